Context: an optimization exercise on an open-source flow, tuned for small area and a short achievable clock period. The choices shown serve that exercise and are no tape-out recipe.
At most, simulation tests tie the RTL to the original design; equivalence was not proved.
Runs are listed by start time; runs that overlapped did not see each other's results, and the first one shown may already differ from the original design.
Some runs may be left out. An edit can pass the tests and still lose a function that they never use.
For runs 3 to 6, 14 to 16, 18, 22 to 26 and 34, only the layout was checked, not whether the RTL still works.

File: flow/constraint.sdc
create_clock -name core_clock -period 9.5 [get_ports {clk}]
set_input_delay 1.9000 -clock core_clock [delete_from_list [all_inputs] [get_ports {clk}]]
set_output_delay 1.9000 -clock core_clock [all_outputs]
set_load 0.01 [all_outputs]
File: flow/design.v
module cmplxmul #(
 parameter DBW = 3
) (
 input  [2*DBW-1:0] op1,
 input  [2*DBW-1:0] op2,
 output [4*DBW-1:0] prod
);
wire signed [  DBW-1:0] op1_re, op1_im, op2_re, op2_im;
wire signed [2*DBW-1:0] prod_re, prod_im;
assign {op1_im, op1_re} = op1;
assign {op2_im, op2_re} = op2;
assign prod_re = op1_re * op2_re - op1_im * op2_im;
assign prod_im = op1_re * op2_im + op1_im * op2_re;
assign prod = {prod_im, prod_re};
endmodule
module halfrate #(
 parameter DBW = 3,
 parameter CBW = 3 ) (
 input            clk,
 input  [CBW-1:0] cnt,
 input  [DBW-1:0] din,
 output [DBW-1:0] dout );
reg  [DBW-1:0] mem [(1<<(CBW-1))- 2:0];
reg  [DBW-1:0] mem_rd;
wire [CBW-1:0] cnt_half = {~cnt[CBW-1], cnt[CBW-2:0]};
wire mem_wren = cnt[CBW-1] && |cnt[CBW-2:1];
wire [CBW-2:0] mem_waddr = cnt[CBW-2:0] - 2;
always @(posedge clk)
  if (mem_wren)
    mem[mem_waddr] <= din;
wire mem_rden = cnt[0] && 3 <= cnt_half && !(&cnt_half);
wire [CBW-2:0] mem_raddr = cnt_half[CBW-1:1] - {{(CBW-1){1'b0}}, 1'b1};
always @(posedge clk)
  if (mem_rden)
    mem_rd <= mem[mem_raddr];
reg [DBW-1:0] din_d1;
always @(posedge clk)
  if (cnt[CBW-1] && cnt[CBW-2:1] == 0) din_d1 <= din;
assign dout
 = !cnt[CBW-1]                              ? mem_rd
 : (cnt[CBW-2:0] == 0)                      ? din
 : (1 <= cnt[CBW-2:0] && cnt[CBW-2:0] <= 3) ? din_d1
 :                                            mem_rd;
endmodule
module stage1 #(
 parameter DBW = 4,
 parameter CBW = 3,
 parameter FBW = 2 ) (
 input                           clk,
 input  [               CBW-1:0] cnt,
 input  [2*DBW*(1<<(CBW-1))-1:0] trigon,
 input  [             2*DBW-1:0] din,     
 output [             2*DBW-1:0] dout );  
function [DBW*2:0] addsub(
 input [  DBW-1:0] din1,
 input [DBW*2-1:0] din2,
 input             sub);
  addsub
   = {{(DBW-FBW+1){din1[DBW-1]}}, din1, {(FBW){1'b0}}}
   + ({(2*DBW+1){sub}} ^ {din2[2*DBW-1], din2})
   + {{(2*DBW){1'b0}}, sub};
endfunction
function [DBW+2:0] round(input [DBW*2:0] din);
  round = {din[2*DBW], din[2*DBW:DBW-1]} + {{(DBW+2){1'b0}}, din[DBW-2]};
endfunction
function [DBW-1:0] clip(input [DBW+2:0] din);
  if      (!din[DBW+2] && din[DBW+1:DBW-1] != 3'b000)
    clip = {1'b0, {(DBW-1){1'b1}}};
  else if ( din[DBW+2] && din[DBW+1:DBW-1] != 3'b111)
    clip = {1'b1, {(DBW-1){1'b0}}};
  else
    clip = din[DBW-1:0];
endfunction
reg [2*DBW-1:0] mem [(1<<(CBW-1))-1:0];
reg [2*DBW-1:0] mem_rd;
wire [CBW-2:0] mem_raddr
 = {~cnt[CBW-1], cnt[CBW-2:1]} + {{(CBW-2){1'b0}}, 1'b1};
always @(posedge clk)
  if (!cnt[CBW-1]) mem[cnt[CBW-2:0]] <= din;
always @(posedge clk)
  if (cnt[0])
    mem_rd <= mem[mem_raddr];
wire [2*DBW-1:0] dout_half;
halfrate #( .DBW(2*DBW), .CBW(CBW) ) halfrate_i (
 .clk  (clk),
 .cnt  (cnt),
 .din  (din),
 .dout (dout_half) );
wire [4*DBW-1:0] prod;  
wire [2*DBW-1:0] trigon1 = trigon >> ({~cnt[CBW-1], cnt[CBW-2:1]}*2*DBW);
cmplxmul #( .DBW(DBW) ) cmplxmul_i (
 .op1  (trigon1),
 .op2  (dout_half),
 .prod (prod) );
wire [2*DBW:0] sum_im
 = addsub(mem_rd[2*DBW-1:DBW], prod[4*DBW-1:2*DBW], cnt[0]);  
wire [DBW+2:0] sum_im_round = round(sum_im);  
assign dout[2*DBW-1:DBW] = clip(sum_im_round);  
wire [2*DBW:0] sum_re
 = addsub(mem_rd[DBW-1:0], prod[2*DBW-1:0], cnt[0]);
wire [DBW+2:0] sum_re_round = round(sum_re);
assign dout[DBW-1:0] = clip(sum_re_round);
endmodule
module fft_3_8 #(
 parameter DBW = 8,
 parameter CBW = 3) (
 input                  clk,
 input                  rstx,
 input                  clear,
 input      [  DBW-1:0] din,
 output reg [2*DBW-1:0] dout );
reg [CBW-1:0] cnt;
always @(posedge clk or negedge rstx)
  if (!rstx)      cnt <= {CBW{1'b0}};
  else if (clear) cnt <= {CBW{1'b0}};
  else            cnt <= cnt + {{(CBW-1){1'b0}}, 1'b1};
wire [2*DBW-1:0] dout_1, dout_2, dout_pre;
reg  [2*DBW-1:0] dout_1_d, dout_2_d;
stage1 #(.DBW(DBW), .CBW(CBW), .FBW(6)) stage1_1 (
 .clk    (clk),
 .cnt    (cnt),
 .trigon ({ 8'h00, 8'h40
          , 8'h00, 8'h40
          , 8'h00, 8'h40
          , 8'h00, 8'h40 }),
 .din    ({{DBW{1'b0}}, din}),
 .dout   (dout_1) );
always @(posedge clk) dout_1_d <= dout_1;
stage1 #(.DBW(DBW), .CBW(CBW), .FBW(6)) stage1_2 (
 .clk    (clk),
 .cnt    (cnt + 3'd3),
 .trigon ({ 8'hC0, 8'h00
          , 8'h00, 8'h40
          , 8'hC0, 8'h00
          , 8'h00, 8'h40 }),
 .din    (dout_1_d),
 .dout   (dout_2) );
always @(posedge clk) dout_2_d <= dout_2;
stage1 #(.DBW(DBW), .CBW(CBW), .FBW(6)) stage1_3 (
 .clk    (clk),
 .cnt    (cnt + 3'd6),
 .trigon ({ 8'hD3, 8'hD3
          , 8'hD3, 8'h2D
          , 8'hC0, 8'h00
          , 8'h00, 8'h40 }),
 .din    (dout_2_d),
 .dout   (dout_pre) );
always @(posedge clk) dout <= dout_pre;
endmodule
File: flow/config.mk
export PLATFORM = sky130hd
export DESIGN_NAME = fft_3_8
export DESIGN_NICKNAME = fft_3_8
export VERILOG_FILES = /design/flow/design.v
export SDC_FILE = /design/flow/constraint.sdc
export NUM_CORES = 4
export LEC_CHECK = 0
export CAP_MARGIN = 20
export CORE_MARGIN = 2
export CORE_UTILIZATION = 40
export SLEW_MARGIN = 20
File: flow/run.sh
#!/bin/bash
# synth_recipe.tcl (not shown) runs the flow's synth.tcl, then flattens the netlist and writes it again
# the make line also repeats each setting of config.mk as NAME=value (left out here)
make -C /OpenROAD-flow-scripts/flow DESIGN_CONFIG=/design/flow/config.mk WORK_HOME=/design/flow/orfs CLKGATE_MAP_FILE= SYNTH_SCRIPT=/design/flow/synth_recipe.tcl finish
==> flow_summary.ini, run 1 <==
[clocking]
cts_tree = done
clk_latency_ns = 0.57
cts_root_buffer = clkbuf_16
cts.sinks = 363
cts.hold.buffers_added = 0
cts_max_level = 2
numCtsBuffers = 39
clk_pin_slew_worst_paths_ns = 0.07
cts.path.max_buffers = 3

[floorplan]
initial_core_util_pct = 40.4
rows = 97
core_area_sq_mm = 0.0700
boundaryPins = 27
die_area_sq_mm = 0.0729
dieHeight_um = 270
die_w_um = 270

[logic_synthesis]
synth_compound_area_share_pct = 8.29
synth_top_family_by_area = adder cells
yosysWarningCount = 3
yosys.area_share.simple_pct = 7.22
syn_nets = 2992
syn_inst = 2458
synth_area_sq_mm = 0.0283
async_flop_share_pct = 0.826
synthAdderAreaFrac_pct = 29.1
synth_flop_cell = edfxtp_1
yosysUniqueCellTypes = 96
synth_xor_area_share_pct = 6.49
ys_ff_latch = 363
synth_area_per_cell_sq_um = 11.5
yosysSeqAreaShare_pct = 37.1
synth-edff-count = 320
yosys-mux-area-fraction_pct = 4.96

[drt]
ant_nets = 0
dr.first_iter.drc_count = 883
avgViaCountPerCell = 4.95
drc_errors = 0
totalWireLength_um = 57500
first_pass_iters = 5
routedWlPerCell_um = 16.6
via_count = 17167

[timing]
slew_viol_final = 0
finalCriticalPeriod_ns = 8.90
period_share_pct = 93.7
worstMarginPinSlew_ns = 1.06
holdWs_ns = 0.514
setup_viol = 0
fin_ws_ns = 0.596
rsz0062_at_grt = false
fin_skew_ns = 0.0339
setup_tns_ns = 0
relSlewSlack_pct = 29.1
final-hold-violation-count = 0
fmax_mhz = 112

[grt]
grt_max_degree = 55
use_met2_pct = 28.0
grt_first_pass_wirelength_um = 94800
grt-busiest-layer = met2
track_usage_pct = 16.1
grt_pass1_vias = 17993
use_met3_pct = 1.90
grt_use_met1_pct = 21.5
grt_overflow_total = 0
antenna_found_initial = 2

[critical_path]
critical_path.startpoint = cnt[1]
path_common_cell = inv_1
crit_path_end_kind = register
r2r_end = dout[2]
reg2regPathDepth = 36
critPathMaxStageDelay_ns = 0.55
worstPathRequired_ns = 9.92
r2r-start = cnt[1]
arrival_ns = 9.33
crit_path_max_fanout = 23
slowest_stage = fa_1
worstSetupPathType = reg2reg
r2r_slack_ns = 0.60
start_kind = register

[placed_design]
gp_congestion = 0.888
dp.cells = 3395
place.port_buffers = 26
pre_cts_ws_ns = 0.452
dp_hpwl_um = 45200

[final_layout]
antennaDiodeCount = 0
final_common_cell = inv_1
final_cell_mix = inv_1 (449), edfxtp_1 (320), ha_1 (299), fa_1 (222), xnor2_1 (153)
nFillCells = 6462
area_delta_synth_final_pct = 9.84
num-nets-final = 3030
instances_no_fill = 3467
drive_gt1_share_pct = 7.44

[outcome]
status = timing/DRC/antenna clean

[hold_path]
holdPathEnd = stage1_1.halfrate_i.mem_rd[4]
hold_start = stage1_1.halfrate_i.mem[2][4]
whs_path_depth = 2
worstHoldPathType = reg2reg

[job]
cap_violations = 0
-- stage by stage --
stage	cell area, sq um	util [%]
global route	31100	44.4
floorplan	28300	-
detailed placement	29700	42.4
finish	31100	44.4
CTS	31000	44.3
global placement	29700	42.4
-- final cells by class --
| class | count | area [sq um] | area share [%] |
|---|---|---|---|
| multi-input combinational | 1586 | 15900 | 51.2 |
| sequential | 363 | 10500 | 33.8 |
| inverter | 451 | 1690 | 5.45 |
| tap | 940 | 1180 | 3.78 |
| clock buffer | 44 | 995 | 3.20 |
| timing repair buffer | 55 | 478 | 1.54 |
| clock inverter | 28 | 327 | 1.05 |
-- cell usage after synthesis (4+ instances only) --
master / n / area [sq um]
o21bai_1: 10 / 75.1
or3_1: 9 / 56.3
o21ai_0: 86 / 430
clkbuf_1: 41 / 154
nor2b_1: 27 / 169
nand3_1: 17 / 85.1
nand2b_1: 16 / 100
buf_1: 8 / 30.0
nand2_1: 101 / 379
edfxtp_1: 320 / 9610
fa_1: 222 / 4440
nor3b_1: 5 / 37.5
xor2_1: 55 / 482
dfxtp_1: 40 / 801
inv_1: 449 / 1690
a211o_1: 4 / 35.0
nor2_1: 108 / 405
o21a_1: 17 / 128
o211ai_2: 4 / 50.1
or2_2: 13 / 81.3
ha_1: 301 / 3770
xnor2_1: 153 / 1340
a21boi_0: 9 / 67.6
nor4_1: 5 / 31.3
a31oi_1: 12 / 75.1
buf_2: 5 / 25.0
mux4_2: 32 / 721
and3_1: 10 / 62.6
a21o_1: 41 / 308
a211oi_1: 9 / 67.6
a21oi_1: 74 / 370
mux2i_1: 66 / 661
o211ai_1: 6 / 45.0
nand4_1: 8 / 50.1
nor3_1: 20 / 100
and2_1: 38 / 238
o21ai_1: 23 / 115
-- cells by family after synthesis --
kind of cell,after synthesis
fa+ha+maj,526
buf+inv,509
simple gates,403
flops,363
compound gates,348
xor+xnor,209
mux,100
-- worst max-delay path by stage --
stage,to,slack (ns)
2_1_floorplan,dout[2],0.05
3_3_place_gp,dout[8],0.68
3_5_place_dp,dout[6],0.45
4_1_cts,dout[6],0.38
5_1_grt,dout[2],0.008
6_report,dout[2],0.60
-- critical path: cells and delay by family, from the launching register on --
family	cells	cell delay, ns
AOI/OAI and AO/OA	11	2.34
xor gates and xnor gates	2	0.29
adders and majority gates	9	4.05
buffers and inverters	9	0.93
DFF	1	0.45
and+or+nand+nor	5	0.68
-- routing by layer --
metal  up-vias  share of wire, %
met5         -             0.047
met4         4               1.8
met3        70               3.2
met2       241                50
met1      8476                45
li1       8376                 -
-- flip-flops by register name (all words and copies together) (netlist names), 16 cells and up --
name                        cells
stage1_1.halfrate_i.mem        24
stage1_1.mem                   32
stage1_3.halfrate_i.din_d1     16
dout_2_d                       16
stage1_2.mem                   32
stage1_2.halfrate_i.mem        24
stage1_3.halfrate_i.mem        48
dout                           16
stage1_3.halfrate_i.mem_rd     16
stage1_3.mem_rd                16
stage1_3.mem                   64
-- timing repair --
item                                   CTS  global route
setup endpoints to repair                0            13
resized for setup                        0            11
buffers inserted                         0             0
endpoints found under the hold margin    0             0
Power of run 1 is not shown: default switching activity piles up to over one toggle a cycle in this logic, so the estimate is an artifact.
==> inputs of run 2 (changes only) <==
==> flow/design.v (replaced) <==
module fft_3_8 #(
 parameter DBW = 8,
 parameter CBW = 3) (
 input                  clk,
 input                  rstx,
 input                  clear,
 input      [  DBW-1:0] din,
 output reg [2*DBW-1:0] dout );
reg [2:0] cnt;
always @(posedge clk or negedge rstx)
  if (!rstx)      cnt <= 3'd0;
  else if (clear) cnt <= 3'd0;
  else            cnt <= cnt + 3'd1;
wire ph0 = cnt == 3'd0;
wire ph1 = cnt == 3'd1;
wire ph2 = cnt == 3'd2;
wire ph3 = cnt == 3'd3;
wire ph4 = cnt == 3'd4;
wire ph5 = cnt == 3'd5;
wire ph6 = cnt == 3'd6;
wire ph7 = cnt == 3'd7;
reg [7:0] din_r, sr1, sr2, sr3, sr4;
wire st1 = ph5 | ph6 | ph7 | ph0;
wire [7:0] opb = (ph1 | ph2) ? sr2 : din_r;
wire [9:0] sum  = {{2{sr4[7]}}, sr4} + {{2{opb[7]}}, opb} + 10'd1;
wire [9:0] diff = {{2{sr4[7]}}, sr4} - {{2{opb[7]}}, opb} + 10'd1;
wire [7:0] s = sum[8:1];
wire [7:0] d = (!diff[9] && diff[8]) ? 8'h7f : diff[8:1];
always @(posedge clk) begin
  din_r <= din;
  sr1   <= st1 ? s : din_r;
  sr2   <= sr1;
  sr3   <= sr2;
  sr4   <= sr3;
end
reg [7:0] d0, d1, d2, d3;       
reg [7:0] c0, c1, c4, c5;
always @(posedge clk) begin
  if (ph5) d0 <= d;
  if (ph6) d1 <= d;
  if (ph7) d2 <= d;
  if (ph0) d3 <= d;
  if (ph1) begin c0 <= s; c1 <= d; end
  if (ph2) begin c4 <= s; c5 <= d; end
end
wire [9:0] w2 = {{2{d1[7]}}, d1} + {9'd0, d1[0]};        
wire [8:0] w  = w2[9:1];
wire [8:0] m7 = -{{2{d3[7]}}, d3[7:1]};
wire [8:0] tsum = (cnt[0] ? -w : w) + m7;    
reg  [8:0] t;
always @(posedge clk) t <= tsum;
wire [13:0] tx = {{5{t[8]}}, t};
wire [13:0] p45 = (tx << 5) + (tx << 3) + (tx << 2) + tx;
reg [13:0] wp1, wp2;
reg [7:0] wa1, wa5;
reg       we;
always @(posedge clk) begin
  if (ph5) begin wp1 <= p45; wa1 <= d0; wa5 <= d2; we <= d3[0]; end
  if (ph6) wp2 <= p45;
end
wire real_a  = ph6 | ph7;           
wire real_b  = ph0 | ph1;           
wire cplx    = ph2 | ph3 | ph4 | ph5;
wire [15:0] are = real_a ? {{2{c0[7]}}, c0, 6'd0}
                       : real_b ? {{2{c1[7]}}, c1, 6'd0}
                       :          {{3{wa1[7]}}, wa1, 5'd0};
wire [15:0] pre = real_a ? {{2{c4[7]}}, c4, 6'd0}
                       : cplx   ? {{2{wp1[13]}}, wp1}
                       :          16'd0;
wire neg_re = ph7 | ph3 | ph4;
wire [15:0] kre = 16'd64 + (cplx ? {10'd0, wa1[0], 5'd0} : 16'd0)
                       + (ph4 & we ? 16'd45 : 16'd0)
                       - (ph5 & we ? 16'd45 : 16'd0);
wire [15:0] vre = are + (neg_re ? -pre : pre) + kre;
wire [7:0] xre = (!vre[15] && vre[14]) ? 8'h7f : vre[14:7];
wire neg_a5 = ph2 | ph3;
wire [15:0] aim = cplx ? {{3{wa5[7]}}, wa5, 5'd0} : 16'd0;
wire [15:0] pim = real_b ? {{2{c5[7]}}, c5, 6'd0}
                       : cplx   ? {{2{wp2[13]}}, wp2}
                       :          16'd0;
wire neg_im = ph0 | ph3 | ph5;
wire [15:0] kim = 16'd64 + (cplx ? {10'd0, wa5[0], 5'd0} : 16'd0)
                       - (ph4 & we ? 16'd45 : 16'd0)
                       + (ph5 & we ? 16'd45 : 16'd0);
wire [15:0] vim = (neg_a5 ? -aim : aim) + (neg_im ? -pim : pim) + kim;
wire [7:0] xim = vim[14:7];
always @(posedge clk) dout <= {xim, xre};
endmodule
==> run 2 against run 1 <==
  * Clock skew down 0.016 ns
  * Utilization increased by 1.6 points
  * Count of clock-buffer cells in the layout fell by 26
  * Routed wire length is 63% lower
  * Via count down 61%
  * Synthesized cell count fell by 62%
  * Critical path depth down 13
  * Register-to-register slack improved by 2.5 ns
  * Flip-flop and latch count shrank 186
  * Die area is 63% lower
  * Global-route usage grew 0.78 points
  * Area after synthesis down 63%
  * Critical path type unchanged
==> flow_summary.ini, run 2 <==
[floorplan]
core_area_sq_mm = 0.0253
rows = 58
die_w_um = 165
boundaryPins = 27
die_area_sq_mm = 0.0272
dieHeight_um = 165
initial_core_util_pct = 40.9

[critical_path]
crit_path_max_fanout = 24
crit_path_end_kind = register
arrival_ns = 6.81
worstPathRequired_ns = 9.87
start_kind = register
worstSetupPathType = reg2reg

[drt]
drc_errors = 0
totalWireLength_um = 21300
avgViaCountPerCell = 5.13
ant_nets = 0
dr.first_iter.drc_count = 487
via_count = 6766
first_pass_iters = 5
routedWlPerCell_um = 16.2

[logic_synthesis]
syn_inst = 942
yosysWarningCount = 1
synth_area_sq_mm = 0.0104
synth-edff-count = 109
ys_ff_latch = 177
yosys.area.top_type = edfxtp_1
synth.area.top_cells = edfxtp_1 (32%), ha_1 (16%), dfxtp_1 (13%)
synth_area_per_cell_sq_um = 11.0
synth.most_common_cell = ha_1
ys_top_cells_by_count = ha_1 (129), edfxtp_1 (109), nand2_1 (86)
yosysUniqueCellTypes = 78
yosysSeqAreaShare_pct = 44.9
async_flop_share_pct = 1.69
syn_nets = 1107
synth_top_area_share_pct = 31.6
synth_flop_cell = edfxtp_1

[clocking]
ctsResizeCount = 0
clk_pin_slew_worst_paths_ns = 0.07
cts.path.max_buffers = 2
cts_setup_buffers = 0
numCtsBuffers = 17
cts_tree = done
cts_root_buffer = clkbuf_16
cts.hold.buffers_added = 0
cts.sinks = 177
clk_latency_ns = 0.44
cts_max_level = 4

[timing]
rsz0062_at_grt = false
fin_ws_ns = 3.05
final-hold-violation-count = 0
worstMarginPinSlew_ns = 1.02
finalCriticalPeriod_ns = 6.45
period_share_pct = 67.9
slew_viol_final = 0
setup_viol = 0
relSlewSlack_pct = 32.1
setup_tns_ns = 0
fmax_mhz = 155
fin_skew_ns = 0.0178

[final_layout]
final_common_cell = ha_1
largest-register = dout
antennaDiodeCount = 0
drive_gt1_share_pct = 6.58
area_delta_synth_final_pct = 12.3
top_regs = dout (16), wp1 (14), wp2 (14)
largest_register_ffs = 16
final_cell_mix = ha_1 (129), edfxtp_1 (109), nand2_1 (86), inv_1 (70), dfxtp_1 (65)
instances_no_fill = 1318
num-nets-final = 1140

[grt]
grt_max_degree = 43
grt_first_pass_wirelength_um = 34700
grt_overflow_total = 0
antenna_found_initial = 0
track_usage_pct = 16.9
grt_pass1_vias = 6458

[placed_design]
pre_cts_ws_ns = 3.11
dp_hpwl_um = 16500
gp_congestion = 0.880
dp.cells = 1285
place.port_buffers = 26

[outcome]
status = timing/DRC/antenna clean

[hold_path]
worstHoldPathType = reg2reg

[job]
cap_violations = 0
-- run 2: cell types whose count changed in the layout (fill, tap and decap cells not counted), moves of 27 or more --
cell	delta
a21o_1	-27
o21ai_0	-48
xor2_1	-31
inv_1	-379
and2_1	-31
mux2i_1	-61
mux4_2	-32
xnor2_1	-98
nor2_1	-53
fa_1	-197
ha_1	-170
edfxtp_1	-211
-- run 2: routing by layer --
layer	up-vias	part of all wire [%]	track usage, %
met4	0	2.8	6.80
met1	3163	49	23.8
li1	3429	-	-
met5	-	0	0
met3	28	3.8	2.41
met2	146	44	26.1
-- run 2: final cells by class --
| type | instances | area, sq um |
|---|---|---|
| Fill cell | 2345 | 13700 |
| Sequential cell | 177 | 4650 |
| Multi-Input combinational cell | 675 | 5370 |
| Timing Repair Buffer | 33 | 310 |
| Clock inverter | 14 | 183 |
| Inverter | 71 | 267 |
| Clock buffer | 18 | 450 |
| Tap cell | 330 | 413 |
-- run 2: path summary, 6_finish.rpt --
kind	start	to	depth (start not counted)	slack, ns
max	cnt[0]	dout[2]	23	3.05
min	sr3[7]	sr4[7]	0	0.33
max reg2reg	cnt[0]	dout[2]	23	3.05
min reg2reg	sr3[7]	sr4[7]	0	0.33
max in group asynchronous	rstx	cnt[2]	1	7.64
min in group asynchronous	rstx	cnt[0]	1	1.68
-- run 2: through the flow --
step	hold WS (ns)	utilization, %	instance area [sq um]
floorplan	0.310	-	10400
global placement	0.310	43.4	11000
detailed placement	0.312	43.4	11000
CTS	0.331	45.9	11600
global route	0.334	46.0	11600
finish	0.330	46.0	11600
-- run 2: cells by family after synthesis --
group | Yosys count | share of synthesized area (%)
flops | 177 | 44.9
compound gates | 197 | 12.2
buf+inv | 90 | 3.37
xor+xnor | 80 | 7.01
fa+ha+maj | 154 | 20.4
simple gates | 227 | 10.3
mux | 17 | 1.79
-- run 2: critical path, cell delays in order (launching register included) --
cell and delay [ns]:
dfrtp_1 0.52, ha_1 0.29, ha_1 0.35, a21o_1 0.49
a21oi_2 0.65, nand2_1 0.16, ha_1 0.27, o21ai_0 0.20
o21ai_0 0.17, o31ai_1 0.22, o21a_1 0.15, a21oi_1 0.04
ha_1 0.28, inv_1 0.04, ha_1 0.28, ha_1 0.30
ha_1 0.36, a21o_1 0.21, a2111oi_0 0.38, o21a_1 0.20
nor2_1 0.07, o311a_1 0.34, or2_1 0.30, o21ai_1 0.10
Power of run 2 is not shown: the default activity estimate is doubtful for this run.
==> inputs of run 3 (changes only) <==
==> flow/design.v (replaced) <==
module fft_3_8 #(
 parameter DBW = 8,
 parameter CBW = 3) (
 input                  clk,
 input                  rstx,
 input                  clear,
 input      [  DBW-1:0] din,
 output reg [2*DBW-1:0] dout );
reg [7:0] ph;
always @(posedge clk or negedge rstx)
  if (!rstx)      ph <= 8'd1;
  else if (clear) ph <= 8'd1;
  else            ph <= {ph[6:0], ph[7]};
reg [7:0] din_r, sr1, sr2, sr3, sr4;
wire st1 = ph[5] | ph[6] | ph[7] | ph[0];
wire [7:0] opb = (ph[1] | ph[2]) ? sr2 : din_r;
wire [9:0] sum  = {{2{sr4[7]}}, sr4} + {{2{opb[7]}}, opb} + 10'd1;
wire [9:0] diff = {{2{sr4[7]}}, sr4} - {{2{opb[7]}}, opb} + 10'd1;
wire [7:0] s = sum[8:1];
wire [7:0] d = (!diff[9] && diff[8]) ? 8'h7f : diff[8:1];
always @(posedge clk) begin
  din_r <= din;
  sr1   <= st1 ? s : din_r;
  sr2   <= sr1;
  sr3   <= sr2;
  sr4   <= sr3;
end
reg [7:0] d0, d1, d2, d3;       
reg [7:0] c0, c1, c4, c5;
always @(posedge clk) begin
  if (ph[5]) d0 <= d;
  if (ph[6]) d1 <= d;
  if (ph[7]) d2 <= d;
  if (ph[0]) d3 <= d;
  if (ph[1]) begin c0 <= s; c1 <= d; end
  if (ph[2]) begin c4 <= s; c5 <= d; end
end
wire       tneg = ph[5];
wire [9:0] ta3  = {{2{d1[7]}}, d1} ^ {10{tneg}};
wire [9:0] ta7  = ~{{2{d3[7]}}, d3};
wire [1:0] tk   = tneg ? (2'd2 - d1[0] + d3[0]) : (2'd1 + d1[0] + d3[0]);
wire [9:0] t2   = ta3 + ta7 + {8'd0, tk};
reg  [8:0] t;
always @(posedge clk) t <= t2[9:1];
wire [13:0] tx  = {{5{t[8]}}, t};
wire [13:0] p45 = (tx << 5) + (tx << 3) + (tx << 2) + tx;
reg [13:0] wp1, wp2;
reg [7:0]  wa1, wa5;
reg        we;
always @(posedge clk) begin
  if (ph[5]) begin wp1 <= p45; wa1 <= d0; wa5 <= d2; we <= d3[0]; end
  if (ph[6]) wp2 <= p45;
end
wire rA = ph[6] | ph[7];                
wire rB = ph[0] | ph[1];                
wire cx = ph[2] | ph[3] | ph[4] | ph[5];
wire [15:0] are = ({16{rA}} & {{2{c0[7]}}, c0, 6'd0})
                | ({16{rB}} & {{2{c1[7]}}, c1, 6'd0})
                | ({16{cx}} & {{3{wa1[7]}}, wa1, 5'd0});
wire [15:0] pre = ({16{rA}} & {{2{c4[7]}}, c4, 6'd0})
                | ({16{cx}} & {{2{wp1[13]}}, wp1});
wire nre = ph[7] | ph[3] | ph[4];
wire [7:0] kre = (ph[2] | ph[6] | rB) ? 8'd64
               : ph[5] ? (we ? 8'd19 : 8'd64)
               : ph[4] ? (we ? 8'd110 : 8'd65)
               :         8'd65;
wire [7:0] kre2 = kre + {2'd0, cx & wa1[0], 5'd0};
wire [15:0] vre = are + (pre ^ {16{nre}}) + {8'd0, kre2};
wire [7:0] xre = (!vre[15] && vre[14]) ? 8'h7f : vre[14:7];
wire nai = ph[2] | ph[3];
wire [15:0] aim = {16{cx}} & ({{3{wa5[7]}}, wa5, 5'd0} ^ {16{nai}});
wire [15:0] pim = ({16{rB}} & {{2{c5[7]}}, c5, 6'd0})
                | ({16{cx}} & {{2{wp2[13]}}, wp2});
wire nim = ph[0] | ph[3] | ph[5];
wire [7:0] kim = (ph[6] | ph[7]) ? 8'd0
               : ph[0] ? 8'd65
               : ph[1] ? 8'd64
               : ph[2] ? 8'd65
               : ph[3] ? 8'd66
               : ph[4] ? (we ? 8'd19 : 8'd64)
               :         (we ? 8'd110 : 8'd65);
wire [7:0] kim2 = kim + {2'd0, cx & wa5[0], 5'd0};
wire [15:0] vim = aim + (pim ^ {16{nim}}) + {8'd0, kim2};
wire [7:0] xim = vim[14:7];
always @(posedge clk) dout <= {xim, xre};
endmodule
==> run 3 against run 2 <==
  * Still clean on timing, DRC and antenna
  * Clock skew fell by 0.00079 ns
  * Flip-flop and latch count rose by 5
  * Design area down 8.0%
  * Synthesized cell count decreased by 18%
  * Via count is 17% lower
  * Routed wire length down 16%
  * Cell count shrank 14%
  * Critical path depth is 4 lower
  * Die area shrank 8.2%
  * Non-clock buffer count decreased by 1
  * Register-to-register slack better by 1.5 ns
  * Utilization decreased by 0.18 points
  * Largest cell class is now sequential cells
==> flow_summary.ini, run 3 <==
[outcome]
status = timing/DRC/antenna clean

[logic_synthesis]
synth_area_sq_mm = 0.00949
synth-edff-count = 109
synth_area_per_cell_sq_um = 12.3
syn_nets = 921
syn_inst = 773
synth_flop_cell = edfxtp_1
async_flop_share_pct = 4.40
yosysUniqueCellTypes = 61
synth.area.top_cells = edfxtp_1 (34%), ha_1 (15%), dfxtp_1 (14%)
synth_top_area_share_pct = 34.5
yosysSeqAreaShare_pct = 50.3
synth.most_common_cell = ha_1
yosys.area.top_type = edfxtp_1
yosysWarningCount = 1
ys_ff_latch = 182
ys_top_cells_by_count = ha_1 (110), edfxtp_1 (109), inv_1 (73)

[placed_design]
pre_cts_ws_ns = 4.46
place.port_buffers = 26
dp.cells = 1107
dp_hpwl_um = 13300
gp_congestion = 0.772

[critical_path]
start_kind = register
critical_path.startpoint = ph[2]
arrival_ns = 5.29
crit_path_end_kind = register
worstPathRequired_ns = 9.81
r2r_slack_ns = 4.52
r2r-start = ph[2]
crit_path_max_fanout = 37
worstSetupPathType = reg2reg

[floorplan]
die_area_sq_mm = 0.0250
die_w_um = 158
initial_core_util_pct = 40.5
dieHeight_um = 158
core_area_sq_mm = 0.0234
rows = 56
boundaryPins = 27

[timing]
period_share_pct = 52.4
finalCriticalPeriod_ns = 4.98
worstMarginPinSlew_ns = 0.883
slew_viol_final = 0
final-hold-violation-count = 0
setup_tns_ns = 0
fmax_mhz = 201
relSlewSlack_pct = 41.1
fin_ws_ns = 4.52
rsz0062_at_grt = false
setup_viol = 0
fin_skew_ns = 0.0170

[drt]
drc_errors = 0
avgViaCountPerCell = 4.94
ant_nets = 0
dr.first_iter.drc_count = 361
via_count = 5628
wl_met2_um = 8190
top_layer_used = met4
wl_met1_um = 8830
wl_met3_um = 531
first_pass_iters = 7
routedWlPerCell_um = 15.6
totalWireLength_um = 17800

[clocking]
ctsResizeCount = 0
cts_setup_buffers = 0
numCtsBuffers = 17
cts.path.max_buffers = 2
cts.hold.buffers_added = 0
cts_tree = done
cts.sinks = 182
clk_latency_ns = 0.45
cts_root_buffer = clkbuf_16
clk_pin_slew_worst_paths_ns = 0.07
cts_max_level = 4

[grt]
grt_pass1_vias = 5464
grt_first_pass_wirelength_um = 28700
grt_overflow_total = 0
track_usage_pct = 15.4
grt_max_degree = 61
antenna_found_initial = 0

[final_layout]
top_regs = dout (16), wp1 (14), wp2 (14)
largest_register_ffs = 16
drive_gt1_share_pct = 8.05
instances_no_fill = 1139
num-nets-final = 955
final_common_cell = ha_1
largest-register = dout
final_cell_mix = ha_1 (110), edfxtp_1 (109), inv_1 (73), dfxtp_1 (65)
antennaDiodeCount = 0
area_delta_synth_final_pct = 12.9

[job]
cap_violations = 0

[hold_path]
hold_start = sr3[1]
worstHoldPathType = reg2reg
run 3: changes by cell type in the layout (fill, tap and decap cells not counted), moves of 6 or more:
| cell | change |
|---|---|
| xnor2_1 | -22 |
| nand3_1 | +9 |
| nand2_1 | -50 |
| ha_1 | -19 |
| a21o_1 | -6 |
| o21ai_0 | -19 |
| a222oi_1 | +6 |
| o21ai_1 | -11 |
| xor2_1 | +16 |
| or3_1 | -7 |
| a21oi_1 | -18 |
| nor2_1 | -20 |
| a22oi_1 | +11 |
run 3: path summary, 6_finish.rpt:
kind	endpoint	cells after the start
setup reg to reg	dout[6]	19
min in group asynchronous	ph[4]	1
hold / removal	sr4[1]	0
max in group asynchronous	ph[0]	1
setup / recovery	dout[6]	19
hold reg to reg	sr4[1]	0
run 3: cells by family (layout without fill, tap and decap cells):
| family | count (synthesis) | after routing | share of synthesized area (%) |
|---|---|---|---|
| xor+xnor | 72 | 72 | 6.65 |
| simple gates | 144 | 144 | 7.85 |
| mux | 16 | 16 | 1.89 |
| compound gates | 132 | 132 | 9.41 |
| fa+ha+maj | 137 | 137 | 20.2 |
| buf+inv | 90 | 137 | 3.68 |
| flops | 182 | 182 | 50.3 |
run 3: final cells by class:
type	instances	area, sq um
repair buffers	32	305
clock inverters	14	158
clock buffers	18	429
inverters	73	274
fillers	2132	12700
multi-input cells	501	4370
well taps	319	399
flip-flops and latches	182	4780
run 3: routing by layer:
| metal | vias to the layer above | track usage (%) |
|---|---|---|
| li1 | 2826 | - |
| met1 | 2686 | 21.2 |
| met2 | 98 | 24.6 |
| met3 | 18 | 2.55 |
| met4 | 0 | 5.45 |
| met5 | - | 0 |
run 3: stage by stage:
step | area (sq um) | utilization, % | hold WS, ns
2_1_floorplan | 9490 | - | 0.310
3_3_place_gp | 10100 | 43.3 | 0.310
3_5_place_dp | 10100 | 43.3 | 0.313
4_1_cts | 10700 | 45.8 | 0.326
5_1_grt | 10700 | 45.8 | 0.332
6_report | 10700 | 45.8 | 0.324
run 3: critical path, cell delays in order, from the launching register on:
cell and delay, ns:
dfrtp_1 0.42, buf_4 0.24, nor2_1 0.35, inv_1 0.30, or3_1 0.37, buf_4 0.25
and2_1 0.22, ha_1 0.20, ha_1 0.27, inv_1 0.05, fa_1 0.47, inv_1 0.04
ha_1 0.19, a211oi_1 0.28, nand2_1 0.15, a31oi_4 0.27, nor3_4 0.09, o211ai_2 0.23
a221o_1 0.32, o211ai_1 0.12
Power of run 3 is not shown: the default activity estimate is doubtful for this run.
==> inputs of run 4 (changes only) <==
--- a/flow/config.mk
+++ b/flow/config.mk
@@ -5,7 +5,9 @@
 export SDC_FILE = /design/flow/constraint.sdc
 export NUM_CORES = 4
 export LEC_CHECK = 0
+export ABC_CLOCK_PERIOD_IN_PS = 3500
 export CAP_MARGIN = 20
 export CORE_MARGIN = 2
 export CORE_UTILIZATION = 40
+export SETUP_SLACK_MARGIN = 5
 export SLEW_MARGIN = 20
==> run 4 against run 3 <==
  * Global-route usage is essentially flat
  * Area after synthesis is the same
  * Register-to-register slack gained 0.75 ns
  * Worst setup slack gained 0.75 ns
  * Hold slack gained 0.0044 ns
  * Cell count grew 0.26%
  * Flip-flop and latch count is the same
  * Fmax grew 18%
  * Utilization grew 0.40 points
  * Highest routed layer unchanged
==> flow_summary.ini, run 4 <==
[final_layout]
largest-register = dout
num-nets-final = 958
final_common_cell = ha_1
area_delta_synth_final_pct = 13.9
instances_no_fill = 1142
drive_gt1_share_pct = 9.84
largest_register_ffs = 16
final_cell_mix = ha_1 (110), edfxtp_1 (109), inv_1 (72), dfxtp_1 (65)
top_regs = dout (16), wp1 (14), wp2 (14)
antennaDiodeCount = 0

[critical_path]
crit_chain = nor2_4 > clkinvlp_4 > or3_4 > buf_6 > and2_1 > ha_1 > ha_1 > inv_1 > fa_1 > inv_1 > ha_1 > a211oi_2 > nand2_1 > a31oi_4 > nor3_4 > o211ai_2 > a221o_2 > o211ai_1
crit_path_end_kind = register
crit_buf_inv = 4
path_common_cell = ha_1
r2r-start = ph[3]
worstSetupPathType = reg2reg
arrival_ns = 4.55
reg2regPathDepth = 18
slowest_stage = dfrtp_1
cp_top_family = adder cells
crit_path_max_fanout = 29
start_kind = register
critPathMaxStageDelay_ns = 0.53
r2r_end = dout[6]
r2r_slack_ns = 5.27
worstPathRequired_ns = 9.82

[drt]
via_count = 5643
avgViaCountPerCell = 4.94
ant_nets = 0
first_pass_iters = 6
totalWireLength_um = 18000
drc_errors = 0
dr.first_iter.drc_count = 333
routedWlPerCell_um = 15.7

[logic_synthesis]
ys_top_cells_by_count = ha_1 (110), edfxtp_1 (109), inv_1 (73)
async_flop_share_pct = 4.40
synth_area_per_cell_sq_um = 12.3
ys_ff_latch = 182
yosys.area_share.simple_pct = 7.85
synth_flop_cell = edfxtp_1
synth.most_common_cell = ha_1
yosysSeqAreaShare_pct = 50.3
yosysUniqueCellTypes = 61
syn_nets = 921
yosys.area.top_type = edfxtp_1
synthAdderAreaFrac_pct = 20.2
synth_top_area_share_pct = 34.5
syn_inst = 773
synth-edff-count = 109
synth.area.top_cells = edfxtp_1 (34%), ha_1 (15%), dfxtp_1 (14%)
synth_xor_area_share_pct = 6.65
synth_compound_area_share_pct = 9.41
synth_area_sq_mm = 0.00949
synth_top_family_by_area = adder cells
yosysWarningCount = 1
yosys-mux-area-fraction_pct = 1.89

[clocking]
cts_tree = done
clk_pin_slew_worst_paths_ns = 0.07
cts.path.max_buffers = 2
cts_root_buffer = clkbuf_16
cts.hold.buffers_added = 0
clk_latency_ns = 0.44
cts.sinks = 182
cts_max_level = 4
numCtsBuffers = 17

[timing]
rsz0062_at_grt = true
final-hold-violation-count = 0
worstMarginPinSlew_ns = 0.908
relSlewSlack_pct = 39.5
fin_ws_ns = 5.27
setup_viol = 0
holdWs_ns = 0.329
setup_tns_ns = 0
slew_viol_final = 0
fin_skew_ns = 0.0114
period_share_pct = 44.6
fmax_mhz = 236
finalCriticalPeriod_ns = 4.23

[hold_path]
whs_path_depth = 0
holdPathEnd = sr2[5]
worstHoldPathType = reg2reg
hold_start = sr1[5]

[placed_design]
dp.cells = 1106
place.port_buffers = 26
dp_hpwl_um = 13200
gp_congestion = 0.772
pre_cts_ws_ns = 4.59

[floorplan]
die_area_sq_mm = 0.0250
boundaryPins = 27
rows = 56
core_area_sq_mm = 0.0234
initial_core_util_pct = 40.5
dieHeight_um = 158
die_w_um = 158

[grt]
grt_first_pass_wirelength_um = 28900
antenna_found_initial = 0
grt_overflow_total = 0
grt_max_degree = 33
grt_pass1_vias = 5531
track_usage_pct = 15.4

[outcome]
status = timing/DRC/antenna clean

[job]
cap_violations = 0
run 4: what timing repair did:
item / CTS / global route
setup buffers: 2 / 2
pin swaps: 1 / 3
gates cloned: 0 / 0
setup endpoints to repair: 54 / 61
resized for setup: 5 / 11
hold endpoints to repair: 0 / 0
run 4: worst register-to-register path, cell delays in order (launching register included):
cell	delay, ns
dfrtp_1	0.53
nor2_4	0.22
clkinvlp_4	0.11
or3_4	0.39
buf_6	0.21
and2_1	0.19
ha_1	0.19
ha_1	0.27
inv_1	0.05
fa_1	0.47
inv_1	0.04
ha_1	0.22
a211oi_2	0.19
nand2_1	0.13
a31oi_4	0.25
nor3_4	0.08
o211ai_2	0.22
a221o_2	0.26
o211ai_1	0.10
run 4: worst max path at each step:
stage / from / end / depth (start not counted)
final: ph[3] / dout[6] / 18
after floorplan: ph[5] / dout[14] / 16
after detailed placement: ph[2] / dout[6] / 19
after global placement: ph[2] / dout[6] / 17
after CTS: ph[2] / dout[6] / 19
after global routing: ph[3] / dout[6] / 18
run 4: per-layer routing:
metal  track usage (%)  part of all wire, %  up-vias
met4              5.23                  1.5        0
li1                  -                    -     2831
met5                 0                    0        -
met2              25.1                   47       86
met1              20.4                   48     2707
met3              3.31                  3.5       19
run 4: cell families after synthesis:
family / count (synthesis)
flops: 182
xor+xnor: 72
mux: 16
simple gates: 144
fa+ha+maj: 137
compound gates: 132
buf+inv: 90
run 4: layout make-up:
type,instances,area (sq um)
Tap cell,319,399
Inverter,73,278
Multi-Input combinational cell,501,4420
Timing Repair Buffer,35,348
Sequential cell,182,4780
Clock inverter,15,156
Fill cell,2152,12600
Clock buffer,17,425
run 4: metrics by stage:
| stage | util, % | cell area (sq um) |
|---|---|---|
| floorplan | - | 9500 |
| global route | 46.2 | 10800 |
| global placement | 43.3 | 10100 |
| finish | 46.2 | 10800 |
| CTS | 45.9 | 10800 |
| detailed placement | 43.3 | 10100 |
Power of run 4 is not shown: the default activity estimate is doubtful for this run.
==> inputs of run 5 (changes only) <==
--- a/flow/design.v
+++ b/flow/design.v
@@ -17,7 +17,8 @@
 wire [9:0] sum  = {{2{sr4[7]}}, sr4} + {{2{opb[7]}}, opb} + 10'd1;
 wire [9:0] diff = {{2{sr4[7]}}, sr4} - {{2{opb[7]}}, opb} + 10'd1;
 wire [7:0] s = sum[8:1];
-wire [7:0] d = (!diff[9] && diff[8]) ? 8'h7f : diff[8:1];
+wire       dsat = (sr4 == 8'h7f) && (opb == 8'h80);
+wire [7:0] d = dsat ? 8'h7f : diff[8:1];
 always @(posedge clk) begin
   din_r <= din;
   sr1   <= st1 ? s : din_r;
@@ -51,35 +52,41 @@
   if (ph[5]) begin wp1 <= p45; wa1 <= d0; wa5 <= d2; we <= d3[0]; end
   if (ph[6]) wp2 <= p45;
 end
-wire rA = ph[6] | ph[7];                
-wire rB = ph[0] | ph[1];                
-wire cx = ph[2] | ph[3] | ph[4] | ph[5];
+wire [7:0] phn = clear ? 8'd1 : {ph[6:0], ph[7]};
+reg rA, rB, cx, nre, nim, nai, k4, k5, sat4;
+always @(posedge clk or negedge rstx)
+  if (!rstx) begin
+    rA <= 1'b0; rB <= 1'b1; cx <= 1'b0; nre <= 1'b0; nim <= 1'b1; nai <= 1'b0;
+    k4 <= 1'b0; k5 <= 1'b0;
+  end else begin
+    rA  <= phn[6] | phn[7];                       
+    rB  <= phn[0] | phn[1];                       
+    cx  <= phn[2] | phn[3] | phn[4] | phn[5];     
+    nre <= phn[7] | phn[3] | phn[4];
+    nim <= phn[0] | phn[3] | phn[5];
+    nai <= phn[2] | phn[3];
+    k4  <= phn[4];
+    k5  <= phn[5];
+  end
+reg x4s;
+always @(posedge clk) if (ph[3]) x4s <= (c0 == 8'h7f) && (c4 == 8'h80);
+always @(posedge clk) sat4 <= x4s & phn[7];
 wire [15:0] are = ({16{rA}} & {{2{c0[7]}}, c0, 6'd0})
                 | ({16{rB}} & {{2{c1[7]}}, c1, 6'd0})
                 | ({16{cx}} & {{3{wa1[7]}}, wa1, 5'd0});
 wire [15:0] pre = ({16{rA}} & {{2{c4[7]}}, c4, 6'd0})
                 | ({16{cx}} & {{2{wp1[13]}}, wp1});
-wire nre = ph[7] | ph[3] | ph[4];
-wire [7:0] kre = (ph[2] | ph[6] | rB) ? 8'd64
-               : ph[5] ? (we ? 8'd19 : 8'd64)
-               : ph[4] ? (we ? 8'd110 : 8'd65)
-               :         8'd65;
-wire [7:0] kre2 = kre + {2'd0, cx & wa1[0], 5'd0};
+wire       ken = k4 & we, kep = k5 & we;
+wire [7:0] kre2 = (ken ? 8'd110 : kep ? 8'd19 : {7'd32, nre})
+                + {2'd0, cx & wa1[0], 5'd0};
 wire [15:0] vre = are + (pre ^ {16{nre}}) + {8'd0, kre2};
-wire [7:0] xre = (!vre[15] && vre[14]) ? 8'h7f : vre[14:7];
-wire nai = ph[2] | ph[3];
+wire [7:0] xre = sat4 ? 8'h7f : vre[14:7];
 wire [15:0] aim = {16{cx}} & ({{3{wa5[7]}}, wa5, 5'd0} ^ {16{nai}});
 wire [15:0] pim = ({16{rB}} & {{2{c5[7]}}, c5, 6'd0})
                 | ({16{cx}} & {{2{wp2[13]}}, wp2});
-wire nim = ph[0] | ph[3] | ph[5];
-wire [7:0] kim = (ph[6] | ph[7]) ? 8'd0
-               : ph[0] ? 8'd65
-               : ph[1] ? 8'd64
-               : ph[2] ? 8'd65
-               : ph[3] ? 8'd66
-               : ph[4] ? (we ? 8'd19 : 8'd64)
-               :         (we ? 8'd110 : 8'd65);
-wire [7:0] kim2 = kim + {2'd0, cx & wa5[0], 5'd0};
+wire [7:0] kim2 = (rA ? 8'd0 : ken ? 8'd19 : kep ? 8'd110
+                 : 8'd64 + {6'd0, nai & nim, nai ^ nim})
+                + {2'd0, cx & wa5[0], 5'd0};
 wire [15:0] vim = aim + (pim ^ {16{nim}}) + {8'd0, kim2};
 wire [7:0] xim = vim[14:7];
 always @(posedge clk) dout <= {xim, xre};
==> run 5 against run 4 <==
  * Still clean on timing, DRC and antenna
  * Register-to-register slack gained 0.38 ns
  * Synthesized cell count shrank 0.91%
  * Critical path depth fell by 4
==> flow_summary.ini, run 5 <==
[drt]
wl_met3_um = 522
routedWlPerCell_um = 16.3
drc_errors = 0
via_count = 5578
ant_nets = 0
first_pass_iters = 7
top_layer_used = met4
avgViaCountPerCell = 4.95
dr.first_iter.drc_count = 401
wl_met1_um = 8680
wl_met2_um = 8950
totalWireLength_um = 18300

[timing]
worstMarginPinSlew_ns = 0.833
relSlewSlack_pct = 44.5
rsz0062_at_grt = false
final-hold-violation-count = 0
fin_skew_ns = 0.0182
period_share_pct = 40.5
slew_viol_final = 0
fmax_mhz = 260
finalCriticalPeriod_ns = 3.85
setup_tns_ns = 0
setup_viol = 0

[critical_path]
critPathMaxStageDelay_ns = 0.70
worstPathRequired_ns = 9.63
worstSetupPathType = reg2reg
arrival_ns = 3.98
crit_buf_inv = 2
start_kind = register
crit_chain = nor2_2 > mux2_2 > ha_1 > inv_1 > ha_1 > inv_1 > fa_1 > nor2b_1 > o21a_1 > o21ai_0 > nand2b_1 > a21oi_1 > xor2_1 > nand2_1
cp_top_family = simple AND/OR/NAND/NOR gates
crit_path_max_fanout = 20
crit_path_end_kind = register
slowest_stage = dfrtp_1

[grt]
antenna_found_initial = 0
grt_first_pass_wirelength_um = 29400
track_usage_pct = 14.9
grt_max_degree = 49
grt_overflow_total = 0
grt_pass1_vias = 5517

[floorplan]
die_area_sq_mm = 0.0254
die_w_um = 159
initial_core_util_pct = 40.9
boundaryPins = 27
core_area_sq_mm = 0.0236
rows = 56
dieHeight_um = 159

[clocking]
cts_tree = done
cts_max_level = 4
numCtsBuffers = 17
cts.path.max_buffers = 2
clk_latency_ns = 0.43
cts_root_buffer = clkbuf_16
cts.sinks = 190
clk_pin_slew_worst_paths_ns = 0.08

[logic_synthesis]
async_flop_share_pct = 7.37
yosysWarningCount = 1
synth.area.top_cells = edfxtp_1 (34%), ha_1 (14%), dfxtp_1 (14%)
syn_inst = 766
yosysUniqueCellTypes = 62
yosys.area.top_type = edfxtp_1
synth_area_per_cell_sq_um = 12.6
yosysSeqAreaShare_pct = 51.5
ys_ff_latch = 190
synth.most_common_cell = edfxtp_1
synth_top_area_share_pct = 34.2
syn_nets = 910
synth_area_sq_mm = 0.00966
ys_top_cells_by_count = edfxtp_1 (110), ha_1 (109), inv_1 (67)
synth-edff-count = 110
synth_flop_cell = edfxtp_1

[final_layout]
top_regs = dout (16), wp1 (14), wp2 (14)
multi_input_area_sq_mm = 0.00435
final_common_cell = edfxtp_1
ff_latch_area_sq_mm = 0.00498
final_cell_mix = edfxtp_1 (110), ha_1 (109), inv_1 (67), dfxtp_1 (66), xnor2_1 (49)
num-nets-final = 940
antennaDiodeCount = 0
area_delta_synth_final_pct = 12.6
largest_register_ffs = 16
nFillCells = 2186
drive_gt1_share_pct = 7.42
largest-register = dout

[hold_path]
worstHoldPathType = reg2reg

[job]
cap_violations = 0

[placed_design]
gp_congestion = 0.807
dp_hpwl_um = 13800
place.port_buffers = 26

[outcome]
status = timing/DRC/antenna clean
## run 5: cell count changes after synthesis, moves of 5 or more
cell / change
o21ai_0: -11
nor2b_1: +5
inv_1: -6
nand3_1: -22
nand2b_1: +8
or2_2: -5
xnor2_1: +16
a21oi_1: -15
nand4_1: +7
## run 5: metal layers
layer / up-vias / global-route usage [%]
met5: - / 0
met4: 0 / 3.97
met3: 12 / 2.76
met2: 98 / 25.1
met1: 2704 / 19.7
li1: 2764 / -
## run 5: per-stage QoR
stage / instance area (sq um) / instances / utilization [%] / hold slack, ns / worst slack [ns]
after floorplan: 9660 / 766 / - / 0.310 / 5.39
after global placement: 10300 / 1096 / 43.5 / 0.310 / 5.46
after detailed placement: 10300 / 1096 / 43.5 / 0.312 / 5.34
after CTS: 10900 / 1128 / 46.1 / 0.328 / 5.32
after global routing: 10900 / 1128 / 46.1 / 0.332 / 5.24
final: 10900 / 1128 / 46.1 / 0.328 / 5.65
## run 5: cell families after synthesis
logic type,count (synthesis),synth area share (%)
mux,15,1.67
flops,190,51.5
fa+ha+maj,133,19.1
simple gates,134,7.03
compound gates,117,8.94
xor+xnor,91,8.25
buf+inv,86,3.47
## run 5: worst reg2reg max path, stage by stage, from the launching register on
cell and delay, ns:
dfrtp_1 0.70, nor2_2 0.64, mux2_2 0.46, ha_1 0.30
inv_1 0.09, ha_1 0.17, inv_1 0.05, fa_1 0.37
nor2b_1 0.15, o21a_1 0.14, o21ai_0 0.08, nand2b_1 0.08
a21oi_1 0.07, xor2_1 0.13, nand2_1 0.14
## run 5: worst paths after layout
| path | depth (start not counted) | from | slack (ns) | endpoint |
|---|---|---|---|---|
| max | 14 | ph[2] | 5.65 | d3[6] |
| min reg2reg | 0 | sr3[7] | 0.33 | sr4[7] |
| min | 0 | sr3[7] | 0.33 | sr4[7] |
| max in group asynchronous | 1 | rstx | 7.01 | ph[5] |
| max reg2reg | 14 | ph[2] | 5.65 | d3[6] |
| min in group asynchronous | 1 | rstx | 1.93 | ph[2] |
## run 5: layout make-up
class	instances	share of cell area (%)
clock buffers	18	4.14
clock inverters	14	1.50
inverters	68	2.35
multi-input cells	490	40.0
flip-flops and latches	190	45.8
well taps	319	3.67
repair buffers	29	2.60
## run 5: what timing repair did
| action | 4_1_cts | 5_1_grt |
|---|---|---|
| setup endpoints to repair | 0 | 6 |
| hold buffers | 0 | 0 |
| setup buffers | 0 | 0 |
| gates resized for setup | 0 | 1 |
Power of run 5 is not shown: the default activity estimate is doubtful for this run.
==> inputs of run 6 (changes only) <==
--- a/flow/design.v
+++ b/flow/design.v
@@ -13,7 +13,8 @@
   else            ph <= {ph[6:0], ph[7]};
 reg [7:0] din_r, sr1, sr2, sr3, sr4;
 wire st1 = ph[5] | ph[6] | ph[7] | ph[0];
-wire [7:0] opb = (ph[1] | ph[2]) ? sr2 : din_r;
+reg [7:0] opb;
+always @(posedge clk) opb <= (ph[0] | ph[1]) ? sr1 : din;
 wire [9:0] sum  = {{2{sr4[7]}}, sr4} + {{2{opb[7]}}, opb} + 10'd1;
 wire [9:0] diff = {{2{sr4[7]}}, sr4} - {{2{opb[7]}}, opb} + 10'd1;
 wire [7:0] s = sum[8:1];
@@ -44,7 +45,12 @@
 reg  [8:0] t;
 always @(posedge clk) t <= t2[9:1];
 wire [13:0] tx  = {{5{t[8]}}, t};
-wire [13:0] p45 = (tx << 5) + (tx << 3) + (tx << 2) + tx;
+wire [13:0] q1 = tx << 5, q2 = tx << 3, q3 = tx << 2;
+wire [13:0] ps1 = q1 ^ q2 ^ q3;
+wire [13:0] pc1 = {(q1[12:0] & q2[12:0]) | (q1[12:0] & q3[12:0]) | (q2[12:0] & q3[12:0]), 1'b0};
+wire [13:0] ps2 = ps1 ^ pc1 ^ tx;
+wire [13:0] pc2 = {(ps1[12:0] & pc1[12:0]) | (ps1[12:0] & tx[12:0]) | (pc1[12:0] & tx[12:0]), 1'b0};
+wire [13:0] p45 = ps2 + pc2;
 reg [13:0] wp1, wp2;
 reg [7:0]  wa1, wa5;
 reg        we;
==> run 6 against run 5 <==
  * Still clean on timing, DRC and antenna
  * Register-to-register slack lost 0.08 ns
  * Sequential share of layout area grew 0.70 points
  * Critical endpoint is now dout[7]
  * Die area grew 1.7%
  * Synthesized cell count grew 3.1%
  * Critical path depth shrank 2
  * Via count grew 3.1%
  * Area after synthesis grew 1.8%
  * Utilization shrank 0.46 points
  * Hold slack gained 0.0027 ns
  * Critical path type unchanged
  * First-iteration DRC count shrank 15%
  * Worst setup slack lost 0.078 ns
  * Fmax shrank 2.0%
==> flow_summary.ini, run 6 <==
[outcome]
status = timing/DRC/antenna clean

[logic_synthesis]
synth-edff-count = 110
ys_top_cells_by_count = edfxtp_1 (110), ha_1 (110), dfxtp_1 (74)
synth.area.top_cells = edfxtp_1 (34%), dfxtp_1 (15%), ha_1 (14%)
yosysUniqueCellTypes = 65
ys_ff_latch = 198
yosysSeqAreaShare_pct = 52.3
async_flop_share_pct = 7.07
syn_nets = 935
yosysWarningCount = 1
yosys.area.top_type = edfxtp_1
synth_area_sq_mm = 0.00983
synth_area_per_cell_sq_um = 12.4
synth_top_area_share_pct = 33.6
synth_flop_cell = edfxtp_1
syn_inst = 790

[clocking]
cts.hold.buffers_added = 0
ctsResizeCount = 0
numCtsBuffers = 17
cts_setup_buffers = 0
cts.path.max_buffers = 2
cts_tree = done
clk_pin_slew_worst_paths_ns = 0.08
clk_latency_ns = 0.44
cts_root_buffer = clkbuf_16
cts.sinks = 198
cts_max_level = 4

[placed_design]
place.port_buffers = 26
dp_hpwl_um = 14000
dp.cells = 1128
placed_area_sq_mm = 0.0105
gp_congestion = 0.807

[timing]
fmax_mhz = 255
finalCriticalPeriod_ns = 3.93
final-hold-violation-count = 0
period_share_pct = 41.3
setup_viol = 0
rsz0062_at_grt = false
slew_viol_final = 0
worstMarginPinSlew_ns = 0.812
relSlewSlack_pct = 45.7
fin_skew_ns = 0.0179
setup_tns_ns = 0

[critical_path]
path_common_cell = ha_1
crit_buf_inv = 0
slowest_stage = dfrtp_1
reg2regPathDepth = 12
r2r_slack_ns = 5.57
r2r_end = dout[7]
arrival_ns = 4.29
worstPathRequired_ns = 9.86
start_kind = register
crit_path_max_fanout = 22
crit_chain = a22oi_1 > xnor2_1 > fa_1 > ha_1 > ha_1 > nand2_1 > o21ai_0 > a31o_2 > a221o_1 > o31a_1 > or3_1 > a21oi_1
crit_path_end_kind = register
worstSetupPathType = reg2reg
critPathMaxStageDelay_ns = 0.82
cp_top_family = compound AO/OA/AOI/OAI gates
cp.depth = 12
r2r-start = rA

[grt]
antenna_found_initial = 0
grt_max_degree = 56
grt_first_pass_wirelength_um = 30000
track_usage_pct = 15.1
grt_pass1_vias = 5726
grt_overflow_total = 0

[final_layout]
antennaDiodeCount = 0
drive_gt1_share_pct = 6.46
instances_no_fill = 1160
area_delta_synth_final_pct = 12.5
final_cell_mix = ha_1 (110), edfxtp_1 (110), dfxtp_1 (74), inv_1 (61), nand2_1 (52)
largest_register_ffs = 16
num-nets-final = 968
largest-register = dout
stdcell_area_sq_mm = 0.0111
top_regs = dout (16), wp1 (14), wp2 (14)
nFillCells = 2246

[drt]
first_pass_iters = 7
drc_errors = 0
avgViaCountPerCell = 4.96
via_count = 5752
ant_nets = 0
routedWlPerCell_um = 16.1
dr.first_iter.drc_count = 340
totalWireLength_um = 18700

[hold_path]
whs_path_depth = 0
hold_start = sr3[3]
holdPathEnd = sr4[3]
worstHoldPathType = reg2reg

[floorplan]
boundaryPins = 27
dieHeight_um = 161
core_area_sq_mm = 0.0242
die_area_sq_mm = 0.0258
rows = 57
die_w_um = 161
initial_core_util_pct = 40.5

[job]
cap_violations = 0
==> run 6: worst max path at each step <==
| stage | from | to | slack [ns] |
|---|---|---|---|
| 6_report | rA | dout[7] | 5.57 |
| 3_3_place_gp | rA | dout[7] | 5.71 |
| 4_1_cts | rA | dout[7] | 5.59 |
| 5_1_grt | cx | dout[7] | 5.36 |
| 3_5_place_dp | rA | dout[7] | 5.62 |
| 2_1_floorplan | ph[5] | dout[7] | 5.31 |
==> run 6: cells by family after synthesis <==
| logic type | Yosys count | synth area share, % |
|---|---|---|
| multiplexers | 14 | 1.59 |
| buffers and inverters | 80 | 3.11 |
| XOR/XNOR | 86 | 7.66 |
| AND/OR/NAND/NOR | 151 | 7.59 |
| AO/OA/AOI/OAI | 127 | 8.90 |
| flip-flops | 198 | 52.3 |
| adder cells (fa/ha/maj) | 134 | 18.9 |
==> run 6: layout make-up <==
type,count,area (sq um),share of cell area (%)
repair buffers,30,290,2.63
inverters,64,240,2.17
flip-flops and latches,198,5140,46.5
multi-input cells,512,4390,39.7
clock inverters,15,170,1.54
well taps,324,405,3.67
clock buffers,17,425,3.85
==> run 6: per-stage QoR <==
step | setup slack, ns | utilization, % | hold slack (ns)
after global routing | 5.36 | 45.6 | 0.341
after global placement | 5.71 | 43.1 | 0.310
after detailed placement | 5.62 | 43.1 | 0.312
final | 5.57 | 45.6 | 0.331
after floorplan | 5.31 | - | 0.310
after CTS | 5.59 | 45.6 | 0.331
==> run 6: layer usage <==
metal / GRT usage, % / up-vias / part of all wire [%]
met4: 4.10 / 0 / 1.7
met3: 3.18 / 17 / 3.1
met2: 26.1 / 86 / 49
met1: 19.4 / 2774 / 46
li1: - / 2875 / -
met5: 0 / - / 0
Power of run 6 is not shown: the default activity estimate is doubtful for this run.
==> inputs of run 7 (changes only) <==
--- a/flow/design.v
+++ b/flow/design.v
@@ -11,6 +11,7 @@
   if (!rstx)      ph <= 8'd1;
   else if (clear) ph <= 8'd1;
   else            ph <= {ph[6:0], ph[7]};
+wire [7:0] phn = clear ? 8'd1 : {ph[6:0], ph[7]};    
 reg [7:0] din_r, sr1, sr2, sr3, sr4;
 wire st1 = ph[5] | ph[6] | ph[7] | ph[0];
 reg [7:0] opb;
@@ -37,7 +38,8 @@
   if (ph[1]) begin c0 <= s; c1 <= d; end
   if (ph[2]) begin c4 <= s; c5 <= d; end
 end
-wire       tneg = ph[5];
+reg        tneg;                   
+always @(posedge clk) tneg <= phn[5] | phn[6];
 wire [9:0] ta3  = {{2{d1[7]}}, d1} ^ {10{tneg}};
 wire [9:0] ta7  = ~{{2{d3[7]}}, d3};
 wire [1:0] tk   = tneg ? (2'd2 - d1[0] + d3[0]) : (2'd1 + d1[0] + d3[0]);
@@ -58,21 +60,20 @@
   if (ph[5]) begin wp1 <= p45; wa1 <= d0; wa5 <= d2; we <= d3[0]; end
   if (ph[6]) wp2 <= p45;
 end
-wire [7:0] phn = clear ? 8'd1 : {ph[6:0], ph[7]};
-reg rA, rB, cx, nre, nim, nai, k4, k5, sat4;
+reg rA, rB, cx, nre, nim, nai, ken, kep, sat4;
 always @(posedge clk or negedge rstx)
   if (!rstx) begin
-    rA <= 1'b0; rB <= 1'b1; cx <= 1'b0; nre <= 1'b0; nim <= 1'b1; nai <= 1'b0;
-    k4 <= 1'b0; k5 <= 1'b0;
+    rA <= 1'b0; rB <= 1'b1; cx <= 1'b0; nre <= 1'b0; nim <= 1'b0; nai <= 1'b0;
+    ken <= 1'b0; kep <= 1'b0;
   end else begin
-    rA  <= phn[6] | phn[7];                       
-    rB  <= phn[0] | phn[1];                       
-    cx  <= phn[2] | phn[3] | phn[4] | phn[5];     
-    nre <= phn[7] | phn[3] | phn[4];
-    nim <= phn[0] | phn[3] | phn[5];
-    nai <= phn[2] | phn[3];
-    k4  <= phn[4];
-    k5  <= phn[5];
+    rA  <= phn[5] | phn[6];                       
+    rB  <= phn[7] | phn[0];                       
+    cx  <= phn[1] | phn[2] | phn[3] | phn[4];     
+    nre <= phn[6] | phn[2] | phn[3];
+    nim <= phn[7] | phn[2] | phn[4];
+    nai <= phn[1] | phn[2];
+    ken <= phn[3] & we;
+    kep <= phn[4] & we;
   end
 reg x4s;
 always @(posedge clk) if (ph[3]) x4s <= (c0 == 8'h7f) && (c4 == 8'h80);
@@ -80,20 +81,29 @@
 wire [15:0] are = ({16{rA}} & {{2{c0[7]}}, c0, 6'd0})
                 | ({16{rB}} & {{2{c1[7]}}, c1, 6'd0})
                 | ({16{cx}} & {{3{wa1[7]}}, wa1, 5'd0});
-wire [15:0] pre = ({16{rA}} & {{2{c4[7]}}, c4, 6'd0})
-                | ({16{cx}} & {{2{wp1[13]}}, wp1});
-wire       ken = k4 & we, kep = k5 & we;
-wire [7:0] kre2 = (ken ? 8'd110 : kep ? 8'd19 : {7'd32, nre})
-                + {2'd0, cx & wa1[0], 5'd0};
-wire [15:0] vre = are + (pre ^ {16{nre}}) + {8'd0, kre2};
-wire [7:0] xre = sat4 ? 8'h7f : vre[14:7];
+wire [15:0] pre = (({16{rA}} & {{2{c4[7]}}, c4, 6'd0})
+                |  ({16{cx}} & {{2{wp1[13]}}, wp1})) ^ {16{nre}};
+wire [7:0] kre = (ken ? 8'd110 : kep ? 8'd19 : {7'd32, nre})
+               + {2'd0, cx & wa1[0], 5'd0};
 wire [15:0] aim = {16{cx}} & ({{3{wa5[7]}}, wa5, 5'd0} ^ {16{nai}});
-wire [15:0] pim = ({16{rB}} & {{2{c5[7]}}, c5, 6'd0})
-                | ({16{cx}} & {{2{wp2[13]}}, wp2});
-wire [7:0] kim2 = (rA ? 8'd0 : ken ? 8'd19 : kep ? 8'd110
+wire [15:0] pim = (({16{rB}} & {{2{c5[7]}}, c5, 6'd0})
+                |  ({16{cx}} & {{2{wp2[13]}}, wp2})) ^ {16{nim}};
+wire [7:0] kim = (rA ? 8'd0 : ken ? 8'd19 : kep ? 8'd110
                  : 8'd64 + {6'd0, nai & nim, nai ^ nim})
-                + {2'd0, cx & wa5[0], 5'd0};
-wire [15:0] vim = aim + (pim ^ {16{nim}}) + {8'd0, kim2};
-wire [7:0] xim = vim[14:7];
+               + {2'd0, cx & wa5[0], 5'd0};
+wire [14:0] sre = are[14:0] ^ pre[14:0] ^ {7'd0, kre};
+wire [14:0] cre = {(are[13:0] & pre[13:0]) | ((are[13:0] | pre[13:0]) & {6'd0, kre}), 1'b0};
+wire [14:0] sim = aim[14:0] ^ pim[14:0] ^ {7'd0, kim};
+wire [14:0] cim = {(aim[13:0] & pim[13:0]) | ((aim[13:0] | pim[13:0]) & {6'd0, kim}), 1'b0};
+wire [7:0] lre = {1'b0, sre[6:0]} + {1'b0, cre[6:0]};
+wire [7:0] lim = {1'b0, sim[6:0]} + {1'b0, cim[6:0]};
+reg [7:0] hre_s, hre_c, him_s, him_c;
+reg       hre_k, him_k;
+always @(posedge clk) begin
+  hre_s <= sre[14:7]; hre_c <= cre[14:7]; hre_k <= lre[7];
+  him_s <= sim[14:7]; him_c <= cim[14:7]; him_k <= lim[7];
+end
+wire [7:0] xre = sat4 ? 8'h7f : hre_s + hre_c + {7'd0, hre_k};
+wire [7:0] xim = him_s + him_c + {7'd0, him_k};
 always @(posedge clk) dout <= {xim, xre};
 endmodule
--- a/flow/config.mk
+++ b/flow/config.mk
@@ -5,7 +5,6 @@
 export SDC_FILE = /design/flow/constraint.sdc
 export NUM_CORES = 4
 export LEC_CHECK = 0
-export ABC_CLOCK_PERIOD_IN_PS = 3500
 export CAP_MARGIN = 20
 export CORE_MARGIN = 2
 export CORE_UTILIZATION = 40
==> run 7 against run 6 <==
  * Die area rose by 7.9%
  * Via count is 5.6% higher
  * Sequential share of layout area grew 2.0 points
  * Non-clock buffer count is 3 higher
  * Cell count increased by 6.6%
  * Critical endpoint is now wp2[12]
==> flow_summary.ini, run 7 <==
[outcome]
status = timing/DRC/antenna clean

[critical_path]
start_kind = register
worstSetupPathType = reg2reg
arrival_ns = 3.50
crit_path_max_fanout = 5
crit_path_end_kind = register
worstPathRequired_ns = 9.76

[logic_synthesis]
synth.area.top_cells = edfxtp_1 (31%), dfxtp_1 (20%), ha_1 (11%)
yosys.area.top_type = edfxtp_1
ys_top_cells_by_count = edfxtp_1 (110), dfxtp_1 (107), ha_1 (97)
synth_area_per_cell_sq_um = 12.7
async_flop_share_pct = 6.87
synth.most_common_cell = edfxtp_1
yosysSeqAreaShare_pct = 55.0
synth-edff-count = 110
syn_nets = 977
yosysWarningCount = 1
synth_top_area_share_pct = 31.1
syn_inst = 839
synth_area_sq_mm = 0.0106
yosysUniqueCellTypes = 59
ys_ff_latch = 233
synth_flop_cell = edfxtp_1

[timing]
finalCriticalPeriod_ns = 3.24
final-hold-violation-count = 0
period_share_pct = 34.1
worstMarginPinSlew_ns = 1.03
relSlewSlack_pct = 30.8
fin_skew_ns = 0.0101
fmax_mhz = 308
setup_viol = 0
setup_tns_ns = 0
rsz0062_at_grt = false
slew_viol_final = 0

[grt]
grt_overflow_total = 0
grt_first_pass_wirelength_um = 32200
track_usage_pct = 14.4
grt_pass1_vias = 6131
antenna_found_initial = 0
grt_max_degree = 51

[floorplan]
dieHeight_um = 167
die_w_um = 167
rows = 59
boundaryPins = 27
initial_core_util_pct = 40.8
die_area_sq_mm = 0.0279
core_area_sq_mm = 0.0261

[drt]
first_pass_iters = 4
wl_met3_um = 717
routedWlPerCell_um = 15.8
via_count = 6074
avgViaCountPerCell = 4.91
wl_met2_um = 8990
ant_nets = 0
wl_met1_um = 9220
drc_errors = 0
dr.first_iter.drc_count = 413
totalWireLength_um = 19500
top_layer_used = met4

[clocking]
cts.path.max_buffers = 3
clk_latency_ns = 0.51
ctsResizeCount = 0
cts_root_buffer = clkbuf_16
cts_max_level = 1
cts_tree = done
cts.hold.buffers_added = 0
clk_pin_slew_worst_paths_ns = 0.06
numCtsBuffers = 25
cts_setup_buffers = 0
cts.sinks = 233

[final_layout]
ff_latch_area_sq_mm = 0.00585
area_delta_synth_final_pct = 13.4
final_common_cell = edfxtp_1
top_regs = dout (16), wp1 (14), wp2 (14)
nFillCells = 2338
drive_gt1_share_pct = 7.33
final_cell_mix = edfxtp_1 (110), dfxtp_1 (107), ha_1 (97), inv_1 (84), nand2_1 (49)
antennaDiodeCount = 0
multi_input_area_sq_mm = 0.00441
largest-register = dout
largest_register_ffs = 16
num-nets-final = 1021

[placed_design]
gp_congestion = 0.787
place.port_buffers = 26
dp_hpwl_um = 14200

[hold_path]
worstHoldPathType = reg2reg

[job]
cap_violations = 0
-- run 7: worst paths after layout --
check | to | startpoint | slack, ns | cells after the start
worst min register to register | sr3[3] | sr2[3] | 0.32 | 0
max in group asynchronous | ken | rstx | 7.22 | 1
min in group asynchronous | nai | rstx | 1.82 | 1
worst max register to register | wp2[12] | t[3] | 6.26 | 10
worst min-delay path | sr3[3] | sr2[3] | 0.32 | 0
worst max-delay path | wp2[12] | t[3] | 6.26 | 10
-- run 7: per-stage QoR --
stage	hold WS (ns)	utilization, %	setup WS (ns)	cells	instance area (sq um)
final	0.325	46.3	6.26	1236	12100
after global routing	0.330	46.3	6.02	1236	12100
after CTS	0.326	46.3	6.22	1236	12100
after detailed placement	0.313	43.4	6.15	1191	11300
after global placement	0.310	43.4	6.15	1191	11300
after floorplan	0.310	-	6.44	839	10600
-- run 7: layout make-up --
type / count / area share (%)
clock inverter: 10 / 0.405
inverter: 84 / 2.62
timing repair buffer: 33 / 2.59
tap: 335 / 3.48
multi-input combinational: 506 / 36.6
sequential: 233 / 48.5
clock buffer: 35 / 5.84
-- run 7: cells by family after synthesis --
kind of cell,synth area share [%]
fa+ha+maj,17.1
simple gates,7.85
flops,55.0
xor+xnor,7.09
compound gates,8.15
buf+inv,3.58
mux,1.26
-- run 7: metal layers --
metal / track usage [%] / vias up
li1: - / 3037
met5: 0 / -
met1: 19.8 / 2899
met3: 2.19 / 33
met4: 4.39 / 0
met2: 23.5 / 105
-- run 7: critical path, stage by stage (launching register included) --
cell and delay [ns]:
dfxtp_1 0.43, inv_1 0.10, fa_1 0.52, fa_1 0.51, inv_1 0.04, ha_1 0.33
and3_1 0.24, a2111oi_4 0.42, o21ai_0 0.13, a21oi_1 0.18, xnor2_1 0.09
Power of run 7 is not shown: the default activity estimate is doubtful for this run.
==> inputs of run 8 (changes only) <==
--- a/flow/config.mk
+++ b/flow/config.mk
@@ -7,6 +7,7 @@
 export LEC_CHECK = 0
 export CAP_MARGIN = 20
 export CORE_MARGIN = 2
-export CORE_UTILIZATION = 40
+export CORE_UTILIZATION = 60
+export CTS_BUF_LIST = sky130_fd_sc_hd__clkbuf_4 sky130_fd_sc_hd__clkbuf_8
 export SETUP_SLACK_MARGIN = 5
 export SLEW_MARGIN = 20
==> run 8 against run 7 <==
  * Worst setup slack got worse by 0.032 ns
  * Design area did not move
  * Die area fell by 33%
  * Sequential share of layout area barely moved
  * Critical endpoint is now wp1[12]
  * Hold slack barely moved
  * Cell count fell by 7.0%
  * Largest cell class unchanged
  * Utilization rose by 23 points
  * Register-to-register slack got worse by 0.03 ns
==> flow_summary.ini, run 8 <==
[logic_synthesis]
synth.area.top_cells = edfxtp_1 (31%), dfxtp_1 (20%), ha_1 (11%)
synth_xor_area_share_pct = 7.09
synth_compound_area_share_pct = 8.15
synth_area_per_cell_sq_um = 12.7
synth-edff-count = 110
yosys.area_share.simple_pct = 7.85
syn_nets = 977
ys_ff_latch = 233
ys_top_cells_by_count = edfxtp_1 (110), dfxtp_1 (107), ha_1 (97)
yosysWarningCount = 1
synth_area_sq_mm = 0.0106
yosys-mux-area-fraction_pct = 1.26
yosysUniqueCellTypes = 59
synth_top_family_by_area = adder cells
async_flop_share_pct = 6.87
synthAdderAreaFrac_pct = 17.1
synth_flop_cell = edfxtp_1
yosysSeqAreaShare_pct = 55.0
yosys.area.top_type = edfxtp_1
synth_top_area_share_pct = 31.1
syn_inst = 839
synth.most_common_cell = edfxtp_1

[critical_path]
arrival_ns = 3.55
worstSetupPathType = reg2reg
crit_path_end_kind = register
worstPathRequired_ns = 9.77
start_kind = register
crit_chain = inv_1 > fa_1 > fa_1 > inv_1 > ha_1 > and3_1 > a2111oi_4 > o21ai_0 > a21oi_1 > xnor2_1
crit_path_max_fanout = 5
crit_buf_inv = 2
critPathMaxStageDelay_ns = 0.53
cp_top_family = adder cells
reg2regPathDepth = 10
slowest_stage = fa_1
cp.depth = 10

[drt]
via_count = 6284
ant_nets = 0
drc_errors = 0
totalWireLength_um = 20200
routedWlPerCell_um = 17.6
avgViaCountPerCell = 5.47
first_pass_iters = 6
dr.first_iter.drc_count = 352

[placed_design]
gp_congestion = 0.851
place.port_buffers = 26
dp_hpwl_um = 14800

[final_layout]
drive_gt1_share_pct = 10.7
nFillCells = 1269
antennaDiodeCount = 0
largest-register = dout
top_regs = dout (16), wp1 (14), wp2 (14)
area_delta_synth_final_pct = 13.4
final_common_cell = edfxtp_1
final_cell_mix = edfxtp_1 (110), dfxtp_1 (107), ha_1 (97), inv_1 (84), nand2_1 (49)
num-nets-final = 1031
largest_register_ffs = 16

[grt]
use_met3_pct = 4.59
grt-busiest-layer = met2
grt_use_met1_pct = 29.7
grt_max_degree = 51
antenna_found_initial = 0
track_usage_pct = 22.9
grt_first_pass_wirelength_um = 32600
grt_overflow_total = 0
use_met2_pct = 37.3
grt_pass1_vias = 6453

[timing]
setup_tns_ns = 0
rsz0062_at_grt = false
holdWs_ns = 0.325
slew_viol_final = 0
setup_viol = 0
fmax_mhz = 305
finalCriticalPeriod_ns = 3.28
relSlewSlack_pct = 36.8
period_share_pct = 34.5
worstMarginPinSlew_ns = 0.945
final-hold-violation-count = 0
fin_skew_ns = 0.0159

[floorplan]
boundaryPins = 27
rows = 48
core_area_sq_mm = 0.0173
die_area_sq_mm = 0.0188
initial_core_util_pct = 61.5
dieHeight_um = 137
die_w_um = 137

[job]
cap_violations = 0

[hold_path]
whs_path_depth = 0
worstHoldPathType = reg2reg

[clocking]
cts.path.max_buffers = 3
cts_root_buffer = clkbuf_8
cts.sinks = 233
numCtsBuffers = 39
clk_pin_slew_worst_paths_ns = 0.06
cts_setup_buffers = 0
cts_tree = done
clk_latency_ns = 0.52
ctsResizeCount = 0
cts.hold.buffers_added = 0
cts_max_level = 2

[outcome]
status = timing/DRC/antenna clean
==> run 8: layout make-up <==
| class | instances | area (sq um) | share of cell area [%] |
|---|---|---|---|
| Clock inverter | 17 | 244 | 2.02 |
| Inverter | 84 | 315 | 2.62 |
| Clock buffer | 55 | 676 | 5.60 |
| Timing Repair Buffer | 29 | 283 | 2.35 |
| Sequential cell | 233 | 5850 | 48.5 |
| Tap cell | 225 | 282 | 2.33 |
| Multi-Input combinational cell | 506 | 4410 | 36.6 |
==> run 8: final timing paths <==
check,start,end,slack (ns)
min in group asynchronous,rstx,ph[5],1.81
min reg2reg,sr3[0],sr4[0],0.32
min,sr3[0],sr4[0],0.32
max,t[3],wp1[12],6.22
max reg2reg,t[3],wp1[12],6.22
max in group asynchronous,rstx,ph[6],7.20
==> run 8: through the flow <==
step | setup slack, ns | std cells | cell area, sq um | utilization [%]
after floorplan | 6.44 | 839 | 10600 | -
after global placement | 6.19 | 1077 | 11100 | 64.3
after detailed placement | 6.15 | 1077 | 11100 | 64.4
after CTS | 6.22 | 1149 | 12100 | 69.7
after global routing | 5.99 | 1149 | 12100 | 69.7
final | 6.22 | 1149 | 12100 | 69.7
==> run 8: routing by layer <==
metal | vias up | share of wire (%)
met5 | - | 0
li1 | 3057 | -
met3 | 43 | 4.4
met4 | 0 | 3.4
met2 | 131 | 48
met1 | 3053 | 44
==> run 8: cell families (layout without fill, tap and decap cells) <==
| kind of cell | Yosys count | in the layout |
|---|---|---|
| and+or+nand+nor | 160 | 160 |
| AOI/OAI and AO/OA | 121 | 121 |
| muxes | 12 | 12 |
| DFF | 233 | 233 |
| adders and majority gates | 127 | 127 |
| buffers and inverters | 100 | 185 |
| xor gates and xnor gates | 86 | 86 |
Power of run 8 is left out: the tool's default activity adds up to more than one toggle a clock period on the data nets, which glitch-free logic cannot reach.
==> inputs of run 9 (changes only) <==
==> flow/flow/run.sh (new file) <==
#!/bin/bash
set -euo pipefail
MARGIN=${MARGIN:-7}
sed "s/SETUP_SLACK_MARGIN=[0-9.]*/SETUP_SLACK_MARGIN=$MARGIN/" standard.sh > margin_flow.sh
bash margin_flow.sh > margin_flow.log 2>&1
==> flow/standard.sh (new file) <==
#!/bin/bash
# synth_recipe.tcl (not shown) runs the flow's synth.tcl, then flattens the netlist and writes it again
# the make line also repeats each setting of config.mk as NAME=value (left out here)
make -C /OpenROAD-flow-scripts/flow DESIGN_CONFIG=/design/flow/config.mk WORK_HOME=/design/flow/orfs CLKGATE_MAP_FILE= SYNTH_SCRIPT=/design/flow/synth_recipe.tcl "${@:-finish}"
--- a/flow/config.mk
+++ b/flow/config.mk
@@ -7,7 +7,6 @@
 export LEC_CHECK = 0
 export CAP_MARGIN = 20
 export CORE_MARGIN = 2
-export CORE_UTILIZATION = 60
-export CTS_BUF_LIST = sky130_fd_sc_hd__clkbuf_4 sky130_fd_sc_hd__clkbuf_8
+export CORE_UTILIZATION = 40
 export SETUP_SLACK_MARGIN = 5
 export SLEW_MARGIN = 20
removed: flow/run.sh
==> run 9 against run 8 <==
  * Highest routed layer unchanged
  * Hold slack about the same
  * Critical path depth stayed put
  * Fmax increased by 13%
  * Still clean on timing, DRC and antenna
  * Flip-flop and latch count did not move
  * Routed wire length is 1.5% higher
  * Register-to-register slack gained 0.37 ns
  * Clock skew grew 0.00094 ns
  * Utilization decreased by 21 points
  * Area after synthesis unchanged
  * Sequential share of layout area decreased by 1.9 points
==> flow_summary.ini, run 9 <==
[placed_design]
dp_hpwl_um = 14100
placed_area_sq_mm = 0.0114
gp_congestion = 0.786
pre_cts_ws_ns = 6.07
place.port_buffers = 26
dp.cells = 1189

[drt]
wl_met1_um = 9260
wl_met2_um = 9750
wl_met3_um = 941
routedWlPerCell_um = 16.3
ant_nets = 0
first_pass_iters = 5
totalWireLength_um = 20500
dr.first_iter.drc_count = 434
drc_errors = 0
avgViaCountPerCell = 4.91
via_count = 6181
top_layer_used = met4

[final_layout]
instances_no_fill = 1260
largest_register_ffs = 16
stdcell_area_sq_mm = 0.0127
multi_input_area_sq_mm = 0.00476
area_delta_synth_final_pct = 19.0
drive_gt1_share_pct = 21.4
num-nets-final = 1044
final_common_cell = edfxtp_1
ff_latch_area_sq_mm = 0.00590
largest-register = dout
nFillCells = 2273
top_regs = dout (16), wp1 (14), wp2 (14)
final_cell_mix = edfxtp_1 (110), dfxtp_1 (92), ha_1 (82), inv_1 (74), nand2_1 (48)

[clocking]
cts.sinks = 233
cts_root_buffer = clkbuf_16
numCtsBuffers = 25
cts.path.max_buffers = 3
cts_max_level = 1
clk_latency_ns = 0.52
clk_pin_slew_worst_paths_ns = 0.06
cts_tree = done
cts.hold.buffers_added = 0

[timing]
rsz0062_at_grt = true
fmax_mhz = 344
period_share_pct = 30.6
slew_viol_final = 0
setup_viol = 0
relSlewSlack_pct = 35.2
worstMarginPinSlew_ns = 0.968
fin_ws_ns = 6.60
final-hold-violation-count = 0
fin_skew_ns = 0.0169
setup_tns_ns = 0
finalCriticalPeriod_ns = 2.90

[critical_path]
crit_path_max_fanout = 5
slowest_stage = fa_1
critPathMaxStageDelay_ns = 0.51
arrival_ns = 3.15
worstSetupPathType = reg2reg
cp_top_family = adder cells
worstPathRequired_ns = 9.74
crit_chain = inv_2 > fa_1 > fa_1 > inv_2 > ha_4 > and3_4 > a2111oi_4 > o21bai_1 > a21oi_1 > xnor2_1
crit_buf_inv = 2
crit_path_end_kind = register
start_kind = register

[grt]
grt_max_degree = 42
grt_overflow_total = 0
track_usage_pct = 14.9
grt_pass1_vias = 6263
antenna_found_initial = 1
grt_first_pass_wirelength_um = 32900

[hold_path]
worstHoldPathType = reg2reg

[logic_synthesis]
async_flop_share_pct = 6.87
yosysUniqueCellTypes = 59
synth_top_area_share_pct = 31.1
synth_area_per_cell_sq_um = 12.7
synth_flop_cell = edfxtp_1
yosysSeqAreaShare_pct = 55.0
ys_top_cells_by_count = edfxtp_1 (110), dfxtp_1 (107), ha_1 (97)
synth-edff-count = 110
yosysWarningCount = 1
synth_area_sq_mm = 0.0106
synth.area.top_cells = edfxtp_1 (31%), dfxtp_1 (20%), ha_1 (11%)
syn_inst = 839
yosys.area.top_type = edfxtp_1
syn_nets = 977
ys_ff_latch = 233
synth.most_common_cell = edfxtp_1

[floorplan]
boundaryPins = 27
die_w_um = 167
rows = 59
die_area_sq_mm = 0.0279
dieHeight_um = 167
initial_core_util_pct = 40.8
core_area_sq_mm = 0.0261

[outcome]
status = timing/DRC/antenna clean

[job]
cap_violations = 0
[run 9: kinds of logic after synthesis]
| logic type | after synthesis | share of synthesized area [%] |
|---|---|---|
| flops | 233 | 55.0 |
| simple gates | 160 | 7.85 |
| fa+ha+maj | 127 | 17.1 |
| compound gates | 121 | 8.15 |
| buf+inv | 100 | 3.58 |
| xor+xnor | 86 | 7.09 |
| mux | 12 | 1.26 |
[run 9: repair_timing]
action	4_1_cts	5_1_grt
pin swaps	26	25
endpoints found under the setup margin	73	59
resized for setup	131	41
setup buffers	20	4
gates cloned	1	0
[run 9: final cells by class]
cell class                      instances  area share [%]
Clock inverter                         17            1.14
Inverter                               84            2.55
Sequential cell                       233            46.6
Tap cell                              335            3.31
Clock buffer                           28            5.03
Timing Repair Buffer                   56            3.71
Antenna cell                            1          0.0198
Multi-Input combinational cell        506            37.6
[run 9: final timing paths]
check | cells past startpoint | startpoint | slack (ns) | endpoint
worst max register to register | 10 | t[1] | 6.60 | wp1[10]
worst min register to register | 0 | sr2[7] | 0.32 | sr3[7]
worst max-delay path | 10 | t[1] | 6.60 | wp1[10]
worst min-delay path | 0 | sr2[7] | 0.32 | sr3[7]
max in group asynchronous | 1 | rstx | 7.54 | rA
min in group asynchronous | 1 | rstx | 1.43 | nim
[run 9: per-stage QoR]
stage	utilization [%]	hold WS, ns
final	48.6	0.325
after global routing	48.5	0.327
after CTS	47.8	0.326
after detailed placement	43.7	0.312
after global placement	43.7	0.310
after floorplan	-	0.310
[run 9: per-layer routing]
| metal | track usage [%] | vias to the layer above |
|---|---|---|
| met1 | 19.6 | 2947 |
| met2 | 25.3 | 124 |
| met4 | 4.12 | 0 |
| li1 | - | 3076 |
| met3 | 2.73 | 34 |
| met5 | 0 | - |
Power of run 9 is left out for the same reason.
==> inputs of run 10 (changes only) <==
==> flow/run.sh (new file) <==
#!/bin/bash
# synth_recipe.tcl (not shown) runs the flow's synth.tcl, then flattens the netlist and writes it again
# the make line also repeats each setting of config.mk as NAME=value (left out here)
make -C /OpenROAD-flow-scripts/flow DESIGN_CONFIG=/design/flow/config.mk WORK_HOME=/design/flow/orfs CLKGATE_MAP_FILE= SYNTH_SCRIPT=/design/flow/synth_recipe.tcl finish
--- a/flow/config.mk
+++ b/flow/config.mk
@@ -8,5 +8,7 @@
 export CAP_MARGIN = 20
 export CORE_MARGIN = 2
 export CORE_UTILIZATION = 40
+export CTS_CLUSTER_DIAMETER = 100
+export CTS_CLUSTER_SIZE = 30
 export SETUP_SLACK_MARGIN = 5
 export SLEW_MARGIN = 20
removed: flow/flow/run.sh
removed: flow/standard.sh
==> run 10 against run 9 <==
  * Fmax is 11% lower
  * Sequential share of layout area is 3.7 points higher
  * Routed wire length is 6.4% lower
  * Largest cell class unchanged
==> flow_summary.ini, run 10 <==
[logic_synthesis]
synth_flop_cell = edfxtp_1
yosys.area_share.simple_pct = 7.85
synthAdderAreaFrac_pct = 17.1
async_flop_share_pct = 6.87
synth-edff-count = 110
syn_inst = 839
yosysUniqueCellTypes = 59
ys_top_cells_by_count = edfxtp_1 (110), dfxtp_1 (107), ha_1 (97)
synth.most_common_cell = edfxtp_1
syn_nets = 977
yosysWarningCount = 1
synth_top_area_share_pct = 31.1
synth_top_family_by_area = adder cells
synth_xor_area_share_pct = 7.09
yosys-mux-area-fraction_pct = 1.26
ys_ff_latch = 233
yosys.area.top_type = edfxtp_1
synth_area_per_cell_sq_um = 12.7
synth_area_sq_mm = 0.0106
synth_compound_area_share_pct = 8.15
yosysSeqAreaShare_pct = 55.0
synth.area.top_cells = edfxtp_1 (31%), dfxtp_1 (20%), ha_1 (11%)

[clocking]
ctsResizeCount = 0
cts_tree = done
cts.path.max_buffers = 3
cts_setup_buffers = 0
cts.sinks = 233
clk_latency_ns = 0.47
cts_max_level = 1
cts.hold.buffers_added = 0
numCtsBuffers = 11
cts_root_buffer = clkbuf_16
clk_pin_slew_worst_paths_ns = 0.11

[final_layout]
antennaDiodeCount = 0
area_delta_synth_final_pct = 9.43
drive_gt1_share_pct = 5.04
top_regs = dout (16), wp1 (14), wp2 (14)
nFillCells = 2370
final_cell_mix = edfxtp_1 (110), dfxtp_1 (107), ha_1 (97), inv_1 (84), nand2_1 (49)
largest_register_ffs = 16
largest-register = dout
num-nets-final = 1007
final_common_cell = edfxtp_1

[placed_design]
dp_hpwl_um = 14200
gp_congestion = 0.787
place.port_buffers = 26

[timing]
relSlewSlack_pct = 31.5
rsz0062_at_grt = false
finalCriticalPeriod_ns = 3.26
period_share_pct = 34.3
final-hold-violation-count = 0
setup_viol = 0
fmax_mhz = 307
fin_skew_ns = 0.0113
worstMarginPinSlew_ns = 1.02
setup_tns_ns = 0
slew_viol_final = 0

[critical_path]
r2r_slack_ns = 6.24
r2r_end = wp1[12]
worstPathRequired_ns = 9.73
r2r-start = t[3]
reg2regPathDepth = 10
crit_path_max_fanout = 5
crit_path_end_kind = register
arrival_ns = 3.49
worstSetupPathType = reg2reg
start_kind = register

[drt]
via_count = 5926
ant_nets = 0
drc_errors = 0
dr.first_iter.drc_count = 439
totalWireLength_um = 19200
first_pass_iters = 5
avgViaCountPerCell = 4.91
routedWlPerCell_um = 15.9

[floorplan]
core_area_sq_mm = 0.0261
boundaryPins = 27
die_area_sq_mm = 0.0279
rows = 59
dieHeight_um = 167
initial_core_util_pct = 40.8
die_w_um = 167

[grt]
antenna_found_initial = 0
grt_max_degree = 51
grt_first_pass_wirelength_um = 31600
grt_pass1_vias = 6030
grt_overflow_total = 0
track_usage_pct = 14.1

[hold_path]
whs_path_depth = 0
holdPathEnd = sr3[3]
worstHoldPathType = reg2reg
hold_start = sr2[3]

[job]
cap_violations = 0

[outcome]
status = timing/DRC/antenna clean
[run 10: cell counts after synthesis]
No cell type changed its count.
[run 10: cell families (layout without fill, tap and decap cells)]
family,after synthesis,in the layout
adder cells (fa/ha/maj),127,127
flip-flops,233,233
multiplexers,12,12
AO/OA/AOI/OAI,121,121
buffers and inverters,100,134
AND/OR/NAND/NOR,160,160
XOR/XNOR,86,86
[run 10: area by class of cell]
cell class | instances | area (sq um) | area share (%)
sequential | 233 | 5850 | 50.3
multi-input combinational | 506 | 4410 | 37.9
tap | 335 | 419 | 3.60
clock buffer | 17 | 329 | 2.83
inverter | 84 | 315 | 2.71
timing repair buffer | 33 | 313 | 2.69
[run 10: per-stage QoR]
stage                     cells  hold slack (ns)  utilization, %  worst slack [ns]  area [sq um]
final                      1208            0.331            44.6              6.24         11600
after global routing       1208            0.344            44.6              6.00         11600
after CTS                  1208            0.336            44.6              6.22         11600
after detailed placement   1191            0.313            43.4              6.15         11300
after global placement     1191            0.310            43.4              6.15         11300
after floorplan             839            0.310               -              6.44         10600
[run 10: worst max path at each step]
stage	startpoint	to	cells past startpoint
6_report	t[3]	wp1[12]	10
5_1_grt	t[3]	wp2[10]	10
4_1_cts	t[3]	wp1[12]	10
3_5_place_dp	clear	cx	3
3_3_place_gp	clear	cx	3
2_1_floorplan	t[3]	wp1[12]	10
[run 10: critical path, cell delays in order, from the launching register on]
cell and delay, ns:
dfxtp_1 0.45, inv_1 0.10, fa_1 0.52, fa_1 0.51, inv_1 0.04, ha_1 0.33, and3_1 0.24, a2111oi_4 0.41
o21ai_0 0.13, a21oi_1 0.18, xnor2_1 0.09
[run 10: metal layers]
layer / share of wire [%] / track usage [%] / vias up
li1: - / - / 2982
met1: 48 / 19.9 / 2841
met2: 46 / 23.6 / 85
met3: 3.5 / 1.69 / 18
met4: 1.7 / 2.89 / 0
met5: 0 / 0 / -
Power of run 10 is not shown: the default activity estimate is doubtful for this run.
==> inputs of run 11 (changes only) <==
==> flow/flow/run.sh (new file) <==
#!/bin/bash
set -euo pipefail
MARGIN=${MARGIN:-8}
sed "s/SETUP_SLACK_MARGIN=[0-9.]*/SETUP_SLACK_MARGIN=$MARGIN/" standard.sh > margin_flow.sh
bash margin_flow.sh > margin_flow.log 2>&1
==> flow/standard.sh (new file) <==
#!/bin/bash
# synth_recipe.tcl (not shown) runs the flow's synth.tcl, then flattens the netlist and writes it again
# the make line also repeats each setting of config.mk as NAME=value (left out here)
make -C /OpenROAD-flow-scripts/flow DESIGN_CONFIG=/design/flow/config.mk WORK_HOME=/design/flow/orfs CLKGATE_MAP_FILE= SYNTH_SCRIPT=/design/flow/synth_recipe.tcl "${@:-finish}"
removed: flow/run.sh
==> run 11 against run 10 <==
  * Synthesized cell count did not move
  * Worst setup slack improved by 0.31 ns
  * Count of clock-buffer cells in the layout fell by 1
  * First-iteration DRC count fell by 25%
  * Highest routed layer unchanged
  * Register-to-register slack improved by 0.31 ns
  * Design area rose by 19%
==> flow_summary.ini, run 11 <==
[outcome]
status = timing/DRC/antenna clean

[clocking]
cts_max_level = 1
cts.sinks = 233
numCtsBuffers = 12
cts.path.max_buffers = 3
cts.hold.buffers_added = 0
cts_root_buffer = clkbuf_16
clk_latency_ns = 0.48
clk_pin_slew_worst_paths_ns = 0.11
cts_tree = done

[final_layout]
num-nets-final = 1089
antennaDiodeCount = 0
largest_register_ffs = 16
top_regs = dout (16), wp1 (14), wp2 (14)
area_delta_synth_final_pct = 29.9
drive_gt1_share_pct = 38.9
nFillCells = 2200
largest-register = dout
final_cell_mix = edfxtp_1 (110), dfxtp_1 (72), ha_1 (65), inv_1 (59), buf_6 (56)
final_common_cell = edfxtp_1

[timing]
relSlewSlack_pct = 45.9
worstMarginPinSlew_ns = 0.811
holdWs_ns = 0.333
slew_viol_final = 0
setup_viol = 0
fin_skew_ns = 0.0183
period_share_pct = 31.0
final-hold-violation-count = 0
setup_tns_ns = 0
rsz0062_at_grt = true
fmax_mhz = 340
finalCriticalPeriod_ns = 2.94

[critical_path]
start_kind = register
crit_path_end_kind = register
slowest_stage = fa_1
worstSetupPathType = reg2reg
arrival_ns = 3.18
crit_chain = inv_2 > fa_1 > fa_1 > inv_2 > ha_4 > and3_4 > a2111oi_4 > o21bai_1 > a21oi_2 > xnor2_1
crit_path_max_fanout = 6
worstPathRequired_ns = 9.74
critPathMaxStageDelay_ns = 0.51

[logic_synthesis]
synth.area.top_cells = edfxtp_1 (31%), dfxtp_1 (20%), ha_1 (11%)
synth_top_area_share_pct = 31.1
synth-edff-count = 110
syn_nets = 977
async_flop_share_pct = 6.87
yosys.area.top_type = edfxtp_1
ys_top_cells_by_count = edfxtp_1 (110), dfxtp_1 (107), ha_1 (97)
synth_flop_cell = edfxtp_1
synth.most_common_cell = edfxtp_1
synth_area_per_cell_sq_um = 12.7
ys_ff_latch = 233
syn_inst = 839
yosysUniqueCellTypes = 59
yosysWarningCount = 1
yosysSeqAreaShare_pct = 55.0
synth_area_sq_mm = 0.0106

[grt]
track_usage_pct = 15.0
grt_first_pass_wirelength_um = 33500
grt_pass1_vias = 6291
grt_overflow_total = 0
grt_max_degree = 51
antenna_found_initial = 0

[drt]
via_count = 6420
first_pass_iters = 5
routedWlPerCell_um = 16.7
drc_errors = 0
avgViaCountPerCell = 4.97
totalWireLength_um = 21500
dr.first_iter.drc_count = 331
ant_nets = 0

[floorplan]
core_area_sq_mm = 0.0261
dieHeight_um = 167
die_w_um = 167
die_area_sq_mm = 0.0279
boundaryPins = 27
initial_core_util_pct = 40.8
rows = 59

[job]
cap_violations = 0

[placed_design]
gp_congestion = 0.815
place.port_buffers = 26
dp_hpwl_um = 14100

[hold_path]
worstHoldPathType = reg2reg
==> run 11: cell count changes in the layout (fill, tap and decap cells not counted), moves of 14 or more <==
cell	change
buf_6	+56
buf_4	+38
dfxtp_1	-35
ha_1	-32
clkdlybuf4s50_1	-26
dfxtp_2	+26
inv_1	-25
ha_4	+24
inv_2	+22
o21ai_0	-16
a21oi_1	-14
==> run 11: cells by family (layout without fill, tap and decap cells) <==
logic type	count (synthesis)	after routing	synth area share [%]
AND/OR/NAND/NOR	160	160	7.85
buffers and inverters	100	218	3.58
XOR/XNOR	86	86	7.09
multiplexers	12	12	1.26
adder cells (fa/ha/maj)	127	127	17.1
AO/OA/AOI/OAI	121	121	8.15
flip-flops	233	233	55.0
==> run 11: per-layer routing <==
| layer | GRT usage, % | vias up | routed length, um |
|---|---|---|---|
| met5 | 0 | - | 0 |
| met4 | 4.16 | 0 | 461 |
| met3 | 1.76 | 25 | 725 |
| met2 | 24.3 | 94 | 10300 |
| met1 | 21.4 | 3151 | 10100 |
| li1 | - | 3150 | - |
==> run 11: metrics by stage <==
| stage | utilization, % | cells | instance area (sq um) | setup WS, ns |
|---|---|---|---|---|
| 2_1_floorplan | - | 839 | 11200 | 6.71 |
| 3_3_place_gp | 45.1 | 1188 | 11800 | 5.83 |
| 3_5_place_dp | 45.1 | 1188 | 11800 | 5.82 |
| 4_1_cts | 50.1 | 1255 | 13100 | 6.57 |
| 5_1_grt | 53.0 | 1292 | 13800 | 6.46 |
| 6_report | 53.0 | 1292 | 13800 | 6.56 |
==> run 11: worst paths after layout <==
check,from,end,slack [ns],cells past startpoint
worst max-delay path,t[2],wp2[10],6.56,10
worst min register to register,sr3[1],sr4[1],0.33,0
worst max register to register,t[2],wp2[10],6.56,10
worst min-delay path,sr3[1],sr4[1],0.33,0
max in group asynchronous,rstx,rB,8.05,1
min in group asynchronous,rstx,ph[2],1.21,1
==> run 11: final cells by class <==
| cell class | instances | area, sq um | area share, % |
|---|---|---|---|
| clock buffers | 16 | 337 | 2.44 |
| clock inverters | 4 | 52.6 | 0.380 |
| inverters | 84 | 323 | 2.34 |
| multi-input cells | 506 | 5510 | 39.9 |
| flip-flops and latches | 233 | 5930 | 43.0 |
| well taps | 335 | 419 | 3.03 |
| repair buffers | 114 | 1240 | 8.97 |
==> run 11: critical path: cells and delay by family, from the launching register on <==
kind,cells,cell delay (ns)
xor+xnor,1,0.10
simple gates,1,0.16
flops,1,0.40
compound gates,3,0.72
buf+inv,2,0.09
fa+ha+maj,3,1.22
==> run 11: what timing repair did <==
item                                    in CTS  in global routing
cloned                                       0                  2
endpoints found under the setup margin     204                186
buffers inserted                            47                 35
hold endpoints to repair                     0                  0
resized for setup                          244                100
pin swaps                                   42                 63
Power of run 11 is not shown: default switching activity piles up to over one toggle a cycle in this logic, so the estimate is an artifact.
==> inputs of run 12 (changes only) <==
==> flow/flow/run.sh (replaced) <==
#!/bin/bash
set -euo pipefail
MARGIN=${MARGIN:-7}
sed "s/SETUP_SLACK_MARGIN=[0-9.]*/SETUP_SLACK_MARGIN=$MARGIN/" standard.sh > margin_flow.sh
bash margin_flow.sh > margin_flow.log 2>&1
==> run 12 against run 11 <==
  * Count of clock-buffer cells in the layout unchanged
  * Synthesized cell count unchanged
  * Area after synthesis unchanged
  * Die area unchanged
  * Sequential share of layout area increased by 4.8 points
  * First-iteration DRC count increased by 11%
  * Non-clock buffer count decreased by 51
  * Fmax increased by 1.1%
  * Flip-flop and latch count unchanged
==> flow_summary.ini, run 12 <==
[logic_synthesis]
yosys.area.top_type = edfxtp_1
ys_ff_latch = 233
syn_nets = 977
synth.most_common_cell = edfxtp_1
yosysWarningCount = 1
synth_area_per_cell_sq_um = 12.7
yosysUniqueCellTypes = 59
synth_flop_cell = edfxtp_1
yosysSeqAreaShare_pct = 55.0
synth_top_area_share_pct = 31.1
ys_top_cells_by_count = edfxtp_1 (110), dfxtp_1 (107), ha_1 (97)
synth-edff-count = 110
synth.area.top_cells = edfxtp_1 (31%), dfxtp_1 (20%), ha_1 (11%)
synth_area_sq_mm = 0.0106
async_flop_share_pct = 6.87
syn_inst = 839

[critical_path]
arrival_ns = 3.13
worstSetupPathType = reg2reg
worstPathRequired_ns = 9.72
crit_buf_inv = 2
r2r_slack_ns = 6.59
start_kind = register
critical_path.startpoint = t[1]
crit_path_max_fanout = 5
r2r-start = t[1]
crit_chain = inv_2 > fa_1 > fa_1 > inv_2 > ha_4 > and3_4 > a2111oi_4 > o21bai_1 > a21oi_1 > xnor2_1
reg2regPathDepth = 10
critPathMaxStageDelay_ns = 0.51
crit_path_end_kind = register
slowest_stage = fa_1
cp_top_family = adder cells
cp.depth = 10
r2r_end = wp1[10]
cp-endpoint = wp1[10]

[clocking]
cts.path.max_buffers = 3
cts_tree = done
clk_latency_ns = 0.48
cts.sinks = 233
cts_root_buffer = clkbuf_16
numCtsBuffers = 12
clk_pin_slew_worst_paths_ns = 0.11
cts_max_level = 1

[floorplan]
dieHeight_um = 167
rows = 59
die_area_sq_mm = 0.0279
die_w_um = 167
core_area_sq_mm = 0.0261
initial_core_util_pct = 40.8
boundaryPins = 27

[timing]
setup_tns_ns = 0
period_share_pct = 30.7
rsz0062_at_grt = true
relSlewSlack_pct = 35.2
worstMarginPinSlew_ns = 0.969
setup_viol = 0
finalCriticalPeriod_ns = 2.91
final-hold-violation-count = 0
slew_viol_final = 0
fin_skew_ns = 0.0125
fmax_mhz = 343

[drt]
ant_nets = 0
via_count = 6176
drc_errors = 0
routedWlPerCell_um = 16.6
avgViaCountPerCell = 4.97
totalWireLength_um = 20600
first_pass_iters = 7
dr.first_iter.drc_count = 369

[final_layout]
area_delta_synth_final_pct = 16.2
largest-register = dout
drive_gt1_share_pct = 20.4
final_common_cell = edfxtp_1
largest_register_ffs = 16
top_regs = dout (16), wp1 (14), wp2 (14)
num-nets-final = 1038
final_cell_mix = edfxtp_1 (110), dfxtp_1 (92), ha_1 (83), inv_1 (74), nand2_1 (48)

[grt]
grt_first_pass_wirelength_um = 32500
grt_max_degree = 51
grt_overflow_total = 0
antenna_found_initial = 1
track_usage_pct = 14.7
grt_pass1_vias = 6142

[job]
cap_violations = 0

[placed_design]
gp_congestion = 0.786
dp_hpwl_um = 14100
place.port_buffers = 26

[hold_path]
worstHoldPathType = reg2reg

[outcome]
status = timing/DRC/antenna clean
[run 12: cell counts after synthesis]
Identical to the previous run, type by type.
[run 12: area by class of cell]
type                       count  area (sq um)
timing repair buffer          63           526
fill                        2304         13700
multi-input combinational    506          4800
sequential                   233          5900
antenna                        1          2.50
clock inverter                 4          45.0
inverter                      84           323
tap                          335           419
clock buffer                  16           337
[run 12: how the worst min path moves through the flow]
stage	startpoint	endpoint	slack, ns	depth (start not counted)
2_1_floorplan	sr2[0]	sr3[0]	0.31	0
4_1_cts	sr2[1]	sr3[1]	0.33	0
3_3_place_gp	sr2[6]	sr3[6]	0.31	0
5_1_grt	sr2[1]	sr3[1]	0.33	0
6_report	sr2[1]	sr3[1]	0.33	0
3_5_place_dp	sr2[4]	sr3[4]	0.31	0
[run 12: logic make-up after synthesis]
family                   share of synthesized area [%]
AO/OA/AOI/OAI                                     8.15
XOR/XNOR                                          7.09
adder cells (fa/ha/maj)                           17.1
buffers and inverters                             3.58
flip-flops                                        55.0
multiplexers                                      1.26
AND/OR/NAND/NOR                                   7.85
[run 12: what timing repair did]
| action | CTS | global route |
|---|---|---|
| resized for setup | 133 | 45 |
| setup buffers | 20 | 11 |
| endpoints found under the hold margin | 0 | 0 |
| endpoints found under the setup margin | 74 | 64 |
| gates cloned | 0 | 1 |
| hold buffers | 0 | 0 |
| pin swaps | 28 | 23 |
[run 12: through the flow]
step / hold slack [ns] / util (%) / instances / setup WS [ns] / area [sq um]
floorplan: 0.310 / - / 839 / 6.71 / 10700
global placement: 0.310 / 43.7 / 1189 / 6.12 / 11400
detailed placement: 0.312 / 43.7 / 1189 / 6.07 / 11400
CTS: 0.330 / 46.3 / 1229 / 6.55 / 12100
global route: 0.331 / 47.4 / 1241 / 6.47 / 12300
finish: 0.328 / 47.4 / 1242 / 6.59 / 12400
[run 12: layer usage]
layer	vias up	GRT usage [%]	part of all wire [%]
li1	3042	-	-
met1	3012	19.6	46
met2	94	24.9	48
met3	28	2.04	3.4
met4	0	4.39	2.7
met5	-	0	0
[run 12: worst register-to-register path: stages, from the launching register on]
cell,delay [ns]
dfxtp_4,0.37
inv_2,0.04
fa_1,0.48
fa_1,0.51
inv_2,0.05
ha_4,0.23
and3_4,0.19
a2111oi_4,0.40
o21bai_1,0.10
a21oi_1,0.16
xnor2_1,0.13
Power of run 12 is left out for the same reason.
==> inputs of run 13 (changes only) <==
==> flow/flow/run.sh (replaced) <==
#!/bin/bash
set -euo pipefail
MARGIN=${MARGIN:-6.5}
sed "s/SETUP_SLACK_MARGIN=[0-9.]*/SETUP_SLACK_MARGIN=$MARGIN/" standard.sh > margin_flow.sh
bash margin_flow.sh > margin_flow.log 2>&1
==> run 13 against run 12 <==
  * Fmax fell by 1.6%
  * Via count fell by 1.9%
  * Clock skew rose by 0.021 ns
  * Flip-flop and latch count did not move
  * Count of clock-buffer cells in the layout rose by 2
  * Hold slack got worse by 0.0027 ns
  * Critical path depth fell by 9
  * Design area fell by 4.2%
  * Cell count fell by 1.7%
  * Global-route usage fell by 0.23 points
  * Still clean
  * Largest cell class unchanged
  * First-iteration DRC count rose by 15%
  * Synthesized cell count did not move
==> flow_summary.ini, run 13 <==
[outcome]
status = timing/DRC/antenna clean

[floorplan]
die_w_um = 167
initial_core_util_pct = 40.8
dieHeight_um = 167
die_area_sq_mm = 0.0279
boundaryPins = 27
core_area_sq_mm = 0.0261
rows = 59

[timing]
rsz0062_at_grt = true
period_share_pct = 31.1
relSlewSlack_pct = 28.5
finalCriticalPeriod_ns = 2.96
setup_viol = 0
worstMarginPinSlew_ns = 1.06
setup_tns_ns = 0
fin_ws_ns = 6.54
fin_skew_ns = 0.0331
fmax_mhz = 338
final-hold-violation-count = 0
holdWs_ns = 0.325
slew_viol_final = 0

[clocking]
cts.path.max_buffers = 3
cts_max_level = 1
cts.hold.buffers_added = 0
cts_root_buffer = clkbuf_16
cts.sinks = 233
clk_pin_slew_worst_paths_ns = 0.11
numCtsBuffers = 12
clk_latency_ns = 0.49
cts_tree = done

[grt]
use_met2_pct = 23.9
use_met3_pct = 2.16
grt_use_met1_pct = 20.0
grt-busiest-layer = met2
track_usage_pct = 14.5
grt_pass1_vias = 5905
grt_overflow_total = 0
grt_first_pass_wirelength_um = 32100
antenna_found_initial = 0
grt_max_degree = 51

[logic_synthesis]
synth_flop_cell = edfxtp_1
async_flop_share_pct = 6.87
yosysUniqueCellTypes = 59
ys_top_cells_by_count = edfxtp_1 (110), dfxtp_1 (107), ha_1 (97)
synth-edff-count = 110
synth.most_common_cell = edfxtp_1
yosys.area.top_type = edfxtp_1
synth_area_per_cell_sq_um = 12.7
syn_inst = 839
synth_area_sq_mm = 0.0106
synth.area.top_cells = edfxtp_1 (31%), dfxtp_1 (20%), ha_1 (11%)
synth_top_area_share_pct = 31.1
yosysWarningCount = 1
ys_ff_latch = 233
yosysSeqAreaShare_pct = 55.0
syn_nets = 977

[final_layout]
top_regs = dout (16), wp1 (14), wp2 (14)
drive_gt1_share_pct = 9.14
largest_register_ffs = 16
nFillCells = 2391
largest-register = dout
final_cell_mix = edfxtp_1 (110), dfxtp_1 (98), ha_1 (94), inv_1 (78), nand2_1 (49)
final_common_cell = edfxtp_1
antennaDiodeCount = 0
area_delta_synth_final_pct = 11.4
num-nets-final = 1018

[drt]
ant_nets = 0
first_pass_iters = 5
routedWlPerCell_um = 16.2
avgViaCountPerCell = 4.96
via_count = 6060
drc_errors = 0
dr.first_iter.drc_count = 425
totalWireLength_um = 19800

[critical_path]
cp.depth = 1
arrival_ns = 1.06
crit_path_end_kind = output pin
reg2regPathDepth = 10
r2r_end = wp2[12]
critical_path.startpoint = dout[1]
r2r_slack_ns = 6.56
cp_top_family = flip-flops
worstSetupPathType = reg2out
worstPathRequired_ns = 7.60
crit_chain = dlygate4sd2_1
cp-endpoint = dout[1]
r2r-start = t[5]
start_kind = register
critPathMaxStageDelay_ns = 0.31
crit_path_max_fanout = 1
slowest_stage = dfxtp_1
crit_buf_inv = 1

[job]
cap_violations = 0

[placed_design]
dp_hpwl_um = 14300
pre_cts_ws_ns = 6.08
gp_congestion = 0.776
place.port_buffers = 26

[hold_path]
worstHoldPathType = reg2reg
==> run 13: cell types whose count changed in the layout (fill, tap and decap cells not counted), moves of 5 or more <==
| cell | previous run | this run |
|---|---|---|
| a21oi_1 | 17 | 25 |
| a21oi_2 | 6 | 0 |
| buf_2 | 12 | 0 |
| buf_4 | 31 | 16 |
| buf_6 | 7 | 1 |
| clkdlybuf4s15_1 | 0 | 5 |
| dfxtp_1 | 92 | 98 |
| dlygate4sd2_1 | 0 | 9 |
| ha_1 | 83 | 94 |
| ha_4 | 10 | 3 |
| o21ai_0 | 11 | 19 |
| o21ai_2 | 5 | 0 |
==> run 13: per-layer routing <==
| metal | wire length (um) | vias up |
|---|---|---|
| met3 | 760 | 27 |
| met1 | 9340 | 2924 |
| met4 | 448 | 0 |
| met5 | 0 | - |
| li1 | - | 3010 |
| met2 | 9280 | 99 |
==> run 13: how the worst min path moves through the flow <==
stage | startpoint | to | slack, ns | depth (start not counted)
2_1_floorplan | sr2[0] | sr3[0] | 0.31 | 0
3_3_place_gp | sr2[3] | sr3[3] | 0.31 | 0
3_5_place_dp | sr2[4] | sr3[4] | 0.31 | 0
4_1_cts | sr3[1] | sr4[1] | 0.33 | 0
5_1_grt | sr3[1] | sr4[1] | 0.33 | 0
6_report | sr3[1] | sr4[1] | 0.32 | 0
==> run 13: kinds of logic after synthesis <==
kind of cell             share of synthesized area [%]
XOR/XNOR                                          7.09
AO/OA/AOI/OAI                                     8.15
flip-flops                                        55.0
multiplexers                                      1.26
buffers and inverters                             3.58
AND/OR/NAND/NOR                                   7.85
adder cells (fa/ha/maj)                           17.1
==> run 13: through the flow <==
| step | cell area [sq um] | cells | util [%] |
|---|---|---|---|
| 2_1_floorplan | 10600 | 839 | - |
| 3_3_place_gp | 11300 | 1189 | 43.3 |
| 3_5_place_dp | 11300 | 1189 | 43.3 |
| 4_1_cts | 11700 | 1212 | 45.0 |
| 5_1_grt | 11800 | 1221 | 45.4 |
| 6_report | 11800 | 1221 | 45.4 |
==> run 13: repair_timing <==
item                       CTS  global route
gates resized for setup     25            30
setup endpoints to repair   21            26
buffers inserted             3             9
pin swaps                    1            12
==> run 13: area by class of cell <==
class                      count  area, sq um  share of cell area [%]
sequential                   233         5880                    49.6
multi-input combinational    506         4460                    37.7
tap                          335          419                    3.54
timing repair buffer          43          370                    3.13
clock buffer                  18          344                    2.91
inverter                      84          318                    2.68
clock inverter                 2         46.3                   0.391
Power of run 13 is left out for the same reason.
==> inputs of run 14 (changes only) <==
--- a/flow/design.v
+++ b/flow/design.v
@@ -6,12 +6,14 @@
  input                  clear,
  input      [  DBW-1:0] din,
  output reg [2*DBW-1:0] dout );
-reg [7:0] ph;
+reg [2:0] cnt;
 always @(posedge clk or negedge rstx)
-  if (!rstx)      ph <= 8'd1;
-  else if (clear) ph <= 8'd1;
-  else            ph <= {ph[6:0], ph[7]};
-wire [7:0] phn = clear ? 8'd1 : {ph[6:0], ph[7]};    
+  if (!rstx)      cnt <= 3'd0;
+  else if (clear) cnt <= 3'd0;
+  else            cnt <= cnt + 3'd1;
+wire [2:0] cntn = clear ? 3'd0 : cnt + 3'd1;
+wire [7:0] ph  = 8'd1 << cnt;
+wire [7:0] phn = 8'd1 << cntn;                       
 reg [7:0] din_r, sr1, sr2, sr3, sr4;
 wire st1 = ph[5] | ph[6] | ph[7] | ph[0];
 reg [7:0] opb;
@@ -95,15 +97,18 @@
 wire [14:0] cre = {(are[13:0] & pre[13:0]) | ((are[13:0] | pre[13:0]) & {6'd0, kre}), 1'b0};
 wire [14:0] sim = aim[14:0] ^ pim[14:0] ^ {7'd0, kim};
 wire [14:0] cim = {(aim[13:0] & pim[13:0]) | ((aim[13:0] | pim[13:0]) & {6'd0, kim}), 1'b0};
-wire [7:0] lre = {1'b0, sre[6:0]} + {1'b0, cre[6:0]};
-wire [7:0] lim = {1'b0, sim[6:0]} + {1'b0, cim[6:0]};
-reg [7:0] hre_s, hre_c, him_s, him_c;
+wire [13:0] lre = {1'b0, sre[12:0]} + {1'b0, cre[12:0]};
+wire [13:0] lim = {1'b0, sim[12:0]} + {1'b0, cim[12:0]};
+reg [5:0] hre_l, him_l;
+reg [1:0] hre_s, hre_c, him_s, him_c;
 reg       hre_k, him_k;
 always @(posedge clk) begin
-  hre_s <= sre[14:7]; hre_c <= cre[14:7]; hre_k <= lre[7];
-  him_s <= sim[14:7]; him_c <= cim[14:7]; him_k <= lim[7];
+  hre_l <= lre[12:7]; hre_k <= lre[13]; hre_s <= sre[14:13]; hre_c <= cre[14:13];
+  him_l <= lim[12:7]; him_k <= lim[13]; him_s <= sim[14:13]; him_c <= cim[14:13];
 end
-wire [7:0] xre = sat4 ? 8'h7f : hre_s + hre_c + {7'd0, hre_k};
-wire [7:0] xim = him_s + him_c + {7'd0, him_k};
+wire [1:0] tre = hre_s + hre_c + {1'b0, hre_k};
+wire [1:0] tim = him_s + him_c + {1'b0, him_k};
+wire [7:0] xre = sat4 ? 8'h7f : {tre, hre_l};
+wire [7:0] xim = {tim, him_l};
 always @(posedge clk) dout <= {xim, xre};
 endmodule
==> run 14 against run 13 <==
  * Sequential share of layout area shrank 3.6 points
  * Critical path depth increased by 13
  * Count of clock-buffer cells in the layout fell by 3
  * Register-to-register slack is essentially flat
==> flow_summary.ini, run 14 <==
[logic_synthesis]
ys_top_cells_by_count = edfxtp_1 (110), ha_1 (103), dfxtp_1 (95)
synthAdderAreaFrac_pct = 17.8
yosys.area.top_type = edfxtp_1
synth_flop_cell = edfxtp_1
synth.most_common_cell = edfxtp_1
synth-edff-count = 110
synth.area.top_cells = edfxtp_1 (32%), dfxtp_1 (18%), ha_1 (12%)
synth_top_area_share_pct = 31.8
synth_xor_area_share_pct = 7.51
yosysSeqAreaShare_pct = 52.8
syn_inst = 842
synth_top_family_by_area = adder cells
async_flop_share_pct = 5.09
synth_compound_area_share_pct = 7.72
yosysUniqueCellTypes = 57
syn_nets = 984
yosys.area_share.simple_pct = 8.01
yosys-mux-area-fraction_pct = 2.06
ys_ff_latch = 216
synth_area_sq_mm = 0.0104
synth_area_per_cell_sq_um = 12.3
yosysWarningCount = 1

[placed_design]
place.port_buffers = 26
dp.cells = 1182
dp_hpwl_um = 14100
pre_cts_ws_ns = 6.14
gp_congestion = 0.797

[drt]
avgViaCountPerCell = 4.87
routedWlPerCell_um = 16.3
ant_nets = 0
first_pass_iters = 5
via_count = 5981
drc_errors = 0
dr.first_iter.drc_count = 313
totalWireLength_um = 20000

[clocking]
cts.path.max_buffers = 3
numCtsBuffers = 11
cts_max_level = 1
clk_pin_slew_worst_paths_ns = 0.11
cts_tree = done
clk_latency_ns = 0.47
cts.sinks = 216
cts_root_buffer = clkbuf_16

[floorplan]
die_w_um = 165
dieHeight_um = 165
initial_core_util_pct = 41.0
die_area_sq_mm = 0.0272
core_area_sq_mm = 0.0253
rows = 58
boundaryPins = 27

[timing]
relSlewSlack_pct = 28.9
rsz0062_at_grt = true
finalCriticalPeriod_ns = 2.95
setup_viol = 0
worstMarginPinSlew_ns = 1.06
holdWs_ns = 0.324
slew_viol_final = 0
period_share_pct = 31.1
final-hold-violation-count = 0
fin_ws_ns = 6.55
setup_tns_ns = 0
fmax_mhz = 339
fin_skew_ns = 0.0171

[critical_path]
r2r_slack_ns = 6.55
reg2regPathDepth = 14
crit_path_max_fanout = 13
critical_path.startpoint = cx
start_kind = register
arrival_ns = 3.32
worstSetupPathType = reg2reg
r2r_end = him_k
crit_path_end_kind = register
worstPathRequired_ns = 9.87
r2r-start = cx

[grt]
grt_max_degree = 37
antenna_found_initial = 0
grt_overflow_total = 0
grt_first_pass_wirelength_um = 31700
grt_pass1_vias = 5969
track_usage_pct = 15.0

[final_layout]
antennaDiodeCount = 0
top_regs = dout (16), wp1 (14), wp2 (14)
num-nets-final = 1036
final_cell_mix = edfxtp_1 (110), ha_1 (89), dfxtp_1 (87), inv_1 (82), xnor2_1 (49)
largest_register_ffs = 16
ff_latch_area_sq_mm = 0.00552
multi_input_area_sq_mm = 0.00481
area_delta_synth_final_pct = 15.6
instances_no_fill = 1228
final_common_cell = edfxtp_1
largest-register = dout
drive_gt1_share_pct = 16.7
nFillCells = 2238

[job]
cap_violations = 0

[hold_path]
holdPathEnd = sr4[0]
worstHoldPathType = reg2reg
whs_path_depth = 0
hold_start = sr3[0]

[outcome]
status = timing/DRC/antenna clean
==> run 14: cell types whose count changed in the layout (fill, tap and decap cells not counted), moves of 10 or more <==
cell and delta:
nand2_1 -12, nor2_1 +15, dfxtp_1 -11, ha_4 +10, buf_4 +11
==> run 14: repair_timing <==
item / in CTS / in global routing
endpoints found under the hold margin: 0 / 0
setup endpoints to repair: 40 / 34
pin swaps: 10 / 32
cloned: 2 / 0
resized for setup: 48 / 67
setup buffers: 20 / 7
hold buffers: 0 / 0
==> run 14: cell type report <==
class	count	share of cell area, %
clock buffers	15	2.42
clock inverters	2	0.417
inverters	89	2.79
multi-input cells	517	40.1
flip-flops and latches	216	46.0
well taps	330	3.44
repair buffers	59	4.81
==> run 14: metal layers <==
layer / wire [um] / global-route usage (%) / vias to the layer above
li1: - / - / 3008
met1: 9350 / 20.0 / 2843
met2: 9440 / 25.5 / 100
met3: 520 / 1.91 / 30
met4: 661 / 5.02 / 0
met5: 0 / 0 / -
==> run 14: worst max-delay path, cell delays in order (launching register included) <==
cell and delay [ns]:
dfrtp_2 0.44, buf_4 0.17, buf_16 0.15, nand2_1 0.09, xor2_1 0.22, fa_1 0.44
inv_1 0.10, ha_4 0.20, a21o_1 0.18, a21oi_4 0.14, a2bb2oi_2 0.15, nand2b_1 0.09
nor2_2 0.16, o21ai_2 0.09, or2_4 0.23
==> run 14: how the worst max path moves through the flow <==
| stage | to | slack (ns) | depth (start not counted) |
|---|---|---|---|
| 5_1_grt | him_k | 6.34 | 14 |
| 4_1_cts | t[8] | 6.50 | 13 |
| 3_3_place_gp | hre_k | 6.19 | 10 |
| 3_5_place_dp | him_k | 6.14 | 13 |
| 6_report | him_k | 6.55 | 14 |
| 2_1_floorplan | him_k | 6.44 | 13 |
==> run 14: kinds of logic after synthesis <==
| logic type | count (synthesis) |
|---|---|
| flops | 216 |
| simple gates | 166 |
| compound gates | 112 |
| mux | 19 |
| fa+ha+maj | 131 |
| buf+inv | 109 |
| xor+xnor | 89 |
==> run 14: stage by stage <==
| stage | cell area [sq um] | utilization [%] |
|---|---|---|
| 2_1_floorplan | 10400 | - |
| 3_3_place_gp | 11000 | 43.5 |
| 3_5_place_dp | 11000 | 43.5 |
| 4_1_cts | 11700 | 46.0 |
| 5_1_grt | 12000 | 47.4 |
| 6_report | 12000 | 47.4 |
Power of run 14 is left out for the same reason.
==> inputs of run 15 (changes only) <==
==> flow/flow/run.sh (replaced) <==
#!/bin/bash
set -euo pipefail
MARGIN=${MARGIN:-6}
sed "s/SETUP_SLACK_MARGIN=[0-9.]*/SETUP_SLACK_MARGIN=$MARGIN/" standard.sh > margin_flow.sh
bash margin_flow.sh > margin_flow.log 2>&1
==> run 15 against run 14 <==
  * Highest routed layer unchanged
  * First-iteration DRC count increased by 39%
  * Still clean on timing, DRC and antenna
  * Design area decreased by 5.2%
  * Sequential share of layout area increased by 2.3 points
  * Critical path type unchanged
  * Synthesized cell count unchanged
  * Largest cell class unchanged
  * Via count decreased by 1.6%
==> flow_summary.ini, run 15 <==
[final_layout]
area_delta_synth_final_pct = 9.64
drive_gt1_share_pct = 7.57
nFillCells = 2315
antennaDiodeCount = 0
largest-register = dout
num-nets-final = 1010
ff_latch_area_sq_mm = 0.00549
final_common_cell = edfxtp_1
final_cell_mix = edfxtp_1 (110), ha_1 (103), dfxtp_1 (91), inv_1 (89), xnor2_1 (50)
multi_input_area_sq_mm = 0.00448
largest_register_ffs = 16
top_regs = dout (16), wp1 (14), wp2 (14)

[drt]
avgViaCountPerCell = 4.89
first_pass_iters = 6
drc_errors = 0
via_count = 5883
dr.first_iter.drc_count = 436
routedWlPerCell_um = 15.2
ant_nets = 0
totalWireLength_um = 18300

[critical_path]
worstPathRequired_ns = 9.89
worstSetupPathType = reg2reg
start_kind = register
cp-endpoint = t[8]
critical_path.startpoint = tneg
r2r_slack_ns = 6.27
r2r-start = tneg
arrival_ns = 3.63
r2r_end = t[8]
reg2regPathDepth = 12
crit_path_end_kind = register
crit_path_max_fanout = 10

[timing]
worstMarginPinSlew_ns = 0.915
setup_tns_ns = 0
setup_viol = 0
finalCriticalPeriod_ns = 3.23
rsz0062_at_grt = false
slew_viol_final = 0
fin_ws_ns = 6.27
period_share_pct = 34.0
fmax_mhz = 309
holdWs_ns = 0.337
fin_skew_ns = 0.0239
relSlewSlack_pct = 38.7
final-hold-violation-count = 0

[placed_design]
dp_hpwl_um = 13700
gp_congestion = 0.793
place.port_buffers = 26
pre_cts_ws_ns = 6.05

[grt]
grt_max_degree = 52
grt_first_pass_wirelength_um = 29000
track_usage_pct = 13.7
grt_pass1_vias = 5565
grt_overflow_total = 0
antenna_found_initial = 0

[logic_synthesis]
yosysWarningCount = 1
syn_inst = 842
synth_flop_cell = edfxtp_1
synthAdderAreaFrac_pct = 17.8
synth.area.top_cells = edfxtp_1 (32%), dfxtp_1 (18%), ha_1 (12%)
yosysUniqueCellTypes = 57
synth.most_common_cell = edfxtp_1
synth_area_sq_mm = 0.0104
yosysSeqAreaShare_pct = 52.8
synth_top_family_by_area = adder cells
synth_xor_area_share_pct = 7.51
synth_area_per_cell_sq_um = 12.3
ys_top_cells_by_count = edfxtp_1 (110), ha_1 (103), dfxtp_1 (95)
ys_ff_latch = 216
syn_nets = 984
yosys-mux-area-fraction_pct = 2.06
async_flop_share_pct = 5.09
synth-edff-count = 110
yosys.area_share.simple_pct = 8.01
synth_top_area_share_pct = 31.8
yosys.area.top_type = edfxtp_1
synth_compound_area_share_pct = 7.72

[clocking]
clk_latency_ns = 0.47
clk_pin_slew_worst_paths_ns = 0.11
cts_tree = done
cts_root_buffer = clkbuf_16
cts.sinks = 216
numCtsBuffers = 11
cts.path.max_buffers = 3
cts.hold.buffers_added = 0
cts_max_level = 1

[job]
cap_violations = 0

[outcome]
status = timing/DRC/antenna clean

[floorplan]
boundaryPins = 27
core_area_sq_mm = 0.0253
die_area_sq_mm = 0.0272
initial_core_util_pct = 41.0
rows = 58
dieHeight_um = 165
die_w_um = 165

[hold_path]
worstHoldPathType = reg2reg
[run 15: metrics by stage]
step / instances / utilization, % / area [sq um]
global placement: 1181 / 43.4 / 11000
global route: 1202 / 44.9 / 11400
detailed placement: 1181 / 43.4 / 11000
finish: 1202 / 44.9 / 11400
CTS: 1198 / 44.7 / 11300
floorplan: 842 / - / 10400
[run 15: cell type report]
| type | instances | share of cell area (%) |
|---|---|---|
| Clock buffer | 15 | 2.74 |
| Clock inverter | 2 | 0.209 |
| Inverter | 89 | 2.94 |
| Multi-Input combinational cell | 517 | 39.4 |
| Sequential cell | 216 | 48.3 |
| Tap cell | 330 | 3.63 |
| Timing Repair Buffer | 33 | 2.78 |
[run 15: critical path, stage by stage (launching register included)]
cell,delay [ns]
dfxtp_1,0.67
mux2_2,0.40
fa_1,0.49
inv_1,0.05
ha_1,0.22
fa_1,0.41
a21oi_1,0.17
nor2_1,0.05
nor2_1,0.14
nor2b_1,0.07
o21a_1,0.18
o21ai_0,0.17
a32o_1,0.15
[run 15: worst min path at each step]
stage                  start       end  cells past startpoint
floorplan           him_l[2]  dout[10]                      0
global placement      sr3[1]    sr4[1]                      0
detailed placement    sr2[6]    sr3[6]                      0
CTS                   sr2[6]    sr3[6]                      0
global route          sr2[6]    sr3[6]                      0
finish                sr3[4]    sr4[4]                      0
[run 15: what timing repair did]
action                                  4_1_cts  5_1_grt
buffers inserted                              0        4
endpoints found under the setup margin        0       10
resized for setup                             0        9
[run 15: logic make-up after synthesis]
group / after synthesis
DFF: 216
buffers and inverters: 109
adders and majority gates: 131
and+or+nand+nor: 166
muxes: 19
xor gates and xnor gates: 89
AOI/OAI and AO/OA: 112
[run 15: routing by layer]
metal  up-vias  share of wire, %  track usage (%)
met5         -                 0                0
met4         0               2.1             3.12
met3        25               4.1             1.58
met2       106                48             23.6
met1      2801                46             18.6
li1       2951                 -                -
Power of run 15 is left out for the same reason.
==> inputs of run 16 (changes only) <==
--- a/flow/design.v
+++ b/flow/design.v
@@ -19,10 +19,10 @@
 reg [7:0] opb;
 always @(posedge clk) opb <= (ph[0] | ph[1]) ? sr1 : din;
 wire [9:0] sum  = {{2{sr4[7]}}, sr4} + {{2{opb[7]}}, opb} + 10'd1;
-wire [9:0] diff = {{2{sr4[7]}}, sr4} - {{2{opb[7]}}, opb} + 10'd1;
+wire [8:0] nd = {opb[7], opb} - {sr4[7], sr4};
 wire [7:0] s = sum[8:1];
 wire       dsat = (sr4 == 8'h7f) && (opb == 8'h80);
-wire [7:0] d = dsat ? 8'h7f : diff[8:1];
+wire [7:0] d = dsat ? 8'h81 : nd[8:1];
 always @(posedge clk) begin
   din_r <= din;
   sr1   <= st1 ? s : din_r;
@@ -31,7 +31,7 @@
   sr4   <= sr3;
 end
 reg [7:0] d0, d1, d2, d3;       
-reg [7:0] c0, c1, c4, c5;
+reg [7:0] c0, c1, c4, c5;       
 always @(posedge clk) begin
   if (ph[5]) d0 <= d;
   if (ph[6]) d1 <= d;
@@ -42,9 +42,9 @@
 end
 reg        tneg;                   
 always @(posedge clk) tneg <= phn[5] | phn[6];
-wire [9:0] ta3  = {{2{d1[7]}}, d1} ^ {10{tneg}};
-wire [9:0] ta7  = ~{{2{d3[7]}}, d3};
-wire [1:0] tk   = tneg ? (2'd2 - d1[0] + d3[0]) : (2'd1 + d1[0] + d3[0]);
+wire [9:0] ta3  = {{2{d1[7]}}, d1[7:1], 1'b0} ^ {10{~tneg}};
+wire [9:0] ta7  = {{2{d3[7]}}, d3};
+wire [1:0] tk   = tneg ? {1'b0, d3[0]} : {d3[0], ~d3[0]};
 wire [9:0] t2   = ta3 + ta7 + {8'd0, tk};
 reg  [8:0] t;
 always @(posedge clk) t <= t2[9:1];
@@ -62,18 +62,18 @@
   if (ph[5]) begin wp1 <= p45; wa1 <= d0; wa5 <= d2; we <= d3[0]; end
   if (ph[6]) wp2 <= p45;
 end
-reg rA, rB, cx, nre, nim, nai, ken, kep, sat4;
+reg rA, rB, cx, nre, nim, ni, ken, kep, sat4;
 always @(posedge clk or negedge rstx)
   if (!rstx) begin
-    rA <= 1'b0; rB <= 1'b1; cx <= 1'b0; nre <= 1'b0; nim <= 1'b0; nai <= 1'b0;
+    rA <= 1'b0; rB <= 1'b1; cx <= 1'b0; nre <= 1'b0; nim <= 1'b1; ni <= 1'b0;
     ken <= 1'b0; kep <= 1'b0;
   end else begin
     rA  <= phn[5] | phn[6];                       
     rB  <= phn[7] | phn[0];                       
     cx  <= phn[1] | phn[2] | phn[3] | phn[4];     
     nre <= phn[6] | phn[2] | phn[3];
-    nim <= phn[7] | phn[2] | phn[4];
-    nai <= phn[1] | phn[2];
+    nim <= phn[0] | phn[2] | phn[4];
+    ni  <= phn[3] | phn[4];
     ken <= phn[3] & we;
     kep <= phn[4] & we;
   end
@@ -81,18 +81,26 @@
 always @(posedge clk) if (ph[3]) x4s <= (c0 == 8'h7f) && (c4 == 8'h80);
 always @(posedge clk) sat4 <= x4s & phn[7];
 wire [15:0] are = ({16{rA}} & {{2{c0[7]}}, c0, 6'd0})
-                | ({16{rB}} & {{2{c1[7]}}, c1, 6'd0})
-                | ({16{cx}} & {{3{wa1[7]}}, wa1, 5'd0});
+                | ({16{rB}} & {{2{~c1[7]}}, ~c1, 6'd0})
+                | ({16{cx}} & {{3{~wa1[7]}}, ~wa1, 5'd0});
 wire [15:0] pre = (({16{rA}} & {{2{c4[7]}}, c4, 6'd0})
                 |  ({16{cx}} & {{2{wp1[13]}}, wp1})) ^ {16{nre}};
-wire [7:0] kre = (ken ? 8'd110 : kep ? 8'd19 : {7'd32, nre})
-               + {2'd0, cx & wa1[0], 5'd0};
-wire [15:0] aim = {16{cx}} & ({{3{wa5[7]}}, wa5, 5'd0} ^ {16{nai}});
+wire       l1 = wa1[0];
+wire [7:0] kre = rB  ? 8'd128
+               : ken ? (l1 ? 8'd174 : 8'd142)
+               : kep ? (l1 ? 8'd83 : 8'd51)
+               : cx  ? ((l1 ? 8'd128 : 8'd96) | {7'd0, nre})
+               :       {7'd32, nre};
+wire [7:0]  a5x = wa5 ^ {8{ni}};
+wire [15:0] aim = {16{cx}} & {{3{a5x[7]}}, a5x, 5'd0};
 wire [15:0] pim = (({16{rB}} & {{2{c5[7]}}, c5, 6'd0})
                 |  ({16{cx}} & {{2{wp2[13]}}, wp2})) ^ {16{nim}};
-wire [7:0] kim = (rA ? 8'd0 : ken ? 8'd19 : kep ? 8'd110
-                 : 8'd64 + {6'd0, nai & nim, nai ^ nim})
-               + {2'd0, cx & wa5[0], 5'd0};
+wire       q5 = wa5[0];
+wire [7:0] kim = rA  ? 8'd0
+               : ken ? (q5 ? 8'd83 : 8'd51)
+               : kep ? (q5 ? 8'd174 : 8'd142)
+               : cx  ? ((ni ? (q5 ? 8'd128 : 8'd96) : (q5 ? 8'd96 : 8'd64)) | {7'd0, nim})
+               :       {7'd32, nim};
 wire [14:0] sre = are[14:0] ^ pre[14:0] ^ {7'd0, kre};
 wire [14:0] cre = {(are[13:0] & pre[13:0]) | ((are[13:0] | pre[13:0]) & {6'd0, kre}), 1'b0};
 wire [14:0] sim = aim[14:0] ^ pim[14:0] ^ {7'd0, kim};
==> flow/flow/run.sh (replaced) <==
#!/bin/bash
set -euo pipefail
MARGIN=${MARGIN:-6.5}
sed "s/SETUP_SLACK_MARGIN=[0-9.]*/SETUP_SLACK_MARGIN=$MARGIN/" standard.sh > margin_flow.sh
bash margin_flow.sh > margin_flow.log 2>&1
==> run 16 against run 15 <==
  * Still clean on timing, DRC and antenna
  * Via count down 0.51%
  * Critical path depth unchanged
  * Routed wire length up 5.8%
  * Non-clock buffer count up 15
  * Largest cell class unchanged
==> flow_summary.ini, run 16 <==
[critical_path]
worstPathRequired_ns = 9.85
arrival_ns = 3.36
crit_path_end_kind = register
r2r-start = ni
r2r_slack_ns = 6.49
crit_path_max_fanout = 3
r2r_end = him_l[5]
worstSetupPathType = reg2reg
start_kind = register
reg2regPathDepth = 12

[logic_synthesis]
yosys.area_share.simple_pct = 8.85
async_flop_share_pct = 5.12
synth_area_per_cell_sq_um = 12.4
synth_top_family_by_area = adder cells
yosysUniqueCellTypes = 66
yosysSeqAreaShare_pct = 53.9
synth_top_area_share_pct = 32.3
yosys.area.top_type = edfxtp_1
synth-edff-count = 109
syn_inst = 819
synth.most_common_cell = edfxtp_1
synth.area.top_cells = edfxtp_1 (32%), dfxtp_1 (19%), ha_1 (12%)
synth_compound_area_share_pct = 8.67
yosysWarningCount = 1
synth_flop_cell = edfxtp_1
ys_top_cells_by_count = edfxtp_1 (109), dfxtp_1 (95), ha_1 (94)
yosys-mux-area-fraction_pct = 1.85
syn_nets = 949
synth_xor_area_share_pct = 6.84
synthAdderAreaFrac_pct = 16.6
synth_area_sq_mm = 0.0101
ys_ff_latch = 215

[final_layout]
area_delta_synth_final_pct = 14.2
drive_gt1_share_pct = 13.6
largest-register = dout
final_cell_mix = edfxtp_1 (109), dfxtp_1 (87), ha_1 (86), inv_1 (66), xnor2_1 (60)
antennaDiodeCount = 0
stdcell_area_sq_mm = 0.0116
largest_register_ffs = 16
nFillCells = 2275
top_regs = dout (16), wp1 (14), wp2 (14)
num-nets-final = 991
final_common_cell = edfxtp_1

[timing]
final-hold-violation-count = 0
slew_viol_final = 0
finalCriticalPeriod_ns = 3.01
fin_skew_ns = 0.0156
relSlewSlack_pct = 26.2
setup_viol = 0
period_share_pct = 31.7
setup_tns_ns = 0
rsz0062_at_grt = true
worstMarginPinSlew_ns = 1.10
fmax_mhz = 332

[hold_path]
whs_path_depth = 0
worstHoldPathType = reg2reg
hold_start = sr2[3]
holdPathEnd = sr3[3]

[grt]
track_usage_pct = 14.9
grt_first_pass_wirelength_um = 30900
grt_pass1_vias = 5864
antenna_found_initial = 0
grt_use_met1_pct = 19.5
grt-busiest-layer = met2
use_met3_pct = 1.93
grt_max_degree = 40
use_met2_pct = 26.5
grt_overflow_total = 0

[floorplan]
dieHeight_um = 163
initial_core_util_pct = 40.4
die_w_um = 163
core_area_sq_mm = 0.0250
boundaryPins = 27
rows = 58
die_area_sq_mm = 0.0266

[placed_design]
place.port_buffers = 26
placed_area_sq_mm = 0.0108
gp_congestion = 0.839
dp_hpwl_um = 13900

[drt]
first_pass_iters = 5
avgViaCountPerCell = 4.90
dr.first_iter.drc_count = 329
ant_nets = 0
via_count = 5853
totalWireLength_um = 19300
drc_errors = 0
routedWlPerCell_um = 16.2

[clocking]
clk_latency_ns = 0.47
cts_root_buffer = clkbuf_16
cts_tree = done
cts.path.max_buffers = 3
cts_max_level = 1
numCtsBuffers = 11
cts.hold.buffers_added = 0
cts.sinks = 215
clk_pin_slew_worst_paths_ns = 0.11

[job]
cap_violations = 0

[outcome]
status = timing/DRC/antenna clean
-- run 16: metal layers --
layer / part of all wire, % / wire length (um)
met2: 50 / 9600
met5: 0 / 0
met1: 44 / 8560
met4: 1.7 / 334
met3: 4.4 / 850
-- run 16: final cells by class --
type                       count  area (sq um)  share of cell area (%)
clock buffer                  14           308                    2.66
clock inverter                 3          52.6                   0.455
inverter                      69           267                    2.31
multi-input combinational    516          4560                    39.5
sequential                   215          5490                    47.5
tap                          330           413                    3.57
timing repair buffer          48           462                    4.00
-- run 16: per-stage QoR --
step | util (%) | std cells | hold WS (ns) | setup WS (ns)
6_report | 46.1 | 1195 | 0.318 | 6.49
5_1_grt | 46.1 | 1195 | 0.324 | 6.35
4_1_cts | 45.3 | 1189 | 0.323 | 6.45
3_5_place_dp | 43.0 | 1160 | 0.312 | 6.03
3_3_place_gp | 43.0 | 1160 | 0.310 | 6.10
2_1_floorplan | - | 819 | 0.310 | 6.44
-- run 16: critical path, stage by stage (launching register included) --
cell      delay [ns]
dfrtp_2         0.45
ha_4            0.24
and2_4          0.15
mux2i_1         0.19
a21oi_2         0.09
fa_1            0.48
ha_4            0.19
nor2_2          0.11
nand2_1         0.07
o211ai_1        0.27
a21oi_2         0.12
and3b_1         0.17
or3_1           0.36
-- run 16: logic make-up after synthesis --
| group | count (synthesis) |
|---|---|
| and+or+nand+nor | 177 |
| adders and majority gates | 119 |
| DFF | 215 |
| muxes | 17 |
| xor gates and xnor gates | 79 |
| AOI/OAI and AO/OA | 124 |
| buffers and inverters | 88 |
-- run 16: how the worst max path moves through the flow --
stage / startpoint / to / depth (start not counted)
after floorplan: cx / hre_l[4] / 13
after global placement: rB / hre_l[4] / 12
after detailed placement: rB / hre_l[4] / 12
after CTS: rB / hre_l[4] / 12
after global routing: wa5[0] / him_l[5] / 12
final: ni / him_l[5] / 12
-- run 16: timing repair --
action	CTS	global route
resized for setup	48	39
setup buffers	11	6
cloned	1	0
setup endpoints to repair	33	31
pin swaps	5	18
Power of run 16 is left out for the same reason.
==> inputs of run 17 (changes only) <==
==> flow/design.v (replaced) <==
module fft_3_8 #(
 parameter DBW = 8,
 parameter CBW = 3) (
 input                  clk,
 input                  rstx,
 input                  clear,
 input      [  DBW-1:0] din,
 output reg [2*DBW-1:0] dout );
reg [2:0] cnt;
always @(posedge clk or negedge rstx)
  if (!rstx)      cnt <= 3'd0;
  else if (clear) cnt <= 3'd0;
  else            cnt <= cnt + 3'd1;
wire [2:0] cntn = clear ? 3'd0 : cnt + 3'd1;
wire [7:0] ph  = 8'd1 << cnt;
wire [7:0] phn = 8'd1 << cntn;                       
reg [7:0] din_r, sr1, sr2, sr3, sr4, opb;
wire st1 = ph[5] | ph[6] | ph[7] | ph[0];
wire [9:0] sum = {{2{sr4[7]}}, sr4} + {{2{opb[7]}}, opb} + 10'd1;
wire [8:0] nd  = {opb[7], opb} - {sr4[7], sr4};
wire [7:0] s   = sum[8:1];
wire       sat = (sr4 == 8'h7f) && (opb == 8'h80);    
wire [7:0] q   = sat ? 8'h81 : nd[8:1];
always @(posedge clk) begin
  din_r <= din;
  sr1   <= st1 ? s : din_r;
  sr2   <= sr1;
  sr3   <= ph[1] ? s : sr2;              
  sr4   <= sr3;
  opb   <= (ph[0] | ph[1]) ? sr1 : ph[2] ? s : din;
end
reg [7:0] d0, d1, d2, d3;       
reg [7:0] c1, c5, x0, x4;       
always @(posedge clk) begin
  if (ph[5]) d0 <= q;
  if (ph[6]) d1 <= q;
  if (ph[7]) d2 <= q;
  if (ph[0]) d3 <= q;
  if (ph[1]) c1 <= q;
  if (ph[2]) c5 <= q;
  if (ph[3]) begin x0 <= s; x4 <= q; end
end
reg tneg, te;
always @(posedge clk) begin
  tneg <= phn[2] | phn[4];
  te   <= phn[2] | phn[3];
end
wire [8:0] tq3 = {{2{d1[7]}}, d1[7:1]} ^ {9{tneg}};
wire [8:0] tq7 = {{2{d3[7]}}, d3[7:1]};
wire [1:0] tk  = {1'b0, tneg} + {1'b0, te & d3[0]};
wire [8:0] tsum = tq3 + tq7 + {7'd0, tk};
reg  [8:0] t;
always @(posedge clk) t <= tsum;
wire [13:0] tx = {{5{t[8]}}, t};
wire [13:0] q1 = tx << 5, q2 = tx << 3, q3 = tx << 2;
wire [13:0] ps1 = q1 ^ q2 ^ q3;
wire [13:0] pc1 = {(q1[12:0] & q2[12:0]) | (q1[12:0] & q3[12:0]) | (q2[12:0] & q3[12:0]), 1'b0};
wire [13:0] ps2 = ps1 ^ pc1 ^ tx;
wire [13:0] pc2 = {(ps1[12:0] & pc1[12:0]) | (ps1[12:0] & tx[12:0]) | (pc1[12:0] & tx[12:0]), 1'b0};
wire [13:0] p45 = ps2 + pc2;
wire        pz  = t[5:0] == 6'd0;         
wire [7:0] u1 = ~{d0[7], d0[7:1]} + 8'd2;
wire [7:0] mi = ({d2[7], d2} + 9'd3) >> 1;
wire [7:0] ni = ~{d2[7], d2[7:1]} + 8'd2;
reg [7:0] wu, wm, wn, h1, h2, g1, g2;
reg       z1, z2, y1, y2;
always @(posedge clk) begin
  if (ph[3]) begin h1 <= p45[13:6]; z1 <= pz; end         
  if (ph[4]) begin h2 <= p45[13:6]; z2 <= pz; end         
  if (ph[5]) begin g1 <= p45[13:6]; y1 <= pz;             
                   wu <= u1; wm <= mi; wn <= ni; end
  if (ph[6]) begin g2 <= p45[13:6]; y2 <= pz; end         
end
reg rx0, rx4, rc1, rcx, rh, rg, rinv, rci, rzh, rzg;        
reg ic5, ic6, im, in, ih, ig, iinv, ione, izh, izg;         
always @(posedge clk or negedge rstx)
  if (!rstx) begin
    {rx0, rx4, rc1, rcx, rh, rg, rinv, rci, rzh, rzg} <= 10'b0010000100;
    {ic5, ic6, im, in, ih, ig, iinv, ione, izh, izg} <= 10'b1000000000;
  end else begin
    rx0  <= phn[6];                                    
    rx4  <= phn[7];                                    
    rc1  <= phn[0] | phn[1];                           
    rcx  <= phn[2] | phn[3] | phn[4] | phn[5];         
    rh   <= phn[2] | phn[3];
    rg   <= phn[4] | phn[5];
    rinv <= phn[3] | phn[4];
    rci  <= phn[7] | phn[0] | phn[1];
    rzh  <= phn[3];
    rzg  <= phn[4];
    ic5  <= phn[0];                                    
    ic6  <= phn[1];                                    
    im   <= phn[2] | phn[3];
    in   <= phn[4] | phn[5];
    ih   <= phn[2] | phn[3];
    ig   <= phn[4] | phn[5];
    iinv <= phn[3] | phn[5];
    ione <= phn[0] | phn[1];
    izh  <= phn[3];
    izg  <= phn[5];
  end
wire [8:0] are = ({9{rx0}} & {x0, 1'b0})
               | ({9{rx4}} & {~x4, 1'b1})
               | ({9{rc1}} & ~{c1[7], c1})
               | ({9{rcx}} & {wu[7], wu});
wire [7:0] bre = (({8{rh}} & h1) | ({8{rg}} & g1)) ^ {8{rinv}};
wire [8:0] bre9 = {bre[7], bre} | {8'd0, rc1};
wire       cre = rci | (rzh & z1) | (rzg & y1);
wire [8:0] vre = are + bre9 + {8'd0, cre};
wire [8:0] aim = ({9{ic5}} & {c5[7], c5})
               | ({9{ic6}} & ~{c5[7], c5})
               | ({9{im}} & {wm[7], wm})
               | ({9{in}} & {wn[7], wn});
wire [7:0] bim = (({8{ih}} & h2) | ({8{ig}} & g2)) ^ {8{iinv}};
wire [8:0] bim9 = {bim[7], bim} | {8'd0, ic6};
wire       cim = ione | (izh & z2) | (izg & y2);
wire [8:0] vim = aim + bim9 + {8'd0, cim};
always @(posedge clk) dout <= {vim[8:1], vre[8:1]};
endmodule
==> flow/flow/run.sh (replaced) <==
#!/bin/bash
set -euo pipefail
MARGIN=${MARGIN:-7}
sed "s/SETUP_SLACK_MARGIN=[0-9.]*/SETUP_SLACK_MARGIN=$MARGIN/" standard.sh > margin_flow.sh
bash margin_flow.sh > margin_flow.log 2>&1
==> run 17 against run 16 <==
  * Critical path depth shrank 2
  * Utilization grew 1.3 points
  * Fmax increased by 3.2%
  * Die area fell by 2.6%
  * Flip-flop and latch count is the same
  * Routed wire length up 1.1%
  * Hold slack gained 0.0083 ns
  * Critical endpoint is now g2[6]
  * Count of clock-buffer cells in the layout up 1
  * Cell count down 0.50%
  * Area after synthesis shrank 2.7%
  * Still clean
  * Highest routed layer unchanged
  * Sequential share of layout area rose by 1.6 points
==> flow_summary.ini, run 17 <==
[final_layout]
largest_register_ffs = 16
nFillCells = 2187
area_delta_synth_final_pct = 16.8
antennaDiodeCount = 0
num-nets-final = 961
drive_gt1_share_pct = 20.3
final_common_cell = edfxtp_1
final_cell_mix = edfxtp_1 (122), inv_1 (68), ha_1 (63), dfxtp_1 (61), nand2_1 (52)
largest-register = dout
stdcell_area_sq_mm = 0.0115
fin_util_pct = 47.4
top_regs = dout (16), t (9)

[grt]
antenna_found_initial = 0
track_usage_pct = 15.0
grt_max_degree = 42
grt_first_pass_wirelength_um = 30800
grt_overflow_total = 0
grt_pass1_vias = 5825

[timing]
worstMarginPinSlew_ns = 0.855
slew_viol_final = 0
setup_tns_ns = 0
final-hold-violation-count = 0
finalCriticalPeriod_ns = 2.91
rsz0062_at_grt = true
fmax_mhz = 343
relSlewSlack_pct = 42.9
setup_viol = 0
fin_skew_ns = 0.0153
period_share_pct = 30.7

[logic_synthesis]
synth_area_sq_mm = 0.00985
synth_top_area_share_pct = 37.2
synth.most_common_cell = edfxtp_1
yosys.area.top_type = edfxtp_1
ys_ff_latch = 215
syn_inst = 803
syn_nets = 903
yosysWarningCount = 1
synth_flop_cell = edfxtp_1
synth_area_per_cell_sq_um = 12.3
async_flop_share_pct = 8.37
ys_top_cells_by_count = edfxtp_1 (122), dfxtp_1 (75), inv_1 (72)
synth-edff-count = 122
synth.area.top_cells = edfxtp_1 (37%), dfxtp_1 (15%), ha_1 (9.0%)
yosysUniqueCellTypes = 57
yosysSeqAreaShare_pct = 57.0

[floorplan]
die_area_sq_mm = 0.0259
die_w_um = 161
initial_core_util_pct = 40.6
boundaryPins = 27
rows = 57
core_area_sq_mm = 0.0242
dieHeight_um = 161

[drt]
ant_nets = 0
drc_errors = 0
top_layer_used = met4
wl_met2_um = 9510
via_count = 5833
totalWireLength_um = 19600
avgViaCountPerCell = 4.91
wl_met1_um = 9200
dr.first_iter.drc_count = 285
routedWlPerCell_um = 16.5
first_pass_iters = 4
wl_met3_um = 561

[clocking]
cts.sinks = 215
cts_tree = done
clk_pin_slew_worst_paths_ns = 0.11
numCtsBuffers = 11
cts.path.max_buffers = 3
cts_root_buffer = clkbuf_16
cts_max_level = 1
clk_latency_ns = 0.46
cts.hold.buffers_added = 0

[placed_design]
gp_congestion = 0.827
placed_area_sq_mm = 0.0105
place.port_buffers = 26
dp_hpwl_um = 14000

[critical_path]
crit_chain = fa_1 > fa_1 > ha_4 > nand4_1 > a21oi_2 > nor2_2 > o21ai_2 > a21oi_2 > xnor2_1 > buf_4
cp_top_family = adder cells
critPathMaxStageDelay_ns = 0.55
crit_buf_inv = 1
start_kind = register
worstPathRequired_ns = 9.73
worstSetupPathType = reg2reg
slowest_stage = fa_1
arrival_ns = 3.14
crit_path_end_kind = register
crit_path_max_fanout = 5

[hold_path]
worstHoldPathType = reg2reg

[outcome]
status = timing/DRC/antenna clean

[job]
cap_violations = 0
==> run 17: cell types whose count changed after synthesis, moves of 6 or more <==
cell | before | now
dfxtp_1 | 95 | 75
o21ai_0 | 10 | 34
dfrtp_1 | 9 | 15
a22oi_1 | 16 | 25
mux2i_1 | 3 | 12
fa_1 | 25 | 18
a221o_1 | 1 | 10
nand2_1 | 40 | 53
edfxtp_1 | 109 | 122
ha_1 | 94 | 71
xnor2_1 | 60 | 51
or2_2 | 9 | 2
a21o_1 | 15 | 3
==> run 17: layout make-up <==
| type | instances | area [sq um] | area share [%] |
|---|---|---|---|
| multi-input cells | 497 | 4300 | 37.4 |
| flip-flops and latches | 215 | 5650 | 49.2 |
| well taps | 324 | 405 | 3.52 |
| repair buffers | 63 | 533 | 4.63 |
| clock inverters | 2 | 25.0 | 0.218 |
| clock buffers | 15 | 312 | 2.71 |
| inverters | 73 | 277 | 2.40 |
==> run 17: repair_timing <==
action / CTS / global route
gates cloned: 1 / 0
setup endpoints to repair: 104 / 119
buffers inserted: 22 / 11
resized for setup: 129 / 38
pin swaps: 44 / 34
==> run 17: kinds of logic (layout without fill, tap and decap cells) <==
family / after synthesis / in the layout / synth area share, %
adders and majority gates: 89 / 89 / 12.7
buffers and inverters: 91 / 153 / 3.54
AOI/OAI and AO/OA: 139 / 139 / 9.58
and+or+nand+nor: 175 / 175 / 8.42
xor gates and xnor gates: 73 / 73 / 6.49
DFF: 215 / 215 / 57.0
muxes: 21 / 21 / 2.25
==> run 17: path summary, 6_finish.rpt <==
path / start / end / slack [ns] / cells past startpoint
worst max-delay path: t[3] / g2[6] / 6.59 / 10
worst min-delay path: sr3[3] / sr4[3] / 0.33 / 0
worst max register to register: t[3] / g2[6] / 6.59 / 10
worst min register to register: sr3[3] / sr4[3] / 0.33 / 0
max in group asynchronous: rstx / rh / 7.36 / 1
min in group asynchronous: rstx / rh / 1.52 / 1
==> run 17: through the flow <==
step / hold slack (ns) / setup slack (ns) / std cells
2_1_floorplan: 0.310 / 6.86 / 803
3_3_place_gp: 0.310 / 6.25 / 1137
3_5_place_dp: 0.312 / 6.21 / 1138
4_1_cts: 0.333 / 6.58 / 1178
5_1_grt: 0.329 / 6.44 / 1189
6_report: 0.326 / 6.59 / 1189
==> run 17: metal layers <==
layer  vias up  global-route usage [%]
met5         -                       0
met4         0                    2.96
met3        18                    1.70
met2        83                    25.9
met1      2802                    20.6
li1       2930                       -
Power of run 17 is left out for the same reason.
==> inputs of run 18 (changes only) <==
--- a/flow/design.v
+++ b/flow/design.v
@@ -11,9 +11,7 @@
   if (!rstx)      cnt <= 3'd0;
   else if (clear) cnt <= 3'd0;
   else            cnt <= cnt + 3'd1;
-wire [2:0] cntn = clear ? 3'd0 : cnt + 3'd1;
 wire [7:0] ph  = 8'd1 << cnt;
-wire [7:0] phn = 8'd1 << cntn;                       
 reg [7:0] din_r, sr1, sr2, sr3, sr4, opb;
 wire st1 = ph[5] | ph[6] | ph[7] | ph[0];
 wire [9:0] sum = {{2{sr4[7]}}, sr4} + {{2{opb[7]}}, opb} + 10'd1;
@@ -40,11 +38,8 @@
   if (ph[2]) c5 <= q;
   if (ph[3]) begin x0 <= s; x4 <= q; end
 end
-reg tneg, te;
-always @(posedge clk) begin
-  tneg <= phn[2] | phn[4];
-  te   <= phn[2] | phn[3];
-end
+wire tneg = ph[2] | ph[4];
+wire te   = ph[2] | ph[3];
 wire [8:0] tq3 = {{2{d1[7]}}, d1[7:1]} ^ {9{tneg}};
 wire [8:0] tq7 = {{2{d3[7]}}, d3[7:1]};
 wire [1:0] tk  = {1'b0, tneg} + {1'b0, te & d3[0]};
@@ -71,34 +66,26 @@
                    wu <= u1; wm <= mi; wn <= ni; end
   if (ph[6]) begin g2 <= p45[13:6]; y2 <= pz; end         
 end
-reg rx0, rx4, rc1, rcx, rh, rg, rinv, rci, rzh, rzg;        
-reg ic5, ic6, im, in, ih, ig, iinv, ione, izh, izg;         
-always @(posedge clk or negedge rstx)
-  if (!rstx) begin
-    {rx0, rx4, rc1, rcx, rh, rg, rinv, rci, rzh, rzg} <= 10'b0010000100;
-    {ic5, ic6, im, in, ih, ig, iinv, ione, izh, izg} <= 10'b1000000000;
-  end else begin
-    rx0  <= phn[6];                                    
-    rx4  <= phn[7];                                    
-    rc1  <= phn[0] | phn[1];                           
-    rcx  <= phn[2] | phn[3] | phn[4] | phn[5];         
-    rh   <= phn[2] | phn[3];
-    rg   <= phn[4] | phn[5];
-    rinv <= phn[3] | phn[4];
-    rci  <= phn[7] | phn[0] | phn[1];
-    rzh  <= phn[3];
-    rzg  <= phn[4];
-    ic5  <= phn[0];                                    
-    ic6  <= phn[1];                                    
-    im   <= phn[2] | phn[3];
-    in   <= phn[4] | phn[5];
-    ih   <= phn[2] | phn[3];
-    ig   <= phn[4] | phn[5];
-    iinv <= phn[3] | phn[5];
-    ione <= phn[0] | phn[1];
-    izh  <= phn[3];
-    izg  <= phn[5];
-  end
+wire rx0  = ph[6];                                 
+wire rx4  = ph[7];                                 
+wire rc1  = ph[0] | ph[1];                         
+wire rcx  = ph[2] | ph[3] | ph[4] | ph[5];         
+wire rh   = ph[2] | ph[3];
+wire rg   = ph[4] | ph[5];
+wire rinv = ph[3] | ph[4];
+wire rci  = ph[7] | ph[0] | ph[1];
+wire rzh  = ph[3];
+wire rzg  = ph[4];
+wire ic5  = ph[0];                                 
+wire ic6  = ph[1];                                 
+wire im   = rh;
+wire in   = rg;
+wire ih   = rh;
+wire ig   = rg;
+wire iinv = ph[3] | ph[5];
+wire ione = rc1;
+wire izh  = ph[3];
+wire izg  = ph[5];
 wire [8:0] are = ({9{rx0}} & {x0, 1'b0})
                | ({9{rx4}} & {~x4, 1'b1})
                | ({9{rc1}} & ~{c1[7], c1})
==> flow/flow/run.sh (replaced) <==
#!/bin/bash
set -euo pipefail
MARGIN=${MARGIN:-6.5}
sed "s/SETUP_SLACK_MARGIN=[0-9.]*/SETUP_SLACK_MARGIN=$MARGIN/" standard.sh > margin_flow.sh
bash margin_flow.sh > margin_flow.log 2>&1
==> run 18 against run 17 <==
  * Still clean
  * Design area shrank 0.60%
  * Worst setup slack got worse by 0.19 ns
  * Area after synthesis is 4.2% lower
  * Flip-flop and latch count fell by 17
  * Routed wire length increased by 5.4%
  * Die area decreased by 4.1%
  * Cell count down 0.76%
  * Via count is 1.5% higher
  * Clock skew down 0.0081 ns
  * First-iteration DRC count increased by 24%
  * Sequential share of layout area fell by 3.5 points
  * Utilization grew 1.6 points
  * Critical endpoint is now g1[5]
  * Largest cell class unchanged
==> flow_summary.ini, run 18 <==
[critical_path]
worstSetupPathType = reg2reg
worstPathRequired_ns = 9.66
crit_path_max_fanout = 5
r2r_slack_ns = 6.40
arrival_ns = 3.26
start_kind = register
crit_path_end_kind = register

[logic_synthesis]
synth.area.top_cells = edfxtp_1 (39%), dfxtp_1 (15%), ha_1 (9.9%)
syn_nets = 876
synth.most_common_cell = edfxtp_1
yosysWarningCount = 1
synth-edff-count = 122
async_flop_share_pct = 1.52
ys_ff_latch = 198
ys_top_cells_by_count = edfxtp_1 (122), ha_1 (75), dfxtp_1 (73)
yosys.area.top_type = edfxtp_1
synth_area_sq_mm = 0.00943
synth_flop_cell = edfxtp_1
synth_top_area_share_pct = 38.8
synth_area_per_cell_sq_um = 12.2
yosysUniqueCellTypes = 68
yosysSeqAreaShare_pct = 55.1
syn_inst = 772

[timing]
holdWs_ns = 0.328
finalCriticalPeriod_ns = 3.10
fmax_mhz = 322
rsz0062_at_grt = true
fin_skew_ns = 0.00713
setup_tns_ns = 0
period_share_pct = 32.6
worstMarginPinSlew_ns = 1.08
relSlewSlack_pct = 27.6
setup_viol = 0
slew_viol_final = 0
final-hold-violation-count = 0

[final_layout]
antennaDiodeCount = 0
final_cell_mix = edfxtp_1 (122), dfxtp_1 (67), inv_1 (61), ha_1 (59), nand2_1 (47)
largest-register = dout
largest_register_ffs = 16
num-nets-final = 952
drive_gt1_share_pct = 20.1
fin_util_pct = 49.0
top_regs = dout (16), t (9)
final_common_cell = edfxtp_1
area_delta_synth_final_pct = 21.2

[grt]
track_usage_pct = 17.0
grt-busiest-layer = met2
grt_pass1_vias = 5839
use_met3_pct = 3.85
use_met2_pct = 27.6
grt_first_pass_wirelength_um = 31400
grt_overflow_total = 0
antenna_found_initial = 0
grt_max_degree = 25
grt_use_met1_pct = 23.2

[clocking]
clk_pin_slew_worst_paths_ns = 0.07
cts_root_buffer = clkbuf_16
cts_tree = done
cts_max_level = 4
cts.path.max_buffers = 2
clk_latency_ns = 0.43
numCtsBuffers = 17
cts.sinks = 198

[job]
cap_violations = 0

[placed_design]
gp_congestion = 0.814
dp_hpwl_um = 13700
place.port_buffers = 26

[drt]
routedWlPerCell_um = 17.5
dr.first_iter.drc_count = 353
via_count = 5921
first_pass_iters = 4
ant_nets = 0
drc_errors = 0
totalWireLength_um = 20600
avgViaCountPerCell = 5.02

[hold_path]
worstHoldPathType = reg2reg

[floorplan]
rows = 56
die_w_um = 158
core_area_sq_mm = 0.0233
boundaryPins = 27
die_area_sq_mm = 0.0248
initial_core_util_pct = 40.4
dieHeight_um = 158

[outcome]
status = timing/DRC/antenna clean
run 18: cell types whose count changed after synthesis, moves of 5 or more:
cell | before | now
xor2_1 | 22 | 32
a221o_2 | 0 | 5
xnor2_1 | 51 | 40
and2_1 | 8 | 1
dfrtp_1 | 15 | 3
nor2_1 | 50 | 43
mux2_2 | 9 | 1
a22oi_1 | 25 | 16
mux2i_1 | 12 | 2
run 18: path summary, 6_finish.rpt:
path,end,from,depth (start not counted)
setup / recovery,g1[5],t[5],10
hold / removal,sr4[6],sr3[6],0
setup reg to reg,g1[5],t[5],10
hold reg to reg,sr4[6],sr3[6],0
max in group asynchronous,cnt[1],rstx,1
min in group asynchronous,cnt[2],rstx,1
run 18: cell families (layout without fill, tap and decap cells):
group,count (synthesis),count (layout),share of synthesized area [%]
AND/OR/NAND/NOR,162,165,8.69
flip-flops,198,198,55.1
multiplexers,5,5,0.650
XOR/XNOR,72,72,6.69
AO/OA/AOI/OAI,149,149,11.1
adder cells (fa/ha/maj),93,93,13.8
buffers and inverters,93,179,4.01
run 18: routing by layer:
metal / vias to the layer above / wire length, um
met2: 95 / 9940
met3: 16 / 617
li1: 2886 / -
met5: - / 0
met4: 0 / 210
met1: 2924 / 9840
run 18: layout make-up:
class                      instances  area [sq um]
tap                              319           399
inverter                          73           302
clock buffer                      23           500
multi-input combinational        484          4300
sequential                       198          5220
clock inverter                     9          87.6
fill                            2059         11900
timing repair buffer              74           629
run 18: stage by stage:
stage	setup WS [ns]	instances	area, sq um
floorplan	6.48	772	9490
CTS	6.32	1166	11100
detailed placement	5.66	1102	10100
global placement	5.72	1102	10100
finish	6.40	1180	11400
global route	6.28	1180	11400
run 18: repair_timing:
| item | 4_1_cts | 5_1_grt |
|---|---|---|
| buffers inserted | 29 | 14 |
| pin swaps | 19 | 27 |
| cloned | 3 | 0 |
| gates resized for setup | 67 | 45 |
| hold buffers | 0 | 0 |
| setup endpoints to repair | 63 | 30 |
run 18: critical path: stages (launching register included):
cell,delay [ns]
dfxtp_4,0.37
buf_4,0.14
fa_1,0.49
fa_1,0.57
ha_4,0.23
nor2b_2,0.16
a311oi_4,0.32
buf_4,0.19
o21bai_4,0.06
a21oi_2,0.17
xnor2_2,0.13
Power of run 18 is left out for the same reason.
==> inputs of run 19 (changes only) <==
==> flow/design.v: back to that of run 17 <==
==> flow/flow/run.sh (replaced) <==
#!/bin/bash
set -euo pipefail
MARGIN=${MARGIN:-6.25}
sed "s/SETUP_SLACK_MARGIN=[0-9.]*/SETUP_SLACK_MARGIN=$MARGIN/" standard.sh > margin_flow.sh
bash margin_flow.sh > margin_flow.log 2>&1
==> run 19 against run 18 <==
  * Critical path depth is 9 lower
  * Clock skew is 0.013 ns higher
  * Die area is 4.3% higher
  * Via count is 4.7% lower
  * Area after synthesis is 4.4% higher
  * Design area is 5.2% lower
  * Flip-flop and latch count is 17 higher
  * Count of clock-buffer cells in the layout is 9 lower
  * First-iteration DRC count is 14% higher
  * Synthesized cell count is 4.0% higher
  * Sequential share of layout area is 6.3 points higher
  * Non-clock buffer count is 46 lower
==> flow_summary.ini, run 19 <==
[critical_path]
crit_chain = clkdlybuf4s50_1
start_kind = register
critPathMaxStageDelay_ns = 0.52
cp_top_family = buffers and inverters
worstSetupPathType = reg2out
crit_buf_inv = 1
worstPathRequired_ns = 7.60
slowest_stage = clkdlybuf4s50_1
crit_path_max_fanout = 1
crit_path_end_kind = output pin
arrival_ns = 1.29

[timing]
setup_tns_ns = 0
finalCriticalPeriod_ns = 3.19
fmax_mhz = 313
relSlewSlack_pct = 29.6
worstMarginPinSlew_ns = 1.05
slew_viol_final = 0
final-hold-violation-count = 0
fin_skew_ns = 0.0196
setup_viol = 0
period_share_pct = 33.6
rsz0062_at_grt = false

[logic_synthesis]
ys_top_cells_by_count = edfxtp_1 (122), dfxtp_1 (75), inv_1 (72)
yosysSeqAreaShare_pct = 57.0
yosys.area.top_type = edfxtp_1
synth_flop_cell = edfxtp_1
syn_inst = 803
yosysUniqueCellTypes = 57
synth_area_sq_mm = 0.00985
synth.most_common_cell = edfxtp_1
async_flop_share_pct = 8.37
ys_ff_latch = 215
synth.area.top_cells = edfxtp_1 (37%), dfxtp_1 (15%), ha_1 (9.0%)
synth_area_per_cell_sq_um = 12.3
syn_nets = 903
synth-edff-count = 122
synth_top_area_share_pct = 37.2
yosysWarningCount = 1

[clocking]
cts_root_buffer = clkbuf_16
cts_setup_buffers = 0
cts.sinks = 215
clk_pin_slew_worst_paths_ns = 0.10
clk_latency_ns = 0.47
cts.hold.buffers_added = 0
numCtsBuffers = 11
cts_tree = done
cts.path.max_buffers = 3
cts_max_level = 1

[floorplan]
initial_core_util_pct = 40.6
rows = 57
die_area_sq_mm = 0.0259
dieHeight_um = 161
die_w_um = 161
core_area_sq_mm = 0.0242
boundaryPins = 27

[grt]
grt_pass1_vias = 5569
grt_max_degree = 42
grt_overflow_total = 0
use_met2_pct = 24.4
antenna_found_initial = 0
track_usage_pct = 14.8
use_met3_pct = 1.58
grt_use_met1_pct = 21.3
grt_first_pass_wirelength_um = 30200
grt-busiest-layer = met2

[drt]
avgViaCountPerCell = 4.89
first_pass_iters = 4
totalWireLength_um = 19000
routedWlPerCell_um = 16.4
dr.first_iter.drc_count = 404
via_count = 5641
drc_errors = 0
ant_nets = 0

[final_layout]
final_cell_mix = edfxtp_1 (122), inv_1 (72), ha_1 (71), dfxtp_1 (70), nand2_1 (53)
largest-register = dout
num-nets-final = 926
drive_gt1_share_pct = 5.90
area_delta_synth_final_pct = 10.0
nFillCells = 2255
largest_register_ffs = 16
antennaDiodeCount = 0
final_common_cell = edfxtp_1
top_regs = dout (16), t (9)

[placed_design]
dp_hpwl_um = 13700
place.port_buffers = 26
gp_congestion = 0.804

[job]
cap_violations = 0

[hold_path]
worstHoldPathType = reg2reg

[outcome]
status = timing/DRC/antenna clean
run 19: changes by cell type after synthesis, moves of 5 or more:
cell / previous run / this run
a221o_2: 5 / 0
a22oi_1: 16 / 25
and2_1: 1 / 8
dfrtp_1: 3 / 15
mux2_2: 1 / 9
mux2i_1: 2 / 12
nor2_1: 43 / 50
xnor2_1: 40 / 51
xor2_1: 32 / 22
run 19: stage by stage:
stage | area, sq um | setup slack (ns) | cells | hold WS, ns | util [%]
finish | 10800 | 6.31 | 1154 | 0.336 | 44.7
global route | 10800 | 6.26 | 1154 | 0.343 | 44.7
CTS | 10800 | 6.25 | 1154 | 0.337 | 44.5
detailed placement | 10500 | 6.24 | 1137 | 0.312 | 43.1
global placement | 10500 | 6.29 | 1137 | 0.311 | 43.1
floorplan | 9850 | 6.57 | 803 | 0.310 | -
run 19: cells by family after synthesis:
kind of cell    Yosys count  synth area share, %
flops                   215                 57.0
simple gates            175                 8.42
compound gates          139                 9.58
buf+inv                  91                 3.54
fa+ha+maj                89                 12.7
xor+xnor                 73                 6.49
mux                      21                 2.25
run 19: final timing paths:
kind	slack, ns	cells after the start	startpoint	to
hold reg to reg	0.34	0	sr3[6]	sr4[6]
setup reg to reg	6.51	10	t[5]	h1[7]
min in group asynchronous	1.89	1	rstx	izh
hold / removal	0.34	0	sr3[6]	sr4[6]
max in group asynchronous	7.04	1	rstx	rh
setup / recovery	6.31	1	dout[6]	dout[6]
run 19: metal layers:
| metal | vias to the layer above | share of wire, % |
|---|---|---|
| met5 | - | 0 |
| met4 | 0 | 1.6 |
| met3 | 12 | 2.3 |
| met2 | 63 | 47 |
| met1 | 2709 | 49 |
| li1 | 2857 | - |
run 19: layout make-up:
cell class | count | area, sq um | area share (%)
multi-input cells | 497 | 3910 | 36.0
inverters | 73 | 274 | 2.53
clock buffers | 14 | 308 | 2.84
well taps | 324 | 405 | 3.74
clock inverters | 3 | 27.5 | 0.254
flip-flops and latches | 215 | 5630 | 52.0
repair buffers | 28 | 287 | 2.64
run 19: what timing repair did:
action	in CTS	in global routing
pin swaps	0	1
resized for setup	8	20
endpoints found under the setup margin	8	32
Power of run 19 is left out for the same reason.
==> inputs of run 20 (changes only) <==
==> flow/flow/run.sh (replaced) <==
#!/bin/bash
set -euo pipefail
MARGIN=${MARGIN:-6.5}
sed "s/SETUP_SLACK_MARGIN=[0-9.]*/SETUP_SLACK_MARGIN=$MARGIN/" standard.sh > margin_flow.sh
bash margin_flow.sh > margin_flow.log 2>&1
==> run 20 against run 19 <==
  * Design area up 1.3%
  * Area after synthesis did not move
  * Critical path type unchanged
  * Still clean on timing, DRC and antenna
  * Flip-flop and latch count stayed put
  * Critical path depth did not move
  * Fmax grew 8.0%
  * Die area did not move
  * Register-to-register slack better by 0.09 ns
==> flow_summary.ini, run 20 <==
[timing]
period_share_pct = 31.1
fmax_mhz = 338
worstMarginPinSlew_ns = 1.06
relSlewSlack_pct = 29.6
fin_skew_ns = 0.0228
setup_tns_ns = 0
finalCriticalPeriod_ns = 2.95
rsz0062_at_grt = true
slew_viol_final = 0
final-hold-violation-count = 0
setup_viol = 0

[grt]
grt_first_pass_wirelength_um = 30300
grt_pass1_vias = 5576
antenna_found_initial = 0
grt_max_degree = 42
grt_overflow_total = 0
track_usage_pct = 14.8

[drt]
via_count = 5644
drc_errors = 0
routedWlPerCell_um = 16.6
first_pass_iters = 4
dr.first_iter.drc_count = 391
ant_nets = 0
avgViaCountPerCell = 4.87
totalWireLength_um = 19200

[logic_synthesis]
yosysSeqAreaShare_pct = 57.0
synth_area_per_cell_sq_um = 12.3
synth_flop_cell = edfxtp_1
synthAdderAreaFrac_pct = 12.7
synth_top_family_by_area = adder cells
synth_area_sq_mm = 0.00985
yosys.area.top_type = edfxtp_1
synth.most_common_cell = edfxtp_1
yosys.area_share.simple_pct = 8.42
synth-edff-count = 122
ys_top_cells_by_count = edfxtp_1 (122), dfxtp_1 (75), inv_1 (72)
ys_ff_latch = 215
synth_top_area_share_pct = 37.2
async_flop_share_pct = 8.37
yosysUniqueCellTypes = 57
yosys-mux-area-fraction_pct = 2.25
synth.area.top_cells = edfxtp_1 (37%), dfxtp_1 (15%), ha_1 (9.0%)
syn_inst = 803
synth_xor_area_share_pct = 6.49
syn_nets = 903
yosysWarningCount = 1
synth_compound_area_share_pct = 9.58

[clocking]
cts.sinks = 215
numCtsBuffers = 11
cts.path.max_buffers = 3
cts_root_buffer = clkbuf_16
cts_max_level = 1
cts.hold.buffers_added = 0
clk_pin_slew_worst_paths_ns = 0.12
cts_tree = done
clk_latency_ns = 0.48

[job]
cap_violations = 0

[hold_path]
whs_path_depth = 0
holdPathEnd = sr4[6]
worstHoldPathType = reg2reg
hold_start = sr3[6]

[critical_path]
worstSetupPathType = reg2out
crit_buf_inv = 1
r2r_slack_ns = 6.60
cp_top_family = flip-flops
worstPathRequired_ns = 7.60
r2r-start = t[2]
start_kind = register
crit_path_end_kind = output pin
critPathMaxStageDelay_ns = 0.32
reg2regPathDepth = 9
crit_path_max_fanout = 1
crit_chain = dlygate4sd2_1
slowest_stage = dfxtp_1
arrival_ns = 1.05
r2r_end = g2[6]

[placed_design]
gp_congestion = 0.804
place.port_buffers = 26
dp_hpwl_um = 13700

[floorplan]
die_w_um = 161
core_area_sq_mm = 0.0242
die_area_sq_mm = 0.0259
boundaryPins = 27
initial_core_util_pct = 40.6
dieHeight_um = 161
rows = 57

[final_layout]
top_regs = dout (16), t (9)
final_common_cell = edfxtp_1
drive_gt1_share_pct = 8.63
num-nets-final = 930
antennaDiodeCount = 0
largest_register_ffs = 16
final_cell_mix = edfxtp_1 (122), inv_1 (70), ha_1 (68), dfxtp_1 (67), nand2_1 (53)
area_delta_synth_final_pct = 11.4
largest-register = dout

[outcome]
status = timing/DRC/antenna clean
## run 20: changes by cell type in the layout (fill, tap and decap cells not counted), moves of 3 or more
cell	before	now
dlymetal6s2s_1	8	0
ha_1	71	68
dfxtp_4	1	4
dfxtp_1	70	67
ha_4	0	3
clkdlybuf4s15_1	0	7
## run 20: cells by family after synthesis
| logic type | Yosys count |
|---|---|
| buf+inv | 91 |
| simple gates | 175 |
| xor+xnor | 73 |
| mux | 21 |
| compound gates | 139 |
| flops | 215 |
| fa+ha+maj | 89 |
## run 20: worst max path at each step
| stage | slack (ns) | startpoint | cells past startpoint | to |
|---|---|---|---|---|
| finish | 6.55 | dout[8] | 1 | dout[8] |
| global route | 6.44 | t[4] | 11 | g2[6] |
| CTS | 6.46 | dout[7] | 1 | dout[7] |
| detailed placement | 6.24 | rh | 12 | dout[15] |
| global placement | 6.29 | clear | 4 | rinv |
| floorplan | 6.57 | t[5] | 11 | g1[6] |
## run 20: layout make-up
cell class / count / area [sq um]
fillers: 2247 / 13300
clock inverters: 3 / 27.5
well taps: 324 / 405
multi-input cells: 497 / 4010
flip-flops and latches: 215 / 5650
clock buffers: 14 / 308
inverters: 73 / 274
repair buffers: 32 / 300
## run 20: routing by layer
| metal | vias up | part of all wire, % | track usage (%) |
|---|---|---|---|
| met3 | 12 | 2.7 | 1.58 |
| met4 | 0 | 1.5 | 2.92 |
| met2 | 78 | 47 | 24.4 |
| met5 | - | 0 | 0 |
| met1 | 2697 | 49 | 21.3 |
| li1 | 2857 | - | - |
## run 20: through the flow
| stage | hold slack [ns] | util, % | std cells | area [sq um] | setup WS, ns |
|---|---|---|---|---|---|
| detailed placement | 0.312 | 43.1 | 1137 | 10500 | 6.24 |
| floorplan | 0.310 | - | 803 | 9850 | 6.57 |
| finish | 0.336 | 45.3 | 1158 | 11000 | 6.55 |
| global placement | 0.311 | 43.1 | 1137 | 10500 | 6.29 |
| global route | 0.343 | 45.3 | 1158 | 11000 | 6.44 |
| CTS | 0.337 | 44.5 | 1154 | 10800 | 6.46 |
## run 20: what timing repair did
action,in CTS,in global routing
buffers inserted,0,4
resized for setup,28,38
setup endpoints to repair,46,38
pin swaps,4,4
hold endpoints to repair,0,0
Power of run 20 is left out for the same reason.
==> inputs of run 21 (changes only) <==
==> flow/flow/run.sh (replaced) <==
#!/bin/bash
set -euo pipefail
MARGIN=${MARGIN:-6.5}
sed -e "s/SETUP_SLACK_MARGIN=[0-9.]*/SETUP_SLACK_MARGIN=$MARGIN/" \
    -e "s/ SLEW_MARGIN=/ BUFFER_PORTS_ARGS='-buffer_cell sky130_fd_sc_hd__buf_2' SLEW_MARGIN=/" \
    standard.sh > margin_flow.sh
bash margin_flow.sh > margin_flow.log 2>&1
==> run 21 against run 20 <==
  * Still clean
  * First-iteration DRC count fell by 23%
  * Worst setup slack improved by 0.074 ns
  * Synthesized cell count did not move
  * Clock skew rose by 0.0019 ns
  * Register-to-register slack improved by 0.02 ns
  * Die area did not move
  * Utilization fell by 0.49 points
  * Design area fell by 1.1%
  * Non-clock buffer count rose by 9
  * Highest routed layer unchanged
==> flow_summary.ini, run 21 <==
[outcome]
status = timing/DRC/antenna clean

[critical_path]
path_common_cell = fa_1
crit_path_end_kind = register
crit_path_max_fanout = 4
slowest_stage = fa_1
critPathMaxStageDelay_ns = 0.56
worstPathRequired_ns = 9.78
start_kind = register
worstSetupPathType = reg2reg
crit_buf_inv = 0
r2r_slack_ns = 6.62
cp_top_family = adder cells
arrival_ns = 3.16
crit_chain = fa_1 > fa_1 > ha_4 > nand4_1 > a21oi_2 > nor3_2 > o31ai_1 > xor2_1

[logic_synthesis]
yosys.area.top_type = edfxtp_1
yosysSeqAreaShare_pct = 57.0
synth_compound_area_share_pct = 9.58
synth.area.top_cells = edfxtp_1 (37%), dfxtp_1 (15%), ha_1 (9.0%)
syn_inst = 803
yosysWarningCount = 1
yosysUniqueCellTypes = 57
synth_top_area_share_pct = 37.2
synth_flop_cell = edfxtp_1
yosys.area_share.simple_pct = 8.42
synth_top_family_by_area = adder cells
synthAdderAreaFrac_pct = 12.7
async_flop_share_pct = 8.37
synth_area_sq_mm = 0.00985
synth_xor_area_share_pct = 6.49
ys_ff_latch = 215
synth_area_per_cell_sq_um = 12.3
synth.most_common_cell = edfxtp_1
syn_nets = 903
yosys-mux-area-fraction_pct = 2.25
ys_top_cells_by_count = edfxtp_1 (122), dfxtp_1 (75), inv_1 (72)
synth-edff-count = 122

[timing]
worstMarginPinSlew_ns = 0.983
final-hold-violation-count = 0
fmax_mhz = 347
setup_tns_ns = 0
fin_skew_ns = 0.0247
slew_viol_final = 0
relSlewSlack_pct = 34.5
finalCriticalPeriod_ns = 2.88
rsz0062_at_grt = true
period_share_pct = 30.3
setup_viol = 0

[floorplan]
rows = 57
core_area_sq_mm = 0.0242
die_w_um = 161
die_area_sq_mm = 0.0259
dieHeight_um = 161
initial_core_util_pct = 40.6
boundaryPins = 27

[grt]
grt_first_pass_wirelength_um = 30000
track_usage_pct = 14.7
grt_overflow_total = 0
grt_pass1_vias = 5592
grt_max_degree = 42
antenna_found_initial = 0

[clocking]
cts_max_level = 1
cts_root_buffer = clkbuf_16
cts.hold.buffers_added = 0
numCtsBuffers = 11
cts.sinks = 215
clk_pin_slew_worst_paths_ns = 0.12
clk_latency_ns = 0.48
cts_tree = done
cts.path.max_buffers = 3

[job]
cap_violations = 0

[drt]
avgViaCountPerCell = 4.84
top_layer_used = met4
via_count = 5649
totalWireLength_um = 18800
wl_met2_um = 8730
dr.first_iter.drc_count = 303
routedWlPerCell_um = 16.1
wl_met3_um = 631
wl_met1_um = 9130
first_pass_iters = 4
drc_errors = 0
ant_nets = 0

[final_layout]
num-nets-final = 939
largest_register_ffs = 16
drive_gt1_share_pct = 11.6
largest-register = dout
final_common_cell = edfxtp_1
area_delta_synth_final_pct = 10.2
top_regs = dout (16), t (9)
final_cell_mix = edfxtp_1 (122), inv_1 (70), ha_1 (68), dfxtp_1 (68), nand2_1 (53)

[placed_design]
place.port_buffers = 26
dp_hpwl_um = 13800
gp_congestion = 0.808

[hold_path]
worstHoldPathType = reg2reg
## run 21: cell counts after synthesis
Identical to the previous run, type by type.
## run 21: through the flow
stage               setup slack (ns)  util, %  instances  hold slack (ns)  area [sq um]
floorplan                       6.57        -        803            0.310          9850
global placement                6.40     42.6       1138            0.311         10300
detailed placement              6.32     42.6       1138            0.313         10300
CTS                             6.41     44.0       1155            0.339         10700
global route                    6.49     44.8       1167            0.345         10900
finish                          6.62     44.8       1168            0.332         10900
## run 21: path summary, 6_finish.rpt
check | startpoint | end | cells after the start
worst max-delay path | t[2] | g1[7] | 8
worst min-delay path | sr3[0] | sr4[0] | 0
worst max register to register | t[2] | g1[7] | 8
worst min register to register | sr3[0] | sr4[0] | 0
max in group asynchronous | rstx | rg | 1
min in group asynchronous | rstx | cnt[0] | 1
## run 21: worst reg2reg max path, delay by kind of cell (launching register included)
kind | cells | cell delay [ns]
AOI/OAI and AO/OA | 2 | 0.50
xor gates and xnor gates | 1 | 0.27
adders and majority gates | 3 | 1.32
DFF | 1 | 0.38
and+or+nand+nor | 2 | 0.23
## run 21: cell type report
cell class	instances	area (sq um)
Inverter	73	274
Fill cell	2256	13400
Timing Repair Buffer	41	243
Clock inverter	4	35.0
Clock buffer	13	283
Multi-Input combinational cell	497	3970
Tap cell	324	405
Sequential cell	215	5650
Antenna cell	1	2.50
## run 21: what timing repair did
item,in CTS,in global routing
gates resized for setup,7,25
setup endpoints to repair,23,31
gates cloned,0,0
pin swaps,0,12
setup buffers,0,12
## run 21: cells by family after synthesis
logic type / count (synthesis)
flops: 215
mux: 21
buf+inv: 91
fa+ha+maj: 89
simple gates: 175
compound gates: 139
xor+xnor: 73
## run 21: metal layers
metal	global-route usage, %	vias to the layer above
li1	-	2881
met2	23.9	76
met4	3.08	0
met1	21.0	2672
met5	0	-
met3	1.99	20
Power of run 21 is left out for the same reason.
==> inputs of run 22 (changes only) <==
--- a/flow/design.v
+++ b/flow/design.v
@@ -73,11 +73,7 @@
 end
 reg rx0, rx4, rc1, rcx, rh, rg, rinv, rci, rzh, rzg;        
 reg ic5, ic6, im, in, ih, ig, iinv, ione, izh, izg;         
-always @(posedge clk or negedge rstx)
-  if (!rstx) begin
-    {rx0, rx4, rc1, rcx, rh, rg, rinv, rci, rzh, rzg} <= 10'b0010000100;
-    {ic5, ic6, im, in, ih, ig, iinv, ione, izh, izg} <= 10'b1000000000;
-  end else begin
+always @(posedge clk) begin
     rx0  <= phn[6];                                    
     rx4  <= phn[7];                                    
     rc1  <= phn[0] | phn[1];                           
==> run 22 against run 21 <==
  * Sequential share of layout area fell by 0.36 points
  * Fmax shrank 0.73%
  * Non-clock buffer count decreased by 9
  * Area after synthesis shrank 1.2%
  * First-iteration DRC count is 8.3% higher
  * Worst setup slack lost 0.021 ns
  * Design area fell by 1.5%
  * Register-to-register slack worse by 0.02 ns
  * Utilization shrank 0.39 points
==> flow_summary.ini, run 22 <==
[outcome]
status = timing/DRC/antenna clean

[final_layout]
instances_no_fill = 1156
largest_register_ffs = 16
largest-register = dout
num-nets-final = 928
final_common_cell = edfxtp_1
top_regs = dout (16), t (9)
antennaDiodeCount = 0
nFillCells = 2263
ff_latch_area_sq_mm = 0.00553
drive_gt1_share_pct = 10.6
fin_util_pct = 44.4
final_cell_mix = edfxtp_1 (122), dfxtp_1 (80), inv_1 (70), ha_1 (68), nand2_1 (53)
area_delta_synth_final_pct = 9.87
multi_input_area_sq_mm = 0.00399

[floorplan]
core_area_sq_mm = 0.0241
dieHeight_um = 160
die_area_sq_mm = 0.0256
boundaryPins = 27
rows = 57
die_w_um = 160
initial_core_util_pct = 40.4

[critical_path]
crit_path_max_fanout = 4
start_kind = register
crit_path_end_kind = register
worstSetupPathType = reg2reg
arrival_ns = 3.11
worstPathRequired_ns = 9.71

[drt]
wl_met1_um = 8400
drc_errors = 0
avgViaCountPerCell = 4.84
via_count = 5598
top_layer_used = met4
first_pass_iters = 4
dr.first_iter.drc_count = 328
wl_met2_um = 9150
wl_met3_um = 386
totalWireLength_um = 18200
ant_nets = 0
routedWlPerCell_um = 15.8

[logic_synthesis]
yosys.area.top_type = edfxtp_1
synth_area_sq_mm = 0.00974
syn_nets = 902
synth.area.top_cells = edfxtp_1 (38%), dfxtp_1 (18%), ha_1 (9.1%)
synth.most_common_cell = edfxtp_1
yosysUniqueCellTypes = 56
syn_inst = 802
yosysSeqAreaShare_pct = 56.5
synth_top_area_share_pct = 37.6
synth_area_per_cell_sq_um = 12.1
async_flop_share_pct = 1.41
ys_ff_latch = 213
ys_top_cells_by_count = edfxtp_1 (122), dfxtp_1 (88), inv_1 (72)
synth-edff-count = 122
synth_flop_cell = edfxtp_1
yosysWarningCount = 1

[grt]
grt_overflow_total = 0
grt_first_pass_wirelength_um = 28600
grt_max_degree = 42
antenna_found_initial = 0
grt_pass1_vias = 5484
track_usage_pct = 14.0

[timing]
fmax_mhz = 345
rsz0062_at_grt = true
relSlewSlack_pct = 26.9
worstMarginPinSlew_ns = 1.09
period_share_pct = 30.5
fin_skew_ns = 0.00959
setup_viol = 0
setup_tns_ns = 0
finalCriticalPeriod_ns = 2.90
final-hold-violation-count = 0
slew_viol_final = 0

[clocking]
cts.hold.buffers_added = 0
cts_max_level = 1
cts_tree = done
cts.sinks = 213
clk_pin_slew_worst_paths_ns = 0.11
cts.path.max_buffers = 3
cts_root_buffer = clkbuf_16
numCtsBuffers = 11
clk_latency_ns = 0.46

[placed_design]
place.port_buffers = 26
dp_hpwl_um = 13500
dp.cells = 1134
gp_congestion = 0.786

[hold_path]
worstHoldPathType = reg2reg

[job]
cap_violations = 0
## run 22: cell count changes after synthesis, sizes merged
cell | previous run | this run
clkbuf | 15 | 16
dfrtp | 15 | 3
dfxtp | 75 | 88
dfstp | 3 | 0
## run 22: final timing paths
| check | startpoint | endpoint | slack [ns] | depth (start not counted) |
|---|---|---|---|---|
| max reg2reg | t[4] | g1[6] | 6.60 | 9 |
| min in group asynchronous | rstx | cnt[0] | 1.23 | 1 |
| max in group asynchronous | rstx | cnt[1] | 8.15 | 1 |
| max | t[4] | g1[6] | 6.60 | 9 |
| min | sr3[4] | sr4[4] | 0.33 | 0 |
| min reg2reg | sr3[4] | sr4[4] | 0.33 | 0 |
## run 22: kinds of logic after synthesis
logic type	after synthesis	share of synthesized area, %
buffers and inverters	92	3.62
AND/OR/NAND/NOR	175	8.52
XOR/XNOR	73	6.57
AO/OA/AOI/OAI	139	9.69
multiplexers	21	2.27
adder cells (fa/ha/maj)	89	12.8
flip-flops	213	56.5
## run 22: critical path: stages, from the launching register on
cell     delay [ns]
dfxtp_4        0.37
buf_4          0.13
fa_1           0.58
fa_1           0.43
ha_1           0.34
a21o_1         0.19
a21oi_1        0.19
o21ai_2        0.11
a21oi_2        0.18
xnor2_2        0.10
## run 22: per-layer routing
layer	vias to the layer above	global-route usage (%)
met5	-	0
met2	65	25.2
met1	2654	18.4
met4	0	2.54
met3	18	1.84
li1	2861	-
## run 22: stage by stage
step | hold WS (ns) | cell area, sq um | setup WS (ns)
after floorplan | 0.310 | 9740 | 6.57
after global placement | 0.310 | 10200 | 6.29
after detailed placement | 0.312 | 10200 | 6.21
after CTS | 0.338 | 10500 | 6.48
after global routing | 0.343 | 10700 | 6.46
final | 0.334 | 10700 | 6.60
## run 22: area by class of cell
| cell class | count | share of cell area, % |
|---|---|---|
| well taps | 324 | 3.79 |
| multi-input cells | 497 | 37.3 |
| inverters | 73 | 2.56 |
| flip-flops and latches | 213 | 51.7 |
| clock buffers | 14 | 2.77 |
| clock inverters | 3 | 0.328 |
| repair buffers | 32 | 1.64 |
## run 22: timing repair
| item | CTS | global route |
|---|---|---|
| pin swaps | 1 | 5 |
| gates resized for setup | 9 | 24 |
| endpoints found under the setup margin | 29 | 27 |
| buffers inserted | 0 | 5 |
| hold endpoints to repair | 0 | 0 |
Power of run 22 is left out for the same reason.
==> inputs of run 23 (changes only) <==
--- a/flow/config.mk
+++ b/flow/config.mk
@@ -7,7 +7,7 @@
 export LEC_CHECK = 0
 export CAP_MARGIN = 20
 export CORE_MARGIN = 2
-export CORE_UTILIZATION = 40
+export CORE_UTILIZATION = 60
 export CTS_CLUSTER_DIAMETER = 100
 export CTS_CLUSTER_SIZE = 30
 export SETUP_SLACK_MARGIN = 5
==> run 23 against run 22 <==
  * Count of clock-buffer cells in the layout rose by 1
  * Non-clock buffer count shrank 4
  * Die area fell by 33%
  * Critical path depth unchanged
  * Sequential share of layout area increased by 0.75 points
  * Clock skew up 0.015 ns
  * Synthesized cell count unchanged
  * Hold slack gained 0.0022 ns
  * Cell count decreased by 9.7%
==> flow_summary.ini, run 23 <==
[outcome]
status = timing/DRC/antenna clean

[critical_path]
r2r_slack_ns = 6.55
worstSetupPathType = reg2reg
crit_path_max_fanout = 5
r2r_end = h1[6]
r2r-start = t[2]
arrival_ns = 3.16
start_kind = register
reg2regPathDepth = 9
crit_path_end_kind = register
worstPathRequired_ns = 9.72

[logic_synthesis]
synth_area_sq_mm = 0.00974
synth.area.top_cells = edfxtp_1 (38%), dfxtp_1 (18%), ha_1 (9.1%)
yosysWarningCount = 1
async_flop_share_pct = 1.41
yosys.area.top_type = edfxtp_1
syn_inst = 802
yosysSeqAreaShare_pct = 56.5
ys_top_cells_by_count = edfxtp_1 (122), dfxtp_1 (88), inv_1 (72)
ys_ff_latch = 213
synth.most_common_cell = edfxtp_1
yosysUniqueCellTypes = 56
synth_top_area_share_pct = 37.6
synth_area_per_cell_sq_um = 12.1
syn_nets = 902
synth-edff-count = 122
synth_flop_cell = edfxtp_1

[hold_path]
worstHoldPathType = reg2reg
whs_path_depth = 0
holdPathEnd = sr4[1]
hold_start = sr3[1]

[timing]
worstMarginPinSlew_ns = 1.03
relSlewSlack_pct = 31.0
setup_tns_ns = 0
fmax_mhz = 339
slew_viol_final = 0
holdWs_ns = 0.337
final-hold-violation-count = 0
period_share_pct = 31.0
setup_viol = 0
finalCriticalPeriod_ns = 2.95
rsz0062_at_grt = true
fin_skew_ns = 0.0242

[final_layout]
antennaDiodeCount = 0
final_cell_mix = edfxtp_1 (122), dfxtp_1 (80), inv_1 (71), ha_1 (67), nand2_1 (53)
largest-register = dout
nFillCells = 1242
area_delta_synth_final_pct = 8.30
top_regs = dout (16), t (9)
final_common_cell = edfxtp_1
drive_gt1_share_pct = 10.1
num-nets-final = 924
largest_register_ffs = 16

[drt]
dr.first_iter.drc_count = 339
avgViaCountPerCell = 5.56
routedWlPerCell_um = 18.3
first_pass_iters = 7
via_count = 5805
ant_nets = 0
drc_errors = 0
totalWireLength_um = 19100

[clocking]
cts.hold.buffers_added = 0
clk_pin_slew_worst_paths_ns = 0.11
numCtsBuffers = 11
cts.path.max_buffers = 3
cts.sinks = 213
cts_root_buffer = clkbuf_16
clk_latency_ns = 0.47
cts_max_level = 1
cts_tree = done

[grt]
antenna_found_initial = 0
grt_use_met1_pct = 28.5
grt-busiest-layer = met2
use_met2_pct = 40.8
grt_max_degree = 42
grt_first_pass_wirelength_um = 30100
grt_overflow_total = 0
track_usage_pct = 22.1
use_met3_pct = 2.47
grt_pass1_vias = 5841

[job]
cap_violations = 0

[floorplan]
core_area_sq_mm = 0.0159
die_area_sq_mm = 0.0173
dieHeight_um = 131
die_w_um = 131
initial_core_util_pct = 61.3
boundaryPins = 27
rows = 46

[placed_design]
gp_congestion = 0.889
place.port_buffers = 26
dp_hpwl_um = 14100
## run 23: cell type report
type                            count  area, sq um  share of cell area (%)
Sequential cell                   213         5530                    52.4
Multi-Input combinational cell    497         4000                    38.0
Clock buffer                       15          290                    2.75
Inverter                           73          274                    2.60
Tap cell                          216          270                    2.56
Timing Repair Buffer               28          149                    1.41
Clock inverter                      2         31.3                   0.297
## run 23: per-layer routing
layer | vias to the layer above | routed length, um
met1 | 2827 | 8330
li1 | 2845 | -
met4 | 0 | 333
met3 | 25 | 673
met5 | - | 0
met2 | 108 | 9790
## run 23: critical path: stages (launching register included)
cell     delay, ns
dfxtp_4       0.38
fa_1          0.55
fa_1          0.46
ha_4          0.31
nand4_1       0.19
a21oi_4       0.27
nor2_1        0.09
o21ai_2       0.16
a21oi_1       0.12
xnor2_2       0.17
## run 23: kinds of logic (layout without fill, tap and decap cells)
family / after synthesis / after routing / share of synthesized area, %
muxes: 21 / 21 / 2.27
adders and majority gates: 89 / 89 / 12.8
buffers and inverters: 92 / 118 / 3.62
xor gates and xnor gates: 73 / 73 / 6.57
DFF: 213 / 213 / 56.5
and+or+nand+nor: 175 / 175 / 8.52
AOI/OAI and AO/OA: 139 / 139 / 9.69
## run 23: timing repair
item	4_1_cts	5_1_grt
endpoints found under the setup margin	33	26
buffers inserted	0	2
pin swaps	2	10
gates resized for setup	10	25
## run 23: worst max path at each step
stage / start / endpoint / slack (ns) / cells after the start
after floorplan: t[5] / g1[6] / 6.57 / 11
after global placement: te / dout[15] / 6.35 / 12
after detailed placement: te / dout[15] / 6.18 / 12
after CTS: t[0] / g2[2] / 6.50 / 9
after global routing: t[2] / g2[6] / 6.43 / 9
final: t[2] / h1[6] / 6.55 / 9
## run 23: per-stage QoR
stage / std cells / setup slack, ns / area, sq um / util (%)
after floorplan: 802 / 6.57 / 9740 / -
after global placement: 1025 / 6.35 / 10100 / 63.3
after detailed placement: 1025 / 6.18 / 10100 / 63.3
after CTS: 1042 / 6.50 / 10400 / 65.5
after global routing: 1044 / 6.43 / 10500 / 66.4
final: 1044 / 6.55 / 10500 / 66.4
Power of run 23 is left out for the same reason.
==> inputs of run 24 (changes only) <==
==> flow/flow/run.sh (replaced) <==
#!/bin/bash
set -euo pipefail
MARGIN=${MARGIN:-6.75}
sed -e "s/SETUP_SLACK_MARGIN=[0-9.]*/SETUP_SLACK_MARGIN=$MARGIN/" \
    -e "s/ SLEW_MARGIN=/ BUFFER_PORTS_ARGS='-buffer_cell sky130_fd_sc_hd__buf_2' SLEW_MARGIN=/" \
    standard.sh > margin_flow.sh
bash margin_flow.sh > margin_flow.log 2>&1
--- a/flow/config.mk
+++ b/flow/config.mk
@@ -7,7 +7,7 @@
 export LEC_CHECK = 0
 export CAP_MARGIN = 20
 export CORE_MARGIN = 2
-export CORE_UTILIZATION = 60
+export CORE_UTILIZATION = 40
 export CTS_CLUSTER_DIAMETER = 100
 export CTS_CLUSTER_SIZE = 30
 export SETUP_SLACK_MARGIN = 5
==> run 24 against run 23 <==
  * Design area up 4.4%
  * Worst setup slack better by 0.014 ns
  * Area after synthesis is the same
  * Non-clock buffer count is 13 higher
  * Highest routed layer unchanged
  * Hold slack got worse by 0.0041 ns
  * Synthesized cell count stayed put
  * Clock skew decreased by 0.0055 ns
  * Still clean on timing, DRC and antenna
  * First-iteration DRC count is 7.7% higher
  * Routed wire length is 2.0% lower
  * Cell count rose by 12%
  * Count of clock-buffer cells in the layout unchanged
  * Global-route usage down 7.5 points
==> flow_summary.ini, run 24 <==
[outcome]
status = timing/DRC/antenna clean

[final_layout]
final_cell_mix = edfxtp_1 (122), inv_1 (69), dfxtp_1 (66), ha_1 (65), nand2_1 (52)
top_regs = dout (16), t (9)
num-nets-final = 938
stdcell_area_sq_mm = 0.0110
largest-register = dout
antennaDiodeCount = 0
final_common_cell = edfxtp_1
area_delta_synth_final_pct = 13.1
largest_register_ffs = 16
drive_gt1_share_pct = 15.6

[logic_synthesis]
async_flop_share_pct = 1.41
synthAdderAreaFrac_pct = 12.8
syn_inst = 802
yosysWarningCount = 1
yosys-mux-area-fraction_pct = 2.27
synth.most_common_cell = edfxtp_1
synth_xor_area_share_pct = 6.57
synth_area_sq_mm = 0.00974
ys_ff_latch = 213
yosysUniqueCellTypes = 56
synth_compound_area_share_pct = 9.69
synth-edff-count = 122
synth_area_per_cell_sq_um = 12.1
ys_top_cells_by_count = edfxtp_1 (122), dfxtp_1 (88), inv_1 (72)
synth_flop_cell = edfxtp_1
synth_top_area_share_pct = 37.6
yosysSeqAreaShare_pct = 56.5
yosys.area_share.simple_pct = 8.52
synth.area.top_cells = edfxtp_1 (38%), dfxtp_1 (18%), ha_1 (9.1%)
yosys.area.top_type = edfxtp_1
synth_top_family_by_area = adder cells
syn_nets = 902

[clocking]
cts.hold.buffers_added = 0
clk_pin_slew_worst_paths_ns = 0.11
cts.path.max_buffers = 3
numCtsBuffers = 12
cts_root_buffer = clkbuf_16
cts_max_level = 1
clk_latency_ns = 0.48
cts_tree = done
cts.sinks = 213

[grt]
track_usage_pct = 14.6
grt_overflow_total = 0
grt_first_pass_wirelength_um = 30000
grt_max_degree = 42
antenna_found_initial = 0
grt_pass1_vias = 5741

[timing]
fin_skew_ns = 0.0188
finalCriticalPeriod_ns = 2.93
rsz0062_at_grt = true
worstMarginPinSlew_ns = 0.933
setup_tns_ns = 0
relSlewSlack_pct = 37.3
final-hold-violation-count = 0
setup_viol = 0
slew_viol_final = 0
fmax_mhz = 341
period_share_pct = 30.9

[floorplan]
die_w_um = 160
rows = 57
boundaryPins = 27
core_area_sq_mm = 0.0241
dieHeight_um = 160
initial_core_util_pct = 40.4
die_area_sq_mm = 0.0256

[placed_design]
placed_area_sq_mm = 0.0102
place.port_buffers = 26
dp_hpwl_um = 13700
gp_congestion = 0.827

[drt]
routedWlPerCell_um = 16.0
dr.first_iter.drc_count = 365
totalWireLength_um = 18700
first_pass_iters = 4
via_count = 5714
avgViaCountPerCell = 4.89
ant_nets = 0
drc_errors = 0

[critical_path]
start_kind = register
crit_path_end_kind = register
arrival_ns = 3.16
worstPathRequired_ns = 9.72
crit_path_max_fanout = 5
worstSetupPathType = reg2reg

[hold_path]
worstHoldPathType = reg2reg

[job]
cap_violations = 0
==> run 24: cell counts after synthesis <==
Identical to the previous run, type by type.
==> run 24: repair_timing <==
action | 4_1_cts | 5_1_grt
pin swaps | 13 | 6
gates resized for setup | 32 | 41
setup endpoints to repair | 59 | 58
setup buffers | 6 | 7
==> run 24: per-stage QoR <==
| stage | cells | hold slack (ns) | setup WS, ns | util, % |
|---|---|---|---|---|
| floorplan | 802 | 0.310 | 6.75 | - |
| global placement | 1135 | 0.311 | 6.31 | 42.4 |
| detailed placement | 1135 | 0.312 | 6.21 | 42.4 |
| CTS | 1161 | 0.337 | 6.57 | 44.8 |
| global route | 1168 | 0.345 | 6.44 | 45.7 |
| finish | 1168 | 0.333 | 6.57 | 45.7 |
==> run 24: cell type report <==
class                           instances  area, sq um
Clock inverter                          5         66.3
Clock buffer                           15          333
Fill cell                            2255        13100
Multi-Input combinational cell        497         4100
Inverter                               73          274
Timing Repair Buffer                   41          290
Sequential cell                       213         5550
Tap cell                              324          405
==> run 24: final timing paths <==
kind                            cells past startpoint   start  slack [ns]      to
worst max-delay path                                9    t[2]        6.57   h1[7]
worst min-delay path                                0  sr3[0]        0.33  sr4[0]
worst max register to register                      9    t[2]        6.57   h1[7]
worst min register to register                      0  sr3[0]        0.33  sr4[0]
max in group asynchronous                           1    rstx        8.18  cnt[0]
min in group asynchronous                           1    rstx        1.20  cnt[2]
==> run 24: worst max-delay path, stage by stage, from the launching register on <==
cell	delay, ns
dfxtp_4	0.38
fa_1	0.55
fa_1	0.46
ha_4	0.30
nand4_1	0.17
a21oi_4	0.27
nor3_4	0.09
o31ai_2	0.21
xor2_1	0.10
buf_4	0.16
==> run 24: routing by layer <==
metal,GRT usage (%),vias up,routed length [um]
met4,2.70,0,289
li1,-,2881,-
met2,25.4,68,9160
met3,1.82,20,478
met1,20.0,2745,8820
met5,0,-,0
==> run 24: cell families (layout without fill, tap and decap cells) <==
kind of cell,Yosys count,in the layout
multiplexers,21,21
AND/OR/NAND/NOR,175,175
adder cells (fa/ha/maj),89,89
AO/OA/AOI/OAI,139,139
buffers and inverters,92,134
flip-flops,213,213
XOR/XNOR,73,73
Power of run 24 is left out for the same reason.
==> inputs of run 25 (changes only) <==
--- a/flow/design.v
+++ b/flow/design.v
@@ -60,15 +60,14 @@
 wire [13:0] p45 = ps2 + pc2;
 wire        pz  = t[5:0] == 6'd0;         
 wire [7:0] u1 = ~{d0[7], d0[7:1]} + 8'd2;
-wire [7:0] mi = ({d2[7], d2} + 9'd3) >> 1;
-wire [7:0] ni = ~{d2[7], d2[7:1]} + 8'd2;
-reg [7:0] wu, wm, wn, h1, h2, g1, g2;
-reg       z1, z2, y1, y2;
+reg [7:0] wu, h1, h2, g1, g2;
+reg [6:0] wq5;
+reg       wp5, z1, z2, y1, y2;
 always @(posedge clk) begin
   if (ph[3]) begin h1 <= p45[13:6]; z1 <= pz; end         
   if (ph[4]) begin h2 <= p45[13:6]; z2 <= pz; end         
   if (ph[5]) begin g1 <= p45[13:6]; y1 <= pz;             
-                   wu <= u1; wm <= mi; wn <= ni; end
+                   wu <= u1; wq5 <= d2[7:1]; wp5 <= d2[0]; end
   if (ph[6]) begin g2 <= p45[13:6]; y2 <= pz; end         
 end
 reg rx0, rx4, rc1, rcx, rh, rg, rinv, rci, rzh, rzg;        
@@ -105,11 +104,15 @@
 wire [8:0] vre = are + bre9 + {8'd0, cre};
 wire [8:0] aim = ({9{ic5}} & {c5[7], c5})
                | ({9{ic6}} & ~{c5[7], c5})
-               | ({9{im}} & {wm[7], wm})
-               | ({9{in}} & {wn[7], wn});
+               | ({9{im}} & {{2{wq5[6]}}, wq5})
+               | ({9{in}} & ~{{2{wq5[6]}}, wq5});
 wire [7:0] bim = (({8{ih}} & h2) | ({8{ig}} & g2)) ^ {8{iinv}};
-wire [8:0] bim9 = {bim[7], bim} | {8'd0, ic6};
-wire       cim = ione | (izh & z2) | (izg & y2);
-wire [8:0] vim = aim + bim9 + {8'd0, cim};
+wire [8:0] bim9 = {bim[7], bim};
+wire [1:0] kim = ic5 ? 2'd1
+               : ic6 ? 2'd2
+               : im  ? 2'd1 + {1'b0, wp5} + {1'b0, izh & z2}
+               : in  ? {1'b1, izg & y2}
+               :       2'd0;
+wire [8:0] vim = aim + bim9 + {7'd0, kim};
 always @(posedge clk) dout <= {vim[8:1], vre[8:1]};
 endmodule
==> flow/flow/run.sh (replaced) <==
#!/bin/bash
set -euo pipefail
MARGIN=${MARGIN:-6.5}
sed -e "s/SETUP_SLACK_MARGIN=[0-9.]*/SETUP_SLACK_MARGIN=$MARGIN/" \
    -e "s/ SLEW_MARGIN=/ BUFFER_PORTS_ARGS='-buffer_cell sky130_fd_sc_hd__buf_2' SLEW_MARGIN=/" \
    standard.sh > margin_flow.sh
bash margin_flow.sh > margin_flow.log 2>&1
==> run 25 against run 24 <==
  * Global-route usage fell by 0.11 points
  * Worst setup slack improved by 0.052 ns
  * Area after synthesis down 2.6%
  * Via count down 3.8%
  * First-iteration DRC count down 13%
  * Non-clock buffer count decreased by 8
  * Utilization down 1.3 points
  * Hold slack got worse by 0.0031 ns
  * Sequential share of layout area up 0.56 points
  * Cell count down 3.9%
  * Critical path type unchanged
  * Critical endpoint is now g1[7]
==> flow_summary.ini, run 25 <==
[drt]
routedWlPerCell_um = 16.0
ant_nets = 0
drc_errors = 0
via_count = 5497
first_pass_iters = 5
dr.first_iter.drc_count = 318
totalWireLength_um = 17900
avgViaCountPerCell = 4.89

[logic_synthesis]
yosys.area_share.simple_pct = 8.89
synth_top_family_by_area = adder cells
synth_flop_cell = edfxtp_1
syn_nets = 883
synth_top_area_share_pct = 36.1
synth.area.top_cells = edfxtp_1 (36%), dfxtp_1 (19%), ha_1 (9.9%)
ys_top_cells_by_count = edfxtp_1 (114), dfxtp_1 (88), ha_1 (75)
yosys-mux-area-fraction_pct = 2.61
syn_inst = 778
synth_xor_area_share_pct = 5.99
yosysUniqueCellTypes = 58
async_flop_share_pct = 1.46
synth_compound_area_share_pct = 9.60
yosysWarningCount = 1
synth_area_per_cell_sq_um = 12.2
synth.most_common_cell = edfxtp_1
synth-edff-count = 114
synthAdderAreaFrac_pct = 13.9
yosys.area.top_type = edfxtp_1
yosysSeqAreaShare_pct = 55.5
synth_area_sq_mm = 0.00949
ys_ff_latch = 205

[critical_path]
r2r_slack_ns = 6.62
crit_path_max_fanout = 4
arrival_ns = 3.06
start_kind = register
r2r-start = t[4]
reg2regPathDepth = 10
worstSetupPathType = reg2reg
crit_path_end_kind = register
worstPathRequired_ns = 9.68
critical_path.startpoint = t[4]
r2r_end = g1[7]

[final_layout]
fin_util_pct = 44.4
drive_gt1_share_pct = 11.0
num-nets-final = 904
ff_latch_area_sq_mm = 0.00529
multi_input_area_sq_mm = 0.00396
stdcell_area_sq_mm = 0.0104
top_regs = dout (16), t (9)
final_cell_mix = edfxtp_1 (114), dfxtp_1 (78), ha_1 (72), inv_1 (59), nand2_1 (50)
largest_register_ffs = 16
nFillCells = 2184
area_delta_synth_final_pct = 9.47
largest-register = dout
final_common_cell = edfxtp_1

[grt]
antenna_found_initial = 0
grt_first_pass_wirelength_um = 28000
grt_pass1_vias = 5294
grt_max_degree = 33
track_usage_pct = 14.5
grt_overflow_total = 0

[floorplan]
core_area_sq_mm = 0.0234
dieHeight_um = 158
initial_core_util_pct = 40.5
rows = 56
die_w_um = 158
die_area_sq_mm = 0.0250
boundaryPins = 27

[timing]
setup_viol = 0
fmax_mhz = 347
slew_viol_final = 0
relSlewSlack_pct = 32.0
worstMarginPinSlew_ns = 0.991
rsz0062_at_grt = true
setup_tns_ns = 0
fin_skew_ns = 0.0113
period_share_pct = 30.3
finalCriticalPeriod_ns = 2.88
final-hold-violation-count = 0

[clocking]
cts_tree = done
cts.hold.buffers_added = 0
cts_root_buffer = clkbuf_16
cts_max_level = 1
clk_latency_ns = 0.46
cts.path.max_buffers = 3
cts.sinks = 205
numCtsBuffers = 10
clk_pin_slew_worst_paths_ns = 0.11

[outcome]
status = timing/DRC/antenna clean

[hold_path]
hold_start = sr3[2]
worstHoldPathType = reg2reg
whs_path_depth = 0
holdPathEnd = sr4[2]

[job]
cap_violations = 0

[placed_design]
placed_area_sq_mm = 0.00995
dp_hpwl_um = 13000
place.port_buffers = 26
gp_congestion = 0.850
==> run 25: how the worst max path moves through the flow <==
| stage | endpoint | slack [ns] |
|---|---|---|
| floorplan | dout[14] | 6.53 |
| global placement | dout[14] | 6.14 |
| detailed placement | dout[14] | 6.09 |
| CTS | dout[14] | 6.49 |
| global route | g1[7] | 6.44 |
| finish | g1[7] | 6.62 |
==> run 25: per-stage QoR <==
step / hold slack (ns) / setup slack (ns) / cells
6_report: 0.329 / 6.62 / 1123
5_1_grt: 0.344 / 6.44 / 1122
4_1_cts: 0.335 / 6.49 / 1119
3_5_place_dp: 0.313 / 6.09 / 1103
3_3_place_gp: 0.310 / 6.14 / 1103
2_1_floorplan: 0.310 / 6.53 / 778
==> run 25: cells by family (layout without fill, tap and decap cells) <==
logic type | count (synthesis) | count (layout)
AND/OR/NAND/NOR | 175 | 175
multiplexers | 23 | 23
buffers and inverters | 86 | 111
adder cells (fa/ha/maj) | 94 | 94
XOR/XNOR | 64 | 64
other | 0 | 1
flip-flops | 205 | 205
AO/OA/AOI/OAI | 131 | 131
==> run 25: what timing repair did <==
action                                  in CTS  in global routing
gates resized for setup                      9                 18
setup buffers                                0                  3
pin swaps                                    0                  9
endpoints found under the setup margin      23                 23
==> run 25: final cells by class <==
type / count / share of cell area (%)
sequential: 205 / 50.9
multi-input combinational: 487 / 38.1
tap: 319 / 3.84
clock buffer: 15 / 2.90
inverter: 62 / 2.24
timing repair buffer: 33 / 1.80
clock inverter: 1 / 0.169
antenna: 1 / 0.0241
==> run 25: layer usage <==
| layer | routed length, um | GRT usage [%] | vias to the layer above |
|---|---|---|---|
| met5 | 0 | 0 | - |
| met4 | 544 | 5.19 | 0 |
| met3 | 600 | 2.03 | 19 |
| met2 | 8080 | 23.4 | 81 |
| met1 | 8700 | 20.1 | 2612 |
| li1 | - | - | 2785 |
==> run 25: critical path: stages, from the launching register on <==
cell and delay, ns:
dfxtp_4 0.38, inv_2 0.06, fa_1 0.49, fa_1 0.51, inv_1 0.06, ha_4 0.28
nand3_1 0.09, a21oi_2 0.21, o2111ai_2 0.17, mux2i_1 0.17, nand4_1 0.18
Power of run 25 is left out for the same reason.
==> inputs of run 26 (changes only) <==
--- a/flow/design.v
+++ b/flow/design.v
@@ -59,15 +59,14 @@
 wire [13:0] pc2 = {(ps1[12:0] & pc1[12:0]) | (ps1[12:0] & tx[12:0]) | (pc1[12:0] & tx[12:0]), 1'b0};
 wire [13:0] p45 = ps2 + pc2;
 wire        pz  = t[5:0] == 6'd0;         
-wire [7:0] u1 = ~{d0[7], d0[7:1]} + 8'd2;
-reg [7:0] wu, h1, h2, g1, g2;
-reg [6:0] wq5;
+reg [7:0] h1, h2, g1, g2;
+reg [6:0] wq1, wq5;
 reg       wp5, z1, z2, y1, y2;
 always @(posedge clk) begin
   if (ph[3]) begin h1 <= p45[13:6]; z1 <= pz; end         
   if (ph[4]) begin h2 <= p45[13:6]; z2 <= pz; end         
   if (ph[5]) begin g1 <= p45[13:6]; y1 <= pz;             
-                   wu <= u1; wq5 <= d2[7:1]; wp5 <= d2[0]; end
+                   wq1 <= d0[7:1]; wq5 <= d2[7:1]; wp5 <= d2[0]; end
   if (ph[6]) begin g2 <= p45[13:6]; y2 <= pz; end         
 end
 reg rx0, rx4, rc1, rcx, rh, rg, rinv, rci, rzh, rzg;        
@@ -97,11 +96,13 @@
 wire [8:0] are = ({9{rx0}} & {x0, 1'b0})
                | ({9{rx4}} & {~x4, 1'b1})
                | ({9{rc1}} & ~{c1[7], c1})
-               | ({9{rcx}} & {wu[7], wu});
+               | ({9{rcx}} & ~{{2{wq1[6]}}, wq1});
 wire [7:0] bre = (({8{rh}} & h1) | ({8{rg}} & g1)) ^ {8{rinv}};
-wire [8:0] bre9 = {bre[7], bre} | {8'd0, rc1};
-wire       cre = rci | (rzh & z1) | (rzg & y1);
-wire [8:0] vre = are + bre9 + {8'd0, cre};
+wire [8:0] bre9 = {bre[7], bre};
+wire [1:0] kre = rx0 ? 2'd0
+               : rx4 ? 2'd1
+               :       {1'b1, (rzh & z1) | (rzg & y1)};
+wire [8:0] vre = are + bre9 + {7'd0, kre};
 wire [8:0] aim = ({9{ic5}} & {c5[7], c5})
                | ({9{ic6}} & ~{c5[7], c5})
                | ({9{im}} & {{2{wq5[6]}}, wq5})
==> run 26 against run 25 <==
  * Still clean
  * Count of clock-buffer cells in the layout unchanged
  * Global-route usage about the same
  * Hold slack improved by 0.0080 ns
  * Routed wire length decreased by 3.3%
  * Register-to-register slack got worse by 0.03 ns
  * Fmax decreased by 0.89%
  * Critical path depth decreased by 1
  * Die area decreased by 2.2%
==> flow_summary.ini, run 26 <==
[outcome]
status = timing/DRC/antenna clean

[logic_synthesis]
yosys.area.top_type = edfxtp_1
yosysSeqAreaShare_pct = 56.2
synth_top_area_share_pct = 36.6
synthAdderAreaFrac_pct = 15.1
ys_top_cells_by_count = edfxtp_1 (113), dfxtp_1 (87), ha_1 (80)
yosysUniqueCellTypes = 50
synth-edff-count = 113
synth_area_per_cell_sq_um = 12.4
ys_ff_latch = 203
yosys.area_share.simple_pct = 7.91
synth_compound_area_share_pct = 8.77
yosys-mux-area-fraction_pct = 2.74
synth_flop_cell = edfxtp_1
synth_top_family_by_area = adder cells
syn_inst = 745
synth_xor_area_share_pct = 6.05
syn_nets = 856
synth.area.top_cells = edfxtp_1 (37%), dfxtp_1 (19%), ha_1 (11%)
synth_area_sq_mm = 0.00927
async_flop_share_pct = 1.48
synth.most_common_cell = edfxtp_1
yosysWarningCount = 1

[critical_path]
worstSetupPathType = reg2reg
start_kind = register
arrival_ns = 3.12
crit_path_max_fanout = 4
worstPathRequired_ns = 9.71
crit_path_end_kind = register

[floorplan]
dieHeight_um = 156
boundaryPins = 27
core_area_sq_mm = 0.0227
initial_core_util_pct = 40.8
die_area_sq_mm = 0.0244
rows = 55
die_w_um = 156

[hold_path]
worstHoldPathType = reg2reg

[grt]
grt_max_degree = 32
grt_first_pass_wirelength_um = 27600
track_usage_pct = 14.6
grt_pass1_vias = 5030
grt_overflow_total = 0
antenna_found_initial = 1

[timing]
worstMarginPinSlew_ns = 0.995
slew_viol_final = 0
final-hold-violation-count = 0
setup_viol = 0
fin_ws_ns = 6.59
period_share_pct = 30.6
rsz0062_at_grt = false
fmax_mhz = 344
fin_skew_ns = 0.0277
setup_tns_ns = 0
relSlewSlack_pct = 33.7
finalCriticalPeriod_ns = 2.91

[drt]
avgViaCountPerCell = 4.96
dr.first_iter.drc_count = 263
routedWlPerCell_um = 16.4
via_count = 5256
first_pass_iters = 4
ant_nets = 0
totalWireLength_um = 17300
drc_errors = 0

[final_layout]
area_delta_synth_final_pct = 9.65
largest_register_ffs = 16
top_regs = dout (16), t (9)
final_common_cell = edfxtp_1
num-nets-final = 881
largest-register = dout
drive_gt1_share_pct = 10.7
final_cell_mix = edfxtp_1 (113), dfxtp_1 (80), ha_1 (78), inv_1 (56), nor2_1 (51)
nFillCells = 2043
stdcell_area_sq_mm = 0.0102

[clocking]
cts.hold.buffers_added = 0
clk_latency_ns = 0.47
numCtsBuffers = 10
cts.path.max_buffers = 3
clk_pin_slew_worst_paths_ns = 0.11
cts.sinks = 203
cts_max_level = 1
cts_root_buffer = clkbuf_16
cts_tree = done

[placed_design]
dp_hpwl_um = 12400
place.port_buffers = 26
pre_cts_ws_ns = 6.18
placed_area_sq_mm = 0.00971
gp_congestion = 0.826

[job]
cap_violations = 0
[run 26: cell type report]
type | instances | area, sq um | area share, %
antenna | 1 | 2.50 | 0.0246
clock buffer | 15 | 300 | 2.95
clock inverter | 1 | 5.00 | 0.0492
inverter | 60 | 225 | 2.22
multi-input combinational | 463 | 3860 | 38.0
sequential | 203 | 5230 | 51.5
tap | 285 | 357 | 3.51
timing repair buffer | 32 | 175 | 1.72
[run 26: cell families (layout without fill, tap and decap cells)]
group,count (synthesis),after routing
DFF,203,203
and+or+nand+nor,156,156
AOI/OAI and AO/OA,119,119
adders and majority gates,100,100
buffers and inverters,79,108
xor gates and xnor gates,64,64
muxes,24,24
other,0,1
[run 26: worst max-delay path: stages (launching register included)]
cell,delay [ns]
dfxtp_1,0.44
fa_1,0.47
fa_1,0.47
ha_1,0.32
a21oi_2,0.22
nand2_1,0.11
and2_1,0.17
o21a_1,0.19
nor3_1,0.18
nor3_2,0.10
[run 26: per-stage QoR]
stage / hold WS, ns / utilization [%] / cells
final: 0.337 / 44.8 / 1060
after global routing: 0.345 / 44.7 / 1059
after CTS: 0.338 / 44.2 / 1057
after detailed placement: 0.312 / 42.8 / 1041
after global placement: 0.310 / 42.8 / 1041
after floorplan: 0.310 / - / 745
[run 26: timing repair]
| item | in CTS | in global routing |
|---|---|---|
| hold endpoints to repair | 0 | 0 |
| endpoints found under the setup margin | 29 | 30 |
| setup buffers | 0 | 2 |
| pin swaps | 2 | 2 |
| resized for setup | 10 | 21 |
| cloned | 0 | 0 |
[run 26: final timing paths]
| kind | startpoint | slack [ns] | endpoint | cells after the start |
|---|---|---|---|---|
| worst max-delay path | t[0] | 6.59 | g1[2] | 9 |
| worst min-delay path | sr3[6] | 0.34 | sr4[6] | 0 |
| worst max register to register | t[0] | 6.59 | g1[2] | 9 |
| worst min register to register | sr3[6] | 0.34 | sr4[6] | 0 |
| max in group asynchronous | rstx | 8.16 | cnt[0] | 1 |
| min in group asynchronous | rstx | 1.21 | cnt[1] | 1 |
[run 26: per-layer routing]
metal | up-vias | GRT usage, % | wire length [um]
met5 | - | 0 | 0
met4 | 0 | 3.06 | 199
met3 | 11 | 2.30 | 565
met2 | 71 | 23.4 | 7730
met1 | 2506 | 21.0 | 8830
li1 | 2668 | - | -
Power of run 26 is left out for the same reason.
==> inputs of run 27 (changes only) <==
--- a/flow/design.v
+++ b/flow/design.v
@@ -40,14 +40,11 @@
   if (ph[2]) c5 <= q;
   if (ph[3]) begin x0 <= s; x4 <= q; end
 end
-reg tneg, te;
-always @(posedge clk) begin
-  tneg <= phn[2] | phn[4];
-  te   <= phn[2] | phn[3];
-end
+reg tneg;
+always @(posedge clk) tneg <= phn[4];
 wire [8:0] tq3 = {{2{d1[7]}}, d1[7:1]} ^ {9{tneg}};
 wire [8:0] tq7 = {{2{d3[7]}}, d3[7:1]};
-wire [1:0] tk  = {1'b0, tneg} + {1'b0, te & d3[0]};
+wire [1:0] tk  = {1'b0, tneg} + {1'b0, d3[0]};
 wire [8:0] tsum = tq3 + tq7 + {7'd0, tk};
 reg  [8:0] t;
 always @(posedge clk) t <= tsum;
@@ -58,61 +55,57 @@
 wire [13:0] ps2 = ps1 ^ pc1 ^ tx;
 wire [13:0] pc2 = {(ps1[12:0] & pc1[12:0]) | (ps1[12:0] & tx[12:0]) | (pc1[12:0] & tx[12:0]), 1'b0};
 wire [13:0] p45 = ps2 + pc2;
+wire        e   = d3[0];
 wire        pz  = t[5:0] == 6'd0;         
-reg [7:0] h1, h2, g1, g2;
+wire        pc  = e && (p45[5:0] < 6'd45);
+wire        pcy = pc | (e ? (p45[5:0] == 6'd45) : pz);
+reg [7:0] h1, h2;
 reg [6:0] wq1, wq5;
-reg       wp5, z1, z2, y1, y2;
+reg       wp5, z1, z2, c1f, c2f, y1, y2;
 always @(posedge clk) begin
-  if (ph[3]) begin h1 <= p45[13:6]; z1 <= pz; end         
-  if (ph[4]) begin h2 <= p45[13:6]; z2 <= pz; end         
-  if (ph[5]) begin g1 <= p45[13:6]; y1 <= pz;             
+  if (ph[5]) begin h1 <= p45[13:6]; z1 <= pz; c1f <= pc; y1 <= pcy;    
                    wq1 <= d0[7:1]; wq5 <= d2[7:1]; wp5 <= d2[0]; end
-  if (ph[6]) begin g2 <= p45[13:6]; y2 <= pz; end         
+  if (ph[6]) begin h2 <= p45[13:6]; z2 <= pz; c2f <= pc; y2 <= pcy; end  
 end
-reg rx0, rx4, rc1, rcx, rh, rg, rinv, rci, rzh, rzg;        
-reg ic5, ic6, im, in, ih, ig, iinv, ione, izh, izg;         
+reg rx0, rx4, rc1, rcx, rinv, r3, r4, r5;                    
+reg ic5, ic6, im, in, iinv;                                  
 always @(posedge clk) begin
     rx0  <= phn[6];                                    
     rx4  <= phn[7];                                    
     rc1  <= phn[0] | phn[1];                           
     rcx  <= phn[2] | phn[3] | phn[4] | phn[5];         
-    rh   <= phn[2] | phn[3];
-    rg   <= phn[4] | phn[5];
     rinv <= phn[3] | phn[4];
-    rci  <= phn[7] | phn[0] | phn[1];
-    rzh  <= phn[3];
-    rzg  <= phn[4];
+    r3   <= phn[3];
+    r4   <= phn[4];
+    r5   <= phn[5];
     ic5  <= phn[0];                                    
     ic6  <= phn[1];                                    
     im   <= phn[2] | phn[3];
     in   <= phn[4] | phn[5];
-    ih   <= phn[2] | phn[3];
-    ig   <= phn[4] | phn[5];
     iinv <= phn[3] | phn[5];
-    ione <= phn[0] | phn[1];
-    izh  <= phn[3];
-    izg  <= phn[5];
   end
 wire [8:0] are = ({9{rx0}} & {x0, 1'b0})
                | ({9{rx4}} & {~x4, 1'b1})
                | ({9{rc1}} & ~{c1[7], c1})
                | ({9{rcx}} & ~{{2{wq1[6]}}, wq1});
-wire [7:0] bre = (({8{rh}} & h1) | ({8{rg}} & g1)) ^ {8{rinv}};
+wire [7:0] bre = ({8{rcx}} & h1) ^ {8{rinv}};
 wire [8:0] bre9 = {bre[7], bre};
 wire [1:0] kre = rx0 ? 2'd0
                : rx4 ? 2'd1
-               :       {1'b1, (rzh & z1) | (rzg & y1)};
+               : r5  ? {~c1f, c1f}
+               :       {1'b1, (r3 & z1) | (r4 & y1)};
 wire [8:0] vre = are + bre9 + {7'd0, kre};
 wire [8:0] aim = ({9{ic5}} & {c5[7], c5})
                | ({9{ic6}} & ~{c5[7], c5})
                | ({9{im}} & {{2{wq5[6]}}, wq5})
                | ({9{in}} & ~{{2{wq5[6]}}, wq5});
-wire [7:0] bim = (({8{ih}} & h2) | ({8{ig}} & g2)) ^ {8{iinv}};
+wire [7:0] bim = ({8{im | in}} & h2) ^ {8{iinv}};
 wire [8:0] bim9 = {bim[7], bim};
 wire [1:0] kim = ic5 ? 2'd1
                : ic6 ? 2'd2
-               : im  ? 2'd1 + {1'b0, wp5} + {1'b0, izh & z2}
-               : in  ? {1'b1, izg & y2}
+               : im  ? 2'd1 + {1'b0, wp5} + {1'b0, r3 & z2}
+               : r4  ? {~c2f, c2f}
+               : r5  ? {1'b1, y2}
                :       2'd0;
 wire [8:0] vim = aim + bim9 + {7'd0, kim};
 always @(posedge clk) dout <= {vim[8:1], vre[8:1]};
==> run 27 against run 26 <==
  * Still clean on timing, DRC and antenna
  * Via count up 1.1%
  * Synthesized cell count up 1.2%
  * Clock skew down 0.011 ns
  * Count of clock-buffer cells in the layout up 8
  * Fmax down 0.22%
  * Global-route usage up 0.19 points
  * Design area down 0.52%
  * Critical path depth unchanged
  * Critical path type unchanged
==> flow_summary.ini, run 27 <==
[timing]
finalCriticalPeriod_ns = 2.91
setup_viol = 0
slew_viol_final = 0
setup_tns_ns = 0
rsz0062_at_grt = true
final-hold-violation-count = 0
worstMarginPinSlew_ns = 0.924
fmax_mhz = 343
relSlewSlack_pct = 38.4
fin_ws_ns = 6.59
period_share_pct = 30.7
fin_skew_ns = 0.0164
holdWs_ns = 0.330

[logic_synthesis]
yosysSeqAreaShare_pct = 53.2
syn_inst = 754
synth_area_per_cell_sq_um = 11.9
ys_ff_latch = 188
synth.area.top_cells = edfxtp_1 (33%), dfxtp_1 (19%), ha_1 (11%)
synth_top_area_share_pct = 33.1
ys_top_cells_by_count = edfxtp_1 (99), dfxtp_1 (86), ha_1 (82)
async_flop_share_pct = 1.60
synth_area_sq_mm = 0.00897
syn_nets = 868
synth_flop_cell = edfxtp_1
yosys.area.top_type = edfxtp_1
yosysWarningCount = 1
yosysUniqueCellTypes = 60
synth.most_common_cell = edfxtp_1
synth-edff-count = 99

[final_layout]
top_regs = dout (16), t (9)
largest-register = dout
multi_input_area_sq_mm = 0.00393
ff_latch_area_sq_mm = 0.00479
num-nets-final = 906
final_common_cell = edfxtp_1
drive_gt1_share_pct = 12.4
final_cell_mix = edfxtp_1 (99), ha_1 (80), dfxtp_1 (77), inv_1 (64), nor2_1 (55)
largest_register_ffs = 16
instances_no_fill = 1086
nFillCells = 2009
area_delta_synth_final_pct = 12.7

[critical_path]
worstSetupPathType = reg2reg
crit_chain = fa_1 > fa_1 > ha_1 > nor2b_1 > o31a_1 > o21a_1 > nor2_2 > a21oi_1 > xor2_1
worstPathRequired_ns = 9.68
r2r_slack_ns = 6.59
critPathMaxStageDelay_ns = 0.56
slowest_stage = fa_1
start_kind = register
path_common_cell = fa_1
arrival_ns = 3.09
crit_buf_inv = 0
crit_path_end_kind = register
crit_path_max_fanout = 5
cp_top_family = adder cells

[drt]
dr.first_iter.drc_count = 270
totalWireLength_um = 16800
ant_nets = 0
drc_errors = 0
avgViaCountPerCell = 4.89
routedWlPerCell_um = 15.5
first_pass_iters = 5
via_count = 5313

[outcome]
status = timing/DRC/antenna clean

[grt]
antenna_found_initial = 1
track_usage_pct = 14.8
grt_max_degree = 35
grt_overflow_total = 0
grt_first_pass_wirelength_um = 26900
grt_pass1_vias = 5243

[floorplan]
initial_core_util_pct = 41.0
die_area_sq_mm = 0.0236
boundaryPins = 27
rows = 54
die_w_um = 154
core_area_sq_mm = 0.0219
dieHeight_um = 154

[clocking]
cts.path.max_buffers = 2
cts_max_level = 4
cts_tree = done
cts_root_buffer = clkbuf_16
cts.sinks = 188
clk_pin_slew_worst_paths_ns = 0.07
numCtsBuffers = 17
cts.hold.buffers_added = 0
clk_latency_ns = 0.43

[placed_design]
dp_hpwl_um = 12400
dp.cells = 1050
pre_cts_ws_ns = 6.41
gp_congestion = 0.833
place.port_buffers = 26

[hold_path]
worstHoldPathType = reg2reg

[job]
cap_violations = 0
## run 27: changes by cell type after synthesis, sizes merged, moves of 5 or more
cell	change
a21oi	+10
a22oi	-15
buf	+5
clkbuf	-10
edfxtp	-14
inv	+6
nand2	+9
o21ai	+5
## run 27: worst register-to-register path: stages, from the launching register on
cell and delay [ns]:
dfxtp_4 0.36, fa_1 0.56, fa_1 0.43, ha_1 0.34
nor2b_1 0.16, o31a_1 0.28, o21a_1 0.19, nor2_2 0.11
a21oi_1 0.09, xor2_1 0.15
## run 27: cells by family after synthesis
logic type	share of synthesized area, %
flops	53.2
simple gates	9.20
compound gates	9.15
fa+ha+maj	16.1
buf+inv	3.47
xor+xnor	6.15
mux	2.75
## run 27: through the flow
stage               util (%)  area (sq um)
finish                  46.2         10100
global route            46.2         10100
CTS                     45.8         10000
detailed placement      43.0          9420
global placement        43.0          9420
floorplan                  -          8970
## run 27: timing repair
item	in CTS	in global routing
pin swaps	0	2
gates resized for setup	3	21
buffers inserted	0	3
endpoints found under the setup margin	9	22
cloned	0	0
## run 27: area by class of cell
cell class,count,share of cell area [%]
clock buffer,23,4.94
multi-input combinational,485,38.9
inverter,67,2.52
antenna,1,0.0247
timing repair buffer,33,1.81
sequential,188,47.4
clock inverter,9,0.953
tap,280,3.46
## run 27: worst paths after layout
| path | start | endpoint | cells after the start |
|---|---|---|---|
| worst max register to register | t[2] | h1[5] | 9 |
| worst min register to register | sr3[5] | sr4[5] | 0 |
| max in group asynchronous | rstx | cnt[2] | 1 |
| min in group asynchronous | rstx | cnt[1] | 1 |
| worst max-delay path | t[2] | h1[5] | 9 |
| worst min-delay path | sr3[5] | sr4[5] | 0 |
## run 27: per-layer routing
metal  GRT usage [%]  wire length, um
met1            19.6             8120
met2            24.3             8010
met3            3.04              568
met4            4.72              110
met5               0                0
Power of run 27 is left out for the same reason.
==> inputs of run 28 (changes only) <==
--- a/flow/config.mk
+++ b/flow/config.mk
@@ -8,7 +8,7 @@
 export CAP_MARGIN = 20
 export CORE_MARGIN = 2
 export CORE_UTILIZATION = 40
-export CTS_CLUSTER_DIAMETER = 100
-export CTS_CLUSTER_SIZE = 30
+export CTS_CLUSTER_DIAMETER = 120
+export CTS_CLUSTER_SIZE = 26
 export SETUP_SLACK_MARGIN = 5
 export SLEW_MARGIN = 20
==> run 28 against run 27 <==
  * Still clean
  * Die area unchanged
  * Cell count unchanged
  * Flip-flop and latch count unchanged
  * Sequential share of layout area unchanged
  * Routed wire length unchanged
  * Critical path depth unchanged
  * Area after synthesis unchanged
  * Fmax unchanged
  * Clock skew unchanged
  * Design area unchanged
  * Synthesized cell count unchanged
  * Largest cell class unchanged
==> flow_summary.ini, run 28 <==
[clocking]
clk_latency_ns = 0.43
cts.sinks = 188
clk_pin_slew_worst_paths_ns = 0.07
numCtsBuffers = 17
cts.path.max_buffers = 2
cts_root_buffer = clkbuf_16
cts_tree = done
cts_max_level = 4
cts.hold.buffers_added = 0

[placed_design]
dp_hpwl_um = 12400
place.port_buffers = 26
gp_congestion = 0.833

[floorplan]
dieHeight_um = 154
rows = 54
initial_core_util_pct = 41.0
core_area_sq_mm = 0.0219
boundaryPins = 27
die_w_um = 154
die_area_sq_mm = 0.0236

[hold_path]
worstHoldPathType = reg2reg

[drt]
ant_nets = 0
first_pass_iters = 5
drc_errors = 0
dr.first_iter.drc_count = 270
totalWireLength_um = 16800
avgViaCountPerCell = 4.89
via_count = 5313
routedWlPerCell_um = 15.5

[critical_path]
cp_top_family = adder cells
worstPathRequired_ns = 9.68
arrival_ns = 3.09
crit_path_end_kind = register
crit_chain = fa_1 > fa_1 > ha_1 > nor2b_1 > o31a_1 > o21a_1 > nor2_2 > a21oi_1 > xor2_1
critPathMaxStageDelay_ns = 0.56
path_common_cell = fa_1
slowest_stage = fa_1
crit_buf_inv = 0
start_kind = register
crit_path_max_fanout = 5
worstSetupPathType = reg2reg

[timing]
worstMarginPinSlew_ns = 0.924
rsz0062_at_grt = true
fin_skew_ns = 0.0164
slew_viol_final = 0
setup_tns_ns = 0
final-hold-violation-count = 0
fmax_mhz = 343
relSlewSlack_pct = 38.4
finalCriticalPeriod_ns = 2.91
period_share_pct = 30.7
setup_viol = 0

[logic_synthesis]
synth.most_common_cell = edfxtp_1
synth_area_per_cell_sq_um = 11.9
yosysSeqAreaShare_pct = 53.2
syn_nets = 868
synth_area_sq_mm = 0.00897
synth_flop_cell = edfxtp_1
yosysUniqueCellTypes = 60
async_flop_share_pct = 1.60
ys_ff_latch = 188
ys_top_cells_by_count = edfxtp_1 (99), dfxtp_1 (86), ha_1 (82)
syn_inst = 754
yosys.area.top_type = edfxtp_1
yosysWarningCount = 1
synth.area.top_cells = edfxtp_1 (33%), dfxtp_1 (19%), ha_1 (11%)
synth_top_area_share_pct = 33.1
synth-edff-count = 99

[outcome]
status = timing/DRC/antenna clean

[grt]
track_usage_pct = 14.8
grt_pass1_vias = 5243
grt_overflow_total = 0
antenna_found_initial = 1
grt_max_degree = 35
grt_first_pass_wirelength_um = 26900

[final_layout]
final_common_cell = edfxtp_1
drive_gt1_share_pct = 12.4
largest-register = dout
largest_register_ffs = 16
final_cell_mix = edfxtp_1 (99), ha_1 (80), dfxtp_1 (77), inv_1 (64), nor2_1 (55)
area_delta_synth_final_pct = 12.7
top_regs = dout (16), t (9)
num-nets-final = 906

[job]
cap_violations = 0
[run 28: area by class of cell]
cell class                      count  area (sq um)
Clock inverter                      9          96.3
Tap cell                          280           350
Timing Repair Buffer               33           183
Sequential cell                   188          4790
Fill cell                        2009         11800
Inverter                           67           255
Antenna cell                        1          2.50
Multi-Input combinational cell    485          3930
Clock buffer                       23           499
[run 28: through the flow]
| stage | utilization, % | hold slack [ns] | std cells | area, sq um | setup slack [ns] |
|---|---|---|---|---|---|
| final | 46.2 | 0.330 | 1086 | 10100 | 6.59 |
| after global routing | 46.2 | 0.337 | 1085 | 10100 | 6.42 |
| after CTS | 45.8 | 0.331 | 1082 | 10000 | 6.51 |
| after detailed placement | 43.0 | 0.315 | 1050 | 9420 | 6.41 |
| after global placement | 43.0 | 0.311 | 1050 | 9420 | 6.47 |
| after floorplan | - | 0.310 | 754 | 8970 | 6.56 |
[run 28: path summary, 6_finish.rpt]
check                             from      to  slack (ns)  depth (start not counted)
worst min-delay path            sr3[5]  sr4[5]        0.33                          0
max in group asynchronous         rstx  cnt[2]        8.12                          1
worst max register to register    t[2]   h1[5]        6.59                          9
min in group asynchronous         rstx  cnt[1]        1.27                          1
worst max-delay path              t[2]   h1[5]        6.59                          9
worst min register to register  sr3[5]  sr4[5]        0.33                          0
[run 28: timing repair]
item,4_1_cts,5_1_grt
buffers inserted,0,3
gates cloned,0,0
gates resized for setup,3,21
endpoints found under the setup margin,9,22
pin swaps,0,2
[run 28: metal layers]
layer	vias up	track usage, %	routed length (um)
met3	6	3.04	568
met4	0	4.72	110
met5	-	0	0
li1	2699	-	-
met2	68	24.3	8010
met1	2540	19.6	8120
[run 28: logic make-up (layout without fill, tap and decap cells)]
group,Yosys count,in the layout,share of synthesized area (%)
compound gates,123,123,9.15
xor+xnor,63,63,6.15
fa+ha+maj,103,103,16.1
buf+inv,81,132,3.47
flops,188,188,53.2
mux,23,23,2.75
other cells,0,1,0
simple gates,173,173,9.20
Power of run 28 is left out for the same reason.
==> inputs of run 29 (changes only) <==
--- a/flow/config.mk
+++ b/flow/config.mk
@@ -8,7 +8,7 @@
 export CAP_MARGIN = 20
 export CORE_MARGIN = 2
 export CORE_UTILIZATION = 40
-export CTS_CLUSTER_DIAMETER = 120
-export CTS_CLUSTER_SIZE = 26
+export CTS_CLUSTER_DIAMETER = 80
+export CTS_CLUSTER_SIZE = 30
 export SETUP_SLACK_MARGIN = 5
 export SLEW_MARGIN = 20
==> run 29 against run 28 <==
  * Cell count unchanged
  * Worst setup slack unchanged
  * Flip-flop and latch count unchanged
  * Count of clock-buffer cells in the layout unchanged
  * Register-to-register slack about the same
  * First-iteration DRC count unchanged
  * Fmax unchanged
  * Design area unchanged
  * Critical path type unchanged
  * Highest routed layer unchanged
==> flow_summary.ini, run 29 <==
[final_layout]
nFillCells = 2009
drive_gt1_share_pct = 12.4
final_common_cell = edfxtp_1
area_delta_synth_final_pct = 12.7
top_regs = dout (16), t (9)
ff_latch_area_sq_mm = 0.00479
largest_register_ffs = 16
final_cell_mix = edfxtp_1 (99), ha_1 (80), dfxtp_1 (77), inv_1 (64), nor2_1 (55)
multi_input_area_sq_mm = 0.00393
largest-register = dout
num-nets-final = 906

[hold_path]
whs_path_depth = 0
holdPathEnd = sr4[5]
worstHoldPathType = reg2reg
hold_start = sr3[5]

[logic_synthesis]
synth.area.top_cells = edfxtp_1 (33%), dfxtp_1 (19%), ha_1 (11%)
syn_inst = 754
synth-edff-count = 99
synth_flop_cell = edfxtp_1
yosysUniqueCellTypes = 60
synth_top_area_share_pct = 33.1
ys_ff_latch = 188
syn_nets = 868
async_flop_share_pct = 1.60
synth.most_common_cell = edfxtp_1
yosysWarningCount = 1
synth_area_sq_mm = 0.00897
ys_top_cells_by_count = edfxtp_1 (99), dfxtp_1 (86), ha_1 (82)
yosys.area.top_type = edfxtp_1
synth_area_per_cell_sq_um = 11.9
yosysSeqAreaShare_pct = 53.2

[clocking]
numCtsBuffers = 17
clk_pin_slew_worst_paths_ns = 0.07
cts.sinks = 188
clk_latency_ns = 0.43
cts_tree = done
cts_root_buffer = clkbuf_16
cts_max_level = 4
cts.path.max_buffers = 2

[floorplan]
core_area_sq_mm = 0.0219
initial_core_util_pct = 41.0
die_w_um = 154
dieHeight_um = 154
boundaryPins = 27
die_area_sq_mm = 0.0236
rows = 54

[job]
cap_violations = 0

[critical_path]
r2r-start = t[2]
slowest_stage = fa_1
crit_buf_inv = 0
crit_chain = fa_1 > fa_1 > ha_1 > nor2b_1 > o31a_1 > o21a_1 > nor2_2 > a21oi_1 > xor2_1
start_kind = register
arrival_ns = 3.09
crit_path_end_kind = register
worstPathRequired_ns = 9.68
cp_top_family = adder cells
worstSetupPathType = reg2reg
critPathMaxStageDelay_ns = 0.56
reg2regPathDepth = 9
r2r_slack_ns = 6.59
r2r_end = h1[5]
crit_path_max_fanout = 5
path_common_cell = fa_1

[grt]
antenna_found_initial = 1
grt_max_degree = 35
grt_overflow_total = 0
track_usage_pct = 14.8
grt_first_pass_wirelength_um = 26900
grt_pass1_vias = 5243

[drt]
avgViaCountPerCell = 4.89
routedWlPerCell_um = 15.5
drc_errors = 0
via_count = 5313
dr.first_iter.drc_count = 270
ant_nets = 0
totalWireLength_um = 16800
first_pass_iters = 5

[placed_design]
gp_congestion = 0.833
place.port_buffers = 26
dp_hpwl_um = 12400

[timing]
setup_viol = 0
relSlewSlack_pct = 38.4
fin_skew_ns = 0.0164
rsz0062_at_grt = true
worstMarginPinSlew_ns = 0.924
setup_tns_ns = 0
final-hold-violation-count = 0
slew_viol_final = 0
period_share_pct = 30.7
finalCriticalPeriod_ns = 2.91
fmax_mhz = 343

[outcome]
status = timing/DRC/antenna clean
## run 29: area by class of cell
type,instances,share of cell area [%]
multi-input cells,485,38.9
inverters,67,2.52
clock buffers,23,4.94
clock inverters,9,0.953
flip-flops and latches,188,47.4
diodes,1,0.0247
well taps,280,3.46
repair buffers,33,1.81
## run 29: worst max-delay path by stage
stage,startpoint,end,slack [ns],cells past startpoint
floorplan,t[3],h1[5],6.56,11
global placement,t[3],h1[5],6.47,11
detailed placement,tneg,t[8],6.41,11
CTS,t[5],h2[5],6.51,11
global route,ic6,dout[14],6.42,13
finish,t[2],h1[5],6.59,9
## run 29: cell families (layout without fill, tap and decap cells)
group | count (synthesis) | count (layout) | share of synthesized area [%]
AOI/OAI and AO/OA | 123 | 123 | 9.15
xor gates and xnor gates | 63 | 63 | 6.15
adders and majority gates | 103 | 103 | 16.1
buffers and inverters | 81 | 132 | 3.47
DFF | 188 | 188 | 53.2
muxes | 23 | 23 | 2.75
other | 0 | 1 | 0
and+or+nand+nor | 173 | 173 | 9.20
## run 29: routing by layer
| metal | global-route usage, % | part of all wire (%) |
|---|---|---|
| met5 | 0 | 0 |
| met4 | 4.72 | 0.65 |
| met3 | 3.04 | 3.4 |
| met2 | 24.3 | 48 |
| met1 | 19.6 | 48 |
## run 29: through the flow
stage	cells	hold slack [ns]	area, sq um	util [%]	setup WS, ns
5_1_grt	1085	0.337	10100	46.2	6.42
6_report	1086	0.330	10100	46.2	6.59
2_1_floorplan	754	0.310	8970	-	6.56
3_3_place_gp	1050	0.311	9420	43.0	6.47
4_1_cts	1082	0.331	10000	45.8	6.51
3_5_place_dp	1050	0.315	9420	43.0	6.41
## run 29: timing repair
item                       4_1_cts  5_1_grt
pin swaps                        0        2
hold buffers                     0        0
setup endpoints to repair        9       22
setup buffers                    0        3
gates resized for setup          3       21
Power of run 29 is left out for the same reason.
==> inputs of run 30 (changes only) <==
--- a/flow/config.mk
+++ b/flow/config.mk
@@ -7,8 +7,8 @@
 export LEC_CHECK = 0
 export CAP_MARGIN = 20
 export CORE_MARGIN = 2
-export CORE_UTILIZATION = 40
-export CTS_CLUSTER_DIAMETER = 80
+export CORE_UTILIZATION = 45
+export CTS_CLUSTER_DIAMETER = 100
 export CTS_CLUSTER_SIZE = 30
 export SETUP_SLACK_MARGIN = 5
 export SLEW_MARGIN = 20
==> run 30 against run 29 <==
  * Global-route usage grew 2.3 points
  * Register-to-register slack improved by 0.03 ns
  * Critical path depth is the same
  * Fmax up 0.93%
  * Cell count shrank 1.3%
  * Design area increased by 0.31%
  * Hold slack worse by 0.0019 ns
  * Die area is 11% lower
  * Area after synthesis did not move
  * Via count grew 3.0%
  * Sequential share of layout area is 0.060 points lower
  * Critical endpoint unchanged
==> flow_summary.ini, run 30 <==
[outcome]
status = timing/DRC/antenna clean

[logic_synthesis]
synth_top_area_share_pct = 33.1
synth_area_per_cell_sq_um = 11.9
yosysUniqueCellTypes = 60
synth_area_sq_mm = 0.00897
ys_top_cells_by_count = edfxtp_1 (99), dfxtp_1 (86), ha_1 (82)
synth_flop_cell = edfxtp_1
synth.area.top_cells = edfxtp_1 (33%), dfxtp_1 (19%), ha_1 (11%)
async_flop_share_pct = 1.60
yosysSeqAreaShare_pct = 53.2
yosys.area.top_type = edfxtp_1
synth-edff-count = 99
ys_ff_latch = 188
syn_nets = 868
synth.most_common_cell = edfxtp_1
syn_inst = 754
yosysWarningCount = 1

[floorplan]
die_w_um = 145
dieHeight_um = 145
rows = 51
boundaryPins = 27
initial_core_util_pct = 46.0
core_area_sq_mm = 0.0195
die_area_sq_mm = 0.0211

[placed_design]
gp_congestion = 0.856
dp_hpwl_um = 12600
place.port_buffers = 26

[critical_path]
worstSetupPathType = reg2reg
crit_path_end_kind = register
arrival_ns = 3.05
crit_chain = fa_1 > fa_1 > ha_4 > nor2b_2 > o31a_1 > o21a_1 > nor2_2 > a21oi_1 > xor2_1
path_common_cell = fa_1
crit_path_max_fanout = 5
critPathMaxStageDelay_ns = 0.56
start_kind = register
slowest_stage = fa_1
worstPathRequired_ns = 9.67

[final_layout]
num-nets-final = 907
final_common_cell = edfxtp_1
area_delta_synth_final_pct = 13.0
fin_util_pct = 51.9
drive_gt1_share_pct = 13.9
nFillCells = 1667
largest_register_ffs = 16
top_regs = dout (16), t (9)
final_cell_mix = edfxtp_1 (99), ha_1 (79), dfxtp_1 (74), inv_1 (63), nor2_1 (54)
largest-register = dout

[drt]
first_pass_iters = 5
dr.first_iter.drc_count = 339
totalWireLength_um = 17600
avgViaCountPerCell = 5.10
ant_nets = 0
via_count = 5472
drc_errors = 0
routedWlPerCell_um = 16.5

[clocking]
cts_root_buffer = clkbuf_16
cts.path.max_buffers = 2
cts.sinks = 188
cts_max_level = 4
clk_latency_ns = 0.42
clk_pin_slew_worst_paths_ns = 0.07
numCtsBuffers = 17
cts.hold.buffers_added = 0
cts_tree = done

[timing]
relSlewSlack_pct = 40.4
holdWs_ns = 0.328
rsz0062_at_grt = false
setup_viol = 0
final-hold-violation-count = 0
fmax_mhz = 346
slew_viol_final = 0
setup_tns_ns = 0
fin_skew_ns = 0.00619
worstMarginPinSlew_ns = 0.894
finalCriticalPeriod_ns = 2.89
period_share_pct = 30.4

[grt]
track_usage_pct = 17.1
grt_first_pass_wirelength_um = 28400
grt_overflow_total = 0
antenna_found_initial = 1
grt_pass1_vias = 5539
grt_max_degree = 34

[job]
cap_violations = 0

[hold_path]
worstHoldPathType = reg2reg
-- run 30: cell counts after synthesis --
Identical to the previous run, type by type.
-- run 30: cell type report --
| class | instances | area, sq um | share of cell area [%] |
|---|---|---|---|
| timing repair buffer | 33 | 195 | 1.92 |
| timing repair inverter | 1 | 5.00 | 0.0493 |
| inverter | 67 | 255 | 2.52 |
| antenna | 1 | 2.50 | 0.0247 |
| multi-input combinational | 485 | 3970 | 39.1 |
| tap | 265 | 332 | 3.27 |
| sequential | 188 | 4800 | 47.3 |
| clock inverter | 14 | 159 | 1.57 |
| clock buffer | 18 | 429 | 4.23 |
-- run 30: kinds of logic (layout without fill, tap and decap cells) --
group / Yosys count / in the layout / synth area share (%)
other: 0 / 1 / 0
buffers and inverters: 81 / 133 / 3.47
muxes: 23 / 23 / 2.75
and+or+nand+nor: 173 / 173 / 9.20
xor gates and xnor gates: 63 / 63 / 6.15
DFF: 188 / 188 / 53.2
AOI/OAI and AO/OA: 123 / 123 / 9.15
adders and majority gates: 103 / 103 / 16.1
-- run 30: timing repair --
action,CTS,global route
pin swaps,0,4
cloned,0,1
gates resized for setup,8,26
setup endpoints to repair,18,13
setup buffers,0,4
-- run 30: per-stage QoR --
stage | setup slack, ns | instance area (sq um) | cells
final | 6.61 | 10100 | 1072
after global routing | 6.49 | 10100 | 1071
after CTS | 6.50 | 10000 | 1066
after detailed placement | 6.39 | 9400 | 1034
after global placement | 6.47 | 9400 | 1034
after floorplan | 6.56 | 8970 | 754
-- run 30: worst paths after layout --
kind	slack (ns)	from	cells past startpoint	endpoint
max in group asynchronous	8.11	rstx	1	cnt[0]
min	0.33	sr3[3]	0	sr4[3]
max	6.61	t[2]	9	h1[5]
max reg2reg	6.61	t[2]	9	h1[5]
min in group asynchronous	1.27	rstx	1	cnt[1]
min reg2reg	0.33	sr3[3]	0	sr4[3]
-- run 30: metal layers --
metal / share of wire [%] / track usage (%) / up-vias
met3: 3.6 / 3.90 / 19
met5: 0 / 0 / -
met4: 1.6 / 4.85 / 0
met1: 47 / 22.9 / 2650
li1: - / - / 2705
met2: 48 / 27.9 / 98
-- run 30: worst max-delay path: cells and delay by family (launching register included) --
kind	cells	cell delay (ns)
flip-flops	1	0.36
adder cells (fa/ha/maj)	3	1.28
XOR/XNOR	1	0.15
AND/OR/NAND/NOR	2	0.28
AO/OA/AOI/OAI	3	0.55
Power of run 30 is left out for the same reason.
==> inputs of run 31 (changes only) <==
--- a/flow/config.mk
+++ b/flow/config.mk
@@ -7,7 +7,8 @@
 export LEC_CHECK = 0
 export CAP_MARGIN = 20
 export CORE_MARGIN = 2
-export CORE_UTILIZATION = 45
+export CORE_UTILIZATION = 40
+export CTS_BUF_LIST = sky130_fd_sc_hd__clkbuf_8
 export CTS_CLUSTER_DIAMETER = 100
 export CTS_CLUSTER_SIZE = 30
 export SETUP_SLACK_MARGIN = 5
==> run 31 against run 30 <==
  * Highest routed layer unchanged
  * Worst setup slack better by 0.027 ns
  * Global-route usage is 2.3 points lower
  * Clock skew grew 0.017 ns
  * Register-to-register slack better by 0.03 ns
==> flow_summary.ini, run 31 <==
[logic_synthesis]
yosysSeqAreaShare_pct = 53.2
synth_area_per_cell_sq_um = 11.9
synthAdderAreaFrac_pct = 16.1
yosys-mux-area-fraction_pct = 2.75
synth_flop_cell = edfxtp_1
async_flop_share_pct = 1.60
synth_compound_area_share_pct = 9.15
ys_ff_latch = 188
synth_top_family_by_area = adder cells
yosys.area_share.simple_pct = 9.20
synth_area_sq_mm = 0.00897
synth.area.top_cells = edfxtp_1 (33%), dfxtp_1 (19%), ha_1 (11%)
ys_top_cells_by_count = edfxtp_1 (99), dfxtp_1 (86), ha_1 (82)
synth_top_area_share_pct = 33.1
synth_xor_area_share_pct = 6.15
yosys.area.top_type = edfxtp_1
syn_inst = 754
yosysWarningCount = 1
synth-edff-count = 99
syn_nets = 868
synth.most_common_cell = edfxtp_1
yosysUniqueCellTypes = 60

[timing]
fmax_mhz = 350
relSlewSlack_pct = 38.9
fin_skew_ns = 0.0232
slew_viol_final = 0
setup_viol = 0
setup_tns_ns = 0
rsz0062_at_grt = true
final-hold-violation-count = 0
worstMarginPinSlew_ns = 0.917
period_share_pct = 30.1
finalCriticalPeriod_ns = 2.86

[grt]
grt_overflow_total = 0
grt_first_pass_wirelength_um = 26800
grt_max_degree = 35
antenna_found_initial = 1
track_usage_pct = 14.7
grt_pass1_vias = 5219

[final_layout]
final_cell_mix = edfxtp_1 (99), ha_1 (79), dfxtp_1 (76), inv_1 (65), nor2_1 (55)
largest-register = dout
final_common_cell = edfxtp_1
num-nets-final = 906
area_delta_synth_final_pct = 10.8
largest_register_ffs = 16
top_regs = dout (16), t (9)
drive_gt1_share_pct = 12.8

[clocking]
cts.sinks = 188
cts_tree = done
clk_latency_ns = 0.48
cts_root_buffer = clkbuf_8
cts.path.max_buffers = 2
clk_pin_slew_worst_paths_ns = 0.10
cts.hold.buffers_added = 0
numCtsBuffers = 17
cts_max_level = 4

[critical_path]
crit_path_end_kind = register
start_kind = register
r2r-start = ic6
crit_path_max_fanout = 10
arrival_ns = 3.24
critical_path.startpoint = ic6
worstSetupPathType = reg2reg
worstPathRequired_ns = 9.88

[drt]
first_pass_iters = 4
dr.first_iter.drc_count = 292
totalWireLength_um = 16800
routedWlPerCell_um = 15.5
drc_errors = 0
via_count = 5311
ant_nets = 0
avgViaCountPerCell = 4.89

[placed_design]
dp_hpwl_um = 12400
gp_congestion = 0.833
place.port_buffers = 26

[floorplan]
die_area_sq_mm = 0.0236
initial_core_util_pct = 41.0
die_w_um = 154
rows = 54
boundaryPins = 27
dieHeight_um = 154
core_area_sq_mm = 0.0219

[job]
cap_violations = 0

[hold_path]
worstHoldPathType = reg2reg
hold_start = sr3[5]

[outcome]
status = timing/DRC/antenna clean
==> run 31: kinds of logic (layout without fill, tap and decap cells) <==
| family | Yosys count | count (layout) |
|---|---|---|
| xor+xnor | 63 | 63 |
| compound gates | 123 | 123 |
| buf+inv | 81 | 132 |
| other cells | 0 | 1 |
| simple gates | 173 | 173 |
| fa+ha+maj | 103 | 103 |
| flops | 188 | 188 |
| mux | 23 | 23 |
==> run 31: critical path, stage by stage (launching register included) <==
cell      delay (ns)
dfxtp_1         0.43
mux2_2          0.31
a211oi_1        0.31
fa_1            0.45
inv_1           0.07
ha_1            0.17
inv_1           0.06
fa_1            0.40
nor2b_1         0.13
o21a_1          0.13
o21ai_0         0.07
nand2b_1        0.07
a21oi_1         0.07
xnor2_1         0.12
==> run 31: cell type report <==
| cell class | instances | area [sq um] |
|---|---|---|
| fill | 2032 | 12000 |
| sequential | 188 | 4790 |
| multi-input combinational | 485 | 3950 |
| tap | 280 | 350 |
| clock buffer | 20 | 275 |
| inverter | 67 | 255 |
| timing repair buffer | 33 | 183 |
| clock inverter | 12 | 134 |
| antenna | 1 | 2.50 |
==> run 31: what timing repair did <==
item,in CTS,in global routing
gates resized for setup,3,23
buffers inserted,0,3
pin swaps,0,2
endpoints found under the setup margin,9,22
cloned,0,0
hold endpoints to repair,0,0
==> run 31: per-layer routing <==
metal  global-route usage [%]  part of all wire [%]  vias to the layer above
li1                         -                     -                     2703
met1                     19.5                    49                     2538
met2                     24.3                    47                       53
met3                     3.47                   3.0                       17
met4                     4.28                   1.3                        0
met5                        0                     0                        -
==> run 31: final timing paths <==
| path | endpoint | slack (ns) | depth (start not counted) |
|---|---|---|---|
| max | dout[14] | 6.64 | 13 |
| min | sr4[5] | 0.34 | 0 |
| max reg2reg | dout[14] | 6.64 | 13 |
| min reg2reg | sr4[5] | 0.34 | 0 |
| max in group asynchronous | cnt[2] | 8.16 | 1 |
| min in group asynchronous | cnt[0] | 1.22 | 1 |
==> run 31: through the flow <==
step	utilization, %	cells	hold slack [ns]	setup WS, ns	area, sq um
2_1_floorplan	-	754	0.310	6.56	8970
3_5_place_dp	43.0	1050	0.315	6.41	9420
6_report	45.4	1086	0.335	6.64	9940
5_1_grt	45.4	1085	0.343	6.42	9940
3_3_place_gp	43.0	1050	0.311	6.47	9420
4_1_cts	44.9	1082	0.338	6.51	9840
Power of run 31 is left out for the same reason.
==> inputs of run 32 (changes only) <==
--- a/flow/config.mk
+++ b/flow/config.mk
@@ -10,6 +10,6 @@
 export CORE_UTILIZATION = 40
 export CTS_BUF_LIST = sky130_fd_sc_hd__clkbuf_8
 export CTS_CLUSTER_DIAMETER = 100
-export CTS_CLUSTER_SIZE = 30
+export CTS_CLUSTER_SIZE = 20
 export SETUP_SLACK_MARGIN = 5
 export SLEW_MARGIN = 20
==> run 32 against run 31 <==
  * Still clean
  * First-iteration DRC count stayed put
  * Fmax stayed put
  * Flip-flop and latch count stayed put
  * Register-to-register slack hardly changed
  * Synthesized cell count stayed put
  * Design area stayed put
  * Hold slack stayed put
  * Worst setup slack stayed put
  * Area after synthesis stayed put
  * Largest cell class unchanged
  * Highest routed layer unchanged
==> flow_summary.ini, run 32 <==
[critical_path]
arrival_ns = 3.24
slowest_stage = fa_1
crit_chain = mux2_2 > a211oi_1 > fa_1 > inv_1 > ha_1 > inv_1 > fa_1 > nor2b_1 > o21a_1 > o21ai_0 > nand2b_1 > a21oi_1 > xnor2_1
worstPathRequired_ns = 9.88
cp_top_family = adder cells
crit_path_max_fanout = 10
start_kind = register
crit_buf_inv = 2
worstSetupPathType = reg2reg
critPathMaxStageDelay_ns = 0.45
crit_path_end_kind = register

[grt]
use_met2_pct = 24.3
grt_overflow_total = 0
track_usage_pct = 14.7
use_met3_pct = 3.47
antenna_found_initial = 1
grt_use_met1_pct = 19.5
grt-busiest-layer = met2
grt_max_degree = 35
grt_pass1_vias = 5219
grt_first_pass_wirelength_um = 26800

[logic_synthesis]
synth_flop_cell = edfxtp_1
syn_inst = 754
ys_ff_latch = 188
synth-edff-count = 99
synth_area_per_cell_sq_um = 11.9
async_flop_share_pct = 1.60
ys_top_cells_by_count = edfxtp_1 (99), dfxtp_1 (86), ha_1 (82)
yosysSeqAreaShare_pct = 53.2
synth_top_area_share_pct = 33.1
synth.most_common_cell = edfxtp_1
yosysWarningCount = 1
synth_area_sq_mm = 0.00897
syn_nets = 868
synth.area.top_cells = edfxtp_1 (33%), dfxtp_1 (19%), ha_1 (11%)
yosys.area.top_type = edfxtp_1
yosysUniqueCellTypes = 60

[final_layout]
area_delta_synth_final_pct = 10.8
final_cell_mix = edfxtp_1 (99), ha_1 (79), dfxtp_1 (76), inv_1 (65), nor2_1 (55)
largest-register = dout
top_regs = dout (16), t (9)
drive_gt1_share_pct = 12.8
final_common_cell = edfxtp_1
largest_register_ffs = 16
nFillCells = 2032
num-nets-final = 906

[clocking]
cts_tree = done
clk_pin_slew_worst_paths_ns = 0.10
cts_max_level = 4
numCtsBuffers = 17
cts.sinks = 188
cts_root_buffer = clkbuf_8
cts.hold.buffers_added = 0
clk_latency_ns = 0.48
cts.path.max_buffers = 2

[floorplan]
rows = 54
initial_core_util_pct = 41.0
dieHeight_um = 154
core_area_sq_mm = 0.0219
die_area_sq_mm = 0.0236
die_w_um = 154
boundaryPins = 27

[drt]
first_pass_iters = 4
drc_errors = 0
via_count = 5311
avgViaCountPerCell = 4.89
routedWlPerCell_um = 15.5
totalWireLength_um = 16800
ant_nets = 0
dr.first_iter.drc_count = 292

[placed_design]
place.port_buffers = 26
pre_cts_ws_ns = 6.41
gp_congestion = 0.833
dp_hpwl_um = 12400

[timing]
worstMarginPinSlew_ns = 0.917
period_share_pct = 30.1
slew_viol_final = 0
setup_viol = 0
setup_tns_ns = 0
rsz0062_at_grt = true
fmax_mhz = 350
finalCriticalPeriod_ns = 2.86
relSlewSlack_pct = 38.9
fin_skew_ns = 0.0232
final-hold-violation-count = 0
fin_ws_ns = 6.64

[outcome]
status = timing/DRC/antenna clean

[job]
cap_violations = 0

[hold_path]
worstHoldPathType = reg2reg
-- run 32: cell counts in the layout (fill, tap and decap cells not counted) --
No cell type changed its count.
-- run 32: cells by family (layout without fill, tap and decap cells) --
group           count (synthesis)  in the layout  synth area share (%)
fa+ha+maj                     103            103                  16.1
mux                            23             23                  2.75
buf+inv                        81            132                  3.47
xor+xnor                       63             63                  6.15
simple gates                  173            173                  9.20
other cells                     0              1                     0
flops                         188            188                  53.2
compound gates                123            123                  9.15
-- run 32: routing by layer --
layer / part of all wire [%] / up-vias / wire length (um)
met5: 0 / - / 0
met4: 1.3 / 0 / 211
met3: 3.0 / 17 / 499
met2: 47 / 53 / 7910
met1: 49 / 2538 / 8170
li1: - / 2703 / -
-- run 32: final timing paths --
path                        start        to  slack, ns  cells after the start
setup / recovery              ic6  dout[14]       6.64                     13
hold / removal             sr3[5]    sr4[5]       0.34                      0
setup reg to reg              ic6  dout[14]       6.64                     13
hold reg to reg            sr3[5]    sr4[5]       0.34                      0
max in group asynchronous    rstx    cnt[2]       8.16                      1
min in group asynchronous    rstx    cnt[0]       1.22                      1
-- run 32: layout make-up --
cell class | instances | area, sq um | share of cell area, %
inverter | 67 | 255 | 2.57
multi-input combinational | 485 | 3950 | 39.7
clock inverter | 12 | 134 | 1.35
antenna | 1 | 2.50 | 0.0252
clock buffer | 20 | 275 | 2.77
sequential | 188 | 4790 | 48.2
timing repair buffer | 33 | 183 | 1.84
tap | 280 | 350 | 3.52
-- run 32: through the flow --
stage               hold WS (ns)  util (%)  cells  cell area [sq um]
floorplan                  0.310         -    754               8970
CTS                        0.338      44.9   1082               9840
global route               0.343      45.4   1085               9940
detailed placement         0.315      43.0   1050               9420
global placement           0.311      43.0   1050               9420
finish                     0.335      45.4   1086               9940
-- run 32: timing repair --
item                                    in CTS  in global routing
setup buffers                                0                  3
resized for setup                            3                 23
pin swaps                                    0                  2
endpoints found under the setup margin       9                 22
endpoints found under the hold margin        0                  0
-- run 32: worst register-to-register path, delay by kind of cell (launching register included) --
family                     cells  cell delay [ns]
xor gates and xnor gates       1             0.12
adders and majority gates      3             1.02
DFF                            1             0.43
buffers and inverters          2             0.13
muxes                          1             0.31
AOI/OAI and AO/OA              4             0.58
and+or+nand+nor                2             0.20
Power of run 32 is left out for the same reason.
==> inputs of run 33 (changes only) <==
==> flow/flow/run.sh (replaced) <==
#!/bin/bash
set -euo pipefail
MARGIN=${MARGIN:-6.75}
sed -e "s/SETUP_SLACK_MARGIN=[0-9.]*/SETUP_SLACK_MARGIN=$MARGIN/" \
    -e "s/ SLEW_MARGIN=/ BUFFER_PORTS_ARGS='-buffer_cell sky130_fd_sc_hd__buf_2' SLEW_MARGIN=/" \
    standard.sh > margin_flow.sh
bash margin_flow.sh > margin_flow.log 2>&1
--- a/flow/config.mk
+++ b/flow/config.mk
@@ -10,6 +10,6 @@
 export CORE_UTILIZATION = 40
 export CTS_BUF_LIST = sky130_fd_sc_hd__clkbuf_8
 export CTS_CLUSTER_DIAMETER = 100
-export CTS_CLUSTER_SIZE = 20
+export CTS_CLUSTER_SIZE = 30
 export SETUP_SLACK_MARGIN = 5
 export SLEW_MARGIN = 20
==> run 33 against run 32 <==
  * Non-clock buffer count is 10 higher
  * Count of clock-buffer cells in the layout fell by 2
  * Clock skew down 0.0043 ns
==> flow_summary.ini, run 33 <==
[outcome]
status = timing/DRC/antenna clean

[clocking]
cts.sinks = 188
numCtsBuffers = 17
cts.path.max_buffers = 2
clk_pin_slew_worst_paths_ns = 0.10
clk_latency_ns = 0.46
cts_root_buffer = clkbuf_8
cts_tree = done
cts.hold.buffers_added = 0
cts_max_level = 4

[floorplan]
boundaryPins = 27
die_w_um = 154
dieHeight_um = 154
die_area_sq_mm = 0.0236
core_area_sq_mm = 0.0219
rows = 54
initial_core_util_pct = 41.0

[critical_path]
crit_buf_inv = 2
cp_top_family = adder cells
crit_path_max_fanout = 3
worstPathRequired_ns = 9.72
worstSetupPathType = reg2reg
slowest_stage = fa_1
start_kind = register
crit_path_end_kind = register
crit_chain = inv_4 > fa_1 > fa_1 > inv_2 > ha_4 > o21a_1 > o31a_1 > o21a_1 > nor2_4 > a21oi_2 > xor2_1
arrival_ns = 3.05
critPathMaxStageDelay_ns = 0.54

[logic_synthesis]
syn_inst = 754
yosysUniqueCellTypes = 60
synth.area.top_cells = edfxtp_1 (33%), dfxtp_1 (19%), ha_1 (11%)
synth_compound_area_share_pct = 9.15
synth_flop_cell = edfxtp_1
synth_area_sq_mm = 0.00897
synth-edff-count = 99
synthAdderAreaFrac_pct = 16.1
ys_ff_latch = 188
ys_top_cells_by_count = edfxtp_1 (99), dfxtp_1 (86), ha_1 (82)
synth_top_area_share_pct = 33.1
synth_xor_area_share_pct = 6.15
async_flop_share_pct = 1.60
synth_area_per_cell_sq_um = 11.9
yosys-mux-area-fraction_pct = 2.75
syn_nets = 868
synth.most_common_cell = edfxtp_1
synth_top_family_by_area = adder cells
yosysWarningCount = 1
yosys.area.top_type = edfxtp_1
yosysSeqAreaShare_pct = 53.2
yosys.area_share.simple_pct = 9.20

[timing]
relSlewSlack_pct = 37.3
slew_viol_final = 0
period_share_pct = 29.8
rsz0062_at_grt = true
fin_skew_ns = 0.0188
fmax_mhz = 353
setup_tns_ns = 0
final-hold-violation-count = 0
finalCriticalPeriod_ns = 2.83
worstMarginPinSlew_ns = 0.933
holdWs_ns = 0.333
setup_viol = 0

[final_layout]
final_common_cell = edfxtp_1
fin_util_pct = 46.2
num-nets-final = 916
top_regs = dout (16), t (9)
largest-register = dout
final_cell_mix = edfxtp_1 (99), ha_1 (77), dfxtp_1 (70), inv_1 (59), nor2_1 (54)
area_delta_synth_final_pct = 12.6
drive_gt1_share_pct = 17.8
largest_register_ffs = 16
stdcell_area_sq_mm = 0.0101

[grt]
grt_max_degree = 35
track_usage_pct = 15.0
grt_pass1_vias = 5258
antenna_found_initial = 1
grt_overflow_total = 0
grt_first_pass_wirelength_um = 27200

[drt]
routedWlPerCell_um = 15.8
drc_errors = 0
totalWireLength_um = 17300
via_count = 5338
first_pass_iters = 4
dr.first_iter.drc_count = 261
ant_nets = 0
avgViaCountPerCell = 4.87

[placed_design]
dp_hpwl_um = 12600
place.port_buffers = 26
gp_congestion = 0.820
placed_area_sq_mm = 0.00946

[job]
cap_violations = 0

[hold_path]
worstHoldPathType = reg2reg
## run 33: metrics by stage
| step | instances | setup WS (ns) |
|---|---|---|
| 2_1_floorplan | 754 | 6.76 |
| 5_1_grt | 1095 | 6.56 |
| 4_1_cts | 1088 | 6.65 |
| 3_5_place_dp | 1050 | 6.44 |
| 6_report | 1096 | 6.67 |
| 3_3_place_gp | 1050 | 6.52 |
## run 33: final timing paths
path                                to  slack (ns)   start  depth (start not counted)
worst max-delay path             h2[5]        6.67    t[4]                         11
worst min-delay path            sr4[5]        0.33  sr3[5]                          0
worst max register to register   h2[5]        6.67    t[4]                         11
worst min register to register  sr4[5]        0.33  sr3[5]                          0
max in group asynchronous       cnt[1]        8.15    rstx                          1
min in group asynchronous       cnt[0]        1.22    rstx                          1
## run 33: final cells by class
| cell class | instances | area, sq um |
|---|---|---|
| fillers | 2038 | 11800 |
| flip-flops and latches | 188 | 4810 |
| multi-input cells | 485 | 4050 |
| well taps | 280 | 350 |
| repair buffers | 43 | 264 |
| inverters | 67 | 260 |
| clock buffers | 18 | 248 |
| clock inverters | 14 | 118 |
| diodes | 1 | 2.50 |
## run 33: layer usage
layer | global-route usage [%] | vias up | part of all wire [%]
li1 | - | 2724 | -
met1 | 19.9 | 2544 | 48
met2 | 24.8 | 63 | 48
met3 | 3.10 | 7 | 3.4
met4 | 4.72 | 0 | 0.79
met5 | 0 | - | 0
## run 33: cell families after synthesis
family / Yosys count
xor gates and xnor gates: 63
DFF: 188
and+or+nand+nor: 173
muxes: 23
AOI/OAI and AO/OA: 123
buffers and inverters: 81
adders and majority gates: 103
## run 33: repair_timing
action | in CTS | in global routing
setup buffers | 6 | 7
setup endpoints to repair | 44 | 44
resized for setup | 30 | 30
pin swaps | 18 | 12
Power of run 33 is left out for the same reason.
==> inputs of run 34 (changes only) <==
--- a/flow/design.v
+++ b/flow/design.v
@@ -67,23 +67,21 @@
                    wq1 <= d0[7:1]; wq5 <= d2[7:1]; wp5 <= d2[0]; end
   if (ph[6]) begin h2 <= p45[13:6]; z2 <= pz; c2f <= pc; y2 <= pcy; end  
 end
-reg rx0, rx4, rc1, rcx, rinv, r3, r4, r5;                    
-reg ic5, ic6, im, in, iinv;                                  
-always @(posedge clk) begin
-    rx0  <= phn[6];                                    
-    rx4  <= phn[7];                                    
-    rc1  <= phn[0] | phn[1];                           
-    rcx  <= phn[2] | phn[3] | phn[4] | phn[5];         
-    rinv <= phn[3] | phn[4];
-    r3   <= phn[3];
-    r4   <= phn[4];
-    r5   <= phn[5];
-    ic5  <= phn[0];                                    
-    ic6  <= phn[1];                                    
-    im   <= phn[2] | phn[3];
-    in   <= phn[4] | phn[5];
-    iinv <= phn[3] | phn[5];
-  end
+reg [7:0] lp;                           
+always @(posedge clk) lp <= phn;
+wire rx0  = lp[6];                                
+wire rx4  = lp[7];                                
+wire rc1  = lp[0] | lp[1];                        
+wire rcx  = lp[2] | lp[3] | lp[4] | lp[5];        
+wire rinv = lp[3] | lp[4];
+wire r3   = lp[3];
+wire r4   = lp[4];
+wire r5   = lp[5];
+wire ic5  = lp[0];                                
+wire ic6  = lp[1];                                
+wire im   = lp[2] | lp[3];
+wire in   = lp[4] | lp[5];
+wire iinv = lp[3] | lp[5];
 wire [8:0] are = ({9{rx0}} & {x0, 1'b0})
                | ({9{rx4}} & {~x4, 1'b1})
                | ({9{rc1}} & ~{c1[7], c1})
==> flow/flow/run.sh (replaced) <==
#!/bin/bash
set -euo pipefail
MARGIN=${MARGIN:-6.5}
sed -e "s/SETUP_SLACK_MARGIN=[0-9.]*/SETUP_SLACK_MARGIN=$MARGIN/" \
    -e "s/ SLEW_MARGIN=/ BUFFER_PORTS_ARGS='-buffer_cell sky130_fd_sc_hd__buf_2' SLEW_MARGIN=/" \
    standard.sh > margin_flow.sh
bash margin_flow.sh > margin_flow.log 2>&1
==> run 34 against run 33 <==
  * Critical path type unchanged
  * Synthesized cell count down 0.13%
  * Area after synthesis shrank 1.4%
  * Design area fell by 0.46%
  * Count of clock-buffer cells in the layout is 1 lower
  * Hold slack lost 0.0091 ns
==> flow_summary.ini, run 34 <==
[logic_synthesis]
yosysWarningCount = 1
synth_area_sq_mm = 0.00885
synth_flop_cell = edfxtp_1
syn_inst = 753
ys_ff_latch = 183
synth.most_common_cell = edfxtp_1
synth_area_per_cell_sq_um = 11.8
yosysSeqAreaShare_pct = 52.8
async_flop_share_pct = 1.64
syn_nets = 867
yosys.area.top_type = edfxtp_1
synth-edff-count = 99
synth.area.top_cells = edfxtp_1 (34%), dfxtp_1 (18%), ha_1 (12%)
yosysUniqueCellTypes = 55
ys_top_cells_by_count = edfxtp_1 (99), ha_1 (82), dfxtp_1 (81)
synth_top_area_share_pct = 33.6

[grt]
antenna_found_initial = 0
grt_overflow_total = 0
grt_max_degree = 35
grt_first_pass_wirelength_um = 26500
grt_pass1_vias = 5106
track_usage_pct = 14.6

[drt]
avgViaCountPerCell = 4.88
ant_nets = 0
routedWlPerCell_um = 15.3
via_count = 5356
first_pass_iters = 5
totalWireLength_um = 16800
drc_errors = 0
dr.first_iter.drc_count = 465

[final_layout]
final_cell_mix = edfxtp_1 (99), ha_1 (76), dfxtp_1 (74), inv_1 (67), nor2_1 (55)
drive_gt1_share_pct = 17.5
final_common_cell = edfxtp_1
antennaDiodeCount = 0
fin_util_pct = 46.2
nFillCells = 1982
num-nets-final = 919
multi_input_area_sq_mm = 0.00403
area_delta_synth_final_pct = 13.6
ff_latch_area_sq_mm = 0.00469
top_regs = dout (16), t (9)
largest_register_ffs = 16
largest-register = dout

[timing]
setup_viol = 0
slew_viol_final = 0
rsz0062_at_grt = true
fmax_mhz = 334
fin_skew_ns = 0.0237
period_share_pct = 31.5
worstMarginPinSlew_ns = 1.04
relSlewSlack_pct = 30.2
setup_tns_ns = 0
finalCriticalPeriod_ns = 2.99
final-hold-violation-count = 0

[clocking]
cts_root_buffer = clkbuf_8
cts.sinks = 183
clk_latency_ns = 0.46
numCtsBuffers = 17
cts_max_level = 4
cts.hold.buffers_added = 0
clk_pin_slew_worst_paths_ns = 0.12
cts.path.max_buffers = 2
cts_tree = done

[floorplan]
core_area_sq_mm = 0.0218
rows = 54
boundaryPins = 27
die_area_sq_mm = 0.0233
initial_core_util_pct = 40.7
dieHeight_um = 153
die_w_um = 153

[placed_design]
gp_congestion = 0.832
dp_hpwl_um = 12200
place.port_buffers = 26

[critical_path]
slowest_stage = or3_4
critPathMaxStageDelay_ns = 0.38
crit_chain = or2_4 > or3_4 > nand2_2 > xor2_1 > ha_1 > a31o_4 > ha_4 > fa_2 > a21o_1 > a21oi_2 > o21bai_1 > a21oi_2 > xnor2_1
arrival_ns = 3.38
crit_path_end_kind = register
worstSetupPathType = reg2reg
worstPathRequired_ns = 9.89
path_common_cell = a21oi_2
start_kind = register
crit_path_max_fanout = 5

[hold_path]
worstHoldPathType = reg2reg

[outcome]
status = timing/DRC/antenna clean

[job]
cap_violations = 0
==> run 34: cell count changes after synthesis, sizes merged, moves of 4 or more <==
| cell | before | now |
|---|---|---|
| mux2i | 13 | 8 |
| inv | 65 | 71 |
| o211ai | 3 | 7 |
| a21oi | 36 | 46 |
| a22oi | 1 | 8 |
| o21bai | 4 | 8 |
| xnor2 | 46 | 37 |
| a2bb2oi | 6 | 0 |
| nand2 | 48 | 41 |
| dfxtp | 86 | 81 |
==> run 34: critical path, delay by kind of cell (launching register included) <==
family / cells / cell delay [ns]
AO/OA/AOI/OAI: 5 / 0.80
adder cells (fa/ha/maj): 3 / 0.78
flip-flops: 1 / 0.36
AND/OR/NAND/NOR: 3 / 0.72
XOR/XNOR: 2 / 0.26
==> run 34: metrics by stage <==
step                std cells  setup WS, ns  hold WS (ns)  area [sq um]
global route             1098          6.35         0.331         10100
global placement         1046          6.13         0.310          9290
detailed placement       1046          6.02         0.312          9290
finish                   1098          6.51         0.324         10100
CTS                      1091          6.46         0.325          9860
floorplan                 753          6.40         0.310          8880
==> run 34: timing repair <==
action,in CTS,in global routing
pin swaps,13,30
setup endpoints to repair,18,15
setup buffers,13,7
resized for setup,24,39
==> run 34: logic make-up after synthesis <==
logic type / Yosys count / share of synthesized area [%]
flip-flops: 183 / 52.8
adder cells (fa/ha/maj): 103 / 16.3
AND/OR/NAND/NOR: 161 / 8.79
AO/OA/AOI/OAI: 144 / 10.5
multiplexers: 17 / 2.05
XOR/XNOR: 57 / 5.64
buffers and inverters: 88 / 3.93
==> run 34: area by class of cell <==
type	count	share of cell area, %
well taps	280	3.48
inverters	72	2.69
clock inverters	15	1.54
multi-input cells	482	40.1
repair buffers	49	3.21
clock buffers	17	2.33
flip-flops and latches	183	46.7
==> run 34: per-layer routing <==
layer / wire, um / global-route usage, % / vias to the layer above / share of wire [%]
met3: 597 / 3.04 / 10 / 3.6
met4: 127 / 3.97 / 0 / 0.76
met5: 0 / 0 / - / 0
met1: 8130 / 20.2 / 2517 / 48
met2: 7920 / 23.4 / 85 / 47
li1: - / - / 2744 / -
==> run 34: worst paths after layout <==
| kind | start | endpoint | slack, ns | depth (start not counted) |
|---|---|---|---|---|
| worst min-delay path | sr3[4] | sr4[4] | 0.32 | 0 |
| min in group asynchronous | rstx | cnt[1] | 1.22 | 1 |
| worst min register to register | sr3[4] | sr4[4] | 0.32 | 0 |
| worst max-delay path | lp[3] | dout[6] | 6.51 | 13 |
| max in group asynchronous | rstx | cnt[2] | 8.17 | 1 |
| worst max register to register | lp[3] | dout[6] | 6.51 | 13 |
Power of run 34 is left out for the same reason.
==> inputs of run 35 (changes only) <==
--- a/flow/design.v
+++ b/flow/design.v
@@ -67,21 +67,23 @@
                    wq1 <= d0[7:1]; wq5 <= d2[7:1]; wp5 <= d2[0]; end
   if (ph[6]) begin h2 <= p45[13:6]; z2 <= pz; c2f <= pc; y2 <= pcy; end  
 end
-reg [7:0] lp;                           
-always @(posedge clk) lp <= phn;
-wire rx0  = lp[6];                                
-wire rx4  = lp[7];                                
-wire rc1  = lp[0] | lp[1];                        
-wire rcx  = lp[2] | lp[3] | lp[4] | lp[5];        
-wire rinv = lp[3] | lp[4];
-wire r3   = lp[3];
-wire r4   = lp[4];
-wire r5   = lp[5];
-wire ic5  = lp[0];                                
-wire ic6  = lp[1];                                
-wire im   = lp[2] | lp[3];
-wire in   = lp[4] | lp[5];
-wire iinv = lp[3] | lp[5];
+reg rx0, rx4, rc1, rcx, rinv, r3, r4, r5;                    
+reg ic5, ic6, im, in, iinv;                                  
+always @(posedge clk) begin
+    rx0  <= phn[6];                                    
+    rx4  <= phn[7];                                    
+    rc1  <= phn[0] | phn[1];                           
+    rcx  <= phn[2] | phn[3] | phn[4] | phn[5];         
+    rinv <= phn[3] | phn[4];
+    r3   <= phn[3];
+    r4   <= phn[4];
+    r5   <= phn[5];
+    ic5  <= phn[0];                                    
+    ic6  <= phn[1];                                    
+    im   <= phn[2] | phn[3];
+    in   <= phn[4] | phn[5];
+    iinv <= phn[3] | phn[5];
+  end
 wire [8:0] are = ({9{rx0}} & {x0, 1'b0})
                | ({9{rx4}} & {~x4, 1'b1})
                | ({9{rc1}} & ~{c1[7], c1})
--- a/flow/config.mk
+++ b/flow/config.mk
@@ -11,5 +11,6 @@
 export CTS_BUF_LIST = sky130_fd_sc_hd__clkbuf_8
 export CTS_CLUSTER_DIAMETER = 100
 export CTS_CLUSTER_SIZE = 30
+export PLACE_DENSITY = 0.75
 export SETUP_SLACK_MARGIN = 5
 export SLEW_MARGIN = 20
==> run 35 against run 34 <==
  * Utilization fell by 1.1 points
  * Critical endpoint is now dout[14]
  * Sequential share of layout area increased by 1.8 points
  * Still clean
  * Register-to-register slack gained 0.08 ns
  * Count of clock-buffer cells in the layout is the same
==> flow_summary.ini, run 35 <==
[outcome]
status = timing/DRC/antenna clean

[logic_synthesis]
syn_nets = 868
synth-edff-count = 99
synth_area_sq_mm = 0.00897
synth_top_area_share_pct = 33.1
synth.area.top_cells = edfxtp_1 (33%), dfxtp_1 (19%), ha_1 (11%)
syn_inst = 754
yosysSeqAreaShare_pct = 53.2
synth_flop_cell = edfxtp_1
yosysUniqueCellTypes = 60
yosys.area.top_type = edfxtp_1
ys_ff_latch = 188
ys_top_cells_by_count = edfxtp_1 (99), dfxtp_1 (86), ha_1 (82)
synth.most_common_cell = edfxtp_1
yosysWarningCount = 1
async_flop_share_pct = 1.60
synth_area_per_cell_sq_um = 11.9

[placed_design]
gp_congestion = 0.883
dp_hpwl_um = 12100
place.port_buffers = 26
dp.cells = 1047

[drt]
ant_nets = 0
avgViaCountPerCell = 5.00
dr.first_iter.drc_count = 356
via_count = 5399
drc_errors = 0
totalWireLength_um = 16700
first_pass_iters = 4
routedWlPerCell_um = 15.4

[critical_path]
crit_chain = or2_2 > nand2_1 > xor2_1 > fa_1 > inv_1 > ha_1 > inv_1 > fa_1 > nor2b_1 > o21a_1 > o21ai_0 > nand2b_1 > a21oi_1 > xnor2_1
crit_path_end_kind = register
critPathMaxStageDelay_ns = 0.44
arrival_ns = 3.27
start_kind = register
slowest_stage = fa_1
crit_path_max_fanout = 12
worstPathRequired_ns = 9.86
r2r_slack_ns = 6.59
worstSetupPathType = reg2reg

[clocking]
clk_latency_ns = 0.46
cts_root_buffer = clkbuf_8
cts.sinks = 188
cts_max_level = 4
clk_pin_slew_worst_paths_ns = 0.10
numCtsBuffers = 17
cts.hold.buffers_added = 0
cts_tree = done
cts.path.max_buffers = 2

[floorplan]
boundaryPins = 27
rows = 54
die_area_sq_mm = 0.0236
die_w_um = 154
core_area_sq_mm = 0.0219
initial_core_util_pct = 41.0
dieHeight_um = 154

[timing]
period_share_pct = 30.6
slew_viol_final = 0
worstMarginPinSlew_ns = 1.17
final-hold-violation-count = 0
setup_viol = 0
finalCriticalPeriod_ns = 2.91
setup_tns_ns = 0
fin_skew_ns = 0.00988
fmax_mhz = 344
relSlewSlack_pct = 21.4
rsz0062_at_grt = true

[final_layout]
final_common_cell = edfxtp_1
largest_register_ffs = 16
final_cell_mix = edfxtp_1 (99), ha_1 (80), dfxtp_1 (77), inv_1 (63), nor2_1 (54)
top_regs = dout (16), t (9)
num-nets-final = 901
drive_gt1_share_pct = 12.8
antennaDiodeCount = 0
instances_no_fill = 1080
largest-register = dout
area_delta_synth_final_pct = 10.2

[grt]
grt_overflow_total = 0
antenna_found_initial = 0
grt_max_degree = 34
grt_pass1_vias = 5261
track_usage_pct = 14.6
grt_first_pass_wirelength_um = 27100

[job]
cap_violations = 0

[hold_path]
worstHoldPathType = reg2reg
run 35: cell count changes in the layout (fill, tap and decap cells not counted), sizes merged, moves of 5 or more:
cell	previous run	this run
a2bb2oi	0	6
mux2i	8	13
nand2	41	48
buf	49	28
inv	78	70
xnor2	37	46
a22oi	8	1
dfxtp	81	86
a21oi	46	36
run 35: path summary, 6_finish.rpt:
kind | from | endpoint | depth (start not counted)
worst max-delay path | im | dout[14] | 14
worst min-delay path | sr3[6] | sr4[6] | 0
worst max register to register | im | dout[14] | 14
worst min register to register | sr3[6] | sr4[6] | 0
max in group asynchronous | rstx | cnt[1] | 1
min in group asynchronous | rstx | cnt[2] | 1
run 35: through the flow:
step | cell area [sq um] | hold WS (ns) | setup WS [ns] | utilization, %
after global routing | 9890 | 0.333 | 6.35 | 45.2
after global placement | 9400 | 0.311 | 6.47 | 42.9
after CTS | 9820 | 0.330 | 6.51 | 44.8
after detailed placement | 9410 | 0.312 | 6.37 | 43.0
final | 9890 | 0.323 | 6.59 | 45.2
after floorplan | 8970 | 0.310 | 6.56 | -
run 35: kinds of logic (layout without fill, tap and decap cells):
group | count (synthesis) | count (layout) | synth area share [%]
AO/OA/AOI/OAI | 123 | 123 | 9.15
XOR/XNOR | 63 | 63 | 6.15
adder cells (fa/ha/maj) | 103 | 103 | 16.1
buffers and inverters | 81 | 127 | 3.47
flip-flops | 188 | 188 | 53.2
multiplexers | 23 | 23 | 2.75
AND/OR/NAND/NOR | 173 | 173 | 9.20
run 35: area by class of cell:
cell class	count	area [sq um]
clock inverter	15	166
inverter	67	255
clock buffer	17	234
fill	1950	12000
tap	280	350
timing repair buffer	28	145
multi-input combinational	485	3940
sequential	188	4790
run 35: worst max-delay path, delay by kind of cell, from the launching register on:
kind | cells | cell delay [ns]
buffers and inverters | 2 | 0.12
AOI/OAI and AO/OA | 3 | 0.29
and+or+nand+nor | 4 | 0.70
xor gates and xnor gates | 2 | 0.31
adders and majority gates | 3 | 0.99
DFF | 1 | 0.40
run 35: routing by layer:
metal | routed length (um) | share of wire [%] | track usage (%) | up-vias
li1 | - | - | - | 2697
met1 | 7760 | 47 | 18.9 | 2612
met2 | 8130 | 49 | 24.6 | 79
met3 | 608 | 3.6 | 3.64 | 11
met4 | 169 | 1.0 | 3.84 | 0
met5 | 0 | 0 | 0 | -
run 35: what timing repair did:
item | in CTS | in global routing
resized for setup | 6 | 20
pin swaps | 0 | 1
setup endpoints to repair | 11 | 21
buffers inserted | 0 | 1
Power of run 35 is left out for the same reason.
==> inputs of run 36 (changes only) <==
--- a/flow/config.mk
+++ b/flow/config.mk
@@ -11,6 +11,6 @@
 export CTS_BUF_LIST = sky130_fd_sc_hd__clkbuf_8
 export CTS_CLUSTER_DIAMETER = 100
 export CTS_CLUSTER_SIZE = 30
-export PLACE_DENSITY = 0.75
+export GPL_TIMING_DRIVEN = 0
 export SETUP_SLACK_MARGIN = 5
 export SLEW_MARGIN = 20
==> run 36 against run 35 <==
  * Flip-flop and latch count is the same
  * Count of clock-buffer cells in the layout up 1
  * Sequential share of layout area is 0.86 points lower
  * Via count hardly changed
  * Clock skew grew 0.0097 ns
  * Critical path type unchanged
  * Critical endpoint unchanged
==> flow_summary.ini, run 36 <==
[timing]
setup_viol = 0
rsz0062_at_grt = true
finalCriticalPeriod_ns = 2.94
period_share_pct = 30.9
final-hold-violation-count = 0
relSlewSlack_pct = 39.7
fmax_mhz = 340
setup_tns_ns = 0
fin_skew_ns = 0.0195
worstMarginPinSlew_ns = 0.904
slew_viol_final = 0

[floorplan]
die_w_um = 154
dieHeight_um = 154
core_area_sq_mm = 0.0219
rows = 54
boundaryPins = 27
initial_core_util_pct = 41.0
die_area_sq_mm = 0.0236

[final_layout]
top_regs = dout (16), t (9)
area_delta_synth_final_pct = 12.2
largest_register_ffs = 16
num-nets-final = 918
final_common_cell = edfxtp_1
largest-register = dout
final_cell_mix = edfxtp_1 (99), ha_1 (79), dfxtp_1 (77), inv_1 (61), nor2_1 (55)
drive_gt1_share_pct = 15.1

[grt]
antenna_found_initial = 1
grt_pass1_vias = 5460
use_met3_pct = 3.69
grt-busiest-layer = met2
grt_overflow_total = 0
track_usage_pct = 14.9
grt_first_pass_wirelength_um = 27300
grt_use_met1_pct = 19.5
use_met2_pct = 23.8
grt_max_degree = 23

[logic_synthesis]
synth.area.top_cells = edfxtp_1 (33%), dfxtp_1 (19%), ha_1 (11%)
synth_top_area_share_pct = 33.1
syn_nets = 868
synth_flop_cell = edfxtp_1
async_flop_share_pct = 1.60
ys_top_cells_by_count = edfxtp_1 (99), dfxtp_1 (86), ha_1 (82)
synth-edff-count = 99
yosysWarningCount = 1
syn_inst = 754
yosys.area.top_type = edfxtp_1
ys_ff_latch = 188
synth.most_common_cell = edfxtp_1
synth_area_sq_mm = 0.00897
yosysUniqueCellTypes = 60
synth_area_per_cell_sq_um = 11.9
yosysSeqAreaShare_pct = 53.2

[hold_path]
whs_path_depth = 0
holdPathEnd = sr4[6]
worstHoldPathType = reg2reg
hold_start = sr3[6]

[critical_path]
r2r_slack_ns = 6.56
start_kind = register
r2r-start = in
crit_path_max_fanout = 8
worstPathRequired_ns = 9.88
crit_path_end_kind = register
crit_chain = or2_2 > clkbuf_4 > nand2_1 > xor2_1 > fa_1 > inv_1 > ha_1 > inv_1 > fa_2 > nor2b_1 > o21a_1 > o21ai_0 > nand2b_1 > a21oi_1 > xnor2_1
crit_buf_inv = 3
worstSetupPathType = reg2reg
critPathMaxStageDelay_ns = 0.44
cp_top_family = adder cells
r2r_end = dout[14]
reg2regPathDepth = 15
arrival_ns = 3.32
slowest_stage = fa_1
path_common_cell = inv_1

[clocking]
clk_latency_ns = 0.48
cts_max_level = 4
cts.hold.buffers_added = 0
cts.sinks = 188
cts.path.max_buffers = 2
numCtsBuffers = 17
cts_tree = done
clk_pin_slew_worst_paths_ns = 0.11
cts_root_buffer = clkbuf_8

[placed_design]
place.port_buffers = 26
gp_congestion = 0.841
dp_hpwl_um = 12600

[drt]
totalWireLength_um = 16900
routedWlPerCell_um = 15.4
ant_nets = 0
avgViaCountPerCell = 4.92
drc_errors = 0
first_pass_iters = 4
dr.first_iter.drc_count = 227
via_count = 5398

[job]
cap_violations = 0

[outcome]
status = timing/DRC/antenna clean
run 36: cell counts after synthesis:
No cell type changed its count.
run 36: metal layers:
layer | up-vias | wire length [um]
met4 | 0 | 476
li1 | 2732 | -
met2 | 76 | 7800
met5 | - | 0
met3 | 23 | 605
met1 | 2567 | 8000
run 36: per-stage QoR:
step / hold slack (ns) / util (%) / setup slack (ns) / area [sq um] / instances
floorplan: 0.310 / - / 6.56 / 8970 / 754
global placement: 0.311 / 43.2 / 6.16 / 9450 / 1060
detailed placement: 0.313 / 43.4 / 6.15 / 9490 / 1061
CTS: 0.336 / 45.5 / 6.50 / 9970 / 1094
global route: 0.347 / 46.0 / 6.33 / 10100 / 1098
finish: 0.335 / 46.0 / 6.56 / 10100 / 1098
run 36: how the worst max path moves through the flow:
stage / startpoint / end / slack [ns] / depth (start not counted)
3_3_place_gp: tneg / dout[14] / 6.16 / 17
4_1_cts: sr4[1] / c1[6] / 6.50 / 7
5_1_grt: ic5 / dout[14] / 6.33 / 14
3_5_place_dp: tneg / dout[14] / 6.15 / 17
2_1_floorplan: t[3] / h1[5] / 6.56 / 11
6_report: in / dout[14] / 6.56 / 15
run 36: repair_timing:
item / CTS / global route
buffers inserted: 1 / 3
gates resized for setup: 22 / 22
endpoints found under the setup margin: 14 / 21
pin swaps: 1 / 3
run 36: kinds of logic (layout without fill, tap and decap cells):
logic type      Yosys count  in the layout  share of synthesized area (%)
fa+ha+maj               103            103                           16.1
simple gates            173            173                           9.20
mux                      23             23                           2.75
buf+inv                  81            144                           3.47
xor+xnor                 63             63                           6.15
flops                   188            188                           53.2
compound gates          123            123                           9.15
other cells               0              1                              0
run 36: layout make-up:
cell class                      instances  area, sq um
Fill cell                            2044        11800
Antenna cell                            1         2.50
Clock inverter                         14          171
Multi-Input combinational cell        485         3980
Inverter                               67          255
Tap cell                              280          350
Sequential cell                       188         4790
Timing Repair Buffer                   31          188
Clock buffer                           18          248
Buffer                                 14         78.8
run 36: worst reg2reg max path, delay by kind of cell, from the launching register on:
| family | cells | cell delay (ns) |
|---|---|---|
| adder cells (fa/ha/maj) | 3 | 0.98 |
| AND/OR/NAND/NOR | 4 | 0.57 |
| flip-flops | 1 | 0.38 |
| buffers and inverters | 3 | 0.32 |
| XOR/XNOR | 2 | 0.32 |
| AO/OA/AOI/OAI | 3 | 0.29 |
Power of run 36 is left out for the same reason.
==> inputs of run 37 (changes only) <==
==> flow/flow/run.sh (replaced) <==
#!/bin/bash
set -euo pipefail
MARGIN=${MARGIN:-6.4}
sed -e "s/SETUP_SLACK_MARGIN=[0-9.]*/SETUP_SLACK_MARGIN=$MARGIN/" \
    -e "s/ SLEW_MARGIN=/ BUFFER_PORTS_ARGS='-buffer_cell sky130_fd_sc_hd__buf_2' SLEW_MARGIN=/" \
    standard.sh > margin_flow.sh
bash margin_flow.sh > margin_flow.log 2>&1
--- a/flow/config.mk
+++ b/flow/config.mk
@@ -11,6 +11,5 @@
 export CTS_BUF_LIST = sky130_fd_sc_hd__clkbuf_8
 export CTS_CLUSTER_DIAMETER = 100
 export CTS_CLUSTER_SIZE = 30
-export GPL_TIMING_DRIVEN = 0
 export SETUP_SLACK_MARGIN = 5
 export SLEW_MARGIN = 20
==> run 37 against run 36 <==
  * Highest routed layer unchanged
  * Non-clock buffer count down 15
  * Utilization down 0.89 points
  * Area after synthesis unchanged
  * Still clean
  * Worst setup slack better by 0.018 ns
  * Via count down 0.93%
  * Critical path depth down 6
  * Count of clock-buffer cells in the layout up 2
  * Sequential share of layout area up 0.87 points
  * Die area unchanged
  * Routed wire length down 0.38%
  * Critical endpoint is now h1[5]
  * Cell count down 1.4%
==> flow_summary.ini, run 37 <==
[outcome]
status = timing/DRC/antenna clean

[timing]
worstMarginPinSlew_ns = 0.915
fmax_mhz = 342
period_share_pct = 30.7
relSlewSlack_pct = 39.0
finalCriticalPeriod_ns = 2.92
setup_viol = 0
final-hold-violation-count = 0
setup_tns_ns = 0
rsz0062_at_grt = false
fin_skew_ns = 0.0237
slew_viol_final = 0
holdWs_ns = 0.335

[final_layout]
largest_register_ffs = 16
top_regs = dout (16), t (9)
multi_input_area_sq_mm = 0.00391
area_delta_synth_final_pct = 10.0
largest-register = dout
final_cell_mix = edfxtp_1 (99), ha_1 (82), dfxtp_1 (78), inv_1 (65), nor2_1 (55)
ff_latch_area_sq_mm = 0.00479
drive_gt1_share_pct = 11.8
nFillCells = 2040
fin_util_pct = 45.1
num-nets-final = 903
final_common_cell = edfxtp_1

[critical_path]
crit_path_max_fanout = 5
start_kind = register
r2r_end = h1[5]
critical_path.startpoint = t[0]
r2r-start = t[0]
reg2regPathDepth = 9
critPathMaxStageDelay_ns = 0.48
worstPathRequired_ns = 9.73
worstSetupPathType = reg2reg
slowest_stage = fa_1
crit_path_end_kind = register
crit_chain = fa_1 > fa_1 > ha_1 > nor2b_1 > o31a_1 > o21a_1 > nor2_2 > a21oi_1 > xor2_1
path_common_cell = fa_1
r2r_slack_ns = 6.58
arrival_ns = 3.15

[floorplan]
initial_core_util_pct = 41.0
die_area_sq_mm = 0.0236
dieHeight_um = 154
rows = 54
boundaryPins = 27
die_w_um = 154
core_area_sq_mm = 0.0219

[job]
cap_violations = 0

[logic_synthesis]
synth_top_area_share_pct = 33.1
synth-edff-count = 99
ys_ff_latch = 188
async_flop_share_pct = 1.60
synth_area_per_cell_sq_um = 11.9
ys_top_cells_by_count = edfxtp_1 (99), dfxtp_1 (86), ha_1 (82)
synth.area.top_cells = edfxtp_1 (33%), dfxtp_1 (19%), ha_1 (11%)
synth.most_common_cell = edfxtp_1
yosysUniqueCellTypes = 60
yosys.area.top_type = edfxtp_1
yosysSeqAreaShare_pct = 53.2
synth_flop_cell = edfxtp_1
synth_area_sq_mm = 0.00897
yosysWarningCount = 1
syn_nets = 868
syn_inst = 754

[clocking]
clk_pin_slew_worst_paths_ns = 0.10
cts_max_level = 4
cts_root_buffer = clkbuf_8
cts.sinks = 188
cts.hold.buffers_added = 0
cts_setup_buffers = 0
cts_tree = done
clk_latency_ns = 0.47
numCtsBuffers = 17
cts.path.max_buffers = 2

[drt]
dr.first_iter.drc_count = 304
first_pass_iters = 4
via_count = 5348
drc_errors = 0
totalWireLength_um = 16800
routedWlPerCell_um = 15.5
ant_nets = 0
avgViaCountPerCell = 4.94

[grt]
grt_overflow_total = 0
grt_first_pass_wirelength_um = 26800
grt_max_degree = 35
track_usage_pct = 14.7
grt_pass1_vias = 5219
antenna_found_initial = 1

[hold_path]
hold_start = sr3[5]
whs_path_depth = 0
worstHoldPathType = reg2reg
holdPathEnd = sr4[5]

[placed_design]
dp_hpwl_um = 12400
gp_congestion = 0.833
place.port_buffers = 26
==> run 37: cell types whose count changed in the layout (fill, tap and decap cells not counted), moves of 3 or more <==
cell | before | now
buf_2 | 29 | 26
clkbuf_2 | 4 | 0
ha_1 | 79 | 82
ha_4 | 3 | 0
inv_1 | 61 | 65
inv_8 | 4 | 1
==> run 37: cells by family (layout without fill, tap and decap cells) <==
logic type | after synthesis | after routing | share of synthesized area, %
mux | 23 | 23 | 2.75
simple gates | 173 | 173 | 9.20
other cells | 0 | 1 | 0
fa+ha+maj | 103 | 103 | 16.1
flops | 188 | 188 | 53.2
buf+inv | 81 | 129 | 3.47
xor+xnor | 63 | 63 | 6.15
compound gates | 123 | 123 | 9.15
==> run 37: per-stage QoR <==
stage	worst slack [ns]	std cells	area, sq um
after floorplan	6.56	754	8970
after global placement	6.47	1050	9420
after detailed placement	6.41	1050	9420
after CTS	6.46	1082	9830
after global routing	6.42	1082	9870
final	6.58	1083	9870
==> run 37: cell type report <==
cell class	instances	area share, %
inverter	67	2.59
multi-input combinational	485	39.6
clock buffer	20	2.79
clock inverter	12	1.36
antenna	1	0.0253
sequential	188	48.5
timing repair buffer	30	1.62
tap	280	3.55
==> run 37: per-layer routing <==
layer | track usage, % | vias to the layer above | share of wire, %
met4 | 4.28 | 0 | 1.2
met5 | 0 | - | 0
met3 | 3.47 | 15 | 3.3
met2 | 24.3 | 73 | 47
met1 | 19.5 | 2564 | 49
li1 | - | 2696 | -
==> run 37: what timing repair did <==
action                                  4_1_cts  5_1_grt
resized for setup                             1       18
endpoints found under the setup margin        2       17
pin swaps                                     0        1
endpoints found under the hold margin         0        0
==> run 37: worst max-delay path by stage <==
stage               end  cells after the start
6_report          h1[5]                      9
2_1_floorplan     h1[5]                     11
3_3_place_gp      h1[5]                     11
3_5_place_dp       t[8]                     11
4_1_cts           h2[5]                     11
5_1_grt        dout[14]                     13
==> run 37: critical path, delay by kind of cell (launching register included) <==
kind | cells | cell delay (ns)
xor+xnor | 1 | 0.15
compound gates | 3 | 0.55
simple gates | 2 | 0.27
fa+ha+maj | 3 | 1.30
flops | 1 | 0.44
Power of run 37 is left out for the same reason.
==> inputs of run 38 (changes only) <==
==> flow/flow/run.sh (replaced) <==
#!/bin/bash
set -euo pipefail
MARGIN=${MARGIN:-6.6}
sed -e "s/SETUP_SLACK_MARGIN=[0-9.]*/SETUP_SLACK_MARGIN=$MARGIN/" \
    -e "s/ SLEW_MARGIN=/ BUFFER_PORTS_ARGS='-buffer_cell sky130_fd_sc_hd__buf_2' SLEW_MARGIN=/" \
    standard.sh > margin_flow.sh
bash margin_flow.sh > margin_flow.log 2>&1
==> run 38 against run 37 <==
  * Clock skew rose by 0.00064 ns
  * First-iteration DRC count fell by 1.6%
  * Die area did not move
  * Largest cell class unchanged
  * Critical endpoint is now h2[5]
==> flow_summary.ini, run 38 <==
[final_layout]
nFillCells = 1992
final_cell_mix = edfxtp_1 (99), ha_1 (79), dfxtp_1 (70), inv_1 (62), nor2_1 (54)
largest_register_ffs = 16
antennaDiodeCount = 0
top_regs = dout (16), t (9)
instances_no_fill = 1093
final_common_cell = edfxtp_1
largest-register = dout
num-nets-final = 914
area_delta_synth_final_pct = 12.1
drive_gt1_share_pct = 15.7

[hold_path]
worstHoldPathType = reg2reg
hold_start = sr3[5]

[clocking]
numCtsBuffers = 17
clk_pin_slew_worst_paths_ns = 0.11
clk_latency_ns = 0.47
cts_root_buffer = clkbuf_8
cts_max_level = 4
cts_tree = done
cts.path.max_buffers = 2
cts.sinks = 188

[logic_synthesis]
syn_inst = 754
synth_flop_cell = edfxtp_1
synth.area.top_cells = edfxtp_1 (33%), dfxtp_1 (19%), ha_1 (11%)
yosysUniqueCellTypes = 60
yosysWarningCount = 1
yosysSeqAreaShare_pct = 53.2
yosys.area.top_type = edfxtp_1
ys_ff_latch = 188
async_flop_share_pct = 1.60
synth.most_common_cell = edfxtp_1
ys_top_cells_by_count = edfxtp_1 (99), dfxtp_1 (86), ha_1 (82)
synth_top_area_share_pct = 33.1
synth-edff-count = 99
synth_area_per_cell_sq_um = 11.9
syn_nets = 868
synth_area_sq_mm = 0.00897

[outcome]
status = timing/DRC/antenna clean

[timing]
final-hold-violation-count = 0
worstMarginPinSlew_ns = 0.915
setup_viol = 0
period_share_pct = 29.6
holdWs_ns = 0.324
relSlewSlack_pct = 38.5
rsz0062_at_grt = true
slew_viol_final = 0
fin_skew_ns = 0.0243
finalCriticalPeriod_ns = 2.81
fmax_mhz = 355
fin_ws_ns = 6.69
setup_tns_ns = 0

[critical_path]
crit_path_end_kind = register
worstSetupPathType = reg2reg
critical_path.startpoint = t[2]
r2r-start = t[2]
arrival_ns = 3.04
crit_path_max_fanout = 5
start_kind = register
worstPathRequired_ns = 9.72

[placed_design]
pre_cts_ws_ns = 6.41
place.port_buffers = 26
gp_congestion = 0.797
dp.cells = 1050
dp_hpwl_um = 12500

[drt]
avgViaCountPerCell = 4.89
first_pass_iters = 4
drc_errors = 0
totalWireLength_um = 17000
routedWlPerCell_um = 15.5
dr.first_iter.drc_count = 299
via_count = 5344
ant_nets = 0

[grt]
grt_pass1_vias = 5279
grt_first_pass_wirelength_um = 27500
grt_max_degree = 35
track_usage_pct = 15.1
grt_overflow_total = 0
antenna_found_initial = 0

[floorplan]
core_area_sq_mm = 0.0219
initial_core_util_pct = 41.0
boundaryPins = 27
dieHeight_um = 154
rows = 54
die_w_um = 154
die_area_sq_mm = 0.0236

[job]
cap_violations = 0
[run 38: cell counts after synthesis]
No cell type changed its count.
[run 38: path summary, 6_finish.rpt]
path / end / slack, ns / depth (start not counted)
max: h2[5] / 6.69 / 9
min: sr4[5] / 0.32 / 0
max reg2reg: h2[5] / 6.69 / 9
min reg2reg: sr4[5] / 0.32 / 0
max in group asynchronous: cnt[2] / 8.14 / 1
min in group asynchronous: cnt[1] / 1.23 / 1
[run 38: stage by stage]
stage | cell area [sq um] | utilization (%)
2_1_floorplan | 8980 | -
3_3_place_gp | 9430 | 43.1
3_5_place_dp | 9430 | 43.1
4_1_cts | 9870 | 45.1
5_1_grt | 10100 | 45.9
6_report | 10100 | 45.9
[run 38: kinds of logic (layout without fill, tap and decap cells)]
logic type	Yosys count	after routing	share of synthesized area, %
adder cells (fa/ha/maj)	103	103	16.1
AO/OA/AOI/OAI	123	123	9.15
flip-flops	188	188	53.2
AND/OR/NAND/NOR	173	173	9.20
buffers and inverters	81	140	3.47
XOR/XNOR	63	63	6.15
multiplexers	23	23	2.75
[run 38: final cells by class]
cell class | count | area (sq um) | share of cell area, %
multi-input cells | 485 | 3990 | 39.7
clock inverters | 15 | 180 | 1.79
well taps | 280 | 350 | 3.48
repair inverters | 1 | 5.00 | 0.0498
repair buffers | 40 | 235 | 2.34
flip-flops and latches | 188 | 4810 | 47.8
clock buffers | 17 | 234 | 2.33
inverters | 67 | 255 | 2.54
[run 38: critical path: stages, from the launching register on]
cell     delay [ns]
dfxtp_4        0.37
fa_1           0.49
fa_1           0.56
ha_4           0.22
nor2b_4        0.12
o31a_1         0.27
o21a_1         0.19
nor2_2         0.12
a21oi_2        0.07
xor2_1         0.15
[run 38: layer usage]
layer | vias up | routed length (um) | global-route usage [%]
met5 | - | 0 | 0
met3 | 26 | 638 | 3.52
met1 | 2530 | 8160 | 20.5
li1 | 2712 | - | -
met2 | 76 | 7830 | 23.8
met4 | 0 | 362 | 5.20
[run 38: what timing repair did]
action                                  CTS  global route
hold buffers                              0             0
endpoints found under the hold margin     0             0
gates resized for setup                  12            33
buffers inserted                          1             9
cloned                                    0             1
endpoints found under the setup margin   19            35
pin swaps                                 1             9
Power of run 38 is left out for the same reason.

==> what the ideal ports hide <==
Ports are ideal in the flow. The routed layouts listed here were re-timed in OpenROAD. Step 1 assumes that a clkbuf_16 drives the clock port and a buf_2 every other input. Step 2 times the ports against the registers' clock, not the clock port: input delays grow and output delays shrink by t, the midpoint of the rising clock arrivals with the driver on. Three values: ideal ports, drivers, drivers and shift; two values: the first two.
run | t, ns | setup slack, ns | worst slew at a driven data input, ns
run 1 | 0.609 | 0.596 / 0.596 / 0.596 | 0.10
run 2 | 0.479 | 3.053 / 3.053 / 3.053 | 0.03
run 3 | 0.485 | 4.520 / 4.520 / 4.520 | 0.03
run 4 | 0.482 | 5.267 / 5.267 / 5.267 | 0.03
run 5 | 0.465 | 5.651 / 5.651 / 5.651 | 0.03
run 6 | 0.468 | 5.573 / 5.573 / 5.573 | 0.06
run 7 | 0.551 | 6.256 / 6.212 / 6.114 | 0.08
run 8 | 0.554 | 6.225 / 6.218 / 6.110 | 0.05
run 9 | 0.553 | 6.595 / 6.595 / 6.514 | 0.09
run 10 | 0.508 | 6.241 / 6.236 / 6.122 | 0.07
run 11 | 0.520 | 6.556 / 6.556 / 6.556 | 0.10
run 12 | 0.520 | 6.587 / 6.587 / 6.507 | 0.08
run 13 | 0.524 | 6.541 / 6.493 / 6.064 | 0.09
run 14 | 0.504 | 6.547 / 6.508 / 6.301 | 0.03
run 15 | 0.496 | 6.267 / 6.246 / 6.267 | 0.03
run 16 | 0.499 | 6.490 / 6.490 / 6.170 | 0.03
run 17 | 0.498 | 6.585 / 6.585 / 6.585 | 0.05
run 18 | 0.473 | 6.399 / 6.399 / 6.399 | 0.03
run 19 | 0.506 | 6.308 / 6.266 / 6.245 | 0.06
run 20 | 0.506 | 6.545 / 6.503 / 6.221 | 0.09
run 21 | 0.513 | 6.619 / 6.593 / 6.619 | 0.08
run 22 | 0.501 | 6.598 / 6.598 / 6.598 | 0.05
run 23 | 0.495 | 6.552 / 6.552 / 6.552 | 0.05
run 24 | 0.512 | 6.567 / 6.567 / 6.567 | 0.07
run 25 | 0.504 | 6.619 / 6.619 / 6.619 | 0.08
run 26 | 0.507 | 6.593 / 6.593 / 6.584 | 0.06
run 27 | 0.468 | 6.586 / 6.586 / 6.586 | 0.06
run 28 | 0.468 | 6.586 / 6.586 / 6.586 | 0.06
run 29 | 0.468 | 6.586 / 6.586 / 6.586 | 0.06
run 30 | 0.461 | 6.613 / 6.613 / 6.567 | 0.08
run 31 | 0.502 | 6.640 / 6.640 / 6.598 | 0.06
run 32 | 0.502 | 6.640 / 6.640 / 6.598 | 0.06
run 33 | 0.495 | 6.667 / 6.657 / 6.583 | 0.06
run 34 | 0.494 | 6.510 / 6.510 / 6.510 | 0.03
run 35 | 0.493 | 6.591 / 6.591 / 6.566 | 0.06
run 36 | 0.504 | 6.562 / 6.562 / 6.562 | 0.06
run 37 | 0.498 | 6.579 / 6.579 / 6.579 | 0.06
run 38 | 0.495 | 6.686 / 6.655 / 6.594 | 0.05
After both steps every run listed still meets setup and hold. For run 13, which loses most, drivers alone change the setup slack by -0.048 ns; drivers and shift together by -0.477 ns.
